From an optimization exercise on the open Yosys and OpenROAD flow, aimed at small area and a short achievable clock period; shortcuts taken in it are not production practice. At most, simulation tests tie the RTL to the original design; equivalence was not proved. The runs stand in the order in which they began. Some may have run side by side, so a run need not build on the results above it, and the first need not be the original design. Some runs may be left out. An edit can pass the tests and still lose a function that they never use. No functional check of the RTL was part of runs 4, 5, 14, 16, 17, 25, 36 and 37. Power is estimated from default activity; no workload was simulated.

### flow/design.v
`timescale 1ns / 1ps
module reduce_prime2r(
    input               clk,rst_n,
    input [69:0]        c,
    output reg [24:0]   res
    );
reg [69:0] r0;
always@(posedge clk or negedge rst_n)
    if(!rst_n)
        r0 <= 0;
    else
        r0 <= c[23:0] - c[69:24] + (c[69:24] << 6);
always@(posedge clk or negedge rst_n)
    if(!rst_n)
        res <= 0;
    else
        res <= r0[23:0] - r0[69:24] + (r0[69:24] << 6) - 24'd16777153;
endmodule
### flow/run.sh
#!/bin/bash
# synth_recipe.tcl (not shown) runs the flow's synth.tcl, then flattens the netlist and writes it again
# the make line also repeats each setting of config.mk as NAME=value (left out here)
make -C /OpenROAD-flow-scripts/flow DESIGN_CONFIG=/design/flow/config.mk WORK_HOME=/design/flow/orfs CLKGATE_MAP_FILE= SYNTH_SCRIPT=/design/flow/synth_recipe.tcl finish
### flow/config.mk
export PLATFORM = sky130hd
export DESIGN_NAME = reduce_prime2r
export DESIGN_NICKNAME = reduce_prime2r
export VERILOG_FILES = /design/flow/design.v
export SDC_FILE = /design/flow/constraint.sdc
export NUM_CORES = 4
export LEC_CHECK = 0
export CAP_MARGIN = 20
export CORE_MARGIN = 2
export CORE_UTILIZATION = 40
export SLEW_MARGIN = 20
### flow/constraint.sdc
create_clock -name core_clock -period 5.3 [get_ports {clk}]
set_input_delay 1.0600 -clock core_clock [delete_from_list [all_inputs] [get_ports {clk}]]
set_output_delay 1.0600 -clock core_clock [all_outputs]
set_load 0.01 [all_outputs]
==> impl_summary.txt, run 1 <==
----------------------------------------------------
[Floorplanning]
  Vertical extent of the die ... approximately 140 um
  Number of primary I/O pins ... 97
  Floorplan die area ... about 0.020 sq mm
  Die extent in x ... about 140 um
  Standard-cell row count ... 50
  Core area ... 0.0188 sq mm
  Starting utilization of the core area ... between 40% and 50%

[Critical path]
  Maximum fanout along the worst path ... 3
  Critical path's slowest cell ... sky130_fd_sc_hd__clkdlybuf4s50_1
  Crit path kind ... in -> reg
  Delay contributed by the slowest stage of the critical path ... approximately 0.47 ns
  WP data required ... between 5 and 6 ns
  Type of origin of the critical path ... primary input
  CP Buf/Inv Count ... 3
  Worst-path cell chain ... clkdlybuf4s50_1, inv_1, ha_2, a21oi_4, o21ai_1, nor2_1, o21ai_1, a211o_1, o311a_4, o31ai_4, nor3_1, xnor2_1, ha_1, a21o_1, a21o_1, a21oi_2, o21ai_0, buf_4, nand3_2, a31oi_4, or2_4, a21oi_1, xnor2_1
  Cell family contributing the most delay on the critical path ... compound AO/OA/AOI/OAI gates
  Arrival time at the worst endpoint ... approximately 5.4 ns
  Critical Path End Type ... flip-flop

[Synthesis]
  YS warnings ... 1
  Netlist area before placement ... between 0.007 and 0.008 sq mm
  Top cells by area, synth ... sky130_fd_sc_hd__dfrtp_1, sky130_fd_sc_hd__ha_1, sky130_fd_sc_hd__xnor2_1
  Average cell area after synthesis ... ~8.7 sq um
  Fraction of post-synthesis cell area in the top cell type by area ... a little under a quarter
  Number of standard cells after synthesis ... 884
  Post-synth top area cell ... sky130_fd_sc_hd__dfrtp_1
  Post-synthesis net count ... 1095
  Post-synthesis cell type count ... 53
  Share of synthesized registers carrying an async set or reset ... between 90% and 100%
  Sequential fraction of the synthesis area ... around a quarter
  EDFF count, synth ... 0
  Post-synth top flop ... sky130_fd_sc_hd__dfrtp_1
  Yosys reg bits ... 74

[Place]
  Cell total after placement ... around 1400
  Placer congestion estimate ... about 0.84
  Number of buffers added on ports ... 96
  Detailed placer's ending HPWL ... 16.6 mm

[GRT]
  Via count of the first global-routing pass ... between 6000 and 7000
  Number of antenna violations at the first check in global routing ... 0
  Grt total ovfl ... 0
  Wire length of the first global-routing pass ... ~33 mm
  Pin count of the biggest net entering global routing ... 48
  Total global-route track usage ... between 10% and 20%

[Drt]
  First DRT Iteration DRCs ... 207
  Total Wirelength ... between 15 and 20 mm
  Remaining DRCs ... 0
  Routed via count ... ~7100
  Iteration count of the initial detailed-routing pass ... 5
  Number of nets with antenna violations after routing ... 0
  Via count normalized by instance count ... about 5
  Routed wire per std cell ... 13.6 um

[Min path]
  HP Class ... reg -> reg

[Timing]
  Number of max-slew violations in the final report ... 0
  Final setup violating endpoints ... 0
  Unrepaired setup endpoints after global routing ... true
  Worst-margin pin slew ... 0.594 ns
  Fin Clk Skew ... about 0.009 ns
  Maximum clock frequency ... around 0.19 GHz
  Min Clock Period, post-route ... 5.15 ns
  Period utilization ... 97.2%
  Post-Route Setup TNS ... 0 ns
  Slew Limit Headroom ... 60.4%
  Fin. Hold Viols ... 0

[Finish]
  Most common cell after layout, fill and taps aside ... sky130_fd_sc_hd__buf_4
  Multi-input logic area ... approximately 0.0056 sq mm
  # diodes ... 0
  Final nets ... 1388
  Area taken by flip-flops and latches ... roughly 0.0019 sq mm
  Final instance count without filler cells ... between 1000 and 1500
  P&R area growth vs syn ... 43.9%
  Layout fillers ... around 1700
  Layout cells sized above 1 ... between 20% and 30%
  Commonest cells after routing, fill and taps aside ... sky130_fd_sc_hd__buf_4, sky130_fd_sc_hd__inv_1, sky130_fd_sc_hd__ha_1

[Clock network]
  H-tree depth ... 3
  CTS tree ... yes
  Clock latency on the worst-skew pair ... about 0.34 ns
  Buffer levels on the longest clock path ... 2
  Clk Tree Root Cell ... sky130_fd_sc_hd__clkbuf_16
  Clock buffer count from CTS ... 9
  TritonCTS sink count ... 74
  Clock transition at path regs ... 0.06 ns

[Power]
  Leak ... about 5.6 nW
  Internal Dissipation ... between 3 and 4 mW
  Power after layout ... between 5 and 6 mW
  Switching power as a share of total power ... roughly 42%
  Power share of the clock group ... between 10% and 20%
  Switching Power ... roughly 2.3 mW
  Power Dens Cells ... 483 mW/mm^2
  Maximum resistive drop on vdd ... between 0.2 and 0.3 mV
  Sequential Power Share ... 17.2%
  Part of the power in combinational logic ... a little under three quarters

[Status]
  Result of the run ... timing/DRC/antenna clean

[Run]
  Max cap viols ... 0

----------------------------------------------------
[power by group through the flow]
| stage | clock network (mW) | logic [mW] | registers (mW) |
|---|---|---|---|
| after global placement | 0 | 3.72 | 0.934 |
| final | 0.619 | 3.82 | 0.926 |
| after global routing | 0.661 | 4.34 | 0.947 |
| after detailed placement | 0 | 3.74 | 0.937 |
| after floorplan | 0 | 2.63 | 0.970 |
| after CTS | 0.636 | 3.82 | 0.927 |
[cell families (layout without fill, tap and decap cells)]
logic type / after synthesis / count (layout) / share of synthesized area (%)
AO/OA/AOI/OAI: 252 / 252 / 21.0
AND/OR/NAND/NOR: 174 / 174 / 11.7
buffers and inverters: 141 / 439 / 6.89
adder cells (fa/ha/maj): 139 / 139 / 24.6
XOR/XNOR: 103 / 103 / 11.7
flip-flops: 74 / 74 / 24.0
multiplexers: 1 / 1 / 0.130
[state kept, by name, indices dropped and copies added (netlist names)]
signal	count
r0	49
res	25
[worst register-to-register path: cells and delay by family, from the launching register on]
kind | cells | cell delay [ns]
AO/OA/AOI/OAI | 8 | 1.84
XOR/XNOR | 1 | 0.15
adder cells (fa/ha/maj) | 3 | 0.94
buffers and inverters | 1 | 0.13
flip-flops | 1 | 0.39
[metrics by stage]
step	cell area (sq um)	setup WS [ns]	hold slack, ns	util, %
2_1_floorplan	7720	0.208	0.456	-
3_3_place_gp	10400	-0.620	0.470	55.0
3_5_place_dp	10400	-0.661	0.473	55.0
4_1_cts	10800	0.0202	0.486	57.3
5_1_grt	11100	-0.0636	0.502	59.0
6_report	11100	0.148	0.478	59.0
[routing by layer]
metal / share of wire [%] / wire [um] / vias up / global-route usage (%)
li1: - / - / 3679 / -
met1: 51 / 9980 / 3235 / 28.5
met2: 45 / 8910 / 129 / 32.3
met3: 2.7 / 526 / 16 / 1.84
met4: 1.2 / 244 / 0 / 4.48
met5: 0 / 0 / - / 0
[what timing repair did]
action,4_1_cts,5_1_grt
setup buffers,4,11
resized for setup,26,53
pin swaps,15,44
hold buffers,0,0
hold endpoints to repair,0,0
endpoints found under the setup margin,12,20
[cell type report]
type	instances	area share, %
clock buffers	9	2.03
well taps	260	2.93
repair buffers	303	22.8
inverters	120	4.06
multi-input cells	669	50.8
flip-flops and latches	74	16.7
clock inverters	7	0.766
[cell usage after synthesis, types with 6 or more instances]
cell type,n
sky130_fd_sc_hd__a211oi_1,6
sky130_fd_sc_hd__xnor2_1,79
sky130_fd_sc_hd__dfrtp_1,74
sky130_fd_sc_hd__o21bai_1,9
sky130_fd_sc_hd__o21a_1,7
sky130_fd_sc_hd__o21ai_0,38
sky130_fd_sc_hd__nand2_1,33
sky130_fd_sc_hd__nand3_1,17
sky130_fd_sc_hd__or3_1,6
sky130_fd_sc_hd__xor2_1,24
sky130_fd_sc_hd__nor2b_1,11
sky130_fd_sc_hd__clkbuf_1,18
sky130_fd_sc_hd__a31oi_1,12
sky130_fd_sc_hd__nand4_1,15
sky130_fd_sc_hd__nor3_1,22
sky130_fd_sc_hd__fa_1,21
sky130_fd_sc_hd__nor2_1,36
sky130_fd_sc_hd__ha_1,118
sky130_fd_sc_hd__a21o_1,59
sky130_fd_sc_hd__inv_1,120
sky130_fd_sc_hd__a21oi_1,80
[final timing paths]
| kind | start | slack [ns] | depth (start not counted) | to |
|---|---|---|---|---|
| worst max-delay path | c[29] | 0.15 | 23 | r0[44] |
| worst min-delay path | r0[0] | 0.48 | 1 | res[0] |
| worst max register to register | r0[27] | 1.73 | 13 | res[23] |
| worst min register to register | r0[0] | 0.48 | 1 | res[0] |
| max in group asynchronous | rst_n | 3.58 | 2 | r0[7] |
| min in group asynchronous | rst_n | 0.72 | 1 | res[0] |
==> inputs of run 2 (changes only) <==
==> flow/design.v (replaced) <==
module reduce_prime2r(
    input               clk,rst_n,
    input [69:0]        c,
    output reg [24:0]   res
    );
  wire n1;
  wire n2;
  assign n1 = c[6] ^ c[24] ^ ~c[30];
  assign n2 = (c[6] & c[24]) | (~c[30] & (c[6] ^ c[24]));
  wire n3;
  wire n4;
  assign n3 = c[7] ^ c[25] ^ ~c[31];
  assign n4 = (c[7] & c[25]) | (~c[31] & (c[7] ^ c[25]));
  wire n5;
  wire n6;
  assign n5 = c[8] ^ c[26] ^ ~c[32];
  assign n6 = (c[8] & c[26]) | (~c[32] & (c[8] ^ c[26]));
  wire n7;
  wire n8;
  assign n7 = c[9] ^ c[27] ^ ~c[33];
  assign n8 = (c[9] & c[27]) | (~c[33] & (c[9] ^ c[27]));
  wire n9;
  wire n10;
  assign n9 = c[10] ^ c[28] ^ ~c[34];
  assign n10 = (c[10] & c[28]) | (~c[34] & (c[10] ^ c[28]));
  wire n11;
  wire n12;
  assign n11 = c[11] ^ c[29] ^ ~c[35];
  assign n12 = (c[11] & c[29]) | (~c[35] & (c[11] ^ c[29]));
  wire n13;
  wire n14;
  assign n13 = c[12] ^ c[30] ^ ~c[36];
  assign n14 = (c[12] & c[30]) | (~c[36] & (c[12] ^ c[30]));
  wire n15;
  wire n16;
  assign n15 = c[13] ^ c[31] ^ ~c[37];
  assign n16 = (c[13] & c[31]) | (~c[37] & (c[13] ^ c[31]));
  wire n17;
  wire n18;
  assign n17 = c[14] ^ c[32] ^ ~c[38];
  assign n18 = (c[14] & c[32]) | (~c[38] & (c[14] ^ c[32]));
  wire n19;
  wire n20;
  assign n19 = c[15] ^ c[33] ^ ~c[39];
  assign n20 = (c[15] & c[33]) | (~c[39] & (c[15] ^ c[33]));
  wire n21;
  wire n22;
  assign n21 = c[16] ^ c[34] ^ ~c[40];
  assign n22 = (c[16] & c[34]) | (~c[40] & (c[16] ^ c[34]));
  wire n23;
  wire n24;
  assign n23 = c[17] ^ c[35] ^ ~c[41];
  assign n24 = (c[17] & c[35]) | (~c[41] & (c[17] ^ c[35]));
  wire n25;
  wire n26;
  assign n25 = c[18] ^ c[36] ^ ~c[42];
  assign n26 = (c[18] & c[36]) | (~c[42] & (c[18] ^ c[36]));
  wire n27;
  wire n28;
  assign n27 = c[19] ^ c[37] ^ ~c[43];
  assign n28 = (c[19] & c[37]) | (~c[43] & (c[19] ^ c[37]));
  wire n29;
  wire n30;
  assign n29 = c[20] ^ c[38] ^ ~c[44];
  assign n30 = (c[20] & c[38]) | (~c[44] & (c[20] ^ c[38]));
  wire n31;
  wire n32;
  assign n31 = c[21] ^ c[39] ^ ~c[45];
  assign n32 = (c[21] & c[39]) | (~c[45] & (c[21] ^ c[39]));
  wire n33;
  wire n34;
  assign n33 = c[22] ^ c[40] ^ ~c[46];
  assign n34 = (c[22] & c[40]) | (~c[46] & (c[22] ^ c[40]));
  wire n35;
  wire n36;
  assign n35 = c[23] ^ c[41] ^ ~c[47];
  assign n36 = (c[23] & c[41]) | (~c[47] & (c[23] ^ c[41]));
  wire n37;
  wire n38;
  assign n37 = 1'b1 ^ c[1];
  assign n38 = 1'b1 & c[1];
  wire n39;
  wire n40;
  assign n39 = c[2] ^ c[50];
  assign n40 = c[2] & c[50];
  wire n41;
  wire n42;
  assign n41 = c[3] ^ c[51];
  assign n42 = c[3] & c[51];
  wire n43;
  wire n44;
  assign n43 = c[4] ^ c[52];
  assign n44 = c[4] & c[52];
  wire n45;
  wire n46;
  assign n45 = c[53] ^ c[5];
  assign n46 = c[53] & c[5];
  wire n47;
  wire n48;
  assign n47 = 1'b1 ^ c[42];
  assign n48 = 1'b1 & c[42];
  wire n49;
  wire n50;
  assign n49 = c[43] ^ c[55] ^ ~c[48];
  assign n50 = (c[43] & c[55]) | (~c[48] & (c[43] ^ c[55]));
  wire n51;
  wire n52;
  assign n51 = c[44] ^ c[56] ^ ~c[49];
  assign n52 = (c[44] & c[56]) | (~c[49] & (c[44] ^ c[56]));
  wire n53;
  wire n54;
  assign n53 = c[45] ^ c[57] ^ ~c[50];
  assign n54 = (c[45] & c[57]) | (~c[50] & (c[45] ^ c[57]));
  wire n55;
  wire n56;
  assign n55 = c[46] ^ c[58] ^ ~c[51];
  assign n56 = (c[46] & c[58]) | (~c[51] & (c[46] ^ c[58]));
  wire n57;
  wire n58;
  assign n57 = c[47] ^ c[59] ^ ~c[52];
  assign n58 = (c[47] & c[59]) | (~c[52] & (c[47] ^ c[59]));
  wire n59;
  wire n60;
  assign n59 = c[48] ^ c[60] ^ ~c[53];
  assign n60 = (c[48] & c[60]) | (~c[53] & (c[48] ^ c[60]));
  wire n61;
  wire n62;
  assign n61 = c[49] ^ c[61] ^ ~c[54];
  assign n62 = (c[49] & c[61]) | (~c[54] & (c[49] ^ c[61]));
  wire n63;
  wire n64;
  assign n63 = c[50] ^ c[62] ^ ~c[55];
  assign n64 = (c[50] & c[62]) | (~c[55] & (c[50] ^ c[62]));
  wire n65;
  wire n66;
  assign n65 = c[51] ^ c[63] ^ ~c[56];
  assign n66 = (c[51] & c[63]) | (~c[56] & (c[51] ^ c[63]));
  wire n67;
  wire n68;
  assign n67 = c[52] ^ c[64] ^ ~c[57];
  assign n68 = (c[52] & c[64]) | (~c[57] & (c[52] ^ c[64]));
  wire n69;
  wire n70;
  assign n69 = c[53] ^ c[65] ^ ~c[58];
  assign n70 = (c[53] & c[65]) | (~c[58] & (c[53] ^ c[65]));
  wire n71;
  wire n72;
  assign n71 = c[54] ^ c[66] ^ ~c[59];
  assign n72 = (c[54] & c[66]) | (~c[59] & (c[54] ^ c[66]));
  wire n73;
  wire n74;
  assign n73 = c[55] ^ c[67] ^ ~c[60];
  assign n74 = (c[55] & c[67]) | (~c[60] & (c[55] ^ c[67]));
  wire n75;
  wire n76;
  assign n75 = c[56] ^ c[68] ^ ~c[61];
  assign n76 = (c[56] & c[68]) | (~c[61] & (c[56] ^ c[68]));
  wire n77;
  wire n78;
  assign n77 = c[57] ^ c[69] ^ ~c[62];
  assign n78 = (c[57] & c[69]) | (~c[62] & (c[57] ^ c[69]));
  wire n79;
  wire n80;
  assign n79 = c[58] ^ ~c[63];
  assign n80 = c[58] & ~c[63];
  wire n81;
  wire n82;
  assign n81 = c[59] ^ ~c[64];
  assign n82 = c[59] & ~c[64];
  wire n83;
  wire n84;
  assign n83 = 1'b1 ^ c[60];
  assign n84 = 1'b1 & c[60];
  wire n85;
  wire n86;
  assign n85 = c[0] ^ c[48];
  assign n86 = c[0] & c[48];
  wire n87;
  wire n88;
  assign n87 = c[49] ^ ~c[25] ^ ~c[43];
  assign n88 = (c[49] & ~c[25]) | (~c[43] & (c[49] ^ ~c[25]));
  wire n89;
  wire n90;
  assign n89 = ~c[26] ^ ~c[44] ^ n38;
  assign n90 = (~c[26] & ~c[44]) | (n38 & (~c[26] ^ ~c[44]));
  wire n91;
  wire n92;
  assign n91 = ~c[27] ^ ~c[45] ^ n40;
  assign n92 = (~c[27] & ~c[45]) | (n40 & (~c[27] ^ ~c[45]));
  wire n93;
  wire n94;
  assign n93 = ~c[28] ^ ~c[46] ^ n42;
  assign n94 = (~c[28] & ~c[46]) | (n42 & (~c[28] ^ ~c[46]));
  wire n95;
  wire n96;
  assign n95 = ~c[29] ^ ~c[47] ^ n44;
  assign n96 = (~c[29] & ~c[47]) | (n44 & (~c[29] ^ ~c[47]));
  wire n97;
  wire n98;
  assign n97 = c[54] ^ n46 ^ n47;
  assign n98 = (c[54] & n46) | (n47 & (c[54] ^ n46));
  wire n99;
  wire n100;
  assign n99 = n48 ^ n2 ^ n3;
  assign n100 = (n48 & n2) | (n3 & (n48 ^ n2));
  wire n101;
  wire n102;
  assign n101 = n4 ^ n5 ^ n50;
  assign n102 = (n4 & n5) | (n50 & (n4 ^ n5));
  wire n103;
  wire n104;
  assign n103 = n52 ^ n53 ^ n6;
  assign n104 = (n52 & n53) | (n6 & (n52 ^ n53));
  wire n105;
  wire n106;
  assign n105 = n54 ^ n55 ^ n8;
  assign n106 = (n54 & n55) | (n8 & (n54 ^ n55));
  wire n107;
  wire n108;
  assign n107 = n10 ^ n11 ^ n56;
  assign n108 = (n10 & n11) | (n56 & (n10 ^ n11));
  wire n109;
  wire n110;
  assign n109 = n12 ^ n13 ^ n58;
  assign n110 = (n12 & n13) | (n58 & (n12 ^ n13));
  wire n111;
  wire n112;
  assign n111 = n14 ^ n15 ^ n60;
  assign n112 = (n14 & n15) | (n60 & (n14 ^ n15));
  wire n113;
  wire n114;
  assign n113 = n16 ^ n17 ^ n62;
  assign n114 = (n16 & n17) | (n62 & (n16 ^ n17));
  wire n115;
  wire n116;
  assign n115 = n18 ^ n19 ^ n64;
  assign n116 = (n18 & n19) | (n64 & (n18 ^ n19));
  wire n117;
  wire n118;
  assign n117 = n20 ^ n21 ^ n66;
  assign n118 = (n20 & n21) | (n66 & (n20 ^ n21));
  wire n119;
  wire n120;
  assign n119 = n22 ^ n23 ^ n68;
  assign n120 = (n22 & n23) | (n68 & (n22 ^ n23));
  wire n121;
  wire n122;
  assign n121 = n24 ^ n25 ^ n70;
  assign n122 = (n24 & n25) | (n70 & (n24 ^ n25));
  wire n123;
  wire n124;
  assign n123 = n26 ^ n27 ^ n72;
  assign n124 = (n26 & n27) | (n72 & (n26 ^ n27));
  wire n125;
  wire n126;
  assign n125 = n28 ^ n29 ^ n74;
  assign n126 = (n28 & n29) | (n74 & (n28 ^ n29));
  wire n127;
  wire n128;
  assign n127 = n30 ^ n31 ^ n76;
  assign n128 = (n30 & n31) | (n76 & (n30 ^ n31));
  wire n129;
  wire n130;
  assign n129 = n79 ^ n32 ^ n33;
  assign n130 = (n79 & n32) | (n33 & (n79 ^ n32));
  wire n131;
  wire n132;
  assign n131 = n80 ^ n81 ^ n34;
  assign n132 = (n80 & n81) | (n34 & (n80 ^ n81));
  wire n133;
  wire n134;
  assign n133 = ~c[65] ^ n82 ^ n83;
  assign n134 = (~c[65] & n82) | (n83 & (~c[65] ^ n82));
  wire n135;
  wire n136;
  assign n135 = ~c[24] ^ ~c[42];
  assign n136 = ~c[24] & ~c[42];
  wire n137;
  wire n138;
  assign n137 = n37 ^ n86 ^ n87;
  assign n138 = (n37 & n86) | (n87 & (n37 ^ n86));
  wire n139;
  wire n140;
  assign n139 = n39 ^ n88 ^ n89;
  assign n140 = (n39 & n88) | (n89 & (n39 ^ n88));
  wire n141;
  wire n142;
  assign n141 = n41 ^ n90 ^ n91;
  assign n142 = (n41 & n90) | (n91 & (n41 ^ n90));
  wire n143;
  wire n144;
  assign n143 = n43 ^ n92 ^ n93;
  assign n144 = (n43 & n92) | (n93 & (n43 ^ n92));
  wire n145;
  wire n146;
  assign n145 = n45 ^ n94 ^ n95;
  assign n146 = (n45 & n94) | (n95 & (n45 ^ n94));
  wire n147;
  wire n148;
  assign n147 = n1 ^ n96 ^ n97;
  assign n148 = (n1 & n96) | (n97 & (n1 ^ n96));
  wire n149;
  wire n150;
  assign n149 = n49 ^ n98 ^ n99;
  assign n150 = (n49 & n98) | (n99 & (n49 ^ n98));
  wire n151;
  wire n152;
  assign n151 = n51 ^ n100 ^ n101;
  assign n152 = (n51 & n100) | (n101 & (n51 ^ n100));
  wire n153;
  wire n154;
  assign n153 = n7 ^ n102 ^ n103;
  assign n154 = (n7 & n102) | (n103 & (n7 ^ n102));
  wire n155;
  wire n156;
  assign n155 = n9 ^ n104 ^ n105;
  assign n156 = (n9 & n104) | (n105 & (n9 ^ n104));
  wire n157;
  wire n158;
  assign n157 = n57 ^ n106 ^ n107;
  assign n158 = (n57 & n106) | (n107 & (n57 ^ n106));
  wire n159;
  wire n160;
  assign n159 = n59 ^ n108 ^ n109;
  assign n160 = (n59 & n108) | (n109 & (n59 ^ n108));
  wire n161;
  wire n162;
  assign n161 = n61 ^ n110 ^ n111;
  assign n162 = (n61 & n110) | (n111 & (n61 ^ n110));
  wire n163;
  wire n164;
  assign n163 = n63 ^ n112 ^ n113;
  assign n164 = (n63 & n112) | (n113 & (n63 ^ n112));
  wire n165;
  wire n166;
  assign n165 = n65 ^ n114 ^ n115;
  assign n166 = (n65 & n114) | (n115 & (n65 ^ n114));
  wire n167;
  wire n168;
  assign n167 = n67 ^ n116 ^ n117;
  assign n168 = (n67 & n116) | (n117 & (n67 ^ n116));
  wire n169;
  wire n170;
  assign n169 = n69 ^ n118 ^ n119;
  assign n170 = (n69 & n118) | (n119 & (n69 ^ n118));
  wire n171;
  wire n172;
  assign n171 = n71 ^ n120 ^ n121;
  assign n172 = (n71 & n120) | (n121 & (n71 ^ n120));
  wire n173;
  wire n174;
  assign n173 = n73 ^ n122 ^ n123;
  assign n174 = (n73 & n122) | (n123 & (n73 ^ n122));
  wire n175;
  wire n176;
  assign n175 = n75 ^ n124 ^ n125;
  assign n176 = (n75 & n124) | (n125 & (n75 ^ n124));
  wire n177;
  wire n178;
  assign n177 = n77 ^ n126 ^ n127;
  assign n178 = (n77 & n126) | (n127 & (n77 ^ n126));
  wire n179;
  wire n180;
  assign n179 = n78 ^ n128 ^ n129;
  assign n180 = (n78 & n128) | (n129 & (n78 ^ n128));
  wire n181;
  wire n182;
  assign n181 = n35 ^ n130 ^ n131;
  assign n182 = (n35 & n130) | (n131 & (n35 ^ n130));
  wire n183;
  wire n184;
  assign n183 = n36 ^ n133 ^ n132;
  assign n184 = (n36 & n133) | (n132 & (n36 ^ n133));
  wire n185;
  assign n185 = n183 ^ n182;
  wire [24:0] wa = {n185, n181, n179, n177, n175, n173, n171, n169, n167, n165, n163, n161, n159, n157, n155, n153, n151, n149, n147, n145, n143, n141, n139, n137, n85};
  wire [24:0] wb = {1'b0, n180, n178, n176, n174, n172, n170, n168, n166, n164, n162, n160, n158, n156, n154, n152, n150, n148, n146, n144, n142, n140, n138, n136, n135};
  wire [23:0] xa = {n35, n33, n31, n29, n27, n25, n23, n21, n19, n17, n15, n13, n11, n9, n7, n5, n3, n1, c[5], c[4], c[3], c[2], c[1], c[0]};
  wire [23:0] xb = {n34, n32, n30, n28, n26, n24, n22, n20, n18, n16, n14, n12, n10, n8, n6, n4, n2, 1'b0, ~c[29], ~c[28], ~c[27], ~c[26], ~c[25], ~c[24]};
  wire [24:0] xs = {1'b0, xa} + {1'b0, xb} + 25'd1;
  wire [1:0] cin = {1'b0, xs[24]} + {1'b0, n36};
  reg [24:0] ra, rb;
  reg [1:0] rc;
  always @(posedge clk) begin
    ra <= wa; rb <= wb; rc <= cin;
  end
  wire [24:0] inj = {rc[0], 17'd0, rc[1], {5{rc[1] | rc[0]}}, rc[0]};
  always @(posedge clk or negedge rst_n)
    if (!rst_n) res <= 25'd0;
    else res <= ra + rb + inj;
endmodule
==> run 2 against run 1 <==
Effect of this change:
- still clean
- clock skew down 0.0031 ns
- design area down 34%
- die area down 24%
- global-route usage down 2.6 points
- clock power up 0.8%
- routed wire length down 35%
- final cell count down 43%
- synthesized area down 24%
==> impl_summary.txt, run 2 <==
----------------------------------------------------
[Synthesis]
  Sequential fraction of the synthesis area ... approximately 28%
  YS warnings ... 1
  Most frequent cells after synthesis ... sky130_fd_sc_hd__inv_1, sky130_fd_sc_hd__fa_1, sky130_fd_sc_hd__ha_1, sky130_fd_sc_hd__dfxtp_1, sky130_fd_sc_hd__a21oi_1
  Number of standard cells after synthesis ... between 500 and 600
  Post-synthesis net count ... 753
  Top cells by area, synth ... sky130_fd_sc_hd__fa_1, sky130_fd_sc_hd__dfxtp_1, sky130_fd_sc_hd__ha_1
  Post-synthesis simple-gate area fraction ... roughly 4.5%
  Share of synthesized registers carrying an async set or reset ... about a third
  Combinational family with the most area after synthesis ... adder cells
  Post-synthesis cell type count ... 45
  Post-synth top flop ... sky130_fd_sc_hd__dfxtp_1
  Compound-Gate Fraction of Synth Area ... roughly 9.9%
  Multiplexer area fraction after synthesis ... 0.172%
  EDFF count, synth ... 0
  Post-synth top area cell ... sky130_fd_sc_hd__fa_1
  Yosys reg bits ... between 70 and 80
  Average cell area after synthesis ... roughly 11 sq um
  Fraction of post-synthesis cell area in the top cell type by area ... between 20 and 30%
  Most numerous cell in the Yosys netlist ... sky130_fd_sc_hd__inv_1
  Netlist area before placement ... 0.00583 sq mm
  Synth Area in Adders ... 45.1%
  Synthesized-area fraction occupied by xor and xnor cells ... 4.18%

[Clock network]
  Clock transition at path regs ... about 0.060 ns
  CTS tree ... yes
  Setup repair bufs after CTS ... 0
  Number of buffers inserted for hold repair after clock tree synthesis ... 0
  TritonCTS sink count ... 76
  Clock buffer count from CTS ... 9
  Buffer levels on the longest clock path ... 2
  # resized after CTS ... 0
  Clock latency on the worst-skew pair ... approximately 0.34 ns
  H-tree depth ... 3
  Clk Tree Root Cell ... sky130_fd_sc_hd__clkbuf_16

[Critical path]
  Critical Path End Type ... flip-flop
  CP Buf/Inv Count ... 0
  Critical register-to-register path startpoint ... rc[1]
  Delay contributed by the slowest stage of the critical path ... approximately 0.45 ns
  Type of origin of the critical path ... flip-flop
  Critical path's slowest cell ... sky130_fd_sc_hd__fa_1
  Crit path kind ... reg -> reg
  Arrival time at the worst endpoint ... 3.76 ns
  Cell family contributing the most delay on the critical path ... compound AO/OA/AOI/OAI gates
  Worst-path cell chain ... or2_2, fa_1, ha_1, fa_1, a211oi_1, nor2_1, o21a_1, a311oi_2, o21ai_1, o311ai_0, a311oi_1
  WP data required ... around 5.5 ns
  Critical path origin ... rc[1]
  Maximum fanout along the worst path ... 5
  Cell repeated most along the worst path ... sky130_fd_sc_hd__fa_1

[Floorplanning]
  Die extent in x ... 125 um
  Number of primary I/O pins ... 97
  Starting utilization of the core area ... between 40 and 50%
  Floorplan die area ... about 0.016 sq mm
  Standard-cell row count ... 44
  Vertical extent of the die ... approximately 120 um
  Core area ... roughly 0.014 sq mm

[GRT]
  Grt total ovfl ... 0
  Number of antenna violations at the first check in global routing ... 0
  Wire length of the first global-routing pass ... 20.6 mm
  Pin count of the biggest net entering global routing ... 26
  Total global-route track usage ... 17.2%
  Via count of the first global-routing pass ... between 4000 and 5000

[Timing]
  Unrepaired setup endpoints after global routing ... false
  Fin Clk Skew ... slightly below 0.006 ns
  Slew Limit Headroom ... approximately 76%
  Final setup violating endpoints ... 0
  Post-Route Setup TNS ... 0 ns
  Min Clock Period, post-route ... about 3.5 ns
  Worst-margin pin slew ... ~0.36 ns
  Fin. Hold Viols ... 0
  Number of max-slew violations in the final report ... 0
  Period utilization ... 66.9%
  Worst Slack Setup Final ... about 1.8 ns
  Maximum clock frequency ... 0.282 GHz

[Power]
  Switching Power ... 1.64 mW
  Switching power as a share of total power ... 40.5%
  Leak ... 3.59 nW
  Power after layout ... ~4.1 mW
  Maximum resistive drop on vdd ... ~0.19 mV
  Sequential Power Share ... a little under a quarter
  Power Dens Cells ... between 500 and 600 mW/mm^2
  Part of the power in combinational logic ... about three fifths
  Internal Dissipation ... 2.42 mW
  Power share of the clock group ... 15.4%

[Min path]
  Start point of the worst hold path ... rb[0]
  HP Class ... reg -> reg

[Place]
  Detailed placer's ending HPWL ... approximately 11 mm
  Worst slack at placement ... roughly 1.6 ns
  Number of buffers added on ports ... 96
  Placer congestion estimate ... 0.886

[Finish]
  Share of the core filled with cells in the final layout ... roughly half
  Largest registers ... ra (25), res (25), rb (24)
  # diodes ... 0
  P&R area growth vs syn ... 25.7%
  Layout cells sized above 1 ... 3.94%
  Commonest cells after routing, fill and taps aside ... sky130_fd_sc_hd__inv_1, sky130_fd_sc_hd__clkdlybuf4s50_1, sky130_fd_sc_hd__fa_1
  Final nets ... 860
  Most common cell after layout, fill and taps aside ... sky130_fd_sc_hd__inv_1

[Drt]
  Number of nets with antenna violations after routing ... 0
  Routed wire per std cell ... ~16 um
  Iteration count of the initial detailed-routing pass ... 4
  Via count normalized by instance count ... 4.58
  Remaining DRCs ... 0
  Total Wirelength ... 12.8 mm
  Routed via count ... between 3000 and 4000
  First DRT Iteration DRCs ... 148

[Run]
  Max cap viols ... 0

[Status]
  Result of the run ... timing/DRC/antenna clean

----------------------------------------------------
## run 2: cell types whose count changed after synthesis, moves of 27 or more
cell,delta
sky130_fd_sc_hd__a21o_1,-37
sky130_fd_sc_hd__a21oi_1,-53
sky130_fd_sc_hd__dfrtp_1,-49
sky130_fd_sc_hd__dfxtp_1,+51
sky130_fd_sc_hd__fa_1,+66
sky130_fd_sc_hd__ha_1,-47
sky130_fd_sc_hd__o21ai_0,-27
sky130_fd_sc_hd__xnor2_1,-58
## run 2: path summary, 6_finish.rpt
check,endpoint,slack [ns],cells after the start
setup / recovery,res[23],1.75,11
hold / removal,res[0],0.59,3
setup reg to reg,res[23],1.75,11
hold reg to reg,res[0],0.59,3
max in group asynchronous,res[18],3.96,2
min in group asynchronous,res[1],1.09,2
## run 2: area by class of cell
| class | instances | area (sq um) |
|---|---|---|
| flip-flops and latches | 76 | 1650 |
| inverters | 123 | 462 |
| clock buffers | 10 | 229 |
| multi-input cells | 323 | 3720 |
| well taps | 184 | 230 |
| clock inverters | 6 | 72.6 |
| repair buffers | 97 | 968 |
| fillers | 1286 | 7040 |
## run 2: worst reg2reg max path, cell delays in order (launching register included)
cell and delay, ns:
sky130_fd_sc_hd__dfxtp_1 0.35, sky130_fd_sc_hd__or2_2 0.39, sky130_fd_sc_hd__fa_1 0.45, sky130_fd_sc_hd__ha_1 0.23, sky130_fd_sc_hd__fa_1 0.43, sky130_fd_sc_hd__a211oi_1 0.25
sky130_fd_sc_hd__nor2_1 0.11, sky130_fd_sc_hd__o21a_1 0.21, sky130_fd_sc_hd__a311oi_2 0.33, sky130_fd_sc_hd__o21ai_1 0.21, sky130_fd_sc_hd__o311ai_0 0.37, sky130_fd_sc_hd__a311oi_1 0.09
## run 2: power by group through the flow
stage               logic [mW]  clock network [mW]  registers [mW]
floorplan                 1.74                   0           0.982
global placement          2.49                   0           0.947
detailed placement        2.51                   0           0.951
CTS                       2.53               0.637           0.940
global route              2.82               0.663           0.963
finish                    2.50               0.624           0.934
## run 2: metal layers
layer	up-vias	routed length [um]	global-route usage, %
li1	1889	-	-
met1	1764	6000	22.9
met2	78	6190	28.9
met3	16	443	2.88
met4	0	189	5.29
met5	-	0	0
## run 2: cells by family after synthesis
| family | after synthesis |
|---|---|
| AO/OA/AOI/OAI | 88 |
| XOR/XNOR | 27 |
| adder cells (fa/ha/maj) | 158 |
| buffers and inverters | 124 |
| flip-flops | 76 |
| multiplexers | 1 |
| AND/OR/NAND/NOR | 49 |
## run 2: metrics by stage
stage | cell area, sq um | cells | hold WS (ns)
after floorplan | 5830 | 523 | 0.558
final | 7330 | 819 | 0.589
after global routing | 7330 | 819 | 0.625
after global placement | 7030 | 803 | 0.584
after detailed placement | 7030 | 803 | 0.597
after CTS | 7330 | 819 | 0.590
==> inputs of run 3 (changes only) <==
==> flow/design.v (replaced) <==
module reduce_prime2r(
    input               clk,rst_n,
    input [69:0]        c,
    output reg [24:0]   res
    );
  wire n1;
  wire n2;
  wire n3;
  wire n4;
  wire n5;
  wire n6;
  wire n7;
  wire n8;
  wire n9;
  wire n10;
  wire n11;
  wire n12;
  wire n13;
  wire n14;
  wire n15;
  wire n16;
  wire n17;
  wire n18;
  wire n19;
  wire n20;
  wire n21;
  wire n22;
  wire n23;
  wire n24;
  wire n25;
  wire n26;
  wire n27;
  wire n28;
  wire n29;
  wire n30;
  wire n31;
  wire n32;
  wire n33;
  wire n34;
  wire n35;
  wire n36;
  wire n37;
  wire n38;
  wire n39;
  wire n40;
  wire n41;
  wire n42;
  wire n43;
  wire n44;
  wire n45;
  wire n46;
  wire n47;
  wire n48;
  wire n49;
  wire n50;
  wire n51;
  wire n52;
  wire n53;
  wire n54;
  wire n55;
  wire n56;
  wire n57;
  wire n58;
  wire n59;
  wire n60;
  wire n61;
  wire n62;
  wire n63;
  wire n64;
  wire n65;
  wire n66;
  wire n67;
  wire n68;
  wire n69;
  wire n70;
  wire n71;
  wire n72;
  wire n73;
  wire n74;
  wire n75;
  wire n76;
  wire n77;
  wire n78;
  wire n79;
  wire n80;
  wire n81;
  wire n82;
  wire n83;
  wire n84;
  wire n85;
  wire n86;
  wire n87;
  wire n88;
  wire n89;
  wire n90;
  wire n91;
  wire n92;
  wire n93;
  wire n94;
  wire n95;
  wire n96;
  wire n97;
  wire n98;
  wire n99;
  wire n100;
  wire n101;
  wire n102;
  wire n103;
  wire n104;
  wire n105;
  wire n106;
  wire n107;
  wire n108;
  wire n109;
  wire n110;
  wire n111;
  wire n112;
  wire n113;
  wire n114;
  wire n115;
  wire n116;
  wire n117;
  wire n118;
  wire n119;
  wire n120;
  wire n121;
  wire n122;
  wire n123;
  wire n124;
  wire n125;
  wire n126;
  wire n127;
  wire n128;
  wire n129;
  wire n130;
  wire n131;
  wire n132;
  wire n133;
  wire n134;
  wire n135;
  wire n136;
  wire n137;
  wire n138;
  wire n139;
  wire n140;
  wire n141;
  wire n142;
  wire n143;
  wire n144;
  wire n145;
  wire n146;
  wire n147;
  wire n148;
  wire n149;
  wire n150;
  wire n151;
  wire n152;
  wire n153;
  wire n154;
  wire n155;
  wire n156;
  wire n157;
  wire n158;
  wire n159;
  wire n160;
  wire n161;
  wire n162;
  wire n163;
  wire n164;
  wire n165;
  wire n166;
  wire n167;
  wire n168;
  wire n169;
  wire n170;
  wire n171;
  wire n172;
  wire n173;
  wire n174;
  wire n175;
  wire n176;
  wire n177;
  wire n178;
  wire n179;
  wire n180;
  wire n181;
  wire n182;
  wire n183;
  wire n184;
  wire n185;
  wire n186;
  wire n187;
  wire n188;
  wire n189;
  wire n190;
  wire n191;
  wire n192;
  wire n193;
  wire n194;
  wire n195;
  wire n196;
  wire n197;
  wire n198;
  wire n199;
  wire n200;
  wire n201;
  wire n202;
  wire n203;
  wire n204;
  wire n205;
  wire n206;
  wire n207;
  wire n208;
  wire n209;
  wire n210;
  wire n211;
  wire n212;
  wire n213;
  wire n214;
  wire n215;
  wire n216;
  wire n217;
  wire n218;
  wire n219;
  wire n220;
  wire n221;
  wire n222;
  wire n223;
  wire n224;
  wire n225;
  wire n226;
  wire n227;
  wire n228;
  wire n229;
  wire n230;
  wire n231;
  wire n232;
  wire n233;
  wire n234;
  wire n235;
  wire n236;
  wire n237;
  wire n238;
  wire n239;
  wire n240;
  wire n241;
  wire n242;
  wire n243;
  wire n244;
  wire n245;
  wire n246;
  wire n247;
  wire n248;
  wire n249;
  wire n250;
  wire n251;
  wire n252;
  wire n253;
  wire n254;
  wire n255;
  wire n256;
  wire n257;
  wire n258;
  wire n259;
  wire n260;
  wire n261;
  wire n262;
  wire n263;
  wire n264;
  wire n265;
  wire n266;
  wire n267;
  wire n268;
  wire n269;
  wire n270;
  wire n271;
  wire n272;
  wire n273;
  wire n274;
  wire n275;
  wire n276;
  wire n277;
  wire n278;
  wire n279;
  wire n280;
  wire n281;
  wire n282;
  wire n283;
  wire n284;
  wire n285;
  wire n286;
  wire n287;
  wire n288;
  wire n289;
  wire n290;
  wire n291;
  wire n292;
  wire n293;
  wire n294;
  wire n295;
  wire n296;
  assign n1 = c[6] ^ c[24] ^ ~c[30];
  assign n2 = (c[6] & c[24]) | (~c[30] & (c[6] ^ c[24]));
  assign n3 = c[7] ^ c[25] ^ ~c[31];
  assign n4 = (c[7] & c[25]) | (~c[31] & (c[7] ^ c[25]));
  assign n5 = c[8] ^ c[26] ^ ~c[32];
  assign n6 = (c[8] & c[26]) | (~c[32] & (c[8] ^ c[26]));
  assign n7 = c[9] ^ c[27] ^ ~c[33];
  assign n8 = (c[9] & c[27]) | (~c[33] & (c[9] ^ c[27]));
  assign n9 = c[10] ^ c[28] ^ ~c[34];
  assign n10 = (c[10] & c[28]) | (~c[34] & (c[10] ^ c[28]));
  assign n11 = c[11] ^ c[29] ^ ~c[35];
  assign n12 = (c[11] & c[29]) | (~c[35] & (c[11] ^ c[29]));
  assign n13 = c[12] ^ c[30] ^ ~c[36];
  assign n14 = (c[12] & c[30]) | (~c[36] & (c[12] ^ c[30]));
  assign n15 = c[13] ^ c[31] ^ ~c[37];
  assign n16 = (c[13] & c[31]) | (~c[37] & (c[13] ^ c[31]));
  assign n17 = c[14] ^ c[32] ^ ~c[38];
  assign n18 = (c[14] & c[32]) | (~c[38] & (c[14] ^ c[32]));
  assign n19 = c[15] ^ c[33] ^ ~c[39];
  assign n20 = (c[15] & c[33]) | (~c[39] & (c[15] ^ c[33]));
  assign n21 = c[16] ^ c[34] ^ ~c[40];
  assign n22 = (c[16] & c[34]) | (~c[40] & (c[16] ^ c[34]));
  assign n23 = c[17] ^ c[35] ^ ~c[41];
  assign n24 = (c[17] & c[35]) | (~c[41] & (c[17] ^ c[35]));
  assign n25 = c[18] ^ c[36] ^ ~c[42];
  assign n26 = (c[18] & c[36]) | (~c[42] & (c[18] ^ c[36]));
  assign n27 = c[19] ^ c[37] ^ ~c[43];
  assign n28 = (c[19] & c[37]) | (~c[43] & (c[19] ^ c[37]));
  assign n29 = c[20] ^ c[38] ^ ~c[44];
  assign n30 = (c[20] & c[38]) | (~c[44] & (c[20] ^ c[38]));
  assign n31 = c[21] ^ c[39] ^ ~c[45];
  assign n32 = (c[21] & c[39]) | (~c[45] & (c[21] ^ c[39]));
  assign n33 = c[22] ^ c[40] ^ ~c[46];
  assign n34 = (c[22] & c[40]) | (~c[46] & (c[22] ^ c[40]));
  assign n35 = c[23] ^ c[41] ^ ~c[47];
  assign n36 = (c[23] & c[41]) | (~c[47] & (c[23] ^ c[41]));
  assign n37 = c[0] ^ c[48] ^ ~c[24];
  assign n38 = (c[0] & c[48]) | (~c[24] & (c[0] ^ c[48]));
  assign n39 = ~c[42] ^ n37;
  assign n40 = ~c[42] & n37;
  assign n41 = c[1] ^ c[49] ^ ~c[25];
  assign n42 = (c[1] & c[49]) | (~c[25] & (c[1] ^ c[49]));
  assign n43 = ~c[43] ^ n38 ^ n41;
  assign n44 = (~c[43] & n38) | (n41 & (~c[43] ^ n38));
  assign n45 = c[2] ^ c[50] ^ ~c[26];
  assign n46 = (c[2] & c[50]) | (~c[26] & (c[2] ^ c[50]));
  assign n47 = ~c[44] ^ n42 ^ n45;
  assign n48 = (~c[44] & n42) | (n45 & (~c[44] ^ n42));
  assign n49 = c[3] ^ c[51] ^ ~c[27];
  assign n50 = (c[3] & c[51]) | (~c[27] & (c[3] ^ c[51]));
  assign n51 = ~c[45] ^ n46 ^ n49;
  assign n52 = (~c[45] & n46) | (n49 & (~c[45] ^ n46));
  assign n53 = c[4] ^ c[52] ^ ~c[28];
  assign n54 = (c[4] & c[52]) | (~c[28] & (c[4] ^ c[52]));
  assign n55 = ~c[46] ^ n50 ^ n53;
  assign n56 = (~c[46] & n50) | (n53 & (~c[46] ^ n50));
  assign n57 = c[53] ^ c[5] ^ ~c[29];
  assign n58 = (c[53] & c[5]) | (~c[29] & (c[53] ^ c[5]));
  assign n59 = ~c[47] ^ n54 ^ n57;
  assign n60 = (~c[47] & n54) | (n57 & (~c[47] ^ n54));
  assign n61 = 1'b1 ^ c[42] ^ c[54];
  assign n62 = (1'b1 & c[42]) | (c[54] & (1'b1 ^ c[42]));
  assign n63 = n1 ^ n36 ^ n58;
  assign n64 = (n1 & n36) | (n58 & (n1 ^ n36));
  assign n65 = n61 ^ n60 ^ n63;
  assign n66 = (n61 & n60) | (n63 & (n61 ^ n60));
  assign n67 = c[43] ^ c[55] ^ ~c[48];
  assign n68 = (c[43] & c[55]) | (~c[48] & (c[43] ^ c[55]));
  assign n69 = n2 ^ n3 ^ n62;
  assign n70 = (n2 & n3) | (n62 & (n2 ^ n3));
  assign n71 = n67 ^ n64 ^ n69;
  assign n72 = (n67 & n64) | (n69 & (n67 ^ n64));
  assign n73 = c[44] ^ c[56] ^ ~c[49];
  assign n74 = (c[44] & c[56]) | (~c[49] & (c[44] ^ c[56]));
  assign n75 = n4 ^ n5 ^ n68;
  assign n76 = (n4 & n5) | (n68 & (n4 ^ n5));
  assign n77 = n73 ^ n70 ^ n75;
  assign n78 = (n73 & n70) | (n75 & (n73 ^ n70));
  assign n79 = c[45] ^ c[57] ^ ~c[50];
  assign n80 = (c[45] & c[57]) | (~c[50] & (c[45] ^ c[57]));
  assign n81 = n6 ^ n7 ^ n74;
  assign n82 = (n6 & n7) | (n74 & (n6 ^ n7));
  assign n83 = n79 ^ n76 ^ n81;
  assign n84 = (n79 & n76) | (n81 & (n79 ^ n76));
  assign n85 = c[46] ^ c[58] ^ ~c[51];
  assign n86 = (c[46] & c[58]) | (~c[51] & (c[46] ^ c[58]));
  assign n87 = n8 ^ n80 ^ n85;
  assign n88 = (n8 & n80) | (n85 & (n8 ^ n80));
  assign n89 = n9 ^ n82 ^ n87;
  assign n90 = (n9 & n82) | (n87 & (n9 ^ n82));
  assign n91 = c[47] ^ c[59] ^ ~c[52];
  assign n92 = (c[47] & c[59]) | (~c[52] & (c[47] ^ c[59]));
  assign n93 = n10 ^ n11 ^ n86;
  assign n94 = (n10 & n11) | (n86 & (n10 ^ n11));
  assign n95 = n91 ^ n88 ^ n93;
  assign n96 = (n91 & n88) | (n93 & (n91 ^ n88));
  assign n97 = c[48] ^ c[60] ^ ~c[53];
  assign n98 = (c[48] & c[60]) | (~c[53] & (c[48] ^ c[60]));
  assign n99 = n12 ^ n13 ^ n92;
  assign n100 = (n12 & n13) | (n92 & (n12 ^ n13));
  assign n101 = n97 ^ n94 ^ n99;
  assign n102 = (n97 & n94) | (n99 & (n97 ^ n94));
  assign n103 = c[49] ^ c[61] ^ ~c[54];
  assign n104 = (c[49] & c[61]) | (~c[54] & (c[49] ^ c[61]));
  assign n105 = n103 ^ n14 ^ n15;
  assign n106 = (n103 & n14) | (n15 & (n103 ^ n14));
  assign n107 = n98 ^ n100 ^ n105;
  assign n108 = (n98 & n100) | (n105 & (n98 ^ n100));
  assign n109 = c[50] ^ c[62] ^ ~c[55];
  assign n110 = (c[50] & c[62]) | (~c[55] & (c[50] ^ c[62]));
  assign n111 = n104 ^ n109 ^ n16;
  assign n112 = (n104 & n109) | (n16 & (n104 ^ n109));
  assign n113 = n17 ^ n106 ^ n111;
  assign n114 = (n17 & n106) | (n111 & (n17 ^ n106));
  assign n115 = c[51] ^ c[63] ^ ~c[56];
  assign n116 = (c[51] & c[63]) | (~c[56] & (c[51] ^ c[63]));
  assign n117 = n110 ^ n115 ^ n18;
  assign n118 = (n110 & n115) | (n18 & (n110 ^ n115));
  assign n119 = n19 ^ n112 ^ n117;
  assign n120 = (n19 & n112) | (n117 & (n19 ^ n112));
  assign n121 = c[52] ^ c[64] ^ ~c[57];
  assign n122 = (c[52] & c[64]) | (~c[57] & (c[52] ^ c[64]));
  assign n123 = n116 ^ n121 ^ n20;
  assign n124 = (n116 & n121) | (n20 & (n116 ^ n121));
  assign n125 = n21 ^ n118 ^ n123;
  assign n126 = (n21 & n118) | (n123 & (n21 ^ n118));
  assign n127 = c[53] ^ c[65] ^ ~c[58];
  assign n128 = (c[53] & c[65]) | (~c[58] & (c[53] ^ c[65]));
  assign n129 = n122 ^ n127 ^ n22;
  assign n130 = (n122 & n127) | (n22 & (n122 ^ n127));
  assign n131 = n23 ^ n124 ^ n129;
  assign n132 = (n23 & n124) | (n129 & (n23 ^ n124));
  assign n133 = c[54] ^ c[66] ^ ~c[59];
  assign n134 = (c[54] & c[66]) | (~c[59] & (c[54] ^ c[66]));
  assign n135 = n128 ^ n133 ^ n24;
  assign n136 = (n128 & n133) | (n24 & (n128 ^ n133));
  assign n137 = n25 ^ n130 ^ n135;
  assign n138 = (n25 & n130) | (n135 & (n25 ^ n130));
  assign n139 = c[55] ^ c[67] ^ ~c[60];
  assign n140 = (c[55] & c[67]) | (~c[60] & (c[55] ^ c[67]));
  assign n141 = n134 ^ n139 ^ n26;
  assign n142 = (n134 & n139) | (n26 & (n134 ^ n139));
  assign n143 = n27 ^ n136 ^ n141;
  assign n144 = (n27 & n136) | (n141 & (n27 ^ n136));
  assign n145 = c[56] ^ c[68] ^ ~c[61];
  assign n146 = (c[56] & c[68]) | (~c[61] & (c[56] ^ c[68]));
  assign n147 = n140 ^ n145 ^ n28;
  assign n148 = (n140 & n145) | (n28 & (n140 ^ n145));
  assign n149 = n29 ^ n142 ^ n147;
  assign n150 = (n29 & n142) | (n147 & (n29 ^ n142));
  assign n151 = c[57] ^ c[69] ^ ~c[62];
  assign n152 = (c[57] & c[69]) | (~c[62] & (c[57] ^ c[69]));
  assign n153 = n146 ^ n151 ^ n30;
  assign n154 = (n146 & n151) | (n30 & (n146 ^ n151));
  assign n155 = n31 ^ n148 ^ n153;
  assign n156 = (n31 & n148) | (n153 & (n31 ^ n148));
  assign n157 = c[58] ^ ~c[63] ^ n152;
  assign n158 = (c[58] & ~c[63]) | (n152 & (c[58] ^ ~c[63]));
  assign n159 = n32 ^ n33 ^ n154;
  assign n160 = (n32 & n33) | (n154 & (n32 ^ n33));
  assign n161 = n157 ^ n156;
  assign n162 = n157 & n156;
  assign n163 = c[59] ^ ~c[64] ^ n34;
  assign n164 = (c[59] & ~c[64]) | (n34 & (c[59] ^ ~c[64]));
  assign n165 = n35 ^ n158 ^ n163;
  assign n166 = (n35 & n158) | (n163 & (n35 ^ n158));
  assign n167 = n160 ^ n165;
  assign n168 = n160 & n165;
  assign n169 = c[60] ^ ~c[65] ^ n164;
  assign n170 = n166 ^ n169;
  assign n171 = c[0] | ~c[24];
  assign n172 = c[1] & ~c[25];
  assign n173 = c[1] ^ ~c[25];
  assign n174 = c[2] & ~c[26];
  assign n175 = c[2] ^ ~c[26];
  assign n176 = c[3] & ~c[27];
  assign n177 = c[3] ^ ~c[27];
  assign n178 = c[4] & ~c[28];
  assign n179 = c[4] ^ ~c[28];
  assign n180 = c[5] & ~c[29];
  assign n181 = c[5] ^ ~c[29];
  assign n182 = n3 & n2;
  assign n183 = n3 ^ n2;
  assign n184 = n5 & n4;
  assign n185 = n5 ^ n4;
  assign n186 = n7 & n6;
  assign n187 = n7 ^ n6;
  assign n188 = n9 & n8;
  assign n189 = n9 ^ n8;
  assign n190 = n11 & n10;
  assign n191 = n11 ^ n10;
  assign n192 = n13 & n12;
  assign n193 = n13 ^ n12;
  assign n194 = n15 & n14;
  assign n195 = n15 ^ n14;
  assign n196 = n17 & n16;
  assign n197 = n17 ^ n16;
  assign n198 = n19 & n18;
  assign n199 = n19 ^ n18;
  assign n200 = n21 & n20;
  assign n201 = n21 ^ n20;
  assign n202 = n23 & n22;
  assign n203 = n23 ^ n22;
  assign n204 = n25 & n24;
  assign n205 = n25 ^ n24;
  assign n206 = n27 & n26;
  assign n207 = n27 ^ n26;
  assign n208 = n29 & n28;
  assign n209 = n29 ^ n28;
  assign n210 = n31 & n30;
  assign n211 = n31 ^ n30;
  assign n212 = n33 & n32;
  assign n213 = n33 ^ n32;
  assign n214 = n35 & n34;
  assign n215 = n35 ^ n34;
  assign n216 = n172 | (n173 & n171);
  assign n217 = n176 | (n177 & n174);
  assign n218 = n177 & n175;
  assign n219 = n180 | (n181 & n178);
  assign n220 = n181 & n179;
  assign n221 = n182 | (n183 & 1'b0);
  assign n222 = n183 & n1;
  assign n223 = n186 | (n187 & n184);
  assign n224 = n187 & n185;
  assign n225 = n190 | (n191 & n188);
  assign n226 = n191 & n189;
  assign n227 = n194 | (n195 & n192);
  assign n228 = n195 & n193;
  assign n229 = n198 | (n199 & n196);
  assign n230 = n199 & n197;
  assign n231 = n202 | (n203 & n200);
  assign n232 = n203 & n201;
  assign n233 = n206 | (n207 & n204);
  assign n234 = n207 & n205;
  assign n235 = n210 | (n211 & n208);
  assign n236 = n211 & n209;
  assign n237 = n214 | (n215 & n212);
  assign n238 = n215 & n213;
  assign n239 = n174 | (n175 & n216);
  assign n240 = n217 | (n218 & n216);
  assign n241 = 1'b0 | (n1 & n219);
  assign n242 = n1 & n220;
  assign n243 = n221 | (n222 & n219);
  assign n244 = n222 & n220;
  assign n245 = n188 | (n189 & n223);
  assign n246 = n189 & n224;
  assign n247 = n225 | (n226 & n223);
  assign n248 = n226 & n224;
  assign n249 = n196 | (n197 & n227);
  assign n250 = n197 & n228;
  assign n251 = n229 | (n230 & n227);
  assign n252 = n230 & n228;
  assign n253 = n204 | (n205 & n231);
  assign n254 = n205 & n232;
  assign n255 = n233 | (n234 & n231);
  assign n256 = n234 & n232;
  assign n257 = n212 | (n213 & n235);
  assign n258 = n213 & n236;
  assign n259 = n237 | (n238 & n235);
  assign n260 = n238 & n236;
  assign n261 = n178 | (n179 & n240);
  assign n262 = n219 | (n220 & n240);
  assign n263 = n241 | (n242 & n240);
  assign n264 = n243 | (n244 & n240);
  assign n265 = n192 | (n193 & n247);
  assign n266 = n193 & n248;
  assign n267 = n227 | (n228 & n247);
  assign n268 = n228 & n248;
  assign n269 = n249 | (n250 & n247);
  assign n270 = n250 & n248;
  assign n271 = n251 | (n252 & n247);
  assign n272 = n252 & n248;
  assign n273 = n208 | (n209 & n255);
  assign n274 = n209 & n256;
  assign n275 = n235 | (n236 & n255);
  assign n276 = n236 & n256;
  assign n277 = n257 | (n258 & n255);
  assign n278 = n258 & n256;
  assign n279 = n259 | (n260 & n255);
  assign n280 = n260 & n256;
  assign n281 = n184 | (n185 & n264);
  assign n282 = n223 | (n224 & n264);
  assign n283 = n245 | (n246 & n264);
  assign n284 = n247 | (n248 & n264);
  assign n285 = n265 | (n266 & n264);
  assign n286 = n267 | (n268 & n264);
  assign n287 = n269 | (n270 & n264);
  assign n288 = n271 | (n272 & n264);
  assign n289 = n200 | (n201 & n288);
  assign n290 = n231 | (n232 & n288);
  assign n291 = n253 | (n254 & n288);
  assign n292 = n255 | (n256 & n288);
  assign n293 = n273 | (n274 & n288);
  assign n294 = n275 | (n276 & n288);
  assign n295 = n277 | (n278 & n288);
  assign n296 = n279 | (n280 & n288);
  wire [24:0] wa = {n168, n162, n159, n150, n144, n138, n132, n126, n120, n114, n108, n102, n96, n90, n84, n78, n72, n66, n65, n56, n52, n48, n44, n40, ~n36};
  wire [24:0] wb = {n170, n167, n161, n155, n149, n143, n137, n131, n125, n119, n113, n107, n101, n95, n89, n83, n77, n71, 1'b0, n59, n55, n51, n47, n43, n39};
  wire wd = n296;
  reg [24:0] ra, rb;
  reg rd;
  always @(posedge clk) begin
    ra <= wa; rb <= wb; rd <= wd;
  end
  wire m1;
  wire m2;
  wire m3;
  wire m4;
  wire m5;
  wire m6;
  wire m7;
  wire m8;
  wire m9;
  wire m10;
  wire m11;
  wire m12;
  wire m13;
  wire m14;
  wire m15;
  wire m16;
  wire m17;
  wire m18;
  wire m19;
  wire m20;
  wire m21;
  wire m22;
  wire m23;
  wire m24;
  wire m25;
  wire m26;
  wire m27;
  wire m28;
  wire m29;
  wire m30;
  wire m31;
  wire m32;
  wire m33;
  wire m34;
  wire m35;
  wire m36;
  wire m37;
  wire m38;
  wire m39;
  wire m40;
  wire m41;
  wire m42;
  wire m43;
  wire m44;
  wire m45;
  wire m46;
  wire m47;
  wire m48;
  wire m49;
  wire m50;
  wire m51;
  wire m52;
  wire m53;
  wire m54;
  wire m55;
  wire m56;
  wire m57;
  wire m58;
  wire m59;
  wire m60;
  wire m61;
  wire m62;
  wire m63;
  wire m64;
  wire m65;
  wire m66;
  wire m67;
  wire m68;
  wire m69;
  wire m70;
  wire m71;
  wire m72;
  wire m73;
  wire m74;
  wire m75;
  wire m76;
  wire m77;
  wire m78;
  wire m79;
  wire m80;
  wire m81;
  wire m82;
  wire m83;
  wire m84;
  wire m85;
  wire m86;
  wire m87;
  wire m88;
  wire m89;
  wire m90;
  wire m91;
  wire m92;
  wire m93;
  wire m94;
  wire m95;
  wire m96;
  wire m97;
  wire m98;
  wire m99;
  wire m100;
  wire m101;
  wire m102;
  wire m103;
  wire m104;
  wire m105;
  wire m106;
  wire m107;
  wire m108;
  wire m109;
  wire m110;
  wire m111;
  wire m112;
  wire m113;
  wire m114;
  wire m115;
  wire m116;
  wire m117;
  wire m118;
  wire m119;
  wire m120;
  wire m121;
  wire m122;
  wire m123;
  wire m124;
  wire m125;
  wire m126;
  wire m127;
  wire m128;
  wire m129;
  wire m130;
  wire m131;
  wire m132;
  wire m133;
  wire m134;
  wire m135;
  wire m136;
  wire m137;
  wire m138;
  wire m139;
  wire m140;
  wire m141;
  wire m142;
  wire m143;
  wire m144;
  wire m145;
  wire m146;
  wire m147;
  wire m148;
  wire m149;
  wire m150;
  wire m151;
  wire m152;
  wire m153;
  wire m154;
  wire m155;
  assign m1 = ra[0] ^ rb[0];
  assign m2 = ra[0] & rb[0];
  assign m3 = (ra[0] & rb[0]) | (~rd & (ra[0] ^ rb[0]));
  assign m4 = ra[1] ^ rb[1];
  assign m5 = ra[1] & rb[1];
  assign m6 = ra[2] ^ rb[2];
  assign m7 = ra[2] & rb[2];
  assign m8 = ra[3] ^ rb[3];
  assign m9 = ra[3] & rb[3];
  assign m10 = ra[4] ^ rb[4];
  assign m11 = ra[4] & rb[4];
  assign m12 = ra[5] ^ rb[5];
  assign m13 = ra[5] & rb[5];
  assign m14 = ra[6] ^ rd;
  assign m15 = ra[6] & rd;
  assign m16 = ra[7] ^ rb[7];
  assign m17 = ra[7] & rb[7];
  assign m18 = ra[8] ^ rb[8];
  assign m19 = ra[8] & rb[8];
  assign m20 = ra[9] ^ rb[9];
  assign m21 = ra[9] & rb[9];
  assign m22 = ra[10] ^ rb[10];
  assign m23 = ra[10] & rb[10];
  assign m24 = ra[11] ^ rb[11];
  assign m25 = ra[11] & rb[11];
  assign m26 = ra[12] ^ rb[12];
  assign m27 = ra[12] & rb[12];
  assign m28 = ra[13] ^ rb[13];
  assign m29 = ra[13] & rb[13];
  assign m30 = ra[14] ^ rb[14];
  assign m31 = ra[14] & rb[14];
  assign m32 = ra[15] ^ rb[15];
  assign m33 = ra[15] & rb[15];
  assign m34 = ra[16] ^ rb[16];
  assign m35 = ra[16] & rb[16];
  assign m36 = ra[17] ^ rb[17];
  assign m37 = ra[17] & rb[17];
  assign m38 = ra[18] ^ rb[18];
  assign m39 = ra[18] & rb[18];
  assign m40 = ra[19] ^ rb[19];
  assign m41 = ra[19] & rb[19];
  assign m42 = ra[20] ^ rb[20];
  assign m43 = ra[20] & rb[20];
  assign m44 = ra[21] ^ rb[21];
  assign m45 = ra[21] & rb[21];
  assign m46 = ra[22] ^ rb[22];
  assign m47 = ra[22] & rb[22];
  assign m48 = ra[23] ^ rb[23];
  assign m49 = ra[23] & rb[23];
  assign m50 = m5 | (m4 & m3);
  assign m51 = m9 | (m8 & m7);
  assign m52 = m8 & m6;
  assign m53 = m13 | (m12 & m11);
  assign m54 = m12 & m10;
  assign m55 = m17 | (m16 & m15);
  assign m56 = m16 & m14;
  assign m57 = m21 | (m20 & m19);
  assign m58 = m20 & m18;
  assign m59 = m25 | (m24 & m23);
  assign m60 = m24 & m22;
  assign m61 = m29 | (m28 & m27);
  assign m62 = m28 & m26;
  assign m63 = m33 | (m32 & m31);
  assign m64 = m32 & m30;
  assign m65 = m37 | (m36 & m35);
  assign m66 = m36 & m34;
  assign m67 = m41 | (m40 & m39);
  assign m68 = m40 & m38;
  assign m69 = m45 | (m44 & m43);
  assign m70 = m44 & m42;
  assign m71 = m49 | (m48 & m47);
  assign m72 = m48 & m46;
  assign m73 = m7 | (m6 & m50);
  assign m74 = m51 | (m52 & m50);
  assign m75 = m15 | (m14 & m53);
  assign m76 = m14 & m54;
  assign m77 = m55 | (m56 & m53);
  assign m78 = m56 & m54;
  assign m79 = m23 | (m22 & m57);
  assign m80 = m22 & m58;
  assign m81 = m59 | (m60 & m57);
  assign m82 = m60 & m58;
  assign m83 = m31 | (m30 & m61);
  assign m84 = m30 & m62;
  assign m85 = m63 | (m64 & m61);
  assign m86 = m64 & m62;
  assign m87 = m39 | (m38 & m65);
  assign m88 = m38 & m66;
  assign m89 = m67 | (m68 & m65);
  assign m90 = m68 & m66;
  assign m91 = m47 | (m46 & m69);
  assign m92 = m46 & m70;
  assign m93 = m71 | (m72 & m69);
  assign m94 = m72 & m70;
  assign m95 = m11 | (m10 & m74);
  assign m96 = m53 | (m54 & m74);
  assign m97 = m75 | (m76 & m74);
  assign m98 = m77 | (m78 & m74);
  assign m99 = m27 | (m26 & m81);
  assign m100 = m26 & m82;
  assign m101 = m61 | (m62 & m81);
  assign m102 = m62 & m82;
  assign m103 = m83 | (m84 & m81);
  assign m104 = m84 & m82;
  assign m105 = m85 | (m86 & m81);
  assign m106 = m86 & m82;
  assign m107 = m43 | (m42 & m89);
  assign m108 = m42 & m90;
  assign m109 = m69 | (m70 & m89);
  assign m110 = m70 & m90;
  assign m111 = m91 | (m92 & m89);
  assign m112 = m92 & m90;
  assign m113 = m93 | (m94 & m89);
  assign m114 = m94 & m90;
  assign m115 = m19 | (m18 & m98);
  assign m116 = m57 | (m58 & m98);
  assign m117 = m79 | (m80 & m98);
  assign m118 = m81 | (m82 & m98);
  assign m119 = m99 | (m100 & m98);
  assign m120 = m101 | (m102 & m98);
  assign m121 = m103 | (m104 & m98);
  assign m122 = m105 | (m106 & m98);
  assign m123 = m35 | (m34 & m122);
  assign m124 = m65 | (m66 & m122);
  assign m125 = m87 | (m88 & m122);
  assign m126 = m89 | (m90 & m122);
  assign m127 = m107 | (m108 & m122);
  assign m128 = m109 | (m110 & m122);
  assign m129 = m111 | (m112 & m122);
  assign m130 = m113 | (m114 & m122);
  assign m131 = m1 ^ ~rd;
  assign m132 = m4 ^ m3;
  assign m133 = m6 ^ m50;
  assign m134 = m8 ^ m73;
  assign m135 = m10 ^ m74;
  assign m136 = m12 ^ m95;
  assign m137 = m14 ^ m96;
  assign m138 = m16 ^ m97;
  assign m139 = m18 ^ m98;
  assign m140 = m20 ^ m115;
  assign m141 = m22 ^ m116;
  assign m142 = m24 ^ m117;
  assign m143 = m26 ^ m118;
  assign m144 = m28 ^ m119;
  assign m145 = m30 ^ m120;
  assign m146 = m32 ^ m121;
  assign m147 = m34 ^ m122;
  assign m148 = m36 ^ m123;
  assign m149 = m38 ^ m124;
  assign m150 = m40 ^ m125;
  assign m151 = m42 ^ m126;
  assign m152 = m44 ^ m127;
  assign m153 = m46 ^ m128;
  assign m154 = m48 ^ m129;
  assign m155 = ra[24] ^ rb[24] ^ rd ^ 1'b1 ^ m130;
  wire [24:0] sum = {m155, m154, m153, m152, m151, m150, m149, m148, m147, m146, m145, m144, m143, m142, m141, m140, m139, m138, m137, m136, m135, m134, m133, m132, m131};
  always @(posedge clk or negedge rst_n)
    if (!rst_n) res <= 25'd0;
    else res <= sum;
endmodule
==> run 3 against run 2 <==
Effect of this change:
- total power shrank 26%
- register-to-register slack better by 0.52 ns
- still clean on timing, DRC and antenna
- global-route usage grew 0.94 points
- die area shrank 10%
- largest cell class unchanged
- via count is 13% lower
- final cell count is 8.9% lower
- non-clock buffer count fell by 1
- design area down 8.8%
==> impl_summary.txt, run 3 <==
----------------------------------------------------
[Critical path]
  Critical Path End Type ... flip-flop
  Maximum fanout along the worst path ... 3
  Reg-to-reg slack, setup ... 2.27 ns
  Arrival time at the worst endpoint ... roughly 3.5 ns
  Type of origin of the critical path ... primary input
  Crit path kind ... in -> reg
  WP data required ... about 5.5 ns

[Timing]
  Period utilization ... around 62%
  Post-Route Setup TNS ... 0 ns
  Maximum clock frequency ... 0.302 GHz
  Fin Clk Skew ... ~0.0075 ns
  Final setup violating endpoints ... 0
  Worst-margin pin slew ... between 0.5 and 0.6 ns
  Number of max-slew violations in the final report ... 0
  Unrepaired setup endpoints after global routing ... false
  Fin. Hold Viols ... 0
  Min Clock Period, post-route ... 3.31 ns
  Worst Slack Setup Final ... between 1.5 and 2 ns
  Slew Limit Headroom ... around 64%

[Floorplanning]
  Starting utilization of the core area ... 41.2%
  Floorplan die area ... approximately 0.014 sq mm
  Core area ... 0.0127 sq mm
  Standard-cell row count ... 41
  Vertical extent of the die ... around 120 um
  Die extent in x ... approximately 120 um
  Number of primary I/O pins ... between 90 and 100

[Run]
  Max cap viols ... 0

[Power]
  Power share of the clock group ... 20.0%
  Part of the power in combinational logic ... approximately 50%
  Power after layout ... around 3.0 mW
  Switching Power ... around 1.1 mW
  Sequential Power Share ... a little under a third
  Leak ... 3.31 nW
  Power Dens Cells ... between 400 and 500 mW/mm^2
  Maximum resistive drop on vdd ... 0.160 mV
  Switching power as a share of total power ... between 30% and 40%
  Internal Dissipation ... about 2.0 mW

[GRT]
  Pin count of the biggest net entering global routing ... 26
  Number of antenna violations at the first check in global routing ... 0
  Via count of the first global-routing pass ... roughly 3700
  Total global-route track usage ... 18.2%
  Grt total ovfl ... 0
  Wire length of the first global-routing pass ... about 19 mm

[Drt]
  Number of nets with antenna violations after routing ... 0
  Iteration count of the initial detailed-routing pass ... 4
  Via count normalized by instance count ... 4.38
  First DRT Iteration DRCs ... about 120
  Remaining DRCs ... 0
  Routed wire per std cell ... between 15 and 20 um
  Routed via count ... between 3000 and 4000
  Total Wirelength ... 11.6 mm

[Finish]
  Final nets ... between 700 and 800
  Commonest cells after routing, fill and taps aside ... sky130_fd_sc_hd__inv_1, sky130_fd_sc_hd__clkdlybuf4s50_1, sky130_fd_sc_hd__fa_1
  Largest registers ... ra (25), res (25), rb (24)
  Layout cells sized above 1 ... around 3.8%
  Layout fillers ... roughly 1100
  # diodes ... 0
  Most common cell after layout, fill and taps aside ... sky130_fd_sc_hd__inv_1
  P&R area growth vs syn ... 28.1%
  Share of the core filled with cells in the final layout ... 52.7%
  Area of all placed cells without fillers ... about 0.0067 sq mm

[Clock network]
  # resized after CTS ... 0
  Buffer levels on the longest clock path ... 2
  Setup repair bufs after CTS ... 0
  CTS tree ... yes
  Clock transition at path regs ... roughly 0.060 ns
  TritonCTS sink count ... between 70 and 80
  Number of buffers inserted for hold repair after clock tree synthesis ... 0
  H-tree depth ... 3
  Clk Tree Root Cell ... sky130_fd_sc_hd__clkbuf_16
  Clock buffer count from CTS ... 9
  Clock latency on the worst-skew pair ... between 0.3 and 0.4 ns

[Place]
  DP Area ... 0.00639 sq mm
  Detailed placer's ending HPWL ... approximately 10 mm
  Worst slack at placement ... about 1.6 ns
  Placer congestion estimate ... between 0.9 and 1
  Number of buffers added on ports ... between 90 and 100

[Synthesis]
  Post-synthesis net count ... ~670
  Top cells by area, synth ... sky130_fd_sc_hd__fa_1, sky130_fd_sc_hd__dfxtp_1, sky130_fd_sc_hd__dfrtp_1
  Sequential fraction of the synthesis area ... ~31%
  YS warnings ... 1
  Post-synth top area cell ... sky130_fd_sc_hd__fa_1
  Number of standard cells after synthesis ... roughly 460
  Yosys reg bits ... 75
  Post-synth top flop ... sky130_fd_sc_hd__dfxtp_1
  Post-synthesis cell type count ... 33
  Share of synthesized registers carrying an async set or reset ... roughly a third
  Fraction of post-synthesis cell area in the top cell type by area ... between 30% and 40%
  Most frequent cells after synthesis ... sky130_fd_sc_hd__inv_1, sky130_fd_sc_hd__fa_1, sky130_fd_sc_hd__dfxtp_1, sky130_fd_sc_hd__ha_1, sky130_fd_sc_hd__dfrtp_1
  Average cell area after synthesis ... approximately 11 sq um
  Netlist area before placement ... 0.00522 sq mm
  EDFF count, synth ... 0
  Most numerous cell in the Yosys netlist ... sky130_fd_sc_hd__inv_1

[Min path]
  HP Class ... reg -> reg

[Status]
  Result of the run ... timing/DRC/antenna clean

----------------------------------------------------
run 3: changes by cell type in the layout (fill, tap and decap cells not counted), sizes merged, moves of 7 or more:
cell / before / now
a21oi: 28 / 14
ha: 71 / 48
inv: 124 / 147
o21ai: 16 / 9
a21o: 22 / 13
xnor2: 22 / 14
run 3: layout make-up:
cell class                      instances  area, sq um  area share, %
Tap cell                              172          215           3.22
Inverter                              146          548           8.20
Timing Repair Buffer                   96          956           14.3
Clock inverter                          4         48.8          0.730
Clock buffer                           12          246           3.69
Sequential cell                        75         1630           24.3
Multi-Input combinational cell        241         3040           45.5
run 3: kinds of logic after synthesis:
group | Yosys count | share of synthesized area (%)
buf+inv | 146 | 10.5
fa+ha+maj | 134 | 44.5
flops | 75 | 31.2
compound gates | 53 | 7.08
simple gates | 33 | 3.17
xor+xnor | 21 | 3.53
run 3: layer usage:
layer | vias up | wire length (um) | global-route usage [%] | part of all wire, %
met4 | 0 | 221 | 5.65 | 1.9
li1 | 1600 | - | - | -
met1 | 1572 | 5460 | 24.7 | 47
met3 | 13 | 510 | 3.57 | 4.4
met2 | 86 | 5410 | 29.4 | 47
met5 | - | 0 | 0 | 0
run 3: worst max-delay path, cell delays in order:
cell,delay (ns)
sky130_fd_sc_hd__clkdlybuf4s50_1,0.60
sky130_fd_sc_hd__inv_1,0.08
sky130_fd_sc_hd__fa_1,0.44
sky130_fd_sc_hd__fa_1,0.50
sky130_fd_sc_hd__inv_1,0.05
sky130_fd_sc_hd__fa_1,0.47
sky130_fd_sc_hd__inv_1,0.04
sky130_fd_sc_hd__ha_1,0.26
run 3: final timing paths:
kind                            start      end  depth (start not counted)
worst max-delay path            c[46]   rb[23]                          8
worst min-delay path            rb[0]   res[0]                          1
worst max register to register     rd  res[17]                         13
worst min register to register  rb[0]   res[0]                          1
max in group asynchronous       rst_n  res[16]                          1
min in group asynchronous       rst_n  res[12]                          1
run 3: power by group through the flow:
stage / registers (mW) / logic, mW / clock network (mW)
floorplan: 0.957 / 0.919 / 0
detailed placement: 0.920 / 1.51 / 0
CTS: 0.909 / 1.52 / 0.616
finish: 0.905 / 1.51 / 0.604
global route: 0.930 / 1.72 / 0.644
global placement: 0.916 / 1.48 / 0
run 3: stage by stage:
| step | std cells | hold slack [ns] |
|---|---|---|
| 2_1_floorplan | 462 | 0.496 |
| 3_3_place_gp | 730 | 0.508 |
| 3_5_place_dp | 730 | 0.507 |
| 4_1_cts | 746 | 0.525 |
| 5_1_grt | 746 | 0.556 |
| 6_report | 746 | 0.522 |
==> run 4: too many edits to list; what changed since run 3 <==
flow/design.v: 920 -> 1008 lines; modules unchanged: 0
  reduce_prime2r: edited, 920 -> 1008 lines, shown in part
==> module reduce_prime2r as of run 4, first 142 of 1008 lines <==
module reduce_prime2r(
    input               clk,rst_n,
    input [69:0]        c,
    output reg [24:0]   res
    );
  wire n1;
  wire n2;
  wire n3;
  wire n4;
  wire n5;
  wire n6;
  wire n7;
  wire n8;
  wire n9;
  wire n10;
  wire n11;
  wire n12;
  wire n13;
  wire n14;
  wire n15;
  wire n16;
  wire n17;
  wire n18;
  wire n19;
  wire n20;
  wire n21;
  wire n22;
  wire n23;
  wire n24;
  wire n25;
  wire n26;
  wire n27;
  wire n28;
  wire n29;
  wire n30;
  wire n31;
  wire n32;
  wire n33;
  wire n34;
  wire n35;
  wire n36;
  wire n37;
  wire n38;
  wire n39;
  wire n40;
  wire n41;
  wire n42;
  wire n43;
  wire n44;
  wire n45;
  wire n46;
  wire n47;
  wire n48;
  wire n49;
  wire n50;
  wire n51;
  wire n52;
  wire n53;
  wire n54;
  wire n55;
  wire n56;
  wire n57;
  wire n58;
  wire n59;
  wire n60;
  wire n61;
  wire n62;
  wire n63;
  wire n64;
  wire n65;
  wire n66;
  wire n67;
  wire n68;
  wire n69;
  wire n70;
  wire n71;
  wire n72;
  wire n73;
  wire n74;
  wire n75;
  wire n76;
  wire n77;
  wire n78;
  wire n79;
  wire n80;
  wire n81;
  wire n82;
  wire n83;
  wire n84;
  wire n85;
  wire n86;
  wire n87;
  wire n88;
  wire n89;
  wire n90;
  wire n91;
  wire n92;
  wire n93;
  wire n94;
  wire n95;
  wire n96;
  wire n97;
  wire n98;
  wire n99;
  wire n100;
  wire n101;
  wire n102;
  wire n103;
  wire n104;
  wire n105;
  wire n106;
  wire n107;
  wire n108;
  wire n109;
  wire n110;
  wire n111;
  wire n112;
  wire n113;
  wire n114;
  wire n115;
  wire n116;
  wire n117;
  wire n118;
  wire n119;
  wire n120;
  wire n121;
  wire n122;
  wire n123;
  wire n124;
  wire n125;
  wire n126;
  wire n127;
  wire n128;
  wire n129;
  wire n130;
  wire n131;
  wire n132;
  wire n133;
  wire n134;
  wire n135;
  wire n136;
  wire n137;
removed: flow/run.sh
==> flow/flow/run.sh (new file) <==
#!/bin/bash
set -euo pipefail
export BUFFER_PORTS_ARGS="-buffer_cell sky130_fd_sc_hd__buf_1"
bash standard.sh > standard_flow.log 2>&1
==> flow/standard.sh (new file) <==
#!/bin/bash
# synth_recipe.tcl (not shown) runs the flow's synth.tcl, then flattens the netlist and writes it again
# the make line also repeats each setting of config.mk as NAME=value (left out here)
make -C /OpenROAD-flow-scripts/flow DESIGN_CONFIG=/design/flow/config.mk WORK_HOME=/design/flow/orfs CLKGATE_MAP_FILE= SYNTH_SCRIPT=/design/flow/synth_recipe.tcl "${@:-finish}"
==> run 4 against run 3 <==
Effect of this change:
- combinational power down 9%
- total power decreased by 4.5%
- final cell count decreased by 7.4%
==> impl_summary.txt, run 4 <==
----------------------------------------------------
[Synthesis]
  Post-synthesis cell type count ... 42
  Fraction of post-synthesis cell area in the top cell type by area ... 34.2%
  Post-synth top area cell ... sky130_fd_sc_hd__fa_1
  Yosys reg bits ... 74
  YS warnings ... 1
  EDFF count, synth ... 0
  Compound-Gate Fraction of Synth Area ... under 10%
  Share of synthesized registers carrying an async set or reset ... 33.8%
  Post-synthesis simple-gate area fraction ... under 10%
  Most frequent cells after synthesis ... sky130_fd_sc_hd__fa_1, sky130_fd_sc_hd__inv_1, sky130_fd_sc_hd__dfxtp_1, sky130_fd_sc_hd__ha_1, sky130_fd_sc_hd__dfrtp_1
  Most numerous cell in the Yosys netlist ... sky130_fd_sc_hd__fa_1
  Netlist area before placement ... approximately 0.0050 sq mm
  Top cells by area, synth ... sky130_fd_sc_hd__fa_1, sky130_fd_sc_hd__dfxtp_1, sky130_fd_sc_hd__dfrtp_1
  Average cell area after synthesis ... around 12 sq um
  Multiplexer area fraction after synthesis ... 0%
  Post-synthesis net count ... around 610
  Number of standard cells after synthesis ... roughly 400
  Synthesized-area fraction occupied by xor and xnor cells ... about 4%
  Synth Area in Adders ... about 46%
  Post-synth top flop ... sky130_fd_sc_hd__dfxtp_1
  Combinational family with the most area after synthesis ... adder cells
  Sequential fraction of the synthesis area ... between 30% and 40%

[Power]
  Sequential Power Share ... a little under a third
  Maximum resistive drop on vdd ... around 0.14 mV
  Internal Dissipation ... 1.80 mW
  Switching Power ... around 1.1 mW
  Part of the power in combinational logic ... a little under half
  Switching power as a share of total power ... between 30% and 40%
  Power after layout ... approximately 2.9 mW
  Power share of the clock group ... about a fifth
  Leak ... roughly 2.7 nW
  Power Dens Cells ... about 490 mW/mm^2

[Floorplanning]
  Starting utilization of the core area ... between 40% and 50%
  Floorplan die area ... between 0.01 and 0.015 sq mm
  Vertical extent of the die ... between 100 and 150 um
  Number of primary I/O pins ... 97
  Core area ... about 0.012 sq mm
  Die extent in x ... 116 um
  Standard-cell row count ... about 40

[Drt]
  Remaining DRCs ... 0
  First DRT Iteration DRCs ... approximately 110
  Iteration count of the initial detailed-routing pass ... 4
  Routed via count ... around 3100
  Routed wire per std cell ... 15.5 um
  Total Wirelength ... around 11 mm
  Via count normalized by instance count ... 4.53
  Number of nets with antenna violations after routing ... 0

[Timing]
  Period utilization ... between 50% and 60%
  Final setup violating endpoints ... 0
  Maximum clock frequency ... between 0.3 and 0.4 GHz
  Post-Route Setup TNS ... 0 ns
  Fin. Hold Viols ... 0
  Worst-margin pin slew ... roughly 0.4 ns
  Unrepaired setup endpoints after global routing ... false
  Slew Limit Headroom ... approximately 72%
  Number of max-slew violations in the final report ... 0
  Min Clock Period, post-route ... 3.02 ns
  Fin Clk Skew ... ~0.006 ns

[Finish]
  Layout cells sized above 1 ... roughly 4%
  Largest registers ... ra (25), res (25), rb (23)
  Commonest cells after routing, fill and taps aside ... sky130_fd_sc_hd__buf_1, sky130_fd_sc_hd__fa_1, sky130_fd_sc_hd__inv_1
  Area of all placed cells without fillers ... roughly 0.0059 sq mm
  # diodes ... 0
  Most common cell after layout, fill and taps aside ... sky130_fd_sc_hd__buf_1
  Final nets ... a little over 700
  Layout fillers ... between 1000 and 1500
  Area taken by flip-flops and latches ... roughly 0.0016 sq mm
  Multi-input logic area ... roughly 0.0031 sq mm
  Final instance count without filler cells ... 691
  P&R area growth vs syn ... 17.4%

[Clock network]
  Clock latency on the worst-skew pair ... between 0.3 and 0.4 ns
  Setup repair bufs after CTS ... 0
  Clock buffer count from CTS ... 9
  H-tree depth ... 3
  CTS tree ... yes
  Clk Tree Root Cell ... sky130_fd_sc_hd__clkbuf_16
  Clock transition at path regs ... 0.06 ns
  TritonCTS sink count ... between 70 and 80
  Number of buffers inserted for hold repair after clock tree synthesis ... 0
  # resized after CTS ... 0
  Buffer levels on the longest clock path ... 2

[Critical path]
  FF-to-FF End ... res[17]
  Reg-to-reg slack, setup ... approximately 2.3 ns
  Critical path origin ... c[47]
  WP data required ... approximately 5.6 ns
  Critical register-to-register path startpoint ... rd
  Arrival time at the worst endpoint ... 3.28 ns
  Worst-path cell chain ... buf_1, inv_1, fa_1, fa_1, inv_1, fa_1, xor2_1, xnor2_1, xnor2_1
  Delay contributed by the slowest stage of the critical path ... between 0.5 and 0.6 ns
  Type of origin of the critical path ... primary input
  Maximum fanout along the worst path ... 2
  Crit path kind ... in -> reg
  Critical path endpoint ... ra[24]
  Critical Path End Type ... flip-flop
  Critical path's slowest cell ... sky130_fd_sc_hd__fa_1
  Number of cells traversed by the worst register-to-register path ... 11
  Cell repeated most along the worst path ... sky130_fd_sc_hd__fa_1

[Place]
  Cell total after placement ... between 600 and 700
  Detailed placer's ending HPWL ... between 9 and 10 mm
  Number of buffers added on ports ... 96
  DP Area ... about 0.0056 sq mm
  Placer congestion estimate ... slightly above 0.9

[GRT]
  Pin count of the biggest net entering global routing ... 26
  Wire length of the first global-routing pass ... roughly 17 mm
  Number of antenna violations at the first check in global routing ... 0
  Grt total ovfl ... 0
  Total global-route track usage ... between 10% and 20%
  Via count of the first global-routing pass ... approximately 3400

[Run]
  Max cap viols ... 0

[Status]
  Result of the run ... timing/DRC/antenna clean

[Min path]
  HP Class ... reg -> reg

----------------------------------------------------
==> run 4: changes by cell type after synthesis, sizes merged, moves of 3 or more <==
cell / delta
inv: -62
nor2b: +3
nor2: -4
a21oi: +3
==> run 4: power by group through the flow <==
stage               registers (mW)  clock network [mW]  logic (mW)
floorplan                    0.949                   0       0.966
global placement             0.914                   0        1.36
detailed placement           0.916                   0        1.39
CTS                          0.905               0.619        1.40
global route                 0.924               0.640        1.59
finish                       0.901               0.600        1.38
==> run 4: area by class of cell <==
cell class / instances / share of cell area (%)
clock buffer: 10 / 3.87
clock inverter: 6 / 1.12
inverter: 84 / 5.33
multi-input combinational: 248 / 52.7
sequential: 74 / 27.1
tap: 172 / 3.64
timing repair buffer: 97 / 6.22
==> run 4: layer usage <==
metal / up-vias / routed length (um) / GRT usage [%] / part of all wire (%)
li1: 1512 / - / - / -
met1: 1509 / 4770 / 22.7 / 45
met2: 91 / 5140 / 28.0 / 48
met3: 17 / 557 / 3.89 / 5.2
met4: 0 / 248 / 6.59 / 2.3
met5: - / 0 / 0 / 0
==> run 4: kinds of logic (layout without fill, tap and decap cells) <==
| logic type | count (synthesis) | in the layout |
|---|---|---|
| adders and majority gates | 135 | 135 |
| buffers and inverters | 84 | 197 |
| DFF | 74 | 74 |
| AOI/OAI and AO/OA | 54 | 54 |
| and+or+nand+nor | 36 | 36 |
| xor gates and xnor gates | 23 | 23 |
==> run 4: critical path, delay by kind of cell <==
| family | cells | cell delay [ns] |
|---|---|---|
| buffers and inverters | 3 | 0.28 |
| XOR/XNOR | 3 | 0.48 |
| adder cells (fa/ha/maj) | 3 | 1.46 |
==> run 4: worst min path at each step <==
stage	end	from	slack, ns	cells past startpoint
finish	res[0]	rb[0]	0.54	2
global route	res[16]	rb[16]	0.59	1
CTS	res[0]	rb[0]	0.55	2
floorplan	res[0]	rb[0]	0.52	2
detailed placement	res[0]	rb[0]	0.54	2
global placement	res[0]	rb[0]	0.53	2
==> run 4: stage by stage <==
stage               hold WS (ns)  util [%]  worst slack [ns]
global placement           0.533      45.1              2.01
global route               0.594      47.5              2.12
detailed placement         0.542      45.1              1.91
floorplan                  0.518         -              2.22
finish                     0.543      47.5              2.28
CTS                        0.555      47.5              2.27
==> inputs of run 5 (changes only) <==
--- a/flow/config.mk
+++ b/flow/config.mk
@@ -9,3 +9,4 @@
 export CORE_MARGIN = 2
 export CORE_UTILIZATION = 40
+export SETUP_SLACK_MARGIN = 2.7
 export SLEW_MARGIN = 20
==> run 5 against run 4 <==
Effect of this change:
- global-route usage increased by 0.28 points
- highest routed layer is now met5
- flip-flop and latch count is the same
- routed wire length increased by 2.5%
- largest power group unchanged
- critical path type unchanged
==> impl_summary.txt, run 5 <==
----------------------------------------------------
[Clock network]
  Clock transition at path regs ... 0.06 ns
  Buffer levels on the longest clock path ... 2
  CTS tree ... yes
  Clock latency on the worst-skew pair ... ~0.33 ns
  Clk Tree Root Cell ... sky130_fd_sc_hd__clkbuf_16
  TritonCTS sink count ... 74
  H-tree depth ... 3
  Clock buffer count from CTS ... 9

[Timing]
  Number of max-slew violations in the final report ... 0
  Worst-margin pin slew ... ~0.44 ns
  Unrepaired setup endpoints after global routing ... true
  Slew Limit Headroom ... a little over two thirds
  Post-Route Setup TNS ... 0 ns
  Fin. Hold Viols ... 0
  Maximum clock frequency ... between 0.3 and 0.4 GHz
  Period utilization ... between 50 and 60%
  Final setup violating endpoints ... 0
  Min Clock Period, post-route ... 2.76 ns
  Fin Clk Skew ... about 0.0052 ns

[Finish]
  Layout cells sized above 1 ... between 20 and 25%
  Most common cell after layout, fill and taps aside ... sky130_fd_sc_hd__fa_1
  Area of all placed cells without fillers ... between 0.006 and 0.007 sq mm
  Final instance count without filler cells ... 706
  P&R area growth vs syn ... 25.3%
  # diodes ... 0
  Final nets ... around 740
  Largest registers ... ra (25), res (25), rb (23)
  Commonest cells after routing, fill and taps aside ... sky130_fd_sc_hd__fa_1, sky130_fd_sc_hd__inv_1, sky130_fd_sc_hd__buf_1
  Share of the core filled with cells in the final layout ... 50.6%

[Synthesis]
  Share of synthesized registers carrying an async set or reset ... around a third
  Post-synthesis net count ... 613
  Top cells by area, synth ... sky130_fd_sc_hd__fa_1, sky130_fd_sc_hd__dfxtp_1, sky130_fd_sc_hd__dfrtp_1
  Yosys reg bits ... 74
  Post-synth top flop ... sky130_fd_sc_hd__dfxtp_1
  Average cell area after synthesis ... 12.4 sq um
  YS warnings ... 1
  Post-synth top area cell ... sky130_fd_sc_hd__fa_1
  Most numerous cell in the Yosys netlist ... sky130_fd_sc_hd__fa_1
  EDFF count, synth ... 0
  Post-synthesis cell type count ... 42
  Sequential fraction of the synthesis area ... 31.9%
  Netlist area before placement ... roughly 0.0050 sq mm
  Most frequent cells after synthesis ... sky130_fd_sc_hd__fa_1, sky130_fd_sc_hd__inv_1, sky130_fd_sc_hd__dfxtp_1, sky130_fd_sc_hd__ha_1, sky130_fd_sc_hd__dfrtp_1
  Fraction of post-synthesis cell area in the top cell type by area ... 34.2%
  Number of standard cells after synthesis ... roughly 400

[Min path]
  HP Class ... reg -> reg
  Start point of the worst hold path ... rb[4]
  Number of cells traversed by the worst hold path ... 1

[Power]
  Maximum resistive drop on vdd ... ~0.19 mV
  Leak ... about 3.0 nW
  Power after layout ... ~3.1 mW
  Power Dens Cells ... 493 mW/mm^2

[Place]
  Placer congestion estimate ... 0.925
  DP Area ... approximately 0.0056 sq mm
  Cell total after placement ... between 600 and 700
  Detailed placer's ending HPWL ... about 9.6 mm
  Number of buffers added on ports ... between 90 and 100

[Drt]
  Routed via count ... about 3200
  Number of nets with antenna violations after routing ... 0
  Total Wirelength ... between 10 and 15 mm
  First DRT Iteration DRCs ... roughly 100
  Routed wire per std cell ... roughly 16 um
  Remaining DRCs ... 0
  Iteration count of the initial detailed-routing pass ... 4
  Via count normalized by instance count ... ~4.5

[Critical path]
  Number of cells traversed by the worst register-to-register path ... 11
  Critical register-to-register path startpoint ... rd
  Critical Path End Type ... flip-flop
  Crit path kind ... in -> reg
  Critical path origin ... c[47]
  Arrival time at the worst endpoint ... 2.98 ns
  Type of origin of the critical path ... primary input
  Maximum fanout along the worst path ... 2
  WP data required ... between 5 and 6 ns

[Floorplanning]
  Floorplan die area ... about 0.014 sq mm
  Starting utilization of the core area ... 40.4%
  Die extent in x ... 116 um
  Standard-cell row count ... ~40
  Core area ... 0.0125 sq mm
  Number of primary I/O pins ... slightly below 100
  Vertical extent of the die ... between 100 and 150 um

[GRT]
  Via count of the first global-routing pass ... 3352
  Wire length of the first global-routing pass ... 17.2 mm
  Number of antenna violations at the first check in global routing ... 1
  Pin count of the biggest net entering global routing ... 26
  Total global-route track usage ... about 18%
  Grt total ovfl ... 0

[Run]
  Max cap viols ... 0

[Status]
  Result of the run ... timing/DRC/antenna clean

----------------------------------------------------
## run 5: cell types whose count changed in the layout (fill, tap and decap cells not counted), sizes merged
cell      delta
buf          +6
clkbuf      +11
inv          -1
clkinvlp     -2
clkinv       -1
bufinv       +2
## run 5: area by class of cell
type                    count  area (sq um)
clock buffers              12           256
clock inverters             4          97.6
fillers                  1147          6150
inverters                  84           330
multi-input cells         248          3230
flip-flops and latches     74          1610
well taps                 172           215
repair buffers            112           572
## run 5: power breakdown
part	switching (mW)	leakage (nW)	total [mW]	internal [mW]
sequential	0.0805	0.705	0.901	0.821
clock	0.223	0.169	0.708	0.485
combinational	0.807	2.08	1.50	0.697
## run 5: cell families (layout without fill, tap and decap cells)
| family | Yosys count | count (layout) | synth area share (%) |
|---|---|---|---|
| xor gates and xnor gates | 23 | 23 | 4.00 |
| buffers and inverters | 84 | 212 | 6.26 |
| AOI/OAI and AO/OA | 54 | 54 | 7.52 |
| DFF | 74 | 74 | 31.9 |
| and+or+nand+nor | 36 | 36 | 4.02 |
| adders and majority gates | 135 | 135 | 46.3 |
## run 5: worst max-delay path, cell delays in order
cell                      delay (ns)
sky130_fd_sc_hd__buf_8          0.08
sky130_fd_sc_hd__inv_6          0.03
sky130_fd_sc_hd__fa_2           0.48
sky130_fd_sc_hd__fa_1           0.51
sky130_fd_sc_hd__inv_2          0.04
sky130_fd_sc_hd__fa_2           0.34
sky130_fd_sc_hd__xor2_2         0.17
sky130_fd_sc_hd__xnor2_2        0.15
sky130_fd_sc_hd__xnor2_1        0.12
## run 5: routing by layer
metal | wire, um | global-route usage, % | vias up
met5 | 17 | 0 | -
met4 | 150 | 4.68 | 2
met3 | 575 | 4.05 | 15
met2 | 5410 | 29.0 | 81
met1 | 4830 | 23.4 | 1525
li1 | - | - | 1542
## run 5: through the flow
step,hold slack (ns),worst slack [ns]
after floorplan,0.518,2.37
after global placement,0.534,2.04
after detailed placement,0.544,1.97
after CTS,0.555,2.50
after global routing,0.579,2.51
final,0.557,2.54
## run 5: final timing paths
check | to | slack (ns)
worst min-delay path | res[4] | 0.56
max in group asynchronous | res[20] | 4.35
worst max-delay path | ra[24] | 2.54
min in group asynchronous | res[3] | 0.70
worst max register to register | res[17] | 2.70
worst min register to register | res[4] | 0.56
## run 5: timing repair
item	in CTS	in global routing
hold endpoints to repair	0	0
hold buffers	0	0
pin swaps	13	26
buffers inserted	8	7
endpoints found under the setup margin	21	25
resized for setup	37	46
--- run 6: outline of the changes from run 5 ---
flow/design.v: 1008 -> 1008 lines; modules unchanged: 0
  reduce_prime2r: edited, 1008 -> 1008 lines, shown in part
==> module reduce_prime2r as of run 6, first 142 of 1008 lines <==
module reduce_prime2r(
    input               clk,rst_n,
    input [69:0]        c,
    output reg [24:0]   res
    );
  wire n1;
  wire n2;
  wire n3;
  wire n4;
  wire n5;
  wire n6;
  wire n7;
  wire n8;
  wire n9;
  wire n10;
  wire n11;
  wire n12;
  wire n13;
  wire n14;
  wire n15;
  wire n16;
  wire n17;
  wire n18;
  wire n19;
  wire n20;
  wire n21;
  wire n22;
  wire n23;
  wire n24;
  wire n25;
  wire n26;
  wire n27;
  wire n28;
  wire n29;
  wire n30;
  wire n31;
  wire n32;
  wire n33;
  wire n34;
  wire n35;
  wire n36;
  wire n37;
  wire n38;
  wire n39;
  wire n40;
  wire n41;
  wire n42;
  wire n43;
  wire n44;
  wire n45;
  wire n46;
  wire n47;
  wire n48;
  wire n49;
  wire n50;
  wire n51;
  wire n52;
  wire n53;
  wire n54;
  wire n55;
  wire n56;
  wire n57;
  wire n58;
  wire n59;
  wire n60;
  wire n61;
  wire n62;
  wire n63;
  wire n64;
  wire n65;
  wire n66;
  wire n67;
  wire n68;
  wire n69;
  wire n70;
  wire n71;
  wire n72;
  wire n73;
  wire n74;
  wire n75;
  wire n76;
  wire n77;
  wire n78;
  wire n79;
  wire n80;
  wire n81;
  wire n82;
  wire n83;
  wire n84;
  wire n85;
  wire n86;
  wire n87;
  wire n88;
  wire n89;
  wire n90;
  wire n91;
  wire n92;
  wire n93;
  wire n94;
  wire n95;
  wire n96;
  wire n97;
  wire n98;
  wire n99;
  wire n100;
  wire n101;
  wire n102;
  wire n103;
  wire n104;
  wire n105;
  wire n106;
  wire n107;
  wire n108;
  wire n109;
  wire n110;
  wire n111;
  wire n112;
  wire n113;
  wire n114;
  wire n115;
  wire n116;
  wire n117;
  wire n118;
  wire n119;
  wire n120;
  wire n121;
  wire n122;
  wire n123;
  wire n124;
  wire n125;
  wire n126;
  wire n127;
  wire n128;
  wire n129;
  wire n130;
  wire n131;
  wire n132;
  wire n133;
  wire n134;
  wire n135;
  wire n136;
  wire n137;
--- a/flow/config.mk
+++ b/flow/config.mk
@@ -9,4 +9,3 @@
 export CORE_MARGIN = 2
 export CORE_UTILIZATION = 40
-export SETUP_SLACK_MARGIN = 2.7
 export SLEW_MARGIN = 20
==> run 6 against run 5 <==
Effect of this change:
- synthesized area up 4.3%
- die area up 4.1%
- total power down 4.0%
- critical path type unchanged
- sequential share of layout area up 3.0 points
- global-route usage up 0.50 points
- clock power down 14%
- clock skew up 0.0032 ns
- routed wire length up 7.6%
- sequential power up 6.2%
- critical endpoint is now rb[21]
- largest power group unchanged
- combinational power down 5%
==> impl_summary.txt, run 6 <==
----------------------------------------------------
[Power]
  Power Dens Cells ... 488 mW/mm^2
  Maximum resistive drop on vdd ... approximately 0.15 mV
  Leak ... ~2.8 nW

[Timing]
  Min Clock Period, post-route ... ~2.8 ns
  Post-Route Setup TNS ... 0 ns
  Slew Limit Headroom ... 66.4%
  Fin. Hold Viols ... 0
  Worst-margin pin slew ... roughly 0.5 ns
  Maximum clock frequency ... around 0.36 GHz
  Final setup violating endpoints ... 0
  Period utilization ... 51.9%
  Unrepaired setup endpoints after global routing ... false
  Fin Clk Skew ... about 0.0084 ns
  Worst Hold Margin ... around 0.48 ns
  Number of max-slew violations in the final report ... 0

[GRT]
  Via count of the first global-routing pass ... 3731
  Pin count of the biggest net entering global routing ... 26
  Total global-route track usage ... a little under a fifth
  Grt total ovfl ... 0
  Number of antenna violations at the first check in global routing ... 0
  Wire length of the first global-routing pass ... about 19 mm

[Clock network]
  H-tree depth ... 3
  CTS tree ... yes
  Clock latency on the worst-skew pair ... between 0.3 and 0.4 ns
  Buffer levels on the longest clock path ... 2
  TritonCTS sink count ... 81
  Clock buffer count from CTS ... 9
  Clock transition at path regs ... 0.06 ns
  Clk Tree Root Cell ... sky130_fd_sc_hd__clkbuf_16
  # resized after CTS ... 0
  Number of buffers inserted for hold repair after clock tree synthesis ... 0
  Setup repair bufs after CTS ... 0

[Critical path]
  Number of cells traversed by the worst register-to-register path ... 7
  Maximum fanout along the worst path ... 3
  Delay contributed by the slowest stage of the critical path ... between 0.5 and 0.6 ns
  CP Buf/Inv Count ... 2
  Critical Path End Type ... flip-flop
  Type of origin of the critical path ... primary input
  WP data required ... ~5.5 ns
  Arrival time at the worst endpoint ... 2.95 ns
  Worst-path cell chain ... buf_1, inv_1, fa_1, fa_1, fa_1
  Cell family contributing the most delay on the critical path ... adder cells
  Critical path's slowest cell ... sky130_fd_sc_hd__fa_1
  Crit path kind ... in -> reg
  Critical register-to-register path startpoint ... rdp1
  WP depth ... 5
  FF-to-FF End ... res[20]
  Reg-to-reg slack, setup ... 2.68 ns
  Cell repeated most along the worst path ... sky130_fd_sc_hd__fa_1
  Critical path origin ... c[45]
  Critical path endpoint ... rb[21]

[Floorplanning]
  Starting utilization of the core area ... 41.3%
  Standard-cell row count ... between 40 and 50
  Number of primary I/O pins ... 97
  Vertical extent of the die ... about 120 um
  Floorplan die area ... between 0.01 and 0.015 sq mm
  Die extent in x ... about 120 um
  Core area ... approximately 0.013 sq mm

[Synthesis]
  Post-synthesis cell type count ... 37
  Most numerous cell in the Yosys netlist ... sky130_fd_sc_hd__inv_1
  Post-synth top area cell ... sky130_fd_sc_hd__fa_1
  YS warnings ... 1
  Post-synth top flop ... sky130_fd_sc_hd__dfxtp_1
  Netlist area before placement ... around 0.0053 sq mm
  Post-synthesis net count ... 647
  Fraction of post-synthesis cell area in the top cell type by area ... between 30% and 40%
  Sequential fraction of the synthesis area ... 33.2%
  Yosys reg bits ... between 80 and 90
  EDFF count, synth ... 0
  Share of synthesized registers carrying an async set or reset ... ~31%
  Number of standard cells after synthesis ... approximately 440
  Most frequent cells after synthesis ... sky130_fd_sc_hd__inv_1, sky130_fd_sc_hd__fa_1, sky130_fd_sc_hd__dfxtp_1, sky130_fd_sc_hd__ha_1, sky130_fd_sc_hd__dfrtp_1
  Average cell area after synthesis ... between 10 and 15 sq um
  Top cells by area, synth ... sky130_fd_sc_hd__fa_1, sky130_fd_sc_hd__dfxtp_1, sky130_fd_sc_hd__dfrtp_1

[Finish]
  Layout cells sized above 1 ... under 10%
  P&R area growth vs syn ... 16.6%
  Most common cell after layout, fill and taps aside ... sky130_fd_sc_hd__buf_1
  # diodes ... 0
  Commonest cells after routing, fill and taps aside ... sky130_fd_sc_hd__buf_1, sky130_fd_sc_hd__inv_1, sky130_fd_sc_hd__fa_1
  Largest registers ... ra (25), res (25), rb (24)
  Layout fillers ... between 1000 and 1500
  Final nets ... roughly 760

[Drt]
  First DRT Iteration DRCs ... between 100 and 150
  Total Wirelength ... 11.8 mm
  Via count normalized by instance count ... about 4.6
  Routed via count ... ~3300
  Remaining DRCs ... 0
  Routed wire per std cell ... 16.2 um
  Iteration count of the initial detailed-routing pass ... 4
  Number of nets with antenna violations after routing ... 0

[Place]
  Number of buffers added on ports ... 96
  Placer congestion estimate ... around 0.86
  Detailed placer's ending HPWL ... 10.5 mm

[Min path]
  HP Class ... reg -> reg

[Run]
  Max cap viols ... 0

[Status]
  Result of the run ... timing/DRC/antenna clean

----------------------------------------------------
## run 6: cell types whose count changed in the layout (fill, tap and decap cells not counted), sizes merged, moves of 4 or more
cell	previous run	this run
buf	103	97
clkbuf	21	11
dfxtp	49	56
fa	86	82
inv	84	90
nand2	6	11
nor2	4	14
o21ai	7	16
xor2	8	12
## run 6: where the power goes
| group | switching (mW) | total (mW) | internal [mW] |
|---|---|---|---|
| Clock | 0.248 | 0.612 | 0.364 |
| Sequential | 0.0796 | 0.957 | 0.878 |
| Combinational | 0.794 | 1.42 | 0.624 |
## run 6: per-stage QoR
stage          std cells  power (mW)  setup slack (ns)  utilization (%)  instance area [sq um]
2_1_floorplan        443        1.99              2.62                -                   5260
3_3_place_gp         712        2.35              2.22             45.9                   5840
3_5_place_dp         712        2.40              2.19             45.9                   5840
4_1_cts              728        3.01              2.55             48.2                   6130
5_1_grt              728        3.24              2.42             48.2                   6130
6_report             728        2.99              2.55             48.2                   6130
## run 6: how the worst min path moves through the flow
stage,startpoint,to,cells past startpoint
after floorplan,ra[6],res[6],1
after global placement,ra[6],res[6],1
after detailed placement,ra[6],res[6],1
after CTS,ra[6],res[6],1
after global routing,ra[6],res[6],1
final,ra[6],res[6],1
## run 6: final cells by class
class                      instances  area (sq um)  area share [%]
multi-input combinational        272          3170            51.7
inverter                          90           338            5.51
timing repair buffer              97           368            6.00
clock inverter                     5          56.3           0.919
sequential                        81          1750            28.5
clock buffer                      11           233            3.80
tap                              172           215            3.51
## run 6: routing by layer
| layer | share of wire, % | GRT usage (%) |
|---|---|---|
| met1 | 45 | 23.5 |
| met3 | 4.8 | 4.10 |
| met2 | 48 | 29.7 |
| met4 | 1.9 | 5.88 |
| met5 | 0 | 0 |
## run 6: kinds of logic (layout without fill, tap and decap cells)
kind of cell	Yosys count	after routing	synth area share, %
adder cells (fa/ha/maj)	132	132	43.1
buffers and inverters	90	203	6.43
flip-flops	81	81	33.2
multiplexers	1	1	0.190
AO/OA/AOI/OAI	58	58	7.40
XOR/XNOR	26	26	4.33
AND/OR/NAND/NOR	55	55	5.26
==> inputs of run 7 (changes only) <==
--- a/flow/config.mk
+++ b/flow/config.mk
@@ -9,3 +9,4 @@
 export CORE_MARGIN = 2
 export CORE_UTILIZATION = 40
+export SETUP_SLACK_MARGIN = 2.8
 export SLEW_MARGIN = 20
==> run 7 against run 6 <==
Effect of this change:
- still clean on timing, DRC and antenna
- worst setup slack better by 0.23 ns
- count of clock-buffer cells in the layout unchanged
- combinational power up 11%
- flip-flop and latch count unchanged
- critical path type unchanged
- highest routed layer unchanged
==> impl_summary.txt, run 7 <==
----------------------------------------------------
[Status]
  Result of the run ... timing/DRC/antenna clean

[Synthesis]
  Post-synthesis cell type count ... 37
  Post-synthesis net count ... 647
  Sequential fraction of the synthesis area ... about a third
  YS warnings ... 1
  Number of standard cells after synthesis ... 443
  Fraction of post-synthesis cell area in the top cell type by area ... 31.2%
  Post-synth top area cell ... sky130_fd_sc_hd__fa_1
  Top cells by area, synth ... sky130_fd_sc_hd__fa_1, sky130_fd_sc_hd__dfxtp_1, sky130_fd_sc_hd__dfrtp_1
  Post-synth top flop ... sky130_fd_sc_hd__dfxtp_1
  Share of synthesized registers carrying an async set or reset ... 30.9%
  Average cell area after synthesis ... 11.9 sq um
  EDFF count, synth ... 0
  Most numerous cell in the Yosys netlist ... sky130_fd_sc_hd__inv_1
  Yosys reg bits ... 81
  Most frequent cells after synthesis ... sky130_fd_sc_hd__inv_1, sky130_fd_sc_hd__fa_1, sky130_fd_sc_hd__dfxtp_1, sky130_fd_sc_hd__ha_1, sky130_fd_sc_hd__dfrtp_1
  Netlist area before placement ... 0.00526 sq mm

[Finish]
  P&R area growth vs syn ... 26.2%
  # diodes ... 0
  Layout cells sized above 1 ... around 28%
  Area of all placed cells without fillers ... 0.00663 sq mm
  Most common cell after layout, fill and taps aside ... sky130_fd_sc_hd__inv_1
  Commonest cells after routing, fill and taps aside ... sky130_fd_sc_hd__inv_1, sky130_fd_sc_hd__buf_1, sky130_fd_sc_hd__dfxtp_1
  Final nets ... roughly 770
  Largest registers ... ra (25), res (25), rb (24)

[Floorplanning]
  Die extent in x ... roughly 120 um
  Standard-cell row count ... slightly above 40
  Core area ... around 0.013 sq mm
  Vertical extent of the die ... 119 um
  Starting utilization of the core area ... 41.3%
  Floorplan die area ... 0.0141 sq mm
  Number of primary I/O pins ... 97

[Timing]
  Min Clock Period, post-route ... 2.52 ns
  Period utilization ... 47.6%
  Unrepaired setup endpoints after global routing ... true
  Slew Limit Headroom ... a little over three fifths
  Maximum clock frequency ... approximately 0.4 GHz
  Fin Clk Skew ... roughly 0.0062 ns
  Number of max-slew violations in the final report ... 0
  Post-Route Setup TNS ... 0 ns
  Worst-margin pin slew ... ~0.55 ns
  Final setup violating endpoints ... 0
  Fin. Hold Viols ... 0
  Worst Slack Setup Final ... about 2.8 ns

[Min path]
  HP Class ... reg -> reg

[Clock network]
  Clock transition at path regs ... about 0.060 ns
  Clk Tree Root Cell ... sky130_fd_sc_hd__clkbuf_16
  H-tree depth ... 3
  TritonCTS sink count ... about 80
  Buffer levels on the longest clock path ... 2
  Clock buffer count from CTS ... 9
  Clock latency on the worst-skew pair ... between 0.3 and 0.4 ns
  CTS tree ... yes

[Power]
  Power after layout ... approximately 3.1 mW
  Maximum resistive drop on vdd ... roughly 0.17 mV
  Power Dens Cells ... 470 mW/mm^2
  Leak ... 3.02 nW

[Place]
  Placer congestion estimate ... around 0.89
  DP Area ... between 0.005 and 0.006 sq mm
  Detailed placer's ending HPWL ... between 10 and 15 mm
  Worst slack at placement ... between 2 and 2.5 ns
  Number of buffers added on ports ... 96

[Run]
  Max cap viols ... 0

[GRT]
  Number of antenna violations at the first check in global routing ... 0
  Total global-route track usage ... 18.3%
  Wire length of the first global-routing pass ... a little under 20 mm
  Pin count of the biggest net entering global routing ... 26
  Via count of the first global-routing pass ... roughly 3700
  Grt total ovfl ... 0

[Drt]
  Total Wirelength ... 12.2 mm
  First DRT Iteration DRCs ... ~110
  Number of nets with antenna violations after routing ... 0
  Iteration count of the initial detailed-routing pass ... 6
  Remaining DRCs ... 0
  Via count normalized by instance count ... 4.58
  Routed via count ... about 3400
  Routed wire per std cell ... around 16 um

[Critical path]
  Critical Path End Type ... flip-flop
  Type of origin of the critical path ... primary input
  WP data required ... approximately 5.6 ns
  Arrival time at the worst endpoint ... between 2 and 3 ns
  Crit path kind ... in -> reg
  Reg-to-reg slack, setup ... between 2 and 3 ns
  Maximum fanout along the worst path ... 2

----------------------------------------------------
==> run 7: worst paths after layout <==
path / start / endpoint / cells after the start
max in group asynchronous: rst_n / res[15] / 2
worst max register to register: ra[8] / res[23] / 8
worst min register to register: ra[6] / res[6] / 1
worst min-delay path: ra[6] / res[6] / 1
worst max-delay path: c[21] / rb[21] / 4
min in group asynchronous: rst_n / res[0] / 2
==> run 7: logic make-up after synthesis <==
| group | share of synthesized area (%) |
|---|---|
| XOR/XNOR | 4.33 |
| adder cells (fa/ha/maj) | 43.1 |
| AND/OR/NAND/NOR | 5.26 |
| AO/OA/AOI/OAI | 7.40 |
| buffers and inverters | 6.43 |
| flip-flops | 33.2 |
| multiplexers | 0.190 |
==> run 7: timing repair <==
item                       in CTS  in global routing
gates resized for setup        85                 63
pin swaps                      24                 35
hold buffers                    0                  0
setup endpoints to repair      32                 26
cloned                          0                  0
setup buffers                   6                  6
==> run 7: area by class of cell <==
type | count | area (sq um)
clock buffer | 11 | 243
timing repair buffer | 109 | 667
tap | 172 | 215
fill | 1188 | 6090
multi-input combinational | 272 | 3360
inverter | 90 | 365
clock inverter | 5 | 30.0
sequential | 81 | 1750
==> run 7: metal layers <==
layer	track usage [%]	share of wire, %	up-vias
li1	-	-	1645
met1	24.1	45	1646
met2	30.4	50	80
met5	0	0	-
met4	6.03	1.5	0
met3	3.62	3.8	15
==> run 7: power by group <==
group	switching, mW	total (mW)	internal (mW)	leakage, nW
Combinational	0.837	1.57	0.731	2.12
Sequential	0.0881	0.969	0.881	0.762
Clock	0.250	0.579	0.329	0.140
==> run 7: through the flow <==
| step | util [%] | cells | hold slack [ns] |
|---|---|---|---|
| 6_report | 52.1 | 740 | 0.473 |
| 5_1_grt | 52.1 | 740 | 0.490 |
| 4_1_cts | 50.1 | 734 | 0.475 |
| 3_5_place_dp | 46.4 | 712 | 0.463 |
| 3_3_place_gp | 46.4 | 712 | 0.479 |
| 2_1_floorplan | - | 443 | 0.441 |
==> run 7: critical path, cell delays in order <==
cell	delay (ns)
sky130_fd_sc_hd__buf_6	0.10
sky130_fd_sc_hd__fa_1	0.58
sky130_fd_sc_hd__fa_1	0.47
sky130_fd_sc_hd__fa_2	0.60
==> inputs of run 8 (changes only) <==
--- a/flow/config.mk
+++ b/flow/config.mk
@@ -9,4 +9,5 @@
 export CORE_MARGIN = 2
 export CORE_UTILIZATION = 40
+export CTS_BUF_LIST = sky130_fd_sc_hd__clkbuf_4 sky130_fd_sc_hd__clkbuf_8
 export SETUP_SLACK_MARGIN = 2.8
 export SLEW_MARGIN = 20
==> run 8 against run 7 <==
Effect of this change:
- critical path type unchanged
- synthesized area stayed put
- core utilization is 1.9 points lower
- design area is 3.6% lower
- register-to-register slack hardly changed
- sequential share of layout area is 0.98 points higher
- count of clock-buffer cells in the layout stayed put
- synthesized cell count stayed put
- clock skew is 0.00076 ns higher
==> impl_summary.txt, run 8 <==
----------------------------------------------------
[Critical path]
  WP data required ... ~5.5 ns
  Type of origin of the critical path ... primary input
  Arrival time at the worst endpoint ... 2.75 ns
  Worst-path cell chain ... buf_2, inv_8, fa_1, inv_1, fa_1, fa_1
  CP Buf/Inv Count ... 3
  Maximum fanout along the worst path ... 2
  Critical Path End Type ... flip-flop
  Critical register-to-register path startpoint ... ra[8]
  Crit path kind ... in -> reg
  Cell repeated most along the worst path ... sky130_fd_sc_hd__fa_1
  Critical path's slowest cell ... sky130_fd_sc_hd__fa_1
  Critical path origin ... c[7]
  Cell family contributing the most delay on the critical path ... adder cells
  Delay contributed by the slowest stage of the critical path ... between 0.5 and 0.6 ns

[Power]
  Power Dens Cells ... between 400 and 500 mW/mm^2
  Leak ... 2.93 nW
  Maximum resistive drop on vdd ... 0.133 mV

[Floorplanning]
  Starting utilization of the core area ... 41.3%
  Standard-cell row count ... 41
  Core area ... roughly 0.013 sq mm
  Number of primary I/O pins ... 97
  Floorplan die area ... between 0.01 and 0.015 sq mm
  Vertical extent of the die ... between 100 and 150 um
  Die extent in x ... approximately 120 um

[Synthesis]
  Post-synthesis cell type count ... 37
  Fraction of post-synthesis cell area in the top cell type by area ... between 30% and 40%
  YS warnings ... 1
  Compound-Gate Fraction of Synth Area ... under 10%
  Post-synthesis net count ... roughly 650
  Yosys reg bits ... roughly 80
  Synth Area in Adders ... 43.1%
  Sequential fraction of the synthesis area ... 33.2%
  Most frequent cells after synthesis ... sky130_fd_sc_hd__inv_1, sky130_fd_sc_hd__fa_1, sky130_fd_sc_hd__dfxtp_1, sky130_fd_sc_hd__ha_1, sky130_fd_sc_hd__dfrtp_1
  EDFF count, synth ... 0
  Synthesized-area fraction occupied by xor and xnor cells ... between 4 and 5%
  Post-synth top area cell ... sky130_fd_sc_hd__fa_1
  Post-synth top flop ... sky130_fd_sc_hd__dfxtp_1
  Top cells by area, synth ... sky130_fd_sc_hd__fa_1, sky130_fd_sc_hd__dfxtp_1, sky130_fd_sc_hd__dfrtp_1
  Average cell area after synthesis ... around 12 sq um
  Post-synthesis simple-gate area fraction ... 5.26%
  Combinational family with the most area after synthesis ... adder cells
  Multiplexer area fraction after synthesis ... 0.190%
  Most numerous cell in the Yosys netlist ... sky130_fd_sc_hd__inv_1
  Share of synthesized registers carrying an async set or reset ... 30.9%
  Netlist area before placement ... approximately 0.0053 sq mm
  Number of standard cells after synthesis ... 443

[Finish]
  Commonest cells after routing, fill and taps aside ... sky130_fd_sc_hd__inv_1, sky130_fd_sc_hd__buf_1, sky130_fd_sc_hd__dfxtp_1
  P&R area growth vs syn ... 21.7%
  Final instance count without filler cells ... between 700 and 800
  Most common cell after layout, fill and taps aside ... sky130_fd_sc_hd__inv_1
  Layout cells sized above 1 ... 24.6%
  Final nets ... 764
  Largest registers ... ra (25), res (25), rb (24)
  Area of all placed cells without fillers ... 0.00639 sq mm
  # diodes ... 0
  Layout fillers ... 1215

[Place]
  Cell total after placement ... a little over 700
  DP Area ... 0.00590 sq mm
  Detailed placer's ending HPWL ... ~11 mm
  Placer congestion estimate ... 0.895
  Number of buffers added on ports ... 96

[Clock network]
  Clk Tree Root Cell ... sky130_fd_sc_hd__clkbuf_8
  Clock latency on the worst-skew pair ... roughly 0.37 ns
  Clock buffer count from CTS ... 9
  TritonCTS sink count ... 81
  CTS tree ... yes
  H-tree depth ... 3
  Number of buffers inserted for hold repair after clock tree synthesis ... 0
  Clock transition at path regs ... 0.08 ns
  Buffer levels on the longest clock path ... 2

[Min path]
  HP Class ... reg -> reg
  Start point of the worst hold path ... ra[6]

[Drt]
  Total Wirelength ... roughly 12 mm
  Iteration count of the initial detailed-routing pass ... 4
  Routed via count ... between 3000 and 4000
  Via count normalized by instance count ... approximately 4.5
  Routed wire per std cell ... about 16 um
  Number of nets with antenna violations after routing ... 0
  First DRT Iteration DRCs ... 94
  Remaining DRCs ... 0

[GRT]
  Pin count of the biggest net entering global routing ... 26
  Grt total ovfl ... 0
  Total global-route track usage ... 18.4%
  Number of antenna violations at the first check in global routing ... 0
  Wire length of the first global-routing pass ... 19.5 mm
  Via count of the first global-routing pass ... approximately 3700

[Timing]
  Post-Route Setup TNS ... 0 ns
  Number of max-slew violations in the final report ... 0
  Period utilization ... 47.3%
  Maximum clock frequency ... ~0.4 GHz
  Min Clock Period, post-route ... 2.51 ns
  Unrepaired setup endpoints after global routing ... true
  Worst-margin pin slew ... around 0.57 ns
  Fin Clk Skew ... 0.00700 ns
  Fin. Hold Viols ... 0
  Slew Limit Headroom ... slightly above 60%
  Final setup violating endpoints ... 0

[Run]
  Max cap viols ... 0

[Status]
  Result of the run ... timing/DRC/antenna clean

----------------------------------------------------
[run 8: cell types whose count changed in the layout (fill, tap and decap cells not counted), sizes merged]
cell and delta:
buf -5, clkbuf +2, clkinv -2, inv +2
[run 8: final timing paths]
path / endpoint / cells past startpoint / slack [ns]
hold / removal: res[6] / 1 / 0.48
setup reg to reg: res[23] / 8 / 2.87
hold reg to reg: res[6] / 1 / 0.48
setup / recovery: rb[7] / 6 / 2.79
max in group asynchronous: res[10] / 2 / 4.39
min in group asynchronous: res[0] / 2 / 0.67
[run 8: routing by layer]
metal  global-route usage [%]  share of wire, %  routed length (um)
met1                     24.5                46                5540
met5                        0                 0                   0
met2                     30.4                49                6010
met4                     6.55               1.7                 211
met3                     3.28               3.3                 397
[run 8: cell type report]
type / instances / area (sq um) / share of cell area (%)
sequential: 81 / 1750 / 27.4
clock buffer: 11 / 145 / 2.27
inverter: 90 / 355 / 5.56
multi-input combinational: 272 / 3350 / 52.4
timing repair buffer: 106 / 547 / 8.55
clock inverter: 5 / 30.0 / 0.470
tap: 172 / 215 / 3.37
[run 8: worst register-to-register path, stage by stage (launching register included)]
cell	delay, ns
sky130_fd_sc_hd__dfxtp_2	0.33
sky130_fd_sc_hd__ha_4	0.25
sky130_fd_sc_hd__a21o_1	0.17
sky130_fd_sc_hd__a221o_1	0.32
sky130_fd_sc_hd__a221o_1	0.38
sky130_fd_sc_hd__a221o_1	0.35
sky130_fd_sc_hd__o21ai_4	0.21
sky130_fd_sc_hd__nor3b_2	0.07
sky130_fd_sc_hd__a211o_1	0.24
[run 8: logic make-up (layout without fill, tap and decap cells)]
| kind of cell | after synthesis | count (layout) |
|---|---|---|
| and+or+nand+nor | 55 | 55 |
| xor gates and xnor gates | 26 | 26 |
| AOI/OAI and AO/OA | 58 | 58 |
| muxes | 1 | 1 |
| buffers and inverters | 90 | 212 |
| DFF | 81 | 81 |
| adders and majority gates | 132 | 132 |
[run 8: timing repair]
| item | in CTS | in global routing |
|---|---|---|
| pin swaps | 12 | 27 |
| gates cloned | 0 | 0 |
| buffers inserted | 3 | 6 |
| endpoints found under the setup margin | 29 | 25 |
| gates resized for setup | 46 | 64 |
[run 8: stage by stage]
stage               power (mW)  hold WS [ns]  worst slack (ns)  utilization, %
floorplan                 2.00         0.441              2.64               -
CTS                       2.88         0.480              2.80            48.6
global route              3.21         0.496              2.76            50.3
finish                    2.95         0.476              2.79            50.3
global placement          2.37         0.479              2.26            46.4
detailed placement        2.43         0.463              2.25            46.4
[run 8: power by group]
part,total (mW),switching [mW],internal [mW]
Sequential,0.967,0.0878,0.880
Clock,0.418,0.231,0.187
Combinational,1.56,0.843,0.720
Total,2.95,1.16,1.79
==> inputs of run 9 (changes only) <==
--- a/flow/config.mk
+++ b/flow/config.mk
@@ -6,4 +6,5 @@
 export NUM_CORES = 4
 export LEC_CHECK = 0
+export ABC_AREA = 1
 export CAP_MARGIN = 20
 export CORE_MARGIN = 2
==> run 9 against run 8 <==
Effect of this change:
- worst setup slack better by 0.0083 ns
- critical path type unchanged
- sequential power down 2.3%
- design area up 3.6%
==> impl_summary.txt, run 9 <==
----------------------------------------------------
[Place]
  Placer congestion estimate ... a little under 0.9
  Cell total after placement ... between 800 and 900
  Detailed placer's ending HPWL ... approximately 12 mm
  Number of buffers added on ports ... 96
  Worst slack at placement ... ~2.2 ns

[Synthesis]
  Yosys reg bits ... a little over 80
  EDFF count, synth ... 0
  Top cells by area, synth ... sky130_fd_sc_hd__fa_1, sky130_fd_sc_hd__dfxtp_1, sky130_fd_sc_hd__dfrtp_1
  Most frequent cells after synthesis ... sky130_fd_sc_hd__inv_1, sky130_fd_sc_hd__nand2_1, sky130_fd_sc_hd__fa_1, sky130_fd_sc_hd__dfxtp_1, sky130_fd_sc_hd__ha_1
  Post-synth top flop ... sky130_fd_sc_hd__dfxtp_1
  Most numerous cell in the Yosys netlist ... sky130_fd_sc_hd__inv_1
  Average cell area after synthesis ... 9.72 sq um
  Sequential fraction of the synthesis area ... between 30% and 40%
  Post-synthesis cell type count ... 24
  Fraction of post-synthesis cell area in the top cell type by area ... between 20% and 30%
  YS warnings ... 1
  Post-synth top area cell ... sky130_fd_sc_hd__fa_1
  Share of synthesized registers carrying an async set or reset ... a little under a third
  Netlist area before placement ... 0.00563 sq mm
  Post-synthesis net count ... around 780
  Number of standard cells after synthesis ... 579

[Critical path]
  Critical register-to-register path startpoint ... ra[1]
  Cell family contributing the most delay on the critical path ... adder cells
  Crit path kind ... in -> reg
  Critical path's slowest cell ... sky130_fd_sc_hd__fa_2
  Critical path origin ... c[24]
  Delay contributed by the slowest stage of the critical path ... approximately 0.52 ns
  WP data required ... roughly 5.6 ns
  Arrival time at the worst endpoint ... 2.74 ns
  Worst-path cell chain ... buf_1, fa_2, fa_1, fa_2
  Cell repeated most along the worst path ... sky130_fd_sc_hd__fa_2
  Critical Path End Type ... flip-flop
  Type of origin of the critical path ... primary input
  CP Buf/Inv Count ... 1
  Maximum fanout along the worst path ... 3

[Clock network]
  Clk Tree Root Cell ... sky130_fd_sc_hd__clkbuf_8
  H-tree depth ... 3
  Clock buffer count from CTS ... 9
  TritonCTS sink count ... 81
  Number of buffers inserted for hold repair after clock tree synthesis ... 0
  Clock transition at path regs ... 0.08 ns
  CTS tree ... yes
  Clock latency on the worst-skew pair ... around 0.37 ns
  Buffer levels on the longest clock path ... 2

[Finish]
  Final nets ... just under 900
  Layout fillers ... around 1300
  Layout cells sized above 1 ... between 10% and 20%
  Final instance count without filler cells ... between 800 and 900
  Area taken by flip-flops and latches ... around 0.0017 sq mm
  Commonest cells after routing, fill and taps aside ... sky130_fd_sc_hd__inv_1, sky130_fd_sc_hd__nand2_1, sky130_fd_sc_hd__buf_1, sky130_fd_sc_hd__dfxtp_1, sky130_fd_sc_hd__fa_1
  Multi-input logic area ... between 0.003 and 0.004 sq mm
  P&R area growth vs syn ... 17.7%
  Most common cell after layout, fill and taps aside ... sky130_fd_sc_hd__inv_1
  # diodes ... 0
  Largest registers ... ra (25), res (25), rb (24)

[Drt]
  First DRT Iteration DRCs ... approximately 230
  Number of nets with antenna violations after routing ... 0
  Remaining DRCs ... 0
  Via count normalized by instance count ... approximately 4.6
  Routed via count ... approximately 4000
  Length of routed met3 wiring ... about 740 um
  Uppermost routed layer ... met4
  Routed wire per std cell ... between 15 and 20 um
  Iteration count of the initial detailed-routing pass ... 4
  Total Wirelength ... 13.6 mm
  Routed met1 length ... 6.00 mm
  Met2 wire len ... between 6 and 7 mm

[GRT]
  Number of antenna violations at the first check in global routing ... 0
  Grt total ovfl ... 0
  Total global-route track usage ... between 10% and 20%
  Via count of the first global-routing pass ... about 4300
  Wire length of the first global-routing pass ... approximately 22 mm
  Pin count of the biggest net entering global routing ... 26

[Min path]
  Start point of the worst hold path ... ra[6]
  HP Class ... reg -> reg

[Timing]
  Fin. Hold Viols ... 0
  Worst-margin pin slew ... roughly 0.35 ns
  Final setup violating endpoints ... 0
  Maximum clock frequency ... 0.400 GHz
  Slew Limit Headroom ... 76.7%
  Number of max-slew violations in the final report ... 0
  Unrepaired setup endpoints after global routing ... true
  Worst Slack Setup Final ... about 2.8 ns
  Worst Hold Margin ... between 0.5 and 0.6 ns
  Min Clock Period, post-route ... 2.50 ns
  Period utilization ... ~47%
  Post-Route Setup TNS ... 0 ns
  Fin Clk Skew ... roughly 0.011 ns

[Floorplanning]
  Number of primary I/O pins ... 97
  Floorplan die area ... between 0.015 and 0.02 sq mm
  Vertical extent of the die ... ~120 um
  Die extent in x ... 123 um
  Starting utilization of the core area ... between 40% and 50%
  Core area ... 0.0138 sq mm
  Standard-cell row count ... 43

[Run]
  Max cap viols ... 0

[Power]
  Maximum resistive drop on vdd ... 0.133 mV
  Leak ... between 3 and 4 nW
  Power Dens Cells ... roughly 460 mW/mm^2

[Status]
  Result of the run ... timing/DRC/antenna clean

----------------------------------------------------
## run 9: worst paths after layout
path,cells past startpoint,end,slack (ns)
setup / recovery,4,ra[6],2.80
hold / removal,2,res[6],0.54
setup reg to reg,13,res[8],3.15
hold reg to reg,2,res[6],0.54
max in group asynchronous,2,res[24],4.35
min in group asynchronous,2,res[13],0.68
## run 9: layer usage
layer	vias to the layer above	global-route usage, %
met5	-	0
met4	0	7.47
met3	18	4.14
met2	132	32.8
met1	1913	25.7
li1	1966	-
## run 9: worst register-to-register path, cell delays in order, from the launching register on
cell and delay, ns:
sky130_fd_sc_hd__dfxtp_1 0.32, sky130_fd_sc_hd__inv_1 0.04, sky130_fd_sc_hd__ha_1 0.32, sky130_fd_sc_hd__nand2_1 0.06
sky130_fd_sc_hd__nand2_1 0.07, sky130_fd_sc_hd__nand3_1 0.06, sky130_fd_sc_hd__nand2_1 0.09, sky130_fd_sc_hd__nand2_1 0.07
sky130_fd_sc_hd__nand2_2 0.08, sky130_fd_sc_hd__nand2_2 0.06, sky130_fd_sc_hd__nand2_4 0.23, sky130_fd_sc_hd__inv_1 0.11
sky130_fd_sc_hd__fa_1 0.38, sky130_fd_sc_hd__xnor2_1 0.13
## run 9: metrics by stage
| stage | area [sq um] | power (mW) | util [%] |
|---|---|---|---|
| global route | 6630 | 3.36 | 47.9 |
| floorplan | 5680 | 2.17 | - |
| finish | 6630 | 3.04 | 47.9 |
| CTS | 6510 | 3.06 | 47.1 |
| detailed placement | 6250 | 2.59 | 45.2 |
| global placement | 6250 | 2.53 | 45.2 |
## run 9: repair_timing
| item | 4_1_cts | 5_1_grt |
|---|---|---|
| buffers inserted | 1 | 3 |
| pin swaps | 4 | 18 |
| endpoints found under the setup margin | 22 | 16 |
| resized for setup | 38 | 47 |
## run 9: where the power goes
part	switching [mW]	internal [mW]
registers	0.0742	0.870
logic	1.00	0.633
clock network	0.223	0.231
## run 9: layout make-up
class	count	share of cell area [%]
Inverter	130	7.59
Clock buffer	16	2.95
Timing Repair Buffer	101	7.65
Tap cell	180	3.40
Multi-Input combinational cell	367	52.1
Sequential cell	81	26.4
## run 9: cell families after synthesis
group                    count (synthesis)  synth area share (%)
AND/OR/NAND/NOR                        184                  13.8
adder cells (fa/ha/maj)                132                  40.3
buffers and inverters                  131                  9.02
flip-flops                              81                  31.0
AO/OA/AOI/OAI                           39                  3.96
XOR/XNOR                                12                  1.87
==> inputs of run 10 (changes only) <==
--- a/flow/config.mk
+++ b/flow/config.mk
@@ -6,9 +6,8 @@
 export NUM_CORES = 4
 export LEC_CHECK = 0
-export ABC_AREA = 1
 export CAP_MARGIN = 20
 export CORE_MARGIN = 2
 export CORE_UTILIZATION = 40
 export CTS_BUF_LIST = sky130_fd_sc_hd__clkbuf_4 sky130_fd_sc_hd__clkbuf_8
-export SETUP_SLACK_MARGIN = 2.8
+export SETUP_SLACK_MARGIN = 3.0
 export SLEW_MARGIN = 20
==> run 10 against run 9 <==
Effect of this change:
- critical path depth grew 1
- still clean on timing, DRC and antenna
- sequential share of layout area fell by 0.86 points
- first-iteration DRC count down 57%
==> impl_summary.txt, run 10 <==
----------------------------------------------------
[Synthesis]
  Post-synthesis cell type count ... 37
  Most numerous cell in the Yosys netlist ... sky130_fd_sc_hd__inv_1
  EDFF count, synth ... 0
  Fraction of post-synthesis cell area in the top cell type by area ... between 30% and 40%
  Sequential fraction of the synthesis area ... between 30 and 40%
  Post-synthesis net count ... 647
  Top cells by area, synth ... sky130_fd_sc_hd__fa_1, sky130_fd_sc_hd__dfxtp_1, sky130_fd_sc_hd__dfrtp_1
  YS warnings ... 1
  Number of standard cells after synthesis ... roughly 440
  Most frequent cells after synthesis ... sky130_fd_sc_hd__inv_1, sky130_fd_sc_hd__fa_1, sky130_fd_sc_hd__dfxtp_1, sky130_fd_sc_hd__ha_1, sky130_fd_sc_hd__dfrtp_1
  Yosys reg bits ... 81
  Post-synth top flop ... sky130_fd_sc_hd__dfxtp_1
  Post-synth top area cell ... sky130_fd_sc_hd__fa_1
  Share of synthesized registers carrying an async set or reset ... between 30% and 40%
  Netlist area before placement ... between 0.005 and 0.006 sq mm
  Average cell area after synthesis ... around 12 sq um

[Timing]
  Min Clock Period, post-route ... roughly 2.5 ns
  Period utilization ... 47.3%
  Slew Limit Headroom ... 73.4%
  Fin Clk Skew ... 0.00677 ns
  Fin. Hold Viols ... 0
  Final setup violating endpoints ... 0
  Post-Route Setup TNS ... 0 ns
  Unrepaired setup endpoints after global routing ... true
  Maximum clock frequency ... roughly 0.40 GHz
  Number of max-slew violations in the final report ... 0
  Worst-margin pin slew ... around 0.40 ns

[GRT]
  Wire length of the first global-routing pass ... 18.9 mm
  Pin count of the biggest net entering global routing ... 26
  Grt total ovfl ... 0
  Number of antenna violations at the first check in global routing ... 0
  Total global-route track usage ... 17.7%
  Via count of the first global-routing pass ... 3735

[Drt]
  Total Wirelength ... 11.9 mm
  Iteration count of the initial detailed-routing pass ... 4
  Remaining DRCs ... 0
  Number of nets with antenna violations after routing ... 0
  Routed wire per std cell ... about 16 um
  First DRT Iteration DRCs ... 98
  Via count normalized by instance count ... 4.56
  Routed via count ... about 3400

[Floorplanning]
  Starting utilization of the core area ... 41.3%
  Core area ... 0.0127 sq mm
  Number of primary I/O pins ... 97
  Floorplan die area ... about 0.014 sq mm
  Die extent in x ... 119 um
  Vertical extent of the die ... 119 um
  Standard-cell row count ... 41

[Finish]
  Largest registers ... ra (25), res (25), rb (24)
  Layout fillers ... around 1100
  Layout cells sized above 1 ... between 30% and 40%
  Final nets ... 779
  Commonest cells after routing, fill and taps aside ... sky130_fd_sc_hd__inv_1, sky130_fd_sc_hd__dfxtp_1, sky130_fd_sc_hd__ha_1, sky130_fd_sc_hd__buf_1, sky130_fd_sc_hd__fa_1
  Most common cell after layout, fill and taps aside ... sky130_fd_sc_hd__inv_1
  # diodes ... 0
  P&R area growth vs syn ... 30.7%

[Clock network]
  Clk Tree Root Cell ... sky130_fd_sc_hd__clkbuf_8
  Buffer levels on the longest clock path ... 2
  Clock transition at path regs ... about 0.08 ns
  Clock latency on the worst-skew pair ... between 0.3 and 0.4 ns
  Clock buffer count from CTS ... 9
  TritonCTS sink count ... slightly above 80
  H-tree depth ... 3
  CTS tree ... yes
  Number of buffers inserted for hold repair after clock tree synthesis ... 0

[Power]
  Leak ... between 3 and 4 nW
  Maximum resistive drop on vdd ... around 0.15 mV
  Power after layout ... around 3.1 mW
  Power Dens Cells ... ~460 mW/mm^2

[Critical path]
  Worst-path cell chain ... buf_8, fa_1, buf_4, fa_2, fa_2
  CP Buf/Inv Count ... 2
  Critical path's slowest cell ... sky130_fd_sc_hd__fa_2
  Critical Path End Type ... flip-flop
  Type of origin of the critical path ... primary input
  Cell family contributing the most delay on the critical path ... adder cells
  Maximum fanout along the worst path ... 2
  Arrival time at the worst endpoint ... 2.75 ns
  Cell repeated most along the worst path ... sky130_fd_sc_hd__fa_2
  Crit path kind ... in -> reg
  WP data required ... approximately 5.6 ns
  Delay contributed by the slowest stage of the critical path ... 0.52 ns

[Place]
  Number of buffers added on ports ... 96
  Placer congestion estimate ... roughly 0.87
  Detailed placer's ending HPWL ... between 10 and 15 mm

[Run]
  Max cap viols ... 0

[Status]
  Result of the run ... timing/DRC/antenna clean

[Min path]
  HP Class ... reg -> reg

----------------------------------------------------
-- run 10: changes by cell type after synthesis, sizes merged, moves of 5 or more --
cell and change:
nand2 -119, nand3 -23, xor2 +5, inv -40
nand2b +7, nor2 -9, xnor2 +9, a21oi -9
nor2b +5, a21o +9, o21ai +12, nand4 +5
-- run 10: per-layer routing --
layer	global-route usage, %	up-vias	share of wire [%]
met4	5.80	0	1.7
met5	0	-	0
li1	-	1669	-
met1	22.8	1664	45
met2	29.7	79	49
met3	3.91	14	4.5
-- run 10: area by class of cell --
| type | count | area (sq um) | share of cell area (%) |
|---|---|---|---|
| flip-flops and latches | 81 | 1750 | 25.5 |
| repair buffers | 121 | 885 | 12.9 |
| inverters | 90 | 375 | 5.46 |
| clock inverters | 2 | 60.1 | 0.874 |
| multi-input cells | 272 | 3400 | 49.5 |
| well taps | 172 | 215 | 3.13 |
| clock buffers | 14 | 180 | 2.62 |
-- run 10: final timing paths --
| kind | from | endpoint | slack, ns | cells past startpoint |
|---|---|---|---|---|
| hold reg to reg | ra[6] | res[6] | 0.49 | 1 |
| setup reg to reg | ra[9] | res[24] | 2.88 | 8 |
| max in group asynchronous | rst_n | res[23] | 4.38 | 2 |
| setup / recovery | c[31] | rb[13] | 2.79 | 5 |
| hold / removal | ra[6] | res[6] | 0.49 | 1 |
| min in group asynchronous | rst_n | res[11] | 0.68 | 2 |
-- run 10: logic make-up after synthesis --
| kind of cell | synth area share (%) |
|---|---|
| flops | 33.2 |
| mux | 0.190 |
| compound gates | 7.40 |
| buf+inv | 6.43 |
| fa+ha+maj | 43.1 |
| simple gates | 5.26 |
| xor+xnor | 4.33 |
-- run 10: report_power, final --
part | switching [mW] | internal [mW] | total, mW
Clock | 0.217 | 0.315 | 0.532
Sequential | 0.0909 | 0.879 | 0.970
Combinational | 0.856 | 0.791 | 1.65
Total | 1.16 | 1.99 | 3.15
-- run 10: timing repair --
action | 4_1_cts | 5_1_grt
gates resized for setup | 125 | 77
buffers inserted | 15 | 9
pin swaps | 28 | 37
hold endpoints to repair | 0 | 0
setup endpoints to repair | 47 | 51
-- run 10: worst reg2reg max path, stage by stage (launching register included) --
cell	delay, ns
sky130_fd_sc_hd__dfxtp_2	0.34
sky130_fd_sc_hd__ha_4	0.24
sky130_fd_sc_hd__and2_4	0.16
sky130_fd_sc_hd__a221o_1	0.35
sky130_fd_sc_hd__a221o_1	0.36
sky130_fd_sc_hd__a221o_1	0.36
sky130_fd_sc_hd__o21ai_4	0.19
sky130_fd_sc_hd__o221ai_2	0.13
sky130_fd_sc_hd__xnor2_1	0.21
-- run 10: metrics by stage --
step | hold slack, ns | area (sq um) | utilization, % | std cells | setup WS (ns)
CTS | 0.492 | 6550 | 51.5 | 743 | 2.80
global route | 0.525 | 6870 | 54.0 | 752 | 2.75
floorplan | 0.441 | 5340 | - | 443 | 2.65
detailed placement | 0.479 | 5920 | 46.6 | 712 | 2.20
finish | 0.495 | 6870 | 54.0 | 752 | 2.79
global placement | 0.470 | 5920 | 46.6 | 712 | 2.28
==> inputs of run 11 (changes only) <==
--- a/flow/design.v
+++ b/flow/design.v
@@ -319,212 +319,132 @@
   wire n314;
   assign n1 = ~c[30];
-  assign n2 = c[6] ^ c[24] ^ n1;
-  assign n3 = (c[6] & c[24]) | (c[6] & n1) | (c[24] & n1);
+  fa_cell u_fa1 (.a(c[6]), .b(c[24]), .c(n1), .s(n2), .co(n3));
   assign n4 = ~c[31];
-  assign n5 = c[7] ^ c[25] ^ n4;
-  assign n6 = (c[7] & c[25]) | (c[7] & n4) | (c[25] & n4);
+  fa_cell u_fa2 (.a(c[7]), .b(c[25]), .c(n4), .s(n5), .co(n6));
   assign n7 = ~c[32];
-  assign n8 = c[8] ^ c[26] ^ n7;
-  assign n9 = (c[8] & c[26]) | (c[8] & n7) | (c[26] & n7);
+  fa_cell u_fa3 (.a(c[8]), .b(c[26]), .c(n7), .s(n8), .co(n9));
   assign n10 = ~c[33];
-  assign n11 = c[9] ^ c[27] ^ n10;
-  assign n12 = (c[9] & c[27]) | (c[9] & n10) | (c[27] & n10);
+  fa_cell u_fa4 (.a(c[9]), .b(c[27]), .c(n10), .s(n11), .co(n12));
   assign n13 = ~c[34];
-  assign n14 = c[10] ^ c[28] ^ n13;
-  assign n15 = (c[10] & c[28]) | (c[10] & n13) | (c[28] & n13);
+  fa_cell u_fa5 (.a(c[10]), .b(c[28]), .c(n13), .s(n14), .co(n15));
   assign n16 = ~c[35];
-  assign n17 = c[11] ^ c[29] ^ n16;
-  assign n18 = (c[11] & c[29]) | (c[11] & n16) | (c[29] & n16);
+  fa_cell u_fa6 (.a(c[11]), .b(c[29]), .c(n16), .s(n17), .co(n18));
   assign n19 = ~c[36];
-  assign n20 = c[12] ^ c[30] ^ n19;
-  assign n21 = (c[12] & c[30]) | (c[12] & n19) | (c[30] & n19);
+  fa_cell u_fa7 (.a(c[12]), .b(c[30]), .c(n19), .s(n20), .co(n21));
   assign n22 = ~c[37];
-  assign n23 = c[13] ^ c[31] ^ n22;
-  assign n24 = (c[13] & c[31]) | (c[13] & n22) | (c[31] & n22);
+  fa_cell u_fa8 (.a(c[13]), .b(c[31]), .c(n22), .s(n23), .co(n24));
   assign n25 = ~c[38];
-  assign n26 = c[14] ^ c[32] ^ n25;
-  assign n27 = (c[14] & c[32]) | (c[14] & n25) | (c[32] & n25);
+  fa_cell u_fa9 (.a(c[14]), .b(c[32]), .c(n25), .s(n26), .co(n27));
   assign n28 = ~c[39];
-  assign n29 = c[15] ^ c[33] ^ n28;
-  assign n30 = (c[15] & c[33]) | (c[15] & n28) | (c[33] & n28);
+  fa_cell u_fa10 (.a(c[15]), .b(c[33]), .c(n28), .s(n29), .co(n30));
   assign n31 = ~c[40];
-  assign n32 = c[16] ^ c[34] ^ n31;
-  assign n33 = (c[16] & c[34]) | (c[16] & n31) | (c[34] & n31);
+  fa_cell u_fa11 (.a(c[16]), .b(c[34]), .c(n31), .s(n32), .co(n33));
   assign n34 = ~c[41];
-  assign n35 = c[17] ^ c[35] ^ n34;
-  assign n36 = (c[17] & c[35]) | (c[17] & n34) | (c[35] & n34);
+  fa_cell u_fa12 (.a(c[17]), .b(c[35]), .c(n34), .s(n35), .co(n36));
   assign n37 = ~c[42];
-  assign n38 = c[18] ^ c[36] ^ n37;
-  assign n39 = (c[18] & c[36]) | (c[18] & n37) | (c[36] & n37);
+  fa_cell u_fa13 (.a(c[18]), .b(c[36]), .c(n37), .s(n38), .co(n39));
   assign n40 = ~c[43];
-  assign n41 = c[19] ^ c[37] ^ n40;
-  assign n42 = (c[19] & c[37]) | (c[19] & n40) | (c[37] & n40);
+  fa_cell u_fa14 (.a(c[19]), .b(c[37]), .c(n40), .s(n41), .co(n42));
   assign n43 = ~c[44];
-  assign n44 = c[20] ^ c[38] ^ n43;
-  assign n45 = (c[20] & c[38]) | (c[20] & n43) | (c[38] & n43);
+  fa_cell u_fa15 (.a(c[20]), .b(c[38]), .c(n43), .s(n44), .co(n45));
   assign n46 = ~c[45];
-  assign n47 = c[21] ^ c[39] ^ n46;
-  assign n48 = (c[21] & c[39]) | (c[21] & n46) | (c[39] & n46);
+  fa_cell u_fa16 (.a(c[21]), .b(c[39]), .c(n46), .s(n47), .co(n48));
   assign n49 = ~c[46];
-  assign n50 = c[22] ^ c[40] ^ n49;
-  assign n51 = (c[22] & c[40]) | (c[22] & n49) | (c[40] & n49);
+  fa_cell u_fa17 (.a(c[22]), .b(c[40]), .c(n49), .s(n50), .co(n51));
   assign n52 = ~c[47];
-  assign n53 = c[23] ^ c[41] ^ n52;
-  assign n54 = (c[23] & c[41]) | (c[23] & n52) | (c[41] & n52);
+  fa_cell u_fa18 (.a(c[23]), .b(c[41]), .c(n52), .s(n53), .co(n54));
   assign n55 = c[0] ^ c[24];
   assign n56 = c[0] & ~c[24];
   assign n57 = ~c[48];
-  assign n58 = n57 ^ c[42] ^ n55;
-  assign n59 = (n57 & c[42]) | (n57 & n55) | (c[42] & n55);
+  fa_cell u_fa19 (.a(n57), .b(c[42]), .c(n55), .s(n58), .co(n59));
   assign n60 = ~c[25];
-  assign n61 = c[1] ^ n60 ^ c[49];
-  assign n62 = (c[1] & n60) | (c[1] & c[49]) | (n60 & c[49]);
-  assign n63 = n40 ^ n56 ^ n61;
-  assign n64 = (n40 & n56) | (n40 & n61) | (n56 & n61);
+  fa_cell u_fa20 (.a(c[1]), .b(n60), .c(c[49]), .s(n61), .co(n62));
+  fa_cell u_fa21 (.a(n40), .b(n56), .c(n61), .s(n63), .co(n64));
   assign n65 = ~c[26];
-  assign n66 = c[2] ^ n65 ^ c[50];
-  assign n67 = (c[2] & n65) | (c[2] & c[50]) | (n65 & c[50]);
-  assign n68 = n43 ^ n62 ^ n66;
-  assign n69 = (n43 & n62) | (n43 & n66) | (n62 & n66);
+  fa_cell u_fa22 (.a(c[2]), .b(n65), .c(c[50]), .s(n66), .co(n67));
+  fa_cell u_fa23 (.a(n43), .b(n62), .c(n66), .s(n68), .co(n69));
   assign n70 = ~c[27];
-  assign n71 = c[3] ^ n70 ^ c[51];
-  assign n72 = (c[3] & n70) | (c[3] & c[51]) | (n70 & c[51]);
-  assign n73 = n46 ^ n67 ^ n71;
-  assign n74 = (n46 & n67) | (n46 & n71) | (n67 & n71);
+  fa_cell u_fa24 (.a(c[3]), .b(n70), .c(c[51]), .s(n71), .co(n72));
+  fa_cell u_fa25 (.a(n46), .b(n67), .c(n71), .s(n73), .co(n74));
   assign n75 = ~c[28];
-  assign n76 = c[4] ^ n75 ^ c[52];
-  assign n77 = (c[4] & n75) | (c[4] & c[52]) | (n75 & c[52]);
-  assign n78 = n49 ^ n72 ^ n76;
-  assign n79 = (n49 & n72) | (n49 & n76) | (n72 & n76);
+  fa_cell u_fa26 (.a(c[4]), .b(n75), .c(c[52]), .s(n76), .co(n77));
+  fa_cell u_fa27 (.a(n49), .b(n72), .c(n76), .s(n78), .co(n79));
   assign n80 = ~c[29];
-  assign n81 = c[5] ^ n80 ^ c[53];
-  assign n82 = (c[5] & n80) | (c[5] & c[53]) | (n80 & c[53]);
-  assign n83 = n52 ^ n77 ^ n81;
-  assign n84 = (n52 & n77) | (n52 & n81) | (n77 & n81);
+  fa_cell u_fa28 (.a(c[5]), .b(n80), .c(c[53]), .s(n81), .co(n82));
+  fa_cell u_fa29 (.a(n52), .b(n77), .c(n81), .s(n83), .co(n84));
   assign n85 = c[54] ^ c[42];
   assign n86 = c[54] | c[42];
-  assign n87 = n2 ^ n54 ^ n82;
-  assign n88 = (n2 & n54) | (n2 & n82) | (n54 & n82);
+  fa_cell u_fa30 (.a(n2), .b(n54), .c(n82), .s(n87), .co(n88));
   assign n89 = ~n85;
-  assign n90 = n89 ^ n87 ^ n84;
-  assign n91 = (n89 & n87) | (n89 & n84) | (n87 & n84);
-  assign n92 = n57 ^ c[55] ^ c[43];
-  assign n93 = (n57 & c[55]) | (n57 & c[43]) | (c[55] & c[43]);
-  assign n94 = n86 ^ n5 ^ n3;
-  assign n95 = (n86 & n5) | (n86 & n3) | (n5 & n3);
-  assign n96 = n92 ^ n88 ^ n94;
-  assign n97 = (n92 & n88) | (n92 & n94) | (n88 & n94);
+  fa_cell u_fa31 (.a(n89), .b(n87), .c(n84), .s(n90), .co(n91));
+  fa_cell u_fa32 (.a(n57), .b(c[55]), .c(c[43]), .s(n92), .co(n93));
+  fa_cell u_fa33 (.a(n86), .b(n5), .c(n3), .s(n94), .co(n95));
+  fa_cell u_fa34 (.a(n92), .b(n88), .c(n94), .s(n96), .co(n97));
   assign n98 = ~c[49];
-  assign n99 = n98 ^ c[56] ^ c[44];
-  assign n100 = (n98 & c[56]) | (n98 & c[44]) | (c[56] & c[44]);
-  assign n101 = n8 ^ n6 ^ n93;
-  assign n102 = (n8 & n6) | (n8 & n93) | (n6 & n93);
-  assign n103 = n99 ^ n95 ^ n101;
-  assign n104 = (n99 & n95) | (n99 & n101) | (n95 & n101);
+  fa_cell u_fa35 (.a(n98), .b(c[56]), .c(c[44]), .s(n99), .co(n100));
+  fa_cell u_fa36 (.a(n8), .b(n6), .c(n93), .s(n101), .co(n102));
+  fa_cell u_fa37 (.a(n99), .b(n95), .c(n101), .s(n103), .co(n104));
   assign n105 = ~c[50];
-  assign n106 = n105 ^ c[57] ^ c[45];
-  assign n107 = (n105 & c[57]) | (n105 & c[45]) | (c[57] & c[45]);
-  assign n108 = n11 ^ n9 ^ n100;
-  assign n109 = (n11 & n9) | (n11 & n100) | (n9 & n100);
-  assign n110 = n106 ^ n102 ^ n108;
-  assign n111 = (n106 & n102) | (n106 & n108) | (n102 & n108);
+  fa_cell u_fa38 (.a(n105), .b(c[57]), .c(c[45]), .s(n106), .co(n107));
+  fa_cell u_fa39 (.a(n11), .b(n9), .c(n100), .s(n108), .co(n109));
+  fa_cell u_fa40 (.a(n106), .b(n102), .c(n108), .s(n110), .co(n111));
   assign n112 = ~c[51];
-  assign n113 = n112 ^ c[58] ^ c[46];
-  assign n114 = (n112 & c[58]) | (n112 & c[46]) | (c[58] & c[46]);
-  assign n115 = n14 ^ n12 ^ n107;
-  assign n116 = (n14 & n12) | (n14 & n107) | (n12 & n107);
-  assign n117 = n113 ^ n109 ^ n115;
-  assign n118 = (n113 & n109) | (n113 & n115) | (n109 & n115);
+  fa_cell u_fa41 (.a(n112), .b(c[58]), .c(c[46]), .s(n113), .co(n114));
+  fa_cell u_fa42 (.a(n14), .b(n12), .c(n107), .s(n115), .co(n116));
+  fa_cell u_fa43 (.a(n113), .b(n109), .c(n115), .s(n117), .co(n118));
   assign n119 = ~c[52];
-  assign n120 = n119 ^ c[59] ^ c[47];
-  assign n121 = (n119 & c[59]) | (n119 & c[47]) | (c[59] & c[47]);
-  assign n122 = n17 ^ n15 ^ n114;
-  assign n123 = (n17 & n15) | (n17 & n114) | (n15 & n114);
-  assign n124 = n120 ^ n116 ^ n122;
-  assign n125 = (n120 & n116) | (n120 & n122) | (n116 & n122);
+  fa_cell u_fa44 (.a(n119), .b(c[59]), .c(c[47]), .s(n120), .co(n121));
+  fa_cell u_fa45 (.a(n17), .b(n15), .c(n114), .s(n122), .co(n123));
+  fa_cell u_fa46 (.a(n120), .b(n116), .c(n122), .s(n124), .co(n125));
   assign n126 = ~c[53];
-  assign n127 = c[48] ^ n126 ^ c[60];
-  assign n128 = (c[48] & n126) | (c[48] & c[60]) | (n126 & c[60]);
-  assign n129 = n20 ^ n18 ^ n121;
-  assign n130 = (n20 & n18) | (n20 & n121) | (n18 & n121);
-  assign n131 = n127 ^ n123 ^ n129;
-  assign n132 = (n127 & n123) | (n127 & n129) | (n123 & n129);
+  fa_cell u_fa47 (.a(c[48]), .b(n126), .c(c[60]), .s(n127), .co(n128));
+  fa_cell u_fa48 (.a(n20), .b(n18), .c(n121), .s(n129), .co(n130));
+  fa_cell u_fa49 (.a(n127), .b(n123), .c(n129), .s(n131), .co(n132));
   assign n133 = ~c[54];
-  assign n134 = c[49] ^ n133 ^ c[61];
-  assign n135 = (c[49] & n133) | (c[49] & c[61]) | (n133 & c[61]);
-  assign n136 = n23 ^ n21 ^ n128;
-  assign n137 = (n23 & n21) | (n23 & n128) | (n21 & n128);
-  assign n138 = n134 ^ n130 ^ n136;
-  assign n139 = (n134 & n130) | (n134 & n136) | (n130 & n136);
+  fa_cell u_fa50 (.a(c[49]), .b(n133), .c(c[61]), .s(n134), .co(n135));
+  fa_cell u_fa51 (.a(n23), .b(n21), .c(n128), .s(n136), .co(n137));
+  fa_cell u_fa52 (.a(n134), .b(n130), .c(n136), .s(n138), .co(n139));
   assign n140 = ~c[55];
-  assign n141 = c[50] ^ n140 ^ c[62];
-  assign n142 = (c[50] & n140) | (c[50] & c[62]) | (n140 & c[62]);
-  assign n143 = n26 ^ n24 ^ n135;
-  assign n144 = (n26 & n24) | (n26 & n135) | (n24 & n135);
-  assign n145 = n141 ^ n137 ^ n143;
-  assign n146 = (n141 & n137) | (n141 & n143) | (n137 & n143);
+  fa_cell u_fa53 (.a(c[50]), .b(n140), .c(c[62]), .s(n141), .co(n142));
+  fa_cell u_fa54 (.a(n26), .b(n24), .c(n135), .s(n143), .co(n144));
+  fa_cell u_fa55 (.a(n141), .b(n137), .c(n143), .s(n145), .co(n146));
   assign n147 = ~c[56];
-  assign n148 = c[51] ^ n147 ^ c[63];
-  assign n149 = (c[51] & n147) | (c[51] & c[63]) | (n147 & c[63]);
-  assign n150 = n29 ^ n27 ^ n142;
-  assign n151 = (n29 & n27) | (n29 & n142) | (n27 & n142);
-  assign n152 = n148 ^ n144 ^ n150;
-  assign n153 = (n148 & n144) | (n148 & n150) | (n144 & n150);
+  fa_cell u_fa56 (.a(c[51]), .b(n147), .c(c[63]), .s(n148), .co(n149));
+  fa_cell u_fa57 (.a(n29), .b(n27), .c(n142), .s(n150), .co(n151));
+  fa_cell u_fa58 (.a(n148), .b(n144), .c(n150), .s(n152), .co(n153));
   assign n154 = ~c[57];
-  assign n155 = c[52] ^ n154 ^ c[64];
-  assign n156 = (c[52] & n154) | (c[52] & c[64]) | (n154 & c[64]);
-  assign n157 = n32 ^ n30 ^ n149;
-  assign n158 = (n32 & n30) | (n32 & n149) | (n30 & n149);
-  assign n159 = n155 ^ n151 ^ n157;
-  assign n160 = (n155 & n151) | (n155 & n157) | (n151 & n157);
+  fa_cell u_fa59 (.a(c[52]), .b(n154), .c(c[64]), .s(n155), .co(n156));
+  fa_cell u_fa60 (.a(n32), .b(n30), .c(n149), .s(n157), .co(n158));
+  fa_cell u_fa61 (.a(n155), .b(n151), .c(n157), .s(n159), .co(n160));
   assign n161 = ~c[58];
-  assign n162 = c[53] ^ n161 ^ c[65];
-  assign n163 = (c[53] & n161) | (c[53] & c[65]) | (n161 & c[65]);
-  assign n164 = n35 ^ n33 ^ n156;
-  assign n165 = (n35 & n33) | (n35 & n156) | (n33 & n156);
-  assign n166 = n162 ^ n158 ^ n164;
-  assign n167 = (n162 & n158) | (n162 & n164) | (n158 & n164);
+  fa_cell u_fa62 (.a(c[53]), .b(n161), .c(c[65]), .s(n162), .co(n163));
+  fa_cell u_fa63 (.a(n35), .b(n33), .c(n156), .s(n164), .co(n165));
+  fa_cell u_fa64 (.a(n162), .b(n158), .c(n164), .s(n166), .co(n167));
   assign n168 = ~c[59];
-  assign n169 = c[54] ^ n168 ^ c[66];
-  assign n170 = (c[54] & n168) | (c[54] & c[66]) | (n168 & c[66]);
-  assign n171 = n38 ^ n36 ^ n163;
-  assign n172 = (n38 & n36) | (n38 & n163) | (n36 & n163);
-  assign n173 = n169 ^ n165 ^ n171;
-  assign n174 = (n169 & n165) | (n169 & n171) | (n165 & n171);
+  fa_cell u_fa65 (.a(c[54]), .b(n168), .c(c[66]), .s(n169), .co(n170));
+  fa_cell u_fa66 (.a(n38), .b(n36), .c(n163), .s(n171), .co(n172));
+  fa_cell u_fa67 (.a(n169), .b(n165), .c(n171), .s(n173), .co(n174));
   assign n175 = ~c[60];
-  assign n176 = c[55] ^ n175 ^ c[67];
-  assign n177 = (c[55] & n175) | (c[55] & c[67]) | (n175 & c[67]);
-  assign n178 = n41 ^ n39 ^ n170;
-  assign n179 = (n41 & n39) | (n41 & n170) | (n39 & n170);
-  assign n180 = n176 ^ n172 ^ n178;
-  assign n181 = (n176 & n172) | (n176 & n178) | (n172 & n178);
+  fa_cell u_fa68 (.a(c[55]), .b(n175), .c(c[67]), .s(n176), .co(n177));
+  fa_cell u_fa69 (.a(n41), .b(n39), .c(n170), .s(n178), .co(n179));
+  fa_cell u_fa70 (.a(n176), .b(n172), .c(n178), .s(n180), .co(n181));
   assign n182 = ~c[61];
-  assign n183 = c[56] ^ n182 ^ c[68];
-  assign n184 = (c[56] & n182) | (c[56] & c[68]) | (n182 & c[68]);
-  assign n185 = n44 ^ n42 ^ n177;
-  assign n186 = (n44 & n42) | (n44 & n177) | (n42 & n177);
-  assign n187 = n183 ^ n179 ^ n185;
-  assign n188 = (n183 & n179) | (n183 & n185) | (n179 & n185);
+  fa_cell u_fa71 (.a(c[56]), .b(n182), .c(c[68]), .s(n183), .co(n184));
+  fa_cell u_fa72 (.a(n44), .b(n42), .c(n177), .s(n185), .co(n186));
+  fa_cell u_fa73 (.a(n183), .b(n179), .c(n185), .s(n187), .co(n188));
   assign n189 = ~c[62];
-  assign n190 = c[57] ^ n189 ^ c[69];
-  assign n191 = (c[57] & n189) | (c[57] & c[69]) | (n189 & c[69]);
-  assign n192 = n47 ^ n45 ^ n184;
-  assign n193 = (n47 & n45) | (n47 & n184) | (n45 & n184);
-  assign n194 = n190 ^ n186 ^ n192;
-  assign n195 = (n190 & n186) | (n190 & n192) | (n186 & n192);
+  fa_cell u_fa74 (.a(c[57]), .b(n189), .c(c[69]), .s(n190), .co(n191));
+  fa_cell u_fa75 (.a(n47), .b(n45), .c(n184), .s(n192), .co(n193));
+  fa_cell u_fa76 (.a(n190), .b(n186), .c(n192), .s(n194), .co(n195));
   assign n196 = c[58] ^ c[63];
   assign n197 = c[58] & ~c[63];
-  assign n198 = n50 ^ n48 ^ n191;
-  assign n199 = (n50 & n48) | (n50 & n191) | (n48 & n191);
+  fa_cell u_fa77 (.a(n50), .b(n48), .c(n191), .s(n198), .co(n199));
   assign n200 = ~n196;
-  assign n201 = n200 ^ n193 ^ n198;
-  assign n202 = (n200 & n193) | (n200 & n198) | (n193 & n198);
+  fa_cell u_fa78 (.a(n200), .b(n193), .c(n198), .s(n201), .co(n202));
   assign n203 = c[59] ^ c[64];
   assign n204 = c[59] & ~c[64];
-  assign n205 = n197 ^ n53 ^ n51;
-  assign n206 = (n197 & n53) | (n197 & n51) | (n53 & n51);
+  fa_cell u_fa79 (.a(n197), .b(n53), .c(n51), .s(n205), .co(n206));
   assign n207 = ~n203;
-  assign n208 = n207 ^ n199 ^ n205;
-  assign n209 = (n207 & n199) | (n207 & n205) | (n199 & n205);
+  fa_cell u_fa80 (.a(n207), .b(n199), .c(n205), .s(n208), .co(n209));
   assign n210 = c[60] ^ c[65];
   assign n211 = n210;
@@ -1007,2 +927,6 @@
     else res <= sum;
 endmodule
+module fa_cell(input a, b, c, output s, co);
+  assign s = a ^ b ^ c;
+  assign co = (a & b) | (a & c) | (b & c);
+endmodule
--- a/flow/config.mk
+++ b/flow/config.mk
@@ -10,4 +10,5 @@
 export CORE_UTILIZATION = 40
 export CTS_BUF_LIST = sky130_fd_sc_hd__clkbuf_4 sky130_fd_sc_hd__clkbuf_8
-export SETUP_SLACK_MARGIN = 3.0
+export SETUP_SLACK_MARGIN = 2.6
 export SLEW_MARGIN = 20
+export SYNTH_HIERARCHICAL = 1
==> run 11 against run 10 <==
Effect of this change:
- hold slack better by 0.092 ns
- clock power down 4.9%
- clock skew down 0.00093 ns
- fmax down 5.5%
- global-route usage about the same
- worst setup slack worse by 0.15 ns
- via count up 1.4%
- combinational power down 7%
- synthesized area up 1.8%
- synthesized cell count up 0.68%
- first-iteration DRC count down 19%
- largest cell class unchanged
==> impl_summary.txt, run 11 <==
----------------------------------------------------
[Status]
  Result of the run ... timing/DRC/antenna clean

[Clock network]
  H-tree depth ... 3
  TritonCTS sink count ... between 80 and 90
  Clk Tree Root Cell ... sky130_fd_sc_hd__clkbuf_8
  Setup repair bufs after CTS ... 0
  Clock latency on the worst-skew pair ... 0.36 ns
  Clock transition at path regs ... roughly 0.080 ns
  Buffer levels on the longest clock path ... 2
  Clock buffer count from CTS ... 9
  CTS tree ... yes

[Finish]
  # diodes ... 0
  Layout cells sized above 1 ... under 10%
  Most common cell after layout, fill and taps aside ... sky130_fd_sc_hd__buf_1
  P&R area growth vs syn ... 15.0%
  Final nets ... about 760
  Largest registers ... ra (25), res (25), rb (24)
  Area of all placed cells without fillers ... 0.00615 sq mm
  Commonest cells after routing, fill and taps aside ... sky130_fd_sc_hd__buf_1, sky130_fd_sc_hd__fa_1, sky130_fd_sc_hd__inv_1

[Power]
  Internal Dissipation ... 1.82 mW
  Switching Power ... around 1.2 mW
  Leak ... roughly 2.7 nW
  Power share of the clock group ... 16.8%
  Maximum resistive drop on vdd ... about 0.15 mV
  Part of the power in combinational logic ... just over 50%
  Switching power as a share of total power ... approximately two fifths
  Power after layout ... between 3 and 4 mW
  Sequential Power Share ... about a third
  Power Dens Cells ... ~490 mW/mm^2

[Timing]
  Fin. Hold Viols ... 0
  Slew Limit Headroom ... between 60% and 70%
  Number of max-slew violations in the final report ... 0
  Worst Slack Setup Final ... 2.65 ns
  Post-Route Setup TNS ... 0 ns
  Unrepaired setup endpoints after global routing ... true
  Min Clock Period, post-route ... 2.65 ns
  Worst-margin pin slew ... roughly 0.54 ns
  Maximum clock frequency ... 0.377 GHz
  Worst Hold Margin ... a little under 0.6 ns
  Final setup violating endpoints ... 0
  Fin Clk Skew ... roughly 0.0058 ns
  Period utilization ... between 50% and 60%

[Synthesis]
  Average cell area after synthesis ... around 12 sq um
  Most frequent cells after synthesis ... sky130_fd_sc_hd__fa_1, sky130_fd_sc_hd__inv_1, sky130_fd_sc_hd__dfxtp_1, sky130_fd_sc_hd__ha_1, sky130_fd_sc_hd__dfrtp_1
  Number of standard cells after synthesis ... between 400 and 500
  YS warnings ... 7
  Top cells by area, synth ... sky130_fd_sc_hd__fa_1, sky130_fd_sc_hd__dfxtp_1, sky130_fd_sc_hd__dfrtp_1
  Yosys reg bits ... between 80 and 90
  Most numerous cell in the Yosys netlist ... sky130_fd_sc_hd__fa_1
  Share of synthesized registers carrying an async set or reset ... 30.9%
  Post-synth top flop ... sky130_fd_sc_hd__dfxtp_1
  EDFF count, synth ... 0
  Sequential fraction of the synthesis area ... ~33%
  Netlist area before placement ... 0.00535 sq mm
  Post-synthesis cell type count ... 48
  Post-synth top area cell ... sky130_fd_sc_hd__fa_1
  Post-synthesis net count ... 650
  Fraction of post-synthesis cell area in the top cell type by area ... a little under a third

[Floorplanning]
  Vertical extent of the die ... about 120 um
  Number of primary I/O pins ... just under 100
  Die extent in x ... around 120 um
  Core area ... between 0.01 and 0.015 sq mm
  Floorplan die area ... 0.0143 sq mm
  Standard-cell row count ... 42
  Starting utilization of the core area ... approximately two fifths

[GRT]
  Number of antenna violations at the first check in global routing ... 0
  Via count of the first global-routing pass ... between 3000 and 4000
  Grt total ovfl ... 0
  Wire length of the first global-routing pass ... between 15 and 20 mm
  Total global-route track usage ... 17.8%
  Pin count of the biggest net entering global routing ... 26

[Min path]
  Number of cells traversed by the worst hold path ... 2
  HP Class ... reg -> reg
  Endpoint, Worst Hold ... res[0]
  Start point of the worst hold path ... rb[0]

[Drt]
  Iteration count of the initial detailed-routing pass ... 4
  Via count normalized by instance count ... about 4.7
  Remaining DRCs ... 0
  Number of nets with antenna violations after routing ... 0
  Routed via count ... 3475
  Total Wirelength ... around 12 mm
  First DRT Iteration DRCs ... between 70 and 80
  Routed wire per std cell ... between 15 and 20 um

[Critical path]
  Reg-to-reg slack, setup ... between 2 and 3 ns
  Crit path kind ... in -> reg
  WP data required ... ~5.5 ns
  Critical Path End Type ... flip-flop
  Critical register-to-register path startpoint ... ra[8]
  FF-to-FF End ... res[24]
  Maximum fanout along the worst path ... 2
  Critical path origin ... c[44]
  Arrival time at the worst endpoint ... about 2.9 ns
  Type of origin of the critical path ... primary input
  Number of cells traversed by the worst register-to-register path ... 8

[Place]
  DP Area ... ~0.0059 sq mm
  Placer congestion estimate ... roughly 0.86
  Number of buffers added on ports ... 96
  Worst slack at placement ... around 2.3 ns
  Detailed placer's ending HPWL ... 10.5 mm

[Run]
  Max cap viols ... 0

----------------------------------------------------
run 11: changes by cell type in the layout (fill, tap and decap cells not counted), sizes merged, moves of 3 or more:
cell / previous run / this run
a21oi: 16 / 23
a31oi: 0 / 3
clkinv: 0 / 3
a221o: 3 / 0
xor2: 12 / 7
inv: 90 / 67
nand2: 11 / 16
o311ai: 1 / 4
nand3: 3 / 7
and4: 0 / 3
buf: 119 / 94
run 11: stage by stage:
step / utilization [%] / cells
after floorplan: - / 446
after global placement: 45.1 / 717
after detailed placement: 45.1 / 717
after CTS: 46.8 / 733
after global routing: 46.8 / 733
final: 46.8 / 733
run 11: final cells by class:
| type | count | area [sq um] |
|---|---|---|
| Inverter | 67 | 251 |
| Clock inverter | 5 | 78.8 |
| Clock buffer | 11 | 145 |
| Timing Repair Buffer | 97 | 372 |
| Multi-Input combinational cell | 296 | 3340 |
| Tap cell | 176 | 220 |
| Sequential cell | 81 | 1750 |
| Fill cell | 1246 | 6990 |
run 11: cells by family after synthesis:
kind of cell | synth area share (%)
xor gates and xnor gates | 3.60
and+or+nand+nor | 7.67
adders and majority gates | 42.4
DFF | 32.7
buffers and inverters | 4.98
AOI/OAI and AO/OA | 8.70
run 11: worst max-delay path, stage by stage:
cell                    delay [ns]
sky130_fd_sc_hd__buf_1        0.16
sky130_fd_sc_hd__inv_1        0.16
sky130_fd_sc_hd__fa_1         0.51
sky130_fd_sc_hd__fa_1         0.58
sky130_fd_sc_hd__fa_1         0.42
run 11: power groups by stage:
| stage | clock (mW) | sequential, mW | combinational (mW) |
|---|---|---|---|
| 6_report | 0.506 | 0.960 | 1.54 |
| 5_1_grt | 0.547 | 0.988 | 1.74 |
| 4_1_cts | 0.522 | 0.962 | 1.54 |
| 3_5_place_dp | 0 | 0.976 | 1.54 |
| 3_3_place_gp | 0 | 0.975 | 1.49 |
| 2_1_floorplan | 0 | 1.01 | 1.09 |
run 11: metal layers:
metal  vias to the layer above  GRT usage, %  part of all wire (%)
li1                       1677             -                     -
met1                      1689          23.5                    44
met2                        97          29.3                    49
met3                        12          3.71                   5.5
met4                         0          5.88                   1.4
met5                         -             0                     0
run 11: worst max-delay path by stage:
stage	end	slack (ns)	depth (start not counted)
after floorplan	rdg3	2.60	9
after detailed placement	rdg3	2.27	10
after CTS	rdg3	2.65	10
after global routing	rdg3	2.59	10
final	rb[20]	2.65	5
after global placement	rdg3	2.31	10
run 11: timing repair:
action	4_1_cts	5_1_grt
hold buffers	0	0
endpoints found under the setup margin	0	3
resized for setup	0	4
hold endpoints to repair	0	0
run 11: per-module statistics from Yosys, one instance, submodules excluded:
module	times used	cells	area [sq um]	flip-flops and latches
reduce_prime2r	1	366	3750	81
fa_cell	80	1	20.0	0
==> inputs of run 12 (changes only) <==
--- a/flow/config.mk
+++ b/flow/config.mk
@@ -10,5 +10,5 @@
 export CORE_UTILIZATION = 40
 export CTS_BUF_LIST = sky130_fd_sc_hd__clkbuf_4 sky130_fd_sc_hd__clkbuf_8
-export SETUP_SLACK_MARGIN = 2.6
+export SETUP_SLACK_MARGIN = 2.8
 export SLEW_MARGIN = 20
 export SYNTH_HIERARCHICAL = 1
==> run 12 against run 11 <==
Effect of this change:
- first-iteration DRC count increased by 57%
- clock power decreased by 3%
- routed wire length increased by 4.6%
- register-to-register slack about the same
- total power increased by 1.5%
- sequential power decreased by 0.5%
- combinational power increased by 4%
- largest cell class unchanged
- via count increased by 0.29%
- synthesized area unchanged
- count of clock-buffer cells in the layout decreased by 2
==> impl_summary.txt, run 12 <==
----------------------------------------------------
[Synthesis]
  Post-synth top area cell ... sky130_fd_sc_hd__fa_1
  Top cells by area, synth ... sky130_fd_sc_hd__fa_1, sky130_fd_sc_hd__dfxtp_1, sky130_fd_sc_hd__dfrtp_1
  Post-synthesis cell type count ... 48
  YS warnings ... 7
  Yosys reg bits ... 81
  Number of standard cells after synthesis ... approximately 450
  Post-synth top flop ... sky130_fd_sc_hd__dfxtp_1
  Netlist area before placement ... between 0.005 and 0.006 sq mm
  EDFF count, synth ... 0
  Most numerous cell in the Yosys netlist ... sky130_fd_sc_hd__fa_1
  Share of synthesized registers carrying an async set or reset ... 30.9%
  Most frequent cells after synthesis ... sky130_fd_sc_hd__fa_1, sky130_fd_sc_hd__inv_1, sky130_fd_sc_hd__dfxtp_1, sky130_fd_sc_hd__ha_1, sky130_fd_sc_hd__dfrtp_1
  Sequential fraction of the synthesis area ... 32.7%
  Fraction of post-synthesis cell area in the top cell type by area ... a little under a third
  Post-synthesis net count ... 650
  Average cell area after synthesis ... about 12 sq um

[Drt]
  Remaining DRCs ... 0
  Iteration count of the initial detailed-routing pass ... 4
  Routed via count ... 3485
  Via count normalized by instance count ... 4.73
  Total Wirelength ... 12.4 mm
  First DRT Iteration DRCs ... around 120
  Routed wire per std cell ... 16.9 um
  Number of nets with antenna violations after routing ... 0

[Place]
  Placer congestion estimate ... around 0.86
  DP Area ... 0.00598 sq mm
  Detailed placer's ending HPWL ... 10.6 mm
  Worst slack at placement ... ~2.2 ns
  Number of buffers added on ports ... between 90 and 100
  Cell total after placement ... around 720

[Critical path]
  Critical register-to-register path startpoint ... ra[1]
  Worst-path cell chain ... buf_6, inv_4, fa_1, fa_1, fa_2
  Cell family contributing the most delay on the critical path ... adder cells
  Maximum fanout along the worst path ... 2
  WP data required ... around 5.6 ns
  Number of cells traversed by the worst register-to-register path ... 9
  CP Buf/Inv Count ... 2
  Cell repeated most along the worst path ... sky130_fd_sc_hd__fa_1
  Critical Path End Type ... flip-flop
  Type of origin of the critical path ... primary input
  Arrival time at the worst endpoint ... about 2.8 ns
  Crit path kind ... in -> reg
  Delay contributed by the slowest stage of the critical path ... roughly 0.59 ns
  Critical path's slowest cell ... sky130_fd_sc_hd__fa_2
  Reg-to-reg slack, setup ... approximately 3.0 ns
  FF-to-FF End ... res[23]

[Floorplanning]
  Die extent in x ... roughly 120 um
  Core area ... ~0.013 sq mm
  Vertical extent of the die ... roughly 120 um
  Number of primary I/O pins ... 97
  Starting utilization of the core area ... 40.7%
  Floorplan die area ... 0.0143 sq mm
  Standard-cell row count ... between 40 and 50

[GRT]
  Number of antenna violations at the first check in global routing ... 0
  Total global-route track usage ... 18.2%
  Via count of the first global-routing pass ... 3748
  Grt total ovfl ... 0
  Wire length of the first global-routing pass ... roughly 20 mm
  Pin count of the biggest net entering global routing ... 26

[Clock network]
  H-tree depth ... 3
  Number of buffers inserted for hold repair after clock tree synthesis ... 0
  CTS tree ... yes
  Clk Tree Root Cell ... sky130_fd_sc_hd__clkbuf_8
  TritonCTS sink count ... 81
  Clock transition at path regs ... roughly 0.080 ns
  Clock buffer count from CTS ... 9
  Clock latency on the worst-skew pair ... ~0.36 ns
  Buffer levels on the longest clock path ... 2

[Timing]
  Maximum clock frequency ... about 0.4 GHz
  Fin Clk Skew ... just under 0.008 ns
  Slew Limit Headroom ... 63.2%
  Fin. Hold Viols ... 0
  Final setup violating endpoints ... 0
  Period utilization ... 47.4%
  Unrepaired setup endpoints after global routing ... true
  Worst-margin pin slew ... 0.547 ns
  Worst Hold Margin ... about 0.56 ns
  Min Clock Period, post-route ... 2.51 ns
  Number of max-slew violations in the final report ... 0
  Worst Slack Setup Final ... roughly 2.8 ns
  Post-Route Setup TNS ... 0 ns

[Finish]
  Layout cells sized above 1 ... about a fifth
  Layout fillers ... 1243
  # diodes ... 0
  Final instance count without filler cells ... ~740
  Area of all placed cells without fillers ... between 0.006 and 0.007 sq mm
  Final nets ... 760
  Commonest cells after routing, fill and taps aside ... sky130_fd_sc_hd__buf_1, sky130_fd_sc_hd__dfxtp_1, sky130_fd_sc_hd__inv_1
  Most common cell after layout, fill and taps aside ... sky130_fd_sc_hd__buf_1
  P&R area growth vs syn ... 19.9%
  Share of the core filled with cells in the final layout ... between 40% and 50%
  Largest registers ... ra (25), res (25), rb (24)

[Status]
  Result of the run ... timing/DRC/antenna clean

[Power]
  Internal Dissipation ... approximately 1.8 mW
  Sequential Power Share ... 31.3%
  Part of the power in combinational logic ... around 53%
  Switching Power ... about 1.2 mW
  Power share of the clock group ... about 16%
  Power Dens Cells ... between 400 and 500 mW/mm^2
  Maximum resistive drop on vdd ... 0.142 mV
  Switching power as a share of total power ... between 30% and 40%
  Leak ... ~2.8 nW
  Power after layout ... approximately 3.0 mW

[Min path]
  Number of cells traversed by the worst hold path ... 1
  Endpoint, Worst Hold ... res[6]
  HP Class ... reg -> reg
  Start point of the worst hold path ... ra[6]

[Run]
  Max cap viols ... 0

----------------------------------------------------
[run 12: cell counts after synthesis]
Identical to the previous run, type by type.
[run 12: worst max-delay path by stage]
| stage | startpoint | end | cells after the start |
|---|---|---|---|
| 2_1_floorplan | c[19] | rb[19] | 3 |
| 3_3_place_gp | c[57] | rb[17] | 5 |
| 3_5_place_dp | c[57] | rb[17] | 5 |
| 4_1_cts | c[57] | rb[17] | 5 |
| 5_1_grt | c[42] | rdg3 | 10 |
| 6_report | c[45] | rb[21] | 5 |
[run 12: power groups by stage]
stage	clock (mW)	sequential, mW	combinational (mW)
2_1_floorplan	0	1.01	1.10
3_3_place_gp	0	0.975	1.50
3_5_place_dp	0	0.971	1.56
4_1_cts	0.503	0.956	1.58
5_1_grt	0.529	0.978	1.81
6_report	0.490	0.955	1.60
[run 12: kinds of logic after synthesis]
logic type      synth area share (%)
fa+ha+maj                       42.4
flops                           32.7
xor+xnor                        3.60
buf+inv                         4.98
compound gates                  8.70
simple gates                    7.67
[run 12: final cells by class]
cell class	count	area, sq um	area share (%)
clock buffer	9	124	1.93
clock inverter	7	85.1	1.33
inverter	67	262	4.08
multi-input combinational	296	3450	53.9
sequential	81	1750	27.2
tap	176	220	3.43
timing repair buffer	101	520	8.12
[run 12: repair_timing]
item                                    in CTS  in global routing
setup buffers                                0                  4
resized for setup                           38                 51
pin swaps                                    6                 22
endpoints found under the setup margin      24                 15
endpoints found under the hold margin        0                  0
[run 12: per-module statistics from Yosys (local to each module, per instance)]
module,area (sq um),times used
reduce_prime2r,3750,1
fa_cell,20.0,80
[run 12: worst reg2reg max path: cells and delay by family, from the launching register on]
| kind | cells | cell delay [ns] |
|---|---|---|
| adders and majority gates | 1 | 0.33 |
| AOI/OAI and AO/OA | 4 | 0.63 |
| buffers and inverters | 1 | 0.04 |
| and+or+nand+nor | 3 | 0.97 |
| DFF | 1 | 0.31 |
[run 12: metal layers]
metal | up-vias | wire length, um | share of wire, % | track usage [%]
met5 | - | 0 | 0 | 0
met4 | 0 | 234 | 1.9 | 8.16
met3 | 16 | 663 | 5.3 | 2.76
met2 | 114 | 6120 | 49 | 29.6
met1 | 1672 | 5410 | 44 | 24.3
li1 | 1683 | - | - | -
==> inputs of run 13 (changes only) <==
--- a/flow/config.mk
+++ b/flow/config.mk
@@ -8,5 +8,5 @@
 export CAP_MARGIN = 20
 export CORE_MARGIN = 2
-export CORE_UTILIZATION = 40
+export CORE_UTILIZATION = 60
 export CTS_BUF_LIST = sky130_fd_sc_hd__clkbuf_4 sky130_fd_sc_hd__clkbuf_8
 export SETUP_SLACK_MARGIN = 2.8
==> run 13 against run 12 <==
Effect of this change:
- still clean
- hold slack improved by 0.0043 ns
- synthesized area unchanged
- design area decreased by 1.3%
- global-route usage increased by 6.7 points
- non-clock buffer count increased by 1
- routed wire length decreased by 7.8%
- sequential share of layout area increased by 0.37 points
- register-to-register slack got worse by 0.06 ns
- critical path depth unchanged
- via count increased by 0.14%
- fmax about the same
==> impl_summary.txt, run 13 <==
----------------------------------------------------
[Critical path]
  Critical Path End Type ... flip-flop
  Cell family contributing the most delay on the critical path ... adder cells
  Type of origin of the critical path ... primary input
  Reg-to-reg slack, setup ... around 2.9 ns
  CP Buf/Inv Count ... 2
  Number of cells traversed by the worst register-to-register path ... 8
  Cell repeated most along the worst path ... sky130_fd_sc_hd__fa_1
  Worst-path cell chain ... buf_2, inv_2, fa_1, fa_1, fa_2
  WP depth ... 5
  Critical path's slowest cell ... sky130_fd_sc_hd__fa_1
  Maximum fanout along the worst path ... 2
  Arrival time at the worst endpoint ... roughly 2.7 ns
  Crit path kind ... in -> reg
  Delay contributed by the slowest stage of the critical path ... roughly 0.52 ns
  WP data required ... 5.51 ns
  Critical register-to-register path startpoint ... ra[4]
  FF-to-FF End ... res[23]

[Timing]
  Unrepaired setup endpoints after global routing ... true
  Slew Limit Headroom ... 72.4%
  Period utilization ... between 40% and 50%
  Worst-margin pin slew ... approximately 0.41 ns
  Maximum clock frequency ... between 0.3 and 0.4 GHz
  Post-Route Setup TNS ... 0 ns
  Number of max-slew violations in the final report ... 0
  Fin Clk Skew ... around 0.011 ns
  Fin. Hold Viols ... 0
  Worst Slack Setup Final ... between 2 and 3 ns
  Final setup violating endpoints ... 0
  Min Clock Period, post-route ... roughly 2.5 ns

[Place]
  Detailed placer's ending HPWL ... just under 10 mm
  Worst slack at placement ... 2.24 ns
  Placer congestion estimate ... just under 1
  Cell total after placement ... approximately 650
  Number of buffers added on ports ... 96

[Drt]
  First DRT Iteration DRCs ... around 120
  Iteration count of the initial detailed-routing pass ... 4
  Remaining DRCs ... 0
  Routed via count ... roughly 3500
  Via count normalized by instance count ... 5.21
  Number of nets with antenna violations after routing ... 0
  Routed wire per std cell ... 17.1 um
  Total Wirelength ... 11.5 mm

[Finish]
  Layout fillers ... 614
  # diodes ... 0
  Final instance count without filler cells ... 670
  Share of the core filled with cells in the final layout ... 72.9%
  Largest registers ... ra (25), res (25), rb (24)
  Most common cell after layout, fill and taps aside ... sky130_fd_sc_hd__buf_1
  P&R area growth vs syn ... 18.3%
  Commonest cells after routing, fill and taps aside ... sky130_fd_sc_hd__buf_1, sky130_fd_sc_hd__inv_1, sky130_fd_sc_hd__dfxtp_1
  Final nets ... 761
  Layout cells sized above 1 ... 20.5%

[Floorplanning]
  Vertical extent of the die ... 98.4 um
  Die extent in x ... 98.4 um
  Core area ... between 0.008 and 0.009 sq mm
  Floorplan die area ... just under 0.01 sq mm
  Number of primary I/O pins ... between 90 and 100
  Starting utilization of the core area ... about three fifths
  Standard-cell row count ... 34

[Synthesis]
  Sequential fraction of the synthesis area ... 32.7%
  Average cell area after synthesis ... around 12 sq um
  EDFF count, synth ... 0
  Share of synthesized registers carrying an async set or reset ... 30.9%
  Fraction of post-synthesis cell area in the top cell type by area ... 30.7%
  Post-synth top area cell ... sky130_fd_sc_hd__fa_1
  Most frequent cells after synthesis ... sky130_fd_sc_hd__fa_1, sky130_fd_sc_hd__inv_1, sky130_fd_sc_hd__dfxtp_1, sky130_fd_sc_hd__ha_1, sky130_fd_sc_hd__dfrtp_1
  Most numerous cell in the Yosys netlist ... sky130_fd_sc_hd__fa_1
  Yosys reg bits ... slightly above 80
  Netlist area before placement ... ~0.0053 sq mm
  Post-synthesis cell type count ... between 40 and 50
  Post-synthesis net count ... 650
  Top cells by area, synth ... sky130_fd_sc_hd__fa_1, sky130_fd_sc_hd__dfxtp_1, sky130_fd_sc_hd__dfrtp_1
  Post-synth top flop ... sky130_fd_sc_hd__dfxtp_1
  Number of standard cells after synthesis ... 446
  YS warnings ... 7

[GRT]
  Total global-route track usage ... between 20 and 25%
  Via count of the first global-routing pass ... roughly 3700
  Grt total ovfl ... 0
  Pin count of the biggest net entering global routing ... 26
  Wire length of the first global-routing pass ... 18.3 mm
  Number of antenna violations at the first check in global routing ... 0

[Clock network]
  Buffer levels on the longest clock path ... 2
  Clock latency on the worst-skew pair ... ~0.35 ns
  Clk Tree Root Cell ... sky130_fd_sc_hd__clkbuf_8
  Clock transition at path regs ... ~0.080 ns
  TritonCTS sink count ... between 80 and 90
  H-tree depth ... 3
  Clock buffer count from CTS ... 9
  CTS tree ... yes

[Run]
  Max cap viols ... 0

[Power]
  Leak ... 2.83 nW
  Switching power as a share of total power ... approximately 39%
  Power share of the clock group ... approximately 17%
  Switching Power ... between 1 and 1.5 mW
  Part of the power in combinational logic ... a little over half
  Power Dens Cells ... around 480 mW/mm^2
  Sequential Power Share ... 31.5%
  Internal Dissipation ... roughly 1.9 mW
  Maximum resistive drop on vdd ... 0.184 mV

[Min path]
  Endpoint, Worst Hold ... res[6]
  Start point of the worst hold path ... ra[6]
  HP Class ... reg -> reg
  Number of cells traversed by the worst hold path ... 1

[Status]
  Result of the run ... timing/DRC/antenna clean

----------------------------------------------------
## run 13: changes by cell type in the layout (fill, tap and decap cells not counted), moves of 2 or more
cell	change
sky130_fd_sc_hd__fa_2	+2
sky130_fd_sc_hd__clkinv_2	-5
sky130_fd_sc_hd__clkinv_4	+2
sky130_fd_sc_hd__buf_4	+2
sky130_fd_sc_hd__buf_6	-4
sky130_fd_sc_hd__buf_1	+3
sky130_fd_sc_hd__fa_1	-2
sky130_fd_sc_hd__inv_2	-2
sky130_fd_sc_hd__inv_6	+2
## run 13: final cells by class
type	count	area [sq um]	share of cell area, %
inverter	67	267	4.21
clock buffer	10	138	2.18
timing repair buffer	102	499	7.89
tap	108	135	2.14
multi-input combinational	296	3450	54.6
clock inverter	6	90.1	1.42
sequential	81	1750	27.6
## run 13: logic make-up after synthesis
| group | share of synthesized area [%] |
|---|---|
| compound gates | 8.70 |
| xor+xnor | 3.60 |
| fa+ha+maj | 42.4 |
| buf+inv | 4.98 |
| flops | 32.7 |
| simple gates | 7.67 |
## run 13: how the worst max path moves through the flow
| stage | from | endpoint | slack, ns |
|---|---|---|---|
| after floorplan | c[19] | rb[19] | 2.67 |
| after global placement | c[57] | rb[17] | 2.25 |
| after detailed placement | c[57] | rb[17] | 2.24 |
| after CTS | c[57] | rb[17] | 2.77 |
| after global routing | c[43] | rdg3 | 2.75 |
| final | c[46] | rb[22] | 2.79 |
## run 13: metal layers
layer | vias up | part of all wire [%] | global-route usage (%)
met1 | 1686 | 45 | 34.5
li1 | 1694 | - | -
met2 | 102 | 49 | 42.1
met3 | 8 | 4.5 | 3.76
met4 | 0 | 1.3 | 5.90
met5 | - | 0 | 0
## run 13: power by group through the flow
stage | Clock [mW] | Combinational [mW] | Sequential (mW)
after floorplan | 0 | 1.10 | 1.01
after global placement | 0 | 1.49 | 0.974
after detailed placement | 0 | 1.53 | 0.975
after CTS | 0.520 | 1.56 | 0.961
after global routing | 0.544 | 1.79 | 0.981
final | 0.506 | 1.59 | 0.960
## run 13: Yosys stat by module (local to each module, per instance)
module / copies in the design / cell area [sq um]
fa_cell: 80 / 20.0
reduce_prime2r: 1 / 3750
## run 13: per-stage QoR
step | hold WS (ns) | cell area, sq um | power, mW
after floorplan | 0.487 | 5410 | 2.11
after detailed placement | 0.555 | 5890 | 2.51
after global routing | 0.595 | 6330 | 3.31
final | 0.566 | 6330 | 3.05
after global placement | 0.566 | 5890 | 2.46
after CTS | 0.556 | 6200 | 3.04
## run 13: what timing repair did
action                                  CTS  global route
hold buffers                              0             0
gates cloned                              0             0
resized for setup                        38            42
buffers inserted                          1             4
pin swaps                                11            23
endpoints found under the setup margin   24            20
endpoints found under the hold margin     0             0
==> inputs of run 14 (changes only) <==
--- a/flow/design.v
+++ b/flow/design.v
@@ -318,4 +318,52 @@
   wire n313;
   wire n314;
+  wire n315;
+  wire n316;
+  wire n317;
+  wire n318;
+  wire n319;
+  wire n320;
+  wire n321;
+  wire n322;
+  wire n323;
+  wire n324;
+  wire n325;
+  wire n326;
+  wire n327;
+  wire n328;
+  wire n329;
+  wire n330;
+  wire n331;
+  wire n332;
+  wire n333;
+  wire n334;
+  wire n335;
+  wire n336;
+  wire n337;
+  wire n338;
+  wire n339;
+  wire n340;
+  wire n341;
+  wire n342;
+  wire n343;
+  wire n344;
+  wire n345;
+  wire n346;
+  wire n347;
+  wire n348;
+  wire n349;
+  wire n350;
+  wire n351;
+  wire n352;
+  wire n353;
+  wire n354;
+  wire n355;
+  wire n356;
+  wire n357;
+  wire n358;
+  wire n359;
+  wire n360;
+  wire n361;
+  wire n362;
   assign n1 = ~c[30];
   fa_cell u_fa1 (.a(c[6]), .b(c[24]), .c(n1), .s(n2), .co(n3));
@@ -502,67 +550,109 @@
   assign n263 = n223 | (n224 & n221);
   assign n264 = n224 & n222;
-  assign n265 = n217 | (n218 & n259);
-  assign n266 = n218 & n260;
-  assign n267 = n261 | (n262 & n259);
-  assign n268 = n262 & n260;
-  assign n269 = n221 | (n222 & n267);
-  assign n270 = n222 & n268;
-  assign n271 = n263 | (n264 & n267);
-  assign n272 = n264 & n268;
-  assign n273 = n225 | (n226 & 1'b0);
-  assign n274 = n226 & n2;
-  assign n275 = n229 | (n230 & n227);
-  assign n276 = n230 & n228;
-  assign n277 = n233 | (n234 & n231);
-  assign n278 = n234 & n232;
-  assign n279 = n227 | (n228 & n273);
-  assign n280 = n228 & n274;
-  assign n281 = n275 | (n276 & n273);
-  assign n282 = n276 & n274;
-  assign n283 = n231 | (n232 & n281);
-  assign n284 = n232 & n282;
-  assign n285 = n277 | (n278 & n281);
-  assign n286 = n278 & n282;
-  assign n287 = n237 | (n238 & n235);
-  assign n288 = n238 & n236;
-  assign n289 = n241 | (n242 & n239);
-  assign n290 = n242 & n240;
-  assign n291 = n245 | (n246 & n243);
-  assign n292 = n246 & n244;
-  assign n293 = n239 | (n240 & n287);
-  assign n294 = n240 & n288;
-  assign n295 = n289 | (n290 & n287);
-  assign n296 = n290 & n288;
-  assign n297 = n243 | (n244 & n295);
-  assign n298 = n244 & n296;
-  assign n299 = n291 | (n292 & n295);
-  assign n300 = n292 & n296;
-  assign n301 = n249 | (n250 & n247);
-  assign n302 = n250 & n248;
-  assign n303 = n253 | (n254 & n251);
-  assign n304 = n254 & n252;
-  assign n305 = n257 | (n258 & n255);
-  assign n306 = n258 & n256;
-  assign n307 = n251 | (n252 & n301);
-  assign n308 = n252 & n302;
-  assign n309 = n303 | (n304 & n301);
-  assign n310 = n304 & n302;
-  assign n311 = n255 | (n256 & n309);
-  assign n312 = n256 & n310;
-  assign n313 = n305 | (n306 & n309);
-  assign n314 = n306 & n310;
+  assign n265 = n225 | (n226 & 1'b0);
+  assign n266 = n226 & n2;
+  assign n267 = n229 | (n230 & n227);
+  assign n268 = n230 & n228;
+  assign n269 = n233 | (n234 & n231);
+  assign n270 = n234 & n232;
+  assign n271 = n237 | (n238 & n235);
+  assign n272 = n238 & n236;
+  assign n273 = n241 | (n242 & n239);
+  assign n274 = n242 & n240;
+  assign n275 = n245 | (n246 & n243);
+  assign n276 = n246 & n244;
+  assign n277 = n249 | (n250 & n247);
+  assign n278 = n250 & n248;
+  assign n279 = n253 | (n254 & n251);
+  assign n280 = n254 & n252;
+  assign n281 = n257 | (n258 & n255);
+  assign n282 = n258 & n256;
+  assign n283 = n217 | (n218 & n259);
+  assign n284 = n218 & n260;
+  assign n285 = n261 | (n262 & n259);
+  assign n286 = n262 & n260;
+  assign n287 = 1'b0 | (n2 & n263);
+  assign n288 = n2 & n264;
+  assign n289 = n265 | (n266 & n263);
+  assign n290 = n266 & n264;
+  assign n291 = n231 | (n232 & n267);
+  assign n292 = n232 & n268;
+  assign n293 = n269 | (n270 & n267);
+  assign n294 = n270 & n268;
+  assign n295 = n239 | (n240 & n271);
+  assign n296 = n240 & n272;
+  assign n297 = n273 | (n274 & n271);
+  assign n298 = n274 & n272;
+  assign n299 = n247 | (n248 & n275);
+  assign n300 = n248 & n276;
+  assign n301 = n277 | (n278 & n275);
+  assign n302 = n278 & n276;
+  assign n303 = n255 | (n256 & n279);
+  assign n304 = n256 & n280;
+  assign n305 = n281 | (n282 & n279);
+  assign n306 = n282 & n280;
+  assign n307 = n221 | (n222 & n285);
+  assign n308 = n222 & n286;
+  assign n309 = n263 | (n264 & n285);
+  assign n310 = n264 & n286;
+  assign n311 = n287 | (n288 & n285);
+  assign n312 = n288 & n286;
+  assign n313 = n289 | (n290 & n285);
+  assign n314 = n290 & n286;
+  assign n315 = n235 | (n236 & n293);
+  assign n316 = n236 & n294;
+  assign n317 = n271 | (n272 & n293);
+  assign n318 = n272 & n294;
+  assign n319 = n295 | (n296 & n293);
+  assign n320 = n296 & n294;
+  assign n321 = n297 | (n298 & n293);
+  assign n322 = n298 & n294;
+  assign n323 = n251 | (n252 & n301);
+  assign n324 = n252 & n302;
+  assign n325 = n279 | (n280 & n301);
+  assign n326 = n280 & n302;
+  assign n327 = n303 | (n304 & n301);
+  assign n328 = n304 & n302;
+  assign n329 = n305 | (n306 & n301);
+  assign n330 = n306 & n302;
+  assign n331 = n227 | (n228 & n313);
+  assign n332 = n228 & n314;
+  assign n333 = n267 | (n268 & n313);
+  assign n334 = n268 & n314;
+  assign n335 = n291 | (n292 & n313);
+  assign n336 = n292 & n314;
+  assign n337 = n293 | (n294 & n313);
+  assign n338 = n294 & n314;
+  assign n339 = n315 | (n316 & n313);
+  assign n340 = n316 & n314;
+  assign n341 = n317 | (n318 & n313);
+  assign n342 = n318 & n314;
+  assign n343 = n319 | (n320 & n313);
+  assign n344 = n320 & n314;
+  assign n345 = n321 | (n322 & n313);
+  assign n346 = n322 & n314;
+  assign n347 = n243 | (n244 & n345);
+  assign n348 = n244 & n346;
+  assign n349 = n275 | (n276 & n345);
+  assign n350 = n276 & n346;
+  assign n351 = n299 | (n300 & n345);
+  assign n352 = n300 & n346;
+  assign n353 = n301 | (n302 & n345);
+  assign n354 = n302 & n346;
+  assign n355 = n323 | (n324 & n345);
+  assign n356 = n324 & n346;
+  assign n357 = n325 | (n326 & n345);
+  assign n358 = n326 & n346;
+  assign n359 = n327 | (n328 & n345);
+  assign n360 = n328 & n346;
+  assign n361 = n329 | (n330 & n345);
+  assign n362 = n330 & n346;
   wire [24:0] wa = {n209, n202, n195, n188, n181, n174, n167, n160, n153, n146, n139, n132, n125, n118, n111, n104, n97, n91, n90, n79, n74, n69, n64, n59, n54};
   wire [24:0] wb = {n213, n208, n201, n194, n187, n180, n173, n166, n159, n152, n145, n138, n131, n124, n117, n110, n103, n96, 1'b0, n83, n78, n73, n68, n63, n58};
-  wire wdg0 = n271;
-  wire wdg1 = n285;
-  wire wdp1 = n286;
-  wire wdg2 = n299;
-  wire wdp2 = n300;
-  wire wdg3 = n313;
-  wire wdp3 = n314;
+  wire wdg0 = n361;
   reg [24:0] ra, rb;
-  reg rdg0, rdg1, rdp1, rdg2, rdp2, rdg3, rdp3;
+  reg rdg0;
   always @(posedge clk) begin
-    ra <= wa; rb <= wb; rdg0 <= wdg0; rdg1 <= wdg1; rdp1 <= wdp1; rdg2 <= wdg2; rdp2 <= wdp2; rdg3 <= wdg3; rdp3 <= wdp3;
+    ra <= wa; rb <= wb; rdg0 <= wdg0;
   end
   wire m1;
@@ -743,184 +833,182 @@
   wire m176;
   wire m177;
-  wire m178;
-  assign m1 = (rdg3 | (rdp3 & (rdg2 | (rdp2 & (rdg1 | (rdp1 & rdg0))))));
-  assign m2 = ~ra[0] ^ ~rb[0];
-  assign m3 = ~ra[0] & ~rb[0];
-  assign m4 = ~ra[1] ^ rb[1];
-  assign m5 = ~ra[1] & rb[1];
-  assign m6 = ra[2] ^ rb[2];
-  assign m7 = ra[2] & rb[2];
-  assign m8 = ra[3] ^ rb[3];
-  assign m9 = ra[3] & rb[3];
-  assign m10 = ra[4] ^ rb[4];
-  assign m11 = ra[4] & rb[4];
-  assign m12 = ra[5] ^ rb[5];
-  assign m13 = ra[5] & rb[5];
-  assign m14 = ra[7] ^ rb[7];
-  assign m15 = ra[7] & rb[7];
-  assign m16 = ra[8] ^ rb[8];
-  assign m17 = ra[8] & rb[8];
-  assign m18 = ra[9] ^ rb[9];
-  assign m19 = ra[9] & rb[9];
-  assign m20 = ra[10] ^ rb[10];
-  assign m21 = ra[10] & rb[10];
-  assign m22 = ra[11] ^ rb[11];
-  assign m23 = ra[11] & rb[11];
-  assign m24 = ra[12] ^ rb[12];
-  assign m25 = ra[12] & rb[12];
-  assign m26 = ra[13] ^ rb[13];
-  assign m27 = ra[13] & rb[13];
-  assign m28 = ra[14] ^ rb[14];
-  assign m29 = ra[14] & rb[14];
-  assign m30 = ra[15] ^ rb[15];
-  assign m31 = ra[15] & rb[15];
-  assign m32 = ra[16] ^ rb[16];
-  assign m33 = ra[16] & rb[16];
-  assign m34 = ra[17] ^ rb[17];
-  assign m35 = ra[17] & rb[17];
-  assign m36 = ra[18] ^ rb[18];
-  assign m37 = ra[18] & rb[18];
-  assign m38 = ra[19] ^ rb[19];
-  assign m39 = ra[19] & rb[19];
-  assign m40 = ra[20] ^ rb[20];
-  assign m41 = ra[20] & rb[20];
-  assign m42 = ra[21] ^ rb[21];
-  assign m43 = ra[21] & rb[21];
-  assign m44 = ra[22] ^ rb[22];
-  assign m45 = ra[22] & rb[22];
-  assign m46 = ra[23] ^ rb[23];
-  assign m47 = ra[23] & rb[23];
-  assign m48 = m5 | (m4 & m3);
-  assign m49 = m4 & m2;
-  assign m50 = m9 | (m8 & m7);
-  assign m51 = m8 & m6;
-  assign m52 = m13 | (m12 & m11);
-  assign m53 = m12 & m10;
-  assign m54 = m7 | (m6 & m48);
-  assign m55 = m6 & m49;
-  assign m56 = m50 | (m51 & m48);
-  assign m57 = m51 & m49;
-  assign m58 = m11 | (m10 & m56);
-  assign m59 = m10 & m57;
-  assign m60 = m52 | (m53 & m56);
-  assign m61 = m53 & m57;
-  assign m62 = m3 | (m2 & ~m1);
-  assign m63 = m48 | (m49 & ~m1);
-  assign m64 = m54 | (m55 & ~m1);
-  assign m65 = m56 | (m57 & ~m1);
-  assign m66 = m58 | (m59 & ~m1);
-  assign m67 = m60 | (m61 & ~m1);
-  assign m68 = ra[6] | m60;
-  assign m69 = ra[6] & (m60 | m61);
-  assign m70 = m1 ? m68 : m69;
-  assign m71 = m17 | (m16 & m15);
-  assign m72 = m16 & m14;
-  assign m73 = m21 | (m20 & m19);
-  assign m74 = m20 & m18;
-  assign m75 = m25 | (m24 & m23);
-  assign m76 = m24 & m22;
-  assign m77 = m29 | (m28 & m27);
-  assign m78 = m28 & m26;
-  assign m79 = m33 | (m32 & m31);
-  assign m80 = m32 & m30;
-  assign m81 = m37 | (m36 & m35);
-  assign m82 = m36 & m34;
-  assign m83 = m41 | (m40 & m39);
-  assign m84 = m40 & m38;
-  assign m85 = m45 | (m44 & m43);
-  assign m86 = m44 & m42;
-  assign m87 = m19 | (m18 & m71);
-  assign m88 = m18 & m72;
-  assign m89 = m73 | (m74 & m71);
-  assign m90 = m74 & m72;
-  assign m91 = m27 | (m26 & m75);
-  assign m92 = m26 & m76;
-  assign m93 = m77 | (m78 & m75);
-  assign m94 = m78 & m76;
-  assign m95 = m35 | (m34 & m79);
-  assign m96 = m34 & m80;
-  assign m97 = m81 | (m82 & m79);
-  assign m98 = m82 & m80;
-  assign m99 = m43 | (m42 & m83);
-  assign m100 = m42 & m84;
-  assign m101 = m85 | (m86 & m83);
-  assign m102 = m86 & m84;
-  assign m103 = m23 | (m22 & m89);
-  assign m104 = m22 & m90;
-  assign m105 = m75 | (m76 & m89);
-  assign m106 = m76 & m90;
-  assign m107 = m91 | (m92 & m89);
-  assign m108 = m92 & m90;
-  assign m109 = m93 | (m94 & m89);
-  assign m110 = m94 & m90;
-  assign m111 = m39 | (m38 & m97);
-  assign m112 = m38 & m98;
-  assign m113 = m83 | (m84 & m97);
-  assign m114 = m84 & m98;
-  assign m115 = m99 | (m100 & m97);
-  assign m116 = m100 & m98;
-  assign m117 = m101 | (m102 & m97);
-  assign m118 = m102 & m98;
-  assign m119 = m31 | (m30 & m109);
-  assign m120 = m30 & m110;
-  assign m121 = m79 | (m80 & m109);
-  assign m122 = m80 & m110;
-  assign m123 = m95 | (m96 & m109);
-  assign m124 = m96 & m110;
-  assign m125 = m97 | (m98 & m109);
-  assign m126 = m98 & m110;
-  assign m127 = m111 | (m112 & m109);
-  assign m128 = m112 & m110;
-  assign m129 = m113 | (m114 & m109);
-  assign m130 = m114 & m110;
-  assign m131 = m115 | (m116 & m109);
-  assign m132 = m116 & m110;
-  assign m133 = m117 | (m118 & m109);
-  assign m134 = m118 & m110;
-  assign m135 = m47 | (m46 & m133);
-  assign m136 = m46 & m134;
-  assign m137 = m15 | (m14 & m70);
-  assign m138 = m71 | (m72 & m70);
-  assign m139 = m87 | (m88 & m70);
-  assign m140 = m89 | (m90 & m70);
-  assign m141 = m103 | (m104 & m70);
-  assign m142 = m105 | (m106 & m70);
-  assign m143 = m107 | (m108 & m70);
-  assign m144 = m109 | (m110 & m70);
-  assign m145 = m119 | (m120 & m70);
-  assign m146 = m121 | (m122 & m70);
-  assign m147 = m123 | (m124 & m70);
-  assign m148 = m125 | (m126 & m70);
-  assign m149 = m127 | (m128 & m70);
-  assign m150 = m129 | (m130 & m70);
-  assign m151 = m131 | (m132 & m70);
-  assign m152 = m133 | (m134 & m70);
-  assign m153 = m135 | (m136 & m70);
-  assign m154 = m2 ^ ~m1;
-  assign m155 = m4 ^ m62;
-  assign m156 = m6 ^ m63;
-  assign m157 = m8 ^ m64;
-  assign m158 = m10 ^ m65;
-  assign m159 = m12 ^ m66;
-  assign m160 = ra[6] ^ m1 ^ m67;
-  assign m161 = m14 ^ m70;
-  assign m162 = m16 ^ m137;
-  assign m163 = m18 ^ m138;
-  assign m164 = m20 ^ m139;
-  assign m165 = m22 ^ m140;
-  assign m166 = m24 ^ m141;
-  assign m167 = m26 ^ m142;
-  assign m168 = m28 ^ m143;
-  assign m169 = m30 ^ m144;
-  assign m170 = m32 ^ m145;
-  assign m171 = m34 ^ m146;
-  assign m172 = m36 ^ m147;
-  assign m173 = m38 ^ m148;
-  assign m174 = m40 ^ m149;
-  assign m175 = m42 ^ m150;
-  assign m176 = m44 ^ m151;
-  assign m177 = m46 ^ m152;
-  assign m178 = ra[24] ^ rb[24] ^ m1 ^ m153;
-  wire [24:0] sum = {m178, m177, m176, m175, m174, m173, m172, m171, m170, m169, m168, m167, m166, m165, m164, m163, m162, m161, m160, m159, m158, m157, m156, m155, m154};
+  assign m1 = ~ra[0] ^ ~rb[0];
+  assign m2 = ~ra[0] & ~rb[0];
+  assign m3 = ~ra[1] ^ rb[1];
+  assign m4 = ~ra[1] & rb[1];
+  assign m5 = ra[2] ^ rb[2];
+  assign m6 = ra[2] & rb[2];
+  assign m7 = ra[3] ^ rb[3];
+  assign m8 = ra[3] & rb[3];
+  assign m9 = ra[4] ^ rb[4];
+  assign m10 = ra[4] & rb[4];
+  assign m11 = ra[5] ^ rb[5];
+  assign m12 = ra[5] & rb[5];
+  assign m13 = ra[7] ^ rb[7];
+  assign m14 = ra[7] & rb[7];
+  assign m15 = ra[8] ^ rb[8];
+  assign m16 = ra[8] & rb[8];
+  assign m17 = ra[9] ^ rb[9];
+  assign m18 = ra[9] & rb[9];
+  assign m19 = ra[10] ^ rb[10];
+  assign m20 = ra[10] & rb[10];
+  assign m21 = ra[11] ^ rb[11];
+  assign m22 = ra[11] & rb[11];
+  assign m23 = ra[12] ^ rb[12];
+  assign m24 = ra[12] & rb[12];
+  assign m25 = ra[13] ^ rb[13];
+  assign m26 = ra[13] & rb[13];
+  assign m27 = ra[14] ^ rb[14];
+  assign m28 = ra[14] & rb[14];
+  assign m29 = ra[15] ^ rb[15];
+  assign m30 = ra[15] & rb[15];
+  assign m31 = ra[16] ^ rb[16];
+  assign m32 = ra[16] & rb[16];
+  assign m33 = ra[17] ^ rb[17];
+  assign m34 = ra[17] & rb[17];
+  assign m35 = ra[18] ^ rb[18];
+  assign m36 = ra[18] & rb[18];
+  assign m37 = ra[19] ^ rb[19];
+  assign m38 = ra[19] & rb[19];
+  assign m39 = ra[20] ^ rb[20];
+  assign m40 = ra[20] & rb[20];
+  assign m41 = ra[21] ^ rb[21];
+  assign m42 = ra[21] & rb[21];
+  assign m43 = ra[22] ^ rb[22];
+  assign m44 = ra[22] & rb[22];
+  assign m45 = ra[23] ^ rb[23];
+  assign m46 = ra[23] & rb[23];
+  assign m47 = m4 | (m3 & m2);
+  assign m48 = m3 & m1;
+  assign m49 = m8 | (m7 & m6);
+  assign m50 = m7 & m5;
+  assign m51 = m12 | (m11 & m10);
+  assign m52 = m11 & m9;
+  assign m53 = m6 | (m5 & m47);
+  assign m54 = m5 & m48;
+  assign m55 = m49 | (m50 & m47);
+  assign m56 = m50 & m48;
+  assign m57 = m10 | (m9 & m55);
+  assign m58 = m9 & m56;
+  assign m59 = m51 | (m52 & m55);
+  assign m60 = m52 & m56;
+  assign m61 = m2 | (m1 & ~rdg0);
+  assign m62 = m47 | (m48 & ~rdg0);
+  assign m63 = m53 | (m54 & ~rdg0);
+  assign m64 = m55 | (m56 & ~rdg0);
+  assign m65 = m57 | (m58 & ~rdg0);
+  assign m66 = m59 | (m60 & ~rdg0);
+  assign m67 = ra[6] | m59;
+  assign m68 = ra[6] & (m59 | m60);
+  assign m69 = rdg0 ? m67 : m68;
+  assign m70 = m16 | (m15 & m14);
+  assign m71 = m15 & m13;
+  assign m72 = m20 | (m19 & m18);
+  assign m73 = m19 & m17;
+  assign m74 = m24 | (m23 & m22);
+  assign m75 = m23 & m21;
+  assign m76 = m28 | (m27 & m26);
+  assign m77 = m27 & m25;
+  assign m78 = m32 | (m31 & m30);
+  assign m79 = m31 & m29;
+  assign m80 = m36 | (m35 & m34);
+  assign m81 = m35 & m33;
+  assign m82 = m40 | (m39 & m38);
+  assign m83 = m39 & m37;
+  assign m84 = m44 | (m43 & m42);
+  assign m85 = m43 & m41;
+  assign m86 = m18 | (m17 & m70);
+  assign m87 = m17 & m71;
+  assign m88 = m72 | (m73 & m70);
+  assign m89 = m73 & m71;
+  assign m90 = m26 | (m25 & m74);
+  assign m91 = m25 & m75;
+  assign m92 = m76 | (m77 & m74);
+  assign m93 = m77 & m75;
+  assign m94 = m34 | (m33 & m78);
+  assign m95 = m33 & m79;
+  assign m96 = m80 | (m81 & m78);
+  assign m97 = m81 & m79;
+  assign m98 = m42 | (m41 & m82);
+  assign m99 = m41 & m83;
+  assign m100 = m84 | (m85 & m82);
+  assign m101 = m85 & m83;
+  assign m102 = m22 | (m21 & m88);
+  assign m103 = m21 & m89;
+  assign m104 = m74 | (m75 & m88);
+  assign m105 = m75 & m89;
+  assign m106 = m90 | (m91 & m88);
+  assign m107 = m91 & m89;
+  assign m108 = m92 | (m93 & m88);
+  assign m109 = m93 & m89;
+  assign m110 = m38 | (m37 & m96);
+  assign m111 = m37 & m97;
+  assign m112 = m82 | (m83 & m96);
+  assign m113 = m83 & m97;
+  assign m114 = m98 | (m99 & m96);
+  assign m115 = m99 & m97;
+  assign m116 = m100 | (m101 & m96);
+  assign m117 = m101 & m97;
+  assign m118 = m30 | (m29 & m108);
+  assign m119 = m29 & m109;
+  assign m120 = m78 | (m79 & m108);
+  assign m121 = m79 & m109;
+  assign m122 = m94 | (m95 & m108);
+  assign m123 = m95 & m109;
+  assign m124 = m96 | (m97 & m108);
+  assign m125 = m97 & m109;
+  assign m126 = m110 | (m111 & m108);
+  assign m127 = m111 & m109;
+  assign m128 = m112 | (m113 & m108);
+  assign m129 = m113 & m109;
+  assign m130 = m114 | (m115 & m108);
+  assign m131 = m115 & m109;
+  assign m132 = m116 | (m117 & m108);
+  assign m133 = m117 & m109;
+  assign m134 = m46 | (m45 & m132);
+  assign m135 = m45 & m133;
+  assign m136 = m14 | (m13 & m69);
+  assign m137 = m70 | (m71 & m69);
+  assign m138 = m86 | (m87 & m69);
+  assign m139 = m88 | (m89 & m69);
+  assign m140 = m102 | (m103 & m69);
+  assign m141 = m104 | (m105 & m69);
+  assign m142 = m106 | (m107 & m69);
+  assign m143 = m108 | (m109 & m69);
+  assign m144 = m118 | (m119 & m69);
+  assign m145 = m120 | (m121 & m69);
+  assign m146 = m122 | (m123 & m69);
+  assign m147 = m124 | (m125 & m69);
+  assign m148 = m126 | (m127 & m69);
+  assign m149 = m128 | (m129 & m69);
+  assign m150 = m130 | (m131 & m69);
+  assign m151 = m132 | (m133 & m69);
+  assign m152 = m134 | (m135 & m69);
+  assign m153 = m1 ^ ~rdg0;
+  assign m154 = m3 ^ m61;
+  assign m155 = m5 ^ m62;
+  assign m156 = m7 ^ m63;
+  assign m157 = m9 ^ m64;
+  assign m158 = m11 ^ m65;
+  assign m159 = ra[6] ^ rdg0 ^ m66;
+  assign m160 = m13 ^ m69;
+  assign m161 = m15 ^ m136;
+  assign m162 = m17 ^ m137;
+  assign m163 = m19 ^ m138;
+  assign m164 = m21 ^ m139;
+  assign m165 = m23 ^ m140;
+  assign m166 = m25 ^ m141;
+  assign m167 = m27 ^ m142;
+  assign m168 = m29 ^ m143;
+  assign m169 = m31 ^ m144;
+  assign m170 = m33 ^ m145;
+  assign m171 = m35 ^ m146;
+  assign m172 = m37 ^ m147;
+  assign m173 = m39 ^ m148;
+  assign m174 = m41 ^ m149;
+  assign m175 = m43 ^ m150;
+  assign m176 = m45 ^ m151;
+  assign m177 = ra[24] ^ rb[24] ^ rdg0 ^ m152;
+  wire [24:0] sum = {m177, m176, m175, m174, m173, m172, m171, m170, m169, m168, m167, m166, m165, m164, m163, m162, m161, m160, m159, m158, m157, m156, m155, m154, m153};
   always @(posedge clk or negedge rst_n)
     if (!rst_n) res <= 25'd0;
--- a/flow/config.mk
+++ b/flow/config.mk
@@ -8,5 +8,5 @@
 export CAP_MARGIN = 20
 export CORE_MARGIN = 2
-export CORE_UTILIZATION = 60
+export CORE_UTILIZATION = 40
 export CTS_BUF_LIST = sky130_fd_sc_hd__clkbuf_4 sky130_fd_sc_hd__clkbuf_8
 export SETUP_SLACK_MARGIN = 2.8
==> run 14 against run 13 <==
Effect of this change:
- synthesized area down 6.5%
- global-route usage down 6.8 points
- via count down 6.8%
- core utilization down 21 points
- fmax down 3.5%
- flip-flop and latch count down 6
- clock skew about the same
- critical path depth unchanged
- highest routed layer unchanged
==> impl_summary.txt, run 14 <==
----------------------------------------------------
[Timing]
  Slew Limit Headroom ... 68.8%
  Worst-margin pin slew ... 0.463 ns
  Final setup violating endpoints ... 0
  Fin Clk Skew ... 0.0117 ns
  Maximum clock frequency ... between 0.3 and 0.4 GHz
  Number of max-slew violations in the final report ... 0
  Min Clock Period, post-route ... approximately 2.6 ns
  Period utilization ... between 40% and 50%
  Fin. Hold Viols ... 0
  Post-Route Setup TNS ... 0 ns
  Unrepaired setup endpoints after global routing ... true
  Worst Hold Margin ... approximately 0.51 ns

[Finish]
  Largest registers ... ra (25), res (25), rb (24)
  Commonest cells after routing, fill and taps aside ... sky130_fd_sc_hd__buf_1, sky130_fd_sc_hd__inv_1, sky130_fd_sc_hd__dfxtp_1
  # diodes ... 0
  Layout cells sized above 1 ... a little over a quarter
  Layout fillers ... 1122
  Most common cell after layout, fill and taps aside ... sky130_fd_sc_hd__buf_1
  P&R area growth vs syn ... 24.8%
  Final instance count without filler cells ... 695
  Final nets ... 726

[Min path]
  Number of cells traversed by the worst hold path ... 1
  Start point of the worst hold path ... ra[6]
  HP Class ... reg -> reg
  Endpoint, Worst Hold ... res[6]

[Clock network]
  Clk Tree Root Cell ... sky130_fd_sc_hd__clkbuf_8
  Clock transition at path regs ... about 0.07 ns
  CTS tree ... yes
  TritonCTS sink count ... 75
  H-tree depth ... 3
  Clock buffer count from CTS ... 9
  Buffer levels on the longest clock path ... 2
  Clock latency on the worst-skew pair ... about 0.35 ns

[Synthesis]
  Most numerous cell in the Yosys netlist ... sky130_fd_sc_hd__fa_1
  Most frequent cells after synthesis ... sky130_fd_sc_hd__fa_1, sky130_fd_sc_hd__inv_1, sky130_fd_sc_hd__dfxtp_1, sky130_fd_sc_hd__ha_1, sky130_fd_sc_hd__dfrtp_1
  Yosys reg bits ... 75
  EDFF count, synth ... 0
  Post-synth top flop ... sky130_fd_sc_hd__dfxtp_1
  Post-synthesis net count ... just over 600
  Number of standard cells after synthesis ... roughly 400
  Post-synthesis cell type count ... 42
  Sequential fraction of the synthesis area ... between 30% and 40%
  Average cell area after synthesis ... 12.4 sq um
  Synth Area in Adders ... between 40% and 50%
  Netlist area before placement ... ~0.0050 sq mm
  Synthesized-area fraction occupied by xor and xnor cells ... 4.03%
  Share of synthesized registers carrying an async set or reset ... 33.3%
  Top cells by area, synth ... sky130_fd_sc_hd__fa_1, sky130_fd_sc_hd__dfxtp_1, sky130_fd_sc_hd__dfrtp_1
  Fraction of post-synthesis cell area in the top cell type by area ... approximately 33%
  Multiplexer area fraction after synthesis ... 0%
  Post-synth top area cell ... sky130_fd_sc_hd__fa_1
  Combinational family with the most area after synthesis ... adder cells
  YS warnings ... 7
  Compound-Gate Fraction of Synth Area ... 8.38%
  Post-synthesis simple-gate area fraction ... 5.06%

[GRT]
  Wire length of the first global-routing pass ... ~18 mm
  Number of antenna violations at the first check in global routing ... 0
  Via count of the first global-routing pass ... roughly 3500
  Total global-route track usage ... between 10% and 20%
  Pin count of the biggest net entering global routing ... 26
  Grt total ovfl ... 0

[Critical path]
  Type of origin of the critical path ... primary input
  FF-to-FF End ... res[14]
  Crit path kind ... in -> reg
  Arrival time at the worst endpoint ... 2.90 ns
  Critical path origin ... c[35]
  Cell family contributing the most delay on the critical path ... adder cells
  WP data required ... approximately 5.6 ns
  Reg-to-reg slack, setup ... ~3 ns
  Cell repeated most along the worst path ... sky130_fd_sc_hd__fa_2
  CP Buf/Inv Count ... 2
  Number of cells traversed by the worst register-to-register path ... 10
  Worst-path cell chain ... buf_6, fa_2, buf_6, fa_2, fa_2
  Maximum fanout along the worst path ... 2
  Critical path's slowest cell ... sky130_fd_sc_hd__fa_2
  Critical Path End Type ... flip-flop
  Delay contributed by the slowest stage of the critical path ... around 0.60 ns
  Critical register-to-register path startpoint ... ra[0]

[Drt]
  Remaining DRCs ... 0
  Total Wirelength ... 11.3 mm
  First DRT Iteration DRCs ... 106
  Routed wire per std cell ... between 15 and 20 um
  Iteration count of the initial detailed-routing pass ... 4
  Number of nets with antenna violations after routing ... 0
  Routed via count ... around 3300
  Via count normalized by instance count ... 4.68

[Power]
  Internal Dissipation ... 1.76 mW
  Part of the power in combinational logic ... around 53%
  Power Dens Cells ... ~460 mW/mm^2
  Switching power as a share of total power ... 38.6%
  Switching Power ... about 1.1 mW
  Sequential Power Share ... 31.8%
  Power share of the clock group ... 15.7%
  Leak ... around 2.7 nW
  Maximum resistive drop on vdd ... about 0.18 mV

[Status]
  Result of the run ... timing/DRC/antenna clean

[Place]
  Detailed placer's ending HPWL ... 9.78 mm
  Number of buffers added on ports ... 96
  Placer congestion estimate ... about 0.89
  Cell total after placement ... about 670

[Run]
  Max cap viols ... 0

[Floorplanning]
  Floorplan die area ... ~0.013 sq mm
  Die extent in x ... about 120 um
  Number of primary I/O pins ... 97
  Starting utilization of the core area ... about two fifths
  Core area ... between 0.01 and 0.015 sq mm
  Standard-cell row count ... 40
  Vertical extent of the die ... approximately 120 um

----------------------------------------------------
==> run 14: power by group through the flow <==
stage                     clock, mW  sequential, mW  combinational (mW)
final                         0.452           0.913                1.51
after global routing          0.489           0.935                1.71
after floorplan                   0           0.953               0.979
after global placement            0           0.916                1.37
after detailed placement          0           0.917                1.40
after CTS                     0.467           0.905                1.43
==> run 14: metal layers <==
layer | track usage, % | share of wire, %
met4 | 7.38 | 2.5
met1 | 23.6 | 44
met2 | 30.4 | 50
met3 | 2.98 | 3.6
met5 | 0 | 0
==> run 14: timing repair <==
item,in CTS,in global routing
buffers inserted,7,5
resized for setup,46,52
hold buffers,0,0
pin swaps,10,30
setup endpoints to repair,22,23
==> run 14: cell type report <==
class | count | area, sq um | area share, %
clock inverter | 4 | 51.3 | 0.822
sequential | 75 | 1630 | 26.1
inverter | 62 | 248 | 3.97
multi-input combinational | 265 | 3390 | 54.4
timing repair buffer | 109 | 559 | 8.96
clock buffer | 12 | 153 | 2.45
tap | 168 | 210 | 3.37
==> run 14: cell families after synthesis <==
logic type,after synthesis
xor+xnor,23
fa+ha+maj,132
flops,75
buf+inv,62
simple gates,49
compound gates,61
==> run 14: how the worst max path moves through the flow <==
stage | endpoint | slack, ns | cells past startpoint
after floorplan | rdg0 | 2.54 | 7
after global placement | rb[17] | 2.23 | 5
after detailed placement | rdg0 | 2.18 | 9
after CTS | rdg0 | 2.70 | 11
after global routing | rdg0 | 2.59 | 11
final | rb[17] | 2.69 | 5
==> run 14: modules after synthesis, one instance, submodules excluded <==
module / cells inside / area, sq um
fa_cell: 1 / 20.0
reduce_prime2r: 322 / 3400
==> run 14: per-stage QoR <==
step | total power [mW] | utilization, % | setup slack [ns] | cell area [sq um]
after global placement | 2.28 | 46.7 | 2.23 | 5650
final | 2.88 | 51.5 | 2.69 | 6240
after CTS | 2.80 | 49.6 | 2.70 | 6010
after detailed placement | 2.32 | 46.7 | 2.18 | 5650
after global routing | 3.13 | 51.5 | 2.59 | 6240
after floorplan | 1.93 | - | 2.54 | 5070
==> inputs of run 15 (changes only) <==
==> flow/design.v: back to that of run 11 <==
--- a/flow/config.mk
+++ b/flow/config.mk
@@ -8,6 +8,7 @@
 export CAP_MARGIN = 20
 export CORE_MARGIN = 2
-export CORE_UTILIZATION = 40
+export CORE_UTILIZATION = 60
 export CTS_BUF_LIST = sky130_fd_sc_hd__clkbuf_4 sky130_fd_sc_hd__clkbuf_8
+export PLACE_DENSITY = 0.75
 export SETUP_SLACK_MARGIN = 2.8
 export SLEW_MARGIN = 20
==> run 15 against run 14 <==
Effect of this change:
- clock power rose by 3%
- combinational power rose by 5%
- sequential share of layout area rose by 1.8 points
- clock skew fell by 0.0026 ns
- register-to-register slack got worse by 0.05 ns
- routed wire length rose by 2.0%
- final cell count fell by 3.9%
- worst setup slack improved by 0.090 ns
- critical path depth rose by 4
- via count rose by 10%
- hold slack improved by 0.071 ns
- synthesized area rose by 7.0%
- critical endpoint is now rdg3
- largest power group unchanged
==> impl_summary.txt, run 15 <==
----------------------------------------------------
[Place]
  Number of buffers added on ports ... 96
  Detailed placer's ending HPWL ... about 9.7 mm
  Cell total after placement ... between 600 and 700
  Placer congestion estimate ... approximately 0.9

[Drt]
  Iteration count of the initial detailed-routing pass ... 4
  Routed wire per std cell ... roughly 17 um
  Number of nets with antenna violations after routing ... 0
  First DRT Iteration DRCs ... 161
  Via count normalized by instance count ... ~5.4
  Remaining DRCs ... 0
  Routed via count ... 3590
  Total Wirelength ... 11.6 mm

[Finish]
  P&R area growth vs syn ... 17.2%
  Final instance count without filler cells ... between 600 and 700
  # diodes ... 0
  Final nets ... 759
  Most common cell after layout, fill and taps aside ... sky130_fd_sc_hd__buf_1
  Largest registers ... ra (25), res (25), rb (24)
  Layout cells sized above 1 ... 19.6%
  Commonest cells after routing, fill and taps aside ... sky130_fd_sc_hd__buf_1, sky130_fd_sc_hd__inv_1, sky130_fd_sc_hd__dfxtp_1

[Timing]
  Min Clock Period, post-route ... about 2.5 ns
  Number of max-slew violations in the final report ... 0
  Worst-margin pin slew ... approximately 0.4 ns
  Period utilization ... a little under half
  Fin Clk Skew ... about 0.009 ns
  Final setup violating endpoints ... 0
  Post-Route Setup TNS ... 0 ns
  Fin. Hold Viols ... 0
  Maximum clock frequency ... 0.398 GHz
  Slew Limit Headroom ... ~73%
  Unrepaired setup endpoints after global routing ... true

[Clock network]
  Clock transition at path regs ... ~0.080 ns
  Clock latency on the worst-skew pair ... between 0.3 and 0.4 ns
  Clock buffer count from CTS ... 9
  H-tree depth ... 3
  TritonCTS sink count ... between 80 and 90
  Buffer levels on the longest clock path ... 2
  CTS tree ... yes
  Number of buffers inserted for hold repair after clock tree synthesis ... 0
  Clk Tree Root Cell ... sky130_fd_sc_hd__clkbuf_8

[Min path]
  HP Class ... reg -> reg

[Synthesis]
  Top cells by area, synth ... sky130_fd_sc_hd__fa_1, sky130_fd_sc_hd__dfxtp_1, sky130_fd_sc_hd__dfrtp_1
  Post-synthesis cell type count ... 48
  Average cell area after synthesis ... between 10 and 15 sq um
  Share of synthesized registers carrying an async set or reset ... ~31%
  Number of standard cells after synthesis ... roughly 450
  Post-synthesis net count ... 650
  YS warnings ... 7
  Most frequent cells after synthesis ... sky130_fd_sc_hd__fa_1, sky130_fd_sc_hd__inv_1, sky130_fd_sc_hd__dfxtp_1, sky130_fd_sc_hd__ha_1, sky130_fd_sc_hd__dfrtp_1
  Post-synth top area cell ... sky130_fd_sc_hd__fa_1
  Yosys reg bits ... 81
  Post-synth top flop ... sky130_fd_sc_hd__dfxtp_1
  Netlist area before placement ... 0.00535 sq mm
  Sequential fraction of the synthesis area ... between 30% and 40%
  Fraction of post-synthesis cell area in the top cell type by area ... between 30% and 40%
  Most numerous cell in the Yosys netlist ... sky130_fd_sc_hd__fa_1
  EDFF count, synth ... 0

[Critical path]
  WP data required ... around 5.5 ns
  Arrival time at the worst endpoint ... 2.75 ns
  Maximum fanout along the worst path ... 2
  Critical Path End Type ... flip-flop
  Type of origin of the critical path ... primary input
  Crit path kind ... in -> reg

[GRT]
  Via count of the first global-routing pass ... about 3800
  Grt total ovfl ... 0
  Number of antenna violations at the first check in global routing ... 0
  Pin count of the biggest net entering global routing ... 26
  Wire length of the first global-routing pass ... about 19 mm
  Total global-route track usage ... around 26%

[Floorplanning]
  Number of primary I/O pins ... 97
  Core area ... 0.00868 sq mm
  Die extent in x ... ~98 um
  Vertical extent of the die ... ~100 um
  Standard-cell row count ... 34
  Floorplan die area ... 0.00969 sq mm
  Starting utilization of the core area ... between 60% and 70%

[Power]
  Leak ... about 2.8 nW
  Power Dens Cells ... ~480 mW/mm^2
  Maximum resistive drop on vdd ... 0.198 mV

[Status]
  Result of the run ... timing/DRC/antenna clean

[Run]
  Max cap viols ... 0

----------------------------------------------------
run 15: cell type report:
type / count / area, sq um
clock buffer: 13 / 160
clock inverter: 3 / 42.5
fill: 629 / 2410
inverter: 67 / 259
multi-input combinational: 296 / 3460
sequential: 81 / 1750
tap: 108 / 135
timing repair buffer: 100 / 462
run 15: path summary, 6_finish.rpt:
path | startpoint | to | slack (ns) | cells past startpoint
max | c[37] | rdg3 | 2.78 | 9
min | ra[6] | res[6] | 0.58 | 1
max reg2reg | ra[4] | res[23] | 2.90 | 8
min reg2reg | ra[6] | res[6] | 0.58 | 1
max in group asynchronous | rst_n | res[9] | 4.38 | 2
min in group asynchronous | rst_n | res[4] | 0.68 | 2
run 15: metal layers:
metal	vias to the layer above	track usage (%)	share of wire, %
met3	11	3.40	5.1
met4	0	7.80	1.2
met2	122	42.4	50
li1	1688	-	-
met1	1769	35.7	43
met5	-	0	0
run 15: modules after synthesis (local to each module, per instance):
module,cells inside,cell area (sq um)
reduce_prime2r,366,3750
fa_cell,1,20.0
run 15: where the power goes:
part           leakage (nW)  switching (mW)  internal (mW)
registers             0.762          0.0838          0.875
clock network         0.104           0.218          0.246
logic                  1.93           0.897          0.696
run 15: cells by family (layout without fill, tap and decap cells):
| logic type | count (synthesis) | count (layout) | synth area share, % |
|---|---|---|---|
| buffers and inverters | 69 | 183 | 4.98 |
| xor gates and xnor gates | 22 | 22 | 3.60 |
| adders and majority gates | 132 | 132 | 42.4 |
| and+or+nand+nor | 73 | 73 | 7.67 |
| AOI/OAI and AO/OA | 69 | 69 | 8.70 |
| DFF | 81 | 81 | 32.7 |
run 15: timing repair:
| item | 4_1_cts | 5_1_grt |
|---|---|---|
| setup buffers | 1 | 2 |
| gates resized for setup | 33 | 35 |
| endpoints found under the setup margin | 23 | 19 |
| cloned | 0 | 0 |
| pin swaps | 12 | 14 |
run 15: metrics by stage:
step                      power [mW]  hold slack (ns)  worst slack, ns  util, %  instance area [sq um]
after floorplan                 2.11            0.487             2.67        -                   5410
after global placement          2.43            0.553             2.24     67.9                   5890
after detailed placement        2.52            0.567             2.21     67.9                   5890
after CTS                       3.00            0.577             2.76     71.1                   6170
after global routing            3.28            0.622             2.76     72.2                   6270
final                           3.02            0.581             2.78     72.2                   6270
run 15: worst max-delay path: stages:
cell and delay, ns:
sky130_fd_sc_hd__buf_4 0.13, sky130_fd_sc_hd__fa_2 0.61, sky130_fd_sc_hd__ha_4 0.21, sky130_fd_sc_hd__a21o_1 0.15
sky130_fd_sc_hd__a21o_1 0.17, sky130_fd_sc_hd__a21oi_2 0.14, sky130_fd_sc_hd__nor2b_1 0.06, sky130_fd_sc_hd__o21ai_1 0.15
sky130_fd_sc_hd__nand2b_1 0.08
==> inputs of run 16 (changes only) <==
--- a/flow/design.v
+++ b/flow/design.v
@@ -318,4 +318,28 @@
   wire n313;
   wire n314;
+  wire n315;
+  wire n316;
+  wire n317;
+  wire n318;
+  wire n319;
+  wire n320;
+  wire n321;
+  wire n322;
+  wire n323;
+  wire n324;
+  wire n325;
+  wire n326;
+  wire n327;
+  wire n328;
+  wire n329;
+  wire n330;
+  wire n331;
+  wire n332;
+  wire n333;
+  wire n334;
+  wire n335;
+  wire n336;
+  wire n337;
+  wire n338;
   assign n1 = ~c[30];
   fa_cell u_fa1 (.a(c[6]), .b(c[24]), .c(n1), .s(n2), .co(n3));
@@ -502,67 +526,87 @@
   assign n263 = n223 | (n224 & n221);
   assign n264 = n224 & n222;
-  assign n265 = n217 | (n218 & n259);
-  assign n266 = n218 & n260;
-  assign n267 = n261 | (n262 & n259);
-  assign n268 = n262 & n260;
-  assign n269 = n221 | (n222 & n267);
-  assign n270 = n222 & n268;
-  assign n271 = n263 | (n264 & n267);
-  assign n272 = n264 & n268;
-  assign n273 = n225 | (n226 & 1'b0);
-  assign n274 = n226 & n2;
-  assign n275 = n229 | (n230 & n227);
-  assign n276 = n230 & n228;
-  assign n277 = n233 | (n234 & n231);
-  assign n278 = n234 & n232;
-  assign n279 = n227 | (n228 & n273);
-  assign n280 = n228 & n274;
-  assign n281 = n275 | (n276 & n273);
-  assign n282 = n276 & n274;
-  assign n283 = n231 | (n232 & n281);
-  assign n284 = n232 & n282;
-  assign n285 = n277 | (n278 & n281);
-  assign n286 = n278 & n282;
-  assign n287 = n237 | (n238 & n235);
-  assign n288 = n238 & n236;
-  assign n289 = n241 | (n242 & n239);
-  assign n290 = n242 & n240;
-  assign n291 = n245 | (n246 & n243);
-  assign n292 = n246 & n244;
-  assign n293 = n239 | (n240 & n287);
-  assign n294 = n240 & n288;
-  assign n295 = n289 | (n290 & n287);
-  assign n296 = n290 & n288;
-  assign n297 = n243 | (n244 & n295);
-  assign n298 = n244 & n296;
-  assign n299 = n291 | (n292 & n295);
-  assign n300 = n292 & n296;
-  assign n301 = n249 | (n250 & n247);
-  assign n302 = n250 & n248;
-  assign n303 = n253 | (n254 & n251);
-  assign n304 = n254 & n252;
-  assign n305 = n257 | (n258 & n255);
-  assign n306 = n258 & n256;
-  assign n307 = n251 | (n252 & n301);
-  assign n308 = n252 & n302;
-  assign n309 = n303 | (n304 & n301);
-  assign n310 = n304 & n302;
-  assign n311 = n255 | (n256 & n309);
-  assign n312 = n256 & n310;
-  assign n313 = n305 | (n306 & n309);
-  assign n314 = n306 & n310;
+  assign n265 = n225 | (n226 & 1'b0);
+  assign n266 = n226 & n2;
+  assign n267 = n229 | (n230 & n227);
+  assign n268 = n230 & n228;
+  assign n269 = n233 | (n234 & n231);
+  assign n270 = n234 & n232;
+  assign n271 = n217 | (n218 & n259);
+  assign n272 = n218 & n260;
+  assign n273 = n261 | (n262 & n259);
+  assign n274 = n262 & n260;
+  assign n275 = 1'b0 | (n2 & n263);
+  assign n276 = n2 & n264;
+  assign n277 = n265 | (n266 & n263);
+  assign n278 = n266 & n264;
+  assign n279 = n231 | (n232 & n267);
+  assign n280 = n232 & n268;
+  assign n281 = n269 | (n270 & n267);
+  assign n282 = n270 & n268;
+  assign n283 = n221 | (n222 & n273);
+  assign n284 = n222 & n274;
+  assign n285 = n263 | (n264 & n273);
+  assign n286 = n264 & n274;
+  assign n287 = n275 | (n276 & n273);
+  assign n288 = n276 & n274;
+  assign n289 = n277 | (n278 & n273);
+  assign n290 = n278 & n274;
+  assign n291 = n227 | (n228 & n289);
+  assign n292 = n228 & n290;
+  assign n293 = n267 | (n268 & n289);
+  assign n294 = n268 & n290;
+  assign n295 = n279 | (n280 & n289);
+  assign n296 = n280 & n290;
+  assign n297 = n281 | (n282 & n289);
+  assign n298 = n282 & n290;
+  assign n299 = n237 | (n238 & n235);
+  assign n300 = n238 & n236;
+  assign n301 = n241 | (n242 & n239);
+  assign n302 = n242 & n240;
+  assign n303 = n245 | (n246 & n243);
+  assign n304 = n246 & n244;
+  assign n305 = n249 | (n250 & n247);
+  assign n306 = n250 & n248;
+  assign n307 = n253 | (n254 & n251);
+  assign n308 = n254 & n252;
+  assign n309 = n257 | (n258 & n255);
+  assign n310 = n258 & n256;
+  assign n311 = n239 | (n240 & n299);
+  assign n312 = n240 & n300;
+  assign n313 = n301 | (n302 & n299);
+  assign n314 = n302 & n300;
+  assign n315 = n247 | (n248 & n303);
+  assign n316 = n248 & n304;
+  assign n317 = n305 | (n306 & n303);
+  assign n318 = n306 & n304;
+  assign n319 = n255 | (n256 & n307);
+  assign n320 = n256 & n308;
+  assign n321 = n309 | (n310 & n307);
+  assign n322 = n310 & n308;
+  assign n323 = n243 | (n244 & n313);
+  assign n324 = n244 & n314;
+  assign n325 = n303 | (n304 & n313);
+  assign n326 = n304 & n314;
+  assign n327 = n315 | (n316 & n313);
+  assign n328 = n316 & n314;
+  assign n329 = n317 | (n318 & n313);
+  assign n330 = n318 & n314;
+  assign n331 = n251 | (n252 & n329);
+  assign n332 = n252 & n330;
+  assign n333 = n307 | (n308 & n329);
+  assign n334 = n308 & n330;
+  assign n335 = n319 | (n320 & n329);
+  assign n336 = n320 & n330;
+  assign n337 = n321 | (n322 & n329);
+  assign n338 = n322 & n330;
   wire [24:0] wa = {n209, n202, n195, n188, n181, n174, n167, n160, n153, n146, n139, n132, n125, n118, n111, n104, n97, n91, n90, n79, n74, n69, n64, n59, n54};
   wire [24:0] wb = {n213, n208, n201, n194, n187, n180, n173, n166, n159, n152, n145, n138, n131, n124, n117, n110, n103, n96, 1'b0, n83, n78, n73, n68, n63, n58};
-  wire wdg0 = n271;
-  wire wdg1 = n285;
-  wire wdp1 = n286;
-  wire wdg2 = n299;
-  wire wdp2 = n300;
-  wire wdg3 = n313;
-  wire wdp3 = n314;
+  wire wdg0 = n297;
+  wire wdg1 = n337;
+  wire wdp1 = n338;
   reg [24:0] ra, rb;
-  reg rdg0, rdg1, rdp1, rdg2, rdp2, rdg3, rdp3;
+  reg rdg0, rdg1, rdp1;
   always @(posedge clk) begin
-    ra <= wa; rb <= wb; rdg0 <= wdg0; rdg1 <= wdg1; rdp1 <= wdp1; rdg2 <= wdg2; rdp2 <= wdp2; rdg3 <= wdg3; rdp3 <= wdp3;
+    ra <= wa; rb <= wb; rdg0 <= wdg0; rdg1 <= wdg1; rdp1 <= wdp1;
   end
   wire m1;
@@ -744,5 +788,5 @@
   wire m177;
   wire m178;
-  assign m1 = (rdg3 | (rdp3 & (rdg2 | (rdp2 & (rdg1 | (rdp1 & rdg0))))));
+  assign m1 = (rdg1 | (rdp1 & rdg0));
   assign m2 = ~ra[0] ^ ~rb[0];
   assign m3 = ~ra[0] & ~rb[0];
==> run 16 against run 15 <==
Effect of this change:
- clock skew grew 0.0016 ns
- highest routed layer unchanged
- routed wire length grew 10%
- non-clock buffer count grew 11
- core utilization grew 2.5 points
- sequential power shrank 3.0%
- clock power grew about 20%
- flip-flop and latch count shrank 4
- critical path depth is the same
- total power grew 9.5%
- design area grew 2.9%
==> impl_summary.txt, run 16 <==
----------------------------------------------------
[Status]
  Result of the run ... timing/DRC/antenna clean

[Critical path]
  Type of origin of the critical path ... primary input
  Reg-to-reg slack, setup ... around 2.9 ns
  Critical register-to-register path startpoint ... ra[12]
  Crit path kind ... in -> reg
  FF-to-FF End ... res[24]
  Arrival time at the worst endpoint ... between 2 and 3 ns
  Critical Path End Type ... flip-flop
  Number of cells traversed by the worst register-to-register path ... 7
  Maximum fanout along the worst path ... 2
  WP data required ... around 5.5 ns

[GRT]
  Grt total ovfl ... 0
  Wire length of the first global-routing pass ... roughly 20 mm
  Via count of the first global-routing pass ... a little under 4000
  Total global-route track usage ... a little over a quarter
  Pin count of the biggest net entering global routing ... 26
  Number of antenna violations at the first check in global routing ... 0

[Timing]
  Period utilization ... 49.4%
  Worst Hold Margin ... 0.549 ns
  Final setup violating endpoints ... 0
  Number of max-slew violations in the final report ... 0
  Fin. Hold Viols ... 0
  Unrepaired setup endpoints after global routing ... true
  Fin Clk Skew ... around 0.011 ns
  Worst-margin pin slew ... approximately 0.47 ns
  Slew Limit Headroom ... between 60% and 70%
  Min Clock Period, post-route ... 2.62 ns
  Maximum clock frequency ... 0.382 GHz
  Post-Route Setup TNS ... 0 ns

[Finish]
  Largest registers ... ra (25), res (25), rb (24)
  Layout fillers ... around 580
  Most common cell after layout, fill and taps aside ... sky130_fd_sc_hd__buf_1
  P&R area growth vs syn ... 22.1%
  Area of all placed cells without fillers ... ~0.0064 sq mm
  Commonest cells after routing, fill and taps aside ... sky130_fd_sc_hd__buf_1, sky130_fd_sc_hd__dfxtp_1, sky130_fd_sc_hd__inv_1
  # diodes ... 0
  Layout cells sized above 1 ... ~24%
  Final nets ... ~750
  Final instance count without filler cells ... 661

[Synthesis]
  Most numerous cell in the Yosys netlist ... sky130_fd_sc_hd__fa_1
  Post-synth top area cell ... sky130_fd_sc_hd__fa_1
  Share of synthesized registers carrying an async set or reset ... 32.5%
  Post-synth top flop ... sky130_fd_sc_hd__dfxtp_1
  Yosys reg bits ... 77
  Average cell area after synthesis ... about 12 sq um
  Most frequent cells after synthesis ... sky130_fd_sc_hd__fa_1, sky130_fd_sc_hd__inv_1, sky130_fd_sc_hd__dfxtp_1, sky130_fd_sc_hd__ha_1, sky130_fd_sc_hd__dfrtp_1
  Netlist area before placement ... between 0.005 and 0.006 sq mm
  Fraction of post-synthesis cell area in the top cell type by area ... a little under a third
  Post-synthesis cell type count ... between 50 and 60
  EDFF count, synth ... 0
  YS warnings ... 7
  Number of standard cells after synthesis ... around 430
  Top cells by area, synth ... sky130_fd_sc_hd__fa_1, sky130_fd_sc_hd__dfxtp_1, sky130_fd_sc_hd__dfrtp_1
  Post-synthesis net count ... between 600 and 700
  Sequential fraction of the synthesis area ... between 30% and 40%

[Floorplanning]
  Vertical extent of the die ... around 98 um
  Standard-cell row count ... 34
  Starting utilization of the core area ... 61.2%
  Floorplan die area ... about 0.0096 sq mm
  Core area ... 0.00864 sq mm
  Die extent in x ... 97.8 um
  Number of primary I/O pins ... 97

[Place]
  Number of buffers added on ports ... 96
  Placer congestion estimate ... ~0.94
  Cell total after placement ... around 630
  DP Area ... between 0.005 and 0.006 sq mm
  Detailed placer's ending HPWL ... 10.2 mm

[Drt]
  Via count normalized by instance count ... between 5 and 6
  Number of nets with antenna violations after routing ... 0
  Iteration count of the initial detailed-routing pass ... 4
  Routed via count ... approximately 3700
  First DRT Iteration DRCs ... about 160
  Routed wire per std cell ... between 15 and 20 um
  Remaining DRCs ... 0
  Total Wirelength ... about 13 mm

[Clock network]
  Clk Tree Root Cell ... sky130_fd_sc_hd__clkbuf_8
  Clock buffer count from CTS ... 9
  TritonCTS sink count ... just under 80
  CTS tree ... yes
  H-tree depth ... 3
  Clock latency on the worst-skew pair ... about 0.36 ns
  Buffer levels on the longest clock path ... 2
  Clock transition at path regs ... roughly 0.09 ns
  Number of buffers inserted for hold repair after clock tree synthesis ... 0

[Min path]
  Endpoint, Worst Hold ... res[6]
  Start point of the worst hold path ... ra[6]
  HP Class ... reg -> reg
  Number of cells traversed by the worst hold path ... 1

[Power]
  Leak ... around 2.8 nW
  Power Dens Cells ... ~510 mW/mm^2
  Maximum resistive drop on vdd ... roughly 0.20 mV

[Run]
  Max cap viols ... 0

----------------------------------------------------
==> run 16: changes by cell type after synthesis, moves of 3 or more <==
cell | before | now
sky130_fd_sc_hd__inv_1 | 67 | 60
sky130_fd_sc_hd__nand2_1 | 16 | 10
sky130_fd_sc_hd__nand3_1 | 6 | 1
sky130_fd_sc_hd__dfxtp_1 | 56 | 52
sky130_fd_sc_hd__nand2b_1 | 7 | 3
sky130_fd_sc_hd__o211ai_1 | 0 | 4
sky130_fd_sc_hd__a21oi_1 | 23 | 20
sky130_fd_sc_hd__clkbuf_1 | 1 | 4
sky130_fd_sc_hd__o21ai_1 | 4 | 1
sky130_fd_sc_hd__o31ai_1 | 0 | 3
==> run 16: metal layers <==
metal	GRT usage (%)	routed length, um
met1	37.9	5460
met2	44.9	6250
met3	4.65	742
met4	7.91	303
met5	0	0
==> run 16: how the worst max path moves through the flow <==
stage | endpoint | slack (ns) | startpoint
after global routing | rdg1 | 2.59 | c[31]
after detailed placement | rdg1 | 2.19 | c[37]
after CTS | rb[14] | 2.71 | c[32]
after global placement | rb[9] | 2.24 | c[49]
after floorplan | rdg0 | 2.51 | c[27]
final | rdg1 | 2.68 | c[31]
==> run 16: worst max-delay path, cell delays in order <==
cell and delay (ns):
sky130_fd_sc_hd__buf_6 0.10, sky130_fd_sc_hd__fa_2 0.60, sky130_fd_sc_hd__ha_4 0.21, sky130_fd_sc_hd__a21oi_1 0.12, sky130_fd_sc_hd__nor2b_1 0.07, sky130_fd_sc_hd__o21ai_1 0.15, sky130_fd_sc_hd__nand2b_1 0.11, sky130_fd_sc_hd__a2111oi_4 0.30
sky130_fd_sc_hd__o31ai_1 0.11
==> run 16: per-stage QoR <==
step                util (%)  setup slack, ns  power, mW
floorplan                  -             2.51       2.15
global placement        67.5             2.24       2.49
detailed placement      67.5             2.19       2.57
CTS                     72.3             2.71       3.18
global route            74.7             2.59       3.54
finish                  74.7             2.68       3.30
==> run 16: logic make-up (layout without fill, tap and decap cells) <==
logic type | count (synthesis) | in the layout | share of synthesized area (%)
adders and majority gates | 132 | 132 | 42.9
AOI/OAI and AO/OA | 77 | 77 | 10.9
DFF | 77 | 77 | 31.5
buffers and inverters | 65 | 187 | 4.76
and+or+nand+nor | 56 | 56 | 5.83
xor gates and xnor gates | 23 | 23 | 3.81
muxes | 1 | 1 | 0.189
==> run 16: cell type report <==
type	count	area (sq um)	share of cell area, %
Clock buffer	10	131	2.04
Clock inverter	6	119	1.84
Inverter	60	253	3.92
Multi-Input combinational cell	289	3550	55.1
Sequential cell	77	1670	25.8
Tap cell	108	135	2.10
Timing Repair Buffer	111	589	9.14
==> run 16: per-module statistics from Yosys (local to each module, per instance) <==
module / cells inside / flip-flops and latches / area (sq um) / copies in the design
fa_cell: 1 / 0 / 20.0 / 80
reduce_prime2r: 351 / 77 / 3680 / 1
==> run 16: report_power, final <==
part | internal [mW] | switching (mW) | leakage, nW
Clock | 0.324 | 0.235 | 0.126
Sequential | 0.842 | 0.0876 | 0.729
Combinational | 0.830 | 0.984 | 1.96
Total | 2.00 | 1.31 | 2.81
==> run 16: repair_timing <==
item	CTS	global route
gates resized for setup	58	41
endpoints found under the hold margin	0	0
buffers inserted	5	9
pin swaps	19	24
cloned	0	0
endpoints found under the setup margin	24	22
## Run 17: large edit since run 16, in outline
flow/design.v: 976 -> 1002 lines; modules unchanged: 1
  reduce_prime2r: edited, 972 -> 994 lines, shown in part
  gpn_cell: new, 4 lines
==> module reduce_prime2r, changes in run 17, first 75 of 659 lines <==
@@ -342,4 +342,28 @@
   wire n337;
   wire n338;
+  wire n339;
+  wire n340;
+  wire n341;
+  wire n342;
+  wire n343;
+  wire n344;
+  wire n345;
+  wire n346;
+  wire n347;
+  wire n348;
+  wire n349;
+  wire n350;
+  wire n351;
+  wire n352;
+  wire n353;
+  wire n354;
+  wire n355;
+  wire n356;
+  wire n357;
+  wire n358;
+  wire n359;
+  wire n360;
+  wire n361;
+  wire n362;
   assign n1 = ~c[30];
   fa_cell u_fa1 (.a(c[6]), .b(c[24]), .c(n1), .s(n2), .co(n3));
@@ -476,137 +500,137 @@
   assign n213 = n212 ^ n206;
   assign n214 = c[0] | ~c[24];
-  assign n215 = c[1] & ~c[25];
-  assign n216 = c[1] ^ ~c[25];
-  assign n217 = c[2] & ~c[26];
-  assign n218 = c[2] ^ ~c[26];
-  assign n219 = c[3] & ~c[27];
-  assign n220 = c[3] ^ ~c[27];
-  assign n221 = c[4] & ~c[28];
-  assign n222 = c[4] ^ ~c[28];
-  assign n223 = c[5] & ~c[29];
-  assign n224 = c[5] ^ ~c[29];
-  assign n225 = n5 & n3;
-  assign n226 = n5 ^ n3;
-  assign n227 = n8 & n6;
-  assign n228 = n8 ^ n6;
-  assign n229 = n11 & n9;
-  assign n230 = n11 ^ n9;
-  assign n231 = n14 & n12;
-  assign n232 = n14 ^ n12;
-  assign n233 = n17 & n15;
-  assign n234 = n17 ^ n15;
-  assign n235 = n20 & n18;
-  assign n236 = n20 ^ n18;
-  assign n237 = n23 & n21;
-  assign n238 = n23 ^ n21;
-  assign n239 = n26 & n24;
-  assign n240 = n26 ^ n24;
-  assign n241 = n29 & n27;
-  assign n242 = n29 ^ n27;
-  assign n243 = n32 & n30;
-  assign n244 = n32 ^ n30;
-  assign n245 = n35 & n33;
-  assign n246 = n35 ^ n33;
-  assign n247 = n38 & n36;
-  assign n248 = n38 ^ n36;
-  assign n249 = n41 & n39;
-  assign n250 = n41 ^ n39;
-  assign n251 = n44 & n42;
-  assign n252 = n44 ^ n42;
-  assign n253 = n47 & n45;
-  assign n254 = n47 ^ n45;
-  assign n255 = n50 & n48;
-  assign n256 = n50 ^ n48;
-  assign n257 = n53 & n51;
==> module gpn_cell as of run 17 <==
module gpn_cell(input a, b, output ng, nt);
  assign ng = ~(a & b);
  assign nt = ~(a | b);
endmodule
==> run 17 against run 16 <==
Effect of this change:
- routed wire length shrank 14%
- synthesized cell count shrank 3.5%
- largest power group unchanged
- still clean on timing, DRC and antenna
- design area shrank 7.6%
- flip-flop and latch count shrank 2
- critical endpoint is now rdg0
==> impl_summary.txt, run 17 <==
----------------------------------------------------
[Status]
  Result of the run ... timing/DRC/antenna clean

[Timing]
  Final setup violating endpoints ... 0
  Fin Clk Skew ... between 0.009 and 0.01 ns
  Min Clock Period, post-route ... 2.65 ns
  Maximum clock frequency ... 0.377 GHz
  Worst-margin pin slew ... approximately 0.44 ns
  Fin. Hold Viols ... 0
  Slew Limit Headroom ... a little over two thirds
  Worst Slack Setup Final ... approximately 2.7 ns
  Number of max-slew violations in the final report ... 0
  Post-Route Setup TNS ... 0 ns
  Unrepaired setup endpoints after global routing ... true
  Period utilization ... 50.0%

[Power]
  Power Dens Cells ... 483 mW/mm^2
  Maximum resistive drop on vdd ... 0.245 mV
  Leak ... 2.55 nW

[Drt]
  Remaining DRCs ... 0
  First DRT Iteration DRCs ... 194
  Routed wire per std cell ... between 15 and 20 um
  Iteration count of the initial detailed-routing pass ... 4
  Routed via count ... around 3400
  Via count normalized by instance count ... between 5 and 6
  Number of nets with antenna violations after routing ... 0
  Total Wirelength ... approximately 11 mm

[Critical path]
  Arrival time at the worst endpoint ... between 2 and 3 ns
  Cell repeated most along the worst path ... sky130_fd_sc_hd__o21a_1
  Maximum fanout along the worst path ... 2
  Critical Path End Type ... flip-flop
  Worst-path cell chain ... buf_6, fa_1, nand2_1, o21a_1, o21a_1, o21a_1, o21a_1, o21ai_1, nand2b_1, a21oi_2, or3_1
  Critical path's slowest cell ... sky130_fd_sc_hd__fa_1
  WP data required ... between 5 and 6 ns
  Crit path kind ... in -> reg
  Delay contributed by the slowest stage of the critical path ... 0.56 ns
  Type of origin of the critical path ... primary input
  Number of cells traversed by the worst register-to-register path ... 10

[Place]
  Cell total after placement ... 614
  Placer congestion estimate ... 0.935
  Detailed placer's ending HPWL ... around 9.2 mm
  Number of buffers added on ports ... 96
  Worst slack at placement ... about 2.2 ns

[Finish]
  Commonest cells after routing, fill and taps aside ... sky130_fd_sc_hd__buf_1, sky130_fd_sc_hd__dfxtp_1, sky130_fd_sc_hd__fa_2
  P&R area growth vs syn ... 21.4%
  Most common cell after layout, fill and taps aside ... sky130_fd_sc_hd__buf_1
  Layout cells sized above 1 ... a little over a quarter
  Final nets ... roughly 710
  Largest registers ... ra (25), res (25), rb (24)
  # diodes ... 0
  Final instance count without filler cells ... 636

[Floorplanning]
  Starting utilization of the core area ... between 60% and 70%
  Die extent in x ... between 90 and 100 um
  Standard-cell row count ... 32
  Vertical extent of the die ... 94.4 um
  Floorplan die area ... between 0.008 and 0.009 sq mm
  Core area ... between 0.007 and 0.008 sq mm
  Number of primary I/O pins ... slightly below 100

[Clock network]
  Clock buffer count from CTS ... 9
  Clock latency on the worst-skew pair ... around 0.34 ns
  Buffer levels on the longest clock path ... 2
  Clock transition at path regs ... roughly 0.080 ns
  CTS tree ... yes
  H-tree depth ... 3
  Clk Tree Root Cell ... sky130_fd_sc_hd__clkbuf_8
  Number of buffers inserted for hold repair after clock tree synthesis ... 0
  TritonCTS sink count ... 75

[Min path]
  Number of cells traversed by the worst hold path ... 1
  HP Class ... reg -> reg

[GRT]
  Total global-route track usage ... 26.9%
  GR peak layer ... met2
  Fraction of met2 tracks used by global routing ... 46.0%
  Number of antenna violations at the first check in global routing ... 0
  Via count of the first global-routing pass ... between 3000 and 4000
  Wire length of the first global-routing pass ... 17.5 mm
  Pin count of the biggest net entering global routing ... 26
  Met3 capacity usage during global routing ... under 10%
  Met1 demand-to-capacity share in global routing ... a little over a third
  Grt total ovfl ... 0

[Run]
  Max cap viols ... 0

[Synthesis]
  Yosys reg bits ... 75
  Top cells by area, synth ... sky130_fd_sc_hd__fa_1, sky130_fd_sc_hd__dfxtp_1, sky130_fd_sc_hd__dfrtp_1
  Average cell area after synthesis ... 11.8 sq um
  Post-synthesis net count ... 598
  Number of standard cells after synthesis ... about 420
  Post-synth top area cell ... sky130_fd_sc_hd__fa_1
  Post-synth top flop ... sky130_fd_sc_hd__dfxtp_1
  Most numerous cell in the Yosys netlist ... sky130_fd_sc_hd__fa_1
  EDFF count, synth ... 0
  Share of synthesized registers carrying an async set or reset ... 33.3%
  Sequential fraction of the synthesis area ... approximately 33%
  Netlist area before placement ... about 0.0049 sq mm
  Most frequent cells after synthesis ... sky130_fd_sc_hd__fa_1, sky130_fd_sc_hd__inv_1, sky130_fd_sc_hd__dfxtp_1, sky130_fd_sc_hd__nor2_1, sky130_fd_sc_hd__nand2_1
  Fraction of post-synthesis cell area in the top cell type by area ... ~33%
  Post-synthesis cell type count ... 42
  YS warnings ... 7

----------------------------------------------------
## run 17: Yosys stat by module (local to each module, per instance)
module,copies in the design,cells inside,flip-flops and latches,cell area (sq um)
reduce_prime2r,1,292,75,3140
fa_cell,80,1,0,20.0
gpn_cell,22,2,0,7.51
## run 17: worst paths after layout
check / from / slack, ns / endpoint
max reg2reg: ra[0] / 3.01 / res[23]
max in group asynchronous: rst_n / 4.35 / res[17]
min reg2reg: ra[6] / 0.51 / res[6]
min in group asynchronous: rst_n / 0.70 / res[6]
min: ra[6] / 0.51 / res[6]
max: c[34] / 2.65 / rdg0
## run 17: per-stage QoR
stage / util (%) / power, mW / instance area, sq um / hold slack, ns
after floorplan: - / 1.96 / 4960 / 0.485
final: 76.3 / 2.87 / 5960 / 0.512
after global routing: 76.3 / 3.10 / 5960 / 0.528
after global placement: 69.9 / 2.27 / 5460 / 0.499
after CTS: 74.5 / 2.87 / 5810 / 0.515
after detailed placement: 69.9 / 2.33 / 5460 / 0.504
## run 17: cell families after synthesis
logic type	Yosys count	share of synthesized area, %
adder cells (fa/ha/maj)	110	40.6
buffers and inverters	56	4.31
flip-flops	75	33.2
AND/OR/NAND/NOR	90	8.47
AO/OA/AOI/OAI	60	8.98
XOR/XNOR	25	4.46
## run 17: timing repair
item,in CTS,in global routing
hold endpoints to repair,0,0
resized for setup,50,59
buffers inserted,4,2
pin swaps,9,28
endpoints found under the setup margin,24,18
## run 17: layout make-up
| type | count | area [sq um] |
|---|---|---|
| clock inverters | 5 | 82.6 |
| fillers | 532 | 1850 |
| multi-input cells | 285 | 3190 |
| repair buffers | 103 | 548 |
| well taps | 102 | 128 |
| inverters | 55 | 229 |
| clock buffers | 11 | 151 |
| flip-flops and latches | 75 | 1630 |
## run 17: where the power goes
group,switching (mW),internal (mW)
sequential,0.0845,0.825
clock,0.215,0.293
combinational,0.800,0.657
total,1.10,1.77
## run 17: critical path, delay by kind of cell
kind / cells / cell delay [ns]
AO/OA/AOI/OAI: 6 / 0.96
adder cells (fa/ha/maj): 1 / 0.56
buffers and inverters: 1 / 0.11
AND/OR/NAND/NOR: 3 / 0.26
## run 17: metal layers
layer | wire, um | vias to the layer above
met2 | 5440 | 131
met1 | 4670 | 1660
met3 | 649 | 21
met5 | 0 | -
li1 | - | 1567
met4 | 246 | 0
==> inputs of run 18 (changes only) <==
--- a/flow/design.v
+++ b/flow/design.v
@@ -318,52 +318,4 @@
   wire n313;
   wire n314;
-  wire n315;
-  wire n316;
-  wire n317;
-  wire n318;
-  wire n319;
-  wire n320;
-  wire n321;
-  wire n322;
-  wire n323;
-  wire n324;
-  wire n325;
-  wire n326;
-  wire n327;
-  wire n328;
-  wire n329;
-  wire n330;
-  wire n331;
-  wire n332;
-  wire n333;
-  wire n334;
-  wire n335;
-  wire n336;
-  wire n337;
-  wire n338;
-  wire n339;
-  wire n340;
-  wire n341;
-  wire n342;
-  wire n343;
-  wire n344;
-  wire n345;
-  wire n346;
-  wire n347;
-  wire n348;
-  wire n349;
-  wire n350;
-  wire n351;
-  wire n352;
-  wire n353;
-  wire n354;
-  wire n355;
-  wire n356;
-  wire n357;
-  wire n358;
-  wire n359;
-  wire n360;
-  wire n361;
-  wire n362;
   assign n1 = ~c[30];
   fa_cell u_fa1 (.a(c[6]), .b(c[24]), .c(n1), .s(n2), .co(n3));
@@ -528,109 +480,67 @@
   assign n263 = ~n223 | (~n224 & ~n221);
   assign n264 = ~n224 & ~n222;
-  assign n265 = ~n225 | (~n226 & 1'b0);
-  assign n266 = ~n226 & n2;
-  assign n267 = ~n229 | (~n230 & ~n227);
-  assign n268 = ~n230 & ~n228;
-  assign n269 = ~n233 | (~n234 & ~n231);
-  assign n270 = ~n234 & ~n232;
-  assign n271 = ~n237 | (~n238 & ~n235);
-  assign n272 = ~n238 & ~n236;
-  assign n273 = ~n241 | (~n242 & ~n239);
-  assign n274 = ~n242 & ~n240;
-  assign n275 = ~n245 | (~n246 & ~n243);
-  assign n276 = ~n246 & ~n244;
-  assign n277 = ~n249 | (~n250 & ~n247);
-  assign n278 = ~n250 & ~n248;
-  assign n279 = ~n253 | (~n254 & ~n251);
-  assign n280 = ~n254 & ~n252;
-  assign n281 = ~n257 | (~n258 & ~n255);
-  assign n282 = ~n258 & ~n256;
-  assign n283 = ~n217 | (~n218 & n259);
-  assign n284 = ~n218 & n260;
-  assign n285 = n261 | (n262 & n259);
-  assign n286 = n262 & n260;
-  assign n287 = 1'b0 | (n2 & n263);
-  assign n288 = n2 & n264;
-  assign n289 = n265 | (n266 & n263);
-  assign n290 = n266 & n264;
-  assign n291 = ~n231 | (~n232 & n267);
-  assign n292 = ~n232 & n268;
-  assign n293 = n269 | (n270 & n267);
-  assign n294 = n270 & n268;
-  assign n295 = ~n239 | (~n240 & n271);
-  assign n296 = ~n240 & n272;
-  assign n297 = n273 | (n274 & n271);
-  assign n298 = n274 & n272;
-  assign n299 = ~n247 | (~n248 & n275);
-  assign n300 = ~n248 & n276;
-  assign n301 = n277 | (n278 & n275);
-  assign n302 = n278 & n276;
-  assign n303 = ~n255 | (~n256 & n279);
-  assign n304 = ~n256 & n280;
-  assign n305 = n281 | (n282 & n279);
-  assign n306 = n282 & n280;
-  assign n307 = ~n221 | (~n222 & n285);
-  assign n308 = ~n222 & n286;
-  assign n309 = n263 | (n264 & n285);
-  assign n310 = n264 & n286;
-  assign n311 = n287 | (n288 & n285);
-  assign n312 = n288 & n286;
-  assign n313 = n289 | (n290 & n285);
-  assign n314 = n290 & n286;
-  assign n315 = ~n235 | (~n236 & n293);
-  assign n316 = ~n236 & n294;
-  assign n317 = n271 | (n272 & n293);
-  assign n318 = n272 & n294;
-  assign n319 = n295 | (n296 & n293);
-  assign n320 = n296 & n294;
-  assign n321 = n297 | (n298 & n293);
-  assign n322 = n298 & n294;
-  assign n323 = ~n251 | (~n252 & n301);
-  assign n324 = ~n252 & n302;
-  assign n325 = n279 | (n280 & n301);
-  assign n326 = n280 & n302;
-  assign n327 = n303 | (n304 & n301);
-  assign n328 = n304 & n302;
-  assign n329 = n305 | (n306 & n301);
-  assign n330 = n306 & n302;
-  assign n331 = ~n227 | (~n228 & n313);
-  assign n332 = ~n228 & n314;
-  assign n333 = n267 | (n268 & n313);
-  assign n334 = n268 & n314;
-  assign n335 = n291 | (n292 & n313);
-  assign n336 = n292 & n314;
-  assign n337 = n293 | (n294 & n313);
-  assign n338 = n294 & n314;
-  assign n339 = n315 | (n316 & n313);
-  assign n340 = n316 & n314;
-  assign n341 = n317 | (n318 & n313);
-  assign n342 = n318 & n314;
-  assign n343 = n319 | (n320 & n313);
-  assign n344 = n320 & n314;
-  assign n345 = n321 | (n322 & n313);
-  assign n346 = n322 & n314;
-  assign n347 = ~n243 | (~n244 & n345);
-  assign n348 = ~n244 & n346;
-  assign n349 = n275 | (n276 & n345);
-  assign n350 = n276 & n346;
-  assign n351 = n299 | (n300 & n345);
-  assign n352 = n300 & n346;
-  assign n353 = n301 | (n302 & n345);
-  assign n354 = n302 & n346;
-  assign n355 = n323 | (n324 & n345);
-  assign n356 = n324 & n346;
-  assign n357 = n325 | (n326 & n345);
-  assign n358 = n326 & n346;
-  assign n359 = n327 | (n328 & n345);
-  assign n360 = n328 & n346;
-  assign n361 = n329 | (n330 & n345);
-  assign n362 = n330 & n346;
+  assign n265 = ~n217 | (~n218 & n259);
+  assign n266 = ~n218 & n260;
+  assign n267 = n261 | (n262 & n259);
+  assign n268 = n262 & n260;
+  assign n269 = ~n221 | (~n222 & n267);
+  assign n270 = ~n222 & n268;
+  assign n271 = n263 | (n264 & n267);
+  assign n272 = n264 & n268;
+  assign n273 = ~n225 | (~n226 & 1'b0);
+  assign n274 = ~n226 & n2;
+  assign n275 = ~n229 | (~n230 & ~n227);
+  assign n276 = ~n230 & ~n228;
+  assign n277 = ~n233 | (~n234 & ~n231);
+  assign n278 = ~n234 & ~n232;
+  assign n279 = ~n227 | (~n228 & n273);
+  assign n280 = ~n228 & n274;
+  assign n281 = n275 | (n276 & n273);
+  assign n282 = n276 & n274;
+  assign n283 = ~n231 | (~n232 & n281);
+  assign n284 = ~n232 & n282;
+  assign n285 = n277 | (n278 & n281);
+  assign n286 = n278 & n282;
+  assign n287 = ~n237 | (~n238 & ~n235);
+  assign n288 = ~n238 & ~n236;
+  assign n289 = ~n241 | (~n242 & ~n239);
+  assign n290 = ~n242 & ~n240;
+  assign n291 = ~n245 | (~n246 & ~n243);
+  assign n292 = ~n246 & ~n244;
+  assign n293 = ~n239 | (~n240 & n287);
+  assign n294 = ~n240 & n288;
+  assign n295 = n289 | (n290 & n287);
+  assign n296 = n290 & n288;
+  assign n297 = ~n243 | (~n244 & n295);
+  assign n298 = ~n244 & n296;
+  assign n299 = n291 | (n292 & n295);
+  assign n300 = n292 & n296;
+  assign n301 = ~n249 | (~n250 & ~n247);
+  assign n302 = ~n250 & ~n248;
+  assign n303 = ~n253 | (~n254 & ~n251);
+  assign n304 = ~n254 & ~n252;
+  assign n305 = ~n257 | (~n258 & ~n255);
+  assign n306 = ~n258 & ~n256;
+  assign n307 = ~n251 | (~n252 & n301);
+  assign n308 = ~n252 & n302;
+  assign n309 = n303 | (n304 & n301);
+  assign n310 = n304 & n302;
+  assign n311 = ~n255 | (~n256 & n309);
+  assign n312 = ~n256 & n310;
+  assign n313 = n305 | (n306 & n309);
+  assign n314 = n306 & n310;
   wire [24:0] wa = {n209, n202, n195, n188, n181, n174, n167, n160, n153, n146, n139, n132, n125, n118, n111, n104, n97, n91, n90, n79, n74, n69, n64, n59, n54};
   wire [24:0] wb = {n213, n208, n201, n194, n187, n180, n173, n166, n159, n152, n145, n138, n131, n124, n117, n110, n103, n96, 1'b0, n83, n78, n73, n68, n63, n58};
-  wire wdg0 = n361;
+  wire wdg0 = n271;
+  wire wdg1 = n285;
+  wire wdp1 = n286;
+  wire wdg2 = n299;
+  wire wdp2 = n300;
+  wire wdg3 = n313;
+  wire wdp3 = n314;
   reg [24:0] ra, rb;
-  reg rdg0;
+  reg rdg0, rdg1, rdp1, rdg2, rdp2, rdg3, rdp3;
   always @(posedge clk) begin
-    ra <= wa; rb <= wb; rdg0 <= wdg0;
+    ra <= wa; rb <= wb; rdg0 <= wdg0; rdg1 <= wdg1; rdp1 <= wdp1; rdg2 <= wdg2; rdp2 <= wdp2; rdg3 <= wdg3; rdp3 <= wdp3;
   end
   wire m1;
@@ -811,182 +721,184 @@
   wire m176;
   wire m177;
-  assign m1 = ~ra[0] ^ ~rb[0];
-  assign m2 = ~ra[0] & ~rb[0];
-  assign m3 = ~ra[1] ^ rb[1];
-  assign m4 = ~ra[1] & rb[1];
-  assign m5 = ra[2] ^ rb[2];
-  assign m6 = ra[2] & rb[2];
-  assign m7 = ra[3] ^ rb[3];
-  assign m8 = ra[3] & rb[3];
-  assign m9 = ra[4] ^ rb[4];
-  assign m10 = ra[4] & rb[4];
-  assign m11 = ra[5] ^ rb[5];
-  assign m12 = ra[5] & rb[5];
-  assign m13 = ra[7] ^ rb[7];
-  assign m14 = ra[7] & rb[7];
-  assign m15 = ra[8] ^ rb[8];
-  assign m16 = ra[8] & rb[8];
-  assign m17 = ra[9] ^ rb[9];
-  assign m18 = ra[9] & rb[9];
-  assign m19 = ra[10] ^ rb[10];
-  assign m20 = ra[10] & rb[10];
-  assign m21 = ra[11] ^ rb[11];
-  assign m22 = ra[11] & rb[11];
-  assign m23 = ra[12] ^ rb[12];
-  assign m24 = ra[12] & rb[12];
-  assign m25 = ra[13] ^ rb[13];
-  assign m26 = ra[13] & rb[13];
-  assign m27 = ra[14] ^ rb[14];
-  assign m28 = ra[14] & rb[14];
-  assign m29 = ra[15] ^ rb[15];
-  assign m30 = ra[15] & rb[15];
-  assign m31 = ra[16] ^ rb[16];
-  assign m32 = ra[16] & rb[16];
-  assign m33 = ra[17] ^ rb[17];
-  assign m34 = ra[17] & rb[17];
-  assign m35 = ra[18] ^ rb[18];
-  assign m36 = ra[18] & rb[18];
-  assign m37 = ra[19] ^ rb[19];
-  assign m38 = ra[19] & rb[19];
-  assign m39 = ra[20] ^ rb[20];
-  assign m40 = ra[20] & rb[20];
-  assign m41 = ra[21] ^ rb[21];
-  assign m42 = ra[21] & rb[21];
-  assign m43 = ra[22] ^ rb[22];
-  assign m44 = ra[22] & rb[22];
-  assign m45 = ra[23] ^ rb[23];
-  assign m46 = ra[23] & rb[23];
-  assign m47 = m4 | (m3 & m2);
-  assign m48 = m3 & m1;
-  assign m49 = m8 | (m7 & m6);
-  assign m50 = m7 & m5;
-  assign m51 = m12 | (m11 & m10);
-  assign m52 = m11 & m9;
-  assign m53 = m6 | (m5 & m47);
-  assign m54 = m5 & m48;
-  assign m55 = m49 | (m50 & m47);
-  assign m56 = m50 & m48;
-  assign m57 = m10 | (m9 & m55);
-  assign m58 = m9 & m56;
-  assign m59 = m51 | (m52 & m55);
-  assign m60 = m52 & m56;
-  assign m61 = m2 | (m1 & ~rdg0);
-  assign m62 = m47 | (m48 & ~rdg0);
-  assign m63 = m53 | (m54 & ~rdg0);
-  assign m64 = m55 | (m56 & ~rdg0);
-  assign m65 = m57 | (m58 & ~rdg0);
-  assign m66 = m59 | (m60 & ~rdg0);
-  assign m67 = ra[6] | m59;
-  assign m68 = ra[6] & (m59 | m60);
-  assign m69 = rdg0 ? m67 : m68;
-  assign m70 = m16 | (m15 & m14);
-  assign m71 = m15 & m13;
-  assign m72 = m20 | (m19 & m18);
-  assign m73 = m19 & m17;
-  assign m74 = m24 | (m23 & m22);
-  assign m75 = m23 & m21;
-  assign m76 = m28 | (m27 & m26);
-  assign m77 = m27 & m25;
-  assign m78 = m32 | (m31 & m30);
-  assign m79 = m31 & m29;
-  assign m80 = m36 | (m35 & m34);
-  assign m81 = m35 & m33;
-  assign m82 = m40 | (m39 & m38);
-  assign m83 = m39 & m37;
-  assign m84 = m44 | (m43 & m42);
-  assign m85 = m43 & m41;
-  assign m86 = m18 | (m17 & m70);
-  assign m87 = m17 & m71;
-  assign m88 = m72 | (m73 & m70);
-  assign m89 = m73 & m71;
-  assign m90 = m26 | (m25 & m74);
-  assign m91 = m25 & m75;
-  assign m92 = m76 | (m77 & m74);
-  assign m93 = m77 & m75;
-  assign m94 = m34 | (m33 & m78);
-  assign m95 = m33 & m79;
-  assign m96 = m80 | (m81 & m78);
-  assign m97 = m81 & m79;
-  assign m98 = m42 | (m41 & m82);
-  assign m99 = m41 & m83;
-  assign m100 = m84 | (m85 & m82);
-  assign m101 = m85 & m83;
-  assign m102 = m22 | (m21 & m88);
-  assign m103 = m21 & m89;
-  assign m104 = m74 | (m75 & m88);
-  assign m105 = m75 & m89;
-  assign m106 = m90 | (m91 & m88);
-  assign m107 = m91 & m89;
-  assign m108 = m92 | (m93 & m88);
-  assign m109 = m93 & m89;
-  assign m110 = m38 | (m37 & m96);
-  assign m111 = m37 & m97;
-  assign m112 = m82 | (m83 & m96);
-  assign m113 = m83 & m97;
-  assign m114 = m98 | (m99 & m96);
-  assign m115 = m99 & m97;
-  assign m116 = m100 | (m101 & m96);
-  assign m117 = m101 & m97;
-  assign m118 = m30 | (m29 & m108);
-  assign m119 = m29 & m109;
-  assign m120 = m78 | (m79 & m108);
-  assign m121 = m79 & m109;
-  assign m122 = m94 | (m95 & m108);
-  assign m123 = m95 & m109;
-  assign m124 = m96 | (m97 & m108);
-  assign m125 = m97 & m109;
-  assign m126 = m110 | (m111 & m108);
-  assign m127 = m111 & m109;
-  assign m128 = m112 | (m113 & m108);
-  assign m129 = m113 & m109;
-  assign m130 = m114 | (m115 & m108);
-  assign m131 = m115 & m109;
-  assign m132 = m116 | (m117 & m108);
-  assign m133 = m117 & m109;
-  assign m134 = m46 | (m45 & m132);
-  assign m135 = m45 & m133;
-  assign m136 = m14 | (m13 & m69);
-  assign m137 = m70 | (m71 & m69);
-  assign m138 = m86 | (m87 & m69);
-  assign m139 = m88 | (m89 & m69);
-  assign m140 = m102 | (m103 & m69);
-  assign m141 = m104 | (m105 & m69);
-  assign m142 = m106 | (m107 & m69);
-  assign m143 = m108 | (m109 & m69);
-  assign m144 = m118 | (m119 & m69);
-  assign m145 = m120 | (m121 & m69);
-  assign m146 = m122 | (m123 & m69);
-  assign m147 = m124 | (m125 & m69);
-  assign m148 = m126 | (m127 & m69);
-  assign m149 = m128 | (m129 & m69);
-  assign m150 = m130 | (m131 & m69);
-  assign m151 = m132 | (m133 & m69);
-  assign m152 = m134 | (m135 & m69);
-  assign m153 = m1 ^ ~rdg0;
-  assign m154 = m3 ^ m61;
-  assign m155 = m5 ^ m62;
-  assign m156 = m7 ^ m63;
-  assign m157 = m9 ^ m64;
-  assign m158 = m11 ^ m65;
-  assign m159 = ra[6] ^ rdg0 ^ m66;
-  assign m160 = m13 ^ m69;
-  assign m161 = m15 ^ m136;
-  assign m162 = m17 ^ m137;
-  assign m163 = m19 ^ m138;
-  assign m164 = m21 ^ m139;
-  assign m165 = m23 ^ m140;
-  assign m166 = m25 ^ m141;
-  assign m167 = m27 ^ m142;
-  assign m168 = m29 ^ m143;
-  assign m169 = m31 ^ m144;
-  assign m170 = m33 ^ m145;
-  assign m171 = m35 ^ m146;
-  assign m172 = m37 ^ m147;
-  assign m173 = m39 ^ m148;
-  assign m174 = m41 ^ m149;
-  assign m175 = m43 ^ m150;
-  assign m176 = m45 ^ m151;
-  assign m177 = ra[24] ^ rb[24] ^ rdg0 ^ m152;
-  wire [24:0] sum = {m177, m176, m175, m174, m173, m172, m171, m170, m169, m168, m167, m166, m165, m164, m163, m162, m161, m160, m159, m158, m157, m156, m155, m154, m153};
+  wire m178;
+  assign m1 = (rdg3 | (rdp3 & (rdg2 | (rdp2 & (rdg1 | (rdp1 & rdg0))))));
+  assign m2 = ~ra[0] ^ ~rb[0];
+  assign m3 = ~ra[0] & ~rb[0];
+  assign m4 = ~ra[1] ^ rb[1];
+  assign m5 = ~ra[1] & rb[1];
+  assign m6 = ra[2] ^ rb[2];
+  assign m7 = ra[2] & rb[2];
+  assign m8 = ra[3] ^ rb[3];
+  assign m9 = ra[3] & rb[3];
+  assign m10 = ra[4] ^ rb[4];
+  assign m11 = ra[4] & rb[4];
+  assign m12 = ra[5] ^ rb[5];
+  assign m13 = ra[5] & rb[5];
+  assign m14 = ra[7] ^ rb[7];
+  assign m15 = ra[7] & rb[7];
+  assign m16 = ra[8] ^ rb[8];
+  assign m17 = ra[8] & rb[8];
+  assign m18 = ra[9] ^ rb[9];
+  assign m19 = ra[9] & rb[9];
+  assign m20 = ra[10] ^ rb[10];
+  assign m21 = ra[10] & rb[10];
+  assign m22 = ra[11] ^ rb[11];
+  assign m23 = ra[11] & rb[11];
+  assign m24 = ra[12] ^ rb[12];
+  assign m25 = ra[12] & rb[12];
+  assign m26 = ra[13] ^ rb[13];
+  assign m27 = ra[13] & rb[13];
+  assign m28 = ra[14] ^ rb[14];
+  assign m29 = ra[14] & rb[14];
+  assign m30 = ra[15] ^ rb[15];
+  assign m31 = ra[15] & rb[15];
+  assign m32 = ra[16] ^ rb[16];
+  assign m33 = ra[16] & rb[16];
+  assign m34 = ra[17] ^ rb[17];
+  assign m35 = ra[17] & rb[17];
+  assign m36 = ra[18] ^ rb[18];
+  assign m37 = ra[18] & rb[18];
+  assign m38 = ra[19] ^ rb[19];
+  assign m39 = ra[19] & rb[19];
+  assign m40 = ra[20] ^ rb[20];
+  assign m41 = ra[20] & rb[20];
+  assign m42 = ra[21] ^ rb[21];
+  assign m43 = ra[21] & rb[21];
+  assign m44 = ra[22] ^ rb[22];
+  assign m45 = ra[22] & rb[22];
+  assign m46 = ra[23] ^ rb[23];
+  assign m47 = ra[23] & rb[23];
+  assign m48 = m5 | (m4 & m3);
+  assign m49 = m4 & m2;
+  assign m50 = m9 | (m8 & m7);
+  assign m51 = m8 & m6;
+  assign m52 = m13 | (m12 & m11);
+  assign m53 = m12 & m10;
+  assign m54 = m7 | (m6 & m48);
+  assign m55 = m6 & m49;
+  assign m56 = m50 | (m51 & m48);
+  assign m57 = m51 & m49;
+  assign m58 = m11 | (m10 & m56);
+  assign m59 = m10 & m57;
+  assign m60 = m52 | (m53 & m56);
+  assign m61 = m53 & m57;
+  assign m62 = m3 | (m2 & ~m1);
+  assign m63 = m48 | (m49 & ~m1);
+  assign m64 = m54 | (m55 & ~m1);
+  assign m65 = m56 | (m57 & ~m1);
+  assign m66 = m58 | (m59 & ~m1);
+  assign m67 = m60 | (m61 & ~m1);
+  assign m68 = ra[6] | m60;
+  assign m69 = ra[6] & (m60 | m61);
+  assign m70 = m1 ? m68 : m69;
+  assign m71 = m17 | (m16 & m15);
+  assign m72 = m16 & m14;
+  assign m73 = m21 | (m20 & m19);
+  assign m74 = m20 & m18;
+  assign m75 = m25 | (m24 & m23);
+  assign m76 = m24 & m22;
+  assign m77 = m29 | (m28 & m27);
+  assign m78 = m28 & m26;
+  assign m79 = m33 | (m32 & m31);
+  assign m80 = m32 & m30;
+  assign m81 = m37 | (m36 & m35);
+  assign m82 = m36 & m34;
+  assign m83 = m41 | (m40 & m39);
+  assign m84 = m40 & m38;
+  assign m85 = m45 | (m44 & m43);
+  assign m86 = m44 & m42;
+  assign m87 = m19 | (m18 & m71);
+  assign m88 = m18 & m72;
+  assign m89 = m73 | (m74 & m71);
+  assign m90 = m74 & m72;
+  assign m91 = m27 | (m26 & m75);
+  assign m92 = m26 & m76;
+  assign m93 = m77 | (m78 & m75);
+  assign m94 = m78 & m76;
+  assign m95 = m35 | (m34 & m79);
+  assign m96 = m34 & m80;
+  assign m97 = m81 | (m82 & m79);
+  assign m98 = m82 & m80;
+  assign m99 = m43 | (m42 & m83);
+  assign m100 = m42 & m84;
+  assign m101 = m85 | (m86 & m83);
+  assign m102 = m86 & m84;
+  assign m103 = m23 | (m22 & m89);
+  assign m104 = m22 & m90;
+  assign m105 = m75 | (m76 & m89);
+  assign m106 = m76 & m90;
+  assign m107 = m91 | (m92 & m89);
+  assign m108 = m92 & m90;
+  assign m109 = m93 | (m94 & m89);
+  assign m110 = m94 & m90;
+  assign m111 = m39 | (m38 & m97);
+  assign m112 = m38 & m98;
+  assign m113 = m83 | (m84 & m97);
+  assign m114 = m84 & m98;
+  assign m115 = m99 | (m100 & m97);
+  assign m116 = m100 & m98;
+  assign m117 = m101 | (m102 & m97);
+  assign m118 = m102 & m98;
+  assign m119 = m31 | (m30 & m109);
+  assign m120 = m30 & m110;
+  assign m121 = m79 | (m80 & m109);
+  assign m122 = m80 & m110;
+  assign m123 = m95 | (m96 & m109);
+  assign m124 = m96 & m110;
+  assign m125 = m97 | (m98 & m109);
+  assign m126 = m98 & m110;
+  assign m127 = m111 | (m112 & m109);
+  assign m128 = m112 & m110;
+  assign m129 = m113 | (m114 & m109);
+  assign m130 = m114 & m110;
+  assign m131 = m115 | (m116 & m109);
+  assign m132 = m116 & m110;
+  assign m133 = m117 | (m118 & m109);
+  assign m134 = m118 & m110;
+  assign m135 = m47 | (m46 & m133);
+  assign m136 = m46 & m134;
+  assign m137 = m15 | (m14 & m70);
+  assign m138 = m71 | (m72 & m70);
+  assign m139 = m87 | (m88 & m70);
+  assign m140 = m89 | (m90 & m70);
+  assign m141 = m103 | (m104 & m70);
+  assign m142 = m105 | (m106 & m70);
+  assign m143 = m107 | (m108 & m70);
+  assign m144 = m109 | (m110 & m70);
+  assign m145 = m119 | (m120 & m70);
+  assign m146 = m121 | (m122 & m70);
+  assign m147 = m123 | (m124 & m70);
+  assign m148 = m125 | (m126 & m70);
+  assign m149 = m127 | (m128 & m70);
+  assign m150 = m129 | (m130 & m70);
+  assign m151 = m131 | (m132 & m70);
+  assign m152 = m133 | (m134 & m70);
+  assign m153 = m135 | (m136 & m70);
+  assign m154 = m2 ^ ~m1;
+  assign m155 = m4 ^ m62;
+  assign m156 = m6 ^ m63;
+  assign m157 = m8 ^ m64;
+  assign m158 = m10 ^ m65;
+  assign m159 = m12 ^ m66;
+  assign m160 = ra[6] ^ m1 ^ m67;
+  assign m161 = m14 ^ m70;
+  assign m162 = m16 ^ m137;
+  assign m163 = m18 ^ m138;
+  assign m164 = m20 ^ m139;
+  assign m165 = m22 ^ m140;
+  assign m166 = m24 ^ m141;
+  assign m167 = m26 ^ m142;
+  assign m168 = m28 ^ m143;
+  assign m169 = m30 ^ m144;
+  assign m170 = m32 ^ m145;
+  assign m171 = m34 ^ m146;
+  assign m172 = m36 ^ m147;
+  assign m173 = m38 ^ m148;
+  assign m174 = m40 ^ m149;
+  assign m175 = m42 ^ m150;
+  assign m176 = m44 ^ m151;
+  assign m177 = m46 ^ m152;
+  assign m178 = ra[24] ^ rb[24] ^ m1 ^ m153;
+  wire [24:0] sum = {m178, m177, m176, m175, m174, m173, m172, m171, m170, m169, m168, m167, m166, m165, m164, m163, m162, m161, m160, m159, m158, m157, m156, m155, m154};
   always @(posedge clk or negedge rst_n)
     if (!rst_n) res <= 25'd0;
--- a/flow/config.mk
+++ b/flow/config.mk
@@ -11,5 +11,5 @@
 export CTS_BUF_LIST = sky130_fd_sc_hd__clkbuf_4 sky130_fd_sc_hd__clkbuf_8
 export PLACE_DENSITY = 0.75
-export SETUP_SLACK_MARGIN = 2.8
+export SETUP_SLACK_MARGIN = 2.6
 export SLEW_MARGIN = 20
 export SYNTH_HIERARCHICAL = 1
==> run 18 against run 17 <==
Effect of this change:
- critical path depth down 6
- clock power down 6.9%
- register-to-register slack worse by 0.13 ns
- via count up 6.8%
- count of clock-buffer cells in the layout up 1
- total power up 1.9%
- flip-flop and latch count up 6
- global-route usage down 1.5 points
- largest cell class unchanged
- non-clock buffer count down 6
- hold slack better by 0.070 ns
- core utilization down 5.3 points
==> impl_summary.txt, run 18 <==
----------------------------------------------------
[Status]
  Result of the run ... timing/DRC/antenna clean

[Clock network]
  Clock transition at path regs ... 0.08 ns
  Clk Tree Root Cell ... sky130_fd_sc_hd__clkbuf_8
  H-tree depth ... 3
  # resized after CTS ... 0
  Setup repair bufs after CTS ... 0
  Clock buffer count from CTS ... 9
  Clock latency on the worst-skew pair ... 0.35 ns
  CTS tree ... yes
  Buffer levels on the longest clock path ... 2
  Number of buffers inserted for hold repair after clock tree synthesis ... 0
  TritonCTS sink count ... between 80 and 90

[Critical path]
  FF-to-FF End ... res[20]
  Cell repeated most along the worst path ... sky130_fd_sc_hd__fa_1
  Reg-to-reg slack, setup ... approximately 2.9 ns
  Crit path kind ... in -> reg
  Critical register-to-register path startpoint ... ra[8]
  Maximum fanout along the worst path ... 3
  Type of origin of the critical path ... primary input
  Arrival time at the worst endpoint ... 2.87 ns
  Worst-path cell chain ... buf_1, inv_1, fa_1, fa_1, fa_1
  WP data required ... roughly 5.5 ns
  Delay contributed by the slowest stage of the critical path ... around 0.57 ns
  Critical Path End Type ... flip-flop
  Number of cells traversed by the worst register-to-register path ... 8
  Critical path's slowest cell ... sky130_fd_sc_hd__fa_1

[Synthesis]
  Average cell area after synthesis ... between 10 and 15 sq um
  YS warnings ... 7
  Post-synth top area cell ... sky130_fd_sc_hd__fa_1
  Synth Area in Adders ... between 30% and 40%
  Post-synthesis simple-gate area fraction ... between 10% and 20%
  Combinational family with the most area after synthesis ... adder cells
  Post-synthesis net count ... between 600 and 700
  Yosys reg bits ... 81
  EDFF count, synth ... 0
  Post-synth top flop ... sky130_fd_sc_hd__dfxtp_1
  Most numerous cell in the Yosys netlist ... sky130_fd_sc_hd__fa_1
  Most frequent cells after synthesis ... sky130_fd_sc_hd__fa_1, sky130_fd_sc_hd__inv_1, sky130_fd_sc_hd__dfxtp_1, sky130_fd_sc_hd__nand2_1, sky130_fd_sc_hd__nor2_1
  Netlist area before placement ... 0.00520 sq mm
  Share of synthesized registers carrying an async set or reset ... 30.9%
  Number of standard cells after synthesis ... around 460
  Fraction of post-synthesis cell area in the top cell type by area ... about a third
  Synthesized-area fraction occupied by xor and xnor cells ... approximately 3.7%
  Top cells by area, synth ... sky130_fd_sc_hd__fa_1, sky130_fd_sc_hd__dfxtp_1, sky130_fd_sc_hd__dfrtp_1
  Sequential fraction of the synthesis area ... ~34%
  Post-synthesis cell type count ... 50
  Compound-Gate Fraction of Synth Area ... approximately 8.5%
  Multiplexer area fraction after synthesis ... less than 1%

[Drt]
  Number of nets with antenna violations after routing ... 0
  Iteration count of the initial detailed-routing pass ... 5
  First DRT Iteration DRCs ... 137
  Routed via count ... 3609
  Routed wire per std cell ... 16.4 um
  Via count normalized by instance count ... approximately 5.3
  Total Wirelength ... around 11 mm
  Remaining DRCs ... 0

[Floorplanning]
  Starting utilization of the core area ... 62.6%
  Floorplan die area ... ~0.0094 sq mm
  Die extent in x ... 97.1 um
  Number of primary I/O pins ... slightly below 100
  Vertical extent of the die ... 97.1 um
  Standard-cell row count ... 33
  Core area ... slightly above 0.008 sq mm

[Timing]
  Fin Clk Skew ... approximately 0.011 ns
  Final setup violating endpoints ... 0
  Worst Hold Margin ... between 0.5 and 0.6 ns
  Period utilization ... 49.7%
  Number of max-slew violations in the final report ... 0
  Min Clock Period, post-route ... about 2.6 ns
  Fin. Hold Viols ... 0
  Post-Route Setup TNS ... 0 ns
  Worst Slack Setup Final ... 2.67 ns
  Unrepaired setup endpoints after global routing ... false
  Slew Limit Headroom ... just over 60%
  Maximum clock frequency ... between 0.3 and 0.4 GHz
  Worst-margin pin slew ... just under 0.6 ns

[Power]
  Power share of the clock group ... 16.1%
  Leak ... approximately 2.6 nW
  Switching power as a share of total power ... between 30% and 40%
  Sequential Power Share ... between 30 and 40%
  Switching Power ... approximately 1.2 mW
  Part of the power in combinational logic ... roughly 50%
  Maximum resistive drop on vdd ... slightly above 0.2 mV
  Internal Dissipation ... ~1.8 mW
  Power Dens Cells ... around 500 mW/mm^2

[GRT]
  Pin count of the biggest net entering global routing ... 26
  Grt total ovfl ... 0
  Via count of the first global-routing pass ... 3853
  Number of antenna violations at the first check in global routing ... 0
  Wire length of the first global-routing pass ... 18.3 mm
  Total global-route track usage ... around a quarter

[Place]
  Cell total after placement ... about 660
  Placer congestion estimate ... approximately 0.9
  Detailed placer's ending HPWL ... approximately 9.5 mm
  Number of buffers added on ports ... 96
  Worst slack at placement ... 2.32 ns

[Finish]
  Most common cell after layout, fill and taps aside ... sky130_fd_sc_hd__buf_1
  Layout cells sized above 1 ... 4.89%
  Commonest cells after routing, fill and taps aside ... sky130_fd_sc_hd__buf_1, sky130_fd_sc_hd__fa_1, sky130_fd_sc_hd__inv_1
  Share of the core filled with cells in the final layout ... roughly 71%
  Final instance count without filler cells ... a little under 700
  # diodes ... 0
  Layout fillers ... 617
  Largest registers ... ra (25), res (25), rb (24)
  Final nets ... 750
  P&R area growth vs syn ... 13.4%

[Min path]
  Start point of the worst hold path ... ra[6]
  Endpoint, Worst Hold ... res[6]
  Number of cells traversed by the worst hold path ... 1
  HP Class ... reg -> reg

[Run]
  Max cap viols ... 0

----------------------------------------------------
[run 18: cell families (layout without fill, tap and decap cells)]
| family | count (synthesis) | after routing |
|---|---|---|
| AO/OA/AOI/OAI | 67 | 67 |
| flip-flops | 81 | 81 |
| multiplexers | 2 | 2 |
| XOR/XNOR | 22 | 22 |
| buffers and inverters | 67 | 178 |
| adder cells (fa/ha/maj) | 110 | 110 |
| AND/OR/NAND/NOR | 113 | 113 |
[run 18: how the worst max path moves through the flow]
stage / startpoint / to / slack (ns) / depth (start not counted)
floorplan: c[43] / rb[19] / 2.60 / 4
global placement: c[45] / rb[21] / 2.33 / 5
detailed placement: c[45] / rb[21] / 2.32 / 5
CTS: c[44] / rb[20] / 2.69 / 5
global route: c[42] / rb[18] / 2.61 / 5
finish: c[44] / rb[20] / 2.67 / 5
[run 18: final cells by class]
cell class                      instances  area (sq um)  share of cell area [%]
Multi-Input combinational cell        314          3200                    54.3
Inverter                               65           244                    4.14
Timing Repair Buffer                   97           368                    6.24
Clock buffer                           12           153                    2.59
Sequential cell                        81          1750                    29.6
Clock inverter                          4          52.6                   0.892
Tap cell                              105           131                    2.23
[run 18: per-layer routing]
layer  share of wire (%)  GRT usage [%]  up-vias
li1                    -              -     1705
met1                  43           33.0     1748
met2                  48           41.4      134
met3                 6.0           4.89       22
met4                 3.1           11.9        0
met5                   0              0        -
[run 18: power groups by stage]
stage | combinational, mW | clock (mW) | sequential [mW]
floorplan | 1.06 | 0 | 1.01
global placement | 1.42 | 0 | 0.973
detailed placement | 1.48 | 0 | 0.981
CTS | 1.49 | 0.481 | 0.968
global route | 1.68 | 0.506 | 0.986
finish | 1.49 | 0.472 | 0.966
[run 18: Yosys stat by module, one instance, submodules excluded]
module / cell area, sq um / flip-flops and latches / cells inside / copies in the design
gpn_cell: 7.51 / 0 / 2 / 22
fa_cell: 20.0 / 0 / 1 / 80
reduce_prime2r: 3430 / 81 / 338 / 1
[run 18: per-stage QoR]
| step | instance area [sq um] | power, mW |
|---|---|---|
| floorplan | 5200 | 2.07 |
| global placement | 5690 | 2.39 |
| detailed placement | 5690 | 2.46 |
| CTS | 5890 | 2.94 |
| global route | 5890 | 3.18 |
| finish | 5890 | 2.93 |
[run 18: critical path, delay by kind of cell]
kind,cells,cell delay (ns)
buf+inv,2,0.32
fa+ha+maj,3,1.49
==> inputs of run 19 (changes only) <==
--- a/flow/config.mk
+++ b/flow/config.mk
@@ -11,5 +11,5 @@
 export CTS_BUF_LIST = sky130_fd_sc_hd__clkbuf_4 sky130_fd_sc_hd__clkbuf_8
 export PLACE_DENSITY = 0.75
-export SETUP_SLACK_MARGIN = 2.6
+export SETUP_SLACK_MARGIN = 2.4
 export SLEW_MARGIN = 20
 export SYNTH_HIERARCHICAL = 1
==> run 19 against run 18 <==
Effect of this change:
- still clean
- non-clock buffer count unchanged
- sequential power about the same
- clock skew shrank 0.0016 ns
- worst setup slack got worse by 0.0017 ns
- sequential share of layout area did not move
- combinational power hardly changed
- first-iteration DRC count unchanged
- synthesized area did not move
- critical path type unchanged
==> impl_summary.txt, run 19 <==
----------------------------------------------------
[Synthesis]
  Post-synthesis net count ... around 640
  Netlist area before placement ... approximately 0.0052 sq mm
  Synthesized-area fraction occupied by xor and xnor cells ... ~3.7%
  Post-synthesis cell type count ... 50
  Yosys reg bits ... between 80 and 90
  Most numerous cell in the Yosys netlist ... sky130_fd_sc_hd__fa_1
  EDFF count, synth ... 0
  Most frequent cells after synthesis ... sky130_fd_sc_hd__fa_1, sky130_fd_sc_hd__inv_1, sky130_fd_sc_hd__dfxtp_1, sky130_fd_sc_hd__nand2_1, sky130_fd_sc_hd__nor2_1
  Compound-Gate Fraction of Synth Area ... under 10%
  Synth Area in Adders ... about two fifths
  Number of standard cells after synthesis ... ~460
  YS warnings ... 7
  Fraction of post-synthesis cell area in the top cell type by area ... a little under a third
  Post-synth top flop ... sky130_fd_sc_hd__dfxtp_1
  Combinational family with the most area after synthesis ... adder cells
  Average cell area after synthesis ... 11.2 sq um
  Top cells by area, synth ... sky130_fd_sc_hd__fa_1, sky130_fd_sc_hd__dfxtp_1, sky130_fd_sc_hd__dfrtp_1
  Post-synthesis simple-gate area fraction ... a little over a tenth
  Post-synth top area cell ... sky130_fd_sc_hd__fa_1
  Multiplexer area fraction after synthesis ... less than 1%
  Sequential fraction of the synthesis area ... 33.6%
  Share of synthesized registers carrying an async set or reset ... between 30% and 40%

[Critical path]
  Crit path kind ... in -> reg
  Arrival time at the worst endpoint ... ~2.9 ns
  FF-to-FF End ... res[20]
  Maximum fanout along the worst path ... 3
  WP depth ... 5
  Critical path's slowest cell ... sky130_fd_sc_hd__fa_1
  Critical Path End Type ... flip-flop
  Number of cells traversed by the worst register-to-register path ... 8
  Delay contributed by the slowest stage of the critical path ... 0.57 ns
  Cell repeated most along the worst path ... sky130_fd_sc_hd__fa_1
  WP data required ... 5.54 ns
  Worst-path cell chain ... buf_1, inv_1, fa_1, fa_1, fa_1
  Reg-to-reg slack, setup ... roughly 2.8 ns
  Cell family contributing the most delay on the critical path ... adder cells
  CP Buf/Inv Count ... 2
  Type of origin of the critical path ... primary input
  Critical register-to-register path startpoint ... ra[3]

[Status]
  Result of the run ... timing/DRC/antenna clean

[GRT]
  Pin count of the biggest net entering global routing ... 26
  Grt total ovfl ... 0
  Wire length of the first global-routing pass ... between 15 and 20 mm
  Number of antenna violations at the first check in global routing ... 0
  Total global-route track usage ... around 25%
  Via count of the first global-routing pass ... between 3000 and 4000

[Finish]
  Area taken by flip-flops and latches ... approximately 0.0017 sq mm
  Most common cell after layout, fill and taps aside ... sky130_fd_sc_hd__buf_1
  Final nets ... 750
  # diodes ... 0
  Largest registers ... ra (25), res (25), rb (24)
  Commonest cells after routing, fill and taps aside ... sky130_fd_sc_hd__buf_1, sky130_fd_sc_hd__fa_1, sky130_fd_sc_hd__inv_1
  Layout fillers ... slightly above 600
  P&R area growth vs syn ... 13.4%
  Multi-input logic area ... 0.00320 sq mm
  Layout cells sized above 1 ... under 10%

[Drt]
  First DRT Iteration DRCs ... 137
  Routed wire per std cell ... about 16 um
  Iteration count of the initial detailed-routing pass ... 5
  Via count normalized by instance count ... ~5.3
  Number of nets with antenna violations after routing ... 0
  Total Wirelength ... around 11 mm
  Routed via count ... 3611
  Remaining DRCs ... 0

[Floorplanning]
  Standard-cell row count ... 33
  Vertical extent of the die ... about 97 um
  Floorplan die area ... roughly 0.0094 sq mm
  Starting utilization of the core area ... 62.6%
  Core area ... between 0.008 and 0.009 sq mm
  Die extent in x ... around 97 um
  Number of primary I/O pins ... a little under 100

[Clock network]
  TritonCTS sink count ... 81
  H-tree depth ... 3
  Clock transition at path regs ... approximately 0.09 ns
  # resized after CTS ... 0
  Number of buffers inserted for hold repair after clock tree synthesis ... 0
  Clock latency on the worst-skew pair ... 0.35 ns
  Buffer levels on the longest clock path ... 2
  Setup repair bufs after CTS ... 0
  CTS tree ... yes
  Clock buffer count from CTS ... 9
  Clk Tree Root Cell ... sky130_fd_sc_hd__clkbuf_8

[Timing]
  Unrepaired setup endpoints after global routing ... false
  Slew Limit Headroom ... approximately three fifths
  Number of max-slew violations in the final report ... 0
  Worst-margin pin slew ... 0.581 ns
  Min Clock Period, post-route ... ~2.6 ns
  Maximum clock frequency ... between 0.3 and 0.4 GHz
  Post-Route Setup TNS ... 0 ns
  Period utilization ... between 40% and 50%
  Fin Clk Skew ... roughly 0.009 ns
  Final setup violating endpoints ... 0
  Fin. Hold Viols ... 0

[Power]
  Maximum resistive drop on vdd ... about 0.2 mV
  Leak ... 2.61 nW
  Power after layout ... a little under 3 mW
  Power Dens Cells ... ~500 mW/mm^2

[Place]
  Placer congestion estimate ... around 0.91
  Number of buffers added on ports ... 96
  Detailed placer's ending HPWL ... around 9.5 mm

[Min path]
  Endpoint, Worst Hold ... res[6]
  HP Class ... reg -> reg
  Number of cells traversed by the worst hold path ... 1
  Start point of the worst hold path ... ra[6]

[Run]
  Max cap viols ... 0

----------------------------------------------------
[run 19: cell counts after synthesis]
Identical to the previous run, type by type.
[run 19: worst max-delay path by stage]
stage	slack, ns	end	startpoint
3_3_place_gp	2.33	rb[21]	c[45]
3_5_place_dp	2.32	rb[21]	c[45]
6_report	2.67	rb[20]	c[44]
5_1_grt	2.60	res[20]	ra[4]
2_1_floorplan	2.60	rb[19]	c[43]
4_1_cts	2.69	rb[20]	c[44]
[run 19: routing by layer]
layer	wire (um)	GRT usage [%]
met5	0	0
met3	683	4.89
met2	5290	41.4
met4	356	11.9
met1	4790	33.0
[run 19: report_power, final]
group	switching [mW]	internal [mW]
sequential	0.0882	0.878
clock	0.229	0.243
combinational	0.834	0.655
total	1.15	1.78
[run 19: cell type report]
cell class | instances | area share [%]
multi-input cells | 314 | 54.3
flip-flops and latches | 81 | 29.6
clock buffers | 12 | 2.59
clock inverters | 4 | 0.892
repair buffers | 97 | 6.24
inverters | 65 | 4.14
well taps | 105 | 2.23
[run 19: Yosys stat by module (local to each module, per instance)]
module          copies in the design  cells  flops+latches
gpn_cell                          22      2              0
reduce_prime2r                     1    338             81
fa_cell                           80      1              0
[run 19: cell families (layout without fill, tap and decap cells)]
kind of cell,after synthesis,in the layout
muxes,2,2
adders and majority gates,110,110
DFF,81,81
AOI/OAI and AO/OA,67,67
buffers and inverters,67,178
xor gates and xnor gates,22,22
and+or+nand+nor,113,113
[run 19: worst reg2reg max path, delay by kind of cell, from the launching register on]
kind                     cells  cell delay, ns
AO/OA/AOI/OAI                4            1.04
adder cells (fa/ha/maj)      1            0.36
flip-flops                   1            0.31
multiplexers                 1            0.22
AND/OR/NAND/NOR              2            0.48
[run 19: metrics by stage]
step           setup slack, ns  instances  instance area [sq um]  util [%]  hold WS [ns]
6_report                  2.67        678                   5890      71.0         0.578
5_1_grt                   2.60        678                   5890      71.0         0.605
4_1_cts                   2.69        678                   5890      71.0         0.576
3_5_place_dp              2.32        662                   5690      68.5         0.566
3_3_place_gp              2.33        662                   5690      68.5         0.557
2_1_floorplan             2.60        462                   5200         -         0.487
==> inputs of run 20 (changes only) <==
--- a/flow/config.mk
+++ b/flow/config.mk
@@ -6,10 +6,10 @@
 export NUM_CORES = 4
 export LEC_CHECK = 0
-export CAP_MARGIN = 20
+export CAP_MARGIN = 0
 export CORE_MARGIN = 2
 export CORE_UTILIZATION = 60
 export CTS_BUF_LIST = sky130_fd_sc_hd__clkbuf_4 sky130_fd_sc_hd__clkbuf_8
 export PLACE_DENSITY = 0.75
-export SETUP_SLACK_MARGIN = 2.4
-export SLEW_MARGIN = 20
+export SETUP_SLACK_MARGIN = 2.8
+export SLEW_MARGIN = 0
 export SYNTH_HIERARCHICAL = 1
==> run 20 against run 19 <==
Effect of this change:
- synthesized area did not move
- critical path type unchanged
- largest cell class unchanged
- register-to-register slack gained 0.14 ns
- sequential share of layout area shrank 1.2 points
- still clean
- design area increased by 4.2%
- die area unchanged
- total power grew 2.2%
==> impl_summary.txt, run 20 <==
----------------------------------------------------
[Timing]
  Fin Clk Skew ... roughly 0.011 ns
  Period utilization ... between 40 and 50%
  Min Clock Period, post-route ... ~2.5 ns
  Worst-margin pin slew ... around 0.52 ns
  Maximum clock frequency ... around 0.40 GHz
  Post-Route Setup TNS ... 0 ns
  Unrepaired setup endpoints after global routing ... true
  Number of max-slew violations in the final report ... 0
  Fin. Hold Viols ... 0
  Slew Limit Headroom ... approximately 65%
  Final setup violating endpoints ... 0

[GRT]
  Number of antenna violations at the first check in global routing ... 0
  Total global-route track usage ... approximately a quarter
  Via count of the first global-routing pass ... between 3000 and 4000
  Pin count of the biggest net entering global routing ... 26
  Grt total ovfl ... 0
  Wire length of the first global-routing pass ... between 15 and 20 mm

[Critical path]
  FF-to-FF End ... res[24]
  Arrival time at the worst endpoint ... roughly 2.8 ns
  Critical Path End Type ... flip-flop
  Delay contributed by the slowest stage of the critical path ... between 0.5 and 0.6 ns
  Reg-to-reg slack, setup ... 2.92 ns
  Number of cells traversed by the worst register-to-register path ... 8
  Type of origin of the critical path ... primary input
  Maximum fanout along the worst path ... 3
  Crit path kind ... in -> reg
  WP data required ... ~5.6 ns
  Critical register-to-register path startpoint ... ra[8]
  Cell repeated most along the worst path ... sky130_fd_sc_hd__fa_2
  Cell family contributing the most delay on the critical path ... adder cells
  Critical path's slowest cell ... sky130_fd_sc_hd__fa_2
  CP Buf/Inv Count ... 2
  Worst-path cell chain ... buf_2, inv_1, fa_2, fa_1, fa_2

[Status]
  Result of the run ... timing/DRC/antenna clean

[Finish]
  Largest registers ... ra (25), res (25), rb (24)
  Commonest cells after routing, fill and taps aside ... sky130_fd_sc_hd__buf_1, sky130_fd_sc_hd__dfxtp_1, sky130_fd_sc_hd__inv_1
  # diodes ... 0
  Most common cell after layout, fill and taps aside ... sky130_fd_sc_hd__buf_1
  Final instance count without filler cells ... approximately 700
  Share of the core filled with cells in the final layout ... approximately three quarters
  P&R area growth vs syn ... 18.2%
  Layout cells sized above 1 ... slightly above 20%
  Final nets ... 756

[Synthesis]
  Post-synth top flop ... sky130_fd_sc_hd__dfxtp_1
  Netlist area before placement ... slightly above 0.005 sq mm
  Fraction of post-synthesis cell area in the top cell type by area ... between 30% and 40%
  YS warnings ... 7
  Post-synthesis cell type count ... 50
  Average cell area after synthesis ... about 11 sq um
  Share of synthesized registers carrying an async set or reset ... between 30% and 40%
  EDFF count, synth ... 0
  Top cells by area, synth ... sky130_fd_sc_hd__fa_1, sky130_fd_sc_hd__dfxtp_1, sky130_fd_sc_hd__dfrtp_1
  Sequential fraction of the synthesis area ... 33.6%
  Number of standard cells after synthesis ... between 400 and 500
  Most frequent cells after synthesis ... sky130_fd_sc_hd__fa_1, sky130_fd_sc_hd__inv_1, sky130_fd_sc_hd__dfxtp_1, sky130_fd_sc_hd__nand2_1, sky130_fd_sc_hd__nor2_1
  Post-synth top area cell ... sky130_fd_sc_hd__fa_1
  Yosys reg bits ... 81
  Post-synthesis net count ... approximately 640
  Most numerous cell in the Yosys netlist ... sky130_fd_sc_hd__fa_1

[Clock network]
  H-tree depth ... 3
  Buffer levels on the longest clock path ... 2
  TritonCTS sink count ... 81
  Clock buffer count from CTS ... 9
  Number of buffers inserted for hold repair after clock tree synthesis ... 0
  Clock transition at path regs ... approximately 0.090 ns
  CTS tree ... yes
  Clk Tree Root Cell ... sky130_fd_sc_hd__clkbuf_8
  Clock latency on the worst-skew pair ... roughly 0.35 ns

[Min path]
  HP Class ... reg -> reg
  Start point of the worst hold path ... ra[6]
  Number of cells traversed by the worst hold path ... 1
  Endpoint, Worst Hold ... res[6]

[Drt]
  Remaining DRCs ... 0
  Number of nets with antenna violations after routing ... 0
  Iteration count of the initial detailed-routing pass ... 5
  Via count normalized by instance count ... approximately 5.3
  Routed wire per std cell ... 16.8 um
  Total Wirelength ... ~12 mm
  First DRT Iteration DRCs ... 153
  Routed via count ... 3614

[Power]
  Leak ... 2.70 nW
  Power Dens Cells ... ~500 mW/mm^2
  Maximum resistive drop on vdd ... a little under 0.2 mV

[Run]
  Max cap viols ... 0

[Floorplanning]
  Core area ... ~0.0083 sq mm
  Floorplan die area ... approximately 0.0094 sq mm
  Vertical extent of the die ... 97.1 um
  Number of primary I/O pins ... 97
  Starting utilization of the core area ... between 60% and 70%
  Standard-cell row count ... 33
  Die extent in x ... about 97 um

[Place]
  Number of buffers added on ports ... between 90 and 100
  Cell total after placement ... 662
  Placer congestion estimate ... roughly 0.91
  Detailed placer's ending HPWL ... roughly 9.6 mm

----------------------------------------------------
-- run 20: cell counts after synthesis --
No cell type changed its count.
-- run 20: per-layer routing --
| metal | track usage (%) | vias to the layer above | wire length, um |
|---|---|---|---|
| met4 | 7.91 | 0 | 361 |
| met3 | 5.47 | 27 | 610 |
| met2 | 43.1 | 136 | 5490 |
| met5 | 0 | - | 0 |
| li1 | - | 1720 | - |
| met1 | 35.9 | 1731 | 5040 |
-- run 20: where the power goes --
part,internal [mW],switching [mW],total [mW]
Clock,0.268,0.228,0.496
Sequential,0.878,0.0854,0.963
Combinational,0.688,0.845,1.53
-- run 20: cell type report --
type / instances / area, sq um
clock inverter: 5 / 81.3
clock buffer: 10 / 131
tap: 105 / 131
timing repair buffer: 103 / 489
fill: 586 / 2160
sequential: 81 / 1750
multi-input combinational: 314 / 3300
inverter: 65 / 256
-- run 20: modules after synthesis (local to each module, per instance) --
module / cells / times used
reduce_prime2r: 338 / 1
fa_cell: 1 / 80
gpn_cell: 2 / 22
-- run 20: worst max path at each step --
| stage | from | to | slack [ns] | cells after the start |
|---|---|---|---|---|
| 2_1_floorplan | c[43] | rb[19] | 2.65 | 4 |
| 3_3_place_gp | c[49] | rb[9] | 2.25 | 5 |
| 3_5_place_dp | c[49] | rb[9] | 2.24 | 5 |
| 4_1_cts | c[49] | rb[9] | 2.74 | 5 |
| 5_1_grt | c[59] | rb[19] | 2.78 | 5 |
| 6_report | c[32] | rb[8] | 2.78 | 5 |
-- run 20: logic make-up (layout without fill, tap and decap cells) --
group           Yosys count  count (layout)  share of synthesized area (%)
xor+xnor                 22              22                           3.71
fa+ha+maj               110             110                           38.3
buf+inv                  67             183                           4.86
flops                    81              81                           33.6
mux                       2               2                          0.385
simple gates            113             113                           10.6
compound gates           67              67                           8.52
-- run 20: what timing repair did --
item                       in CTS  in global routing
pin swaps                       7                 22
setup buffers                   4                  2
setup endpoints to repair      23                 29
resized for setup              33                 52
-- run 20: per-stage QoR --
stage | area (sq um) | power (mW) | hold slack [ns] | worst slack, ns
after floorplan | 5250 | 2.08 | 0.487 | 2.65
after global placement | 5740 | 2.41 | 0.552 | 2.25
after detailed placement | 5740 | 2.46 | 0.564 | 2.24
after CTS | 6030 | 2.98 | 0.576 | 2.74
after global routing | 6140 | 3.27 | 0.617 | 2.78
final | 6140 | 2.99 | 0.577 | 2.78
==> inputs of run 21 (changes only) <==
--- a/flow/config.mk
+++ b/flow/config.mk
@@ -6,5 +6,5 @@
 export NUM_CORES = 4
 export LEC_CHECK = 0
-export CAP_MARGIN = 0
+export CAP_MARGIN = 20
 export CORE_MARGIN = 2
 export CORE_UTILIZATION = 60
@@ -12,4 +12,4 @@
 export PLACE_DENSITY = 0.75
 export SETUP_SLACK_MARGIN = 2.8
-export SLEW_MARGIN = 0
+export SLEW_MARGIN = 20
 export SYNTH_HIERARCHICAL = 1
==> run 21 against run 20 <==
Effect of this change:
- combinational power is essentially flat
- total power is the same
- final cell count is the same
- largest cell class unchanged
- synthesized area is the same
- worst setup slack is the same
- still clean
- critical path depth is the same
- routed wire length is the same
- count of clock-buffer cells in the layout is the same
- sequential power is essentially flat
- first-iteration DRC count is the same
- largest power group unchanged
- global-route usage is the same
- clock power is essentially flat
==> impl_summary.txt, run 21 <==
----------------------------------------------------
[Critical path]
  Reg-to-reg slack, setup ... 2.92 ns
  WP data required ... 5.59 ns
  Crit path kind ... in -> reg
  Type of origin of the critical path ... primary input
  Maximum fanout along the worst path ... 3
  CP Buf/Inv Count ... 2
  Arrival time at the worst endpoint ... between 2 and 3 ns
  Critical path endpoint ... rb[8]
  FF-to-FF End ... res[24]
  Critical register-to-register path startpoint ... ra[8]
  Delay contributed by the slowest stage of the critical path ... around 0.56 ns
  Worst-path cell chain ... buf_2, inv_1, fa_2, fa_1, fa_2
  Cell family contributing the most delay on the critical path ... adder cells
  Critical path origin ... c[32]
  Critical path's slowest cell ... sky130_fd_sc_hd__fa_2
  Number of cells traversed by the worst register-to-register path ... 8
  Cell repeated most along the worst path ... sky130_fd_sc_hd__fa_2
  Critical Path End Type ... flip-flop
  WP depth ... 5

[Place]
  Number of buffers added on ports ... 96
  Detailed placer's ending HPWL ... between 9 and 10 mm
  Placer congestion estimate ... 0.908
  Worst slack at placement ... 2.24 ns

[Power]
  Part of the power in combinational logic ... 51.2%
  Power share of the clock group ... between 10% and 20%
  Sequential Power Share ... about a third
  Power Dens Cells ... about 490 mW/mm^2
  Switching Power ... around 1.2 mW
  Maximum resistive drop on vdd ... about 0.19 mV
  Leak ... ~2.7 nW
  Switching power as a share of total power ... about two fifths
  Internal Dissipation ... 1.83 mW

[GRT]
  Grt total ovfl ... 0
  Total global-route track usage ... a little over a quarter
  Pin count of the biggest net entering global routing ... 26
  GR peak layer ... met2
  Met3 capacity usage during global routing ... under 10%
  Met1 demand-to-capacity share in global routing ... a little over a third
  Via count of the first global-routing pass ... roughly 3800
  Wire length of the first global-routing pass ... between 15 and 20 mm
  Number of antenna violations at the first check in global routing ... 0
  Fraction of met2 tracks used by global routing ... 43.1%

[Finish]
  Largest registers ... ra (25), res (25), rb (24)
  Layout cells sized above 1 ... 20.8%
  P&R area growth vs syn ... 18.2%
  Final nets ... 756
  Commonest cells after routing, fill and taps aside ... sky130_fd_sc_hd__buf_1, sky130_fd_sc_hd__dfxtp_1, sky130_fd_sc_hd__inv_1
  Most common cell after layout, fill and taps aside ... sky130_fd_sc_hd__buf_1
  # diodes ... 0
  Layout fillers ... 586

[Min path]
  Number of cells traversed by the worst hold path ... 1
  HP Class ... reg -> reg

[Floorplanning]
  Core area ... approximately 0.0083 sq mm
  Vertical extent of the die ... between 90 and 100 um
  Starting utilization of the core area ... 62.6%
  Number of primary I/O pins ... 97
  Die extent in x ... between 90 and 100 um
  Floorplan die area ... between 0.009 and 0.01 sq mm
  Standard-cell row count ... 33

[Synthesis]
  Post-synthesis net count ... 644
  Number of standard cells after synthesis ... roughly 460
  Post-synth top flop ... sky130_fd_sc_hd__dfxtp_1
  Most frequent cells after synthesis ... sky130_fd_sc_hd__fa_1, sky130_fd_sc_hd__inv_1, sky130_fd_sc_hd__dfxtp_1, sky130_fd_sc_hd__nand2_1, sky130_fd_sc_hd__nor2_1
  Yosys reg bits ... 81
  Top cells by area, synth ... sky130_fd_sc_hd__fa_1, sky130_fd_sc_hd__dfxtp_1, sky130_fd_sc_hd__dfrtp_1
  Most numerous cell in the Yosys netlist ... sky130_fd_sc_hd__fa_1
  Sequential fraction of the synthesis area ... 33.6%
  EDFF count, synth ... 0
  YS warnings ... 7
  Post-synthesis cell type count ... 50
  Share of synthesized registers carrying an async set or reset ... between 30% and 40%
  Average cell area after synthesis ... ~11 sq um
  Netlist area before placement ... 0.00520 sq mm
  Fraction of post-synthesis cell area in the top cell type by area ... 31.6%
  Post-synth top area cell ... sky130_fd_sc_hd__fa_1

[Clock network]
  Clock transition at path regs ... ~0.090 ns
  CTS tree ... yes
  Buffer levels on the longest clock path ... 2
  Clock buffer count from CTS ... 9
  Number of buffers inserted for hold repair after clock tree synthesis ... 0
  Clock latency on the worst-skew pair ... around 0.35 ns
  Clk Tree Root Cell ... sky130_fd_sc_hd__clkbuf_8
  H-tree depth ... 3
  TritonCTS sink count ... between 80 and 90

[Drt]
  Routed wire per std cell ... between 15 and 20 um
  Iteration count of the initial detailed-routing pass ... 5
  First DRT Iteration DRCs ... between 150 and 200
  Total Wirelength ... 11.5 mm
  Remaining DRCs ... 0
  Routed via count ... ~3600
  Number of nets with antenna violations after routing ... 0
  Via count normalized by instance count ... about 5.3

[Timing]
  Slew Limit Headroom ... 64.9%
  Final setup violating endpoints ... 0
  Maximum clock frequency ... ~0.4 GHz
  Worst Slack Setup Final ... ~2.8 ns
  Unrepaired setup endpoints after global routing ... true
  Number of max-slew violations in the final report ... 0
  Fin. Hold Viols ... 0
  Fin Clk Skew ... 0.0113 ns
  Min Clock Period, post-route ... approximately 2.5 ns
  Period utilization ... a little under half
  Post-Route Setup TNS ... 0 ns
  Worst-margin pin slew ... around 0.52 ns

[Status]
  Result of the run ... timing/DRC/antenna clean

[Run]
  Max cap viols ... 0

----------------------------------------------------
-- run 21: cell counts in the layout (fill, tap and decap cells not counted) --
Identical to the previous run, type by type.
-- run 21: layout make-up --
type | count | area, sq um | share of cell area (%)
inverters | 65 | 256 | 4.18
well taps | 105 | 131 | 2.14
flip-flops and latches | 81 | 1750 | 28.4
repair buffers | 103 | 489 | 7.97
clock buffers | 10 | 131 | 2.14
clock inverters | 5 | 81.3 | 1.32
multi-input cells | 314 | 3300 | 53.8
-- run 21: timing repair --
action | CTS | global route
pin swaps | 7 | 22
endpoints found under the setup margin | 23 | 29
gates cloned | 0 | 0
setup buffers | 4 | 2
resized for setup | 33 | 52
-- run 21: routing by layer --
layer | vias up | part of all wire [%]
li1 | 1720 | -
met1 | 1731 | 44
met2 | 136 | 48
met3 | 27 | 5.3
met4 | 0 | 3.1
met5 | - | 0
-- run 21: per-stage QoR --
stage | total power [mW] | hold WS [ns] | utilization (%) | cell area [sq um] | std cells
4_1_cts | 2.98 | 0.576 | 72.7 | 6030 | 681
3_5_place_dp | 2.46 | 0.564 | 69.2 | 5740 | 662
2_1_floorplan | 2.08 | 0.487 | - | 5250 | 462
3_3_place_gp | 2.41 | 0.552 | 69.2 | 5740 | 662
6_report | 2.99 | 0.577 | 74.0 | 6140 | 683
5_1_grt | 3.27 | 0.617 | 74.0 | 6140 | 683
-- run 21: how the worst min path moves through the flow --
stage,start,end,slack [ns]
after floorplan,ra[6],res[6],0.49
after global placement,ra[6],res[6],0.55
after detailed placement,ra[6],res[6],0.56
after CTS,ra[6],res[6],0.58
after global routing,ra[6],res[6],0.62
final,ra[6],res[6],0.58
-- run 21: power groups by stage --
stage | clock, mW | combinational [mW] | sequential, mW
after CTS | 0.507 | 1.51 | 0.964
after global placement | 0 | 1.43 | 0.977
after global routing | 0.535 | 1.75 | 0.985
final | 0.496 | 1.53 | 0.963
after detailed placement | 0 | 1.48 | 0.978
after floorplan | 0 | 1.07 | 1.01
-- run 21: Yosys stat by module, one instance, submodules excluded --
module | flip-flops and latches | times used
fa_cell | 0 | 80
reduce_prime2r | 81 | 1
gpn_cell | 0 | 22
-- run 21: kinds of logic after synthesis --
group | count (synthesis) | synth area share, %
simple gates | 113 | 10.6
fa+ha+maj | 110 | 38.3
flops | 81 | 33.6
compound gates | 67 | 8.52
buf+inv | 67 | 4.86
xor+xnor | 22 | 3.71
mux | 2 | 0.385
==> inputs of run 22 (changes only) <==
--- a/flow/design.v
+++ b/flow/design.v
@@ -710,16 +710,4 @@
   wire m165;
   wire m166;
-  wire m167;
-  wire m168;
-  wire m169;
-  wire m170;
-  wire m171;
-  wire m172;
-  wire m173;
-  wire m174;
-  wire m175;
-  wire m176;
-  wire m177;
-  wire m178;
   assign m1 = (rdg3 | (rdp3 & (rdg2 | (rdp2 & (rdg1 | (rdp1 & rdg0))))));
   assign m2 = ~ra[0] ^ ~rb[0];
@@ -808,97 +796,85 @@
   assign m85 = m45 | (m44 & m43);
   assign m86 = m44 & m42;
-  assign m87 = m19 | (m18 & m71);
-  assign m88 = m18 & m72;
-  assign m89 = m73 | (m74 & m71);
-  assign m90 = m74 & m72;
-  assign m91 = m27 | (m26 & m75);
-  assign m92 = m26 & m76;
-  assign m93 = m77 | (m78 & m75);
-  assign m94 = m78 & m76;
-  assign m95 = m35 | (m34 & m79);
-  assign m96 = m34 & m80;
-  assign m97 = m81 | (m82 & m79);
-  assign m98 = m82 & m80;
-  assign m99 = m43 | (m42 & m83);
-  assign m100 = m42 & m84;
-  assign m101 = m85 | (m86 & m83);
-  assign m102 = m86 & m84;
-  assign m103 = m23 | (m22 & m89);
-  assign m104 = m22 & m90;
-  assign m105 = m75 | (m76 & m89);
-  assign m106 = m76 & m90;
-  assign m107 = m91 | (m92 & m89);
-  assign m108 = m92 & m90;
-  assign m109 = m93 | (m94 & m89);
-  assign m110 = m94 & m90;
-  assign m111 = m39 | (m38 & m97);
-  assign m112 = m38 & m98;
-  assign m113 = m83 | (m84 & m97);
-  assign m114 = m84 & m98;
-  assign m115 = m99 | (m100 & m97);
-  assign m116 = m100 & m98;
-  assign m117 = m101 | (m102 & m97);
-  assign m118 = m102 & m98;
-  assign m119 = m31 | (m30 & m109);
-  assign m120 = m30 & m110;
-  assign m121 = m79 | (m80 & m109);
-  assign m122 = m80 & m110;
-  assign m123 = m95 | (m96 & m109);
-  assign m124 = m96 & m110;
-  assign m125 = m97 | (m98 & m109);
-  assign m126 = m98 & m110;
-  assign m127 = m111 | (m112 & m109);
-  assign m128 = m112 & m110;
-  assign m129 = m113 | (m114 & m109);
-  assign m130 = m114 & m110;
-  assign m131 = m115 | (m116 & m109);
-  assign m132 = m116 & m110;
-  assign m133 = m117 | (m118 & m109);
-  assign m134 = m118 & m110;
-  assign m135 = m47 | (m46 & m133);
-  assign m136 = m46 & m134;
-  assign m137 = m15 | (m14 & m70);
-  assign m138 = m71 | (m72 & m70);
-  assign m139 = m87 | (m88 & m70);
-  assign m140 = m89 | (m90 & m70);
-  assign m141 = m103 | (m104 & m70);
-  assign m142 = m105 | (m106 & m70);
-  assign m143 = m107 | (m108 & m70);
-  assign m144 = m109 | (m110 & m70);
-  assign m145 = m119 | (m120 & m70);
-  assign m146 = m121 | (m122 & m70);
-  assign m147 = m123 | (m124 & m70);
-  assign m148 = m125 | (m126 & m70);
-  assign m149 = m127 | (m128 & m70);
-  assign m150 = m129 | (m130 & m70);
-  assign m151 = m131 | (m132 & m70);
-  assign m152 = m133 | (m134 & m70);
-  assign m153 = m135 | (m136 & m70);
-  assign m154 = m2 ^ ~m1;
-  assign m155 = m4 ^ m62;
-  assign m156 = m6 ^ m63;
-  assign m157 = m8 ^ m64;
-  assign m158 = m10 ^ m65;
-  assign m159 = m12 ^ m66;
-  assign m160 = ra[6] ^ m1 ^ m67;
-  assign m161 = m14 ^ m70;
-  assign m162 = m16 ^ m137;
-  assign m163 = m18 ^ m138;
-  assign m164 = m20 ^ m139;
-  assign m165 = m22 ^ m140;
-  assign m166 = m24 ^ m141;
-  assign m167 = m26 ^ m142;
-  assign m168 = m28 ^ m143;
-  assign m169 = m30 ^ m144;
-  assign m170 = m32 ^ m145;
-  assign m171 = m34 ^ m146;
-  assign m172 = m36 ^ m147;
-  assign m173 = m38 ^ m148;
-  assign m174 = m40 ^ m149;
-  assign m175 = m42 ^ m150;
-  assign m176 = m44 ^ m151;
-  assign m177 = m46 ^ m152;
-  assign m178 = ra[24] ^ rb[24] ^ m1 ^ m153;
-  wire [24:0] sum = {m178, m177, m176, m175, m174, m173, m172, m171, m170, m169, m168, m167, m166, m165, m164, m163, m162, m161, m160, m159, m158, m157, m156, m155, m154};
+  assign m87 = m73 | (m74 & m71);
+  assign m88 = m74 & m72;
+  assign m89 = m77 | (m78 & m75);
+  assign m90 = m78 & m76;
+  assign m91 = m81 | (m82 & m79);
+  assign m92 = m82 & m80;
+  assign m93 = m85 | (m86 & m83);
+  assign m94 = m86 & m84;
+  assign m95 = m89 | (m90 & m87);
+  assign m96 = m90 & m88;
+  assign m97 = m93 | (m94 & m91);
+  assign m98 = m94 & m92;
+  assign m99 = m97 | (m98 & m95);
+  assign m100 = m98 & m96;
+  assign m101 = m91 | (m92 & m95);
+  assign m102 = m92 & m96;
+  assign m103 = m75 | (m76 & m87);
+  assign m104 = m76 & m88;
+  assign m105 = m79 | (m80 & m95);
+  assign m106 = m80 & m96;
+  assign m107 = m83 | (m84 & m101);
+  assign m108 = m84 & m102;
+  assign m109 = m19 | (m18 & m71);
+  assign m110 = m18 & m72;
+  assign m111 = m23 | (m22 & m87);
+  assign m112 = m22 & m88;
+  assign m113 = m27 | (m26 & m103);
+  assign m114 = m26 & m104;
+  assign m115 = m31 | (m30 & m95);
+  assign m116 = m30 & m96;
+  assign m117 = m35 | (m34 & m105);
+  assign m118 = m34 & m106;
+  assign m119 = m39 | (m38 & m101);
+  assign m120 = m38 & m102;
+  assign m121 = m43 | (m42 & m107);
+  assign m122 = m42 & m108;
+  assign m123 = m47 | (m46 & m99);
+  assign m124 = m46 & m100;
+  assign m125 = m15 | (m14 & m70);
+  assign m126 = m71 | (m72 & m70);
+  assign m127 = m109 | (m110 & m70);
+  assign m128 = m87 | (m88 & m70);
+  assign m129 = m111 | (m112 & m70);
+  assign m130 = m103 | (m104 & m70);
+  assign m131 = m113 | (m114 & m70);
+  assign m132 = m95 | (m96 & m70);
+  assign m133 = m115 | (m116 & m70);
+  assign m134 = m105 | (m106 & m70);
+  assign m135 = m117 | (m118 & m70);
+  assign m136 = m101 | (m102 & m70);
+  assign m137 = m119 | (m120 & m70);
+  assign m138 = m107 | (m108 & m70);
+  assign m139 = m121 | (m122 & m70);
+  assign m140 = m99 | (m100 & m70);
+  assign m141 = m123 | (m124 & m70);
+  assign m142 = m2 ^ ~m1;
+  assign m143 = m4 ^ m62;
+  assign m144 = m6 ^ m63;
+  assign m145 = m8 ^ m64;
+  assign m146 = m10 ^ m65;
+  assign m147 = m12 ^ m66;
+  assign m148 = ra[6] ^ m1 ^ m67;
+  assign m149 = m14 ^ m70;
+  assign m150 = m16 ^ m125;
+  assign m151 = m18 ^ m126;
+  assign m152 = m20 ^ m127;
+  assign m153 = m22 ^ m128;
+  assign m154 = m24 ^ m129;
+  assign m155 = m26 ^ m130;
+  assign m156 = m28 ^ m131;
+  assign m157 = m30 ^ m132;
+  assign m158 = m32 ^ m133;
+  assign m159 = m34 ^ m134;
+  assign m160 = m36 ^ m135;
+  assign m161 = m38 ^ m136;
+  assign m162 = m40 ^ m137;
+  assign m163 = m42 ^ m138;
+  assign m164 = m44 ^ m139;
+  assign m165 = m46 ^ m140;
+  assign m166 = ra[24] ^ rb[24] ^ m1 ^ m141;
+  wire [24:0] sum = {m166, m165, m164, m163, m162, m161, m160, m159, m158, m157, m156, m155, m154, m153, m152, m151, m150, m149, m148, m147, m146, m145, m144, m143, m142};
   always @(posedge clk or negedge rst_n)
     if (!rst_n) res <= 25'd0;
--- a/flow/config.mk
+++ b/flow/config.mk
@@ -6,4 +6,5 @@
 export NUM_CORES = 4
 export LEC_CHECK = 0
+export ABC_CLOCK_PERIOD_IN_PS = 1200
 export CAP_MARGIN = 20
 export CORE_MARGIN = 2
==> run 22 against run 21 <==
Effect of this change:
- non-clock buffer count grew 2
- routed wire length is 4.4% lower
- sequential power about the same
- combinational power decreased by 3%
- clock skew down 0.0040 ns
- largest cell class unchanged
- highest routed layer unchanged
==> impl_summary.txt, run 22 <==
----------------------------------------------------
[Run]
  Max cap viols ... 0

[Finish]
  Final nets ... 724
  # diodes ... 0
  Most common cell after layout, fill and taps aside ... sky130_fd_sc_hd__buf_1
  P&R area growth vs syn ... 20.3%
  Area taken by flip-flops and latches ... around 0.0017 sq mm
  Share of the core filled with cells in the final layout ... about three quarters
  Commonest cells after routing, fill and taps aside ... sky130_fd_sc_hd__buf_1, sky130_fd_sc_hd__dfxtp_1, sky130_fd_sc_hd__fa_1
  Area of all placed cells without fillers ... ~0.0060 sq mm
  Layout cells sized above 1 ... between 20% and 30%
  Largest registers ... ra (25), res (25), rb (24)
  Multi-input logic area ... roughly 0.0032 sq mm
  Layout fillers ... 564

[Floorplanning]
  Standard-cell row count ... 33
  Starting utilization of the core area ... 61.5%
  Vertical extent of the die ... between 90 and 100 um
  Die extent in x ... 95.3 um
  Floorplan die area ... between 0.009 and 0.01 sq mm
  Number of primary I/O pins ... 97
  Core area ... ~0.0081 sq mm

[Drt]
  Routed wire per std cell ... 16.9 um
  Remaining DRCs ... 0
  Iteration count of the initial detailed-routing pass ... 4
  Via count normalized by instance count ... 5.22
  Total Wirelength ... ~11 mm
  First DRT Iteration DRCs ... around 170
  Routed via count ... 3406
  Number of nets with antenna violations after routing ... 0

[Timing]
  Fin. Hold Viols ... 0
  Worst Slack Setup Final ... around 2.8 ns
  Final setup violating endpoints ... 0
  Number of max-slew violations in the final report ... 0
  Maximum clock frequency ... roughly 0.40 GHz
  Min Clock Period, post-route ... 2.50 ns
  Unrepaired setup endpoints after global routing ... true
  Period utilization ... between 40% and 50%
  Fin Clk Skew ... 0.00731 ns
  Post-Route Setup TNS ... 0 ns
  Worst-margin pin slew ... between 0.6 and 0.7 ns
  Slew Limit Headroom ... 54.3%

[Critical path]
  WP data required ... 5.59 ns
  Maximum fanout along the worst path ... 3
  Critical Path End Type ... flip-flop
  Arrival time at the worst endpoint ... between 2 and 3 ns
  Type of origin of the critical path ... primary input
  Crit path kind ... in -> reg

[Place]
  DP Area ... 0.00555 sq mm
  Placer congestion estimate ... approximately 1
  Detailed placer's ending HPWL ... between 9 and 10 mm
  Number of buffers added on ports ... 96
  Worst slack at placement ... 2.26 ns

[Synthesis]
  Most numerous cell in the Yosys netlist ... sky130_fd_sc_hd__fa_1
  Most frequent cells after synthesis ... sky130_fd_sc_hd__fa_1, sky130_fd_sc_hd__dfxtp_1, sky130_fd_sc_hd__inv_1, sky130_fd_sc_hd__nor2_1, sky130_fd_sc_hd__nand2_1
  Top cells by area, synth ... sky130_fd_sc_hd__fa_1, sky130_fd_sc_hd__dfxtp_1, sky130_fd_sc_hd__dfrtp_1
  EDFF count, synth ... 0
  Sequential fraction of the synthesis area ... 34.9%
  Post-synth top flop ... sky130_fd_sc_hd__dfxtp_1
  Yosys reg bits ... between 80 and 90
  Netlist area before placement ... about 0.005 sq mm
  Post-synth top area cell ... sky130_fd_sc_hd__fa_1
  Fraction of post-synthesis cell area in the top cell type by area ... approximately a third
  Average cell area after synthesis ... about 12 sq um
  Post-synthesis cell type count ... 39
  Post-synthesis net count ... just over 600
  Number of standard cells after synthesis ... approximately 430
  YS warnings ... 7
  Share of synthesized registers carrying an async set or reset ... a little under a third

[Clock network]
  Clock buffer count from CTS ... 9
  CTS tree ... yes
  TritonCTS sink count ... 81
  H-tree depth ... 3
  Clock latency on the worst-skew pair ... 0.34 ns
  Clock transition at path regs ... about 0.08 ns
  Clk Tree Root Cell ... sky130_fd_sc_hd__clkbuf_8
  Buffer levels on the longest clock path ... 2

[Power]
  Leak ... 2.63 nW
  Power Dens Cells ... slightly below 500 mW/mm^2
  Part of the power in combinational logic ... about half
  Maximum resistive drop on vdd ... around 0.18 mV
  Switching power as a share of total power ... ~38%
  Switching Power ... 1.11 mW
  Power share of the clock group ... between 15 and 20%
  Sequential Power Share ... 32.8%
  Internal Dissipation ... 1.83 mW

[Min path]
  HP Class ... reg -> reg

[GRT]
  Total global-route track usage ... about 26%
  Grt total ovfl ... 0
  Via count of the first global-routing pass ... 3530
  Pin count of the biggest net entering global routing ... 26
  Number of antenna violations at the first check in global routing ... 0
  Wire length of the first global-routing pass ... between 15 and 20 mm

[Status]
  Result of the run ... timing/DRC/antenna clean

----------------------------------------------------
==> run 22: cell types whose count changed after synthesis, sizes merged, moves of 3 or more <==
cell / previous run / this run
nand3: 8 / 2
xnor2: 15 / 18
nand2: 34 / 31
o21ai: 18 / 12
or2: 3 / 0
inv: 65 / 54
a21o: 5 / 8
==> run 22: final cells by class <==
cell class / count / area share [%]
inverter: 54 / 3.58
tap: 105 / 2.19
clock buffer: 11 / 2.31
sequential: 81 / 29.1
clock inverter: 5 / 1.35
timing repair buffer: 105 / 8.45
multi-input combinational: 291 / 53.1
==> run 22: what timing repair did <==
item	4_1_cts	5_1_grt
buffers inserted	4	4
setup endpoints to repair	23	19
gates resized for setup	52	30
hold buffers	0	0
pin swaps	14	16
==> run 22: per-module statistics from Yosys (local to each module, per instance) <==
module,cell area (sq um),cells
reduce_prime2r,3230,302
fa_cell,20.0,1
gpn_cell,7.51,2
==> run 22: power groups by stage <==
stage | sequential, mW | clock [mW] | combinational [mW]
floorplan | 1.01 | 0 | 0.979
global placement | 0.968 | 0 | 1.35
detailed placement | 0.975 | 0 | 1.40
CTS | 0.962 | 0.507 | 1.43
global route | 0.986 | 0.536 | 1.65
finish | 0.966 | 0.499 | 1.48
==> run 22: critical path, stage by stage <==
cell and delay [ns]:
sky130_fd_sc_hd__buf_1 0.12, sky130_fd_sc_hd__inv_1 0.07, sky130_fd_sc_hd__fa_1 0.54, sky130_fd_sc_hd__fa_1 0.45, sky130_fd_sc_hd__fa_2 0.54
==> run 22: cell families after synthesis <==
logic type,Yosys count,synth area share [%]
simple gates,93,8.49
buf+inv,54,4.05
compound gates,61,7.94
flops,81,34.9
xor+xnor,27,4.73
fa+ha+maj,110,39.8
==> run 22: per-stage QoR <==
stage | hold slack, ns | total power [mW] | std cells
after global placement | 0.487 | 2.32 | 628
after floorplan | 0.467 | 1.99 | 426
after CTS | 0.502 | 2.90 | 648
after detailed placement | 0.492 | 2.37 | 628
final | 0.524 | 2.94 | 652
after global routing | 0.568 | 3.18 | 652
==> run 22: per-layer routing <==
| metal | vias to the layer above | share of wire, % | track usage, % |
|---|---|---|---|
| met5 | - | 0 | 0 |
| li1 | 1593 | - | - |
| met4 | 0 | 2.2 | 8.45 |
| met2 | 149 | 50 | 43.4 |
| met1 | 1645 | 42 | 33.9 |
| met3 | 19 | 5.9 | 5.85 |
==> run 22: worst paths after layout <==
kind                       depth (start not counted)  start  slack, ns       to
setup / recovery                                   5  c[40]       2.80   rb[16]
hold / removal                                     2  ra[6]       0.52   res[6]
setup reg to reg                                   9  ra[8]       2.91  res[24]
hold reg to reg                                    2  ra[6]       0.52   res[6]
max in group asynchronous                          2  rst_n       4.39  res[16]
min in group asynchronous                          2  rst_n       0.68   res[8]
==> inputs of run 23 (changes only) <==
--- a/flow/config.mk
+++ b/flow/config.mk
@@ -6,5 +6,5 @@
 export NUM_CORES = 4
 export LEC_CHECK = 0
-export ABC_CLOCK_PERIOD_IN_PS = 1200
+export ABC_CLOCK_PERIOD_IN_PS = 2000
 export CAP_MARGIN = 20
 export CORE_MARGIN = 2
==> run 23 against run 22 <==
Effect of this change:
- flip-flop and latch count stayed put
- via count stayed put
- synthesized area stayed put
- critical path type unchanged
- critical endpoint unchanged
- largest cell class unchanged
==> impl_summary.txt, run 23 <==
----------------------------------------------------
[Status]
  Result of the run ... timing/DRC/antenna clean

[Timing]
  Number of max-slew violations in the final report ... 0
  Fin. Hold Viols ... 0
  Fin Clk Skew ... ~0.0073 ns
  Slew Limit Headroom ... between 50% and 60%
  Post-Route Setup TNS ... 0 ns
  Worst Slack Setup Final ... around 2.8 ns
  Maximum clock frequency ... between 0.3 and 0.4 GHz
  Min Clock Period, post-route ... 2.50 ns
  Final setup violating endpoints ... 0
  Period utilization ... between 40 and 50%
  Unrepaired setup endpoints after global routing ... true
  Worst-margin pin slew ... 0.678 ns

[Synthesis]
  Synthesized-area fraction occupied by xor and xnor cells ... between 4 and 5%
  Fraction of post-synthesis cell area in the top cell type by area ... roughly a third
  Average cell area after synthesis ... around 12 sq um
  Netlist area before placement ... approximately 0.005 sq mm
  Combinational family with the most area after synthesis ... adder cells
  Top cells by area, synth ... sky130_fd_sc_hd__fa_1, sky130_fd_sc_hd__dfxtp_1, sky130_fd_sc_hd__dfrtp_1
  Sequential fraction of the synthesis area ... about a third
  Post-synth top area cell ... sky130_fd_sc_hd__fa_1
  Post-synth top flop ... sky130_fd_sc_hd__dfxtp_1
  Multiplexer area fraction after synthesis ... 0%
  Most frequent cells after synthesis ... sky130_fd_sc_hd__fa_1, sky130_fd_sc_hd__dfxtp_1, sky130_fd_sc_hd__inv_1, sky130_fd_sc_hd__nor2_1, sky130_fd_sc_hd__nand2_1
  Number of standard cells after synthesis ... ~430
  EDFF count, synth ... 0
  Synth Area in Adders ... between 30 and 40%
  Share of synthesized registers carrying an async set or reset ... between 30% and 40%
  Post-synthesis net count ... 608
  Most numerous cell in the Yosys netlist ... sky130_fd_sc_hd__fa_1
  Post-synthesis simple-gate area fraction ... under 10%
  YS warnings ... 7
  Post-synthesis cell type count ... 39
  Compound-Gate Fraction of Synth Area ... ~8%
  Yosys reg bits ... 81

[Clock network]
  Clock transition at path regs ... 0.08 ns
  Buffer levels on the longest clock path ... 2
  H-tree depth ... 3
  Clock latency on the worst-skew pair ... approximately 0.34 ns
  CTS tree ... yes
  TritonCTS sink count ... 81
  Clock buffer count from CTS ... 9
  Clk Tree Root Cell ... sky130_fd_sc_hd__clkbuf_8

[Finish]
  Layout fillers ... around 560
  Final nets ... roughly 720
  Share of the core filled with cells in the final layout ... roughly three quarters
  Most common cell after layout, fill and taps aside ... sky130_fd_sc_hd__buf_1
  # diodes ... 0
  Largest registers ... ra (25), res (25), rb (24)
  Commonest cells after routing, fill and taps aside ... sky130_fd_sc_hd__buf_1, sky130_fd_sc_hd__dfxtp_1, sky130_fd_sc_hd__fa_1
  P&R area growth vs syn ... 20.3%
  Area of all placed cells without fillers ... 0.00601 sq mm
  Layout cells sized above 1 ... roughly 22%
  Final instance count without filler cells ... about 650

[GRT]
  Number of antenna violations at the first check in global routing ... 0
  Total global-route track usage ... about a quarter
  Via count of the first global-routing pass ... between 3000 and 4000
  Grt total ovfl ... 0
  Wire length of the first global-routing pass ... around 17 mm
  Pin count of the biggest net entering global routing ... 26

[Place]
  Detailed placer's ending HPWL ... 9.27 mm
  DP Area ... approximately 0.0056 sq mm
  Placer congestion estimate ... slightly below 1
  Cell total after placement ... between 600 and 700
  Worst slack at placement ... 2.26 ns
  Number of buffers added on ports ... 96

[Drt]
  First DRT Iteration DRCs ... 172
  Met2 wire len ... 5.54 mm
  Routed wire per std cell ... about 17 um
  Total Wirelength ... 11.0 mm
  Number of nets with antenna violations after routing ... 0
  Remaining DRCs ... 0
  Via count normalized by instance count ... around 5.2
  Length of routed met3 wiring ... around 650 um
  Routed met1 length ... between 4 and 5 mm
  Iteration count of the initial detailed-routing pass ... 4
  Uppermost routed layer ... met4
  Routed via count ... between 3000 and 4000

[Floorplanning]
  Floorplan die area ... slightly above 0.009 sq mm
  Vertical extent of the die ... approximately 95 um
  Standard-cell row count ... 33
  Number of primary I/O pins ... 97
  Die extent in x ... 95.3 um
  Core area ... 0.00813 sq mm
  Starting utilization of the core area ... between 60% and 70%

[Critical path]
  Maximum fanout along the worst path ... 3
  Delay contributed by the slowest stage of the critical path ... ~0.54 ns
  WP data required ... about 5.6 ns
  Crit path kind ... in -> reg
  Worst-path cell chain ... buf_1, inv_1, fa_1, fa_1, fa_2
  Critical Path End Type ... flip-flop
  Cell repeated most along the worst path ... sky130_fd_sc_hd__fa_1
  CP Buf/Inv Count ... 2
  Critical path's slowest cell ... sky130_fd_sc_hd__fa_1
  Cell family contributing the most delay on the critical path ... adder cells
  Type of origin of the critical path ... primary input
  Arrival time at the worst endpoint ... 2.79 ns

[Power]
  Leak ... roughly 2.6 nW
  Maximum resistive drop on vdd ... between 0.15 and 0.2 mV
  Power Dens Cells ... 489 mW/mm^2

[Min path]
  HP Class ... reg -> reg

[Run]
  Max cap viols ... 0

----------------------------------------------------
## run 23: cell counts after synthesis
Identical to the previous run, type by type.
## run 23: final timing paths
check	start	end	slack, ns	cells past startpoint
worst min-delay path	ra[6]	res[6]	0.52	2
max in group asynchronous	rst_n	res[16]	4.39	2
worst max register to register	ra[8]	res[24]	2.91	9
min in group asynchronous	rst_n	res[8]	0.68	2
worst max-delay path	c[40]	rb[16]	2.80	5
worst min register to register	ra[6]	res[6]	0.52	2
## run 23: logic make-up (layout without fill, tap and decap cells)
family | count (synthesis) | count (layout)
buffers and inverters | 54 | 175
AO/OA/AOI/OAI | 61 | 61
flip-flops | 81 | 81
AND/OR/NAND/NOR | 93 | 93
adder cells (fa/ha/maj) | 110 | 110
XOR/XNOR | 27 | 27
## run 23: report_power, final
group          leakage, nW  internal [mW]  switching (mW)
combinational         1.76          0.676           0.800
sequential           0.763          0.879          0.0867
clock                0.110          0.276           0.222
total                 2.63           1.83            1.11
## run 23: metrics by stage
stage          power (mW)  hold WS, ns
3_5_place_dp         2.37        0.492
3_3_place_gp         2.32        0.487
6_report             2.94        0.524
2_1_floorplan        1.99        0.467
4_1_cts              2.90        0.502
5_1_grt              3.18        0.568
## run 23: per-layer routing
layer / GRT usage [%] / vias to the layer above
met2: 43.4 / 149
met1: 33.9 / 1645
met5: 0 / -
met3: 5.85 / 19
met4: 8.45 / 0
li1: - / 1593
## run 23: cell type report
cell class | instances | area (sq um) | share of cell area (%)
multi-input combinational | 291 | 3190 | 53.1
sequential | 81 | 1750 | 29.1
timing repair buffer | 105 | 508 | 8.45
inverter | 54 | 215 | 3.58
clock buffer | 11 | 139 | 2.31
tap | 105 | 131 | 2.19
clock inverter | 5 | 81.3 | 1.35
## run 23: per-module statistics from Yosys, one instance, submodules excluded
| module | copies in the design | cells |
|---|---|---|
| fa_cell | 80 | 1 |
| reduce_prime2r | 1 | 302 |
| gpn_cell | 22 | 2 |
## run 23: what timing repair did
action	CTS	global route
pin swaps	14	16
gates resized for setup	52	30
setup buffers	4	4
hold buffers	0	0
setup endpoints to repair	23	19
## run 23: tightest hold or removal path: cells and delay by family, from the launching register on
family                 cells  cell delay, ns
flip-flops                 1            0.33
XOR/XNOR                   1            0.07
buffers and inverters      1            0.08
==> inputs of run 24 (changes only) <==
--- a/flow/config.mk
+++ b/flow/config.mk
@@ -6,5 +6,4 @@
 export NUM_CORES = 4
 export LEC_CHECK = 0
-export ABC_CLOCK_PERIOD_IN_PS = 2000
 export CAP_MARGIN = 20
 export CORE_MARGIN = 2
==> run 24 against run 23 <==
Effect of this change:
- flip-flop and latch count did not move
- clock skew unchanged
- clock power hardly changed
- die area is the same
- first-iteration DRC count unchanged
- final cell count is the same
- non-clock buffer count is the same
- register-to-register slack about the same
- global-route usage is the same
- count of clock-buffer cells in the layout unchanged
- critical endpoint unchanged
- largest cell class unchanged
- highest routed layer unchanged
==> impl_summary.txt, run 24 <==
----------------------------------------------------
[Synthesis]
  Top cells by area, synth ... sky130_fd_sc_hd__fa_1, sky130_fd_sc_hd__dfxtp_1, sky130_fd_sc_hd__dfrtp_1
  Average cell area after synthesis ... 11.7 sq um
  Fraction of post-synthesis cell area in the top cell type by area ... between 30% and 40%
  Netlist area before placement ... between 0.004 and 0.005 sq mm
  Sequential fraction of the synthesis area ... between 30% and 40%
  Yosys reg bits ... 81
  Post-synth top area cell ... sky130_fd_sc_hd__fa_1
  Post-synth top flop ... sky130_fd_sc_hd__dfxtp_1
  EDFF count, synth ... 0
  Share of synthesized registers carrying an async set or reset ... 30.9%
  Post-synthesis net count ... between 600 and 700
  Post-synthesis cell type count ... 39
  Number of standard cells after synthesis ... about 430
  YS warnings ... 7
  Most frequent cells after synthesis ... sky130_fd_sc_hd__fa_1, sky130_fd_sc_hd__dfxtp_1, sky130_fd_sc_hd__inv_1, sky130_fd_sc_hd__nor2_1, sky130_fd_sc_hd__nand2_1
  Most numerous cell in the Yosys netlist ... sky130_fd_sc_hd__fa_1

[Floorplanning]
  Die extent in x ... around 95 um
  Core area ... 0.00813 sq mm
  Number of primary I/O pins ... 97
  Standard-cell row count ... 33
  Vertical extent of the die ... ~95 um
  Starting utilization of the core area ... around three fifths
  Floorplan die area ... slightly above 0.009 sq mm

[Drt]
  Number of nets with antenna violations after routing ... 0
  Routed wire per std cell ... around 17 um
  Iteration count of the initial detailed-routing pass ... 4
  Routed via count ... roughly 3400
  Via count normalized by instance count ... ~5.2
  Total Wirelength ... 11.0 mm
  First DRT Iteration DRCs ... 172
  Remaining DRCs ... 0

[Timing]
  Unrepaired setup endpoints after global routing ... true
  Post-Route Setup TNS ... 0 ns
  Worst Slack Setup Final ... between 2 and 3 ns
  Number of max-slew violations in the final report ... 0
  Maximum clock frequency ... about 0.4 GHz
  Final setup violating endpoints ... 0
  Fin. Hold Viols ... 0
  Min Clock Period, post-route ... 2.50 ns
  Fin Clk Skew ... 0.00731 ns
  Worst-margin pin slew ... roughly 0.68 ns
  Slew Limit Headroom ... 54.3%
  Period utilization ... between 40% and 50%

[Place]
  Worst slack at placement ... 2.26 ns
  Placer congestion estimate ... roughly 1
  DP Area ... between 0.005 and 0.006 sq mm
  Number of buffers added on ports ... 96
  Detailed placer's ending HPWL ... just over 9 mm

[Min path]
  Endpoint, Worst Hold ... res[6]
  HP Class ... reg -> reg
  Number of cells traversed by the worst hold path ... 2
  Start point of the worst hold path ... ra[6]

[Finish]
  Final nets ... around 720
  Area of all placed cells without fillers ... between 0.006 and 0.007 sq mm
  Share of the core filled with cells in the final layout ... about three quarters
  Commonest cells after routing, fill and taps aside ... sky130_fd_sc_hd__buf_1, sky130_fd_sc_hd__dfxtp_1, sky130_fd_sc_hd__fa_1
  # diodes ... 0
  Largest registers ... ra (25), res (25), rb (24)
  P&R area growth vs syn ... 20.3%
  Layout cells sized above 1 ... 22.1%
  Most common cell after layout, fill and taps aside ... sky130_fd_sc_hd__buf_1

[Clock network]
  Buffer levels on the longest clock path ... 2
  Clk Tree Root Cell ... sky130_fd_sc_hd__clkbuf_8
  Clock buffer count from CTS ... 9
  Clock transition at path regs ... 0.08 ns
  CTS tree ... yes
  TritonCTS sink count ... 81
  H-tree depth ... 3
  Clock latency on the worst-skew pair ... ~0.34 ns

[Critical path]
  Critical Path End Type ... flip-flop
  Delay contributed by the slowest stage of the critical path ... roughly 0.54 ns
  Number of cells traversed by the worst register-to-register path ... 9
  Maximum fanout along the worst path ... 3
  Arrival time at the worst endpoint ... around 2.8 ns
  Critical register-to-register path startpoint ... ra[8]
  Cell family contributing the most delay on the critical path ... adder cells
  Cell repeated most along the worst path ... sky130_fd_sc_hd__fa_1
  Reg-to-reg slack, setup ... ~2.9 ns
  CP Buf/Inv Count ... 2
  Crit path kind ... in -> reg
  Critical path's slowest cell ... sky130_fd_sc_hd__fa_1
  Type of origin of the critical path ... primary input
  Worst-path cell chain ... buf_1, inv_1, fa_1, fa_1, fa_2
  WP data required ... 5.59 ns
  FF-to-FF End ... res[24]

[GRT]
  Grt total ovfl ... 0
  Number of antenna violations at the first check in global routing ... 0
  Total global-route track usage ... between 20% and 30%
  Via count of the first global-routing pass ... 3530
  Wire length of the first global-routing pass ... approximately 17 mm
  Pin count of the biggest net entering global routing ... 26

[Power]
  Maximum resistive drop on vdd ... between 0.15 and 0.2 mV
  Leak ... 2.63 nW
  Power after layout ... a little under 3 mW
  Power Dens Cells ... 489 mW/mm^2

[Run]
  Max cap viols ... 0

[Status]
  Result of the run ... timing/DRC/antenna clean

----------------------------------------------------
==> run 24: cells by family (layout without fill, tap and decap cells) <==
family / after synthesis / in the layout / share of synthesized area [%]
flip-flops: 81 / 81 / 34.9
AND/OR/NAND/NOR: 93 / 93 / 8.49
AO/OA/AOI/OAI: 61 / 61 / 7.94
adder cells (fa/ha/maj): 110 / 110 / 39.8
XOR/XNOR: 27 / 27 / 4.73
buffers and inverters: 54 / 175 / 4.05
==> run 24: per-module statistics from Yosys, one instance, submodules excluded <==
module          cells inside  cell area (sq um)  copies in the design
reduce_prime2r           302               3230                     1
fa_cell                    1               20.0                    80
gpn_cell                   2               7.51                    22
==> run 24: area by class of cell <==
cell class | count | area (sq um)
Multi-Input combinational cell | 291 | 3190
Fill cell | 564 | 2120
Sequential cell | 81 | 1750
Timing Repair Buffer | 105 | 508
Inverter | 54 | 215
Clock buffer | 11 | 139
Tap cell | 105 | 131
Clock inverter | 5 | 81.3
==> run 24: per-layer routing <==
layer  share of wire (%)  wire length, um  track usage [%]  vias up
met2                  50             5540             43.4      149
met4                 2.2              242             8.45        0
met1                  42             4570             33.9     1645
met5                   0                0                0        -
met3                 5.9              651             5.85       19
li1                    -                -                -     1593
==> run 24: what timing repair did <==
item / in CTS / in global routing
pin swaps: 14 / 16
hold buffers: 0 / 0
resized for setup: 52 / 30
buffers inserted: 4 / 4
endpoints found under the setup margin: 23 / 19
==> run 24: worst register-to-register path, cell delays in order (launching register included) <==
cell                       delay, ns
sky130_fd_sc_hd__dfxtp_1        0.31
sky130_fd_sc_hd__ha_1           0.33
sky130_fd_sc_hd__a21o_2         0.18
sky130_fd_sc_hd__a211oi_2       0.08
sky130_fd_sc_hd__o31a_1         0.29
sky130_fd_sc_hd__or3_4          0.42
sky130_fd_sc_hd__a21oi_2        0.19
sky130_fd_sc_hd__o21ai_2        0.08
sky130_fd_sc_hd__o311ai_2       0.28
sky130_fd_sc_hd__xnor2_1        0.11
==> run 24: where the power goes <==
part	internal, mW	total, mW	switching, mW
logic	0.676	1.48	0.800
clock network	0.276	0.499	0.222
registers	0.879	0.966	0.0867
==> run 24: stage by stage <==
stage	cells	hold WS (ns)
finish	652	0.524
global placement	628	0.487
detailed placement	628	0.492
CTS	648	0.502
global route	652	0.568
floorplan	426	0.467
==> run 24: how the worst max path moves through the flow <==
stage,startpoint,end,cells past startpoint
floorplan,c[43],rb[19],4
global placement,c[49],rb[9],5
global route,ra[3],res[12],9
finish,c[40],rb[16],5
detailed placement,c[49],rb[9],5
CTS,c[49],rb[9],5
==> inputs of run 25 (changes only) <==
--- a/flow/design.v
+++ b/flow/design.v
@@ -318,4 +318,52 @@
   wire n313;
   wire n314;
+  wire n315;
+  wire n316;
+  wire n317;
+  wire n318;
+  wire n319;
+  wire n320;
+  wire n321;
+  wire n322;
+  wire n323;
+  wire n324;
+  wire n325;
+  wire n326;
+  wire n327;
+  wire n328;
+  wire n329;
+  wire n330;
+  wire n331;
+  wire n332;
+  wire n333;
+  wire n334;
+  wire n335;
+  wire n336;
+  wire n337;
+  wire n338;
+  wire n339;
+  wire n340;
+  wire n341;
+  wire n342;
+  wire n343;
+  wire n344;
+  wire n345;
+  wire n346;
+  wire n347;
+  wire n348;
+  wire n349;
+  wire n350;
+  wire n351;
+  wire n352;
+  wire n353;
+  wire n354;
+  wire n355;
+  wire n356;
+  wire n357;
+  wire n358;
+  wire n359;
+  wire n360;
+  wire n361;
+  wire n362;
   assign n1 = ~c[30];
   fa_cell u_fa1 (.a(c[6]), .b(c[24]), .c(n1), .s(n2), .co(n3));
@@ -480,67 +528,109 @@
   assign n263 = ~n223 | (~n224 & ~n221);
   assign n264 = ~n224 & ~n222;
-  assign n265 = ~n217 | (~n218 & n259);
-  assign n266 = ~n218 & n260;
-  assign n267 = n261 | (n262 & n259);
-  assign n268 = n262 & n260;
-  assign n269 = ~n221 | (~n222 & n267);
-  assign n270 = ~n222 & n268;
-  assign n271 = n263 | (n264 & n267);
-  assign n272 = n264 & n268;
-  assign n273 = ~n225 | (~n226 & 1'b0);
-  assign n274 = ~n226 & n2;
-  assign n275 = ~n229 | (~n230 & ~n227);
-  assign n276 = ~n230 & ~n228;
-  assign n277 = ~n233 | (~n234 & ~n231);
-  assign n278 = ~n234 & ~n232;
-  assign n279 = ~n227 | (~n228 & n273);
-  assign n280 = ~n228 & n274;
-  assign n281 = n275 | (n276 & n273);
-  assign n282 = n276 & n274;
-  assign n283 = ~n231 | (~n232 & n281);
-  assign n284 = ~n232 & n282;
-  assign n285 = n277 | (n278 & n281);
-  assign n286 = n278 & n282;
-  assign n287 = ~n237 | (~n238 & ~n235);
-  assign n288 = ~n238 & ~n236;
-  assign n289 = ~n241 | (~n242 & ~n239);
-  assign n290 = ~n242 & ~n240;
-  assign n291 = ~n245 | (~n246 & ~n243);
-  assign n292 = ~n246 & ~n244;
-  assign n293 = ~n239 | (~n240 & n287);
-  assign n294 = ~n240 & n288;
-  assign n295 = n289 | (n290 & n287);
-  assign n296 = n290 & n288;
-  assign n297 = ~n243 | (~n244 & n295);
-  assign n298 = ~n244 & n296;
-  assign n299 = n291 | (n292 & n295);
-  assign n300 = n292 & n296;
-  assign n301 = ~n249 | (~n250 & ~n247);
-  assign n302 = ~n250 & ~n248;
-  assign n303 = ~n253 | (~n254 & ~n251);
-  assign n304 = ~n254 & ~n252;
-  assign n305 = ~n257 | (~n258 & ~n255);
-  assign n306 = ~n258 & ~n256;
-  assign n307 = ~n251 | (~n252 & n301);
-  assign n308 = ~n252 & n302;
-  assign n309 = n303 | (n304 & n301);
-  assign n310 = n304 & n302;
-  assign n311 = ~n255 | (~n256 & n309);
-  assign n312 = ~n256 & n310;
-  assign n313 = n305 | (n306 & n309);
-  assign n314 = n306 & n310;
+  assign n265 = ~n225 | (~n226 & 1'b0);
+  assign n266 = ~n226 & n2;
+  assign n267 = ~n229 | (~n230 & ~n227);
+  assign n268 = ~n230 & ~n228;
+  assign n269 = ~n233 | (~n234 & ~n231);
+  assign n270 = ~n234 & ~n232;
+  assign n271 = ~n237 | (~n238 & ~n235);
+  assign n272 = ~n238 & ~n236;
+  assign n273 = ~n241 | (~n242 & ~n239);
+  assign n274 = ~n242 & ~n240;
+  assign n275 = ~n245 | (~n246 & ~n243);
+  assign n276 = ~n246 & ~n244;
+  assign n277 = ~n249 | (~n250 & ~n247);
+  assign n278 = ~n250 & ~n248;
+  assign n279 = ~n253 | (~n254 & ~n251);
+  assign n280 = ~n254 & ~n252;
+  assign n281 = ~n257 | (~n258 & ~n255);
+  assign n282 = ~n258 & ~n256;
+  assign n283 = ~n217 | (~n218 & n259);
+  assign n284 = ~n218 & n260;
+  assign n285 = n261 | (n262 & n259);
+  assign n286 = n262 & n260;
+  assign n287 = 1'b0 | (n2 & n263);
+  assign n288 = n2 & n264;
+  assign n289 = n265 | (n266 & n263);
+  assign n290 = n266 & n264;
+  assign n291 = ~n231 | (~n232 & n267);
+  assign n292 = ~n232 & n268;
+  assign n293 = n269 | (n270 & n267);
+  assign n294 = n270 & n268;
+  assign n295 = ~n239 | (~n240 & n271);
+  assign n296 = ~n240 & n272;
+  assign n297 = n273 | (n274 & n271);
+  assign n298 = n274 & n272;
+  assign n299 = ~n247 | (~n248 & n275);
+  assign n300 = ~n248 & n276;
+  assign n301 = n277 | (n278 & n275);
+  assign n302 = n278 & n276;
+  assign n303 = ~n255 | (~n256 & n279);
+  assign n304 = ~n256 & n280;
+  assign n305 = n281 | (n282 & n279);
+  assign n306 = n282 & n280;
+  assign n307 = ~n221 | (~n222 & n285);
+  assign n308 = ~n222 & n286;
+  assign n309 = n263 | (n264 & n285);
+  assign n310 = n264 & n286;
+  assign n311 = n287 | (n288 & n285);
+  assign n312 = n288 & n286;
+  assign n313 = n289 | (n290 & n285);
+  assign n314 = n290 & n286;
+  assign n315 = ~n235 | (~n236 & n293);
+  assign n316 = ~n236 & n294;
+  assign n317 = n271 | (n272 & n293);
+  assign n318 = n272 & n294;
+  assign n319 = n295 | (n296 & n293);
+  assign n320 = n296 & n294;
+  assign n321 = n297 | (n298 & n293);
+  assign n322 = n298 & n294;
+  assign n323 = ~n251 | (~n252 & n301);
+  assign n324 = ~n252 & n302;
+  assign n325 = n279 | (n280 & n301);
+  assign n326 = n280 & n302;
+  assign n327 = n303 | (n304 & n301);
+  assign n328 = n304 & n302;
+  assign n329 = n305 | (n306 & n301);
+  assign n330 = n306 & n302;
+  assign n331 = ~n227 | (~n228 & n313);
+  assign n332 = ~n228 & n314;
+  assign n333 = n267 | (n268 & n313);
+  assign n334 = n268 & n314;
+  assign n335 = n291 | (n292 & n313);
+  assign n336 = n292 & n314;
+  assign n337 = n293 | (n294 & n313);
+  assign n338 = n294 & n314;
+  assign n339 = n315 | (n316 & n313);
+  assign n340 = n316 & n314;
+  assign n341 = n317 | (n318 & n313);
+  assign n342 = n318 & n314;
+  assign n343 = n319 | (n320 & n313);
+  assign n344 = n320 & n314;
+  assign n345 = n321 | (n322 & n313);
+  assign n346 = n322 & n314;
+  assign n347 = ~n243 | (~n244 & n345);
+  assign n348 = ~n244 & n346;
+  assign n349 = n275 | (n276 & n345);
+  assign n350 = n276 & n346;
+  assign n351 = n299 | (n300 & n345);
+  assign n352 = n300 & n346;
+  assign n353 = n301 | (n302 & n345);
+  assign n354 = n302 & n346;
+  assign n355 = n323 | (n324 & n345);
+  assign n356 = n324 & n346;
+  assign n357 = n325 | (n326 & n345);
+  assign n358 = n326 & n346;
+  assign n359 = n327 | (n328 & n345);
+  assign n360 = n328 & n346;
+  assign n361 = n329 | (n330 & n345);
+  assign n362 = n330 & n346;
   wire [24:0] wa = {n209, n202, n195, n188, n181, n174, n167, n160, n153, n146, n139, n132, n125, n118, n111, n104, n97, n91, n90, n79, n74, n69, n64, n59, n54};
   wire [24:0] wb = {n213, n208, n201, n194, n187, n180, n173, n166, n159, n152, n145, n138, n131, n124, n117, n110, n103, n96, 1'b0, n83, n78, n73, n68, n63, n58};
-  wire wdg0 = n271;
-  wire wdg1 = n285;
-  wire wdp1 = n286;
-  wire wdg2 = n299;
-  wire wdp2 = n300;
-  wire wdg3 = n313;
-  wire wdp3 = n314;
+  wire wdg0 = n361;
   reg [24:0] ra, rb;
-  reg rdg0, rdg1, rdp1, rdg2, rdp2, rdg3, rdp3;
+  reg rdg0;
   always @(posedge clk) begin
-    ra <= wa; rb <= wb; rdg0 <= wdg0; rdg1 <= wdg1; rdp1 <= wdp1; rdg2 <= wdg2; rdp2 <= wdp2; rdg3 <= wdg3; rdp3 <= wdp3;
+    ra <= wa; rb <= wb; rdg0 <= wdg0;
   end
   wire m1;
@@ -709,172 +799,170 @@
   wire m164;
   wire m165;
-  wire m166;
-  assign m1 = (rdg3 | (rdp3 & (rdg2 | (rdp2 & (rdg1 | (rdp1 & rdg0))))));
-  assign m2 = ~ra[0] ^ ~rb[0];
-  assign m3 = ~ra[0] & ~rb[0];
-  assign m4 = ~ra[1] ^ rb[1];
-  assign m5 = ~ra[1] & rb[1];
-  assign m6 = ra[2] ^ rb[2];
-  assign m7 = ra[2] & rb[2];
-  assign m8 = ra[3] ^ rb[3];
-  assign m9 = ra[3] & rb[3];
-  assign m10 = ra[4] ^ rb[4];
-  assign m11 = ra[4] & rb[4];
-  assign m12 = ra[5] ^ rb[5];
-  assign m13 = ra[5] & rb[5];
-  assign m14 = ra[7] ^ rb[7];
-  assign m15 = ra[7] & rb[7];
-  assign m16 = ra[8] ^ rb[8];
-  assign m17 = ra[8] & rb[8];
-  assign m18 = ra[9] ^ rb[9];
-  assign m19 = ra[9] & rb[9];
-  assign m20 = ra[10] ^ rb[10];
-  assign m21 = ra[10] & rb[10];
-  assign m22 = ra[11] ^ rb[11];
-  assign m23 = ra[11] & rb[11];
-  assign m24 = ra[12] ^ rb[12];
-  assign m25 = ra[12] & rb[12];
-  assign m26 = ra[13] ^ rb[13];
-  assign m27 = ra[13] & rb[13];
-  assign m28 = ra[14] ^ rb[14];
-  assign m29 = ra[14] & rb[14];
-  assign m30 = ra[15] ^ rb[15];
-  assign m31 = ra[15] & rb[15];
-  assign m32 = ra[16] ^ rb[16];
-  assign m33 = ra[16] & rb[16];
-  assign m34 = ra[17] ^ rb[17];
-  assign m35 = ra[17] & rb[17];
-  assign m36 = ra[18] ^ rb[18];
-  assign m37 = ra[18] & rb[18];
-  assign m38 = ra[19] ^ rb[19];
-  assign m39 = ra[19] & rb[19];
-  assign m40 = ra[20] ^ rb[20];
-  assign m41 = ra[20] & rb[20];
-  assign m42 = ra[21] ^ rb[21];
-  assign m43 = ra[21] & rb[21];
-  assign m44 = ra[22] ^ rb[22];
-  assign m45 = ra[22] & rb[22];
-  assign m46 = ra[23] ^ rb[23];
-  assign m47 = ra[23] & rb[23];
-  assign m48 = m5 | (m4 & m3);
-  assign m49 = m4 & m2;
-  assign m50 = m9 | (m8 & m7);
-  assign m51 = m8 & m6;
-  assign m52 = m13 | (m12 & m11);
-  assign m53 = m12 & m10;
-  assign m54 = m7 | (m6 & m48);
-  assign m55 = m6 & m49;
-  assign m56 = m50 | (m51 & m48);
-  assign m57 = m51 & m49;
-  assign m58 = m11 | (m10 & m56);
-  assign m59 = m10 & m57;
-  assign m60 = m52 | (m53 & m56);
-  assign m61 = m53 & m57;
-  assign m62 = m3 | (m2 & ~m1);
-  assign m63 = m48 | (m49 & ~m1);
-  assign m64 = m54 | (m55 & ~m1);
-  assign m65 = m56 | (m57 & ~m1);
-  assign m66 = m58 | (m59 & ~m1);
-  assign m67 = m60 | (m61 & ~m1);
-  assign m68 = ra[6] | m60;
-  assign m69 = ra[6] & (m60 | m61);
-  assign m70 = m1 ? m68 : m69;
-  assign m71 = m17 | (m16 & m15);
-  assign m72 = m16 & m14;
-  assign m73 = m21 | (m20 & m19);
-  assign m74 = m20 & m18;
-  assign m75 = m25 | (m24 & m23);
-  assign m76 = m24 & m22;
-  assign m77 = m29 | (m28 & m27);
-  assign m78 = m28 & m26;
-  assign m79 = m33 | (m32 & m31);
-  assign m80 = m32 & m30;
-  assign m81 = m37 | (m36 & m35);
-  assign m82 = m36 & m34;
-  assign m83 = m41 | (m40 & m39);
-  assign m84 = m40 & m38;
-  assign m85 = m45 | (m44 & m43);
-  assign m86 = m44 & m42;
-  assign m87 = m73 | (m74 & m71);
-  assign m88 = m74 & m72;
-  assign m89 = m77 | (m78 & m75);
-  assign m90 = m78 & m76;
-  assign m91 = m81 | (m82 & m79);
-  assign m92 = m82 & m80;
-  assign m93 = m85 | (m86 & m83);
-  assign m94 = m86 & m84;
-  assign m95 = m89 | (m90 & m87);
-  assign m96 = m90 & m88;
-  assign m97 = m93 | (m94 & m91);
-  assign m98 = m94 & m92;
-  assign m99 = m97 | (m98 & m95);
-  assign m100 = m98 & m96;
-  assign m101 = m91 | (m92 & m95);
-  assign m102 = m92 & m96;
-  assign m103 = m75 | (m76 & m87);
-  assign m104 = m76 & m88;
-  assign m105 = m79 | (m80 & m95);
-  assign m106 = m80 & m96;
-  assign m107 = m83 | (m84 & m101);
-  assign m108 = m84 & m102;
-  assign m109 = m19 | (m18 & m71);
-  assign m110 = m18 & m72;
-  assign m111 = m23 | (m22 & m87);
-  assign m112 = m22 & m88;
-  assign m113 = m27 | (m26 & m103);
-  assign m114 = m26 & m104;
-  assign m115 = m31 | (m30 & m95);
-  assign m116 = m30 & m96;
-  assign m117 = m35 | (m34 & m105);
-  assign m118 = m34 & m106;
-  assign m119 = m39 | (m38 & m101);
-  assign m120 = m38 & m102;
-  assign m121 = m43 | (m42 & m107);
-  assign m122 = m42 & m108;
-  assign m123 = m47 | (m46 & m99);
-  assign m124 = m46 & m100;
-  assign m125 = m15 | (m14 & m70);
-  assign m126 = m71 | (m72 & m70);
-  assign m127 = m109 | (m110 & m70);
-  assign m128 = m87 | (m88 & m70);
-  assign m129 = m111 | (m112 & m70);
-  assign m130 = m103 | (m104 & m70);
-  assign m131 = m113 | (m114 & m70);
-  assign m132 = m95 | (m96 & m70);
-  assign m133 = m115 | (m116 & m70);
-  assign m134 = m105 | (m106 & m70);
-  assign m135 = m117 | (m118 & m70);
-  assign m136 = m101 | (m102 & m70);
-  assign m137 = m119 | (m120 & m70);
-  assign m138 = m107 | (m108 & m70);
-  assign m139 = m121 | (m122 & m70);
-  assign m140 = m99 | (m100 & m70);
-  assign m141 = m123 | (m124 & m70);
-  assign m142 = m2 ^ ~m1;
-  assign m143 = m4 ^ m62;
-  assign m144 = m6 ^ m63;
-  assign m145 = m8 ^ m64;
-  assign m146 = m10 ^ m65;
-  assign m147 = m12 ^ m66;
-  assign m148 = ra[6] ^ m1 ^ m67;
-  assign m149 = m14 ^ m70;
-  assign m150 = m16 ^ m125;
-  assign m151 = m18 ^ m126;
-  assign m152 = m20 ^ m127;
-  assign m153 = m22 ^ m128;
-  assign m154 = m24 ^ m129;
-  assign m155 = m26 ^ m130;
-  assign m156 = m28 ^ m131;
-  assign m157 = m30 ^ m132;
-  assign m158 = m32 ^ m133;
-  assign m159 = m34 ^ m134;
-  assign m160 = m36 ^ m135;
-  assign m161 = m38 ^ m136;
-  assign m162 = m40 ^ m137;
-  assign m163 = m42 ^ m138;
-  assign m164 = m44 ^ m139;
-  assign m165 = m46 ^ m140;
-  assign m166 = ra[24] ^ rb[24] ^ m1 ^ m141;
-  wire [24:0] sum = {m166, m165, m164, m163, m162, m161, m160, m159, m158, m157, m156, m155, m154, m153, m152, m151, m150, m149, m148, m147, m146, m145, m144, m143, m142};
+  assign m1 = ~ra[0] ^ ~rb[0];
+  assign m2 = ~ra[0] & ~rb[0];
+  assign m3 = ~ra[1] ^ rb[1];
+  assign m4 = ~ra[1] & rb[1];
+  assign m5 = ra[2] ^ rb[2];
+  assign m6 = ra[2] & rb[2];
+  assign m7 = ra[3] ^ rb[3];
+  assign m8 = ra[3] & rb[3];
+  assign m9 = ra[4] ^ rb[4];
+  assign m10 = ra[4] & rb[4];
+  assign m11 = ra[5] ^ rb[5];
+  assign m12 = ra[5] & rb[5];
+  assign m13 = ra[7] ^ rb[7];
+  assign m14 = ra[7] & rb[7];
+  assign m15 = ra[8] ^ rb[8];
+  assign m16 = ra[8] & rb[8];
+  assign m17 = ra[9] ^ rb[9];
+  assign m18 = ra[9] & rb[9];
+  assign m19 = ra[10] ^ rb[10];
+  assign m20 = ra[10] & rb[10];
+  assign m21 = ra[11] ^ rb[11];
+  assign m22 = ra[11] & rb[11];
+  assign m23 = ra[12] ^ rb[12];
+  assign m24 = ra[12] & rb[12];
+  assign m25 = ra[13] ^ rb[13];
+  assign m26 = ra[13] & rb[13];
+  assign m27 = ra[14] ^ rb[14];
+  assign m28 = ra[14] & rb[14];
+  assign m29 = ra[15] ^ rb[15];
+  assign m30 = ra[15] & rb[15];
+  assign m31 = ra[16] ^ rb[16];
+  assign m32 = ra[16] & rb[16];
+  assign m33 = ra[17] ^ rb[17];
+  assign m34 = ra[17] & rb[17];
+  assign m35 = ra[18] ^ rb[18];
+  assign m36 = ra[18] & rb[18];
+  assign m37 = ra[19] ^ rb[19];
+  assign m38 = ra[19] & rb[19];
+  assign m39 = ra[20] ^ rb[20];
+  assign m40 = ra[20] & rb[20];
+  assign m41 = ra[21] ^ rb[21];
+  assign m42 = ra[21] & rb[21];
+  assign m43 = ra[22] ^ rb[22];
+  assign m44 = ra[22] & rb[22];
+  assign m45 = ra[23] ^ rb[23];
+  assign m46 = ra[23] & rb[23];
+  assign m47 = m4 | (m3 & m2);
+  assign m48 = m3 & m1;
+  assign m49 = m8 | (m7 & m6);
+  assign m50 = m7 & m5;
+  assign m51 = m12 | (m11 & m10);
+  assign m52 = m11 & m9;
+  assign m53 = m6 | (m5 & m47);
+  assign m54 = m5 & m48;
+  assign m55 = m49 | (m50 & m47);
+  assign m56 = m50 & m48;
+  assign m57 = m10 | (m9 & m55);
+  assign m58 = m9 & m56;
+  assign m59 = m51 | (m52 & m55);
+  assign m60 = m52 & m56;
+  assign m61 = m2 | (m1 & ~rdg0);
+  assign m62 = m47 | (m48 & ~rdg0);
+  assign m63 = m53 | (m54 & ~rdg0);
+  assign m64 = m55 | (m56 & ~rdg0);
+  assign m65 = m57 | (m58 & ~rdg0);
+  assign m66 = m59 | (m60 & ~rdg0);
+  assign m67 = ra[6] | m59;
+  assign m68 = ra[6] & (m59 | m60);
+  assign m69 = rdg0 ? m67 : m68;
+  assign m70 = m16 | (m15 & m14);
+  assign m71 = m15 & m13;
+  assign m72 = m20 | (m19 & m18);
+  assign m73 = m19 & m17;
+  assign m74 = m24 | (m23 & m22);
+  assign m75 = m23 & m21;
+  assign m76 = m28 | (m27 & m26);
+  assign m77 = m27 & m25;
+  assign m78 = m32 | (m31 & m30);
+  assign m79 = m31 & m29;
+  assign m80 = m36 | (m35 & m34);
+  assign m81 = m35 & m33;
+  assign m82 = m40 | (m39 & m38);
+  assign m83 = m39 & m37;
+  assign m84 = m44 | (m43 & m42);
+  assign m85 = m43 & m41;
+  assign m86 = m72 | (m73 & m70);
+  assign m87 = m73 & m71;
+  assign m88 = m76 | (m77 & m74);
+  assign m89 = m77 & m75;
+  assign m90 = m80 | (m81 & m78);
+  assign m91 = m81 & m79;
+  assign m92 = m84 | (m85 & m82);
+  assign m93 = m85 & m83;
+  assign m94 = m88 | (m89 & m86);
+  assign m95 = m89 & m87;
+  assign m96 = m92 | (m93 & m90);
+  assign m97 = m93 & m91;
+  assign m98 = m96 | (m97 & m94);
+  assign m99 = m97 & m95;
+  assign m100 = m90 | (m91 & m94);
+  assign m101 = m91 & m95;
+  assign m102 = m74 | (m75 & m86);
+  assign m103 = m75 & m87;
+  assign m104 = m78 | (m79 & m94);
+  assign m105 = m79 & m95;
+  assign m106 = m82 | (m83 & m100);
+  assign m107 = m83 & m101;
+  assign m108 = m18 | (m17 & m70);
+  assign m109 = m17 & m71;
+  assign m110 = m22 | (m21 & m86);
+  assign m111 = m21 & m87;
+  assign m112 = m26 | (m25 & m102);
+  assign m113 = m25 & m103;
+  assign m114 = m30 | (m29 & m94);
+  assign m115 = m29 & m95;
+  assign m116 = m34 | (m33 & m104);
+  assign m117 = m33 & m105;
+  assign m118 = m38 | (m37 & m100);
+  assign m119 = m37 & m101;
+  assign m120 = m42 | (m41 & m106);
+  assign m121 = m41 & m107;
+  assign m122 = m46 | (m45 & m98);
+  assign m123 = m45 & m99;
+  assign m124 = m14 | (m13 & m69);
+  assign m125 = m70 | (m71 & m69);
+  assign m126 = m108 | (m109 & m69);
+  assign m127 = m86 | (m87 & m69);
+  assign m128 = m110 | (m111 & m69);
+  assign m129 = m102 | (m103 & m69);
+  assign m130 = m112 | (m113 & m69);
+  assign m131 = m94 | (m95 & m69);
+  assign m132 = m114 | (m115 & m69);
+  assign m133 = m104 | (m105 & m69);
+  assign m134 = m116 | (m117 & m69);
+  assign m135 = m100 | (m101 & m69);
+  assign m136 = m118 | (m119 & m69);
+  assign m137 = m106 | (m107 & m69);
+  assign m138 = m120 | (m121 & m69);
+  assign m139 = m98 | (m99 & m69);
+  assign m140 = m122 | (m123 & m69);
+  assign m141 = m1 ^ ~rdg0;
+  assign m142 = m3 ^ m61;
+  assign m143 = m5 ^ m62;
+  assign m144 = m7 ^ m63;
+  assign m145 = m9 ^ m64;
+  assign m146 = m11 ^ m65;
+  assign m147 = ra[6] ^ rdg0 ^ m66;
+  assign m148 = m13 ^ m69;
+  assign m149 = m15 ^ m124;
+  assign m150 = m17 ^ m125;
+  assign m151 = m19 ^ m126;
+  assign m152 = m21 ^ m127;
+  assign m153 = m23 ^ m128;
+  assign m154 = m25 ^ m129;
+  assign m155 = m27 ^ m130;
+  assign m156 = m29 ^ m131;
+  assign m157 = m31 ^ m132;
+  assign m158 = m33 ^ m133;
+  assign m159 = m35 ^ m134;
+  assign m160 = m37 ^ m135;
+  assign m161 = m39 ^ m136;
+  assign m162 = m41 ^ m137;
+  assign m163 = m43 ^ m138;
+  assign m164 = m45 ^ m139;
+  assign m165 = ra[24] ^ rb[24] ^ rdg0 ^ m140;
+  wire [24:0] sum = {m165, m164, m163, m162, m161, m160, m159, m158, m157, m156, m155, m154, m153, m152, m151, m150, m149, m148, m147, m146, m145, m144, m143, m142, m141};
   always @(posedge clk or negedge rst_n)
     if (!rst_n) res <= 25'd0;
==> run 25 against run 24 <==
Effect of this change:
- routed wire length grew 13%
- hold slack gained 0.038 ns
- final cell count grew 0.77%
- first-iteration DRC count grew 37%
- critical path type unchanged
- critical endpoint is now rdg0
- largest cell class unchanged
- largest power group unchanged
==> impl_summary.txt, run 25 <==
----------------------------------------------------
[Status]
  Result of the run ... timing/DRC/antenna clean

[Finish]
  Final instance count without filler cells ... ~660
  Area of all placed cells without fillers ... 0.00632 sq mm
  Final nets ... approximately 730
  Most common cell after layout, fill and taps aside ... sky130_fd_sc_hd__buf_1
  Commonest cells after routing, fill and taps aside ... sky130_fd_sc_hd__buf_1, sky130_fd_sc_hd__dfxtp_1, sky130_fd_sc_hd__inv_1
  P&R area growth vs syn ... 29.2%
  Layout fillers ... 450
  Layout cells sized above 1 ... 29.5%
  # diodes ... 0
  Largest registers ... ra (25), res (25), rb (24)

[Floorplanning]
  Starting utilization of the core area ... a little over three fifths
  Number of primary I/O pins ... 97
  Die extent in x ... ~94 um
  Standard-cell row count ... 32
  Floorplan die area ... 0.00889 sq mm
  Core area ... approximately 0.0078 sq mm
  Vertical extent of the die ... 94.3 um

[Clock network]
  CTS tree ... yes
  Clock latency on the worst-skew pair ... about 0.35 ns
  Clock transition at path regs ... about 0.09 ns
  Clk Tree Root Cell ... sky130_fd_sc_hd__clkbuf_8
  H-tree depth ... 3
  Clock buffer count from CTS ... 9
  TritonCTS sink count ... 75
  Number of buffers inserted for hold repair after clock tree synthesis ... 0
  Buffer levels on the longest clock path ... 2

[Synthesis]
  Yosys reg bits ... 75
  Netlist area before placement ... 0.00489 sq mm
  EDFF count, synth ... 0
  Most numerous cell in the Yosys netlist ... sky130_fd_sc_hd__fa_1
  Share of synthesized registers carrying an async set or reset ... around 33%
  Post-synth top flop ... sky130_fd_sc_hd__dfxtp_1
  Top cells by area, synth ... sky130_fd_sc_hd__fa_1, sky130_fd_sc_hd__dfxtp_1, sky130_fd_sc_hd__dfrtp_1
  YS warnings ... 7
  Fraction of post-synthesis cell area in the top cell type by area ... 33.6%
  Sequential fraction of the synthesis area ... between 30 and 40%
  Most frequent cells after synthesis ... sky130_fd_sc_hd__fa_1, sky130_fd_sc_hd__inv_1, sky130_fd_sc_hd__dfxtp_1, sky130_fd_sc_hd__nor2_1
  Average cell area after synthesis ... 11.7 sq um
  Number of standard cells after synthesis ... 418
  Post-synthesis net count ... 600
  Post-synthesis cell type count ... 38
  Post-synth top area cell ... sky130_fd_sc_hd__fa_1

[Critical path]
  Arrival time at the worst endpoint ... between 3 and 4 ns
  Reg-to-reg slack, setup ... between 2 and 3 ns
  Type of origin of the critical path ... primary input
  Crit path kind ... in -> reg
  Critical Path End Type ... flip-flop
  Critical path origin ... c[27]
  Maximum fanout along the worst path ... 3
  Critical register-to-register path startpoint ... rb[3]
  Critical path's slowest cell ... sky130_fd_sc_hd__fa_2
  WP data required ... 5.54 ns
  Delay contributed by the slowest stage of the critical path ... approximately 0.60 ns
  Cell repeated most along the worst path ... sky130_fd_sc_hd__o21a_1
  Worst-path cell chain ... buf_6, fa_2, nor2_2, o21a_1, o21a_1, o21a_1, o21a_1, o21ai_2, a21o_1, a31oi_1, o41ai_1

[Drt]
  Iteration count of the initial detailed-routing pass ... 5
  Routed via count ... 3607
  Total Wirelength ... roughly 12 mm
  First DRT Iteration DRCs ... 236
  Via count normalized by instance count ... ~5.5
  Remaining DRCs ... 0
  Number of nets with antenna violations after routing ... 0
  Routed wire per std cell ... about 19 um

[Timing]
  Maximum clock frequency ... between 0.3 and 0.4 GHz
  Min Clock Period, post-route ... 2.84 ns
  Final setup violating endpoints ... 0
  Fin Clk Skew ... about 0.013 ns
  Slew Limit Headroom ... between 60% and 70%
  Post-Route Setup TNS ... 0 ns
  Number of max-slew violations in the final report ... 0
  Unrepaired setup endpoints after global routing ... true
  Worst-margin pin slew ... around 0.46 ns
  Fin. Hold Viols ... 0
  Period utilization ... between 50% and 60%

[GRT]
  Wire length of the first global-routing pass ... ~18 mm
  Number of antenna violations at the first check in global routing ... 0
  Grt total ovfl ... 0
  Pin count of the biggest net entering global routing ... 26
  Via count of the first global-routing pass ... 3646
  Total global-route track usage ... around 28%

[Power]
  Power after layout ... around 3.2 mW
  Leak ... 2.74 nW
  Maximum resistive drop on vdd ... ~0.26 mV
  Power Dens Cells ... roughly 500 mW/mm^2

[Run]
  Max cap viols ... 0

[Min path]
  HP Class ... reg -> reg
  Start point of the worst hold path ... rb[0]

[Place]
  Number of buffers added on ports ... 96
  DP Area ... roughly 0.0054 sq mm
  Placer congestion estimate ... ~0.91
  Cell total after placement ... around 600
  Detailed placer's ending HPWL ... 9.05 mm

----------------------------------------------------
## run 25: cell types whose count changed after synthesis, sizes merged, moves of 2 or more
cell,before,now
o2111a,0,2
and2,0,2
dfxtp,56,50
nor4,0,2
o21a,3,14
nand3,2,6
xnor2,18,13
inv,54,58
a21oi,22,12
nand2b,4,2
nor2b,6,2
nand2,31,28
## run 25: worst paths after layout
check	end	cells after the start
setup / recovery	rdg0	11
hold / removal	res[0]	2
setup reg to reg	res[24]	10
hold reg to reg	res[0]	2
max in group asynchronous	res[15]	2
min in group asynchronous	res[6]	2
## run 25: where the power goes
group / internal (mW) / leakage, nW / switching, mW / total (mW)
clock network: 0.368 / 0.134 / 0.223 / 0.592
logic: 0.795 / 1.89 / 0.883 / 1.68
registers: 0.827 / 0.712 / 0.103 / 0.929
total: 1.99 / 2.74 / 1.21 / 3.20
## run 25: worst max-delay path, delay by kind of cell
kind                     cells  cell delay (ns)
AO/OA/AOI/OAI                8             1.26
AND/OR/NAND/NOR              1             0.06
buffers and inverters        1             0.10
adder cells (fa/ha/maj)      1             0.60
## run 25: layout make-up
class	instances	area (sq um)	area share, %
multi-input combinational	285	3340	52.9
inverter	58	248	3.92
clock inverter	6	138	2.18
sequential	75	1640	25.9
timing repair buffer	121	701	11.1
clock buffer	10	131	2.08
tap	102	128	2.02
## run 25: what timing repair did
action	4_1_cts	5_1_grt
gates resized for setup	66	82
setup endpoints to repair	37	25
pin swaps	22	40
buffers inserted	14	10
## run 25: stage by stage
step	util (%)	setup WS, ns	hold slack [ns]
after floorplan	-	2.42	0.503
after global placement	69.8	2.20	0.522
after detailed placement	69.8	2.07	0.529
after CTS	76.6	2.45	0.563
after global routing	81.0	2.41	0.601
final	81.0	2.46	0.562
## run 25: per-layer routing
layer  global-route usage, %  vias to the layer above  routed length, um
met5                       0                        -                  0
met4                    7.85                        0                427
met3                    6.02                       39                868
met2                    47.7                      190               6310
met1                    35.7                     1769               4840
li1                        -                     1609                  -
## run 25: per-module statistics from Yosys, one instance, submodules excluded
| module | flip-flops and latches | times used | cell area [sq um] |
|---|---|---|---|
| fa_cell | 0 | 80 | 20.0 |
| gpn_cell | 0 | 22 | 7.51 |
| reduce_prime2r | 75 | 1 | 3130 |
## run 25: kinds of logic (layout without fill, tap and decap cells)
| kind of cell | count (synthesis) | in the layout | share of synthesized area [%] |
|---|---|---|---|
| xor+xnor | 22 | 22 | 3.94 |
| simple gates | 89 | 89 | 8.06 |
| compound gates | 64 | 64 | 9.59 |
| fa+ha+maj | 110 | 110 | 40.7 |
| flops | 75 | 75 | 33.2 |
| buf+inv | 58 | 195 | 4.45 |
==> inputs of run 26 (changes only) <==
==> flow/design.v: back to that of run 22 <==
--- a/flow/config.mk
+++ b/flow/config.mk
@@ -11,5 +11,5 @@
 export CTS_BUF_LIST = sky130_fd_sc_hd__clkbuf_4 sky130_fd_sc_hd__clkbuf_8
 export PLACE_DENSITY = 0.75
-export SETUP_SLACK_MARGIN = 2.8
+export SETUP_SLACK_MARGIN = 2.9
 export SLEW_MARGIN = 20
 export SYNTH_HIERARCHICAL = 1
==> run 26 against run 25 <==
Effect of this change:
- synthesized area increased by 2.2%
- non-clock buffer count increased by 1
- final cell count increased by 1.8%
- count of clock-buffer cells in the layout increased by 1
- still clean on timing, DRC and antenna
- largest cell class unchanged
- routed wire length increased by 1.8%
- die area increased by 2.1%
- critical path type unchanged
- register-to-register slack gained 0.22 ns
==> impl_summary.txt, run 26 <==
----------------------------------------------------
[Drt]
  Remaining DRCs ... 0
  Iteration count of the initial detailed-routing pass ... 6
  Number of nets with antenna violations after routing ... 0
  Routed via count ... approximately 3600
  Via count normalized by instance count ... around 5.4
  Routed wire per std cell ... approximately 19 um
  Total Wirelength ... between 10 and 15 mm
  First DRT Iteration DRCs ... approximately 200

[Power]
  Sequential Power Share ... between 30% and 40%
  Switching Power ... around 1.2 mW
  Power after layout ... 3.12 mW
  Leak ... approximately 2.8 nW
  Power share of the clock group ... between 15 and 20%
  Power Dens Cells ... a little under 500 mW/mm^2
  Switching power as a share of total power ... between 30% and 40%
  Internal Dissipation ... around 1.9 mW
  Part of the power in combinational logic ... between 50% and 60%
  Maximum resistive drop on vdd ... 0.177 mV

[Synthesis]
  Multiplexer area fraction after synthesis ... 0%
  Combinational family with the most area after synthesis ... adder cells
  Post-synthesis net count ... 608
  Compound-Gate Fraction of Synth Area ... about 7.9%
  Average cell area after synthesis ... ~12 sq um
  Synth Area in Adders ... 39.8%
  Yosys reg bits ... 81
  Most frequent cells after synthesis ... sky130_fd_sc_hd__fa_1, sky130_fd_sc_hd__dfxtp_1, sky130_fd_sc_hd__inv_1, sky130_fd_sc_hd__nor2_1, sky130_fd_sc_hd__nand2_1
  Share of synthesized registers carrying an async set or reset ... 30.9%
  Post-synth top area cell ... sky130_fd_sc_hd__fa_1
  YS warnings ... 7
  Top cells by area, synth ... sky130_fd_sc_hd__fa_1, sky130_fd_sc_hd__dfxtp_1, sky130_fd_sc_hd__dfrtp_1
  Sequential fraction of the synthesis area ... between 30% and 40%
  EDFF count, synth ... 0
  Fraction of post-synthesis cell area in the top cell type by area ... around 33%
  Number of standard cells after synthesis ... approximately 430
  Post-synthesis cell type count ... 39
  Most numerous cell in the Yosys netlist ... sky130_fd_sc_hd__fa_1
  Synthesized-area fraction occupied by xor and xnor cells ... ~4.7%
  Post-synthesis simple-gate area fraction ... between 8 and 9%
  Netlist area before placement ... 0.00500 sq mm
  Post-synth top flop ... sky130_fd_sc_hd__dfxtp_1

[Min path]
  HP Class ... reg -> reg
  Number of cells traversed by the worst hold path ... 2
  Endpoint, Worst Hold ... res[6]
  Start point of the worst hold path ... ra[6]

[GRT]
  Via count of the first global-routing pass ... about 3800
  Total global-route track usage ... between 20 and 30%
  Wire length of the first global-routing pass ... around 19 mm
  Pin count of the biggest net entering global routing ... 26
  Grt total ovfl ... 0
  Number of antenna violations at the first check in global routing ... 0

[Floorplanning]
  Starting utilization of the core area ... approximately three fifths
  Number of primary I/O pins ... 97
  Core area ... about 0.0081 sq mm
  Floorplan die area ... 0.00908 sq mm
  Vertical extent of the die ... 95.3 um
  Standard-cell row count ... 33
  Die extent in x ... around 95 um

[Timing]
  Fin Clk Skew ... about 0.014 ns
  Unrepaired setup endpoints after global routing ... true
  Period utilization ... about 48%
  Worst-margin pin slew ... around 0.46 ns
  Slew Limit Headroom ... between 60% and 70%
  Fin. Hold Viols ... 0
  Final setup violating endpoints ... 0
  Maximum clock frequency ... just under 0.4 GHz
  Post-Route Setup TNS ... 0 ns
  Min Clock Period, post-route ... 2.53 ns
  Worst Slack Setup Final ... 2.77 ns
  Number of max-slew violations in the final report ... 0

[Clock network]
  Number of buffers inserted for hold repair after clock tree synthesis ... 0
  CTS tree ... yes
  Buffer levels on the longest clock path ... 2
  Clock latency on the worst-skew pair ... roughly 0.35 ns
  TritonCTS sink count ... a little over 80
  H-tree depth ... 3
  Clock transition at path regs ... 0.08 ns
  Clock buffer count from CTS ... 9
  Clk Tree Root Cell ... sky130_fd_sc_hd__clkbuf_8

[Status]
  Result of the run ... timing/DRC/antenna clean

[Critical path]
  FF-to-FF End ... res[12]
  Critical Path End Type ... flip-flop
  Reg-to-reg slack, setup ... between 2 and 3 ns
  CP Buf/Inv Count ... 2
  Critical path's slowest cell ... sky130_fd_sc_hd__fa_1
  Cell repeated most along the worst path ... sky130_fd_sc_hd__fa_2
  Critical register-to-register path startpoint ... ra[3]
  Cell family contributing the most delay on the critical path ... adder cells
  Arrival time at the worst endpoint ... between 2 and 3 ns
  Delay contributed by the slowest stage of the critical path ... 0.61 ns
  Worst-path cell chain ... buf_8, inv_4, fa_2, fa_1, fa_2
  Type of origin of the critical path ... primary input
  WP data required ... around 5.5 ns
  Crit path kind ... in -> reg
  Number of cells traversed by the worst register-to-register path ... 9
  Maximum fanout along the worst path ... 3

[Finish]
  Largest registers ... ra (25), res (25), rb (24)
  Layout fillers ... 456
  Final nets ... about 740
  P&R area growth vs syn ... 29.0%
  Area of all placed cells without fillers ... between 0.006 and 0.007 sq mm
  Layout cells sized above 1 ... around a third
  # diodes ... 0
  Multi-input logic area ... roughly 0.0033 sq mm
  Commonest cells after routing, fill and taps aside ... sky130_fd_sc_hd__buf_1, sky130_fd_sc_hd__dfxtp_1, sky130_fd_sc_hd__fa_2
  Area taken by flip-flops and latches ... around 0.0018 sq mm

[Run]
  Max cap viols ... 0

[Place]
  Number of buffers added on ports ... between 90 and 100
  Placer congestion estimate ... 0.964
  Detailed placer's ending HPWL ... between 9 and 10 mm
  Worst slack at placement ... between 2 and 2.5 ns
  DP Area ... roughly 0.0056 sq mm

----------------------------------------------------
==> run 26: cell types whose count changed in the layout (fill, tap and decap cells not counted), moves of 5 or more <==
cell                      change
sky130_fd_sc_hd__inv_2        +8
sky130_fd_sc_hd__buf_4        +7
sky130_fd_sc_hd__fa_2         +8
sky130_fd_sc_hd__buf_1        -5
sky130_fd_sc_hd__inv_1        -9
sky130_fd_sc_hd__fa_1         -8
sky130_fd_sc_hd__xnor2_1      +5
sky130_fd_sc_hd__a21oi_1      +9
sky130_fd_sc_hd__o21a_1      -10
sky130_fd_sc_hd__buf_2        -8
sky130_fd_sc_hd__dfxtp_1      +8
==> run 26: what timing repair did <==
action / in CTS / in global routing
pin swaps: 29 / 48
buffers inserted: 16 / 9
setup endpoints to repair: 41 / 38
gates resized for setup: 91 / 86
==> run 26: cells by family after synthesis <==
kind of cell	Yosys count
xor+xnor	27
fa+ha+maj	110
flops	81
compound gates	61
buf+inv	54
simple gates	93
==> run 26: final cells by class <==
class	count	area share, %
clock buffers	11	2.15
inverters	54	3.53
multi-input cells	291	51.9
flip-flops and latches	81	27.1
repair buffers	122	12.0
well taps	105	2.04
clock inverters	5	1.26
==> run 26: power groups by stage <==
stage / clock [mW] / combinational, mW / sequential (mW)
global placement: 0 / 1.35 / 0.968
detailed placement: 0 / 1.41 / 0.975
CTS: 0.503 / 1.47 / 0.961
floorplan: 0 / 0.980 / 1.01
global route: 0.530 / 1.81 / 1.00
finish: 0.498 / 1.64 / 0.977
==> run 26: how the worst max path moves through the flow <==
stage	slack, ns	to	from	depth (start not counted)
after floorplan	2.65	rb[19]	c[43]	4
after global placement	2.27	rb[9]	c[49]	5
after detailed placement	2.26	rb[10]	c[50]	5
after CTS	2.80	rb[16]	c[40]	5
after global routing	2.76	rb[17]	c[41]	5
final	2.77	rb[17]	c[41]	5
==> run 26: Yosys stat by module (local to each module, per instance) <==
module / cells inside / flops+latches / times used / cell area, sq um
fa_cell: 1 / 0 / 80 / 20.0
reduce_prime2r: 302 / 81 / 1 / 3230
gpn_cell: 2 / 0 / 22 / 7.51
==> run 26: layer usage <==
layer	up-vias	track usage, %	wire length [um]
met2	201	49.4	6680
met1	1741	36.0	4680
met3	33	5.69	927
met4	0	11.0	373
li1	1634	-	-
met5	-	0	0
==> run 26: worst register-to-register path: cells and delay by family, from the launching register on <==
family                     cells  cell delay [ns]
AOI/OAI and AO/OA              7             1.51
xor gates and xnor gates       1             0.15
DFF                            1             0.40
adders and majority gates      1             0.24
==> run 26: stage by stage <==
stage	cells	util, %	hold slack (ns)
2_1_floorplan	426	-	0.467
3_3_place_gp	628	68.3	0.486
3_5_place_dp	628	68.3	0.489
4_1_cts	660	75.0	0.499
5_1_grt	669	79.3	0.542
6_report	669	79.3	0.510
==> inputs of run 27 (changes only) <==
--- a/flow/config.mk
+++ b/flow/config.mk
@@ -11,5 +11,5 @@
 export CTS_BUF_LIST = sky130_fd_sc_hd__clkbuf_4 sky130_fd_sc_hd__clkbuf_8
 export PLACE_DENSITY = 0.75
-export SETUP_SLACK_MARGIN = 2.9
+export SETUP_SLACK_MARGIN = 2.7
 export SLEW_MARGIN = 20
 export SYNTH_HIERARCHICAL = 1
==> run 27 against run 26 <==
Effect of this change:
- still clean on timing, DRC and antenna
- core utilization is 8.6 points lower
- combinational power is 15% lower
- final cell count is 3.9% lower
- critical path depth stayed put
- sequential power is 1% lower
- count of clock-buffer cells in the layout is 2 lower
- worst setup slack worse by 0.061 ns
- non-clock buffer count is 25 lower
- flip-flop and latch count stayed put
- sequential share of layout area is 3.3 points higher
- fmax is 2.4% lower
- critical path type unchanged
- largest cell class unchanged
==> impl_summary.txt, run 27 <==
----------------------------------------------------
[Drt]
  Via count normalized by instance count ... 5.15
  First DRT Iteration DRCs ... ~130
  Number of nets with antenna violations after routing ... 0
  Routed via count ... roughly 3300
  Total Wirelength ... approximately 11 mm
  Met2 wire len ... approximately 5.3 mm
  Uppermost routed layer ... met4
  Iteration count of the initial detailed-routing pass ... 5
  Remaining DRCs ... 0
  Routed met1 length ... 4.51 mm
  Length of routed met3 wiring ... around 650 um
  Routed wire per std cell ... 16.5 um

[Critical path]
  Delay contributed by the slowest stage of the critical path ... between 0.5 and 0.6 ns
  Cell repeated most along the worst path ... sky130_fd_sc_hd__fa_1
  Critical path's slowest cell ... sky130_fd_sc_hd__fa_1
  Number of cells traversed by the worst register-to-register path ... 9
  CP Buf/Inv Count ... 2
  Critical register-to-register path startpoint ... rb[8]
  Reg-to-reg slack, setup ... 2.83 ns
  Type of origin of the critical path ... primary input
  Worst-path cell chain ... buf_1, inv_1, fa_1, fa_1, fa_1
  FF-to-FF End ... res[24]
  Cell family contributing the most delay on the critical path ... adder cells
  WP data required ... 5.52 ns
  Maximum fanout along the worst path ... 3
  Arrival time at the worst endpoint ... about 2.8 ns
  Crit path kind ... in -> reg
  Critical Path End Type ... flip-flop

[Synthesis]
  Share of synthesized registers carrying an async set or reset ... between 30% and 40%
  Top cells by area, synth ... sky130_fd_sc_hd__fa_1, sky130_fd_sc_hd__dfxtp_1, sky130_fd_sc_hd__dfrtp_1
  Sequential fraction of the synthesis area ... between 30% and 40%
  Netlist area before placement ... between 0.004 and 0.005 sq mm
  Post-synthesis cell type count ... 39
  Most frequent cells after synthesis ... sky130_fd_sc_hd__fa_1, sky130_fd_sc_hd__dfxtp_1, sky130_fd_sc_hd__inv_1, sky130_fd_sc_hd__nor2_1, sky130_fd_sc_hd__nand2_1
  Yosys reg bits ... 81
  Number of standard cells after synthesis ... 426
  Most numerous cell in the Yosys netlist ... sky130_fd_sc_hd__fa_1
  Fraction of post-synthesis cell area in the top cell type by area ... roughly a third
  YS warnings ... 7
  EDFF count, synth ... 0
  Post-synth top flop ... sky130_fd_sc_hd__dfxtp_1
  Average cell area after synthesis ... about 12 sq um
  Post-synthesis net count ... 608
  Post-synth top area cell ... sky130_fd_sc_hd__fa_1

[Finish]
  Area of all placed cells without fillers ... roughly 0.0057 sq mm
  Largest registers ... ra (25), res (25), rb (24)
  # diodes ... 0
  Layout cells sized above 1 ... 9.48%
  Commonest cells after routing, fill and taps aside ... sky130_fd_sc_hd__fa_1, sky130_fd_sc_hd__buf_1, sky130_fd_sc_hd__dfxtp_1
  P&R area growth vs syn ... 14.9%
  Final instance count without filler cells ... about 640
  Most common cell after layout, fill and taps aside ... sky130_fd_sc_hd__fa_1
  Layout fillers ... approximately 610
  Final nets ... just over 700

[Run]
  Max cap viols ... 0

[Timing]
  Fin Clk Skew ... roughly 0.016 ns
  Min Clock Period, post-route ... between 2 and 3 ns
  Worst-margin pin slew ... slightly below 0.7 ns
  Unrepaired setup endpoints after global routing ... true
  Final setup violating endpoints ... 0
  Period utilization ... between 40% and 50%
  Fin. Hold Viols ... 0
  Post-Route Setup TNS ... 0 ns
  Maximum clock frequency ... between 0.3 and 0.4 GHz
  Number of max-slew violations in the final report ... 0
  Slew Limit Headroom ... 53.1%

[Power]
  Power Dens Cells ... approximately 500 mW/mm^2
  Maximum resistive drop on vdd ... ~0.19 mV
  Leak ... between 2 and 3 nW
  Power after layout ... approximately 2.8 mW

[Floorplanning]
  Number of primary I/O pins ... 97
  Standard-cell row count ... 33
  Floorplan die area ... 0.00908 sq mm
  Vertical extent of the die ... around 95 um
  Starting utilization of the core area ... between 60 and 70%
  Die extent in x ... roughly 95 um
  Core area ... 0.00813 sq mm

[GRT]
  Pin count of the biggest net entering global routing ... 26
  Number of antenna violations at the first check in global routing ... 0
  Wire length of the first global-routing pass ... about 17 mm
  Grt total ovfl ... 0
  Total global-route track usage ... roughly a quarter
  Via count of the first global-routing pass ... between 3000 and 4000

[Min path]
  Number of cells traversed by the worst hold path ... 2
  Endpoint, Worst Hold ... res[6]
  HP Class ... reg -> reg
  Start point of the worst hold path ... ra[6]

[Clock network]
  TritonCTS sink count ... slightly above 80
  Buffer levels on the longest clock path ... 2
  Clk Tree Root Cell ... sky130_fd_sc_hd__clkbuf_8
  Clock transition at path regs ... around 0.080 ns
  CTS tree ... yes
  H-tree depth ... 3
  Clock latency on the worst-skew pair ... 0.34 ns
  Clock buffer count from CTS ... 9

[Place]
  DP Area ... between 0.005 and 0.006 sq mm
  Number of buffers added on ports ... between 90 and 100
  Cell total after placement ... around 630
  Detailed placer's ending HPWL ... approximately 9.2 mm
  Placer congestion estimate ... between 0.9 and 1

[Status]
  Result of the run ... timing/DRC/antenna clean

----------------------------------------------------
run 27: area by class of cell:
cell class | instances | area (sq um) | share of cell area (%)
inverter | 54 | 203 | 3.53
clock inverter | 6 | 90.1 | 1.57
sequential | 81 | 1750 | 30.4
tap | 105 | 131 | 2.29
timing repair buffer | 97 | 390 | 6.79
multi-input combinational | 291 | 3060 | 53.3
clock buffer | 9 | 124 | 2.16
run 27: metrics by stage:
| stage | util (%) | hold WS, ns | worst slack, ns |
|---|---|---|---|
| after detailed placement | 67.7 | 0.487 | 2.25 |
| after floorplan | - | 0.467 | 2.65 |
| final | 70.6 | 0.501 | 2.71 |
| after global placement | 67.7 | 0.486 | 2.27 |
| after global routing | 70.6 | 0.532 | 2.66 |
| after CTS | 70.3 | 0.498 | 2.71 |
run 27: worst max-delay path by stage:
stage / startpoint / endpoint / depth (start not counted)
after floorplan: c[43] / rb[19] / 4
after global placement: c[50] / rb[10] / 5
after detailed placement: c[50] / rb[10] / 5
after CTS: c[59] / rb[19] / 5
after global routing: ra[1] / res[12] / 10
final: c[60] / rb[20] / 5
run 27: worst min-delay path, cell delays in order (launching register included):
cell and delay [ns]:
sky130_fd_sc_hd__dfxtp_1 0.32, sky130_fd_sc_hd__inv_1 0.08, sky130_fd_sc_hd__xnor2_1 0.07
run 27: cell families after synthesis:
kind of cell    Yosys count  share of synthesized area (%)
buf+inv                  54                           4.05
xor+xnor                 27                           4.73
flops                    81                           34.9
simple gates             93                           8.49
fa+ha+maj               110                           39.8
compound gates           61                           7.94
run 27: per-layer routing:
metal / GRT usage, % / vias to the layer above
met5: 0 / -
met2: 43.5 / 117
met4: 7.13 / 0
met1: 34.3 / 1598
li1: - / 1580
met3: 5.22 / 14
run 27: power by group:
part / leakage [nW] / total (mW) / switching (mW) / internal (mW)
combinational: 1.70 / 1.40 / 0.778 / 0.619
clock: 0.106 / 0.487 / 0.222 / 0.265
sequential: 0.763 / 0.964 / 0.0855 / 0.879
run 27: timing repair:
item,4_1_cts,5_1_grt
setup buffers,0,0
endpoints found under the setup margin,4,14
endpoints found under the hold margin,0,0
hold buffers,0,0
gates resized for setup,4,17
pin swaps,0,3
run 27: modules after synthesis (local to each module, per instance):
module / cell area (sq um) / cells inside
reduce_prime2r: 3230 / 302
gpn_cell: 7.51 / 2
fa_cell: 20.0 / 1
==> inputs of run 28 (changes only) <==
--- a/flow/config.mk
+++ b/flow/config.mk
@@ -11,5 +11,5 @@
 export CTS_BUF_LIST = sky130_fd_sc_hd__clkbuf_4 sky130_fd_sc_hd__clkbuf_8
 export PLACE_DENSITY = 0.75
-export SETUP_SLACK_MARGIN = 2.7
+export SETUP_SLACK_MARGIN = 2.6
 export SLEW_MARGIN = 20
 export SYNTH_HIERARCHICAL = 1
==> run 28 against run 27 <==
Effect of this change:
- clock skew shrank 0.0031 ns
- die area unchanged
- highest routed layer unchanged
- final cell count up 0.16%
- combinational power about the same
- synthesized cell count is the same
- largest cell class unchanged
- hold slack better by 0.010 ns
==> impl_summary.txt, run 28 <==
----------------------------------------------------
[Critical path]
  FF-to-FF End ... res[12]
  Worst-path cell chain ... buf_1, inv_1, fa_1, fa_1, fa_1
  Maximum fanout along the worst path ... 3
  Cell repeated most along the worst path ... sky130_fd_sc_hd__fa_1
  Number of cells traversed by the worst register-to-register path ... 10
  Critical path origin ... c[36]
  Arrival time at the worst endpoint ... 2.89 ns
  WP data required ... 5.53 ns
  Reg-to-reg slack, setup ... approximately 2.8 ns
  Critical path's slowest cell ... sky130_fd_sc_hd__fa_1
  Crit path kind ... in -> reg
  Critical Path End Type ... flip-flop
  Type of origin of the critical path ... primary input
  Delay contributed by the slowest stage of the critical path ... roughly 0.60 ns
  Critical register-to-register path startpoint ... ra[1]

[Timing]
  Fin. Hold Viols ... 0
  Fin Clk Skew ... 0.0125 ns
  Slew Limit Headroom ... a little under two thirds
  Number of max-slew violations in the final report ... 0
  Unrepaired setup endpoints after global routing ... false
  Final setup violating endpoints ... 0
  Worst Hold Margin ... a little over 0.5 ns
  Period utilization ... approximately 50%
  Post-Route Setup TNS ... 0 ns
  Worst-margin pin slew ... about 0.54 ns
  Min Clock Period, post-route ... ~2.7 ns
  Maximum clock frequency ... between 0.3 and 0.4 GHz

[Power]
  Power Dens Cells ... between 500 and 600 mW/mm^2
  Leak ... around 2.5 nW
  Power after layout ... 2.90 mW
  Maximum resistive drop on vdd ... 0.195 mV

[Finish]
  Final nets ... between 700 and 800
  Commonest cells after routing, fill and taps aside ... sky130_fd_sc_hd__buf_1, sky130_fd_sc_hd__fa_1, sky130_fd_sc_hd__dfxtp_1
  # diodes ... 0
  Share of the core filled with cells in the final layout ... 70.6%
  Layout cells sized above 1 ... under 10%
  Most common cell after layout, fill and taps aside ... sky130_fd_sc_hd__buf_1
  P&R area growth vs syn ... 14.9%
  Largest registers ... ra (25), res (25), rb (24)

[Run]
  Max cap viols ... 0

[Clock network]
  Clock transition at path regs ... ~0.080 ns
  Number of buffers inserted for hold repair after clock tree synthesis ... 0
  Clock buffer count from CTS ... 9
  Clock latency on the worst-skew pair ... around 0.35 ns
  CTS tree ... yes
  TritonCTS sink count ... slightly above 80
  H-tree depth ... 3
  Setup repair bufs after CTS ... 0
  Clk Tree Root Cell ... sky130_fd_sc_hd__clkbuf_8
  Buffer levels on the longest clock path ... 2
  # resized after CTS ... 0

[Floorplanning]
  Starting utilization of the core area ... between 60% and 70%
  Die extent in x ... 95.3 um
  Number of primary I/O pins ... just under 100
  Core area ... slightly above 0.008 sq mm
  Standard-cell row count ... 33
  Floorplan die area ... about 0.0091 sq mm
  Vertical extent of the die ... around 95 um

[Synthesis]
  Fraction of post-synthesis cell area in the top cell type by area ... 32.8%
  EDFF count, synth ... 0
  Post-synthesis cell type count ... 39
  Sequential fraction of the synthesis area ... between 30% and 40%
  Share of synthesized registers carrying an async set or reset ... between 30 and 40%
  Number of standard cells after synthesis ... 426
  Most numerous cell in the Yosys netlist ... sky130_fd_sc_hd__fa_1
  Average cell area after synthesis ... 11.7 sq um
  Post-synth top area cell ... sky130_fd_sc_hd__fa_1
  Post-synthesis net count ... approximately 610
  Post-synth top flop ... sky130_fd_sc_hd__dfxtp_1
  Most frequent cells after synthesis ... sky130_fd_sc_hd__fa_1, sky130_fd_sc_hd__dfxtp_1, sky130_fd_sc_hd__inv_1, sky130_fd_sc_hd__nor2_1, sky130_fd_sc_hd__nand2_1
  Top cells by area, synth ... sky130_fd_sc_hd__fa_1, sky130_fd_sc_hd__dfxtp_1, sky130_fd_sc_hd__dfrtp_1
  Yosys reg bits ... 81
  YS warnings ... 7
  Netlist area before placement ... around 0.005 sq mm

[Drt]
  Routed wire per std cell ... 16.6 um
  Number of nets with antenna violations after routing ... 0
  Via count normalized by instance count ... 5.18
  Remaining DRCs ... 0
  First DRT Iteration DRCs ... 145
  Length of routed met3 wiring ... about 560 um
  Uppermost routed layer ... met4
  Met2 wire len ... 5.25 mm
  Iteration count of the initial detailed-routing pass ... 4
  Routed met1 length ... around 4.5 mm
  Total Wirelength ... 10.7 mm
  Routed via count ... 3335

[Min path]
  HP Class ... reg -> reg
  Number of cells traversed by the worst hold path ... 2
  Start point of the worst hold path ... ra[6]
  Endpoint, Worst Hold ... res[6]

[GRT]
  Pin count of the biggest net entering global routing ... 26
  Wire length of the first global-routing pass ... ~17 mm
  Grt total ovfl ... 0
  Via count of the first global-routing pass ... about 3500
  Total global-route track usage ... approximately a quarter
  Number of antenna violations at the first check in global routing ... 0

[Place]
  Detailed placer's ending HPWL ... approximately 9.1 mm
  Placer congestion estimate ... roughly 0.93
  Number of buffers added on ports ... between 90 and 100

[Status]
  Result of the run ... timing/DRC/antenna clean

----------------------------------------------------
run 28: cell count changes in the layout (fill, tap and decap cells not counted), sizes merged:
| cell | before | now |
|---|---|---|
| bufinv | 2 | 3 |
| clkbuf | 23 | 10 |
| buf | 83 | 97 |
| clkinv | 1 | 0 |
run 28: layout make-up:
type	instances	area, sq um
multi-input cells	291	3050
fillers	563	2390
flip-flops and latches	81	1750
repair buffers	97	368
inverters	54	203
clock buffers	10	131
well taps	105	131
clock inverters	6	115
run 28: through the flow:
stage / cell area, sq um / worst slack [ns] / std cells
after floorplan: 5000 / 2.60 / 426
after detailed placement: 5500 / 2.29 / 628
after global placement: 5500 / 2.29 / 628
final: 5740 / 2.64 / 644
after CTS: 5740 / 2.65 / 644
after global routing: 5740 / 2.62 / 644
run 28: per-layer routing:
| metal | vias to the layer above | GRT usage (%) |
|---|---|---|
| li1 | 1577 | - |
| met5 | - | 0 |
| met3 | 22 | 4.66 |
| met4 | 0 | 11.1 |
| met1 | 1611 | 33.7 |
| met2 | 125 | 42.9 |
run 28: kinds of logic (layout without fill, tap and decap cells):
logic type	after synthesis	after routing	synth area share, %
flip-flops	81	81	34.9
AO/OA/AOI/OAI	61	61	7.94
XOR/XNOR	27	27	4.73
AND/OR/NAND/NOR	93	93	8.49
buffers and inverters	54	167	4.05
adder cells (fa/ha/maj)	110	110	39.8
run 28: how the worst max path moves through the flow:
stage / to / slack [ns] / cells after the start
finish: rb[12] / 2.64 / 5
global route: rb[14] / 2.62 / 5
CTS: rb[12] / 2.65 / 5
detailed placement: rb[12] / 2.29 / 5
global placement: rb[12] / 2.29 / 5
floorplan: rb[19] / 2.60 / 4
run 28: critical path, delay by kind of cell:
kind	cells	cell delay [ns]
adder cells (fa/ha/maj)	3	1.55
buffers and inverters	2	0.27
run 28: Yosys stat by module (local to each module, per instance):
module	cell area [sq um]	times used
reduce_prime2r	3230	1
gpn_cell	7.51	22
fa_cell	20.0	80
run 28: power by group:
part / internal (mW) / leakage [nW] / switching, mW
logic: 0.611 / 1.65 / 0.776
clock network: 0.322 / 0.121 / 0.227
registers: 0.879 / 0.763 / 0.0869
total: 1.81 / 2.54 / 1.09
==> inputs of run 29 (changes only) <==
--- a/flow/design.v
+++ b/flow/design.v
@@ -318,4 +318,16 @@
   wire n313;
   wire n314;
+  wire n315;
+  wire n316;
+  wire n317;
+  wire n318;
+  wire n319;
+  wire n320;
+  wire n321;
+  wire n322;
+  wire n323;
+  wire n324;
+  wire n325;
+  wire n326;
   assign n1 = ~c[30];
   fa_cell u_fa1 (.a(c[6]), .b(c[24]), .c(n1), .s(n2), .co(n3));
@@ -494,26 +506,26 @@
   assign n277 = ~n233 | (~n234 & ~n231);
   assign n278 = ~n234 & ~n232;
-  assign n279 = ~n227 | (~n228 & n273);
-  assign n280 = ~n228 & n274;
-  assign n281 = n275 | (n276 & n273);
-  assign n282 = n276 & n274;
-  assign n283 = ~n231 | (~n232 & n281);
-  assign n284 = ~n232 & n282;
-  assign n285 = n277 | (n278 & n281);
-  assign n286 = n278 & n282;
-  assign n287 = ~n237 | (~n238 & ~n235);
-  assign n288 = ~n238 & ~n236;
-  assign n289 = ~n241 | (~n242 & ~n239);
-  assign n290 = ~n242 & ~n240;
-  assign n291 = ~n245 | (~n246 & ~n243);
-  assign n292 = ~n246 & ~n244;
-  assign n293 = ~n239 | (~n240 & n287);
-  assign n294 = ~n240 & n288;
-  assign n295 = n289 | (n290 & n287);
-  assign n296 = n290 & n288;
-  assign n297 = ~n243 | (~n244 & n295);
-  assign n298 = ~n244 & n296;
-  assign n299 = n291 | (n292 & n295);
-  assign n300 = n292 & n296;
+  assign n279 = ~n237 | (~n238 & ~n235);
+  assign n280 = ~n238 & ~n236;
+  assign n281 = ~n227 | (~n228 & n273);
+  assign n282 = ~n228 & n274;
+  assign n283 = n275 | (n276 & n273);
+  assign n284 = n276 & n274;
+  assign n285 = ~n235 | (~n236 & n277);
+  assign n286 = ~n236 & n278;
+  assign n287 = n279 | (n280 & n277);
+  assign n288 = n280 & n278;
+  assign n289 = ~n231 | (~n232 & n283);
+  assign n290 = ~n232 & n284;
+  assign n291 = n277 | (n278 & n283);
+  assign n292 = n278 & n284;
+  assign n293 = n285 | (n286 & n283);
+  assign n294 = n286 & n284;
+  assign n295 = n287 | (n288 & n283);
+  assign n296 = n288 & n284;
+  assign n297 = ~n241 | (~n242 & ~n239);
+  assign n298 = ~n242 & ~n240;
+  assign n299 = ~n245 | (~n246 & ~n243);
+  assign n300 = ~n246 & ~n244;
   assign n301 = ~n249 | (~n250 & ~n247);
   assign n302 = ~n250 & ~n248;
@@ -522,25 +534,35 @@
   assign n305 = ~n257 | (~n258 & ~n255);
   assign n306 = ~n258 & ~n256;
-  assign n307 = ~n251 | (~n252 & n301);
-  assign n308 = ~n252 & n302;
-  assign n309 = n303 | (n304 & n301);
-  assign n310 = n304 & n302;
-  assign n311 = ~n255 | (~n256 & n309);
-  assign n312 = ~n256 & n310;
-  assign n313 = n305 | (n306 & n309);
-  assign n314 = n306 & n310;
+  assign n307 = ~n243 | (~n244 & n297);
+  assign n308 = ~n244 & n298;
+  assign n309 = n299 | (n300 & n297);
+  assign n310 = n300 & n298;
+  assign n311 = ~n251 | (~n252 & n301);
+  assign n312 = ~n252 & n302;
+  assign n313 = n303 | (n304 & n301);
+  assign n314 = n304 & n302;
+  assign n315 = ~n247 | (~n248 & n309);
+  assign n316 = ~n248 & n310;
+  assign n317 = n301 | (n302 & n309);
+  assign n318 = n302 & n310;
+  assign n319 = n311 | (n312 & n309);
+  assign n320 = n312 & n310;
+  assign n321 = n313 | (n314 & n309);
+  assign n322 = n314 & n310;
+  assign n323 = ~n255 | (~n256 & n321);
+  assign n324 = ~n256 & n322;
+  assign n325 = n305 | (n306 & n321);
+  assign n326 = n306 & n322;
   wire [24:0] wa = {n209, n202, n195, n188, n181, n174, n167, n160, n153, n146, n139, n132, n125, n118, n111, n104, n97, n91, n90, n79, n74, n69, n64, n59, n54};
   wire [24:0] wb = {n213, n208, n201, n194, n187, n180, n173, n166, n159, n152, n145, n138, n131, n124, n117, n110, n103, n96, 1'b0, n83, n78, n73, n68, n63, n58};
   wire wdg0 = n271;
-  wire wdg1 = n285;
-  wire wdp1 = n286;
-  wire wdg2 = n299;
-  wire wdp2 = n300;
-  wire wdg3 = n313;
-  wire wdp3 = n314;
+  wire wdg1 = n295;
+  wire wdp1 = n296;
+  wire wdg2 = n325;
+  wire wdp2 = n326;
   reg [24:0] ra, rb;
-  reg rdg0, rdg1, rdp1, rdg2, rdp2, rdg3, rdp3;
+  reg rdg0, rdg1, rdp1, rdg2, rdp2;
   always @(posedge clk) begin
-    ra <= wa; rb <= wb; rdg0 <= wdg0; rdg1 <= wdg1; rdp1 <= wdp1; rdg2 <= wdg2; rdp2 <= wdp2; rdg3 <= wdg3; rdp3 <= wdp3;
+    ra <= wa; rb <= wb; rdg0 <= wdg0; rdg1 <= wdg1; rdp1 <= wdp1; rdg2 <= wdg2; rdp2 <= wdp2;
   end
   wire m1;
@@ -710,5 +732,5 @@
   wire m165;
   wire m166;
-  assign m1 = (rdg3 | (rdp3 & (rdg2 | (rdp2 & (rdg1 | (rdp1 & rdg0))))));
+  assign m1 = (rdg2 | (rdp2 & (rdg1 | (rdp1 & rdg0))));
   assign m2 = ~ra[0] ^ ~rb[0];
   assign m3 = ~ra[0] & ~rb[0];
--- a/flow/config.mk
+++ b/flow/config.mk
@@ -11,5 +11,5 @@
 export CTS_BUF_LIST = sky130_fd_sc_hd__clkbuf_4 sky130_fd_sc_hd__clkbuf_8
 export PLACE_DENSITY = 0.75
-export SETUP_SLACK_MARGIN = 2.6
+export SETUP_SLACK_MARGIN = 2.7
 export SLEW_MARGIN = 20
 export SYNTH_HIERARCHICAL = 1
==> run 29 against run 28 <==
Effect of this change:
- die area fell by 1.5%
- synthesized area fell by 1.5%
- critical path depth is 1 higher
- clock skew decreased by 0.0046 ns
- core utilization is 0.27 points higher
==> impl_summary.txt, run 29 <==
----------------------------------------------------
[Status]
  Result of the run ... timing/DRC/antenna clean

[Floorplanning]
  Starting utilization of the core area ... approximately three fifths
  Floorplan die area ... 0.00894 sq mm
  Number of primary I/O pins ... just under 100
  Standard-cell row count ... 33
  Core area ... 0.00809 sq mm
  Die extent in x ... roughly 95 um
  Vertical extent of the die ... between 90 and 100 um

[Synthesis]
  Sequential fraction of the synthesis area ... between 30% and 40%
  Yosys reg bits ... 79
  YS warnings ... 7
  Number of standard cells after synthesis ... ~420
  Post-synthesis cell type count ... 36
  Post-synthesis net count ... just over 600
  Post-synth top flop ... sky130_fd_sc_hd__dfxtp_1
  Most frequent cells after synthesis ... sky130_fd_sc_hd__fa_1, sky130_fd_sc_hd__dfxtp_1, sky130_fd_sc_hd__inv_1, sky130_fd_sc_hd__nor2_1, sky130_fd_sc_hd__nand2_1
  Share of synthesized registers carrying an async set or reset ... a little under a third
  Top cells by area, synth ... sky130_fd_sc_hd__fa_1, sky130_fd_sc_hd__dfxtp_1, sky130_fd_sc_hd__dfrtp_1
  Average cell area after synthesis ... ~12 sq um
  Post-synth top area cell ... sky130_fd_sc_hd__fa_1
  Most numerous cell in the Yosys netlist ... sky130_fd_sc_hd__fa_1
  Netlist area before placement ... 0.00492 sq mm
  EDFF count, synth ... 0
  Fraction of post-synthesis cell area in the top cell type by area ... roughly a third

[Power]
  Switching power as a share of total power ... between 30% and 40%
  Leak ... ~2.5 nW
  Part of the power in combinational logic ... 47.7%
  Switching Power ... 1.03 mW
  Sequential Power Share ... approximately 34%
  Power Dens Cells ... 485 mW/mm^2
  Internal Dissipation ... around 1.7 mW
  Maximum resistive drop on vdd ... between 0.3 and 0.4 mV
  Power share of the clock group ... 18.6%

[GRT]
  Wire length of the first global-routing pass ... ~18 mm
  Grt total ovfl ... 0
  Total global-route track usage ... approximately 28%
  Via count of the first global-routing pass ... 3579
  Pin count of the biggest net entering global routing ... 26
  Number of antenna violations at the first check in global routing ... 0

[Drt]
  Via count normalized by instance count ... between 5 and 6
  Routed via count ... around 3500
  Total Wirelength ... between 10 and 15 mm
  Remaining DRCs ... 0
  First DRT Iteration DRCs ... about 150
  Iteration count of the initial detailed-routing pass ... 5
  Number of nets with antenna violations after routing ... 0
  Routed wire per std cell ... 17.7 um

[Finish]
  Layout fillers ... 645
  # diodes ... 0
  Largest registers ... ra (25), res (25), rb (24)
  Final nets ... around 720
  Most common cell after layout, fill and taps aside ... sky130_fd_sc_hd__buf_1
  Commonest cells after routing, fill and taps aside ... sky130_fd_sc_hd__buf_1, sky130_fd_sc_hd__fa_1, sky130_fd_sc_hd__dfxtp_1
  Layout cells sized above 1 ... approximately an eighth
  Multi-input logic area ... around 0.0031 sq mm
  Share of the core filled with cells in the final layout ... between 70% and 80%
  Area of all placed cells without fillers ... between 0.005 and 0.006 sq mm
  Area taken by flip-flops and latches ... roughly 0.0017 sq mm
  P&R area growth vs syn ... 16.5%

[Clock network]
  Clock buffer count from CTS ... 9
  Clk Tree Root Cell ... sky130_fd_sc_hd__clkbuf_8
  Clock transition at path regs ... approximately 0.080 ns
  H-tree depth ... 3
  Clock latency on the worst-skew pair ... about 0.36 ns
  TritonCTS sink count ... 79
  Buffer levels on the longest clock path ... 2
  CTS tree ... yes
  Number of buffers inserted for hold repair after clock tree synthesis ... 0

[Critical path]
  Crit path kind ... in -> reg
  Number of cells traversed by the worst register-to-register path ... 9
  Arrival time at the worst endpoint ... about 2.8 ns
  Maximum fanout along the worst path ... 3
  Type of origin of the critical path ... primary input
  Critical Path End Type ... flip-flop
  WP data required ... ~5.5 ns

[Timing]
  Worst-margin pin slew ... 0.483 ns
  Number of max-slew violations in the final report ... 0
  Post-Route Setup TNS ... 0 ns
  Maximum clock frequency ... about 0.39 GHz
  Slew Limit Headroom ... between 60 and 70%
  Min Clock Period, post-route ... around 2.6 ns
  Fin Clk Skew ... 0.00783 ns
  Fin. Hold Viols ... 0
  Period utilization ... around half
  Final setup violating endpoints ... 0
  Unrepaired setup endpoints after global routing ... true
  Worst Hold Margin ... 0.519 ns

[Place]
  Placer congestion estimate ... a little over 0.9
  Number of buffers added on ports ... between 90 and 100
  Detailed placer's ending HPWL ... slightly below 10 mm
  DP Area ... 0.00543 sq mm

[Min path]
  Number of cells traversed by the worst hold path ... 1
  HP Class ... reg -> reg

[Run]
  Max cap viols ... 0

----------------------------------------------------
## run 29: cell type report
| class | instances | area share [%] |
|---|---|---|
| Sequential cell | 79 | 29.7 |
| Multi-Input combinational cell | 293 | 53.4 |
| Clock inverter | 3 | 1.13 |
| Timing Repair Buffer | 99 | 7.13 |
| Inverter | 52 | 3.40 |
| Tap cell | 105 | 2.29 |
| Clock buffer | 13 | 2.90 |
## run 29: final timing paths
| check | startpoint | end | slack [ns] |
|---|---|---|---|
| worst min register to register | ra[6] | res[6] | 0.52 |
| min in group asynchronous | rst_n | res[18] | 0.68 |
| max in group asynchronous | rst_n | res[23] | 4.36 |
| worst max-delay path | c[40] | rb[16] | 2.72 |
| worst min-delay path | ra[6] | res[6] | 0.52 |
| worst max register to register | ra[5] | res[17] | 2.85 |
## run 29: cells by family after synthesis
group	count (synthesis)	synth area share, %
adders and majority gates	110	40.5
and+or+nand+nor	98	9.28
buffers and inverters	52	3.97
xor gates and xnor gates	27	4.80
DFF	79	34.7
AOI/OAI and AO/OA	58	6.81
## run 29: power groups by stage
stage / registers [mW] / clock network [mW] / logic [mW]
after CTS: 0.940 / 0.528 / 1.32
after global routing: 0.960 / 0.550 / 1.50
after detailed placement: 0.953 / 0 / 1.31
after floorplan: 0.991 / 0 / 0.909
after global placement: 0.944 / 0 / 1.26
final: 0.937 / 0.517 / 1.33
## run 29: Yosys stat by module (local to each module, per instance)
module / cell area [sq um] / cells
gpn_cell: 7.51 / 2
reduce_prime2r: 3160 / 300
fa_cell: 20.0 / 1
## run 29: timing repair
item,CTS,global route
gates cloned,0,0
gates resized for setup,8,29
endpoints found under the setup margin,9,17
pin swaps,0,9
buffers inserted,0,2
## run 29: per-layer routing
layer	share of wire (%)	GRT usage, %	routed length (um)
met1	41	37.9	4730
met2	47	45.1	5370
met3	8.7	6.86	993
met4	2.8	9.78	317
met5	0	0	0
## run 29: worst max-delay path, stage by stage
cell and delay [ns]:
sky130_fd_sc_hd__clkbuf_2 0.11, sky130_fd_sc_hd__inv_1 0.06, sky130_fd_sc_hd__fa_2 0.60, sky130_fd_sc_hd__buf_4 0.12, sky130_fd_sc_hd__fa_1 0.42, sky130_fd_sc_hd__fa_1 0.43
## run 29: metrics by stage
| step | total power [mW] | setup WS [ns] | instances |
|---|---|---|---|
| after floorplan | 1.90 | 2.65 | 424 |
| after global placement | 2.21 | 2.22 | 626 |
| after detailed placement | 2.26 | 2.26 | 626 |
| after CTS | 2.79 | 2.70 | 642 |
| after global routing | 3.01 | 2.62 | 644 |
| final | 2.78 | 2.72 | 644 |
==> inputs of run 30 (changes only) <==
--- a/flow/config.mk
+++ b/flow/config.mk
@@ -14,2 +14,3 @@
 export SLEW_MARGIN = 20
 export SYNTH_HIERARCHICAL = 1
+export TNS_END_PERCENT = 30
==> run 30 against run 29 <==
Effect of this change:
- synthesized area unchanged
- non-clock buffer count grew 3
- global-route usage is 0.11 points higher
- hold slack improved by 0.00061 ns
- final cell count grew 0.47%
- critical endpoint is now rb[12]
- largest cell class unchanged
- still clean on timing, DRC and antenna
- routed wire length shrank 0.48%
==> impl_summary.txt, run 30 <==
----------------------------------------------------
[Power]
  Power after layout ... 2.77 mW
  Maximum resistive drop on vdd ... 0.295 mV
  Leak ... around 2.5 nW
  Power Dens Cells ... just under 500 mW/mm^2

[Synthesis]
  Top cells by area, synth ... sky130_fd_sc_hd__fa_1, sky130_fd_sc_hd__dfxtp_1, sky130_fd_sc_hd__dfrtp_1
  Post-synthesis cell type count ... 36
  Synthesized-area fraction occupied by xor and xnor cells ... under 10%
  Number of standard cells after synthesis ... 424
  YS warnings ... 7
  Fraction of post-synthesis cell area in the top cell type by area ... between 30% and 40%
  Average cell area after synthesis ... 11.6 sq um
  Netlist area before placement ... a little under 0.005 sq mm
  Most frequent cells after synthesis ... sky130_fd_sc_hd__fa_1, sky130_fd_sc_hd__dfxtp_1, sky130_fd_sc_hd__inv_1, sky130_fd_sc_hd__nor2_1, sky130_fd_sc_hd__nand2_1
  Share of synthesized registers carrying an async set or reset ... 31.6%
  Yosys reg bits ... 79
  Most numerous cell in the Yosys netlist ... sky130_fd_sc_hd__fa_1
  Compound-Gate Fraction of Synth Area ... 6.81%
  Post-synthesis simple-gate area fraction ... under 10%
  Synth Area in Adders ... roughly two fifths
  Post-synthesis net count ... around 600
  Multiplexer area fraction after synthesis ... 0%
  Post-synth top area cell ... sky130_fd_sc_hd__fa_1
  Sequential fraction of the synthesis area ... a little over a third
  Combinational family with the most area after synthesis ... adder cells
  Post-synth top flop ... sky130_fd_sc_hd__dfxtp_1
  EDFF count, synth ... 0

[Critical path]
  Reg-to-reg slack, setup ... around 2.8 ns
  Crit path kind ... in -> reg
  Arrival time at the worst endpoint ... about 2.9 ns
  Critical Path End Type ... flip-flop
  Type of origin of the critical path ... primary input
  WP data required ... 5.53 ns
  Delay contributed by the slowest stage of the critical path ... around 0.58 ns
  Worst-path cell chain ... buf_1, inv_1, fa_1, fa_1, fa_1
  Cell repeated most along the worst path ... sky130_fd_sc_hd__fa_1
  Critical path's slowest cell ... sky130_fd_sc_hd__fa_1
  Maximum fanout along the worst path ... 3

[Floorplanning]
  Number of primary I/O pins ... 97
  Starting utilization of the core area ... between 60% and 70%
  Core area ... 0.00809 sq mm
  Vertical extent of the die ... 94.6 um
  Die extent in x ... approximately 95 um
  Standard-cell row count ... 33
  Floorplan die area ... 0.00894 sq mm

[Clock network]
  Buffer levels on the longest clock path ... 2
  Clock buffer count from CTS ... 9
  Clk Tree Root Cell ... sky130_fd_sc_hd__clkbuf_8
  CTS tree ... yes
  H-tree depth ... 3
  TritonCTS sink count ... 79
  Number of buffers inserted for hold repair after clock tree synthesis ... 0
  Clock latency on the worst-skew pair ... 0.35 ns
  Clock transition at path regs ... roughly 0.09 ns

[Place]
  DP Area ... 0.00542 sq mm
  Cell total after placement ... 626
  Worst slack at placement ... about 2.2 ns
  Placer congestion estimate ... 0.985
  Number of buffers added on ports ... 96
  Detailed placer's ending HPWL ... approximately 9.9 mm

[GRT]
  Grt total ovfl ... 0
  Wire length of the first global-routing pass ... 17.8 mm
  Total global-route track usage ... 28.2%
  Number of antenna violations at the first check in global routing ... 0
  Via count of the first global-routing pass ... 3586
  Pin count of the biggest net entering global routing ... 26

[Drt]
  Remaining DRCs ... 0
  Number of nets with antenna violations after routing ... 0
  Total Wirelength ... ~11 mm
  Routed via count ... 3364
  Routed wire per std cell ... 17.6 um
  Via count normalized by instance count ... about 5.2
  First DRT Iteration DRCs ... 119
  Iteration count of the initial detailed-routing pass ... 4

[Timing]
  Maximum clock frequency ... approximately 0.37 GHz
  Unrepaired setup endpoints after global routing ... true
  Slew Limit Headroom ... 69.3%
  Worst Hold Margin ... roughly 0.52 ns
  Period utilization ... 50.5%
  Worst-margin pin slew ... approximately 0.46 ns
  Post-Route Setup TNS ... 0 ns
  Fin. Hold Viols ... 0
  Worst Slack Setup Final ... ~2.6 ns
  Min Clock Period, post-route ... about 2.7 ns
  Number of max-slew violations in the final report ... 0
  Fin Clk Skew ... 0.0117 ns
  Final setup violating endpoints ... 0

[Finish]
  Most common cell after layout, fill and taps aside ... sky130_fd_sc_hd__buf_1
  Final nets ... 719
  # diodes ... 0
  Area of all placed cells without fillers ... about 0.0057 sq mm
  Largest registers ... ra (25), res (25), rb (24)
  Share of the core filled with cells in the final layout ... just over 70%
  Layout fillers ... about 630
  P&R area growth vs syn ... 16.7%
  Final instance count without filler cells ... 647
  Layout cells sized above 1 ... between 10% and 20%
  Commonest cells after routing, fill and taps aside ... sky130_fd_sc_hd__buf_1, sky130_fd_sc_hd__fa_1, sky130_fd_sc_hd__dfxtp_1

[Status]
  Result of the run ... timing/DRC/antenna clean

[Min path]
  HP Class ... reg -> reg

[Run]
  Max cap viols ... 0

----------------------------------------------------
run 30: cell counts after synthesis:
Identical to the previous run, type by type.
run 30: per-layer routing:
layer  track usage (%)  vias up  wire [um]
li1                  -     1581          -
met4              8.82        0        253
met5                 0        -          0
met3              9.10       18        995
met2              44.4      145       5340
met1              37.7     1620       4770
run 30: power by group:
part	switching, mW	internal [mW]
Clock	0.228	0.273
Sequential	0.0803	0.860
Combinational	0.742	0.585
run 30: cell families after synthesis:
logic type / after synthesis
simple gates: 98
flops: 79
xor+xnor: 27
compound gates: 58
fa+ha+maj: 110
buf+inv: 52
run 30: worst paths after layout:
kind / from / to / cells after the start
worst max-delay path: c[52] / rb[12] / 5
worst min-delay path: ra[6] / res[6] / 1
worst max register to register: ra[5] / res[18] / 9
worst min register to register: ra[6] / res[6] / 1
max in group asynchronous: rst_n / res[16] / 2
min in group asynchronous: rst_n / res[9] / 2
run 30: area by class of cell:
cell class              instances  area (sq um)  area share, %
well taps                     105           131           2.29
flip-flops and latches         79          1710           29.7
clock inverters                 6          92.6           1.61
repair buffers                102           437           7.60
clock buffers                  10           131           2.29
inverters                      52           198           3.44
multi-input cells             293          3050           53.1
run 30: worst max-delay path, delay by kind of cell:
family,cells,cell delay [ns]
buffers and inverters,2,0.38
adders and majority gates,3,1.47
run 30: timing repair:
item	in CTS	in global routing
pin swaps	0	13
endpoints found under the setup margin	14	31
buffers inserted	0	5
resized for setup	4	32
hold endpoints to repair	0	0
run 30: per-module statistics from Yosys (local to each module, per instance):
module | flops+latches | cells inside | cell area, sq um
reduce_prime2r | 79 | 300 | 3160
gpn_cell | 0 | 2 | 7.51
fa_cell | 0 | 1 | 20.0
==> inputs of run 31 (changes only) <==
--- a/flow/config.mk
+++ b/flow/config.mk
@@ -11,6 +11,4 @@
 export CTS_BUF_LIST = sky130_fd_sc_hd__clkbuf_4 sky130_fd_sc_hd__clkbuf_8
 export PLACE_DENSITY = 0.75
-export SETUP_SLACK_MARGIN = 2.7
 export SLEW_MARGIN = 20
 export SYNTH_HIERARCHICAL = 1
-export TNS_END_PERCENT = 30
==> run 31 against run 30 <==
Effect of this change:
- count of clock-buffer cells in the layout increased by 1
- critical endpoint is now rdg2
- synthesized cell count did not move
- still clean on timing, DRC and antenna
- via count up 0.95%
- register-to-register slack got worse by 0.07 ns
- combinational power is essentially flat
==> impl_summary.txt, run 31 <==
----------------------------------------------------
[Timing]
  Unrepaired setup endpoints after global routing ... false
  Number of max-slew violations in the final report ... 0
  Slew Limit Headroom ... between 60 and 70%
  Fin Clk Skew ... 0.0122 ns
  Final setup violating endpoints ... 0
  Worst Slack Setup Final ... around 2.5 ns
  Worst Hold Margin ... between 0.5 and 0.6 ns
  Min Clock Period, post-route ... approximately 2.8 ns
  Fin. Hold Viols ... 0
  Maximum clock frequency ... about 0.36 GHz
  Period utilization ... 53.1%
  Post-Route Setup TNS ... 0 ns
  Worst-margin pin slew ... 0.531 ns

[Floorplanning]
  Core area ... between 0.008 and 0.009 sq mm
  Starting utilization of the core area ... around 61%
  Standard-cell row count ... 33
  Floorplan die area ... approximately 0.0089 sq mm
  Vertical extent of the die ... between 90 and 100 um
  Die extent in x ... 94.6 um
  Number of primary I/O pins ... 97

[Status]
  Result of the run ... timing/DRC/antenna clean

[Critical path]
  Critical register-to-register path startpoint ... rb[15]
  Crit path kind ... in -> reg
  Worst-path cell chain ... buf_1, inv_1, fa_1, nor2_1, nor3_1, o21bai_1, a21oi_1, nor2b_1, o21ai_0, a21oi_1, o21a_1, o21ai_0
  Critical path's slowest cell ... sky130_fd_sc_hd__fa_1
  Arrival time at the worst endpoint ... about 3.1 ns
  Reg-to-reg slack, setup ... between 2 and 3 ns
  CP Buf/Inv Count ... 2
  Critical Path End Type ... flip-flop
  Number of cells traversed by the worst register-to-register path ... 9
  WP data required ... between 5 and 6 ns
  Maximum fanout along the worst path ... 3
  Cell family contributing the most delay on the critical path ... compound AO/OA/AOI/OAI gates
  Type of origin of the critical path ... primary input
  Delay contributed by the slowest stage of the critical path ... roughly 0.57 ns
  FF-to-FF End ... res[24]

[Finish]
  Area of all placed cells without fillers ... approximately 0.0056 sq mm
  Share of the core filled with cells in the final layout ... 69.7%
  Commonest cells after routing, fill and taps aside ... sky130_fd_sc_hd__buf_1, sky130_fd_sc_hd__fa_1, sky130_fd_sc_hd__dfxtp_1
  Final nets ... approximately 710
  # diodes ... 0
  Layout fillers ... between 600 and 700
  Most common cell after layout, fill and taps aside ... sky130_fd_sc_hd__buf_1
  Layout cells sized above 1 ... between 4 and 5%
  Final instance count without filler cells ... about 640
  P&R area growth vs syn ... 14.5%
  Largest registers ... ra (25), res (25), rb (24)

[Synthesis]
  Most numerous cell in the Yosys netlist ... sky130_fd_sc_hd__fa_1
  YS warnings ... 7
  Top cells by area, synth ... sky130_fd_sc_hd__fa_1, sky130_fd_sc_hd__dfxtp_1, sky130_fd_sc_hd__dfrtp_1
  Post-synthesis cell type count ... 36
  Most frequent cells after synthesis ... sky130_fd_sc_hd__fa_1, sky130_fd_sc_hd__dfxtp_1, sky130_fd_sc_hd__inv_1, sky130_fd_sc_hd__nor2_1, sky130_fd_sc_hd__nand2_1
  Average cell area after synthesis ... 11.6 sq um
  Post-synth top flop ... sky130_fd_sc_hd__dfxtp_1
  Yosys reg bits ... around 80
  Post-synth top area cell ... sky130_fd_sc_hd__fa_1
  Number of standard cells after synthesis ... between 400 and 500
  Share of synthesized registers carrying an async set or reset ... 31.6%
  Sequential fraction of the synthesis area ... a little over a third
  EDFF count, synth ... 0
  Fraction of post-synthesis cell area in the top cell type by area ... between 30% and 40%
  Netlist area before placement ... approximately 0.0049 sq mm
  Post-synthesis net count ... 606

[Run]
  Max cap viols ... 0

[Power]
  Power after layout ... roughly 2.7 mW
  Leak ... roughly 2.5 nW
  Maximum resistive drop on vdd ... 0.245 mV
  Power Dens Cells ... 481 mW/mm^2

[Clock network]
  TritonCTS sink count ... slightly below 80
  Setup repair bufs after CTS ... 0
  Clock transition at path regs ... roughly 0.080 ns
  # resized after CTS ... 0
  Number of buffers inserted for hold repair after clock tree synthesis ... 0
  H-tree depth ... 3
  Clk Tree Root Cell ... sky130_fd_sc_hd__clkbuf_8
  Clock buffer count from CTS ... 9
  Buffer levels on the longest clock path ... 2
  CTS tree ... yes
  Clock latency on the worst-skew pair ... ~0.35 ns

[Drt]
  Iteration count of the initial detailed-routing pass ... 6
  Via count normalized by instance count ... 5.29
  Routed via count ... ~3400
  First DRT Iteration DRCs ... ~160
  Total Wirelength ... 10.9 mm
  Remaining DRCs ... 0
  Routed wire per std cell ... 17.0 um
  Number of nets with antenna violations after routing ... 0

[GRT]
  Total global-route track usage ... 26.7%
  Via count of the first global-routing pass ... ~3500
  Wire length of the first global-routing pass ... 17.0 mm
  Grt total ovfl ... 0
  Pin count of the biggest net entering global routing ... 26
  Number of antenna violations at the first check in global routing ... 0

[Place]
  Number of buffers added on ports ... between 90 and 100
  Detailed placer's ending HPWL ... about 9.5 mm
  Placer congestion estimate ... roughly 0.95
  Cell total after placement ... approximately 630
  DP Area ... between 0.005 and 0.006 sq mm
  Worst slack at placement ... 2.12 ns

[Min path]
  HP Class ... reg -> reg
  Start point of the worst hold path ... ra[6]
  Number of cells traversed by the worst hold path ... 1
  Endpoint, Worst Hold ... res[6]

----------------------------------------------------
[run 31: cell counts after synthesis]
No cell type changed its count.
[run 31: worst max path at each step]
stage | startpoint | to | slack, ns | cells after the start
final | c[40] | rdg2 | 2.49 | 12
after global routing | c[40] | rdg2 | 2.22 | 12
after CTS | c[40] | rdg2 | 2.50 | 12
after detailed placement | c[40] | rdg2 | 2.12 | 12
after global placement | c[40] | rdg2 | 2.23 | 12
after floorplan | c[43] | rb[19] | 2.60 | 4
[run 31: logic make-up after synthesis]
kind of cell / synth area share (%)
adders and majority gates: 40.5
and+or+nand+nor: 9.28
DFF: 34.7
AOI/OAI and AO/OA: 6.81
buffers and inverters: 3.97
xor gates and xnor gates: 4.80
[run 31: metal layers]
layer,wire [um],vias to the layer above,GRT usage (%)
met5,0,-,0
met4,316,0,10.1
met3,803,19,6.38
met2,5210,131,43.5
met1,4570,1673,35.2
li1,-,1573,-
[run 31: cell type report]
cell class | instances | area (sq um) | area share [%]
clock buffers | 11 | 151 | 2.69
clock inverters | 5 | 63.8 | 1.13
inverters | 52 | 195 | 3.46
multi-input cells | 293 | 3020 | 53.6
flip-flops and latches | 79 | 1710 | 30.3
well taps | 105 | 131 | 2.33
repair buffers | 97 | 368 | 6.53
[run 31: where the power goes]
group	leakage [nW]	internal, mW	switching [mW]
combinational	1.61	0.570	0.730
clock	0.106	0.247	0.229
sequential	0.746	0.860	0.0780
total	2.46	1.68	1.04
[run 31: worst register-to-register path: stages (launching register included)]
cell	delay, ns
sky130_fd_sc_hd__dfxtp_1	0.31
sky130_fd_sc_hd__ha_1	0.38
sky130_fd_sc_hd__nand4_1	0.15
sky130_fd_sc_hd__nor2_1	0.27
sky130_fd_sc_hd__o211ai_1	0.15
sky130_fd_sc_hd__nor3b_1	0.50
sky130_fd_sc_hd__o2111ai_1	0.20
sky130_fd_sc_hd__a31oi_1	0.26
sky130_fd_sc_hd__a21oi_1	0.13
sky130_fd_sc_hd__xnor2_1	0.13
[run 31: Yosys stat by module, one instance, submodules excluded]
| module | times used | cells inside | flip-flops and latches |
|---|---|---|---|
| fa_cell | 80 | 1 | 0 |
| gpn_cell | 22 | 2 | 0 |
| reduce_prime2r | 1 | 300 | 79 |
==> inputs of run 32 (changes only) <==
--- a/flow/config.mk
+++ b/flow/config.mk
@@ -11,4 +11,5 @@
 export CTS_BUF_LIST = sky130_fd_sc_hd__clkbuf_4 sky130_fd_sc_hd__clkbuf_8
 export PLACE_DENSITY = 0.75
+export SETUP_SLACK_MARGIN = 2.5
 export SLEW_MARGIN = 20
 export SYNTH_HIERARCHICAL = 1
==> run 32 against run 31 <==
Effect of this change:
- count of clock-buffer cells in the layout stayed put
- flip-flop and latch count is the same
- worst setup slack better by 0.11 ns
- routed wire length increased by 0.52%
- clock power barely moved
- non-clock buffer count increased by 2
- total power up 0.26%
- combinational power is essentially flat
- largest cell class unchanged
==> impl_summary.txt, run 32 <==
----------------------------------------------------
[Min path]
  Endpoint, Worst Hold ... res[6]
  Number of cells traversed by the worst hold path ... 1
  Start point of the worst hold path ... ra[6]
  HP Class ... reg -> reg

[Synthesis]
  Number of standard cells after synthesis ... between 400 and 500
  YS warnings ... 7
  Average cell area after synthesis ... ~12 sq um
  Top cells by area, synth ... sky130_fd_sc_hd__fa_1, sky130_fd_sc_hd__dfxtp_1, sky130_fd_sc_hd__dfrtp_1
  Post-synth top flop ... sky130_fd_sc_hd__dfxtp_1
  Post-synthesis cell type count ... 36
  Sequential fraction of the synthesis area ... between 30% and 40%
  Post-synthesis net count ... slightly above 600
  Netlist area before placement ... 0.00492 sq mm
  Post-synth top area cell ... sky130_fd_sc_hd__fa_1
  Most numerous cell in the Yosys netlist ... sky130_fd_sc_hd__fa_1
  Most frequent cells after synthesis ... sky130_fd_sc_hd__fa_1, sky130_fd_sc_hd__dfxtp_1, sky130_fd_sc_hd__inv_1, sky130_fd_sc_hd__nor2_1, sky130_fd_sc_hd__nand2_1
  EDFF count, synth ... 0
  Fraction of post-synthesis cell area in the top cell type by area ... between 30% and 40%
  Yosys reg bits ... between 70 and 80
  Share of synthesized registers carrying an async set or reset ... roughly a third

[Timing]
  Slew Limit Headroom ... between 60% and 70%
  Period utilization ... between 50% and 60%
  Fin Clk Skew ... 0.00843 ns
  Worst-margin pin slew ... ~0.54 ns
  Min Clock Period, post-route ... 2.71 ns
  Number of max-slew violations in the final report ... 0
  Maximum clock frequency ... about 0.37 GHz
  Final setup violating endpoints ... 0
  Unrepaired setup endpoints after global routing ... false
  Post-Route Setup TNS ... 0 ns
  Worst Slack Setup Final ... around 2.6 ns
  Fin. Hold Viols ... 0

[Critical path]
  Arrival time at the worst endpoint ... 2.94 ns
  Critical register-to-register path startpoint ... rb[15]
  Crit path kind ... in -> reg
  FF-to-FF End ... res[24]
  WP data required ... around 5.5 ns
  Critical path origin ... c[46]
  Maximum fanout along the worst path ... 3
  Number of cells traversed by the worst register-to-register path ... 9
  Reg-to-reg slack, setup ... 2.72 ns
  Type of origin of the critical path ... primary input
  Critical Path End Type ... flip-flop

[Place]
  Worst slack at placement ... 2.12 ns
  Detailed placer's ending HPWL ... between 9 and 10 mm
  Placer congestion estimate ... around 0.95
  Number of buffers added on ports ... between 90 and 100
  Cell total after placement ... roughly 630

[Drt]
  Via count normalized by instance count ... 5.29
  Total Wirelength ... ~11 mm
  Iteration count of the initial detailed-routing pass ... 4
  Remaining DRCs ... 0
  Number of nets with antenna violations after routing ... 0
  First DRT Iteration DRCs ... 145
  Routed wire per std cell ... around 17 um
  Routed via count ... 3408

[Status]
  Result of the run ... timing/DRC/antenna clean

[GRT]
  Via count of the first global-routing pass ... between 3000 and 4000
  GR peak layer ... met2
  Total global-route track usage ... between 20% and 30%
  Number of antenna violations at the first check in global routing ... 0
  Fraction of met2 tracks used by global routing ... a little over two fifths
  Met1 demand-to-capacity share in global routing ... a little over a third
  Pin count of the biggest net entering global routing ... 26
  Met3 capacity usage during global routing ... 6.38%
  Grt total ovfl ... 0
  Wire length of the first global-routing pass ... ~17 mm

[Finish]
  Most common cell after layout, fill and taps aside ... sky130_fd_sc_hd__buf_1
  Largest registers ... ra (25), res (25), rb (24)
  # diodes ... 0
  P&R area growth vs syn ... 15.0%
  Final instance count without filler cells ... between 600 and 700
  Final nets ... 716
  Commonest cells after routing, fill and taps aside ... sky130_fd_sc_hd__buf_1, sky130_fd_sc_hd__fa_1, sky130_fd_sc_hd__dfxtp_1
  Layout cells sized above 1 ... ~5.6%

[Floorplanning]
  Standard-cell row count ... 33
  Vertical extent of the die ... around 95 um
  Floorplan die area ... around 0.0089 sq mm
  Starting utilization of the core area ... between 60 and 70%
  Die extent in x ... between 90 and 100 um
  Core area ... 0.00809 sq mm
  Number of primary I/O pins ... 97

[Power]
  Leak ... 2.47 nW
  Maximum resistive drop on vdd ... roughly 0.24 mV
  Power Dens Cells ... slightly below 500 mW/mm^2

[Clock network]
  Clk Tree Root Cell ... sky130_fd_sc_hd__clkbuf_8
  Number of buffers inserted for hold repair after clock tree synthesis ... 0
  TritonCTS sink count ... around 80
  H-tree depth ... 3
  Buffer levels on the longest clock path ... 2
  Clock latency on the worst-skew pair ... ~0.35 ns
  CTS tree ... yes
  Clock buffer count from CTS ... 9
  Clock transition at path regs ... about 0.080 ns

[Run]
  Max cap viols ... 0

----------------------------------------------------
## run 32: per-layer routing
metal	share of wire, %	up-vias	routed length, um
met5	0	-	0
met4	2.8	0	306
met3	6.7	17	737
met2	48	122	5280
met1	42	1691	4630
li1	-	1578	-
## run 32: timing repair
| item | CTS | global route |
|---|---|---|
| setup buffers | 0 | 2 |
| resized for setup | 0 | 9 |
| endpoints found under the setup margin | 0 | 1 |
## run 32: logic make-up after synthesis
family          share of synthesized area, %
compound gates                          6.81
xor+xnor                                4.80
fa+ha+maj                               40.5
buf+inv                                 3.97
flops                                   34.7
simple gates                            9.28
## run 32: where the power goes
group	internal [mW]	switching [mW]
Combinational	0.574	0.734
Sequential	0.860	0.0780
Clock	0.247	0.228
Total	1.68	1.04
## run 32: Yosys stat by module, one instance, submodules excluded
module / area, sq um / copies in the design / cells / flip-flops and latches
reduce_prime2r: 3160 / 1 / 300 / 79
fa_cell: 20.0 / 80 / 1 / 0
gpn_cell: 7.51 / 22 / 2 / 0
## run 32: worst max path at each step
stage | endpoint | slack, ns | cells past startpoint
2_1_floorplan | rb[19] | 2.60 | 4
3_3_place_gp | rdg2 | 2.23 | 12
3_5_place_dp | rdg2 | 2.12 | 12
4_1_cts | rdg2 | 2.50 | 12
5_1_grt | rdg2 | 2.50 | 12
6_report | rb[22] | 2.59 | 5
## run 32: worst max-delay path, stage by stage
cell                    delay, ns
sky130_fd_sc_hd__buf_1       0.20
sky130_fd_sc_hd__inv_1       0.16
sky130_fd_sc_hd__fa_1        0.53
sky130_fd_sc_hd__fa_1        0.58
sky130_fd_sc_hd__fa_1        0.40
## run 32: metrics by stage
step | util [%] | hold WS [ns] | power (mW) | instance area (sq um)
5_1_grt | 70.0 | 0.533 | 2.96 | 5660
6_report | 70.0 | 0.502 | 2.72 | 5660
3_5_place_dp | 67.0 | 0.489 | 2.25 | 5420
3_3_place_gp | 67.0 | 0.487 | 2.21 | 5420
2_1_floorplan | - | 0.471 | 1.90 | 4920
4_1_cts | 69.7 | 0.502 | 2.73 | 5640
## run 32: cell type report
class / count / area (sq um)
Clock inverter: 5 / 63.8
Timing Repair Buffer: 99 / 384
Tap cell: 105 / 131
Fill cell: 638 / 2430
Clock buffer: 11 / 151
Sequential cell: 79 / 1710
Inverter: 52 / 195
Multi-Input combinational cell: 293 / 3030
==> inputs of run 33 (changes only) <==
--- a/flow/config.mk
+++ b/flow/config.mk
@@ -9,7 +9,7 @@
 export CORE_MARGIN = 2
 export CORE_UTILIZATION = 60
-export CTS_BUF_LIST = sky130_fd_sc_hd__clkbuf_4 sky130_fd_sc_hd__clkbuf_8
+export CTS_BUF_LIST = sky130_fd_sc_hd__clkbuf_2 sky130_fd_sc_hd__clkbuf_4 sky130_fd_sc_hd__clkbuf_8
 export PLACE_DENSITY = 0.75
-export SETUP_SLACK_MARGIN = 2.5
+export SETUP_SLACK_MARGIN = 2.7
 export SLEW_MARGIN = 20
 export SYNTH_HIERARCHICAL = 1
==> run 33 against run 32 <==
Effect of this change:
- synthesized area did not move
- via count rose by 1.5%
- final cell count did not move
- total power rose by 2.2%
- routed wire length rose by 4.2%
- sequential share of layout area fell by 0.39 points
- combinational power barely moved
- non-clock buffer count did not move
- count of clock-buffer cells in the layout rose by 2
- sequential power barely moved
- die area did not move
==> impl_summary.txt, run 33 <==
----------------------------------------------------
[Floorplanning]
  Starting utilization of the core area ... between 60 and 70%
  Floorplan die area ... 0.00894 sq mm
  Number of primary I/O pins ... between 90 and 100
  Standard-cell row count ... 33
  Die extent in x ... 94.6 um
  Core area ... around 0.0081 sq mm
  Vertical extent of the die ... roughly 95 um

[Min path]
  Endpoint, Worst Hold ... res[6]
  Number of cells traversed by the worst hold path ... 1
  HP Class ... reg -> reg
  Start point of the worst hold path ... ra[6]

[Critical path]
  Arrival time at the worst endpoint ... between 2 and 3 ns
  WP data required ... about 5.5 ns
  Maximum fanout along the worst path ... 3
  Type of origin of the critical path ... primary input
  Critical path origin ... c[40]
  Critical Path End Type ... flip-flop
  Crit path kind ... in -> reg
  Critical register-to-register path startpoint ... ra[5]
  Number of cells traversed by the worst register-to-register path ... 9
  Reg-to-reg slack, setup ... approximately 2.9 ns
  FF-to-FF End ... res[17]

[Timing]
  Fin. Hold Viols ... 0
  Maximum clock frequency ... 0.388 GHz
  Period utilization ... between 40% and 50%
  Final setup violating endpoints ... 0
  Worst-margin pin slew ... slightly below 0.5 ns
  Slew Limit Headroom ... between 60% and 70%
  Number of max-slew violations in the final report ... 0
  Fin Clk Skew ... approximately 0.0078 ns
  Post-Route Setup TNS ... 0 ns
  Min Clock Period, post-route ... around 2.6 ns
  Unrepaired setup endpoints after global routing ... true

[Clock network]
  Clock latency on the worst-skew pair ... 0.36 ns
  Number of buffers inserted for hold repair after clock tree synthesis ... 0
  CTS tree ... yes
  Clock buffer count from CTS ... 9
  TritonCTS sink count ... 79
  Clk Tree Root Cell ... sky130_fd_sc_hd__clkbuf_8
  Clock transition at path regs ... 0.08 ns
  H-tree depth ... 3
  Buffer levels on the longest clock path ... 2

[Synthesis]
  Yosys reg bits ... between 70 and 80
  Average cell area after synthesis ... roughly 12 sq um
  Post-synthesis cell type count ... 36
  Fraction of post-synthesis cell area in the top cell type by area ... between 30% and 40%
  Sequential fraction of the synthesis area ... a little over a third
  EDFF count, synth ... 0
  Compound-Gate Fraction of Synth Area ... 6.81%
  Post-synthesis simple-gate area fraction ... 9.28%
  Number of standard cells after synthesis ... around 420
  Post-synth top area cell ... sky130_fd_sc_hd__fa_1
  Multiplexer area fraction after synthesis ... 0%
  Post-synth top flop ... sky130_fd_sc_hd__dfxtp_1
  Combinational family with the most area after synthesis ... adder cells
  Synth Area in Adders ... 40.5%
  Most numerous cell in the Yosys netlist ... sky130_fd_sc_hd__fa_1
  Post-synthesis net count ... between 600 and 700
  Top cells by area, synth ... sky130_fd_sc_hd__fa_1, sky130_fd_sc_hd__dfxtp_1, sky130_fd_sc_hd__dfrtp_1
  Most frequent cells after synthesis ... sky130_fd_sc_hd__fa_1, sky130_fd_sc_hd__dfxtp_1, sky130_fd_sc_hd__inv_1, sky130_fd_sc_hd__nor2_1, sky130_fd_sc_hd__nand2_1
  Synthesized-area fraction occupied by xor and xnor cells ... 4.80%
  Netlist area before placement ... 0.00492 sq mm
  YS warnings ... 7
  Share of synthesized registers carrying an async set or reset ... 31.6%

[Drt]
  Routed wire per std cell ... about 18 um
  Remaining DRCs ... 0
  Iteration count of the initial detailed-routing pass ... 5
  Total Wirelength ... about 11 mm
  Routed via count ... approximately 3500
  First DRT Iteration DRCs ... around 150
  Number of nets with antenna violations after routing ... 0
  Via count normalized by instance count ... ~5.4

[Finish]
  Share of the core filled with cells in the final layout ... 70.9%
  Layout fillers ... ~650
  Layout cells sized above 1 ... roughly an eighth
  # diodes ... 0
  Largest registers ... ra (25), res (25), rb (24)
  Final nets ... roughly 720
  Area of all placed cells without fillers ... 0.00574 sq mm
  Commonest cells after routing, fill and taps aside ... sky130_fd_sc_hd__buf_1, sky130_fd_sc_hd__fa_1, sky130_fd_sc_hd__dfxtp_1
  P&R area growth vs syn ... 16.5%
  Most common cell after layout, fill and taps aside ... sky130_fd_sc_hd__buf_1

[Run]
  Max cap viols ... 0

[Place]
  Placer congestion estimate ... 0.922
  DP Area ... ~0.0054 sq mm
  Number of buffers added on ports ... between 90 and 100
  Detailed placer's ending HPWL ... approximately 10 mm

[Power]
  Maximum resistive drop on vdd ... between 0.3 and 0.4 mV
  Leak ... between 2 and 3 nW
  Power Dens Cells ... just under 500 mW/mm^2

[Status]
  Result of the run ... timing/DRC/antenna clean

[GRT]
  Pin count of the biggest net entering global routing ... 26
  Via count of the first global-routing pass ... between 3000 and 4000
  Grt total ovfl ... 0
  Total global-route track usage ... 28.1%
  Wire length of the first global-routing pass ... roughly 18 mm
  Number of antenna violations at the first check in global routing ... 0

----------------------------------------------------
-- run 33: cell types whose count changed in the layout (fill, tap and decap cells not counted), sizes merged --
cell / change
inv: -1
clkinvlp: -1
clkbuf: +15
buf: -13
bufinv: +1
clkinv: -1
-- run 33: Yosys stat by module (local to each module, per instance) --
module / cells / copies in the design
fa_cell: 1 / 80
reduce_prime2r: 300 / 1
gpn_cell: 2 / 22
-- run 33: where the power goes --
| part | internal [mW] | leakage [nW] | switching, mW | total [mW] |
|---|---|---|---|---|
| sequential | 0.860 | 0.746 | 0.0776 | 0.937 |
| clock | 0.301 | 0.120 | 0.216 | 0.517 |
| combinational | 0.584 | 1.67 | 0.741 | 1.33 |
-- run 33: what timing repair did --
| item | CTS | global route |
|---|---|---|
| resized for setup | 8 | 29 |
| setup buffers | 0 | 2 |
| endpoints found under the setup margin | 9 | 17 |
| pin swaps | 0 | 9 |
-- run 33: worst max path at each step --
stage	to	slack [ns]	cells after the start
6_report	rb[16]	2.72	6
5_1_grt	rdg2	2.62	12
4_1_cts	rb[20]	2.70	5
3_5_place_dp	rb[9]	2.26	5
3_3_place_gp	rb[9]	2.22	5
2_1_floorplan	rb[19]	2.65	4
-- run 33: stage by stage --
stage | setup WS (ns) | instances | hold slack (ns) | power (mW)
final | 2.72 | 644 | 0.519 | 2.78
after global routing | 2.62 | 644 | 0.536 | 3.01
after CTS | 2.70 | 642 | 0.515 | 2.79
after detailed placement | 2.26 | 626 | 0.505 | 2.26
after global placement | 2.22 | 626 | 0.489 | 2.21
after floorplan | 2.65 | 424 | 0.471 | 1.90
-- run 33: critical path, cell delays in order --
cell	delay, ns
sky130_fd_sc_hd__clkbuf_2	0.11
sky130_fd_sc_hd__inv_1	0.06
sky130_fd_sc_hd__fa_2	0.60
sky130_fd_sc_hd__buf_4	0.12
sky130_fd_sc_hd__fa_1	0.42
sky130_fd_sc_hd__fa_1	0.43
-- run 33: area by class of cell --
| cell class | instances | area (sq um) | area share, % |
|---|---|---|---|
| Clock buffer | 13 | 166 | 2.90 |
| Multi-Input combinational cell | 293 | 3060 | 53.4 |
| Inverter | 52 | 195 | 3.40 |
| Clock inverter | 3 | 65.1 | 1.13 |
| Timing Repair Buffer | 99 | 409 | 7.13 |
| Tap cell | 105 | 131 | 2.29 |
| Sequential cell | 79 | 1710 | 29.7 |
-- run 33: kinds of logic (layout without fill, tap and decap cells) --
family                     count (synthesis)  count (layout)
buffers and inverters                     52             167
DFF                                       79              79
AOI/OAI and AO/OA                         58              58
adders and majority gates                110             110
xor gates and xnor gates                  27              27
and+or+nand+nor                           98              98
-- run 33: metal layers --
layer	global-route usage (%)	part of all wire, %	vias to the layer above
met4	9.78	2.8	0
met2	45.1	47	172
li1	-	-	1579
met3	6.86	8.7	25
met1	37.9	41	1683
met5	0	0	-
==> inputs of run 34 (changes only) <==
--- a/flow/config.mk
+++ b/flow/config.mk
@@ -9,5 +9,6 @@
 export CORE_MARGIN = 2
 export CORE_UTILIZATION = 60
-export CTS_BUF_LIST = sky130_fd_sc_hd__clkbuf_2 sky130_fd_sc_hd__clkbuf_4 sky130_fd_sc_hd__clkbuf_8
+export CTS_BUF_LIST = sky130_fd_sc_hd__clkbuf_4 sky130_fd_sc_hd__clkbuf_8
+export GPL_ROUTABILITY_DRIVEN = 0
 export PLACE_DENSITY = 0.75
 export SETUP_SLACK_MARGIN = 2.7
==> run 34 against run 33 <==
Effect of this change:
- worst setup slack lost 0.0032 ns
- hold slack worse by 0.00097 ns
- first-iteration DRC count up 34%
- global-route usage shrank 0.91 points
- non-clock buffer count up 2
- clock power about the same
- combinational power is essentially flat
- still clean on timing, DRC and antenna
- sequential power about the same
- count of clock-buffer cells in the layout shrank 2
==> impl_summary.txt, run 34 <==
----------------------------------------------------
[Status]
  Result of the run ... timing/DRC/antenna clean

[Finish]
  Layout cells sized above 1 ... between 10% and 20%
  Area of all placed cells without fillers ... 0.00576 sq mm
  # diodes ... 0
  Share of the core filled with cells in the final layout ... slightly above 70%
  Largest registers ... ra (25), res (25), rb (24)
  Final instance count without filler cells ... approximately 650
  Commonest cells after routing, fill and taps aside ... sky130_fd_sc_hd__buf_1, sky130_fd_sc_hd__fa_1, sky130_fd_sc_hd__dfxtp_1
  Final nets ... slightly above 700
  Most common cell after layout, fill and taps aside ... sky130_fd_sc_hd__buf_1
  P&R area growth vs syn ... 16.9%

[Run]
  Max cap viols ... 0

[Timing]
  Post-Route Setup TNS ... 0 ns
  Fin Clk Skew ... about 0.008 ns
  Slew Limit Headroom ... between 60% and 70%
  Final setup violating endpoints ... 0
  Number of max-slew violations in the final report ... 0
  Worst Slack Setup Final ... about 2.7 ns
  Worst Hold Margin ... about 0.52 ns
  Worst-margin pin slew ... between 0.4 and 0.5 ns
  Period utilization ... roughly half
  Unrepaired setup endpoints after global routing ... true
  Fin. Hold Viols ... 0
  Min Clock Period, post-route ... roughly 2.6 ns
  Maximum clock frequency ... 0.388 GHz

[Clock network]
  Clock latency on the worst-skew pair ... approximately 0.36 ns
  TritonCTS sink count ... between 70 and 80
  CTS tree ... yes
  Number of buffers inserted for hold repair after clock tree synthesis ... 0
  Clock transition at path regs ... 0.08 ns
  H-tree depth ... 3
  Clk Tree Root Cell ... sky130_fd_sc_hd__clkbuf_8
  Buffer levels on the longest clock path ... 2
  Clock buffer count from CTS ... 9

[Synthesis]
  Number of standard cells after synthesis ... roughly 420
  Yosys reg bits ... between 70 and 80
  Share of synthesized registers carrying an async set or reset ... between 30% and 40%
  Post-synthesis cell type count ... 36
  Compound-Gate Fraction of Synth Area ... under 10%
  Synthesized-area fraction occupied by xor and xnor cells ... between 4 and 5%
  Post-synthesis net count ... 606
  Most frequent cells after synthesis ... sky130_fd_sc_hd__fa_1, sky130_fd_sc_hd__dfxtp_1, sky130_fd_sc_hd__inv_1, sky130_fd_sc_hd__nor2_1, sky130_fd_sc_hd__nand2_1
  Combinational family with the most area after synthesis ... adder cells
  Synth Area in Adders ... between 40% and 50%
  EDFF count, synth ... 0
  Top cells by area, synth ... sky130_fd_sc_hd__fa_1, sky130_fd_sc_hd__dfxtp_1, sky130_fd_sc_hd__dfrtp_1
  Post-synth top flop ... sky130_fd_sc_hd__dfxtp_1
  Post-synthesis simple-gate area fraction ... under 10%
  Netlist area before placement ... ~0.0049 sq mm
  Post-synth top area cell ... sky130_fd_sc_hd__fa_1
  YS warnings ... 7
  Most numerous cell in the Yosys netlist ... sky130_fd_sc_hd__fa_1
  Fraction of post-synthesis cell area in the top cell type by area ... around a third
  Multiplexer area fraction after synthesis ... 0%
  Average cell area after synthesis ... around 12 sq um
  Sequential fraction of the synthesis area ... a little over a third

[Critical path]
  Number of cells traversed by the worst register-to-register path ... 9
  Critical Path End Type ... flip-flop
  Type of origin of the critical path ... primary input
  Crit path kind ... in -> reg
  Reg-to-reg slack, setup ... ~2.8 ns
  FF-to-FF End ... res[17]
  Critical path endpoint ... rdg2
  Critical path's slowest cell ... sky130_fd_sc_hd__fa_2
  Delay contributed by the slowest stage of the critical path ... 0.60 ns
  Critical path origin ... c[40]
  Arrival time at the worst endpoint ... approximately 2.9 ns
  Worst-path cell chain ... buf_4, inv_2, fa_2, nor2_2, nor3_2, o21bai_1, a21oi_1, nor2b_1, o21ai_1, a21oi_1, o21a_1, o21ai_1
  WP data required ... 5.58 ns
  Critical register-to-register path startpoint ... ra[5]
  Maximum fanout along the worst path ... 3

[GRT]
  Grt total ovfl ... 0
  Total global-route track usage ... a little over a quarter
  Number of antenna violations at the first check in global routing ... 0
  Wire length of the first global-routing pass ... 17.0 mm
  Via count of the first global-routing pass ... 3427
  Pin count of the biggest net entering global routing ... 26

[Min path]
  Number of cells traversed by the worst hold path ... 1
  HP Class ... reg -> reg

[Floorplanning]
  Starting utilization of the core area ... a little over 60%
  Vertical extent of the die ... around 95 um
  Die extent in x ... between 90 and 100 um
  Standard-cell row count ... 33
  Floorplan die area ... about 0.0089 sq mm
  Number of primary I/O pins ... 97
  Core area ... ~0.008 sq mm

[Drt]
  Via count normalized by instance count ... between 5 and 6
  Total Wirelength ... about 11 mm
  Routed wire per std cell ... about 17 um
  First DRT Iteration DRCs ... around 200
  Iteration count of the initial detailed-routing pass ... 5
  Remaining DRCs ... 0
  Number of nets with antenna violations after routing ... 0
  Routed via count ... approximately 3400

[Power]
  Maximum resistive drop on vdd ... ~0.3 mV
  Power Dens Cells ... a little under 500 mW/mm^2
  Leak ... approximately 2.5 nW
  Power after layout ... ~2.8 mW

[Place]
  Number of buffers added on ports ... 96
  DP Area ... about 0.0054 sq mm
  Detailed placer's ending HPWL ... 9.46 mm
  Worst slack at placement ... around 2.3 ns
  Cell total after placement ... 626

----------------------------------------------------
==> run 34: cell counts after synthesis <==
Identical to the previous run, type by type.
==> run 34: cell families after synthesis <==
group                      count (synthesis)
xor gates and xnor gates                  27
DFF                                       79
and+or+nand+nor                           98
adders and majority gates                110
buffers and inverters                     52
AOI/OAI and AO/OA                         58
==> run 34: final cells by class <==
| type | count | area, sq um |
|---|---|---|
| tap | 105 | 131 |
| timing repair buffer | 101 | 423 |
| sequential | 79 | 1710 |
| clock buffer | 11 | 151 |
| inverter | 52 | 195 |
| fill | 612 | 2340 |
| clock inverter | 5 | 80.1 |
| multi-input combinational | 293 | 3070 |
==> run 34: worst min path at each step <==
stage           from  endpoint
6_report       ra[6]    res[6]
5_1_grt        ra[6]    res[6]
4_1_cts        ra[6]    res[6]
3_5_place_dp   ra[6]    res[6]
3_3_place_gp   ra[6]    res[6]
2_1_floorplan  ra[6]    res[6]
==> run 34: what timing repair did <==
action | CTS | global route
gates resized for setup | 8 | 28
setup buffers | 0 | 4
pin swaps | 0 | 13
endpoints found under the setup margin | 8 | 16
gates cloned | 0 | 0
==> run 34: routing by layer <==
layer,wire length (um),vias up,track usage [%],part of all wire [%]
met2,5350,171,44.6,48
met5,0,-,0,0
met3,1170,31,6.62,11
li1,-,1583,-,-
met4,332,0,12.3,3.0
met1,4300,1624,34.5,39
==> run 34: worst max-delay path, delay by kind of cell <==
family	cells	cell delay, ns
simple gates	3	0.29
fa+ha+maj	1	0.60
buf+inv	2	0.14
compound gates	6	0.78
==> run 34: per-module statistics from Yosys, one instance, submodules excluded <==
module	copies in the design	flip-flops and latches	area, sq um	cells
gpn_cell	22	0	7.51	2
fa_cell	80	0	20.0	1
reduce_prime2r	1	79	3160	300
==> run 34: power breakdown <==
group	switching (mW)	leakage (nW)	total, mW	internal (mW)
sequential	0.0785	0.746	0.938	0.859
clock	0.227	0.112	0.517	0.290
combinational	0.740	1.67	1.33	0.587
==> inputs of run 35 (changes only) <==
--- a/flow/config.mk
+++ b/flow/config.mk
@@ -10,7 +10,6 @@
 export CORE_UTILIZATION = 60
 export CTS_BUF_LIST = sky130_fd_sc_hd__clkbuf_4 sky130_fd_sc_hd__clkbuf_8
-export GPL_ROUTABILITY_DRIVEN = 0
 export PLACE_DENSITY = 0.75
-export SETUP_SLACK_MARGIN = 2.7
+export SETUP_SLACK_MARGIN = 2.75
 export SLEW_MARGIN = 20
 export SYNTH_HIERARCHICAL = 1
==> run 35 against run 34 <==
Effect of this change:
- still clean
- register-to-register slack improved by 0.06 ns
- design area rose by 1.9%
- flip-flop and latch count did not move
- critical endpoint is now rb[14]
- largest cell class unchanged
==> impl_summary.txt, run 35 <==
----------------------------------------------------
[Status]
  Result of the run ... timing/DRC/antenna clean

[Power]
  Leak ... about 2.6 nW
  Power Dens Cells ... 485 mW/mm^2
  Maximum resistive drop on vdd ... between 0.3 and 0.4 mV

[Finish]
  Area of all placed cells without fillers ... a little under 0.006 sq mm
  # diodes ... 0
  Final nets ... about 700
  Layout cells sized above 1 ... 15.9%
  Commonest cells after routing, fill and taps aside ... sky130_fd_sc_hd__fa_1, sky130_fd_sc_hd__buf_1, sky130_fd_sc_hd__dfxtp_1
  Largest registers ... ra (25), res (25), rb (24)
  Most common cell after layout, fill and taps aside ... sky130_fd_sc_hd__fa_1
  P&R area growth vs syn ... 19.2%
  Share of the core filled with cells in the final layout ... between 70 and 80%

[Floorplanning]
  Vertical extent of the die ... ~95 um
  Standard-cell row count ... 33
  Floorplan die area ... slightly below 0.009 sq mm
  Starting utilization of the core area ... 60.8%
  Die extent in x ... ~95 um
  Number of primary I/O pins ... 97
  Core area ... between 0.008 and 0.009 sq mm

[Clock network]
  Clock buffer count from CTS ... 9
  TritonCTS sink count ... 79
  Buffer levels on the longest clock path ... 2
  Clock transition at path regs ... around 0.080 ns
  Number of buffers inserted for hold repair after clock tree synthesis ... 0
  Clock latency on the worst-skew pair ... between 0.3 and 0.4 ns
  H-tree depth ... 3
  Clk Tree Root Cell ... sky130_fd_sc_hd__clkbuf_8
  CTS tree ... yes

[Synthesis]
  Sequential fraction of the synthesis area ... between 30% and 40%
  Post-synthesis cell type count ... 36
  Number of standard cells after synthesis ... between 400 and 500
  EDFF count, synth ... 0
  Post-synth top flop ... sky130_fd_sc_hd__dfxtp_1
  Yosys reg bits ... 79
  Share of synthesized registers carrying an async set or reset ... between 30% and 40%
  Most numerous cell in the Yosys netlist ... sky130_fd_sc_hd__fa_1
  Average cell area after synthesis ... roughly 12 sq um
  Post-synthesis net count ... between 600 and 700
  Most frequent cells after synthesis ... sky130_fd_sc_hd__fa_1, sky130_fd_sc_hd__dfxtp_1, sky130_fd_sc_hd__inv_1, sky130_fd_sc_hd__nor2_1, sky130_fd_sc_hd__nand2_1
  Netlist area before placement ... between 0.004 and 0.005 sq mm
  YS warnings ... 7
  Post-synth top area cell ... sky130_fd_sc_hd__fa_1
  Top cells by area, synth ... sky130_fd_sc_hd__fa_1, sky130_fd_sc_hd__dfxtp_1, sky130_fd_sc_hd__dfrtp_1
  Fraction of post-synthesis cell area in the top cell type by area ... 33.4%

[Min path]
  HP Class ... reg -> reg

[Timing]
  Number of max-slew violations in the final report ... 0
  Maximum clock frequency ... approximately 0.39 GHz
  Slew Limit Headroom ... between 60% and 70%
  Unrepaired setup endpoints after global routing ... true
  Min Clock Period, post-route ... around 2.5 ns
  Fin Clk Skew ... approximately 0.010 ns
  Post-Route Setup TNS ... 0 ns
  Fin. Hold Viols ... 0
  Final setup violating endpoints ... 0
  Period utilization ... between 40% and 50%
  Worst-margin pin slew ... between 0.4 and 0.5 ns

[GRT]
  Number of antenna violations at the first check in global routing ... 0
  Total global-route track usage ... 28.1%
  Via count of the first global-routing pass ... roughly 3600
  Pin count of the biggest net entering global routing ... 26
  Grt total ovfl ... 0
  Wire length of the first global-routing pass ... approximately 18 mm

[Place]
  DP Area ... between 0.005 and 0.006 sq mm
  Number of buffers added on ports ... 96
  Detailed placer's ending HPWL ... 9.60 mm
  Placer congestion estimate ... approximately 0.92

[Drt]
  Remaining DRCs ... 0
  Total Wirelength ... between 10 and 15 mm
  Iteration count of the initial detailed-routing pass ... 4
  Number of nets with antenna violations after routing ... 0
  Routed via count ... around 3400
  Routed wire per std cell ... roughly 18 um
  Via count normalized by instance count ... about 5.3
  First DRT Iteration DRCs ... about 160

[Critical path]
  Maximum fanout along the worst path ... 3
  Type of origin of the critical path ... primary input
  WP data required ... 5.54 ns
  Arrival time at the worst endpoint ... roughly 2.8 ns
  Critical Path End Type ... flip-flop
  Crit path kind ... in -> reg

[Run]
  Max cap viols ... 0

----------------------------------------------------
==> run 35: worst paths after layout <==
kind,from,to,slack (ns),depth (start not counted)
worst min-delay path,ra[6],res[6],0.52,1
worst max-delay path,c[38],rb[14],2.76,6
min in group asynchronous,rst_n,res[15],0.68,2
worst max register to register,rb[0],res[18],2.85,10
worst min register to register,ra[6],res[6],0.52,1
max in group asynchronous,rst_n,res[23],4.36,2
==> run 35: cell families after synthesis <==
kind of cell | share of synthesized area [%]
xor+xnor | 4.80
simple gates | 9.28
flops | 34.7
buf+inv | 3.97
fa+ha+maj | 40.5
compound gates | 6.81
==> run 35: critical path, cell delays in order <==
cell,delay [ns]
sky130_fd_sc_hd__clkbuf_2,0.10
sky130_fd_sc_hd__inv_1,0.07
sky130_fd_sc_hd__fa_2,0.60
sky130_fd_sc_hd__buf_4,0.12
sky130_fd_sc_hd__fa_1,0.41
sky130_fd_sc_hd__fa_1,0.43
==> run 35: per-module statistics from Yosys (local to each module, per instance) <==
module | flip-flops and latches | cells | times used | area [sq um]
gpn_cell | 0 | 2 | 22 | 7.51
reduce_prime2r | 79 | 300 | 1 | 3160
fa_cell | 0 | 1 | 80 | 20.0
==> run 35: metrics by stage <==
| stage | hold WS (ns) | cells | power (mW) | setup slack [ns] |
|---|---|---|---|---|
| after floorplan | 0.471 | 424 | 1.90 | 2.65 |
| after global placement | 0.495 | 626 | 2.20 | 2.27 |
| after detailed placement | 0.500 | 626 | 2.26 | 2.24 |
| after CTS | 0.515 | 643 | 2.78 | 2.75 |
| after global routing | 0.539 | 646 | 3.09 | 2.69 |
| final | 0.520 | 646 | 2.85 | 2.76 |
==> run 35: power breakdown <==
group          leakage, nW  total (mW)  switching [mW]  internal [mW]
clock                0.113       0.509           0.226          0.283
combinational         1.69        1.39           0.769          0.620
sequential           0.746       0.948          0.0871          0.861
==> run 35: cell type report <==
| cell class | instances | area [sq um] |
|---|---|---|
| Clock buffer | 11 | 145 |
| Timing Repair Buffer | 101 | 428 |
| Inverter | 52 | 195 |
| Fill cell | 620 | 2230 |
| Multi-Input combinational cell | 293 | 3180 |
| Clock inverter | 5 | 81.3 |
| Sequential cell | 79 | 1710 |
| Tap cell | 105 | 131 |
==> run 35: metal layers <==
layer	global-route usage [%]	wire length (um)	vias up
met5	0	0	-
met4	11.4	310	0
met3	7.58	969	23
met2	45.3	5550	137
met1	36.6	4710	1699
li1	-	-	1585
==> run 35: what timing repair did <==
action                                  in CTS  in global routing
pin swaps                                    1                 13
setup buffers                                1                  3
endpoints found under the setup margin      18                 16
resized for setup                           17                 42
## Run 36: large edit since run 35, in outline
flow/design.v: 912 -> 972 lines; modules unchanged: 2
  reduce_prime2r: edited, 904 -> 958 lines, shown in part
  xor2_cell: new, 3 lines
  maj_cell: new, 3 lines
==> module reduce_prime2r, changes in run 36, first 53 of 518 lines <==
@@ -330,235 +330,289 @@
   wire n325;
   wire n326;
+  wire n327;
+  wire n328;
+  wire n329;
+  wire n330;
+  wire n331;
+  wire n332;
+  wire n333;
+  wire n334;
+  wire n335;
+  wire n336;
+  wire n337;
+  wire n338;
+  wire n339;
+  wire n340;
+  wire n341;
+  wire n342;
+  wire n343;
+  wire n344;
   assign n1 = ~c[30];
-  fa_cell u_fa1 (.a(c[6]), .b(c[24]), .c(n1), .s(n2), .co(n3));
-  assign n4 = ~c[31];
-  fa_cell u_fa2 (.a(c[7]), .b(c[25]), .c(n4), .s(n5), .co(n6));
-  assign n7 = ~c[32];
-  fa_cell u_fa3 (.a(c[8]), .b(c[26]), .c(n7), .s(n8), .co(n9));
-  assign n10 = ~c[33];
-  fa_cell u_fa4 (.a(c[9]), .b(c[27]), .c(n10), .s(n11), .co(n12));
-  assign n13 = ~c[34];
-  fa_cell u_fa5 (.a(c[10]), .b(c[28]), .c(n13), .s(n14), .co(n15));
-  assign n16 = ~c[35];
-  fa_cell u_fa6 (.a(c[11]), .b(c[29]), .c(n16), .s(n17), .co(n18));
-  assign n19 = ~c[36];
-  fa_cell u_fa7 (.a(c[12]), .b(c[30]), .c(n19), .s(n20), .co(n21));
-  assign n22 = ~c[37];
-  fa_cell u_fa8 (.a(c[13]), .b(c[31]), .c(n22), .s(n23), .co(n24));
-  assign n25 = ~c[38];
-  fa_cell u_fa9 (.a(c[14]), .b(c[32]), .c(n25), .s(n26), .co(n27));
-  assign n28 = ~c[39];
-  fa_cell u_fa10 (.a(c[15]), .b(c[33]), .c(n28), .s(n29), .co(n30));
-  assign n31 = ~c[40];
-  fa_cell u_fa11 (.a(c[16]), .b(c[34]), .c(n31), .s(n32), .co(n33));
-  assign n34 = ~c[41];
-  fa_cell u_fa12 (.a(c[17]), .b(c[35]), .c(n34), .s(n35), .co(n36));
-  assign n37 = ~c[42];
-  fa_cell u_fa13 (.a(c[18]), .b(c[36]), .c(n37), .s(n38), .co(n39));
-  assign n40 = ~c[43];
-  fa_cell u_fa14 (.a(c[19]), .b(c[37]), .c(n40), .s(n41), .co(n42));
-  assign n43 = ~c[44];
-  fa_cell u_fa15 (.a(c[20]), .b(c[38]), .c(n43), .s(n44), .co(n45));
-  assign n46 = ~c[45];
-  fa_cell u_fa16 (.a(c[21]), .b(c[39]), .c(n46), .s(n47), .co(n48));
==> module xor2_cell as of run 36 <==
module xor2_cell(input a, b, output y);
  assign y = a ^ b;
endmodule
==> module maj_cell as of run 36 <==
module maj_cell(input a, b, c, output y);
  assign y = (a & b) | (a & c) | (b & c);
endmodule
--- a/flow/config.mk
+++ b/flow/config.mk
@@ -11,5 +11,5 @@
 export CTS_BUF_LIST = sky130_fd_sc_hd__clkbuf_4 sky130_fd_sc_hd__clkbuf_8
 export PLACE_DENSITY = 0.75
-export SETUP_SLACK_MARGIN = 2.75
+export SETUP_SLACK_MARGIN = 2.7
 export SLEW_MARGIN = 20
 export SYNTH_HIERARCHICAL = 1
==> run 36 against run 35 <==
Effect of this change:
- still clean on timing, DRC and antenna
- largest cell class unchanged
- highest routed layer unchanged
- critical endpoint is now rb[23]
- clock skew about the same
- count of clock-buffer cells in the layout decreased by 1
- routed wire length decreased by 2.8%
- flip-flop and latch count unchanged
- fmax decreased by 0.36%
==> impl_summary.txt, run 36 <==
----------------------------------------------------
[Power]
  Switching Power ... approximately 1.1 mW
  Maximum resistive drop on vdd ... approximately 0.18 mV
  Switching power as a share of total power ... 38.7%
  Power Dens Cells ... 466 mW/mm^2
  Part of the power in combinational logic ... roughly half
  Power share of the clock group ... around 16%
  Internal Dissipation ... roughly 1.7 mW
  Sequential Power Share ... between 30 and 40%
  Leak ... around 2.6 nW

[Drt]
  First DRT Iteration DRCs ... between 150 and 200
  Number of nets with antenna violations after routing ... 0
  Routed via count ... 3574
  Total Wirelength ... 11.2 mm
  Iteration count of the initial detailed-routing pass ... 4
  Via count normalized by instance count ... 5.24
  Routed wire per std cell ... 16.4 um
  Remaining DRCs ... 0

[Synthesis]
  Post-synth top area cell ... sky130_fd_sc_hd__fa_1
  Post-synthesis net count ... 624
  Post-synth top flop ... sky130_fd_sc_hd__dfxtp_1
  YS warnings ... 7
  Post-synthesis cell type count ... 37
  Fraction of post-synthesis cell area in the top cell type by area ... about a quarter
  Share of synthesized registers carrying an async set or reset ... about a third
  Netlist area before placement ... 0.00508 sq mm
  Sequential fraction of the synthesis area ... 33.6%
  Most numerous cell in the Yosys netlist ... sky130_fd_sc_hd__fa_1
  Most frequent cells after synthesis ... sky130_fd_sc_hd__fa_1, sky130_fd_sc_hd__dfxtp_1, sky130_fd_sc_hd__inv_1, sky130_fd_sc_hd__xor2_1, sky130_fd_sc_hd__nor2_1
  Top cells by area, synth ... sky130_fd_sc_hd__fa_1, sky130_fd_sc_hd__dfxtp_1, sky130_fd_sc_hd__dfrtp_1
  Average cell area after synthesis ... 11.0 sq um
  EDFF count, synth ... 0
  Yosys reg bits ... 79
  Number of standard cells after synthesis ... 460

[Status]
  Result of the run ... timing/DRC/antenna clean

[Timing]
  Worst-margin pin slew ... 0.450 ns
  Final setup violating endpoints ... 0
  Post-Route Setup TNS ... 0 ns
  Worst Hold Margin ... a little over 0.5 ns
  Min Clock Period, post-route ... approximately 2.6 ns
  Maximum clock frequency ... slightly below 0.4 GHz
  Unrepaired setup endpoints after global routing ... true
  Fin. Hold Viols ... 0
  Fin Clk Skew ... around 0.011 ns
  Slew Limit Headroom ... a little over two thirds
  Number of max-slew violations in the final report ... 0
  Period utilization ... between 40 and 50%

[Critical path]
  Maximum fanout along the worst path ... 3
  Critical register-to-register path startpoint ... ra[3]
  Critical path origin ... c[41]
  Critical Path End Type ... flip-flop
  WP data required ... 5.52 ns
  Crit path kind ... in -> reg
  Arrival time at the worst endpoint ... about 2.8 ns
  Type of origin of the critical path ... primary input

[Floorplanning]
  Starting utilization of the core area ... approximately three fifths
  Vertical extent of the die ... around 96 um
  Die extent in x ... a little under 100 um
  Number of primary I/O pins ... 97
  Core area ... a little over 0.008 sq mm
  Standard-cell row count ... 33
  Floorplan die area ... slightly above 0.009 sq mm

[Finish]
  # diodes ... 0
  Final instance count without filler cells ... about 680
  Largest registers ... ra (25), res (25), rb (24)
  Layout fillers ... 594
  Most common cell after layout, fill and taps aside ... sky130_fd_sc_hd__buf_1
  Area taken by flip-flops and latches ... between 0.0015 and 0.002 sq mm
  Area of all placed cells without fillers ... 0.00591 sq mm
  P&R area growth vs syn ... 16.3%
  Multi-input logic area ... around 0.0033 sq mm
  Layout cells sized above 1 ... about an eighth
  Commonest cells after routing, fill and taps aside ... sky130_fd_sc_hd__buf_1, sky130_fd_sc_hd__fa_1, sky130_fd_sc_hd__dfxtp_1
  Final nets ... approximately 740

[Clock network]
  Clock latency on the worst-skew pair ... around 0.34 ns
  Clock transition at path regs ... 0.08 ns
  Clk Tree Root Cell ... sky130_fd_sc_hd__clkbuf_8
  CTS tree ... yes
  Buffer levels on the longest clock path ... 2
  H-tree depth ... 3
  TritonCTS sink count ... between 70 and 80
  Clock buffer count from CTS ... 9

[Place]
  DP Area ... 0.00558 sq mm
  Cell total after placement ... about 660
  Number of buffers added on ports ... 96
  Placer congestion estimate ... 0.935
  Detailed placer's ending HPWL ... approximately 9.4 mm

[GRT]
  Wire length of the first global-routing pass ... 17.8 mm
  Via count of the first global-routing pass ... ~3600
  Grt total ovfl ... 0
  Total global-route track usage ... 26.5%
  Pin count of the biggest net entering global routing ... 26
  Number of antenna violations at the first check in global routing ... 0

[Min path]
  Start point of the worst hold path ... ra[6]
  HP Class ... reg -> reg

[Run]
  Max cap viols ... 0

----------------------------------------------------
-- run 36: cell types whose count changed in the layout (fill, tap and decap cells not counted), sizes merged --
cell      delta
xor2        +36
fa          -18
maj3        +18
clkbuf       -3
buf          +2
inv          +2
bufinv       -1
clkinv       -1
clkinvlp     +1
-- run 36: layout make-up --
class	instances	area share, %
Multi-Input combinational cell	329	55.3
Sequential cell	79	28.9
Timing Repair Buffer	101	6.95
Inverter	52	3.31
Clock buffer	10	2.22
Tap cell	105	2.22
Clock inverter	6	1.14
-- run 36: what timing repair did --
action	CTS	global route
hold buffers	0	0
endpoints found under the setup margin	2	15
buffers inserted	3	1
pin swaps	3	5
gates resized for setup	5	21
-- run 36: per-module statistics from Yosys, one instance, submodules excluded --
module / cells / cell area [sq um]
gpn_cell: 2 / 7.51
reduce_prime2r: 300 / 3160
xor2_cell: 1 / 8.76
maj_cell: 1 / 11.3
fa_cell: 1 / 20.0
-- run 36: path summary, 6_finish.rpt --
kind / endpoint / slack [ns] / depth (start not counted)
setup / recovery: rb[23] / 2.75 / 5
min in group asynchronous: res[6] / 0.69 / 2
max in group asynchronous: res[12] / 4.37 / 2
hold reg to reg: res[6] / 0.51 / 1
setup reg to reg: res[17] / 2.87 / 9
hold / removal: res[6] / 0.51 / 1
-- run 36: worst max-delay path, stage by stage --
cell,delay [ns]
sky130_fd_sc_hd__buf_1,0.16
sky130_fd_sc_hd__xor2_1,0.19
sky130_fd_sc_hd__xor2_1,0.41
sky130_fd_sc_hd__fa_1,0.51
sky130_fd_sc_hd__fa_1,0.43
-- run 36: through the flow --
| step | worst slack (ns) | util [%] | total power, mW |
|---|---|---|---|
| 2_1_floorplan | 2.73 | - | 1.91 |
| 3_3_place_gp | 2.23 | 67.9 | 2.22 |
| 3_5_place_dp | 2.12 | 67.9 | 2.28 |
| 4_1_cts | 2.69 | 70.9 | 2.74 |
| 5_1_grt | 2.65 | 71.9 | 2.99 |
| 6_report | 2.75 | 71.9 | 2.75 |
-- run 36: per-layer routing --
metal	track usage (%)	share of wire (%)	wire length, um
met3	3.76	4.7	523
met1	36.9	44	4960
met5	0	0	0
met4	8.21	1.5	165
met2	43.3	50	5560
-- run 36: kinds of logic after synthesis --
kind of cell / Yosys count / share of synthesized area, %
buf+inv: 52 / 3.84
flops: 79 / 33.6
fa+ha+maj: 110 / 36.1
compound gates: 58 / 6.60
simple gates: 98 / 8.99
xor+xnor: 63 / 10.9
-- run 36: power by group through the flow --
stage               clock, mW  combinational [mW]  sequential [mW]
finish                  0.445                1.37            0.942
global route            0.475                1.55            0.967
CTS                     0.453                1.34            0.945
detailed placement          0                1.32            0.957
global placement            0                1.27            0.952
floorplan                   0               0.919            0.991
==> inputs of run 37 (changes only) <==
--- a/flow/config.mk
+++ b/flow/config.mk
@@ -11,5 +11,5 @@
 export CTS_BUF_LIST = sky130_fd_sc_hd__clkbuf_4 sky130_fd_sc_hd__clkbuf_8
 export PLACE_DENSITY = 0.75
-export SETUP_SLACK_MARGIN = 2.7
+export SETUP_SLACK_MARGIN = 2.8
 export SLEW_MARGIN = 20
 export SYNTH_HIERARCHICAL = 1
==> run 37 against run 36 <==
Effect of this change:
- sequential share of layout area fell by 1.3 points
- count of clock-buffer cells in the layout did not move
- flip-flop and latch count did not move
- design area rose by 4.9%
- combinational power rose by 8%
- die area did not move
- clock power rose by 12%
- fmax barely moved
==> impl_summary.txt, run 37 <==
----------------------------------------------------
[Status]
  Result of the run ... timing/DRC/antenna clean

[Clock network]
  TritonCTS sink count ... 79
  Clock latency on the worst-skew pair ... 0.34 ns
  CTS tree ... yes
  Buffer levels on the longest clock path ... 2
  Number of buffers inserted for hold repair after clock tree synthesis ... 0
  Clock buffer count from CTS ... 9
  Clock transition at path regs ... about 0.080 ns
  Clk Tree Root Cell ... sky130_fd_sc_hd__clkbuf_8
  H-tree depth ... 3

[Critical path]
  Number of cells traversed by the worst register-to-register path ... 9
  Reg-to-reg slack, setup ... around 2.8 ns
  Critical Path End Type ... flip-flop
  WP data required ... about 5.5 ns
  Critical register-to-register path startpoint ... ra[4]
  Maximum fanout along the worst path ... 3
  Crit path kind ... in -> reg
  Type of origin of the critical path ... primary input
  FF-to-FF End ... res[18]
  Arrival time at the worst endpoint ... 2.76 ns

[GRT]
  Wire length of the first global-routing pass ... between 15 and 20 mm
  Pin count of the biggest net entering global routing ... 26
  Number of antenna violations at the first check in global routing ... 1
  Via count of the first global-routing pass ... approximately 3800
  Grt total ovfl ... 0
  Total global-route track usage ... between 20% and 30%

[Synthesis]
  Post-synth top area cell ... sky130_fd_sc_hd__fa_1
  Sequential fraction of the synthesis area ... 33.6%
  Top cells by area, synth ... sky130_fd_sc_hd__fa_1, sky130_fd_sc_hd__dfxtp_1, sky130_fd_sc_hd__dfrtp_1
  Number of standard cells after synthesis ... 460
  Yosys reg bits ... between 70 and 80
  Share of synthesized registers carrying an async set or reset ... 31.6%
  Most frequent cells after synthesis ... sky130_fd_sc_hd__fa_1, sky130_fd_sc_hd__dfxtp_1, sky130_fd_sc_hd__inv_1, sky130_fd_sc_hd__xor2_1, sky130_fd_sc_hd__nor2_1
  Netlist area before placement ... roughly 0.005 sq mm
  Post-synthesis net count ... 624
  Most numerous cell in the Yosys netlist ... sky130_fd_sc_hd__fa_1
  Post-synthesis cell type count ... 37
  YS warnings ... 7
  Fraction of post-synthesis cell area in the top cell type by area ... about a quarter
  Average cell area after synthesis ... 11.0 sq um
  Post-synth top flop ... sky130_fd_sc_hd__dfxtp_1
  EDFF count, synth ... 0

[Finish]
  Area of all placed cells without fillers ... 0.00620 sq mm
  # diodes ... 0
  Commonest cells after routing, fill and taps aside ... sky130_fd_sc_hd__buf_1, sky130_fd_sc_hd__dfxtp_1, sky130_fd_sc_hd__inv_1
  Final nets ... approximately 740
  Most common cell after layout, fill and taps aside ... sky130_fd_sc_hd__buf_1
  P&R area growth vs syn ... 22.0%
  Layout cells sized above 1 ... about a fifth
  Largest registers ... ra (25), res (25), rb (24)

[Timing]
  Min Clock Period, post-route ... between 2 and 3 ns
  Fin Clk Skew ... between 0.007 and 0.008 ns
  Slew Limit Headroom ... about 65%
  Fin. Hold Viols ... 0
  Post-Route Setup TNS ... 0 ns
  Period utilization ... between 40% and 50%
  Number of max-slew violations in the final report ... 0
  Unrepaired setup endpoints after global routing ... true
  Worst Hold Margin ... between 0.5 and 0.6 ns
  Worst-margin pin slew ... roughly 0.52 ns
  Final setup violating endpoints ... 0
  Maximum clock frequency ... roughly 0.39 GHz

[Power]
  Sequential Power Share ... about a third
  Leak ... between 2 and 3 nW
  Power share of the clock group ... between 15 and 20%
  Power Dens Cells ... 473 mW/mm^2
  Maximum resistive drop on vdd ... around 0.21 mV
  Switching Power ... approximately 1.2 mW
  Power after layout ... between 2 and 3 mW
  Internal Dissipation ... 1.78 mW
  Switching power as a share of total power ... approximately two fifths
  Part of the power in combinational logic ... 50.4%

[Place]
  DP Area ... approximately 0.0056 sq mm
  Number of buffers added on ports ... 96
  Placer congestion estimate ... between 0.8 and 0.9
  Detailed placer's ending HPWL ... slightly above 10 mm

[Drt]
  First DRT Iteration DRCs ... around 150
  Total Wirelength ... between 10 and 15 mm
  Routed via count ... around 3600
  Routed wire per std cell ... roughly 18 um
  Via count normalized by instance count ... roughly 5.3
  Iteration count of the initial detailed-routing pass ... 5
  Number of nets with antenna violations after routing ... 0
  Remaining DRCs ... 0

[Run]
  Max cap viols ... 0

[Min path]
  Endpoint, Worst Hold ... res[6]
  HP Class ... reg -> reg
  Start point of the worst hold path ... ra[6]
  Number of cells traversed by the worst hold path ... 1

[Floorplanning]
  Die extent in x ... roughly 96 um
  Starting utilization of the core area ... 61.8%
  Vertical extent of the die ... 96.0 um
  Core area ... a little over 0.008 sq mm
  Standard-cell row count ... 33
  Floorplan die area ... between 0.009 and 0.01 sq mm
  Number of primary I/O pins ... slightly below 100

----------------------------------------------------
## run 37: cell counts after synthesis
Identical to the previous run, type by type.
## run 37: metrics by stage
| stage | util (%) | cells | setup WS (ns) |
|---|---|---|---|
| global placement | 68.4 | 662 | 2.27 |
| finish | 75.4 | 685 | 2.75 |
| detailed placement | 68.4 | 662 | 2.30 |
| global route | 75.4 | 685 | 2.71 |
| CTS | 72.0 | 681 | 2.81 |
| floorplan | - | 460 | 2.78 |
## run 37: worst max-delay path, stage by stage
cell,delay [ns]
sky130_fd_sc_hd__buf_6,0.10
sky130_fd_sc_hd__xor2_2,0.16
sky130_fd_sc_hd__xor2_1,0.16
sky130_fd_sc_hd__buf_4,0.15
sky130_fd_sc_hd__buf_4,0.13
sky130_fd_sc_hd__fa_1,0.55
sky130_fd_sc_hd__fa_1,0.44
## run 37: worst max-delay path by stage
stage,start,endpoint,slack (ns),cells after the start
global placement,c[55],ra[17],2.27,5
detailed placement,c[55],rb[15],2.30,5
CTS,c[60],rb[20],2.81,5
finish,c[32],rb[14],2.75,7
global route,c[27],rdg1,2.71,10
floorplan,c[48],rb[8],2.78,4
## run 37: power by group through the flow
stage               Clock, mW  Combinational, mW  Sequential [mW]
finish                  0.500               1.48            0.955
global route            0.540               1.65            0.981
CTS                     0.510               1.38            0.954
detailed placement          0               1.35            0.968
global placement            0               1.30            0.961
floorplan                   0              0.923            0.991
## run 37: layout make-up
cell class,count,area [sq um]
inverter,52,195
clock inverter,6,93.8
tap,105,131
multi-input combinational,329,3460
sequential,79,1710
timing repair buffer,104,472
clock buffer,10,131
fill,571,2020
## run 37: logic make-up after synthesis
logic type | Yosys count | synth area share, %
compound gates | 58 | 6.60
xor+xnor | 63 | 10.9
fa+ha+maj | 110 | 36.1
buf+inv | 52 | 3.84
flops | 79 | 33.6
simple gates | 98 | 8.99
## run 37: modules after synthesis, one instance, submodules excluded
module | times used | cells | area (sq um) | flip-flops and latches
maj_cell | 18 | 1 | 11.3 | 0
gpn_cell | 22 | 2 | 7.51 | 0
xor2_cell | 36 | 1 | 8.76 | 0
reduce_prime2r | 1 | 300 | 3160 | 79
fa_cell | 62 | 1 | 20.0 | 0
## run 37: repair_timing
action                                  in CTS  in global routing
pin swaps                                    4                 23
setup buffers                                3                  4
endpoints found under the setup margin      17                 22
gates resized for setup                     14                 68
## run 37: metal layers
layer / GRT usage, % / share of wire (%) / vias to the layer above
met5: 0 / 0.13 / -
met4: 6.90 / 1.5 / 2
met3: 5.72 / 5.6 / 17
met2: 47.9 / 50 / 131
met1: 37.5 / 43 / 1770
li1: - / - / 1695

## what the ideal ports hide
No port has a modelled driver above. Below, the same layouts with a new extraction and two added sets of constraints. Step 1 (the two cells are an assumption about what drives the block):
set clk [get_ports {clk}]
set_driving_cell -lib_cell sky130_fd_sc_hd__clkbuf_16 $clk
set_driving_cell -lib_cell sky130_fd_sc_hd__buf_2 [delete_from_list [all_inputs] $clk]
Step 2 adds t to the input delays and takes it off the output delays; t is the mean of the earliest and latest rising clock arrival at the registers after step 1. Input paths then give back, and output paths get back, about the clock's delay inside the block. a / b / c = no drivers / after step 1 / after step 2; a / b = the first two.
run | t, ns | setup slack, ns | hold WS [ns] | worst slew at a driven data input, ns
run 1 | 0.376 | 0.148 / 0.160 / -0.215 | 0.478 / 0.478 / 0.478 | 0.04
run 2 | 0.380 | 1.755 / 1.755 / 1.587 | 0.589 / 0.589 / 0.589 | 0.04
run 3 | 0.363 | 1.991 / 2.008 / 1.645 | 0.522 / 0.522 / 0.522 | 0.04
run 4 | 0.371 | 2.276 / 2.295 / 1.924 | 0.543 / 0.543 / 0.543 | 0.04
run 5 | 0.366 | 2.544 / 2.533 / 2.166 | 0.557 / 0.557 / 0.557 | 0.05
run 6 | 0.372 | 2.549 / 2.567 / 2.194 | 0.478 / 0.478 / 0.478 | 0.04
run 7 | 0.374 | 2.778 / 2.773 / 2.399 | 0.473 / 0.473 / 0.473 | 0.07
run 8 | 0.398 | 2.793 / 2.782 / 2.384 | 0.476 / 0.476 / 0.476 | 0.07
run 9 | 0.398 | 2.802 / 2.802 / 2.404 | 0.541 / 0.541 / 0.541 | 0.06
run 10 | 0.391 | 2.795 / 2.784 / 2.393 | 0.495 / 0.495 / 0.495 | 0.06
run 11 | 0.389 | 2.649 / 2.661 / 2.272 | 0.587 / 0.587 / 0.587 | 0.04
run 12 | 0.395 | 2.788 / 2.777 / 2.382 | 0.562 / 0.562 / 0.562 | 0.06
run 13 | 0.372 | 2.787 / 2.788 / 2.416 | 0.566 / 0.566 / 0.566 | 0.06
run 14 | 0.382 | 2.695 / 2.699 / 2.317 | 0.510 / 0.510 / 0.510 | 0.05
run 15 | 0.380 | 2.784 / 2.798 / 2.418 | 0.581 / 0.581 / 0.581 | 0.05
run 16 | 0.386 | 2.680 / 2.678 / 2.293 | 0.549 / 0.549 / 0.549 | 0.06
run 17 | 0.366 | 2.651 / 2.649 / 2.283 | 0.512 / 0.512 / 0.512 | 0.07
run 18 | 0.386 | 2.667 / 2.680 / 2.294 | 0.583 / 0.583 / 0.583 | 0.04
run 19 | 0.385 | 2.665 / 2.678 / 2.293 | 0.578 / 0.578 / 0.578 | 0.04
run 20 | 0.378 | 2.783 / 2.791 / 2.413 | 0.577 / 0.577 / 0.577 | 0.05
run 21 | 0.378 | 2.783 / 2.791 / 2.413 | 0.577 / 0.577 / 0.577 | 0.05
run 22 | 0.370 | 2.796 / 2.801 / 2.430 | 0.524 / 0.524 / 0.524 | 0.05
run 23 | 0.370 | 2.796 / 2.801 / 2.430 | 0.524 / 0.524 / 0.524 | 0.05
run 24 | 0.370 | 2.796 / 2.801 / 2.430 | 0.524 / 0.524 / 0.524 | 0.05
run 25 | 0.377 | 2.463 / 2.448 / 2.072 | 0.562 / 0.562 / 0.562 | 0.07
run 26 | 0.371 | 2.772 / 2.747 / 2.376 | 0.510 / 0.510 / 0.510 | 0.07
run 27 | 0.370 | 2.710 / 2.722 / 2.352 | 0.501 / 0.501 / 0.501 | 0.04
run 28 | 0.374 | 2.642 / 2.650 / 2.275 | 0.512 / 0.512 / 0.512 | 0.04
run 29 | 0.384 | 2.724 / 2.727 / 2.343 | 0.519 / 0.519 / 0.519 | 0.04
run 30 | 0.373 | 2.625 / 2.632 / 2.259 | 0.520 / 0.520 / 0.520 | 0.05
run 31 | 0.379 | 2.486 / 2.496 / 2.117 | 0.502 / 0.502 / 0.502 | 0.04
run 32 | 0.377 | 2.591 / 2.603 / 2.226 | 0.502 / 0.502 / 0.502 | 0.04
run 33 | 0.384 | 2.724 / 2.727 / 2.343 | 0.519 / 0.519 / 0.519 | 0.04
run 34 | 0.386 | 2.721 / 2.729 / 2.343 | 0.518 / 0.518 / 0.518 | 0.04
run 35 | 0.397 | 2.757 / 2.764 / 2.367 | 0.520 / 0.520 / 0.520 | 0.04
run 36 | 0.361 | 2.748 / 2.748 / 2.387 | 0.515 / 0.515 / 0.515 | 0.04
run 37 | 0.368 | 2.748 / 2.747 / 2.379 | 0.530 / 0.530 / 0.530 | 0.05
With both steps, setup timing fails in run 1, where it was met with ideal ports. The setup slack of run 8, which loses most, moves by -0.011 ns with the drivers and by -0.409 ns with both steps.
